This is an optimization exercise on Yosys and OpenROAD, whose aim is small area, not a production implementation.
The RTL was checked by simulation tests, not by an equivalence proof against the original design.
Runs are listed by start time; runs that overlapped did not see each other's results, and the first one shown may already differ from the original design.
Not every run is shown, and edits may drop behaviour that the tests do not exercise.

`flow/run.sh`:
```
#!/bin/bash
# synth_recipe.tcl (not shown) runs the flow's synth.tcl, then flattens the netlist and writes it again
# the make line also repeats each setting of config.mk as NAME=value (left out here)
make -C /OpenROAD-flow-scripts/flow DESIGN_CONFIG=/design/flow/config.mk WORK_HOME=/design/flow/orfs CLKGATE_MAP_FILE= SYNTH_SCRIPT=/design/flow/synth_recipe.tcl finish
```
`flow/config.mk`:
```
export PLATFORM = sky130hd
export DESIGN_NAME = top
export DESIGN_NICKNAME = top
export VERILOG_FILES = /design/flow/design.v
export SDC_FILE = /design/flow/constraint.sdc
export NUM_CORES = 4
export LEC_CHECK = 0
export CAP_MARGIN = 20
export CORE_MARGIN = 2
export CORE_UTILIZATION = 40
export SLEW_MARGIN = 20
```
`flow/constraint.sdc`:
```
create_clock -name core_clock -period 7.0 [get_ports {clk}]
set_input_delay 1.4000 -clock core_clock [delete_from_list [all_inputs] [get_ports {clk}]]
set_output_delay 1.4000 -clock core_clock [all_outputs]
set_load 0.01 [all_outputs]
```
`flow/design.v`:
```
module top(input clk,
           input rst_n,
           input weight_select,
           input [7:0] fmaps_in1,
           input [7:0] fmaps_in2,
           input [7:0] fmaps_in3,
           input [7:0] fmaps_in4,
           input [7:0] fmaps_in5,
           input [7:0] fmaps_in6,
           input [7:0] fmaps_in7,
           input [7:0] weight_in1,
           input [7:0] weight_in2,
           input [7:0] weight_in3,
           input [7:0] weight_in4,
           input [7:0] weight_in5,
           output [1:0] cs,
           output [1:0] we,
           output [4:0] fmaps_addr,
           output [5:0] weight_addr,
           output valid,
           output signed [20:0] acc);
    wire worken;
    wire outputen;
    wire [2:0] flag;
    control control(
    .clk(clk),
    .rst_n(rst_n),
    .weight_select(weight_select),
    .fmaps_addr(fmaps_addr),
    .weight_addr(weight_addr),
    .cs(cs),
    .we(we),
    .worken(worken),
    .outputen(outputen),
    .flag(flag),
    .valid(valid)
    );
    wire [20:0] psum_out1;
    wire [20:0] psum_out2;
    wire [20:0] psum_out3;
    pe_array pe_array(
    .clk(clk),
    .rst_n(rst_n),
    .worken(worken),
    .outputen(outputen),
    .fmaps_in1_1(fmaps_in1),
    .fmaps_in2_1(fmaps_in2),
    .fmaps_in3_1(fmaps_in3),
    .fmaps_in4_1(fmaps_in4),
    .fmaps_in5_1(fmaps_in5),
    .fmaps_in5_2(fmaps_in6),
    .fmaps_in5_3(fmaps_in7),
    .weight_in1(weight_in1),
    .weight_in2(weight_in2),
    .weight_in3(weight_in3),
    .weight_in4(weight_in4),
    .weight_in5(weight_in5),
    .psum_out1_1(psum_out1),
    .psum_out1_2(psum_out2),
    .psum_out1_3(psum_out3)
    );
    mux4_1 mux4_1(
    .s(flag),
    .a(psum_out1),
    .b(psum_out2),
    .c(psum_out3),
    .d(acc)
    );
endmodule  
module control(input clk,
               input rst_n,
               input weight_select,
               output reg [4:0] fmaps_addr,
               output [5:0] weight_addr,
               output reg [1:0] cs,
               output reg [1:0] we,
               output reg worken,
               output reg outputen,
               output reg [2:0] flag,
               output reg valid);
    always @(posedge clk or negedge rst_n) begin
        if (!rst_n)
            fmaps_addr <= 0;
        else if (worken) begin
            if (fmaps_addr == 18)
                fmaps_addr <= 0;
            else
                fmaps_addr <= fmaps_addr + 1;
        end
        else
            fmaps_addr <= fmaps_addr;
    end
    reg [5:0] weight_addr_reg0;
    always @(posedge clk or negedge rst_n) begin
        if (!rst_n)
            weight_addr_reg0 <= 0;
        else if (worken) begin
            if (weight_addr_reg0 == 18)
                weight_addr_reg0 <= 0;
            else
                weight_addr_reg0 <= weight_addr_reg0 + 1;
        end
        else
            weight_addr_reg0 <= weight_addr_reg0;
    end
    reg [5:0] weight_addr_reg1;
    always @(posedge clk or negedge rst_n) begin
        if (!rst_n)
            weight_addr_reg1 <= 18;
        else if (worken) begin
            if (weight_addr_reg1 == 37)
                weight_addr_reg1 <= 18;
            else
                weight_addr_reg1 <= weight_addr_reg1 + 1;
        end
        else
            weight_addr_reg1 <= weight_addr_reg1;
    end
    assign weight_addr = weight_select ? weight_addr_reg1 : weight_addr_reg0;
    always @(posedge clk or negedge rst_n) begin
        if (!rst_n) begin
            worken <= 0;
            cs     <= 0;
            we     <= 0;
        end
        else begin
            worken <= 1;
            cs     <= 2'b11;
        end
    end
    always @(posedge clk or negedge rst_n) begin
        if (!rst_n)
            outputen <= 0;
        else if (fmaps_addr == 5)
            outputen <= 1;
        else if (fmaps_addr == 10)
            outputen <= 1;
        else if (fmaps_addr == 15)
            outputen <= 1;
        else
            outputen <= 0;
    end
    reg [4:0] cnt;       
    always @(posedge clk or negedge rst_n) begin
        if (!rst_n)
            cnt <= 0;
        else 
            cnt <= fmaps_addr;
    end
    reg [2:0] flag_reg;
    always @(posedge clk or negedge rst_n) begin
        if (!rst_n)
            flag_reg <= 0;
        else if (cnt == 8)
            flag_reg <= 1;
        else if (cnt == 13)
            flag_reg <= 1;
        else if (cnt == 18)
            flag_reg <= 1;
        else begin
            flag_reg[2] <= flag_reg[1];
            flag_reg[1] <= flag_reg[0];
            flag_reg[0] <= 0;
        end
    end
    always @(posedge clk or negedge rst_n) begin
        if (!rst_n)
            flag <= 0;
        else 
            flag <= flag_reg;
    end
    reg [2:0] valid_reg;
    always @(posedge clk or negedge rst_n) begin
        if (!rst_n)
            valid_reg <= 0;
        else if (cnt == 8)
            valid_reg <= 1;
        else if (cnt == 13)
            valid_reg <= 1;
        else if (cnt == 18)
            valid_reg <= 1;
        else begin
            valid_reg[2] <= valid_reg[1];
            valid_reg[1] <= valid_reg[0];
            valid_reg[0] <= 0;
        end            
    end
    always @(posedge clk or negedge rst_n) begin
        if (!rst_n)
            valid <= 0;
        else 
            valid = valid_reg[0]|valid_reg[1]|valid_reg[2];
    end
endmodule  
module pe_array(input clk,
                input rst_n,
                input worken,
                input outputen,
                input signed [7:0] fmaps_in1_1,     
                input signed [7:0] fmaps_in2_1,
                input signed [7:0] fmaps_in3_1,
                input signed [7:0] fmaps_in4_1,
                input signed [7:0] fmaps_in5_1,
                input signed [7:0] fmaps_in5_2,
                input signed [7:0] fmaps_in5_3,
                input signed [7:0] weight_in1,      
                input signed [7:0] weight_in2,
                input signed [7:0] weight_in3,
                input signed [7:0] weight_in4,
                input signed [7:0] weight_in5,
                output signed [20:0] psum_out1_1,   
                output signed [20:0] psum_out1_2,
                output signed [20:0] psum_out1_3);
    wire [7:0] connect_in[1:8];
    wire [7:0] connect_out[1:8];
    buffer buffer1(
    .clk(clk),
    .rst_n(rst_n),
    .data_in(connect_in[1]),
    .data_out(connect_out[1])
    );
    buffer buffer2(
    .clk(clk),
    .rst_n(rst_n),
    .data_in(connect_in[2]),
    .data_out(connect_out[2])
    );
    buffer buffer3(
    .clk(clk),
    .rst_n(rst_n),
    .data_in(connect_in[3]),
    .data_out(connect_out[3])
    );
    buffer buffer4(
    .clk(clk),
    .rst_n(rst_n),
    .data_in(connect_in[4]),
    .data_out(connect_out[4])
    );
    buffer buffer5(
    .clk(clk),
    .rst_n(rst_n),
    .data_in(connect_in[5]),
    .data_out(connect_out[5])
    );
    buffer buffer6(
    .clk(clk),
    .rst_n(rst_n),
    .data_in(connect_in[6]),
    .data_out(connect_out[6])
    );
    buffer buffer7(
    .clk(clk),
    .rst_n(rst_n),
    .data_in(connect_in[7]),
    .data_out(connect_out[7])
    );
    buffer buffer8(
    .clk(clk),
    .rst_n(rst_n),
    .data_in(connect_in[8]),
    .data_out(connect_out[8])
    );
    wire outputen_connection[0:5];
    wire [20:0] psum_in1_1, psum_in1_2, psum_in1_3;
    wire [20:0] psum_in2_1, psum_in2_2, psum_in2_3;
    wire [20:0] psum_in3_1, psum_in3_2, psum_in3_3;
    wire [20:0] psum_in4_1, psum_in4_2, psum_in4_3;
    wire [20:0] psum_in5_1, psum_in5_2, psum_in5_3;
    assign psum_in5_1 = 0;
    assign psum_in5_2 = 0;
    assign psum_in5_3 = 0;
    wire [7:0] weight_reuse1_1;
    wire [7:0] weight_reuse2_1;
    wire [7:0] weight_reuse3_1;
    wire [7:0] weight_reuse4_1;
    wire [7:0] weight_reuse5_1;
    pe pe1_1(
    .clk(clk),
    .rst_n(rst_n),
    .worken(worken),
    .outputen(outputen_connection[3]),
    .fmaps_in(fmaps_in1_1),
    .weight_in(weight_in1),
    .psum_in(psum_in1_1),
    .outputen_delay(),
    .fmaps_reuse(),
    .weight_reuse(weight_reuse1_1),
    .psum_out(psum_out1_1)
    );
    pe pe2_1(
    .clk(clk),
    .rst_n(rst_n),
    .worken(worken),
    .outputen(outputen_connection[2]),
    .fmaps_in(fmaps_in2_1),
    .weight_in(weight_in2),
    .psum_in(psum_in2_1),
    .outputen_delay(outputen_connection[3]),
    .fmaps_reuse(connect_in[1]),
    .weight_reuse(weight_reuse2_1),
    .psum_out(psum_in1_1)
    );
    pe pe3_1(
    .clk(clk),
    .rst_n(rst_n),
    .worken(worken),
    .outputen(outputen_connection[1]),
    .fmaps_in(fmaps_in3_1),
    .weight_in(weight_in3),
    .psum_in(psum_in3_1),
    .outputen_delay(outputen_connection[2]),
    .fmaps_reuse(connect_in[2]),
    .weight_reuse(weight_reuse3_1),
    .psum_out(psum_in2_1)
    );
    pe pe4_1(
    .clk(clk),
    .rst_n(rst_n),
    .worken(worken),
    .outputen(outputen_connection[0]),
    .fmaps_in(fmaps_in4_1),
    .weight_in(weight_in4),
    .psum_in(psum_in4_1),
    .outputen_delay(outputen_connection[1]),
    .fmaps_reuse(connect_in[3]),
    .weight_reuse(weight_reuse4_1),
    .psum_out(psum_in3_1)
    );
    pe pe5_1(
    .clk(clk),
    .rst_n(rst_n),
    .worken(worken),
    .outputen(outputen),
    .fmaps_in(fmaps_in5_1),
    .weight_in(weight_in5),
    .psum_in(psum_in5_1),
    .outputen_delay(outputen_connection[0]),
    .fmaps_reuse(connect_in[4]),
    .weight_reuse(weight_reuse5_1),
    .psum_out(psum_in4_1)
    );
    wire [7:0] weight_reuse1_2;
    wire [7:0] weight_reuse2_2;
    wire [7:0] weight_reuse3_2;
    wire [7:0] weight_reuse4_2;
    wire [7:0] weight_reuse5_2;
    pe pe1_2(
    .clk(clk),
    .rst_n(rst_n),
    .worken(worken),
    .outputen(outputen_connection[4]),
    .fmaps_in(connect_out[1]),
    .weight_in(weight_reuse1_1),
    .psum_in(psum_in1_2),
    .outputen_delay(outputen_connection[5]),
    .fmaps_reuse(),
    .weight_reuse(weight_reuse1_2),
    .psum_out(psum_out1_2)
    );
    pe pe2_2(
    .clk(clk),
    .rst_n(rst_n),
    .worken(worken),
    .outputen(outputen_connection[3]),
    .fmaps_in(connect_out[2]),
    .weight_in(weight_reuse2_1),
    .psum_in(psum_in2_2),
    .outputen_delay(outputen_connection[4]),
    .fmaps_reuse(connect_in[5]),
    .weight_reuse(weight_reuse2_2),
    .psum_out(psum_in1_2)
    );
    pe pe3_2(
    .clk(clk),
    .rst_n(rst_n),
    .worken(worken),
    .outputen(outputen_connection[2]),
    .fmaps_in(connect_out[3]),
    .weight_in(weight_reuse3_1),
    .psum_in(psum_in3_2),
    .outputen_delay(outputen_connection[3]),
    .fmaps_reuse(connect_in[6]),
    .weight_reuse(weight_reuse3_2),
    .psum_out(psum_in2_2)
    );
    pe pe4_2(
    .clk(clk),
    .rst_n(rst_n),
    .worken(worken),
    .outputen(outputen_connection[1]),
    .fmaps_in(connect_out[4]),
    .weight_in(weight_reuse4_1),
    .psum_in(psum_in4_2),
    .outputen_delay(outputen_connection[2]),
    .fmaps_reuse(connect_in[7]),
    .weight_reuse(weight_reuse4_2),
    .psum_out(psum_in3_2)
    );
    pe pe5_2(
    .clk(clk),
    .rst_n(rst_n),
    .worken(worken),
    .outputen(outputen_connection[0]),
    .fmaps_in(fmaps_in5_2),
    .weight_in(weight_reuse5_1),
    .psum_in(psum_in5_2),
    .outputen_delay(outputen_connection[1]),
    .fmaps_reuse(connect_in[8]),
    .weight_reuse(weight_reuse5_2),
    .psum_out(psum_in4_2)
    );
    pe pe1_3(
    .clk(clk),
    .rst_n(rst_n),
    .worken(worken),
    .outputen(outputen_connection[5]),
    .fmaps_in(connect_out[5]),
    .weight_in(weight_reuse1_2),
    .psum_in(psum_in1_3),
    .outputen_delay(),
    .fmaps_reuse(),
    .weight_reuse(),
    .psum_out(psum_out1_3)
    );
    pe pe2_3(
    .clk(clk),
    .rst_n(rst_n),
    .worken(worken),
    .outputen(outputen_connection[4]),
    .fmaps_in(connect_out[6]),
    .weight_in(weight_reuse2_2),
    .psum_in(psum_in2_3),
    .outputen_delay(outputen_connection[5]),
    .fmaps_reuse(),
    .weight_reuse(),
    .psum_out(psum_in1_3)
    );
    pe pe3_3(
    .clk(clk),
    .rst_n(rst_n),
    .worken(worken),
    .outputen(outputen_connection[3]),
    .fmaps_in(connect_out[7]),
    .weight_in(weight_reuse3_2),
    .psum_in(psum_in3_3),
    .outputen_delay(outputen_connection[4]),
    .fmaps_reuse(),
    .weight_reuse(),
    .psum_out(psum_in2_3)
    );
    pe pe4_3(
    .clk(clk),
    .rst_n(rst_n),
    .worken(worken),
    .outputen(outputen_connection[2]),
    .fmaps_in(connect_out[8]),
    .weight_in(weight_reuse4_2),
    .psum_in(psum_in4_3),
    .outputen_delay(outputen_connection[3]),
    .fmaps_reuse(),
    .weight_reuse(),
    .psum_out(psum_in3_3)
    );
    pe pe5_3(
    .clk(clk),
    .rst_n(rst_n),
    .worken(worken),
    .outputen(outputen_connection[1]),
    .fmaps_in(fmaps_in5_3),
    .weight_in(weight_reuse5_2),
    .psum_in(psum_in5_3),
    .outputen_delay(outputen_connection[2]),
    .fmaps_reuse(),
    .weight_reuse(),
    .psum_out(psum_in4_3)
    );
endmodule  
module pe(input clk,
          input rst_n,
          input worken,
          input outputen,
          input signed [7:0] fmaps_in,
          input signed [7:0] weight_in,
          input signed [20:0] psum_in,          
          output reg outputen_delay,
          output reg signed [7:0] fmaps_reuse,
          output reg signed [7:0] weight_reuse,
          output reg signed [20:0] psum_out);  
    reg signed [20:0] acc_reg;
    always @(posedge clk or negedge rst_n) begin
        if (!rst_n)
            outputen_delay <= 0;
        else
            outputen_delay <= outputen;
    end
    always @(posedge clk or negedge rst_n) begin
        if (!rst_n)
            fmaps_reuse <= 0;
        else if (worken)
            fmaps_reuse <= fmaps_in;
        else
            fmaps_reuse <= fmaps_reuse;
    end
    always @(posedge clk or negedge rst_n) begin
        if (!rst_n)
            weight_reuse <= 0;
        else if (worken)
            weight_reuse <= weight_in;
        else
            weight_reuse <= weight_reuse;
    end
    reg signed [15:0] mult_reg;
    always @(posedge clk or negedge rst_n) begin
        if (!rst_n)
            mult_reg <= 0;
        else if (worken)
            mult_reg <= fmaps_in*weight_in;
        else
            mult_reg <= mult_reg;
    end
    always @(posedge clk or negedge rst_n) begin
        if (!rst_n)
            acc_reg <= 0;
        else
            case ({outputen,worken})
                2'b01: acc_reg   <= acc_reg + mult_reg;
                2'b11: acc_reg   <= mult_reg;
                default: acc_reg <= acc_reg;
            endcase
    end
    always @(posedge clk or negedge rst_n) begin
        if (!rst_n)
            psum_out <= 0;
        else if (outputen)
            psum_out <= acc_reg + psum_in;
        else
            psum_out <= 0;
    end
endmodule  
module buffer(input clk,
              input rst_n,
              input [7:0] data_in,
              output reg [7:0] data_out);
    always @(posedge clk or negedge rst_n) begin
        if (!rst_n)
            data_out <= 0;
        else 
            data_out <= data_in;
    end
endmodule  
module mux4_1(input [2:0] s,         
              input [20:0] a,        
              input [20:0] b,        
              input [20:0] c,
              output reg [20:0] d);
always @(*) begin
    case (s)
        3'b001: d  = a;
        3'b010: d  = b;
        3'b100: d  = c;
        default: d = 0;
    endcase
end
endmodule  
```
==> results.py, run 1 <==
metrics = {
    "cts": {
        "cts_buffer_depth": 4,
        "clk_latency_ns": 0.82,
        "cts_post_setup_buffers_inserted": 0,
        "cts_resized": 0,
        "cts-htree-levels": 4,
        "hold_buffers": 0,
        "numCtsBuffers": 152,
        "clock-sinks": 1115,
        "clk_pin_slew_ns": 0.06,
        "cts_tree": "built",
        "cts_root_buf": "clkbuf_16",
    },
    "floorplan": {
        "start_util_pct": 40.2,
        "die-area_mm2": 0.256,
        "io_pins": 136,
        "rows": 184,
        "dieWidth_um": 506,
        "core_mm2": 0.251,
        "die_h_um": 506,
    },
    "worst_setup_path": {
        "cp-end-kind": "flop",
        "worstPathRequired_ns": 7.68,
        "cp.arrival_ns": 6.41,
        "startpoint_type": "input pin",
        "path_buf_inv": 5,
        "slowest_delay_ns": 0.60,
        "path_class": "input pin to flop",
        "rrSetupSlack_ns": 1.69,
        "cp_cell_sequence": "clkdlybuf4s50_1 > and2_1 > fa_1 > inv_1 > fa_1 > inv_1 > fa_1 > inv_1 > fa_1 > inv_1 > ha_1 > o21ai_0 > a21boi_0 > o21ai_0 > a21boi_0 > o21ai_0 > a21boi_0 > o21a_1 > o21a_1 > o31ai_1",
        "critPathMaxFanout": 8,
        "slowest_stage": "clkdlybuf4s50_1",
        "cp_top_family": "adder cells",
    },
    "yosys": {
        "synth_area_leader_cell": "dfrtp_1",
        "seq_area_frac_synth_pct": 27.6,
        "synth-seq-cells": 1115,
        "synth_area_mm2": 0.101,
        "synth_ff_type": "dfrtp_1",
        "ys_async_sr_fraction_pct": 100,
        "synth_edf_count": 0,
        "ys_top_cells_by_area": "dfrtp_1, fa_1, ha_1",
        "syn_avg_cell_area_um2": 9.39,
        "yosys_warnings": 10,
        "netlist_instances": 10700,
        "synth_top_area_share_pct": 27.6,
        "ys_types": 84,
    },
    "timing": {
        "slew_headroom_pct": 26.4,
        "finalCritPeriodShare_pct": 82.0,
        "fmax_ghz": 0.174,
        "rsz0062_at_grt": "false",
        "setup_viol": 0,
        "finalSetupTns_ns": 0,
        "worst_slew_pin_slew_ns": 1.10,
        "finalHoldViolCount": 0,
        "min_period_ns": 5.74,
        "drv_slew": 0,
        "clock_skew_ns": 0.0632,
    },
    "placement": {
        "gp_congestion": 0.890,
        "numPortBuffers": 133,
        "dp_hpwl_um": 199000,
    },
    "layout": {
        "fillCellCount": 23900,
        "syn_to_final_growth_pct": 10.1,
        "final_layout_size_suffix_gt1_share_pct": 6.02,
        "nNetsFinal": 12800,
    },
    "route": {
        "drt-wirelength-per-cell_um": 17.9,
        "drt-initial-drc-count": 4077,
        "drc": 0,
        "final_antenna_net_count": 0,
        "wirelength_um": 256000,
        "dr.pass1.iters": 6,
        "via_count": 74600,
        "viasPerCell": 5.22,
    },
    "global_routing": {
        "grt_first_pass_wirelength_um": 418000,
        "antenna_found_initial": 14,
        "grt_pass1_vias": 76800,
        "grt_use_met1_pct": 26.8,
        "grt_max_degree": 179,
        "globalRouteOverflowTotal": 0,
        "grt.total_usage_pct": 20.1,
        "met3_usage_pct": 2.32,
        "busiest_layer": "met2",
        "grtUsageMet2_pct": 33.9,
    },
    "job": {
        "drv_cap": 0,
    },
    "run_status": {
        "status": "finished clean",
    },
    "hold_path": {
        "min_path_type": "flop to flop",
    },
}
[metal layers]
| metal | share of wire, % | vias up |
|---|---|---|
| met1 | 45 | 36900 |
| met4 | 3.6 | 2 |
| met2 | 48 | 1307 |
| met5 | 0.0051 | - |
| li1 | - | 36000 |
| met3 | 3.6 | 351 |
[worst reg2reg max path, delay by kind of cell (launching register included)]
kind                     cells  cell delay (ns)
adder cells (fa/ha/maj)      5             2.28
AO/OA/AOI/OAI                9             1.74
flip-flops                   1             0.81
AND/OR/NAND/NOR              2             0.35
buffers and inverters        1             0.04
[stage by stage]
stage / cells / hold slack (ns) / utilization [%] / worst slack (ns) / cell area, um2
3_3_place_gp: 14000 / 0.355 / 42.2 / 0.547 / 106000
2_1_floorplan: 10700 / 0.346 / - / 1.37 / 101000
4_1_cts: 14300 / 0.363 / 44.2 / 1.33 / 111000
5_1_grt: 14300 / 0.377 / 44.2 / 0.861 / 111000
3_5_place_dp: 14000 / 0.361 / 42.2 / 0.473 / 106000
6_report: 14300 / 0.365 / 44.2 / 1.26 / 111000
[placed cells by master, fill, tap and decap left out, types with 51 or more instances in the layout]
| master | count |
|---|---|
| inv_1 | 1446 |
| dfrtp_1 | 1107 |
| ha_1 | 983 |
| fa_1 | 852 |
| nor2_1 | 841 |
| and2_1 | 732 |
| a21oi_1 | 700 |
| nand2_1 | 693 |
| xnor2_1 | 420 |
| o21ai_0 | 395 |
| mux2_2 | 299 |
| nor3_1 | 221 |
| a21o_1 | 179 |
| xor2_1 | 170 |
| clkbuf_16 | 153 |
| nor2b_1 | 148 |
| clkdlybuf4s50_1 | 132 |
| nand3_1 | 126 |
| o21a_1 | 123 |
| a31oi_1 | 85 |
| nand2b_1 | 72 |
| and3_1 | 70 |
| mux2i_1 | 63 |
| o21bai_1 | 62 |
| or3_1 | 58 |
| o31ai_1 | 51 |
| a21boi_0 | 51 |
[synth_stat cells (63+ instances only)]
| cell | instances |
|---|---|
| mux2_2 | 299 |
| and2_1 | 732 |
| clkbuf_1 | 223 |
| a21oi_1 | 700 |
| inv_1 | 1448 |
| xnor2_1 | 420 |
| nor3_1 | 221 |
| mux2i_1 | 63 |
| nand2b_1 | 72 |
| and3_1 | 70 |
| nand2_1 | 693 |
| fa_1 | 852 |
| nand3_1 | 126 |
| dfrtp_1 | 1113 |
| a31oi_1 | 85 |
| xor2_1 | 170 |
| ha_1 | 983 |
| o21ai_0 | 395 |
| a21o_1 | 179 |
| nor2_1 | 841 |
| o21a_1 | 123 |
| nor2b_1 | 148 |
[layout make-up]
cell class | count | area (um2) | share of cell area [%]
Multi-Input combinational cell | 7910 | 66600 | 59.9
Inverter | 1452 | 5460 | 4.91
Sequential cell | 1115 | 27900 | 25.1
Tap cell | 3348 | 4190 | 3.77
Antenna cell | 9 | 22.5 | 0.0203
Clock buffer | 195 | 4250 | 3.82
Timing Repair Buffer | 185 | 1880 | 1.69
Clock inverter | 65 | 860 | 0.773
[worst paths after layout]
check | start | endpoint | depth (start not counted)
hold / removal | pe_array.pe4_2.fmaps_reuse[7]$_DFFE_PN0P_ | pe_array.buffer7.data_out[7]$_DFF_PN0_ | 0
min in group asynchronous | rst_n | pe_array.pe1_1.weight_reuse[0]$_DFFE_PN0P_ | 1
max in group asynchronous | rst_n | pe_array.pe5_1.weight_reuse[4]$_DFFE_PN0P_ | 3
setup / recovery | fmaps_in7[4] | pe_array.pe5_3.mult_reg[14]$_DFFE_PN0P_ | 20
hold reg to reg | pe_array.pe4_2.fmaps_reuse[7]$_DFFE_PN0P_ | pe_array.buffer7.data_out[7]$_DFF_PN0_ | 0
setup reg to reg | pe_array.pe4_1.weight_reuse[2]$_DFFE_PN0P_ | pe_array.pe4_2.mult_reg[14]$_DFFE_PN0P_ | 17
[cell families (layout without fill, tap and decap cells)]
kind of cell / count (synthesis) / after routing / share of synthesized area (%)
and+or+nand+nor: 3103 / 3103 / 15.1
buffers and inverters: 1724 / 1897 / 6.43
other: 2 / 12 / 0.00744
DFF: 1115 / 1115 / 27.6
xor gates and xnor gates: 590 / 590 / 5.12
adders and majority gates: 1835 / 1835 / 29.1
muxes: 362 / 362 / 3.96
AOI/OAI and AO/OA: 2017 / 2017 / 12.6
Power of run 1 is not shown: the default activity estimate is doubtful for this run.
==> run 2: changes to the inputs <==
==> flow/design.v (replaced) <==
module fa(input a, input b, input c, output s, output co);
    assign s = a ^ b ^ c;
    assign co = (a & b) | (a & c) | (b & c);
endmodule
module ha(input a, input b, output s, output co);
    assign s = a ^ b;
    assign co = a & b;
endmodule
module mac5(input [3:0] one0, input [3:0] two0, input [3:0] neg0, input [7:0] x0,
            input [3:0] one1, input [3:0] two1, input [3:0] neg1, input [7:0] x1,
            input [3:0] one2, input [3:0] two2, input [3:0] neg2, input [7:0] x2,
            input [3:0] one3, input [3:0] two3, input [3:0] neg3, input [7:0] x3,
            input [3:0] one4, input [3:0] two4, input [3:0] neg4, input [7:0] x4,
            input [20:0] base,
            output [20:0] sum);
    wire b1;
    assign b1 = (one0[0] & x0[0]) ^ neg0[0];
    wire b2;
    assign b2 = ((one0[0] & x0[1]) | (two0[0] & x0[0])) ^ neg0[0];
    wire b3;
    assign b3 = ((one0[0] & x0[2]) | (two0[0] & x0[1])) ^ neg0[0];
    wire b4;
    assign b4 = ((one0[0] & x0[3]) | (two0[0] & x0[2])) ^ neg0[0];
    wire b5;
    assign b5 = ((one0[0] & x0[4]) | (two0[0] & x0[3])) ^ neg0[0];
    wire b6;
    assign b6 = ((one0[0] & x0[5]) | (two0[0] & x0[4])) ^ neg0[0];
    wire b7;
    assign b7 = ((one0[0] & x0[6]) | (two0[0] & x0[5])) ^ neg0[0];
    wire b8;
    assign b8 = ((one0[0] & x0[7]) | (two0[0] & x0[6])) ^ neg0[0];
    wire b9;
    assign b9 = ~(((one0[0] | two0[0]) & x0[7]) ^ neg0[0]);
    wire b10;
    assign b10 = (one0[1] & x0[0]) ^ neg0[1];
    wire b11;
    assign b11 = ((one0[1] & x0[1]) | (two0[1] & x0[0])) ^ neg0[1];
    wire b12;
    assign b12 = ((one0[1] & x0[2]) | (two0[1] & x0[1])) ^ neg0[1];
    wire b13;
    assign b13 = ((one0[1] & x0[3]) | (two0[1] & x0[2])) ^ neg0[1];
    wire b14;
    assign b14 = ((one0[1] & x0[4]) | (two0[1] & x0[3])) ^ neg0[1];
    wire b15;
    assign b15 = ((one0[1] & x0[5]) | (two0[1] & x0[4])) ^ neg0[1];
    wire b16;
    assign b16 = ((one0[1] & x0[6]) | (two0[1] & x0[5])) ^ neg0[1];
    wire b17;
    assign b17 = ((one0[1] & x0[7]) | (two0[1] & x0[6])) ^ neg0[1];
    wire b18;
    assign b18 = ~(((one0[1] | two0[1]) & x0[7]) ^ neg0[1]);
    wire b19;
    assign b19 = (one0[2] & x0[0]) ^ neg0[2];
    wire b20;
    assign b20 = ((one0[2] & x0[1]) | (two0[2] & x0[0])) ^ neg0[2];
    wire b21;
    assign b21 = ((one0[2] & x0[2]) | (two0[2] & x0[1])) ^ neg0[2];
    wire b22;
    assign b22 = ((one0[2] & x0[3]) | (two0[2] & x0[2])) ^ neg0[2];
    wire b23;
    assign b23 = ((one0[2] & x0[4]) | (two0[2] & x0[3])) ^ neg0[2];
    wire b24;
    assign b24 = ((one0[2] & x0[5]) | (two0[2] & x0[4])) ^ neg0[2];
    wire b25;
    assign b25 = ((one0[2] & x0[6]) | (two0[2] & x0[5])) ^ neg0[2];
    wire b26;
    assign b26 = ((one0[2] & x0[7]) | (two0[2] & x0[6])) ^ neg0[2];
    wire b27;
    assign b27 = ~(((one0[2] | two0[2]) & x0[7]) ^ neg0[2]);
    wire b28;
    assign b28 = (one0[3] & x0[0]) ^ neg0[3];
    wire b29;
    assign b29 = ((one0[3] & x0[1]) | (two0[3] & x0[0])) ^ neg0[3];
    wire b30;
    assign b30 = ((one0[3] & x0[2]) | (two0[3] & x0[1])) ^ neg0[3];
    wire b31;
    assign b31 = ((one0[3] & x0[3]) | (two0[3] & x0[2])) ^ neg0[3];
    wire b32;
    assign b32 = ((one0[3] & x0[4]) | (two0[3] & x0[3])) ^ neg0[3];
    wire b33;
    assign b33 = ((one0[3] & x0[5]) | (two0[3] & x0[4])) ^ neg0[3];
    wire b34;
    assign b34 = ((one0[3] & x0[6]) | (two0[3] & x0[5])) ^ neg0[3];
    wire b35;
    assign b35 = ((one0[3] & x0[7]) | (two0[3] & x0[6])) ^ neg0[3];
    wire b36;
    assign b36 = ~(((one0[3] | two0[3]) & x0[7]) ^ neg0[3]);
    wire b37;
    assign b37 = (one1[0] & x1[0]) ^ neg1[0];
    wire b38;
    assign b38 = ((one1[0] & x1[1]) | (two1[0] & x1[0])) ^ neg1[0];
    wire b39;
    assign b39 = ((one1[0] & x1[2]) | (two1[0] & x1[1])) ^ neg1[0];
    wire b40;
    assign b40 = ((one1[0] & x1[3]) | (two1[0] & x1[2])) ^ neg1[0];
    wire b41;
    assign b41 = ((one1[0] & x1[4]) | (two1[0] & x1[3])) ^ neg1[0];
    wire b42;
    assign b42 = ((one1[0] & x1[5]) | (two1[0] & x1[4])) ^ neg1[0];
    wire b43;
    assign b43 = ((one1[0] & x1[6]) | (two1[0] & x1[5])) ^ neg1[0];
    wire b44;
    assign b44 = ((one1[0] & x1[7]) | (two1[0] & x1[6])) ^ neg1[0];
    wire b45;
    assign b45 = ~(((one1[0] | two1[0]) & x1[7]) ^ neg1[0]);
    wire b46;
    assign b46 = (one1[1] & x1[0]) ^ neg1[1];
    wire b47;
    assign b47 = ((one1[1] & x1[1]) | (two1[1] & x1[0])) ^ neg1[1];
    wire b48;
    assign b48 = ((one1[1] & x1[2]) | (two1[1] & x1[1])) ^ neg1[1];
    wire b49;
    assign b49 = ((one1[1] & x1[3]) | (two1[1] & x1[2])) ^ neg1[1];
    wire b50;
    assign b50 = ((one1[1] & x1[4]) | (two1[1] & x1[3])) ^ neg1[1];
    wire b51;
    assign b51 = ((one1[1] & x1[5]) | (two1[1] & x1[4])) ^ neg1[1];
    wire b52;
    assign b52 = ((one1[1] & x1[6]) | (two1[1] & x1[5])) ^ neg1[1];
    wire b53;
    assign b53 = ((one1[1] & x1[7]) | (two1[1] & x1[6])) ^ neg1[1];
    wire b54;
    assign b54 = ~(((one1[1] | two1[1]) & x1[7]) ^ neg1[1]);
    wire b55;
    assign b55 = (one1[2] & x1[0]) ^ neg1[2];
    wire b56;
    assign b56 = ((one1[2] & x1[1]) | (two1[2] & x1[0])) ^ neg1[2];
    wire b57;
    assign b57 = ((one1[2] & x1[2]) | (two1[2] & x1[1])) ^ neg1[2];
    wire b58;
    assign b58 = ((one1[2] & x1[3]) | (two1[2] & x1[2])) ^ neg1[2];
    wire b59;
    assign b59 = ((one1[2] & x1[4]) | (two1[2] & x1[3])) ^ neg1[2];
    wire b60;
    assign b60 = ((one1[2] & x1[5]) | (two1[2] & x1[4])) ^ neg1[2];
    wire b61;
    assign b61 = ((one1[2] & x1[6]) | (two1[2] & x1[5])) ^ neg1[2];
    wire b62;
    assign b62 = ((one1[2] & x1[7]) | (two1[2] & x1[6])) ^ neg1[2];
    wire b63;
    assign b63 = ~(((one1[2] | two1[2]) & x1[7]) ^ neg1[2]);
    wire b64;
    assign b64 = (one1[3] & x1[0]) ^ neg1[3];
    wire b65;
    assign b65 = ((one1[3] & x1[1]) | (two1[3] & x1[0])) ^ neg1[3];
    wire b66;
    assign b66 = ((one1[3] & x1[2]) | (two1[3] & x1[1])) ^ neg1[3];
    wire b67;
    assign b67 = ((one1[3] & x1[3]) | (two1[3] & x1[2])) ^ neg1[3];
    wire b68;
    assign b68 = ((one1[3] & x1[4]) | (two1[3] & x1[3])) ^ neg1[3];
    wire b69;
    assign b69 = ((one1[3] & x1[5]) | (two1[3] & x1[4])) ^ neg1[3];
    wire b70;
    assign b70 = ((one1[3] & x1[6]) | (two1[3] & x1[5])) ^ neg1[3];
    wire b71;
    assign b71 = ((one1[3] & x1[7]) | (two1[3] & x1[6])) ^ neg1[3];
    wire b72;
    assign b72 = ~(((one1[3] | two1[3]) & x1[7]) ^ neg1[3]);
    wire b73;
    assign b73 = (one2[0] & x2[0]) ^ neg2[0];
    wire b74;
    assign b74 = ((one2[0] & x2[1]) | (two2[0] & x2[0])) ^ neg2[0];
    wire b75;
    assign b75 = ((one2[0] & x2[2]) | (two2[0] & x2[1])) ^ neg2[0];
    wire b76;
    assign b76 = ((one2[0] & x2[3]) | (two2[0] & x2[2])) ^ neg2[0];
    wire b77;
    assign b77 = ((one2[0] & x2[4]) | (two2[0] & x2[3])) ^ neg2[0];
    wire b78;
    assign b78 = ((one2[0] & x2[5]) | (two2[0] & x2[4])) ^ neg2[0];
    wire b79;
    assign b79 = ((one2[0] & x2[6]) | (two2[0] & x2[5])) ^ neg2[0];
    wire b80;
    assign b80 = ((one2[0] & x2[7]) | (two2[0] & x2[6])) ^ neg2[0];
    wire b81;
    assign b81 = ~(((one2[0] | two2[0]) & x2[7]) ^ neg2[0]);
    wire b82;
    assign b82 = (one2[1] & x2[0]) ^ neg2[1];
    wire b83;
    assign b83 = ((one2[1] & x2[1]) | (two2[1] & x2[0])) ^ neg2[1];
    wire b84;
    assign b84 = ((one2[1] & x2[2]) | (two2[1] & x2[1])) ^ neg2[1];
    wire b85;
    assign b85 = ((one2[1] & x2[3]) | (two2[1] & x2[2])) ^ neg2[1];
    wire b86;
    assign b86 = ((one2[1] & x2[4]) | (two2[1] & x2[3])) ^ neg2[1];
    wire b87;
    assign b87 = ((one2[1] & x2[5]) | (two2[1] & x2[4])) ^ neg2[1];
    wire b88;
    assign b88 = ((one2[1] & x2[6]) | (two2[1] & x2[5])) ^ neg2[1];
    wire b89;
    assign b89 = ((one2[1] & x2[7]) | (two2[1] & x2[6])) ^ neg2[1];
    wire b90;
    assign b90 = ~(((one2[1] | two2[1]) & x2[7]) ^ neg2[1]);
    wire b91;
    assign b91 = (one2[2] & x2[0]) ^ neg2[2];
    wire b92;
    assign b92 = ((one2[2] & x2[1]) | (two2[2] & x2[0])) ^ neg2[2];
    wire b93;
    assign b93 = ((one2[2] & x2[2]) | (two2[2] & x2[1])) ^ neg2[2];
    wire b94;
    assign b94 = ((one2[2] & x2[3]) | (two2[2] & x2[2])) ^ neg2[2];
    wire b95;
    assign b95 = ((one2[2] & x2[4]) | (two2[2] & x2[3])) ^ neg2[2];
    wire b96;
    assign b96 = ((one2[2] & x2[5]) | (two2[2] & x2[4])) ^ neg2[2];
    wire b97;
    assign b97 = ((one2[2] & x2[6]) | (two2[2] & x2[5])) ^ neg2[2];
    wire b98;
    assign b98 = ((one2[2] & x2[7]) | (two2[2] & x2[6])) ^ neg2[2];
    wire b99;
    assign b99 = ~(((one2[2] | two2[2]) & x2[7]) ^ neg2[2]);
    wire b100;
    assign b100 = (one2[3] & x2[0]) ^ neg2[3];
    wire b101;
    assign b101 = ((one2[3] & x2[1]) | (two2[3] & x2[0])) ^ neg2[3];
    wire b102;
    assign b102 = ((one2[3] & x2[2]) | (two2[3] & x2[1])) ^ neg2[3];
    wire b103;
    assign b103 = ((one2[3] & x2[3]) | (two2[3] & x2[2])) ^ neg2[3];
    wire b104;
    assign b104 = ((one2[3] & x2[4]) | (two2[3] & x2[3])) ^ neg2[3];
    wire b105;
    assign b105 = ((one2[3] & x2[5]) | (two2[3] & x2[4])) ^ neg2[3];
    wire b106;
    assign b106 = ((one2[3] & x2[6]) | (two2[3] & x2[5])) ^ neg2[3];
    wire b107;
    assign b107 = ((one2[3] & x2[7]) | (two2[3] & x2[6])) ^ neg2[3];
    wire b108;
    assign b108 = ~(((one2[3] | two2[3]) & x2[7]) ^ neg2[3]);
    wire b109;
    assign b109 = (one3[0] & x3[0]) ^ neg3[0];
    wire b110;
    assign b110 = ((one3[0] & x3[1]) | (two3[0] & x3[0])) ^ neg3[0];
    wire b111;
    assign b111 = ((one3[0] & x3[2]) | (two3[0] & x3[1])) ^ neg3[0];
    wire b112;
    assign b112 = ((one3[0] & x3[3]) | (two3[0] & x3[2])) ^ neg3[0];
    wire b113;
    assign b113 = ((one3[0] & x3[4]) | (two3[0] & x3[3])) ^ neg3[0];
    wire b114;
    assign b114 = ((one3[0] & x3[5]) | (two3[0] & x3[4])) ^ neg3[0];
    wire b115;
    assign b115 = ((one3[0] & x3[6]) | (two3[0] & x3[5])) ^ neg3[0];
    wire b116;
    assign b116 = ((one3[0] & x3[7]) | (two3[0] & x3[6])) ^ neg3[0];
    wire b117;
    assign b117 = ~(((one3[0] | two3[0]) & x3[7]) ^ neg3[0]);
    wire b118;
    assign b118 = (one3[1] & x3[0]) ^ neg3[1];
    wire b119;
    assign b119 = ((one3[1] & x3[1]) | (two3[1] & x3[0])) ^ neg3[1];
    wire b120;
    assign b120 = ((one3[1] & x3[2]) | (two3[1] & x3[1])) ^ neg3[1];
    wire b121;
    assign b121 = ((one3[1] & x3[3]) | (two3[1] & x3[2])) ^ neg3[1];
    wire b122;
    assign b122 = ((one3[1] & x3[4]) | (two3[1] & x3[3])) ^ neg3[1];
    wire b123;
    assign b123 = ((one3[1] & x3[5]) | (two3[1] & x3[4])) ^ neg3[1];
    wire b124;
    assign b124 = ((one3[1] & x3[6]) | (two3[1] & x3[5])) ^ neg3[1];
    wire b125;
    assign b125 = ((one3[1] & x3[7]) | (two3[1] & x3[6])) ^ neg3[1];
    wire b126;
    assign b126 = ~(((one3[1] | two3[1]) & x3[7]) ^ neg3[1]);
    wire b127;
    assign b127 = (one3[2] & x3[0]) ^ neg3[2];
    wire b128;
    assign b128 = ((one3[2] & x3[1]) | (two3[2] & x3[0])) ^ neg3[2];
    wire b129;
    assign b129 = ((one3[2] & x3[2]) | (two3[2] & x3[1])) ^ neg3[2];
    wire b130;
    assign b130 = ((one3[2] & x3[3]) | (two3[2] & x3[2])) ^ neg3[2];
    wire b131;
    assign b131 = ((one3[2] & x3[4]) | (two3[2] & x3[3])) ^ neg3[2];
    wire b132;
    assign b132 = ((one3[2] & x3[5]) | (two3[2] & x3[4])) ^ neg3[2];
    wire b133;
    assign b133 = ((one3[2] & x3[6]) | (two3[2] & x3[5])) ^ neg3[2];
    wire b134;
    assign b134 = ((one3[2] & x3[7]) | (two3[2] & x3[6])) ^ neg3[2];
    wire b135;
    assign b135 = ~(((one3[2] | two3[2]) & x3[7]) ^ neg3[2]);
    wire b136;
    assign b136 = (one3[3] & x3[0]) ^ neg3[3];
    wire b137;
    assign b137 = ((one3[3] & x3[1]) | (two3[3] & x3[0])) ^ neg3[3];
    wire b138;
    assign b138 = ((one3[3] & x3[2]) | (two3[3] & x3[1])) ^ neg3[3];
    wire b139;
    assign b139 = ((one3[3] & x3[3]) | (two3[3] & x3[2])) ^ neg3[3];
    wire b140;
    assign b140 = ((one3[3] & x3[4]) | (two3[3] & x3[3])) ^ neg3[3];
    wire b141;
    assign b141 = ((one3[3] & x3[5]) | (two3[3] & x3[4])) ^ neg3[3];
    wire b142;
    assign b142 = ((one3[3] & x3[6]) | (two3[3] & x3[5])) ^ neg3[3];
    wire b143;
    assign b143 = ((one3[3] & x3[7]) | (two3[3] & x3[6])) ^ neg3[3];
    wire b144;
    assign b144 = ~(((one3[3] | two3[3]) & x3[7]) ^ neg3[3]);
    wire b145;
    assign b145 = (one4[0] & x4[0]) ^ neg4[0];
    wire b146;
    assign b146 = ((one4[0] & x4[1]) | (two4[0] & x4[0])) ^ neg4[0];
    wire b147;
    assign b147 = ((one4[0] & x4[2]) | (two4[0] & x4[1])) ^ neg4[0];
    wire b148;
    assign b148 = ((one4[0] & x4[3]) | (two4[0] & x4[2])) ^ neg4[0];
    wire b149;
    assign b149 = ((one4[0] & x4[4]) | (two4[0] & x4[3])) ^ neg4[0];
    wire b150;
    assign b150 = ((one4[0] & x4[5]) | (two4[0] & x4[4])) ^ neg4[0];
    wire b151;
    assign b151 = ((one4[0] & x4[6]) | (two4[0] & x4[5])) ^ neg4[0];
    wire b152;
    assign b152 = ((one4[0] & x4[7]) | (two4[0] & x4[6])) ^ neg4[0];
    wire b153;
    assign b153 = ~(((one4[0] | two4[0]) & x4[7]) ^ neg4[0]);
    wire b154;
    assign b154 = (one4[1] & x4[0]) ^ neg4[1];
    wire b155;
    assign b155 = ((one4[1] & x4[1]) | (two4[1] & x4[0])) ^ neg4[1];
    wire b156;
    assign b156 = ((one4[1] & x4[2]) | (two4[1] & x4[1])) ^ neg4[1];
    wire b157;
    assign b157 = ((one4[1] & x4[3]) | (two4[1] & x4[2])) ^ neg4[1];
    wire b158;
    assign b158 = ((one4[1] & x4[4]) | (two4[1] & x4[3])) ^ neg4[1];
    wire b159;
    assign b159 = ((one4[1] & x4[5]) | (two4[1] & x4[4])) ^ neg4[1];
    wire b160;
    assign b160 = ((one4[1] & x4[6]) | (two4[1] & x4[5])) ^ neg4[1];
    wire b161;
    assign b161 = ((one4[1] & x4[7]) | (two4[1] & x4[6])) ^ neg4[1];
    wire b162;
    assign b162 = ~(((one4[1] | two4[1]) & x4[7]) ^ neg4[1]);
    wire b163;
    assign b163 = (one4[2] & x4[0]) ^ neg4[2];
    wire b164;
    assign b164 = ((one4[2] & x4[1]) | (two4[2] & x4[0])) ^ neg4[2];
    wire b165;
    assign b165 = ((one4[2] & x4[2]) | (two4[2] & x4[1])) ^ neg4[2];
    wire b166;
    assign b166 = ((one4[2] & x4[3]) | (two4[2] & x4[2])) ^ neg4[2];
    wire b167;
    assign b167 = ((one4[2] & x4[4]) | (two4[2] & x4[3])) ^ neg4[2];
    wire b168;
    assign b168 = ((one4[2] & x4[5]) | (two4[2] & x4[4])) ^ neg4[2];
    wire b169;
    assign b169 = ((one4[2] & x4[6]) | (two4[2] & x4[5])) ^ neg4[2];
    wire b170;
    assign b170 = ((one4[2] & x4[7]) | (two4[2] & x4[6])) ^ neg4[2];
    wire b171;
    assign b171 = ~(((one4[2] | two4[2]) & x4[7]) ^ neg4[2]);
    wire b172;
    assign b172 = (one4[3] & x4[0]) ^ neg4[3];
    wire b173;
    assign b173 = ((one4[3] & x4[1]) | (two4[3] & x4[0])) ^ neg4[3];
    wire b174;
    assign b174 = ((one4[3] & x4[2]) | (two4[3] & x4[1])) ^ neg4[3];
    wire b175;
    assign b175 = ((one4[3] & x4[3]) | (two4[3] & x4[2])) ^ neg4[3];
    wire b176;
    assign b176 = ((one4[3] & x4[4]) | (two4[3] & x4[3])) ^ neg4[3];
    wire b177;
    assign b177 = ((one4[3] & x4[5]) | (two4[3] & x4[4])) ^ neg4[3];
    wire b178;
    assign b178 = ((one4[3] & x4[6]) | (two4[3] & x4[5])) ^ neg4[3];
    wire b179;
    assign b179 = ((one4[3] & x4[7]) | (two4[3] & x4[6])) ^ neg4[3];
    wire b180;
    assign b180 = ~(((one4[3] | two4[3]) & x4[7]) ^ neg4[3]);
    wire s181;
    wire c182;
    fa us181 (.a(b5), .b(b12), .c(b19), .s(s181), .co(c182));
    wire s183;
    wire c184;
    fa us183 (.a(b7), .b(b14), .c(b21), .s(s183), .co(c184));
    wire s185;
    wire c186;
    fa us185 (.a(b28), .b(neg0[3]), .c(b43), .s(s185), .co(c186));
    wire s187;
    wire c188;
    fa us187 (.a(b50), .b(b57), .c(b64), .s(s187), .co(c188));
    wire s189;
    wire c190;
    ha us189 (.a(neg1[3]), .b(b79), .s(s189), .co(c190));
    wire s191;
    wire c192;
    fa us191 (.a(b8), .b(b15), .c(b22), .s(s191), .co(c192));
    wire s193;
    wire c194;
    fa us193 (.a(b29), .b(b44), .c(b51), .s(s193), .co(c194));
    wire s195;
    wire c196;
    fa us195 (.a(b58), .b(b65), .c(b80), .s(s195), .co(c196));
    wire s197;
    wire c198;
    fa us197 (.a(b9), .b(b16), .c(b23), .s(s197), .co(c198));
    wire s199;
    wire c200;
    fa us199 (.a(b30), .b(b45), .c(b52), .s(s199), .co(c200));
    wire s201;
    wire c202;
    fa us201 (.a(b59), .b(b66), .c(b81), .s(s201), .co(c202));
    wire s203;
    wire c204;
    ha us203 (.a(b17), .b(b24), .s(s203), .co(c204));
    wire s205;
    wire c206;
    fa us205 (.a(b3), .b(b10), .c(neg0[1]), .s(s205), .co(c206));
    wire s207;
    wire c208;
    ha us207 (.a(b39), .b(b46), .s(s207), .co(c208));
    wire s209;
    wire c210;
    fa us209 (.a(s181), .b(neg0[2]), .c(b41), .s(s209), .co(c210));
    wire s211;
    wire c212;
    fa us211 (.a(b48), .b(b55), .c(neg1[2]), .s(s211), .co(c212));
    wire s213;
    wire c214;
    fa us213 (.a(b77), .b(b84), .c(b91), .s(s213), .co(c214));
    wire s215;
    wire c216;
    fa us215 (.a(c182), .b(b6), .c(b13), .s(s215), .co(c216));
    wire s217;
    wire c218;
    fa us217 (.a(b20), .b(b42), .c(b49), .s(s217), .co(c218));
    wire s219;
    wire c220;
    fa us219 (.a(b56), .b(b78), .c(b85), .s(s219), .co(c220));
    wire s221;
    wire c222;
    ha us221 (.a(b92), .b(b114), .s(s221), .co(c222));
    wire s223;
    wire c224;
    fa us223 (.a(s183), .b(s185), .c(s187), .s(s223), .co(c224));
    wire s225;
    wire c226;
    fa us225 (.a(s189), .b(b86), .c(b93), .s(s225), .co(c226));
    wire s227;
    wire c228;
    fa us227 (.a(b100), .b(neg2[3]), .c(b115), .s(s227), .co(c228));
    wire s229;
    wire c230;
    fa us229 (.a(b122), .b(b129), .c(b136), .s(s229), .co(c230));
    wire s231;
    wire c232;
    fa us231 (.a(neg3[3]), .b(b151), .c(b158), .s(s231), .co(c232));
    wire s233;
    wire c234;
    fa us233 (.a(c184), .b(c186), .c(c188), .s(s233), .co(c234));
    wire s235;
    wire c236;
    fa us235 (.a(c190), .b(s191), .c(s193), .s(s235), .co(c236));
    wire s237;
    wire c238;
    fa us237 (.a(s195), .b(b87), .c(b94), .s(s237), .co(c238));
    wire s239;
    wire c240;
    fa us239 (.a(b101), .b(b116), .c(b123), .s(s239), .co(c240));
    wire s241;
    wire c242;
    fa us241 (.a(b130), .b(b137), .c(b152), .s(s241), .co(c242));
    wire s243;
    wire c244;
    ha us243 (.a(b159), .b(b166), .s(s243), .co(c244));
    wire s245;
    wire c246;
    fa us245 (.a(c192), .b(c194), .c(c196), .s(s245), .co(c246));
    wire s247;
    wire c248;
    fa us247 (.a(s197), .b(s199), .c(s201), .s(s247), .co(c248));
    wire s249;
    wire c250;
    fa us249 (.a(b88), .b(b95), .c(b102), .s(s249), .co(c250));
    wire s251;
    wire c252;
    fa us251 (.a(b117), .b(b124), .c(b131), .s(s251), .co(c252));
    wire s253;
    wire c254;
    fa us253 (.a(b138), .b(b153), .c(b160), .s(s253), .co(c254));
    wire s255;
    wire c256;
    fa us255 (.a(b167), .b(b174), .c(1'b1), .s(s255), .co(c256));
    wire s257;
    wire c258;
    fa us257 (.a(c198), .b(c200), .c(c202), .s(s257), .co(c258));
    wire s259;
    wire c260;
    fa us259 (.a(s203), .b(b31), .c(b53), .s(s259), .co(c260));
    wire s261;
    wire c262;
    fa us261 (.a(b60), .b(b67), .c(b89), .s(s261), .co(c262));
    wire s263;
    wire c264;
    fa us263 (.a(b96), .b(b103), .c(b125), .s(s263), .co(c264));
    wire s265;
    wire c266;
    fa us265 (.a(b132), .b(b139), .c(b161), .s(s265), .co(c266));
    wire s267;
    wire c268;
    fa us267 (.a(b168), .b(b175), .c(1'b1), .s(s267), .co(c268));
    wire s269;
    wire c270;
    fa us269 (.a(c204), .b(b18), .c(b25), .s(s269), .co(c270));
    wire s271;
    wire c272;
    fa us271 (.a(b32), .b(b54), .c(b61), .s(s271), .co(c272));
    wire s273;
    wire c274;
    fa us273 (.a(b68), .b(b90), .c(b97), .s(s273), .co(c274));
    wire s275;
    wire c276;
    fa us275 (.a(b104), .b(b126), .c(b133), .s(s275), .co(c276));
    wire s277;
    wire c278;
    fa us277 (.a(b140), .b(b162), .c(b169), .s(s277), .co(c278));
    wire s279;
    wire c280;
    ha us279 (.a(b176), .b(1'b1), .s(s279), .co(c280));
    wire s281;
    wire c282;
    fa us281 (.a(b26), .b(b33), .c(b62), .s(s281), .co(c282));
    wire s283;
    wire c284;
    fa us283 (.a(b69), .b(b98), .c(b105), .s(s283), .co(c284));
    wire s285;
    wire c286;
    ha us285 (.a(b27), .b(b34), .s(s285), .co(c286));
    wire s287;
    wire c288;
    fa us287 (.a(b1), .b(neg0[0]), .c(b37), .s(s287), .co(c288));
    wire s289;
    wire c290;
    fa us289 (.a(s205), .b(s207), .c(neg1[1]), .s(s289), .co(c290));
    wire s291;
    wire c292;
    fa us291 (.a(b75), .b(b82), .c(neg2[1]), .s(s291), .co(c292));
    wire s293;
    wire c294;
    fa us293 (.a(c206), .b(c208), .c(b4), .s(s293), .co(c294));
    wire s295;
    wire c296;
    fa us295 (.a(b11), .b(b40), .c(b47), .s(s295), .co(c296));
    wire s297;
    wire c298;
    fa us297 (.a(b76), .b(b83), .c(b112), .s(s297), .co(c298));
    wire s299;
    wire c300;
    fa us299 (.a(s209), .b(s211), .c(s213), .s(s299), .co(c300));
    wire s301;
    wire c302;
    fa us301 (.a(neg2[2]), .b(b113), .c(b120), .s(s301), .co(c302));
    wire s303;
    wire c304;
    fa us303 (.a(b127), .b(neg3[2]), .c(b149), .s(s303), .co(c304));
    wire s305;
    wire c306;
    ha us305 (.a(b156), .b(b163), .s(s305), .co(c306));
    wire s307;
    wire c308;
    fa us307 (.a(c210), .b(c212), .c(c214), .s(s307), .co(c308));
    wire s309;
    wire c310;
    fa us309 (.a(s215), .b(s217), .c(s219), .s(s309), .co(c310));
    wire s311;
    wire c312;
    fa us311 (.a(s221), .b(b121), .c(b128), .s(s311), .co(c312));
    wire s313;
    wire c314;
    fa us313 (.a(b150), .b(b157), .c(b164), .s(s313), .co(c314));
    wire s315;
    wire c316;
    fa us315 (.a(c216), .b(c218), .c(c220), .s(s315), .co(c316));
    wire s317;
    wire c318;
    fa us317 (.a(c222), .b(s223), .c(s225), .s(s317), .co(c318));
    wire s319;
    wire c320;
    fa us319 (.a(s227), .b(s229), .c(s231), .s(s319), .co(c320));
    wire s321;
    wire c322;
    fa us321 (.a(b165), .b(b172), .c(neg4[3]), .s(s321), .co(c322));
    wire s323;
    wire c324;
    fa us323 (.a(c224), .b(c226), .c(c228), .s(s323), .co(c324));
    wire s325;
    wire c326;
    fa us325 (.a(c230), .b(c232), .c(s233), .s(s325), .co(c326));
    wire s327;
    wire c328;
    fa us327 (.a(s235), .b(s237), .c(s239), .s(s327), .co(c328));
    wire s329;
    wire c330;
    fa us329 (.a(s241), .b(s243), .c(b173), .s(s329), .co(c330));
    wire s331;
    wire c332;
    fa us331 (.a(c234), .b(c236), .c(c238), .s(s331), .co(c332));
    wire s333;
    wire c334;
    fa us333 (.a(c240), .b(c242), .c(c244), .s(s333), .co(c334));
    wire s335;
    wire c336;
    fa us335 (.a(s245), .b(s247), .c(s249), .s(s335), .co(c336));
    wire s337;
    wire c338;
    fa us337 (.a(s251), .b(s253), .c(s255), .s(s337), .co(c338));
    wire s339;
    wire c340;
    fa us339 (.a(c246), .b(c248), .c(c250), .s(s339), .co(c340));
    wire s341;
    wire c342;
    fa us341 (.a(c252), .b(c254), .c(c256), .s(s341), .co(c342));
    wire s343;
    wire c344;
    fa us343 (.a(s257), .b(s259), .c(s261), .s(s343), .co(c344));
    wire s345;
    wire c346;
    fa us345 (.a(s263), .b(s265), .c(s267), .s(s345), .co(c346));
    wire s347;
    wire c348;
    fa us347 (.a(c258), .b(c260), .c(c262), .s(s347), .co(c348));
    wire s349;
    wire c350;
    fa us349 (.a(c264), .b(c266), .c(c268), .s(s349), .co(c350));
    wire s351;
    wire c352;
    fa us351 (.a(s269), .b(s271), .c(s273), .s(s351), .co(c352));
    wire s353;
    wire c354;
    fa us353 (.a(s275), .b(s277), .c(s279), .s(s353), .co(c354));
    wire s355;
    wire c356;
    fa us355 (.a(c270), .b(c272), .c(c274), .s(s355), .co(c356));
    wire s357;
    wire c358;
    fa us357 (.a(c276), .b(c278), .c(c280), .s(s357), .co(c358));
    wire s359;
    wire c360;
    fa us359 (.a(s281), .b(s283), .c(b134), .s(s359), .co(c360));
    wire s361;
    wire c362;
    fa us361 (.a(b141), .b(b170), .c(b177), .s(s361), .co(c362));
    wire s363;
    wire c364;
    fa us363 (.a(c282), .b(c284), .c(s285), .s(s363), .co(c364));
    wire s365;
    wire c366;
    fa us365 (.a(b63), .b(b70), .c(b99), .s(s365), .co(c366));
    wire s367;
    wire c368;
    fa us367 (.a(b106), .b(b135), .c(b142), .s(s367), .co(c368));
    wire s369;
    wire c370;
    fa us369 (.a(b171), .b(b178), .c(1'b1), .s(s369), .co(c370));
    wire s371;
    wire c372;
    fa us371 (.a(c286), .b(b35), .c(b71), .s(s371), .co(c372));
    wire s373;
    wire c374;
    fa us373 (.a(s287), .b(neg1[0]), .c(b73), .s(s373), .co(c374));
    wire s375;
    wire c376;
    ha us375 (.a(neg2[0]), .b(b109), .s(s375), .co(c376));
    wire s377;
    wire c378;
    fa us377 (.a(c288), .b(b2), .c(b38), .s(s377), .co(c378));
    wire s379;
    wire c380;
    ha us379 (.a(b74), .b(b110), .s(s379), .co(c380));
    wire s381;
    wire c382;
    fa us381 (.a(s289), .b(s291), .c(b111), .s(s381), .co(c382));
    wire s383;
    wire c384;
    fa us383 (.a(b118), .b(neg3[1]), .c(b147), .s(s383), .co(c384));
    wire s385;
    wire c386;
    ha us385 (.a(b154), .b(neg4[1]), .s(s385), .co(c386));
    wire s387;
    wire c388;
    fa us387 (.a(c290), .b(c292), .c(s293), .s(s387), .co(c388));
    wire s389;
    wire c390;
    fa us389 (.a(s295), .b(s297), .c(b119), .s(s389), .co(c390));
    wire s391;
    wire c392;
    fa us391 (.a(b148), .b(b155), .c(base[3]), .s(s391), .co(c392));
    wire s393;
    wire c394;
    fa us393 (.a(c294), .b(c296), .c(c298), .s(s393), .co(c394));
    wire s395;
    wire c396;
    fa us395 (.a(s299), .b(s301), .c(s303), .s(s395), .co(c396));
    wire s397;
    wire c398;
    fa us397 (.a(s305), .b(neg4[2]), .c(base[4]), .s(s397), .co(c398));
    wire s399;
    wire c400;
    fa us399 (.a(c300), .b(c302), .c(c304), .s(s399), .co(c400));
    wire s401;
    wire c402;
    fa us401 (.a(c306), .b(s307), .c(s309), .s(s401), .co(c402));
    wire s403;
    wire c404;
    fa us403 (.a(s311), .b(s313), .c(base[5]), .s(s403), .co(c404));
    wire s405;
    wire c406;
    fa us405 (.a(c308), .b(c310), .c(c312), .s(s405), .co(c406));
    wire s407;
    wire c408;
    fa us407 (.a(c314), .b(s315), .c(s317), .s(s407), .co(c408));
    wire s409;
    wire c410;
    fa us409 (.a(s319), .b(s321), .c(base[6]), .s(s409), .co(c410));
    wire s411;
    wire c412;
    fa us411 (.a(c316), .b(c318), .c(c320), .s(s411), .co(c412));
    wire s413;
    wire c414;
    fa us413 (.a(c322), .b(s323), .c(s325), .s(s413), .co(c414));
    wire s415;
    wire c416;
    fa us415 (.a(s327), .b(s329), .c(base[7]), .s(s415), .co(c416));
    wire s417;
    wire c418;
    fa us417 (.a(c324), .b(c326), .c(c328), .s(s417), .co(c418));
    wire s419;
    wire c420;
    fa us419 (.a(c330), .b(s331), .c(s333), .s(s419), .co(c420));
    wire s421;
    wire c422;
    fa us421 (.a(s335), .b(s337), .c(base[8]), .s(s421), .co(c422));
    wire s423;
    wire c424;
    fa us423 (.a(c332), .b(c334), .c(c336), .s(s423), .co(c424));
    wire s425;
    wire c426;
    fa us425 (.a(c338), .b(s339), .c(s341), .s(s425), .co(c426));
    wire s427;
    wire c428;
    fa us427 (.a(s343), .b(s345), .c(base[9]), .s(s427), .co(c428));
    wire s429;
    wire c430;
    fa us429 (.a(c340), .b(c342), .c(c344), .s(s429), .co(c430));
    wire s431;
    wire c432;
    fa us431 (.a(c346), .b(s347), .c(s349), .s(s431), .co(c432));
    wire s433;
    wire c434;
    fa us433 (.a(s351), .b(s353), .c(base[10]), .s(s433), .co(c434));
    wire s435;
    wire c436;
    fa us435 (.a(c348), .b(c350), .c(c352), .s(s435), .co(c436));
    wire s437;
    wire c438;
    fa us437 (.a(c354), .b(s355), .c(s357), .s(s437), .co(c438));
    wire s439;
    wire c440;
    fa us439 (.a(s359), .b(s361), .c(base[11]), .s(s439), .co(c440));
    wire s441;
    wire c442;
    fa us441 (.a(c356), .b(c358), .c(c360), .s(s441), .co(c442));
    wire s443;
    wire c444;
    fa us443 (.a(c362), .b(s363), .c(s365), .s(s443), .co(c444));
    wire s445;
    wire c446;
    fa us445 (.a(s367), .b(s369), .c(base[12]), .s(s445), .co(c446));
    wire s447;
    wire c448;
    fa us447 (.a(c364), .b(c366), .c(c368), .s(s447), .co(c448));
    wire s449;
    wire c450;
    fa us449 (.a(c370), .b(s371), .c(b107), .s(s449), .co(c450));
    wire s451;
    wire c452;
    fa us451 (.a(b143), .b(b179), .c(base[13]), .s(s451), .co(c452));
    wire s453;
    wire c454;
    fa us453 (.a(c372), .b(b36), .c(b72), .s(s453), .co(c454));
    wire s455;
    wire c456;
    fa us455 (.a(b108), .b(b144), .c(b180), .s(s455), .co(c456));
    wire s457;
    wire c458;
    ha us457 (.a(1'b1), .b(base[14]), .s(s457), .co(c458));
    wire s459;
    wire c460;
    fa us459 (.a(s373), .b(s375), .c(neg3[0]), .s(s459), .co(c460));
    wire s461;
    wire c462;
    fa us461 (.a(c374), .b(c376), .c(s377), .s(s461), .co(c462));
    wire s463;
    wire c464;
    ha us463 (.a(s379), .b(b146), .s(s463), .co(c464));
    wire s465;
    wire c466;
    fa us465 (.a(c378), .b(c380), .c(s381), .s(s465), .co(c466));
    wire s467;
    wire c468;
    fa us467 (.a(s383), .b(s385), .c(base[2]), .s(s467), .co(c468));
    wire s469;
    wire c470;
    fa us469 (.a(c382), .b(c384), .c(c386), .s(s469), .co(c470));
    wire s471;
    wire c472;
    fa us471 (.a(s387), .b(s389), .c(s391), .s(s471), .co(c472));
    wire s473;
    wire c474;
    fa us473 (.a(c388), .b(c390), .c(c392), .s(s473), .co(c474));
    wire s475;
    wire c476;
    fa us475 (.a(s393), .b(s395), .c(s397), .s(s475), .co(c476));
    wire s477;
    wire c478;
    fa us477 (.a(c394), .b(c396), .c(c398), .s(s477), .co(c478));
    wire s479;
    wire c480;
    fa us479 (.a(s399), .b(s401), .c(s403), .s(s479), .co(c480));
    wire s481;
    wire c482;
    fa us481 (.a(c400), .b(c402), .c(c404), .s(s481), .co(c482));
    wire s483;
    wire c484;
    fa us483 (.a(s405), .b(s407), .c(s409), .s(s483), .co(c484));
    wire s485;
    wire c486;
    fa us485 (.a(c406), .b(c408), .c(c410), .s(s485), .co(c486));
    wire s487;
    wire c488;
    fa us487 (.a(s411), .b(s413), .c(s415), .s(s487), .co(c488));
    wire s489;
    wire c490;
    fa us489 (.a(c412), .b(c414), .c(c416), .s(s489), .co(c490));
    wire s491;
    wire c492;
    fa us491 (.a(s417), .b(s419), .c(s421), .s(s491), .co(c492));
    wire s493;
    wire c494;
    fa us493 (.a(c418), .b(c420), .c(c422), .s(s493), .co(c494));
    wire s495;
    wire c496;
    fa us495 (.a(s423), .b(s425), .c(s427), .s(s495), .co(c496));
    wire s497;
    wire c498;
    fa us497 (.a(c424), .b(c426), .c(c428), .s(s497), .co(c498));
    wire s499;
    wire c500;
    fa us499 (.a(s429), .b(s431), .c(s433), .s(s499), .co(c500));
    wire s501;
    wire c502;
    fa us501 (.a(c430), .b(c432), .c(c434), .s(s501), .co(c502));
    wire s503;
    wire c504;
    fa us503 (.a(s435), .b(s437), .c(s439), .s(s503), .co(c504));
    wire s505;
    wire c506;
    fa us505 (.a(c436), .b(c438), .c(c440), .s(s505), .co(c506));
    wire s507;
    wire c508;
    fa us507 (.a(s441), .b(s443), .c(s445), .s(s507), .co(c508));
    wire s509;
    wire c510;
    fa us509 (.a(c442), .b(c444), .c(c446), .s(s509), .co(c510));
    wire s511;
    wire c512;
    fa us511 (.a(s447), .b(s449), .c(s451), .s(s511), .co(c512));
    wire s513;
    wire c514;
    fa us513 (.a(c448), .b(c450), .c(c452), .s(s513), .co(c514));
    wire s515;
    wire c516;
    fa us515 (.a(s453), .b(s455), .c(s457), .s(s515), .co(c516));
    wire s517;
    wire c518;
    fa us517 (.a(c454), .b(c456), .c(c458), .s(s517), .co(c518));
    wire s519;
    wire c520;
    ha us519 (.a(s459), .b(b145), .s(s519), .co(c520));
    wire s521;
    wire c522;
    fa us521 (.a(c460), .b(s461), .c(s463), .s(s521), .co(c522));
    wire s523;
    wire c524;
    fa us523 (.a(c462), .b(c464), .c(s465), .s(s523), .co(c524));
    wire s525;
    wire c526;
    fa us525 (.a(c466), .b(c468), .c(s469), .s(s525), .co(c526));
    wire s527;
    wire c528;
    fa us527 (.a(c470), .b(c472), .c(s473), .s(s527), .co(c528));
    wire s529;
    wire c530;
    fa us529 (.a(c474), .b(c476), .c(s477), .s(s529), .co(c530));
    wire s531;
    wire c532;
    fa us531 (.a(c478), .b(c480), .c(s481), .s(s531), .co(c532));
    wire s533;
    wire c534;
    fa us533 (.a(c482), .b(c484), .c(s485), .s(s533), .co(c534));
    wire s535;
    wire c536;
    fa us535 (.a(c486), .b(c488), .c(s489), .s(s535), .co(c536));
    wire s537;
    wire c538;
    fa us537 (.a(c490), .b(c492), .c(s493), .s(s537), .co(c538));
    wire s539;
    wire c540;
    fa us539 (.a(c494), .b(c496), .c(s497), .s(s539), .co(c540));
    wire s541;
    wire c542;
    fa us541 (.a(c498), .b(c500), .c(s501), .s(s541), .co(c542));
    wire s543;
    wire c544;
    fa us543 (.a(c502), .b(c504), .c(s505), .s(s543), .co(c544));
    wire s545;
    wire c546;
    fa us545 (.a(c506), .b(c508), .c(s509), .s(s545), .co(c546));
    wire s547;
    wire c548;
    fa us547 (.a(c510), .b(c512), .c(s513), .s(s547), .co(c548));
    wire s549;
    wire c550;
    fa us549 (.a(c514), .b(c516), .c(s517), .s(s549), .co(c550));
    wire s551;
    wire c552;
    ha us551 (.a(s519), .b(neg4[0]), .s(s551), .co(c552));
    wire s553;
    wire c554;
    fa us553 (.a(c520), .b(s521), .c(base[1]), .s(s553), .co(c554));
    wire s555;
    wire c556;
    fa us555 (.a(c522), .b(s523), .c(s467), .s(s555), .co(c556));
    wire s557;
    wire c558;
    fa us557 (.a(c524), .b(s525), .c(s471), .s(s557), .co(c558));
    wire s559;
    wire c560;
    fa us559 (.a(c526), .b(s527), .c(s475), .s(s559), .co(c560));
    wire s561;
    wire c562;
    fa us561 (.a(c528), .b(s529), .c(s479), .s(s561), .co(c562));
    wire s563;
    wire c564;
    fa us563 (.a(c530), .b(s531), .c(s483), .s(s563), .co(c564));
    wire s565;
    wire c566;
    fa us565 (.a(c532), .b(s533), .c(s487), .s(s565), .co(c566));
    wire s567;
    wire c568;
    fa us567 (.a(c534), .b(s535), .c(s491), .s(s567), .co(c568));
    wire s569;
    wire c570;
    fa us569 (.a(c536), .b(s537), .c(s495), .s(s569), .co(c570));
    wire s571;
    wire c572;
    fa us571 (.a(c538), .b(s539), .c(s499), .s(s571), .co(c572));
    wire s573;
    wire c574;
    fa us573 (.a(c540), .b(s541), .c(s503), .s(s573), .co(c574));
    wire s575;
    wire c576;
    fa us575 (.a(c542), .b(s543), .c(s507), .s(s575), .co(c576));
    wire s577;
    wire c578;
    fa us577 (.a(c544), .b(s545), .c(s511), .s(s577), .co(c578));
    wire s579;
    wire c580;
    fa us579 (.a(c546), .b(s547), .c(s515), .s(s579), .co(c580));
    wire s581;
    wire c582;
    fa us581 (.a(c548), .b(s549), .c(base[15]), .s(s581), .co(c582));
    wire s583;
    wire c584;
    fa us583 (.a(c550), .b(c518), .c(base[16]), .s(s583), .co(c584));
    wire s585;
    wire c586;
    ha us585 (.a(1'b1), .b(base[17]), .s(s585), .co(c586));
    wire s587;
    wire c588;
    ha us587 (.a(1'b1), .b(base[18]), .s(s587), .co(c588));
    wire s589;
    wire c590;
    ha us589 (.a(1'b1), .b(base[19]), .s(s589), .co(c590));
    wire s591;
    wire c592;
    ha us591 (.a(1'b1), .b(base[20]), .s(s591), .co(c592));
    wire [20:0] ra = {c590, c588, c586, c584, c582, c580, c578, c576, c574, c572, c570, c568, c566, c564, c562, c560, c558, c556, c554, c552, s551};
    wire [20:0] rb = {s591, s589, s587, s585, s583, s581, s579, s577, s575, s573, s571, s569, s567, s565, s563, s561, s559, s557, s555, s553, base[0]};
    assign sum = ra + rb;
endmodule
module booth_enc(input [7:0] w, output [3:0] one, output [3:0] two, output [3:0] neg);
    wire [8:0] we = {w, 1'b0};
    genvar k;
    generate for (k = 0; k < 4; k = k + 1) begin : dig
        assign one[k] = we[2*k+1] ^ we[2*k];
        assign two[k] = (we[2*k+2] & ~we[2*k+1] & ~we[2*k]) | (~we[2*k+2] & we[2*k+1] & we[2*k]);
        assign neg[k] = we[2*k+2];
    end endgenerate
endmodule
module top(input clk,
           input rst_n,
           input weight_select,
           input [7:0] fmaps_in1,
           input [7:0] fmaps_in2,
           input [7:0] fmaps_in3,
           input [7:0] fmaps_in4,
           input [7:0] fmaps_in5,
           input [7:0] fmaps_in6,
           input [7:0] fmaps_in7,
           input [7:0] weight_in1,
           input [7:0] weight_in2,
           input [7:0] weight_in3,
           input [7:0] weight_in4,
           input [7:0] weight_in5,
           output [1:0] cs,
           output [1:0] we,
           output [4:0] fmaps_addr,
           output [5:0] weight_addr,
           output valid,
           output signed [20:0] acc);
    reg        worken;
    reg [4:0]  faddr;
    reg [5:0]  waddr1;
    reg        started;
    always @(posedge clk or negedge rst_n) begin
        if (!rst_n) begin
            worken  <= 1'b0;
            faddr   <= 5'd0;
            waddr1  <= 6'd18;
            started <= 1'b0;
        end else begin
            worken <= 1'b1;
            if (worken) begin
                faddr  <= (faddr == 5'd18) ? 5'd0 : faddr + 5'd1;
                waddr1 <= (waddr1 == 6'd37) ? 6'd18 : waddr1 + 6'd1;
            end
            if (faddr == 5'd10)
                started <= 1'b1;
        end
    end
    assign cs          = {worken, worken};
    assign we          = 2'b00;
    assign fmaps_addr  = faddr;
    assign weight_addr = weight_select ? waddr1 : {1'b0, faddr};
    assign valid = started & ((faddr == 5'd2)  | (faddr == 5'd3)  | (faddr == 5'd4)  |
                              (faddr == 5'd11) | (faddr == 5'd12) | (faddr == 5'd13) |
                              (faddr == 5'd16) | (faddr == 5'd17) | (faddr == 5'd18));
    wire newwin = (faddr == 5'd1) | (faddr == 5'd10) | (faddr == 5'd15);
    wire [7:0] wk = {8{worken}};
    reg [7:0] x1_0;
    reg [7:0] x2_0, x2_1;
    reg [7:0] x3_0, x3_1, x3_2;
    reg [7:0] x4_0, x4_1, x4_2, x4_3;
    reg [7:0] x5_0, x5_1, x5_2, x5_3, x5_4;
    reg [7:0] x6_0, x6_1, x6_2, x6_3;
    reg [7:0] x7_0, x7_1, x7_2;
    reg [7:0] w5_0;
    always @(posedge clk or negedge rst_n) begin
        if (!rst_n) begin
            x1_0 <= 0;
            x2_0 <= 0; x2_1 <= 0;
            x3_0 <= 0; x3_1 <= 0; x3_2 <= 0;
            x4_0 <= 0; x4_1 <= 0; x4_2 <= 0; x4_3 <= 0;
            x5_0 <= 0; x5_1 <= 0; x5_2 <= 0; x5_3 <= 0; x5_4 <= 0;
            x6_0 <= 0; x6_1 <= 0; x6_2 <= 0; x6_3 <= 0;
            x7_0 <= 0; x7_1 <= 0; x7_2 <= 0;
            w5_0 <= 0;
        end else begin
            x1_0 <= fmaps_in1 & wk; x2_0 <= fmaps_in2 & wk; x3_0 <= fmaps_in3 & wk;
            x4_0 <= fmaps_in4 & wk; x5_0 <= fmaps_in5 & wk; x6_0 <= fmaps_in6 & wk;
            x7_0 <= fmaps_in7 & wk;
            w5_0 <= weight_in5 & wk;
            x2_1 <= x2_0;
            x3_1 <= x3_0; x3_2 <= x3_1;
            x4_1 <= x4_0; x4_2 <= x4_1; x4_3 <= x4_2;
            x5_1 <= x5_0; x5_2 <= x5_1; x5_3 <= x5_2; x5_4 <= x5_3;
            x6_1 <= x6_0; x6_2 <= x6_1; x6_3 <= x6_2;
            x7_1 <= x7_0; x7_2 <= x7_1;
        end
    end
    reg [7:0] w1_0;
    reg [7:0] w2_0, w2_1;
    reg [7:0] w3_0, w3_1, w3_2;
    reg [7:0] w4_0, w4_1, w4_2, w4_3;
    reg [7:0] w5_1, w5_2, w5_3, w5_4;
    always @(posedge clk) begin
        w1_0 <= weight_in1; w2_0 <= weight_in2; w3_0 <= weight_in3;
        w4_0 <= weight_in4;
        w2_1 <= w2_0;
        w3_1 <= w3_0; w3_2 <= w3_1;
        w4_1 <= w4_0; w4_2 <= w4_1; w4_3 <= w4_2;
        w5_1 <= w5_0; w5_2 <= w5_1; w5_3 <= w5_2; w5_4 <= w5_3;
    end
    wire [7:0] X1 = x1_0, X2 = x2_1, X3 = x3_2, X4 = x4_3, X5 = x5_4,
               X6 = x6_3, X7 = x7_2;
    wire [7:0] W1 = w1_0, W2 = w2_1, W3 = w3_2, W4 = w4_3, W5 = w5_4;
    reg [20:0] s1, s2, s3;
    reg [20:0] h2, h3, o;
    wire [20:0] base1 = s1 & {21{~newwin}};
    wire [20:0] base2 = s2 & {21{~newwin}};
    wire [20:0] base3 = s3 & {21{~newwin}};
    wire [3:0] one1, two1, neg1;
    booth_enc enc1(.w(W1), .one(one1), .two(two1), .neg(neg1));
    wire [3:0] one2, two2, neg2;
    booth_enc enc2(.w(W2), .one(one2), .two(two2), .neg(neg2));
    wire [3:0] one3, two3, neg3;
    booth_enc enc3(.w(W3), .one(one3), .two(two3), .neg(neg3));
    wire [3:0] one4, two4, neg4;
    booth_enc enc4(.w(W4), .one(one4), .two(two4), .neg(neg4));
    wire [3:0] one5, two5, neg5;
    booth_enc enc5(.w(W5), .one(one5), .two(two5), .neg(neg5));
    wire [20:0] sum1, sum2, sum3;
    mac5 mac_c1(.one0(one1), .two0(two1), .neg0(neg1), .x0(X1), .one1(one2), .two1(two2), .neg1(neg2), .x1(X2), .one2(one3), .two2(two3), .neg2(neg3), .x2(X3), .one3(one4), .two3(two4), .neg3(neg4), .x3(X4), .one4(one5), .two4(two5), .neg4(neg5), .x4(X5),
                .base(base1), .sum(sum1));
    mac5 mac_c2(.one0(one1), .two0(two1), .neg0(neg1), .x0(X2), .one1(one2), .two1(two2), .neg1(neg2), .x1(X3), .one2(one3), .two2(two3), .neg2(neg3), .x2(X4), .one3(one4), .two3(two4), .neg3(neg4), .x3(X5), .one4(one5), .two4(two5), .neg4(neg5), .x4(X6),
                .base(base2), .sum(sum2));
    mac5 mac_c3(.one0(one1), .two0(two1), .neg0(neg1), .x0(X3), .one1(one2), .two1(two2), .neg1(neg2), .x1(X4), .one2(one3), .two2(two3), .neg2(neg3), .x2(X5), .one3(one4), .two3(two4), .neg3(neg4), .x3(X6), .one4(one5), .two4(two5), .neg4(neg5), .x4(X7),
                .base(base3), .sum(sum3));
    always @(posedge clk) begin
        s1 <= sum1;
        s2 <= sum2;
        s3 <= sum3;
        o  <= newwin ? s1 : h2;
        h2 <= newwin ? s2 : h3;
        h3 <= s3;
    end
    assign acc = o;
endmodule
--- a/flow/config.mk
+++ b/flow/config.mk
@@ -10,2 +10,4 @@
 export CORE_UTILIZATION = 40
 export SLEW_MARGIN = 20
+export SYNTH_HIERARCHICAL = 1
+export SYNTH_MINIMUM_KEEP_SIZE = 0
==> run 2 against run 1 <==
Against the previous run: critical path depth decreased by 1; synthesized cell count fell by 70%; non-clock buffer count grew 108; flip-flop and latch count is 680 lower; highest routed layer unchanged; still clean on timing, DRC and antenna; maximum frequency decreased by 14%; worst hold slack got worse by 0.043 ns; critical endpoint is now s1[20]$_DFF_P_; clock skew decreased by 0.0044 ns; core utilization rose by 1.4 points; via count down 65%; global-route usage increased by 5.2 points.
==> results.py, run 2 <==
metrics = {
    "worst_setup_path": {
        "startpoint_type": "flop",
        "reg2reg_from": "w2_1[6]$_DFF_P_",
        "worstPathRequired_ns": 7.54,
        "cp_cell_sequence": "nand2b_1 > o21ai_2 > buf_4 > a22oi_1 > xnor2_1 > fa_1 > fa_1 > fa_1 > fa_1 > fa_1 > fa_1 > fa_1 > ha_1 > and4_2 > o2111ai_1 > a2111oi_0 > buf_4 > or3b_1 > nand3_1",
        "critPathMaxFanout": 24,
        "path_common_cell": "fa_1",
        "slowest_stage": "fa_1",
        "cp.arrival_ns": 7.22,
        "path_class": "flop to flop",
        "cp-end-kind": "flop",
        "slowest_delay_ns": 0.57,
        "r2r_cells": 19,
        "rrSetupSlack_ns": 0.31,
        "reg2reg_to": "s1[20]$_DFF_P_",
    },
    "route": {
        "drt-wirelength-per-cell_um": 25.9,
        "drc": 0,
        "final_antenna_net_count": 0,
        "drt-initial-drc-count": 2502,
        "dr.pass1.iters": 6,
        "viasPerCell": 5.73,
        "via_count": 26200,
        "wirelength_um": 119000,
    },
    "placement": {
        "dp_hpwl_um": 87300,
        "gp_congestion": 0.958,
        "place_area_mm2": 0.0402,
        "numPortBuffers": 133,
    },
    "yosys": {
        "netlist_instances": 3263,
        "seq_area_frac_synth_pct": 26.1,
        "synth_simple_gate_area_share_pct": 6.16,
        "synth_top_area_share_pct": 30.4,
        "synth_ff_type": "dfxtp_1",
        "yosys_warnings": 7,
        "synthMuxAreaShare_pct": 1.48,
        "synth_edf_count": 0,
        "yosys-top-cells-count": "fa_1, xnor2_1, a22oi_1, clkbuf_1, dfxtp_1",
        "synth_area_leader_cell": "fa_1",
        "synth-seq-cells": 435,
        "syn_avg_cell_area_um2": 11.4,
        "synth-xor-area-share_pct": 14.3,
        "ys_types": 65,
        "synth-compound-area-share_pct": 13.1,
        "yosysMostFrequentCell": "fa_1",
        "ys_top_cells_by_area": "fa_1, dfrtp_1, dfxtp_1",
        "ys_async_sr_fraction_pct": 45.3,
        "synth_top_family_by_area": "adder cells",
        "synth_area_mm2": 0.0371,
        "synthAdderAreaFrac_pct": 34.6,
    },
    "cts": {
        "cts-htree-levels": 2,
        "clk_pin_slew_ns": 0.06,
        "clock-sinks": 435,
        "cts_root_buf": "clkbuf_16",
        "hold_buffers": 0,
        "cts_tree": "built",
        "clk_latency_ns": 0.66,
        "numCtsBuffers": 49,
        "cts_buffer_depth": 3,
        "cts_resized": 0,
        "cts_post_setup_buffers_inserted": 0,
    },
    "layout": {
        "final_cell_area_mm2": 0.0419,
        "layout_common_cells": "fa_1, xnor2_1, a22oi_1",
        "final_common_cell": "fa_1",
        "final_layout_size_suffix_gt1_share_pct": 10.9,
        "nNetsFinal": 4071,
        "syn_to_final_growth_pct": 12.9,
        "post-route-util_pct": 45.7,
        "fillCellCount": 8523,
    },
    "run_status": {
        "status": "finished clean",
    },
    "timing": {
        "clock_skew_ns": 0.0588,
        "finalCritPeriodShare_pct": 95.5,
        "finalHoldViolCount": 0,
        "worst_slew_pin_slew_ns": 0.921,
        "drv_slew": 0,
        "min_period_ns": 6.69,
        "fmax_ghz": 0.150,
        "setup_viol": 0,
        "finalSetupTns_ns": 0,
        "rsz0062_at_grt": "false",
        "slew_headroom_pct": 38.6,
    },
    "global_routing": {
        "grt_pass1_vias": 27500,
        "globalRouteOverflowTotal": 0,
        "grt_max_degree": 80,
        "grt.total_usage_pct": 25.3,
        "grt_first_pass_wirelength_um": 177000,
        "antenna_found_initial": 3,
    },
    "hold_path": {
        "min_path_type": "flop to flop",
        "hold_depth": 0,
        "min_to": "w3_1[1]$_DFF_P_",
        "hp-start": "w3_0[1]$_DFF_P_",
    },
    "floorplan": {
        "core_mm2": 0.0918,
        "dieWidth_um": 309,
        "start_util_pct": 40.5,
        "rows": 111,
        "die_h_um": 309,
        "die-area_mm2": 0.0953,
        "io_pins": 136,
    },
    "job": {
        "drv_cap": 0,
    },
}
-- run 2: cell types whose count changed in the layout (fill, tap and decap cells not counted), moves of 218 or more --
cell,previous run,this run
a22oi_1,26,423
ha_1,983,124
nand2_1,693,114
inv_1,1446,19
fa_1,852,564
mux2_2,299,44
nor2_1,841,29
and2_1,732,134
o21ai_0,395,95
dfxtp_1,0,218
a21oi_1,700,48
dfrtp_1,1107,194
-- run 2: critical path: cells and delay by family, from the launching register on --
kind / cells / cell delay (ns)
compound gates: 4 / 0.94
xor+xnor: 1 / 0.26
fa+ha+maj: 8 / 3.85
buf+inv: 2 / 0.56
flops: 1 / 0.34
simple gates: 4 / 0.61
-- run 2: how the worst max path moves through the flow --
stage	start	end	slack (ns)	depth (start not counted)
2_1_floorplan	w1_0[3]$_DFF_P_	s3[17]$_DFF_P_	0.81	18
3_3_place_gp	w2_1[6]$_DFF_P_	s1[20]$_DFF_P_	0.37	19
3_5_place_dp	w2_1[6]$_DFF_P_	s1[20]$_DFF_P_	0.34	19
4_1_cts	w2_1[6]$_DFF_P_	s1[20]$_DFF_P_	0.31	19
5_1_grt	w2_1[5]$_DFF_P_	s1[20]$_DFF_P_	0.01	20
6_report	w2_1[6]$_DFF_P_	s1[20]$_DFF_P_	0.31	19
-- run 2: routing by layer --
layer,vias to the layer above,global-route usage [%],share of wire (%)
li1,11000,-,-
met4,4,9.87,4.3
met2,1478,38.4,44
met3,265,6.66,11
met1,13400,34.4,41
met5,-,0,0.028
-- run 2: stage by stage --
step	setup slack (ns)	std cells	hold WS, ns
floorplan	0.811	3288	0.310
global placement	0.367	4476	0.310
detailed placement	0.344	4476	0.312
CTS	0.314	4567	0.321
global route	0.0122	4567	0.321
finish	0.315	4572	0.322
-- run 2: kinds of logic after synthesis --
logic type               after synthesis
AO/OA/AOI/OAI                        692
adder cells (fa/ha/maj)              688
XOR/XNOR                             605
flip-flops                           435
AND/OR/NAND/NOR                      422
buffers and inverters                367
multiplexers                          49
other                                  5
-- run 2: layout make-up --
| cell class | count | area [um2] | share of cell area, % |
|---|---|---|---|
| antenna | 5 | 12.5 | 0.0298 |
| sequential | 435 | 9720 | 23.2 |
| tap | 1243 | 1560 | 3.71 |
| multi-input combinational | 2486 | 26200 | 62.3 |
| clock inverter | 24 | 368 | 0.877 |
| timing repair buffer | 293 | 2700 | 6.43 |
| clock buffer | 67 | 1360 | 3.25 |
| inverter | 19 | 71.3 | 0.170 |
-- run 2: per-module statistics from Yosys, one instance, submodules excluded --
module / flops+latches / times used / area, um2
top: 435 / 1 / 11600
mac5: 0 / 3 / 4320
booth_enc: 0 / 5 / 124
fa: 0 / 561 / 20.0
ha: 0 / 57 / 12.5
Power of run 2 is not shown: default switching activity piles up to over one toggle a cycle in this logic, so the estimate is an artifact.
==> run 3: changes to the inputs <==
--- a/flow/design.v
+++ b/flow/design.v
@@ -1,10 +1,10 @@
-module fa(input a, input b, input c, output s, output co);
-    assign s = a ^ b ^ c;
-    assign co = (a & b) | (a & c) | (b & c);
-endmodule
 module ha(input a, input b, output s, output co);
     assign s = a ^ b;
     assign co = a & b;
 endmodule
+module fa(input a, input b, input c, output s, output co);
+    assign s = a ^ b ^ c;
+    assign co = (a & b) | (a & c) | (b & c);
+endmodule
 module mac5(input [3:0] one0, input [3:0] two0, input [3:0] neg0, input [7:0] x0,
             input [3:0] one1, input [3:0] two1, input [3:0] neg1, input [7:0] x1,
@@ -376,622 +376,589 @@
     wire s181;
     wire c182;
-    fa us181 (.a(b5), .b(b12), .c(b19), .s(s181), .co(c182));
+    fa us181 (.a(base[0]), .b(neg0[0]), .c(neg1[0]), .s(s181), .co(c182));
     wire s183;
     wire c184;
-    fa us183 (.a(b7), .b(b14), .c(b21), .s(s183), .co(c184));
+    fa us183 (.a(neg2[0]), .b(neg3[0]), .c(neg4[0]), .s(s183), .co(c184));
     wire s185;
     wire c186;
-    fa us185 (.a(b28), .b(neg0[3]), .c(b43), .s(s185), .co(c186));
+    fa us185 (.a(s181), .b(s183), .c(b1), .s(s185), .co(c186));
     wire s187;
     wire c188;
-    fa us187 (.a(b50), .b(b57), .c(b64), .s(s187), .co(c188));
+    fa us187 (.a(b109), .b(b145), .c(b37), .s(s187), .co(c188));
     wire s189;
     wire c190;
-    ha us189 (.a(neg1[3]), .b(b79), .s(s189), .co(c190));
+    fa us189 (.a(b73), .b(s185), .c(s187), .s(s189), .co(c190));
     wire s191;
     wire c192;
-    fa us191 (.a(b8), .b(b15), .c(b22), .s(s191), .co(c192));
+    fa us191 (.a(base[1]), .b(c182), .c(c184), .s(s191), .co(c192));
     wire s193;
     wire c194;
-    fa us193 (.a(b29), .b(b44), .c(b51), .s(s193), .co(c194));
+    fa us193 (.a(b110), .b(b146), .c(b2), .s(s193), .co(c194));
     wire s195;
     wire c196;
-    fa us195 (.a(b58), .b(b65), .c(b80), .s(s195), .co(c196));
+    fa us195 (.a(b38), .b(b74), .c(s191), .s(s195), .co(c196));
     wire s197;
     wire c198;
-    fa us197 (.a(b9), .b(b16), .c(b23), .s(s197), .co(c198));
+    fa us197 (.a(c186), .b(c188), .c(s193), .s(s197), .co(c198));
     wire s199;
     wire c200;
-    fa us199 (.a(b30), .b(b45), .c(b52), .s(s199), .co(c200));
+    fa us199 (.a(s195), .b(c190), .c(s197), .s(s199), .co(c200));
     wire s201;
     wire c202;
-    fa us201 (.a(b59), .b(b66), .c(b81), .s(s201), .co(c202));
+    fa us201 (.a(base[2]), .b(neg0[1]), .c(neg1[1]), .s(s201), .co(c202));
     wire s203;
     wire c204;
-    ha us203 (.a(b17), .b(b24), .s(s203), .co(c204));
+    fa us203 (.a(neg2[1]), .b(neg3[1]), .c(neg4[1]), .s(s203), .co(c204));
     wire s205;
     wire c206;
-    fa us205 (.a(b3), .b(b10), .c(neg0[1]), .s(s205), .co(c206));
+    fa us205 (.a(s201), .b(s203), .c(b10), .s(s205), .co(c206));
     wire s207;
     wire c208;
-    ha us207 (.a(b39), .b(b46), .s(s207), .co(c208));
+    fa us207 (.a(b111), .b(b118), .c(b147), .s(s207), .co(c208));
     wire s209;
     wire c210;
-    fa us209 (.a(s181), .b(neg0[2]), .c(b41), .s(s209), .co(c210));
+    fa us209 (.a(b154), .b(b3), .c(b39), .s(s209), .co(c210));
     wire s211;
     wire c212;
-    fa us211 (.a(b48), .b(b55), .c(neg1[2]), .s(s211), .co(c212));
+    fa us211 (.a(b46), .b(b75), .c(b82), .s(s211), .co(c212));
     wire s213;
     wire c214;
-    fa us213 (.a(b77), .b(b84), .c(b91), .s(s213), .co(c214));
+    fa us213 (.a(c192), .b(c194), .c(s205), .s(s213), .co(c214));
     wire s215;
     wire c216;
-    fa us215 (.a(c182), .b(b6), .c(b13), .s(s215), .co(c216));
+    fa us215 (.a(s207), .b(s209), .c(s211), .s(s215), .co(c216));
     wire s217;
     wire c218;
-    fa us217 (.a(b20), .b(b42), .c(b49), .s(s217), .co(c218));
+    fa us217 (.a(c196), .b(c198), .c(s213), .s(s217), .co(c218));
     wire s219;
     wire c220;
-    fa us219 (.a(b56), .b(b78), .c(b85), .s(s219), .co(c220));
+    fa us219 (.a(s215), .b(c200), .c(s217), .s(s219), .co(c220));
     wire s221;
     wire c222;
-    ha us221 (.a(b92), .b(b114), .s(s221), .co(c222));
+    fa us221 (.a(base[3]), .b(c202), .c(c204), .s(s221), .co(c222));
     wire s223;
     wire c224;
-    fa us223 (.a(s183), .b(s185), .c(s187), .s(s223), .co(c224));
+    fa us223 (.a(b11), .b(b112), .c(b119), .s(s223), .co(c224));
     wire s225;
     wire c226;
-    fa us225 (.a(s189), .b(b86), .c(b93), .s(s225), .co(c226));
+    fa us225 (.a(b148), .b(b155), .c(b4), .s(s225), .co(c226));
     wire s227;
     wire c228;
-    fa us227 (.a(b100), .b(neg2[3]), .c(b115), .s(s227), .co(c228));
+    fa us227 (.a(b40), .b(b47), .c(b76), .s(s227), .co(c228));
     wire s229;
     wire c230;
-    fa us229 (.a(b122), .b(b129), .c(b136), .s(s229), .co(c230));
+    fa us229 (.a(b83), .b(s221), .c(c206), .s(s229), .co(c230));
     wire s231;
     wire c232;
-    fa us231 (.a(neg3[3]), .b(b151), .c(b158), .s(s231), .co(c232));
+    fa us231 (.a(c208), .b(c210), .c(c212), .s(s231), .co(c232));
     wire s233;
     wire c234;
-    fa us233 (.a(c184), .b(c186), .c(c188), .s(s233), .co(c234));
+    fa us233 (.a(s223), .b(s225), .c(s227), .s(s233), .co(c234));
     wire s235;
     wire c236;
-    fa us235 (.a(c190), .b(s191), .c(s193), .s(s235), .co(c236));
+    fa us235 (.a(c214), .b(c216), .c(s229), .s(s235), .co(c236));
     wire s237;
     wire c238;
-    fa us237 (.a(s195), .b(b87), .c(b94), .s(s237), .co(c238));
+    fa us237 (.a(s231), .b(s233), .c(c218), .s(s237), .co(c238));
     wire s239;
     wire c240;
-    fa us239 (.a(b101), .b(b116), .c(b123), .s(s239), .co(c240));
+    fa us239 (.a(s235), .b(c220), .c(s237), .s(s239), .co(c240));
     wire s241;
     wire c242;
-    fa us241 (.a(b130), .b(b137), .c(b152), .s(s241), .co(c242));
+    fa us241 (.a(base[4]), .b(neg0[2]), .c(neg1[2]), .s(s241), .co(c242));
     wire s243;
     wire c244;
-    ha us243 (.a(b159), .b(b166), .s(s243), .co(c244));
+    fa us243 (.a(neg2[2]), .b(neg3[2]), .c(neg4[2]), .s(s243), .co(c244));
     wire s245;
     wire c246;
-    fa us245 (.a(c192), .b(c194), .c(c196), .s(s245), .co(c246));
+    fa us245 (.a(s241), .b(s243), .c(b113), .s(s245), .co(c246));
     wire s247;
     wire c248;
-    fa us247 (.a(s197), .b(s199), .c(s201), .s(s247), .co(c248));
+    fa us247 (.a(b12), .b(b120), .c(b127), .s(s247), .co(c248));
     wire s249;
     wire c250;
-    fa us249 (.a(b88), .b(b95), .c(b102), .s(s249), .co(c250));
+    fa us249 (.a(b149), .b(b156), .c(b163), .s(s249), .co(c250));
     wire s251;
     wire c252;
-    fa us251 (.a(b117), .b(b124), .c(b131), .s(s251), .co(c252));
+    fa us251 (.a(b19), .b(b41), .c(b48), .s(s251), .co(c252));
     wire s253;
     wire c254;
-    fa us253 (.a(b138), .b(b153), .c(b160), .s(s253), .co(c254));
+    fa us253 (.a(b5), .b(b55), .c(b77), .s(s253), .co(c254));
     wire s255;
     wire c256;
-    fa us255 (.a(b167), .b(b174), .c(1'b1), .s(s255), .co(c256));
+    fa us255 (.a(b84), .b(b91), .c(c222), .s(s255), .co(c256));
     wire s257;
     wire c258;
-    fa us257 (.a(c198), .b(c200), .c(c202), .s(s257), .co(c258));
+    fa us257 (.a(c224), .b(c226), .c(c228), .s(s257), .co(c258));
     wire s259;
     wire c260;
-    fa us259 (.a(s203), .b(b31), .c(b53), .s(s259), .co(c260));
+    fa us259 (.a(s245), .b(s247), .c(s249), .s(s259), .co(c260));
     wire s261;
     wire c262;
-    fa us261 (.a(b60), .b(b67), .c(b89), .s(s261), .co(c262));
+    fa us261 (.a(s251), .b(s253), .c(s255), .s(s261), .co(c262));
     wire s263;
     wire c264;
-    fa us263 (.a(b96), .b(b103), .c(b125), .s(s263), .co(c264));
+    fa us263 (.a(c230), .b(c232), .c(c234), .s(s263), .co(c264));
     wire s265;
     wire c266;
-    fa us265 (.a(b132), .b(b139), .c(b161), .s(s265), .co(c266));
+    fa us265 (.a(s257), .b(s259), .c(s261), .s(s265), .co(c266));
     wire s267;
     wire c268;
-    fa us267 (.a(b168), .b(b175), .c(1'b1), .s(s267), .co(c268));
+    fa us267 (.a(c236), .b(s263), .c(s265), .s(s267), .co(c268));
     wire s269;
     wire c270;
-    fa us269 (.a(c204), .b(b18), .c(b25), .s(s269), .co(c270));
+    fa us269 (.a(c238), .b(s267), .c(c240), .s(s269), .co(c270));
     wire s271;
     wire c272;
-    fa us271 (.a(b32), .b(b54), .c(b61), .s(s271), .co(c272));
+    fa us271 (.a(base[5]), .b(c242), .c(c244), .s(s271), .co(c272));
     wire s273;
     wire c274;
-    fa us273 (.a(b68), .b(b90), .c(b97), .s(s273), .co(c274));
+    fa us273 (.a(b114), .b(b121), .c(b128), .s(s273), .co(c274));
     wire s275;
     wire c276;
-    fa us275 (.a(b104), .b(b126), .c(b133), .s(s275), .co(c276));
+    fa us275 (.a(b13), .b(b150), .c(b157), .s(s275), .co(c276));
     wire s277;
     wire c278;
-    fa us277 (.a(b140), .b(b162), .c(b169), .s(s277), .co(c278));
+    fa us277 (.a(b164), .b(b20), .c(b42), .s(s277), .co(c278));
     wire s279;
     wire c280;
-    ha us279 (.a(b176), .b(1'b1), .s(s279), .co(c280));
+    fa us279 (.a(b49), .b(b56), .c(b6), .s(s279), .co(c280));
     wire s281;
     wire c282;
-    fa us281 (.a(b26), .b(b33), .c(b62), .s(s281), .co(c282));
+    fa us281 (.a(b78), .b(b85), .c(b92), .s(s281), .co(c282));
     wire s283;
     wire c284;
-    fa us283 (.a(b69), .b(b98), .c(b105), .s(s283), .co(c284));
+    fa us283 (.a(s271), .b(c246), .c(c248), .s(s283), .co(c284));
     wire s285;
     wire c286;
-    ha us285 (.a(b27), .b(b34), .s(s285), .co(c286));
+    fa us285 (.a(c250), .b(c252), .c(c254), .s(s285), .co(c286));
     wire s287;
     wire c288;
-    fa us287 (.a(b1), .b(neg0[0]), .c(b37), .s(s287), .co(c288));
+    fa us287 (.a(c256), .b(s273), .c(s275), .s(s287), .co(c288));
     wire s289;
     wire c290;
-    fa us289 (.a(s205), .b(s207), .c(neg1[1]), .s(s289), .co(c290));
+    fa us289 (.a(s277), .b(s279), .c(s281), .s(s289), .co(c290));
     wire s291;
     wire c292;
-    fa us291 (.a(b75), .b(b82), .c(neg2[1]), .s(s291), .co(c292));
+    fa us291 (.a(c258), .b(c260), .c(s283), .s(s291), .co(c292));
     wire s293;
     wire c294;
-    fa us293 (.a(c206), .b(c208), .c(b4), .s(s293), .co(c294));
+    fa us293 (.a(s285), .b(c262), .c(s287), .s(s293), .co(c294));
     wire s295;
     wire c296;
-    fa us295 (.a(b11), .b(b40), .c(b47), .s(s295), .co(c296));
+    fa us295 (.a(s289), .b(c264), .c(s291), .s(s295), .co(c296));
     wire s297;
     wire c298;
-    fa us297 (.a(b76), .b(b83), .c(b112), .s(s297), .co(c298));
+    fa us297 (.a(c266), .b(s293), .c(s295), .s(s297), .co(c298));
     wire s299;
     wire c300;
-    fa us299 (.a(s209), .b(s211), .c(s213), .s(s299), .co(c300));
+    fa us299 (.a(c268), .b(s297), .c(c270), .s(s299), .co(c300));
     wire s301;
     wire c302;
-    fa us301 (.a(neg2[2]), .b(b113), .c(b120), .s(s301), .co(c302));
+    fa us301 (.a(base[6]), .b(neg0[3]), .c(neg1[3]), .s(s301), .co(c302));
     wire s303;
     wire c304;
-    fa us303 (.a(b127), .b(neg3[2]), .c(b149), .s(s303), .co(c304));
+    fa us303 (.a(neg2[3]), .b(neg3[3]), .c(neg4[3]), .s(s303), .co(c304));
     wire s305;
     wire c306;
-    ha us305 (.a(b156), .b(b163), .s(s305), .co(c306));
+    fa us305 (.a(s301), .b(s303), .c(b100), .s(s305), .co(c306));
     wire s307;
     wire c308;
-    fa us307 (.a(c210), .b(c212), .c(c214), .s(s307), .co(c308));
+    fa us307 (.a(b115), .b(b122), .c(b129), .s(s307), .co(c308));
     wire s309;
     wire c310;
-    fa us309 (.a(s215), .b(s217), .c(s219), .s(s309), .co(c310));
+    fa us309 (.a(b136), .b(b14), .c(b151), .s(s309), .co(c310));
     wire s311;
     wire c312;
-    fa us311 (.a(s221), .b(b121), .c(b128), .s(s311), .co(c312));
+    fa us311 (.a(b158), .b(b165), .c(b172), .s(s311), .co(c312));
     wire s313;
     wire c314;
-    fa us313 (.a(b150), .b(b157), .c(b164), .s(s313), .co(c314));
+    fa us313 (.a(b21), .b(b28), .c(b43), .s(s313), .co(c314));
     wire s315;
     wire c316;
-    fa us315 (.a(c216), .b(c218), .c(c220), .s(s315), .co(c316));
+    fa us315 (.a(b50), .b(b57), .c(b64), .s(s315), .co(c316));
     wire s317;
     wire c318;
-    fa us317 (.a(c222), .b(s223), .c(s225), .s(s317), .co(c318));
+    fa us317 (.a(b7), .b(b79), .c(b86), .s(s317), .co(c318));
     wire s319;
     wire c320;
-    fa us319 (.a(s227), .b(s229), .c(s231), .s(s319), .co(c320));
+    fa us319 (.a(b93), .b(c272), .c(c274), .s(s319), .co(c320));
     wire s321;
     wire c322;
-    fa us321 (.a(b165), .b(b172), .c(neg4[3]), .s(s321), .co(c322));
+    fa us321 (.a(c276), .b(c278), .c(c280), .s(s321), .co(c322));
     wire s323;
     wire c324;
-    fa us323 (.a(c224), .b(c226), .c(c228), .s(s323), .co(c324));
+    fa us323 (.a(c282), .b(s305), .c(s307), .s(s323), .co(c324));
     wire s325;
     wire c326;
-    fa us325 (.a(c230), .b(c232), .c(s233), .s(s325), .co(c326));
+    fa us325 (.a(s309), .b(s311), .c(s313), .s(s325), .co(c326));
     wire s327;
     wire c328;
-    fa us327 (.a(s235), .b(s237), .c(s239), .s(s327), .co(c328));
+    fa us327 (.a(s315), .b(s317), .c(c284), .s(s327), .co(c328));
     wire s329;
     wire c330;
-    fa us329 (.a(s241), .b(s243), .c(b173), .s(s329), .co(c330));
+    fa us329 (.a(c286), .b(c288), .c(c290), .s(s329), .co(c330));
     wire s331;
     wire c332;
-    fa us331 (.a(c234), .b(c236), .c(c238), .s(s331), .co(c332));
+    fa us331 (.a(s319), .b(s321), .c(s323), .s(s331), .co(c332));
     wire s333;
     wire c334;
-    fa us333 (.a(c240), .b(c242), .c(c244), .s(s333), .co(c334));
+    fa us333 (.a(s325), .b(c292), .c(s327), .s(s333), .co(c334));
     wire s335;
     wire c336;
-    fa us335 (.a(s245), .b(s247), .c(s249), .s(s335), .co(c336));
+    fa us335 (.a(c294), .b(s329), .c(s331), .s(s335), .co(c336));
     wire s337;
     wire c338;
-    fa us337 (.a(s251), .b(s253), .c(s255), .s(s337), .co(c338));
+    fa us337 (.a(c296), .b(s333), .c(s335), .s(s337), .co(c338));
     wire s339;
     wire c340;
-    fa us339 (.a(c246), .b(c248), .c(c250), .s(s339), .co(c340));
+    fa us339 (.a(c298), .b(s337), .c(c300), .s(s339), .co(c340));
     wire s341;
     wire c342;
-    fa us341 (.a(c252), .b(c254), .c(c256), .s(s341), .co(c342));
+    fa us341 (.a(base[7]), .b(c302), .c(c304), .s(s341), .co(c342));
     wire s343;
     wire c344;
-    fa us343 (.a(s257), .b(s259), .c(s261), .s(s343), .co(c344));
+    fa us343 (.a(b101), .b(b116), .c(b123), .s(s343), .co(c344));
     wire s345;
     wire c346;
-    fa us345 (.a(s263), .b(s265), .c(s267), .s(s345), .co(c346));
+    fa us345 (.a(b130), .b(b137), .c(b15), .s(s345), .co(c346));
     wire s347;
     wire c348;
-    fa us347 (.a(c258), .b(c260), .c(c262), .s(s347), .co(c348));
+    fa us347 (.a(b152), .b(b159), .c(b166), .s(s347), .co(c348));
     wire s349;
     wire c350;
-    fa us349 (.a(c264), .b(c266), .c(c268), .s(s349), .co(c350));
+    fa us349 (.a(b173), .b(b22), .c(b29), .s(s349), .co(c350));
     wire s351;
     wire c352;
-    fa us351 (.a(s269), .b(s271), .c(s273), .s(s351), .co(c352));
+    fa us351 (.a(b44), .b(b51), .c(b58), .s(s351), .co(c352));
     wire s353;
     wire c354;
-    fa us353 (.a(s275), .b(s277), .c(s279), .s(s353), .co(c354));
+    fa us353 (.a(b65), .b(b8), .c(b80), .s(s353), .co(c354));
     wire s355;
     wire c356;
-    fa us355 (.a(c270), .b(c272), .c(c274), .s(s355), .co(c356));
+    fa us355 (.a(b87), .b(b94), .c(s341), .s(s355), .co(c356));
     wire s357;
     wire c358;
-    fa us357 (.a(c276), .b(c278), .c(c280), .s(s357), .co(c358));
+    fa us357 (.a(c306), .b(c308), .c(c310), .s(s357), .co(c358));
     wire s359;
     wire c360;
-    fa us359 (.a(s281), .b(s283), .c(b134), .s(s359), .co(c360));
+    fa us359 (.a(c312), .b(c314), .c(c316), .s(s359), .co(c360));
     wire s361;
     wire c362;
-    fa us361 (.a(b141), .b(b170), .c(b177), .s(s361), .co(c362));
+    fa us361 (.a(c318), .b(s343), .c(s345), .s(s361), .co(c362));
     wire s363;
     wire c364;
-    fa us363 (.a(c282), .b(c284), .c(s285), .s(s363), .co(c364));
+    fa us363 (.a(s347), .b(s349), .c(s351), .s(s363), .co(c364));
     wire s365;
     wire c366;
-    fa us365 (.a(b63), .b(b70), .c(b99), .s(s365), .co(c366));
+    fa us365 (.a(s353), .b(s355), .c(c320), .s(s365), .co(c366));
     wire s367;
     wire c368;
-    fa us367 (.a(b106), .b(b135), .c(b142), .s(s367), .co(c368));
+    fa us367 (.a(c322), .b(c324), .c(c326), .s(s367), .co(c368));
     wire s369;
     wire c370;
-    fa us369 (.a(b171), .b(b178), .c(1'b1), .s(s369), .co(c370));
+    fa us369 (.a(s357), .b(s359), .c(s361), .s(s369), .co(c370));
     wire s371;
     wire c372;
-    fa us371 (.a(c286), .b(b35), .c(b71), .s(s371), .co(c372));
+    fa us371 (.a(s363), .b(c328), .c(c330), .s(s371), .co(c372));
     wire s373;
     wire c374;
-    fa us373 (.a(s287), .b(neg1[0]), .c(b73), .s(s373), .co(c374));
+    fa us373 (.a(s365), .b(c332), .c(s367), .s(s373), .co(c374));
     wire s375;
     wire c376;
-    ha us375 (.a(neg2[0]), .b(b109), .s(s375), .co(c376));
+    fa us375 (.a(s369), .b(c334), .c(s371), .s(s375), .co(c376));
     wire s377;
     wire c378;
-    fa us377 (.a(c288), .b(b2), .c(b38), .s(s377), .co(c378));
+    fa us377 (.a(c336), .b(s373), .c(s375), .s(s377), .co(c378));
     wire s379;
     wire c380;
-    ha us379 (.a(b74), .b(b110), .s(s379), .co(c380));
+    fa us379 (.a(c338), .b(s377), .c(c340), .s(s379), .co(c380));
     wire s381;
     wire c382;
-    fa us381 (.a(s289), .b(s291), .c(b111), .s(s381), .co(c382));
+    fa us381 (.a(base[8]), .b(b102), .c(b117), .s(s381), .co(c382));
     wire s383;
     wire c384;
-    fa us383 (.a(b118), .b(neg3[1]), .c(b147), .s(s383), .co(c384));
+    fa us383 (.a(b124), .b(b131), .c(b138), .s(s383), .co(c384));
     wire s385;
     wire c386;
-    ha us385 (.a(b154), .b(neg4[1]), .s(s385), .co(c386));
+    fa us385 (.a(b153), .b(b16), .c(b160), .s(s385), .co(c386));
     wire s387;
     wire c388;
-    fa us387 (.a(c290), .b(c292), .c(s293), .s(s387), .co(c388));
+    fa us387 (.a(b167), .b(b174), .c(b23), .s(s387), .co(c388));
     wire s389;
     wire c390;
-    fa us389 (.a(s295), .b(s297), .c(b119), .s(s389), .co(c390));
+    fa us389 (.a(b30), .b(b45), .c(b52), .s(s389), .co(c390));
     wire s391;
     wire c392;
-    fa us391 (.a(b148), .b(b155), .c(base[3]), .s(s391), .co(c392));
+    fa us391 (.a(b59), .b(b66), .c(b81), .s(s391), .co(c392));
     wire s393;
     wire c394;
-    fa us393 (.a(c294), .b(c296), .c(c298), .s(s393), .co(c394));
+    fa us393 (.a(b88), .b(b9), .c(b95), .s(s393), .co(c394));
     wire s395;
     wire c396;
-    fa us395 (.a(s299), .b(s301), .c(s303), .s(s395), .co(c396));
+    fa us395 (.a(c342), .b(c344), .c(c346), .s(s395), .co(c396));
     wire s397;
     wire c398;
-    fa us397 (.a(s305), .b(neg4[2]), .c(base[4]), .s(s397), .co(c398));
+    fa us397 (.a(c348), .b(c350), .c(c352), .s(s397), .co(c398));
     wire s399;
     wire c400;
-    fa us399 (.a(c300), .b(c302), .c(c304), .s(s399), .co(c400));
+    fa us399 (.a(c354), .b(s381), .c(s383), .s(s399), .co(c400));
     wire s401;
     wire c402;
-    fa us401 (.a(c306), .b(s307), .c(s309), .s(s401), .co(c402));
+    fa us401 (.a(s385), .b(s387), .c(s389), .s(s401), .co(c402));
     wire s403;
     wire c404;
-    fa us403 (.a(s311), .b(s313), .c(base[5]), .s(s403), .co(c404));
+    fa us403 (.a(s391), .b(s393), .c(c356), .s(s403), .co(c404));
     wire s405;
     wire c406;
-    fa us405 (.a(c308), .b(c310), .c(c312), .s(s405), .co(c406));
+    fa us405 (.a(c358), .b(c360), .c(c362), .s(s405), .co(c406));
     wire s407;
     wire c408;
-    fa us407 (.a(c314), .b(s315), .c(s317), .s(s407), .co(c408));
+    fa us407 (.a(c364), .b(s395), .c(s397), .s(s407), .co(c408));
     wire s409;
     wire c410;
-    fa us409 (.a(s319), .b(s321), .c(base[6]), .s(s409), .co(c410));
+    fa us409 (.a(s399), .b(s401), .c(s403), .s(s409), .co(c410));
     wire s411;
     wire c412;
-    fa us411 (.a(c316), .b(c318), .c(c320), .s(s411), .co(c412));
+    fa us411 (.a(c366), .b(c368), .c(c370), .s(s411), .co(c412));
     wire s413;
     wire c414;
-    fa us413 (.a(c322), .b(s323), .c(s325), .s(s413), .co(c414));
+    fa us413 (.a(s405), .b(s407), .c(s409), .s(s413), .co(c414));
     wire s415;
     wire c416;
-    fa us415 (.a(s327), .b(s329), .c(base[7]), .s(s415), .co(c416));
+    fa us415 (.a(c372), .b(c374), .c(s411), .s(s415), .co(c416));
     wire s417;
     wire c418;
-    fa us417 (.a(c324), .b(c326), .c(c328), .s(s417), .co(c418));
+    fa us417 (.a(s413), .b(c376), .c(s415), .s(s417), .co(c418));
     wire s419;
     wire c420;
-    fa us419 (.a(c330), .b(s331), .c(s333), .s(s419), .co(c420));
+    fa us419 (.a(c378), .b(s417), .c(c380), .s(s419), .co(c420));
     wire s421;
     wire c422;
-    fa us421 (.a(s335), .b(s337), .c(base[8]), .s(s421), .co(c422));
+    fa us421 (.a(base[9]), .b(b103), .c(b125), .s(s421), .co(c422));
     wire s423;
     wire c424;
-    fa us423 (.a(c332), .b(c334), .c(c336), .s(s423), .co(c424));
+    fa us423 (.a(b132), .b(b139), .c(b161), .s(s423), .co(c424));
     wire s425;
     wire c426;
-    fa us425 (.a(c338), .b(s339), .c(s341), .s(s425), .co(c426));
+    fa us425 (.a(b168), .b(b17), .c(b175), .s(s425), .co(c426));
     wire s427;
     wire c428;
-    fa us427 (.a(s343), .b(s345), .c(base[9]), .s(s427), .co(c428));
+    fa us427 (.a(b24), .b(b31), .c(b53), .s(s427), .co(c428));
     wire s429;
     wire c430;
-    fa us429 (.a(c340), .b(c342), .c(c344), .s(s429), .co(c430));
+    fa us429 (.a(b60), .b(b67), .c(b89), .s(s429), .co(c430));
     wire s431;
     wire c432;
-    fa us431 (.a(c346), .b(s347), .c(s349), .s(s431), .co(c432));
+    fa us431 (.a(b96), .b(c382), .c(c384), .s(s431), .co(c432));
     wire s433;
     wire c434;
-    fa us433 (.a(s351), .b(s353), .c(base[10]), .s(s433), .co(c434));
+    fa us433 (.a(c386), .b(c388), .c(c390), .s(s433), .co(c434));
     wire s435;
     wire c436;
-    fa us435 (.a(c348), .b(c350), .c(c352), .s(s435), .co(c436));
+    fa us435 (.a(c392), .b(c394), .c(s421), .s(s435), .co(c436));
     wire s437;
     wire c438;
-    fa us437 (.a(c354), .b(s355), .c(s357), .s(s437), .co(c438));
+    fa us437 (.a(s423), .b(s425), .c(s427), .s(s437), .co(c438));
     wire s439;
     wire c440;
-    fa us439 (.a(s359), .b(s361), .c(base[11]), .s(s439), .co(c440));
+    fa us439 (.a(s429), .b(c396), .c(c398), .s(s439), .co(c440));
     wire s441;
     wire c442;
-    fa us441 (.a(c356), .b(c358), .c(c360), .s(s441), .co(c442));
+    fa us441 (.a(c400), .b(c402), .c(s431), .s(s441), .co(c442));
     wire s443;
     wire c444;
-    fa us443 (.a(c362), .b(s363), .c(s365), .s(s443), .co(c444));
+    fa us443 (.a(s433), .b(c404), .c(s435), .s(s443), .co(c444));
     wire s445;
     wire c446;
-    fa us445 (.a(s367), .b(s369), .c(base[12]), .s(s445), .co(c446));
+    fa us445 (.a(s437), .b(c406), .c(c408), .s(s445), .co(c446));
     wire s447;
     wire c448;
-    fa us447 (.a(c364), .b(c366), .c(c368), .s(s447), .co(c448));
+    fa us447 (.a(s439), .b(s441), .c(c410), .s(s447), .co(c448));
     wire s449;
     wire c450;
-    fa us449 (.a(c370), .b(s371), .c(b107), .s(s449), .co(c450));
+    fa us449 (.a(s443), .b(c412), .c(s445), .s(s449), .co(c450));
     wire s451;
     wire c452;
-    fa us451 (.a(b143), .b(b179), .c(base[13]), .s(s451), .co(c452));
+    fa us451 (.a(c414), .b(s447), .c(c416), .s(s451), .co(c452));
     wire s453;
     wire c454;
-    fa us453 (.a(c372), .b(b36), .c(b72), .s(s453), .co(c454));
+    fa us453 (.a(s449), .b(c418), .c(s451), .s(s453), .co(c454));
     wire s455;
     wire c456;
-    fa us455 (.a(b108), .b(b144), .c(b180), .s(s455), .co(c456));
+    fa us455 (.a(base[10]), .b(b104), .c(b126), .s(s455), .co(c456));
     wire s457;
     wire c458;
-    ha us457 (.a(1'b1), .b(base[14]), .s(s457), .co(c458));
+    fa us457 (.a(b133), .b(b140), .c(b162), .s(s457), .co(c458));
     wire s459;
     wire c460;
-    fa us459 (.a(s373), .b(s375), .c(neg3[0]), .s(s459), .co(c460));
+    fa us459 (.a(b169), .b(b176), .c(b18), .s(s459), .co(c460));
     wire s461;
     wire c462;
-    fa us461 (.a(c374), .b(c376), .c(s377), .s(s461), .co(c462));
+    fa us461 (.a(b25), .b(b32), .c(b54), .s(s461), .co(c462));
     wire s463;
     wire c464;
-    ha us463 (.a(s379), .b(b146), .s(s463), .co(c464));
+    fa us463 (.a(b61), .b(b68), .c(b90), .s(s463), .co(c464));
     wire s465;
     wire c466;
-    fa us465 (.a(c378), .b(c380), .c(s381), .s(s465), .co(c466));
+    fa us465 (.a(b97), .b(c422), .c(c424), .s(s465), .co(c466));
     wire s467;
     wire c468;
-    fa us467 (.a(s383), .b(s385), .c(base[2]), .s(s467), .co(c468));
+    fa us467 (.a(c426), .b(c428), .c(c430), .s(s467), .co(c468));
     wire s469;
     wire c470;
-    fa us469 (.a(c382), .b(c384), .c(c386), .s(s469), .co(c470));
+    fa us469 (.a(s455), .b(s457), .c(s459), .s(s469), .co(c470));
     wire s471;
     wire c472;
-    fa us471 (.a(s387), .b(s389), .c(s391), .s(s471), .co(c472));
+    fa us471 (.a(s461), .b(s463), .c(c432), .s(s471), .co(c472));
     wire s473;
     wire c474;
-    fa us473 (.a(c388), .b(c390), .c(c392), .s(s473), .co(c474));
+    fa us473 (.a(c434), .b(c436), .c(c438), .s(s473), .co(c474));
     wire s475;
     wire c476;
-    fa us475 (.a(s393), .b(s395), .c(s397), .s(s475), .co(c476));
+    fa us475 (.a(s465), .b(s467), .c(s469), .s(s475), .co(c476));
     wire s477;
     wire c478;
-    fa us477 (.a(c394), .b(c396), .c(c398), .s(s477), .co(c478));
+    fa us477 (.a(c440), .b(c442), .c(s471), .s(s477), .co(c478));
     wire s479;
     wire c480;
-    fa us479 (.a(s399), .b(s401), .c(s403), .s(s479), .co(c480));
+    fa us479 (.a(c444), .b(s473), .c(s475), .s(s479), .co(c480));
     wire s481;
     wire c482;
-    fa us481 (.a(c400), .b(c402), .c(c404), .s(s481), .co(c482));
+    fa us481 (.a(c446), .b(s477), .c(c448), .s(s481), .co(c482));
     wire s483;
     wire c484;
-    fa us483 (.a(s405), .b(s407), .c(s409), .s(s483), .co(c484));
+    fa us483 (.a(s479), .b(c450), .c(s481), .s(s483), .co(c484));
     wire s485;
     wire c486;
-    fa us485 (.a(c406), .b(c408), .c(c410), .s(s485), .co(c486));
+    fa us485 (.a(c452), .b(s483), .c(c454), .s(s485), .co(c486));
     wire s487;
     wire c488;
-    fa us487 (.a(s411), .b(s413), .c(s415), .s(s487), .co(c488));
+    fa us487 (.a(base[11]), .b(b105), .c(b134), .s(s487), .co(c488));
     wire s489;
     wire c490;
-    fa us489 (.a(c412), .b(c414), .c(c416), .s(s489), .co(c490));
+    fa us489 (.a(b141), .b(b170), .c(b177), .s(s489), .co(c490));
     wire s491;
     wire c492;
-    fa us491 (.a(s417), .b(s419), .c(s421), .s(s491), .co(c492));
+    fa us491 (.a(b26), .b(b33), .c(b62), .s(s491), .co(c492));
     wire s493;
     wire c494;
-    fa us493 (.a(c418), .b(c420), .c(c422), .s(s493), .co(c494));
+    fa us493 (.a(b69), .b(b98), .c(c456), .s(s493), .co(c494));
     wire s495;
     wire c496;
-    fa us495 (.a(s423), .b(s425), .c(s427), .s(s495), .co(c496));
+    fa us495 (.a(c458), .b(c460), .c(c462), .s(s495), .co(c496));
     wire s497;
     wire c498;
-    fa us497 (.a(c424), .b(c426), .c(c428), .s(s497), .co(c498));
+    fa us497 (.a(c464), .b(s487), .c(s489), .s(s497), .co(c498));
     wire s499;
     wire c500;
-    fa us499 (.a(s429), .b(s431), .c(s433), .s(s499), .co(c500));
+    fa us499 (.a(s491), .b(c466), .c(c468), .s(s499), .co(c500));
     wire s501;
     wire c502;
-    fa us501 (.a(c430), .b(c432), .c(c434), .s(s501), .co(c502));
+    fa us501 (.a(c470), .b(s493), .c(s495), .s(s501), .co(c502));
     wire s503;
     wire c504;
-    fa us503 (.a(s435), .b(s437), .c(s439), .s(s503), .co(c504));
+    fa us503 (.a(s497), .b(c472), .c(c474), .s(s503), .co(c504));
     wire s505;
     wire c506;
-    fa us505 (.a(c436), .b(c438), .c(c440), .s(s505), .co(c506));
+    fa us505 (.a(s499), .b(c476), .c(s501), .s(s505), .co(c506));
     wire s507;
     wire c508;
-    fa us507 (.a(s441), .b(s443), .c(s445), .s(s507), .co(c508));
+    fa us507 (.a(c478), .b(s503), .c(c480), .s(s507), .co(c508));
     wire s509;
     wire c510;
-    fa us509 (.a(c442), .b(c444), .c(c446), .s(s509), .co(c510));
+    fa us509 (.a(s505), .b(c482), .c(s507), .s(s509), .co(c510));
     wire s511;
     wire c512;
-    fa us511 (.a(s447), .b(s449), .c(s451), .s(s511), .co(c512));
+    fa us511 (.a(c484), .b(s509), .c(c486), .s(s511), .co(c512));
     wire s513;
     wire c514;
-    fa us513 (.a(c448), .b(c450), .c(c452), .s(s513), .co(c514));
+    fa us513 (.a(base[12]), .b(b106), .c(b135), .s(s513), .co(c514));
     wire s515;
     wire c516;
-    fa us515 (.a(s453), .b(s455), .c(s457), .s(s515), .co(c516));
+    fa us515 (.a(b142), .b(b171), .c(b178), .s(s515), .co(c516));
     wire s517;
     wire c518;
-    fa us517 (.a(c454), .b(c456), .c(c458), .s(s517), .co(c518));
+    fa us517 (.a(b27), .b(b34), .c(b63), .s(s517), .co(c518));
     wire s519;
     wire c520;
-    ha us519 (.a(s459), .b(b145), .s(s519), .co(c520));
+    fa us519 (.a(b70), .b(b99), .c(c488), .s(s519), .co(c520));
     wire s521;
     wire c522;
-    fa us521 (.a(c460), .b(s461), .c(s463), .s(s521), .co(c522));
+    fa us521 (.a(c490), .b(c492), .c(s513), .s(s521), .co(c522));
     wire s523;
     wire c524;
-    fa us523 (.a(c462), .b(c464), .c(s465), .s(s523), .co(c524));
+    fa us523 (.a(s515), .b(s517), .c(c494), .s(s523), .co(c524));
     wire s525;
     wire c526;
-    fa us525 (.a(c466), .b(c468), .c(s469), .s(s525), .co(c526));
+    fa us525 (.a(c496), .b(c498), .c(s519), .s(s525), .co(c526));
     wire s527;
     wire c528;
-    fa us527 (.a(c470), .b(c472), .c(s473), .s(s527), .co(c528));
+    fa us527 (.a(s521), .b(c500), .c(c502), .s(s527), .co(c528));
     wire s529;
     wire c530;
-    fa us529 (.a(c474), .b(c476), .c(s477), .s(s529), .co(c530));
+    fa us529 (.a(s523), .b(s525), .c(c504), .s(s529), .co(c530));
     wire s531;
     wire c532;
-    fa us531 (.a(c478), .b(c480), .c(s481), .s(s531), .co(c532));
+    fa us531 (.a(c506), .b(s527), .c(s529), .s(s531), .co(c532));
     wire s533;
     wire c534;
-    fa us533 (.a(c482), .b(c484), .c(s485), .s(s533), .co(c534));
+    fa us533 (.a(c508), .b(s531), .c(c510), .s(s533), .co(c534));
     wire s535;
     wire c536;
-    fa us535 (.a(c486), .b(c488), .c(s489), .s(s535), .co(c536));
+    fa us535 (.a(base[13]), .b(b107), .c(b143), .s(s535), .co(c536));
     wire s537;
     wire c538;
-    fa us537 (.a(c490), .b(c492), .c(s493), .s(s537), .co(c538));
+    fa us537 (.a(b179), .b(b35), .c(b71), .s(s537), .co(c538));
     wire s539;
     wire c540;
-    fa us539 (.a(c494), .b(c496), .c(s497), .s(s539), .co(c540));
+    fa us539 (.a(c514), .b(c516), .c(c518), .s(s539), .co(c540));
     wire s541;
     wire c542;
-    fa us541 (.a(c498), .b(c500), .c(s501), .s(s541), .co(c542));
+    fa us541 (.a(s535), .b(s537), .c(c520), .s(s541), .co(c542));
     wire s543;
     wire c544;
-    fa us543 (.a(c502), .b(c504), .c(s505), .s(s543), .co(c544));
+    fa us543 (.a(c522), .b(s539), .c(c524), .s(s543), .co(c544));
     wire s545;
     wire c546;
-    fa us545 (.a(c506), .b(c508), .c(s509), .s(s545), .co(c546));
+    fa us545 (.a(c526), .b(s541), .c(c528), .s(s545), .co(c546));
     wire s547;
     wire c548;
-    fa us547 (.a(c510), .b(c512), .c(s513), .s(s547), .co(c548));
+    fa us547 (.a(s543), .b(c530), .c(s545), .s(s547), .co(c548));
     wire s549;
     wire c550;
-    fa us549 (.a(c514), .b(c516), .c(s517), .s(s549), .co(c550));
+    fa us549 (.a(c532), .b(s547), .c(c534), .s(s549), .co(c550));
     wire s551;
     wire c552;
-    ha us551 (.a(s519), .b(neg4[0]), .s(s551), .co(c552));
+    fa us551 (.a(base[14]), .b(b108), .c(b144), .s(s551), .co(c552));
     wire s553;
     wire c554;
-    fa us553 (.a(c520), .b(s521), .c(base[1]), .s(s553), .co(c554));
+    fa us553 (.a(b180), .b(b36), .c(b72), .s(s553), .co(c554));
     wire s555;
     wire c556;
-    fa us555 (.a(c522), .b(s523), .c(s467), .s(s555), .co(c556));
+    fa us555 (.a(c536), .b(c538), .c(s551), .s(s555), .co(c556));
     wire s557;
     wire c558;
-    fa us557 (.a(c524), .b(s525), .c(s471), .s(s557), .co(c558));
+    fa us557 (.a(s553), .b(c540), .c(s555), .s(s557), .co(c558));
     wire s559;
     wire c560;
-    fa us559 (.a(c526), .b(s527), .c(s475), .s(s559), .co(c560));
+    fa us559 (.a(c542), .b(s557), .c(c544), .s(s559), .co(c560));
     wire s561;
     wire c562;
-    fa us561 (.a(c528), .b(s529), .c(s479), .s(s561), .co(c562));
+    fa us561 (.a(c546), .b(s559), .c(c548), .s(s561), .co(c562));
     wire s563;
     wire c564;
-    fa us563 (.a(c530), .b(s531), .c(s483), .s(s563), .co(c564));
+    fa us563 (.a(base[15]), .b(c552), .c(c554), .s(s563), .co(c564));
     wire s565;
     wire c566;
-    fa us565 (.a(c532), .b(s533), .c(s487), .s(s565), .co(c566));
+    fa us565 (.a(c556), .b(s563), .c(c558), .s(s565), .co(c566));
     wire s567;
     wire c568;
-    fa us567 (.a(c534), .b(s535), .c(s491), .s(s567), .co(c568));
+    fa us567 (.a(s565), .b(c560), .c(c562), .s(s567), .co(c568));
     wire s569;
     wire c570;
-    fa us569 (.a(c536), .b(s537), .c(s495), .s(s569), .co(c570));
-    wire s571;
-    wire c572;
-    fa us571 (.a(c538), .b(s539), .c(s499), .s(s571), .co(c572));
-    wire s573;
-    wire c574;
-    fa us573 (.a(c540), .b(s541), .c(s503), .s(s573), .co(c574));
-    wire s575;
-    wire c576;
-    fa us575 (.a(c542), .b(s543), .c(s507), .s(s575), .co(c576));
-    wire s577;
-    wire c578;
-    fa us577 (.a(c544), .b(s545), .c(s511), .s(s577), .co(c578));
-    wire s579;
-    wire c580;
-    fa us579 (.a(c546), .b(s547), .c(s515), .s(s579), .co(c580));
-    wire s581;
-    wire c582;
-    fa us581 (.a(c548), .b(s549), .c(base[15]), .s(s581), .co(c582));
-    wire s583;
-    wire c584;
-    fa us583 (.a(c550), .b(c518), .c(base[16]), .s(s583), .co(c584));
-    wire s585;
-    wire c586;
-    ha us585 (.a(1'b1), .b(base[17]), .s(s585), .co(c586));
-    wire s587;
-    wire c588;
-    ha us587 (.a(1'b1), .b(base[18]), .s(s587), .co(c588));
-    wire s589;
-    wire c590;
-    ha us589 (.a(1'b1), .b(base[19]), .s(s589), .co(c590));
-    wire s591;
-    wire c592;
-    ha us591 (.a(1'b1), .b(base[20]), .s(s591), .co(c592));
-    wire [20:0] ra = {c590, c588, c586, c584, c582, c580, c578, c576, c574, c572, c570, c568, c566, c564, c562, c560, c558, c556, c554, c552, s551};
-    wire [20:0] rb = {s591, s589, s587, s585, s583, s581, s579, s577, s575, s573, s571, s569, s567, s565, s563, s561, s559, s557, s555, s553, base[0]};
+    fa us569 (.a(base[16]), .b(c564), .c(c566), .s(s569), .co(c570));
+    wire [20:0] ra = {base[20], base[19], base[18], base[17], c568, s567, c550, s549, c512, s511, s485, c420, s419, s379, s339, s299, s269, s239, s219, s199, s189};
+    wire [20:0] rb = {1'b0, 1'b0, 1'b0, c570, s569, 1'b0, s561, 1'b0, s533, 1'b0, 1'b0, s453, 1'b0, 1'b0, 1'b0, 1'b0, 1'b0, 1'b0, 1'b0, 1'b0, 1'b0};
     assign sum = ra + rb;
 endmodule
@@ -1104,7 +1071,8 @@
     reg [20:0] s1, s2, s3;
     reg [20:0] h2, h3, o;
-    wire [20:0] base1 = s1 & {21{~newwin}};
-    wire [20:0] base2 = s2 & {21{~newwin}};
-    wire [20:0] base3 = s3 & {21{~newwin}};
+    wire [20:0] kwin = (faddr == 5'd1) ? 21'd1117952 : 21'd1553152;
+    wire [20:0] base1 = newwin ? kwin : s1;
+    wire [20:0] base2 = newwin ? kwin : s2;
+    wire [20:0] base3 = newwin ? kwin : s3;
     wire [3:0] one1, two1, neg1;
     booth_enc enc1(.w(W1), .one(one1), .two(two1), .neg(neg1));
--- a/flow/config.mk
+++ b/flow/config.mk
@@ -8,5 +8,5 @@
 export CAP_MARGIN = 20
 export CORE_MARGIN = 2
-export CORE_UTILIZATION = 40
+export CORE_UTILIZATION = 60
 export SLEW_MARGIN = 20
 export SYNTH_HIERARCHICAL = 1
==> run 3 against run 2 <==
Against the previous run: via count shrank 7.5%; maximum frequency down 5.4%; core utilization rose by 24 points; critical path type unchanged; critical endpoint is now s1[19]$_DFF_P_; now fails the layout checks on negative setup slack; largest cell class unchanged; design area is 4.9% lower; critical path depth increased by 5; count of clock-buffer cells in the layout down 7.
==> results.py, run 3 <==
metrics = {
    "cts": {
        "numCtsBuffers": 45,
        "cts_tree": "built",
        "clk_latency_ns": 0.63,
        "cts_buffer_depth": 3,
        "cts_root_buf": "clkbuf_16",
        "cts-htree-levels": 2,
        "clk_pin_slew_ns": 0.07,
        "clock-sinks": 435,
    },
    "route": {
        "drt-wirelength-per-cell_um": 31.9,
        "dr.pass1.iters": 7,
        "drt-initial-drc-count": 3364,
        "drc": 0,
        "wirelength_um": 118000,
        "via_count": 24200,
        "final_antenna_net_count": 0,
        "viasPerCell": 6.54,
    },
    "run_status": {
        "status": "finished with violations",
        "so_faults": "negative setup slack",
    },
    "yosys": {
        "syn_avg_cell_area_um2": 12.1,
        "yosys_warnings": 7,
        "synth_area_mm2": 0.0346,
        "ys_async_sr_fraction_pct": 45.3,
        "ys_top_cells_by_area": "fa_1, dfrtp_1, dfxtp_1",
        "ys_types": 50,
        "synth_ff_type": "dfxtp_1",
        "yosys-top-cells-count": "fa_1, xnor2_1, a22oi_1, dfxtp_1, clkbuf_1",
        "synth_area_leader_cell": "fa_1",
        "synth_edf_count": 0,
        "yosysMostFrequentCell": "fa_1",
        "synth_top_area_share_pct": 33.8,
        "netlist_instances": 2875,
        "seq_area_frac_synth_pct": 28.0,
        "synth-seq-cells": 435,
    },
    "timing": {
        "rsz0062_at_grt": "true",
        "worst_slew_pin_slew_ns": 1.04,
        "fmax_ghz": 0.142,
        "slew_headroom_pct": 30.4,
        "clock_skew_ns": 0.0286,
        "setup_viol": 8,
        "finalCritPeriodShare_pct": 101,
        "finalHoldViolCount": 0,
        "min_period_ns": 7.06,
        "finalWorstSetupSlack_ns": -0.0645,
        "drv_slew": 0,
    },
    "placement": {
        "numPortBuffers": 133,
        "place_area_mm2": 0.0377,
        "dp_hpwl_um": 80800,
        "dp.cells": 3614,
        "gp_congestion": 0.973,
    },
    "floorplan": {
        "io_pins": 136,
        "rows": 88,
        "die_h_um": 244,
        "start_util_pct": 60.4,
        "die-area_mm2": 0.0597,
        "core_mm2": 0.0574,
        "dieWidth_um": 244,
    },
    "worst_setup_path": {
        "cp.arrival_ns": 7.60,
        "path_class": "flop to flop",
        "cp_cell_sequence": "ha_4 > and3_4 > ha_4 > a21oi_4 > buf_12 > buf_12 > and2_4 > fa_1 > fa_1 > fa_1 > fa_2 > fa_2 > fa_2 > fa_2 > fa_2 > fa_2 > fa_2 > fa_2 > ha_4 > ha_4 > a31oi_4 > o21bai_4 > a31oi_4 > xnor2_1",
        "path_common_cell": "fa_2",
        "critPathMaxFanout": 7,
        "startpoint_type": "flop",
        "slowest_stage": "fa_1",
        "slowest_delay_ns": 0.53,
        "cp-end-kind": "flop",
        "worstPathRequired_ns": 7.53,
    },
    "layout": {
        "fin_cells": 3710,
        "multi_input_area_mm2": 0.0240,
        "nNetsFinal": 3618,
        "syn_to_final_growth_pct": 15.2,
        "final_cell_area_mm2": 0.0399,
        "antenna_cells": 0,
        "ff_latch_area_mm2": 0.00973,
        "fillCellCount": 4030,
        "final_layout_size_suffix_gt1_share_pct": 18.2,
        "layout_common_cells": "xnor2_1, fa_1, a22oi_1",
    },
    "job": {
        "drv_cap": 0,
    },
    "global_routing": {
        "grt_first_pass_wirelength_um": 176000,
        "globalRouteOverflowTotal": 0,
        "grt_max_degree": 156,
        "grt_pass1_vias": 27200,
        "antenna_found_initial": 2,
        "grt.total_usage_pct": 41.0,
    },
    "hold_path": {
        "min_path_type": "flop to flop",
    },
}
==> run 3: area by class of cell <==
cell class | instances | share of cell area (%)
clock inverter | 23 | 0.812
clock buffer | 60 | 3.17
timing repair buffer | 351 | 9.05
multi-input combinational | 2066 | 60.1
sequential | 435 | 24.4
tap | 765 | 2.40
inverter | 10 | 0.0941
==> run 3: cells by family (layout without fill, tap and decap cells) <==
family / after synthesis / count (layout) / share of synthesized area, %
xor+xnor: 590 / 590 / 14.9
other cells: 2 / 3 / 0.0217
flops: 435 / 435 / 28.0
compound gates: 567 / 567 / 11.7
buf+inv: 375 / 444 / 5.01
fa+ha+maj: 610 / 610 / 34.7
mux: 46 / 46 / 1.70
simple gates: 250 / 250 / 3.93
==> run 3: Yosys stat by module (local to each module, per instance) <==
module | cells inside | area, um2 | flops+latches | copies in the design
booth_enc | 18 | 124 | 0 | 5
fa | 1 | 20.0 | 0 | 585
mac5 | 498 | 3540 | 0 | 3
top | 706 | 11700 | 435 | 1
==> run 3: what timing repair did <==
| item | CTS | global route |
|---|---|---|
| setup buffers | 9 | 4 |
| hold buffers | 0 | 0 |
| gates cloned | 2 | 0 |
| resized for setup | 83 | 45 |
| endpoints found under the setup margin | 24 | 21 |
| pin swaps | 36 | 56 |
==> run 3: metrics by stage <==
step / setup TNS, ns / util [%] / setup WS, ns / hold slack [ns]
finish: -0.281 / 69.6 / -0.0645 / 0.295
global route: -2.90 / 69.6 / -0.239 / 0.328
CTS: -0.590 / 69.2 / -0.107 / 0.308
detailed placement: -4.59 / 65.7 / -0.340 / 0.312
global placement: -2.52 / 65.7 / -0.224 / 0.310
floorplan: 0 / - / 0.00607 / 0.310
==> run 3: worst paths after layout <==
kind,start,end,slack (ns),cells after the start
max reg2reg,faddr[0]$_DFFE_PN0P_,s1[19]$_DFF_P_,-0.06,24
min,w3_1[6]$_DFF_P_,w3_2[6]$_DFF_P_,0.30,0
max,faddr[0]$_DFFE_PN0P_,s1[19]$_DFF_P_,-0.06,24
min in group asynchronous,rst_n,x6_0[4]$_DFF_PN0_,0.71,1
min reg2reg,w3_1[6]$_DFF_P_,w3_2[6]$_DFF_P_,0.30,0
max in group asynchronous,rst_n,faddr[0]$_DFFE_PN0P_,5.04,2
==> run 3: critical path, delay by kind of cell (launching register included) <==
family / cells / cell delay, ns
compound gates: 4 / 0.67
xor+xnor: 1 / 0.14
fa+ha+maj: 15 / 5.08
buf+inv: 2 / 0.28
flops: 1 / 0.46
simple gates: 2 / 0.33
==> run 3: routing by layer <==
layer  wire length, um  GRT usage [%]  share of wire, %  vias up
li1                  -              -                 -     9500
met1             41400           51.0                35    12300
met2             52700           62.2                44     1862
met3             15900           15.3                13      532
met4              8420           22.9               7.1        4
met5                24              0             0.020        -
Power of run 3 is left out for the same reason.
==> run 4: too many edits to list; what changed since run 3 <==
flow/design.v: 1103 -> 3240 lines; modules unchanged: 3
  mac_col1: new, 1113 lines, shown in part
  mac_col2: new, 987 lines, not shown
  mac_col3: new, 987 lines, not shown
  top: edited, 130 -> 136 lines
  removed: mac5
==> module mac_col1 as of run 4, first 77 of 1113 lines <==
module mac_col1(input [7:0] W1,
    input [7:0] X1,
    input [3:0] ew2_one,
    input [3:0] ew2_two,
    input [3:0] ew2_neg,
    input [7:0] X2,
    input [3:0] ew3_one,
    input [3:0] ew3_two,
    input [3:0] ew3_neg,
    input [7:0] X3,
    input [3:0] ew4_one,
    input [3:0] ew4_two,
    input [3:0] ew4_neg,
    input [7:0] X4,
    input [3:0] ew5_one,
    input [3:0] ew5_two,
    input [3:0] ew5_neg,
    input [7:0] X5,
    input [20:0] base,
    output [20:0] sum);
    wire p1;
    assign p1 = W1[0] & X1[0];
    wire p2;
    assign p2 = W1[0] & X1[1];
    wire p3;
    assign p3 = W1[0] & X1[2];
    wire p4;
    assign p4 = W1[0] & X1[3];
    wire p5;
    assign p5 = W1[0] & X1[4];
    wire p6;
    assign p6 = W1[0] & X1[5];
    wire p7;
    assign p7 = W1[0] & X1[6];
    wire p8;
    assign p8 = ~(W1[0] & X1[7]);
    wire p9;
    assign p9 = W1[1] & X1[0];
    wire p10;
    assign p10 = W1[1] & X1[1];
    wire p11;
    assign p11 = W1[1] & X1[2];
    wire p12;
    assign p12 = W1[1] & X1[3];
    wire p13;
    assign p13 = W1[1] & X1[4];
    wire p14;
    assign p14 = W1[1] & X1[5];
    wire p15;
    assign p15 = W1[1] & X1[6];
    wire p16;
    assign p16 = ~(W1[1] & X1[7]);
    wire p17;
    assign p17 = W1[2] & X1[0];
    wire p18;
    assign p18 = W1[2] & X1[1];
    wire p19;
    assign p19 = W1[2] & X1[2];
    wire p20;
    assign p20 = W1[2] & X1[3];
    wire p21;
    assign p21 = W1[2] & X1[4];
    wire p22;
    assign p22 = W1[2] & X1[5];
    wire p23;
    assign p23 = W1[2] & X1[6];
    wire p24;
    assign p24 = ~(W1[2] & X1[7]);
    wire p25;
    assign p25 = W1[3] & X1[0];
    wire p26;
    assign p26 = W1[3] & X1[1];
    wire p27;
    assign p27 = W1[3] & X1[2];
    wire p28;
    assign p28 = W1[3] & X1[3];
    wire p29;
==> module top as of run 4 <==
module top(input clk,
           input rst_n,
           input weight_select,
           input [7:0] fmaps_in1,
           input [7:0] fmaps_in2,
           input [7:0] fmaps_in3,
           input [7:0] fmaps_in4,
           input [7:0] fmaps_in5,
           input [7:0] fmaps_in6,
           input [7:0] fmaps_in7,
           input [7:0] weight_in1,
           input [7:0] weight_in2,
           input [7:0] weight_in3,
           input [7:0] weight_in4,
           input [7:0] weight_in5,
           output [1:0] cs,
           output [1:0] we,
           output [4:0] fmaps_addr,
           output [5:0] weight_addr,
           output valid,
           output signed [20:0] acc);
    reg        worken;
    reg [4:0]  faddr;
    reg [5:0]  waddr1;
    reg        started;
    always @(posedge clk or negedge rst_n) begin
        if (!rst_n) begin
            worken  <= 1'b0;
            faddr   <= 5'd0;
            waddr1  <= 6'd18;
            started <= 1'b0;
        end else begin
            worken <= 1'b1;
            if (worken) begin
                faddr  <= (faddr == 5'd18) ? 5'd0 : faddr + 5'd1;
                waddr1 <= (waddr1 == 6'd37) ? 6'd18 : waddr1 + 6'd1;
            end
            if (faddr == 5'd10)
                started <= 1'b1;
        end
    end
    assign cs          = {worken, worken};
    assign we          = 2'b00;
    assign fmaps_addr  = faddr;
    assign weight_addr = weight_select ? waddr1 : {1'b0, faddr};
    assign valid = started & ((faddr == 5'd2)  | (faddr == 5'd3)  | (faddr == 5'd4)  |
                              (faddr == 5'd11) | (faddr == 5'd12) | (faddr == 5'd13) |
                              (faddr == 5'd16) | (faddr == 5'd17) | (faddr == 5'd18));
    reg newwin, shift, k9;
    always @(posedge clk or negedge rst_n) begin
        if (!rst_n) begin
            newwin <= 1'b1;
            shift  <= 1'b0;
            k9     <= 1'b1;
        end else begin
            newwin <= ~worken | (faddr == 5'd18) | (faddr == 5'd8) | (faddr == 5'd13);
            shift  <= worken & ((faddr == 5'd1) | (faddr == 5'd2) | (faddr == 5'd10) |
                                (faddr == 5'd11) | (faddr == 5'd15) | (faddr == 5'd16));
            k9     <= ~worken | (faddr == 5'd18);
        end
    end
    wire [7:0] wk = {8{worken}};
    reg [7:0] x2_1;
    reg [7:0] x3_1, x3_2;
    reg [7:0] x4_1, x4_2, x4_3;
    reg [7:0] x5_1, x5_2, x5_3, x5_4;
    reg [7:0] x6_1, x6_2, x6_3;
    reg [7:0] x7_1, x7_2;
    reg [7:0] w5_1;
    always @(posedge clk or negedge rst_n) begin
        if (!rst_n) begin
            x2_1 <= 0;
            x3_1 <= 0; x3_2 <= 0;
            x4_1 <= 0; x4_2 <= 0; x4_3 <= 0;
            x5_1 <= 0; x5_2 <= 0; x5_3 <= 0; x5_4 <= 0;
            x6_1 <= 0; x6_2 <= 0; x6_3 <= 0;
            x7_1 <= 0; x7_2 <= 0;
            w5_1 <= 0;
        end else begin
            x2_1 <= fmaps_in2 & wk; x3_1 <= fmaps_in3 & wk; x4_1 <= fmaps_in4 & wk;
            x5_1 <= fmaps_in5 & wk; x6_1 <= fmaps_in6 & wk; x7_1 <= fmaps_in7 & wk;
            w5_1 <= weight_in5 & wk;
            x3_2 <= x3_1;
            x4_2 <= x4_1; x4_3 <= x4_2;
            x5_2 <= x5_1; x5_3 <= x5_2; x5_4 <= x5_3;
            x6_2 <= x6_1; x6_3 <= x6_2;
            x7_2 <= x7_1;
        end
    end
    reg [7:0] w2_1;
    reg [7:0] w3_1, w3_2;
    reg [7:0] w4_1, w4_2, w4_3;
    reg [7:0] w5_2, w5_3, w5_4;
    always @(posedge clk) begin
        w2_1 <= weight_in2; w3_1 <= weight_in3; w4_1 <= weight_in4;
        w3_2 <= w3_1;
        w4_2 <= w4_1; w4_3 <= w4_2;
        w5_2 <= w5_1; w5_3 <= w5_2; w5_4 <= w5_3;
    end
    wire [7:0] X1 = fmaps_in1, X2 = x2_1, X3 = x3_2, X4 = x4_3, X5 = x5_4,
               X6 = x6_3, X7 = x7_2;
    wire [7:0] W1 = weight_in1, W2 = w2_1, W3 = w3_2, W4 = w4_3, W5 = w5_4;
    reg [20:0] s1, s2, s3;
    reg [20:0] o, h2, h3;
    wire [20:0] base1 = newwin ? (k9 ? 21'd1021184 : 21'd1499392) : s1;
    wire [20:0] base2 = newwin ? (k9 ? 21'd1117952 : 21'd1553152) : s2;
    wire [20:0] base3 = newwin ? (k9 ? 21'd1117952 : 21'd1553152) : s3;
    wire [3:0] ew2_one, ew2_two, ew2_neg;
    booth_enc enc_w2(.w(W2), .one(ew2_one), .two(ew2_two), .neg(ew2_neg));
    wire [3:0] ew3_one, ew3_two, ew3_neg;
    booth_enc enc_w3(.w(W3), .one(ew3_one), .two(ew3_two), .neg(ew3_neg));
    wire [3:0] ew4_one, ew4_two, ew4_neg;
    booth_enc enc_w4(.w(W4), .one(ew4_one), .two(ew4_two), .neg(ew4_neg));
    wire [3:0] ew5_one, ew5_two, ew5_neg;
    booth_enc enc_w5(.w(W5), .one(ew5_one), .two(ew5_two), .neg(ew5_neg));
    wire [3:0] ex2_one, ex2_two, ex2_neg;
    booth_enc enc_x2(.w(X2), .one(ex2_one), .two(ex2_two), .neg(ex2_neg));
    wire [3:0] ex3_one, ex3_two, ex3_neg;
    booth_enc enc_x3(.w(X3), .one(ex3_one), .two(ex3_two), .neg(ex3_neg));
    wire [20:0] sum1, sum2, sum3;
    mac_col1 mac1(.W1(W1), .X1(X1), .ew2_one(ew2_one), .ew2_two(ew2_two), .ew2_neg(ew2_neg), .X2(X2), .ew3_one(ew3_one), .ew3_two(ew3_two), .ew3_neg(ew3_neg), .X3(X3), .ew4_one(ew4_one), .ew4_two(ew4_two), .ew4_neg(ew4_neg), .X4(X4), .ew5_one(ew5_one), .ew5_two(ew5_two), .ew5_neg(ew5_neg), .X5(X5),
        .base(base1), .sum(sum1));
    mac_col2 mac2(.ex2_one(ex2_one), .ex2_two(ex2_two), .ex2_neg(ex2_neg), .W1(W1), .ew2_one(ew2_one), .ew2_two(ew2_two), .ew2_neg(ew2_neg), .X3(X3), .ew3_one(ew3_one), .ew3_two(ew3_two), .ew3_neg(ew3_neg), .X4(X4), .ew4_one(ew4_one), .ew4_two(ew4_two), .ew4_neg(ew4_neg), .X5(X5), .ew5_one(ew5_one), .ew5_two(ew5_two), .ew5_neg(ew5_neg), .X6(X6),
        .base(base2), .sum(sum2));
    mac_col3 mac3(.ex3_one(ex3_one), .ex3_two(ex3_two), .ex3_neg(ex3_neg), .W1(W1), .ew2_one(ew2_one), .ew2_two(ew2_two), .ew2_neg(ew2_neg), .X4(X4), .ew3_one(ew3_one), .ew3_two(ew3_two), .ew3_neg(ew3_neg), .X5(X5), .ew4_one(ew4_one), .ew4_two(ew4_two), .ew4_neg(ew4_neg), .X6(X6), .ew5_one(ew5_one), .ew5_two(ew5_two), .ew5_neg(ew5_neg), .X7(X7),
        .base(base3), .sum(sum3));
    always @(posedge clk) begin
        s1 <= sum1;
        s2 <= sum2;
        s3 <= sum3;
        o  <= newwin ? s1 : (shift ? h2 : o);
        h2 <= newwin ? s2 : (shift ? h3 : h2);
        h3 <= newwin ? s3 : h3;
    end
    assign acc = o;
endmodule
--- a/flow/config.mk
+++ b/flow/config.mk
@@ -8,5 +8,5 @@
 export CAP_MARGIN = 20
 export CORE_MARGIN = 2
-export CORE_UTILIZATION = 60
+export CORE_UTILIZATION = 55
 export SLEW_MARGIN = 20
 export SYNTH_HIERARCHICAL = 1
==> run 4 against run 3 <==
Against the previous run: routed wire length rose by 1.4%; flip-flop and latch count fell by 93; cell count rose by 6.1%; clock skew fell by 0.0025 ns; maximum frequency rose by 3.8%; critical path depth fell by 7; now clean on timing, DRC and antenna; critical path type is now input pin to flop; synthesized cell count rose by 4.2%; highest routed layer unchanged; area after synthesis barely moved; count of clock-buffer cells in the layout fell by 13; worst hold slack improved by 0.026 ns; design area fell by 2.0%.
==> results.py, run 4 <==
metrics = {
    "run_status": {
        "status": "finished clean",
    },
    "cts": {
        "hold_buffers": 0,
        "cts_tree": "built",
        "numCtsBuffers": 37,
        "cts_root_buf": "clkbuf_16",
        "clk_pin_slew_ns": 0.06,
        "clock-sinks": 342,
        "cts_buffer_depth": 3,
        "cts_resized": 0,
        "clk_latency_ns": 0.59,
        "cts-htree-levels": 2,
        "cts_post_setup_buffers_inserted": 0,
    },
    "yosys": {
        "ys_top_cells_by_area": "fa_1, xnor2_1, dfrtp_1",
        "synth_area_mm2": 0.0347,
        "yosys-top-cells-count": "fa_1, xnor2_1, a22oi_1, clkbuf_1, dfrtp_1",
        "syn_avg_cell_area_um2": 11.6,
        "synth_edf_count": 63,
        "ys_async_sr_fraction_pct": 42.1,
        "ys_types": 75,
        "yosys_warnings": 7,
        "yosysMostFrequentCell": "fa_1",
        "synth_area_leader_cell": "fa_1",
        "seq_area_frac_synth_pct": 23.7,
        "synth_top_area_share_pct": 34.1,
        "synth-seq-cells": 342,
        "netlist_instances": 2997,
        "synth_ff_type": "dfrtp_1",
    },
    "route": {
        "final_antenna_net_count": 0,
        "viasPerCell": 6.37,
        "drt-wirelength-per-cell_um": 30.5,
        "drt-initial-drc-count": 2581,
        "via_count": 25100,
        "drc": 0,
        "dr.pass1.iters": 7,
        "wirelength_um": 120000,
    },
    "layout": {
        "fillCellCount": 4989,
        "layout_common_cells": "fa_1, xnor2_1, a22oi_1",
        "final_layout_size_suffix_gt1_share_pct": 13.3,
        "syn_to_final_growth_pct": 12.8,
        "final_common_cell": "fa_1",
        "fin_cells": 3936,
        "nNetsFinal": 3841,
        "post-route-util_pct": 62.3,
    },
    "placement": {
        "dp.cells": 3867,
        "numPortBuffers": 133,
        "dp_hpwl_um": 88500,
        "gp_congestion": 1.02,
        "place_ws_ns": -0.408,
    },
    "timing": {
        "setup_viol": 0,
        "fmax_ghz": 0.147,
        "rsz0062_at_grt": "false",
        "worst_slew_pin_slew_ns": 1.16,
        "drv_slew": 0,
        "slew_headroom_pct": 22.8,
        "finalHoldViolCount": 0,
        "finalSetupTns_ns": 0,
        "min_period_ns": 6.80,
        "finalWorstSetupSlack_ns": 0.195,
        "clock_skew_ns": 0.0261,
        "finalCritPeriodShare_pct": 97.2,
    },
    "global_routing": {
        "grt_max_degree": 88,
        "grt_pass1_vias": 27300,
        "globalRouteOverflowTotal": 0,
        "grt_first_pass_wirelength_um": 175000,
        "grt.total_usage_pct": 37.9,
        "antenna_found_initial": 5,
    },
    "worst_setup_path": {
        "cp.arrival_ns": 7.26,
        "crit_start": "fmaps_in1[0]",
        "reg2reg_from": "w4_3[1]$_DFF_P_",
        "worstPathRequired_ns": 7.46,
        "path_class": "input pin to flop",
        "cp-end-kind": "flop",
        "critPathMaxFanout": 4,
        "startpoint_type": "input pin",
    },
    "floorplan": {
        "die-area_mm2": 0.0651,
        "core_mm2": 0.0627,
        "dieWidth_um": 255,
        "rows": 92,
        "die_h_um": 255,
        "start_util_pct": 55.3,
        "io_pins": 136,
    },
    "hold_path": {
        "min_path_type": "flop to flop",
        "hp-start": "w5_2[7]$_DFF_P_",
    },
    "job": {
        "drv_cap": 0,
    },
}
## run 4: cell types whose count changed after synthesis, moves of 30 or more
cell,previous run,this run
buf_2,64,34
xnor2_1,500,470
ha_1,25,91
o21ai_0,11,67
edfxtp_1,0,63
dfrtp_1,195,140
dfxtp_1,238,135
o21ai_1,73,39
clkbuf_1,228,258
nor2b_1,8,39
## run 4: per-layer routing
layer,track usage [%],routed length [um]
met5,0,13
met4,21.3,7500
met3,10.2,13300
met2,59.4,55000
met1,47.8,44400
## run 4: area by class of cell
cell class                      instances  area (um2)  share of cell area, %
Inverter                               35         131                  0.336
Timing Repair Buffer                  355        3250                   8.31
Multi-Input combinational cell       2289       25100                   64.1
Sequential cell                       342        8230                   21.0
Tap cell                              846        1060                   2.71
Clock buffer                           47        1040                   2.65
Antenna cell                            1        2.50                0.00640
Clock inverter                         21         347                  0.886
## run 4: worst paths after layout
kind	to	slack, ns	depth (start not counted)
max reg2reg	s1[19]$_DFF_P_	0.33	19
min	w5_3[7]$_DFF_P_	0.32	0
min in group asynchronous	waddr1[5]$_DFFE_PN0P_	0.85	1
max in group asynchronous	x5_3[2]$_DFF_PN0_	4.79	2
min reg2reg	w5_3[7]$_DFF_P_	0.32	0
max	s1[19]$_DFF_P_	0.20	17
## run 4: modules after synthesis, one instance, submodules excluded
module,cell area (um2),cells inside,flip-flops and latches,times used
top,10100,617,342,1
mac_col2,3910,556,0,1
mac_col3,3910,550,0,1
mac_col1,3670,533,0,1
booth_enc,124,18,0,6
fa,20.0,1,0,585
ha,12.5,1,0,48
## run 4: worst max-delay path, stage by stage
cell and delay, ns:
clkdlybuf4s50_1 0.55, and2_1 0.24, fa_1 0.57, fa_1 0.44
fa_1 0.52, fa_1 0.44, fa_1 0.42, fa_1 0.40
fa_1 0.41, fa_1 0.56, inv_1 0.12, fa_1 0.19
and2b_1 0.20, o211ai_2 0.19, a21oi_1 0.17, a221oi_1 0.29
o311ai_1 0.14
## run 4: cells by family after synthesis
family          count (synthesis)  share of synthesized area, %
other cells                     5                        0.0541
buf+inv                       367                          4.54
mux                            50                          1.61
simple gates                  370                          5.84
compound gates                619                          12.7
flops                         342                          23.7
fa+ha+maj                     682                          37.4
xor+xnor                      562                          14.2
## run 4: metrics by stage
step | hold slack (ns) | instance area, um2
global placement | 0.310 | 37700
finish | 0.321 | 39100
floorplan | 0.310 | 34700
global route | 0.328 | 39100
detailed placement | 0.312 | 37700
CTS | 0.324 | 39100
Power of run 4 is left out for the same reason.
==> run 5: changes to the inputs <==
--- a/flow/config.mk
+++ b/flow/config.mk
@@ -6,8 +6,8 @@
 export NUM_CORES = 4
 export LEC_CHECK = 0
-export CAP_MARGIN = 20
+export CAP_MARGIN = 0
 export CORE_MARGIN = 2
-export CORE_UTILIZATION = 55
-export SLEW_MARGIN = 20
+export CORE_UTILIZATION = 70
+export SLEW_MARGIN = 0
 export SYNTH_HIERARCHICAL = 1
 export SYNTH_MINIMUM_KEEP_SIZE = 0
==> run 5 against run 4 <==
Against the previous run: core utilization up 17 points; count of clock-buffer cells in the layout unchanged; register-to-register slack worse by 0.03 ns; still clean on timing, DRC and antenna; first-iteration DRC count up 46%; non-clock buffer count up 5; sequential share of layout area up 0.16 points.
==> results.py, run 5 <==
metrics = {
    "run_status": {
        "status": "finished clean",
    },
    "worst_setup_path": {
        "cp-end-kind": "flop",
        "startpoint_type": "input pin",
        "cp.arrival_ns": 7.29,
        "path_class": "input pin to flop",
        "worstPathRequired_ns": 7.46,
        "rrSetupSlack_ns": 0.30,
        "crit_start": "weight_in1[1]",
        "critPathMaxFanout": 5,
        "reg2reg_from": "w3_2[3]$_DFF_P_",
    },
    "timing": {
        "fmax_ghz": 0.147,
        "finalCritPeriodShare_pct": 97.5,
        "worst_slew_pin_slew_ns": 1.15,
        "setup_viol": 0,
        "drv_slew": 0,
        "finalHoldViolCount": 0,
        "min_period_ns": 6.82,
        "clock_skew_ns": 0.0399,
        "rsz0062_at_grt": "false",
        "slew_headroom_pct": 23.2,
    },
    "placement": {
        "dp_hpwl_um": 87800,
        "numPortBuffers": 133,
        "gp_congestion": 1.08,
    },
    "route": {
        "viasPerCell": 7.06,
        "drc": 0,
        "dr.pass1.iters": 7,
        "drt-wirelength-per-cell_um": 32.6,
        "wirelength_um": 123000,
        "final_antenna_net_count": 0,
        "via_count": 26600,
        "drt-initial-drc-count": 3769,
    },
    "cts": {
        "clk_pin_slew_ns": 0.06,
        "cts_root_buf": "clkbuf_16",
        "cts_buffer_depth": 3,
        "cts_tree": "built",
        "clk_latency_ns": 0.61,
        "clock-sinks": 342,
        "numCtsBuffers": 38,
        "cts-htree-levels": 2,
    },
    "job": {
        "drv_cap": 0,
    },
    "floorplan": {
        "die-area_mm2": 0.0513,
        "die_h_um": 227,
        "rows": 81,
        "core_mm2": 0.0490,
        "dieWidth_um": 227,
        "io_pins": 136,
        "start_util_pct": 70.8,
    },
    "global_routing": {
        "grt_first_pass_wirelength_um": 180000,
        "antenna_found_initial": 12,
        "grt_pass1_vias": 29400,
        "globalRouteOverflowTotal": 0,
        "grt.total_usage_pct": 49.3,
        "grt_max_degree": 79,
    },
    "hold_path": {
        "min_path_type": "flop to flop",
        "hp-start": "w5_3[4]$_DFF_P_",
    },
    "yosys": {
        "ys_types": 75,
        "seq_area_frac_synth_pct": 23.7,
        "synth_ff_type": "dfrtp_1",
        "synth-seq-cells": 342,
        "synth_top_family_by_area": "adder cells",
        "yosys_warnings": 7,
        "synth_area_mm2": 0.0347,
        "synth_top_area_share_pct": 34.1,
        "yosysMostFrequentCell": "fa_1",
        "synth-xor-area-share_pct": 14.2,
        "synth_simple_gate_area_share_pct": 5.84,
        "netlist_instances": 2997,
        "synthMuxAreaShare_pct": 1.61,
        "yosys-top-cells-count": "fa_1, xnor2_1, a22oi_1, clkbuf_1, dfrtp_1",
        "synthAdderAreaFrac_pct": 37.4,
        "ys_async_sr_fraction_pct": 42.1,
        "synth_edf_count": 63,
        "synth-compound-area-share_pct": 12.7,
        "synth_area_leader_cell": "fa_1",
        "ys_top_cells_by_area": "fa_1, xnor2_1, dfrtp_1",
        "syn_avg_cell_area_um2": 11.6,
    },
    "layout": {
        "layout_common_cells": "fa_1, xnor2_1, a22oi_1",
        "final_layout_size_suffix_gt1_share_pct": 13.3,
        "final_common_cell": "fa_1",
        "nNetsFinal": 3847,
        "fillCellCount": 2874,
        "post-route-util_pct": 79.3,
        "syn_to_final_growth_pct": 12.0,
    },
}
run 5: cell types whose count changed in the layout (fill, tap and decap cells not counted), sizes merged:
cell / delta
buf: +5
bufinv: -5
clkinv: +6
clkinvlp: -1
diode: +3
inv: +2
run 5: per-layer routing:
layer / vias up / track usage [%] / routed length (um)
li1: 10200 / - / -
met1: 13100 / 57.7 / 39300
met2: 2446 / 74.5 / 54600
met3: 859 / 18.2 / 17300
met4: 8 / 37.1 / 11200
met5: - / 0.196 / 100
run 5: final cells by class:
type | count | area (um2) | share of cell area, %
inverter | 35 | 131 | 0.338
sequential | 342 | 8230 | 21.2
antenna | 4 | 10.0 | 0.0258
timing repair buffer | 360 | 3250 | 8.37
tap | 664 | 831 | 2.14
clock inverter | 23 | 258 | 0.664
multi-input combinational | 2289 | 25000 | 64.5
clock buffer | 47 | 1060 | 2.72
run 5: kinds of logic after synthesis:
logic type / count (synthesis)
xor gates and xnor gates: 562
muxes: 50
AOI/OAI and AO/OA: 619
other: 5
DFF: 342
buffers and inverters: 367
adders and majority gates: 682
and+or+nand+nor: 370
run 5: final timing paths:
kind / end / cells past startpoint
min in group asynchronous: waddr1[5]$_DFFE_PN0P_ / 1
worst max-delay path: s3[20]$_DFF_P_ / 18
max in group asynchronous: x5_4[0]$_DFF_PN0_ / 2
worst min register to register: w5_4[4]$_DFF_P_ / 0
worst min-delay path: w5_4[4]$_DFF_P_ / 0
worst max register to register: s1[15]$_DFF_P_ / 17
run 5: per-module statistics from Yosys (local to each module, per instance):
module,times used,flops+latches
top,1,342
mac_col1,1,0
mac_col3,1,0
ha,48,0
booth_enc,6,0
fa,585,0
mac_col2,1,0
run 5: worst max-delay path: stages:
cell and delay, ns:
clkdlybuf4s50_1 0.65, a22oi_1 0.11, buf_4 0.18, xnor2_1 0.24, fa_1 0.48, fa_1 0.51
fa_1 0.44, fa_1 0.42, fa_1 0.39, fa_1 0.39, fa_1 0.38, fa_1 0.49
buf_4 0.19, a211oi_2 0.24, o211ai_2 0.17, a41oi_2 0.29, nand4b_1 0.18, nand3_1 0.12
run 5: metrics by stage:
stage                     TNS, ns  hold slack, ns  cells  instance area, um2  setup slack (ns)
final                           0           0.326   3764               38800             0.178
after global routing            0           0.328   3763               38800            0.0146
after CTS                       0           0.327   3760               38800             0.183
after detailed placement    -5.71           0.312   3690               37500            -0.385
after global placement      -2.71           0.310   3690               37500            -0.222
after floorplan                 0           0.310   2998               34700             0.586
run 5: timing repair:
| item | CTS | global route |
|---|---|---|
| setup endpoints to repair | 0 | 1 |
| buffers inserted | 0 | 0 |
| resized for setup | 0 | 1 |
| hold buffers | 0 | 0 |
Power of run 5 is left out for the same reason.
==> run 6: changes to the inputs <==
--- a/flow/design.v
+++ b/flow/design.v
@@ -3151,45 +3151,47 @@
                               (faddr == 5'd11) | (faddr == 5'd12) | (faddr == 5'd13) |
                               (faddr == 5'd16) | (faddr == 5'd17) | (faddr == 5'd18));
-    reg newwin, shift, k9;
+    reg newwin, k9;
     always @(posedge clk or negedge rst_n) begin
         if (!rst_n) begin
             newwin <= 1'b1;
-            shift  <= 1'b0;
             k9     <= 1'b1;
         end else begin
             newwin <= ~worken | (faddr == 5'd18) | (faddr == 5'd8) | (faddr == 5'd13);
-            shift  <= worken & ((faddr == 5'd1) | (faddr == 5'd2) | (faddr == 5'd10) |
-                                (faddr == 5'd11) | (faddr == 5'd15) | (faddr == 5'd16));
             k9     <= ~worken | (faddr == 5'd18);
         end
     end
     wire [7:0] wk = {8{worken}};
-    reg [7:0] x2_1;
-    reg [7:0] x3_1, x3_2;
-    reg [7:0] x4_1, x4_2, x4_3;
-    reg [7:0] x5_1, x5_2, x5_3, x5_4;
-    reg [7:0] x6_1, x6_2, x6_3;
-    reg [7:0] x7_1, x7_2;
+    reg [7:0] x3_1;
+    reg [7:0] x4_1, x4_2;
+    reg [7:0] x5_1, x5_2, x5_3;
+    reg [7:0] x6_1, x6_2;
+    reg [7:0] x7_1;
     reg [7:0] w5_1;
     always @(posedge clk or negedge rst_n) begin
         if (!rst_n) begin
-            x2_1 <= 0;
-            x3_1 <= 0; x3_2 <= 0;
-            x4_1 <= 0; x4_2 <= 0; x4_3 <= 0;
-            x5_1 <= 0; x5_2 <= 0; x5_3 <= 0; x5_4 <= 0;
-            x6_1 <= 0; x6_2 <= 0; x6_3 <= 0;
-            x7_1 <= 0; x7_2 <= 0;
+            x3_1 <= 0;
+            x4_1 <= 0; x4_2 <= 0;
+            x5_1 <= 0; x5_2 <= 0; x5_3 <= 0;
+            x6_1 <= 0; x6_2 <= 0;
+            x7_1 <= 0;
             w5_1 <= 0;
         end else begin
-            x2_1 <= fmaps_in2 & wk; x3_1 <= fmaps_in3 & wk; x4_1 <= fmaps_in4 & wk;
+            x3_1 <= fmaps_in3 & wk; x4_1 <= fmaps_in4 & wk;
             x5_1 <= fmaps_in5 & wk; x6_1 <= fmaps_in6 & wk; x7_1 <= fmaps_in7 & wk;
             w5_1 <= weight_in5 & wk;
-            x3_2 <= x3_1;
-            x4_2 <= x4_1; x4_3 <= x4_2;
-            x5_2 <= x5_1; x5_3 <= x5_2; x5_4 <= x5_3;
-            x6_2 <= x6_1; x6_3 <= x6_2;
-            x7_2 <= x7_1;
+            x4_2 <= x4_1;
+            x5_2 <= x5_1; x5_3 <= x5_2;
+            x6_2 <= x6_1;
         end
     end
+    reg [7:0] x2_1, x3_2, x4_3, x5_4, x6_3, x7_2;
+    always @(posedge clk) begin
+        x2_1 <= fmaps_in2 & wk;
+        x3_2 <= x3_1;
+        x4_3 <= x4_2;
+        x5_4 <= x5_3;
+        x6_3 <= x6_2;
+        x7_2 <= x7_1;
+    end
     reg [7:0] w2_1;
     reg [7:0] w3_1, w3_2;
@@ -3206,5 +3208,5 @@
     wire [7:0] W1 = weight_in1, W2 = w2_1, W3 = w3_2, W4 = w4_3, W5 = w5_4;
     reg [20:0] s1, s2, s3;
-    reg [20:0] o, h2, h3;
+    reg [20:0] o, h2, h3, h4;
     wire [20:0] base1 = newwin ? (k9 ? 21'd1021184 : 21'd1499392) : s1;
     wire [20:0] base2 = newwin ? (k9 ? 21'd1117952 : 21'd1553152) : s2;
@@ -3233,7 +3235,8 @@
         s2 <= sum2;
         s3 <= sum3;
-        o  <= newwin ? s1 : (shift ? h2 : o);
-        h2 <= newwin ? s2 : (shift ? h3 : h2);
-        h3 <= newwin ? s3 : h3;
+        h2 <= newwin ? s1 : h3;
+        h3 <= newwin ? s2 : h4;
+        h4 <= s3;
+        o  <= h2;
     end
     assign acc = o;
--- a/flow/config.mk
+++ b/flow/config.mk
@@ -6,8 +6,8 @@
 export NUM_CORES = 4
 export LEC_CHECK = 0
-export CAP_MARGIN = 0
+export CAP_MARGIN = 20
 export CORE_MARGIN = 2
-export CORE_UTILIZATION = 70
-export SLEW_MARGIN = 0
+export CORE_UTILIZATION = 65
+export SLEW_MARGIN = 20
 export SYNTH_HIERARCHICAL = 1
 export SYNTH_MINIMUM_KEEP_SIZE = 0
==> run 6 against run 5 <==
Against the previous run: first-iteration DRC count decreased by 9.2%; register-to-register slack got worse by 0.13 ns; flip-flop and latch count increased by 20; clock skew decreased by 0.020 ns; die area increased by 5.9%; worst hold slack got worse by 0.00099 ns; highest routed layer unchanged; count of clock-buffer cells in the layout increased by 1; critical endpoint is now s3[19]$_DFF_P_; critical path depth increased by 1; sequential share of layout area decreased by 1.0 points; area after synthesis decreased by 1.5%.
==> results.py, run 6 <==
metrics = {
    "yosys": {
        "synth_ff_type": "dfxtp_1",
        "ys_types": 65,
        "netlist_instances": 3018,
        "synth_top_area_share_pct": 34.7,
        "seq_area_frac_synth_pct": 22.6,
        "synth-seq-cells": 362,
        "ys_async_sr_fraction_pct": 26.2,
        "ys_top_cells_by_area": "fa_1, dfxtp_1, xnor2_1",
        "synth_edf_count": 0,
        "synth_area_mm2": 0.0341,
        "synth_area_leader_cell": "fa_1",
        "yosys-top-cells-count": "fa_1, xnor2_1, a22oi_1, clkbuf_1, dfxtp_1",
        "yosys_warnings": 7,
        "syn_avg_cell_area_um2": 11.3,
        "yosysMostFrequentCell": "fa_1",
    },
    "route": {
        "drt-wirelength-per-cell_um": 31.9,
        "dr.pass1.iters": 6,
        "via_count": 26000,
        "drc": 0,
        "viasPerCell": 6.81,
        "final_antenna_net_count": 0,
        "wirelength_um": 122000,
        "drt-initial-drc-count": 3424,
    },
    "hold_path": {
        "min_to": "o[17]$_DFF_P_",
        "hold_depth": 0,
        "min_path_type": "flop to flop",
        "hp-start": "h2[17]$_DFF_P_",
    },
    "worst_setup_path": {
        "r2r_cells": 19,
        "reg2reg_from": "w4_3[5]$_DFF_P_",
        "path_class": "flop to flop",
        "path_common_cell": "fa_1",
        "cp.arrival_ns": 7.29,
        "critPathMaxFanout": 31,
        "rrSetupSlack_ns": 0.17,
        "startpoint_type": "flop",
        "cp_cell_sequence": "buf_4 > xor2_2 > buf_4 > a22oi_1 > xnor2_1 > fa_1 > fa_1 > fa_1 > fa_1 > fa_1 > fa_1 > fa_1 > ha_1 > o2111ai_1 > buf_4 > buf_4 > a211oi_1 > o21ai_1 > xnor2_1",
        "reg2reg_to": "s3[19]$_DFF_P_",
        "slowest_delay_ns": 0.69,
        "slowest_stage": "buf_4",
        "worstPathRequired_ns": 7.47,
        "cp-end-kind": "flop",
    },
    "floorplan": {
        "die-area_mm2": 0.0544,
        "rows": 83,
        "io_pins": 136,
        "die_h_um": 233,
        "dieWidth_um": 233,
        "start_util_pct": 66.1,
        "core_mm2": 0.0516,
    },
    "cts": {
        "cts_tree": "built",
        "cts_root_buf": "clkbuf_16",
        "hold_buffers": 0,
        "cts_post_setup_buffers_inserted": 0,
        "clk_latency_ns": 0.59,
        "cts-htree-levels": 2,
        "numCtsBuffers": 38,
        "cts_buffer_depth": 3,
        "clock-sinks": 362,
        "clk_pin_slew_ns": 0.06,
    },
    "run_status": {
        "status": "finished clean",
    },
    "timing": {
        "fmax_ghz": 0.146,
        "rsz0062_at_grt": "false",
        "finalHoldViolCount": 0,
        "drv_slew": 0,
        "finalCritPeriodShare_pct": 97.5,
        "clock_skew_ns": 0.0197,
        "min_period_ns": 6.83,
        "setup_viol": 0,
        "slew_headroom_pct": 17.5,
        "worst_slew_pin_slew_ns": 1.24,
    },
    "global_routing": {
        "grt.total_usage_pct": 46.6,
        "grt_first_pass_wirelength_um": 182000,
        "grt_pass1_vias": 28800,
        "antenna_found_initial": 7,
        "globalRouteOverflowTotal": 0,
        "grt_max_degree": 71,
    },
    "job": {
        "drv_cap": 0,
    },
    "placement": {
        "numPortBuffers": 133,
        "dp_hpwl_um": 89100,
        "gp_congestion": 0.985,
        "place_area_mm2": 0.0371,
    },
    "layout": {
        "final_common_cell": "fa_1",
        "ff_latch_area_mm2": 0.00775,
        "fillCellCount": 3340,
        "syn_to_final_growth_pct": 12.7,
        "layout_common_cells": "fa_1, xnor2_1, a22oi_1",
        "final_cell_area_mm2": 0.0385,
        "final_layout_size_suffix_gt1_share_pct": 13.8,
        "nNetsFinal": 3884,
        "multi_input_area_mm2": 0.0250,
    },
}
[run 6: worst max-delay path, delay by kind of cell, from the launching register on]
family	cells	cell delay, ns
AOI/OAI and AO/OA	4	0.67
adders and majority gates	8	3.66
buffers and inverters	4	1.42
DFF	1	0.39
xor gates and xnor gates	3	0.54
[run 6: final cells by class]
class	instances	area share [%]
Multi-Input combinational cell	2285	65.0
Sequential cell	362	20.2
Timing Repair Buffer	378	8.67
Clock buffer	48	2.70
Tap cell	680	2.21
Clock inverter	22	0.830
Inverter	39	0.381
Antenna cell	5	0.0325
[run 6: cells by family (layout without fill, tap and decap cells)]
| group | after synthesis | in the layout | synth area share (%) |
|---|---|---|---|
| AOI/OAI and AO/OA | 616 | 616 | 12.7 |
| xor gates and xnor gates | 562 | 562 | 14.4 |
| adders and majority gates | 681 | 681 | 38.0 |
| buffers and inverters | 372 | 487 | 4.63 |
| DFF | 362 | 362 | 22.6 |
| muxes | 52 | 52 | 1.69 |
| other | 5 | 11 | 0.0550 |
| and+or+nand+nor | 368 | 368 | 5.85 |
[run 6: worst max-delay path by stage]
stage,startpoint,slack (ns),to,cells past startpoint
global route,w4_3[5]$_DFF_P_,0.01,s1[19]$_DFF_P_,18
global placement,weight_in1[0],-0.35,s1[19]$_DFF_P_,18
finish,w4_3[5]$_DFF_P_,0.17,s3[19]$_DFF_P_,19
floorplan,weight_in1[0],0.60,s2[15]$_DFF_P_,18
detailed placement,weight_in1[1],-0.44,s1[19]$_DFF_P_,18
CTS,weight_in1[0],0.15,s1[19]$_DFF_P_,18
[run 6: per-stage QoR]
step                setup TNS (ns)  hold slack [ns]  util [%]  setup slack (ns)  instances
floorplan                        0            0.310         -             0.602       3019
CTS                              0            0.325      74.4             0.152       3814
detailed placement           -6.47            0.312      71.8            -0.444       3744
global route                     0            0.328      74.5            0.0140       3814
global placement             -3.65            0.309      71.8            -0.351       3744
finish                           0            0.325      74.5             0.172       3819
[run 6: modules after synthesis, one instance, submodules excluded, a selection]
| module | cells | cell area, um2 | times used | flops+latches |
|---|---|---|---|---|
| booth_enc | 18 | 124 | 6 | 0 |
| mac_col1 | 533 | 3670 | 1 | 0 |
| fa | 1 | 20.0 | 585 | 0 |
| ha | 1 | 12.5 | 48 | 0 |
| mac_col3 | 556 | 3910 | 1 | 0 |
| mac_col2 | 556 | 3910 | 1 | 0 |
[run 6: layer usage]
metal | vias up | part of all wire (%) | track usage, %
li1 | 10200 | - | -
met1 | 13000 | 34 | 57.5
met2 | 2110 | 44 | 71.2
met3 | 710 | 13 | 13.7
met4 | 6 | 8.3 | 31.3
met5 | - | 0.067 | 0
[run 6: what timing repair did]
item / CTS / global route
endpoints found under the hold margin: 0 / 0
resized for setup: 0 / 6
setup endpoints to repair: 0 / 5
Power of run 6 is left out for the same reason.
==> run 7: changes to the inputs <==
--- a/flow/config.mk
+++ b/flow/config.mk
@@ -9,4 +9,6 @@
 export CORE_MARGIN = 2
 export CORE_UTILIZATION = 65
+export CTS_BUF_LIST = sky130_fd_sc_hd__clkbuf_4 sky130_fd_sc_hd__clkbuf_8
+export GPL_TIMING_DRIVEN = 0
 export SLEW_MARGIN = 20
 export SYNTH_HIERARCHICAL = 1
==> run 7 against run 6 <==
Against the previous run: now fails the layout checks on negative setup slack; flip-flop and latch count unchanged; via count is 3.4% lower; design area down 1.8%; worst setup slack got worse by 0.17 ns; first-iteration DRC count shrank 26%; die area unchanged; count of clock-buffer cells in the layout increased by 35; routed wire length shrank 9.3%; sequential share of layout area increased by 0.30 points; non-clock buffer count is 83 higher; register-to-register slack got worse by 0.17 ns; critical endpoint is now s2[15]$_DFF_P_.
==> results.py, run 7 <==
metrics = {
    "route": {
        "via_count": 25100,
        "drt-wirelength-per-cell_um": 28.0,
        "drt-initial-drc-count": 2541,
        "drc": 0,
        "dr.pass1.iters": 8,
        "wirelength_um": 110000,
        "final_antenna_net_count": 0,
        "viasPerCell": 6.39,
    },
    "yosys": {
        "yosys_warnings": 7,
        "ys_async_sr_fraction_pct": 26.2,
        "synth_edf_count": 0,
        "yosysMostFrequentCell": "fa_1",
        "synth_area_leader_cell": "fa_1",
        "yosys-top-cells-count": "fa_1, xnor2_1, a22oi_1, clkbuf_1, dfxtp_1",
        "ys_top_cells_by_area": "fa_1, dfxtp_1, xnor2_1",
        "synthMuxAreaShare_pct": 1.69,
        "synth_area_mm2": 0.0341,
        "ys_types": 65,
        "synth-compound-area-share_pct": 12.7,
        "synth_ff_type": "dfxtp_1",
        "synth_top_family_by_area": "adder cells",
        "seq_area_frac_synth_pct": 22.6,
        "synth_top_area_share_pct": 34.7,
        "synth_simple_gate_area_share_pct": 5.85,
        "synth-xor-area-share_pct": 14.4,
        "syn_avg_cell_area_um2": 11.3,
        "synthAdderAreaFrac_pct": 38.0,
        "netlist_instances": 3018,
        "synth-seq-cells": 362,
    },
    "cts": {
        "clk_latency_ns": 0.70,
        "cts_tree": "built",
        "cts_root_buf": "clkbuf_8",
        "clk_pin_slew_ns": 0.07,
        "cts-htree-levels": 2,
        "hold_buffers": 0,
        "cts_buffer_depth": 3,
        "numCtsBuffers": 57,
        "clock-sinks": 362,
    },
    "layout": {
        "syn_to_final_growth_pct": 10.7,
        "nNetsFinal": 3986,
        "layout_common_cells": "fa_1, xnor2_1, a22oi_1",
        "fillCellCount": 3610,
        "final_cell_area_mm2": 0.0378,
        "final_layout_size_suffix_gt1_share_pct": 8.40,
        "final_common_cell": "fa_1",
        "ff_latch_area_mm2": 0.00773,
        "multi_input_area_mm2": 0.0250,
    },
    "timing": {
        "finalWorstSetupSlack_ns": -0.000354,
        "clock_skew_ns": 0.0422,
        "finalHoldViolCount": 0,
        "rsz0062_at_grt": "true",
        "whs_ns": 0.305,
        "setup_viol": 1,
        "min_period_ns": 7.00,
        "slew_headroom_pct": 23.6,
        "finalSetupTns_ns": -0.000354,
        "drv_slew": 0,
        "fmax_ghz": 0.143,
        "worst_slew_pin_slew_ns": 1.14,
        "finalCritPeriodShare_pct": 100,
    },
    "worst_setup_path": {
        "cp_cell_sequence": "nor2b_4 > clkbuf_1 > a22oi_1 > xnor2_1 > ha_1 > fa_1 > fa_1 > fa_1 > fa_1 > fa_1 > fa_1 > fa_1 > inv_1 > fa_1 > nor2b_1 > o2111ai_2 > a21boi_1 > o21a_1 > nor4_1",
        "slowest_stage": "nor2b_4",
        "path_common_cell": "fa_1",
        "cp-end-kind": "flop",
        "critPathMaxFanout": 10,
        "slowest_delay_ns": 0.61,
        "path_class": "flop to flop",
        "startpoint_type": "flop",
        "worstPathRequired_ns": 7.55,
        "rrSetupSlack_ns": -0.0004,
        "cp.arrival_ns": 7.55,
    },
    "hold_path": {
        "min_path_type": "flop to flop",
    },
    "placement": {
        "numPortBuffers": 132,
        "place_area_mm2": 0.0363,
        "gp_congestion": 1.05,
        "dp_hpwl_um": 88300,
    },
    "global_routing": {
        "grt_first_pass_wirelength_um": 163000,
        "globalRouteOverflowTotal": 0,
        "grt.total_usage_pct": 41.8,
        "antenna_found_initial": 4,
        "grt_max_degree": 55,
        "grt_pass1_vias": 26000,
    },
    "floorplan": {
        "rows": 83,
        "io_pins": 136,
        "die_h_um": 233,
        "dieWidth_um": 233,
        "start_util_pct": 66.1,
        "die-area_mm2": 0.0544,
        "core_mm2": 0.0516,
    },
    "run_status": {
        "status": "finished with violations",
        "so_faults": "negative setup slack",
    },
    "job": {
        "drv_cap": 0,
    },
}
[run 7: cell types whose count changed in the layout (fill, tap and decap cells not counted), sizes merged]
| cell | before | now |
|---|---|---|
| dlygate4sd2 | 0 | 1 |
| dlymetal6s2s | 2 | 6 |
| bufinv | 5 | 2 |
| diode | 5 | 6 |
| clkbuf | 48 | 357 |
| inv | 44 | 42 |
| buf | 246 | 57 |
| clkdlybuf4s15 | 0 | 2 |
| clkinv | 10 | 11 |
| clkinvlp | 2 | 3 |
| clkdlybuf4s50 | 130 | 121 |
[run 7: metal layers]
metal | track usage (%) | routed length [um] | vias up | part of all wire (%)
met3 | 10.4 | 11700 | 386 | 11
met2 | 61.9 | 48200 | 1640 | 44
met1 | 53.6 | 41100 | 12700 | 37
met4 | 30.7 | 9330 | 4 | 8.5
met5 | 0 | 26 | - | 0.024
li1 | - | - | 10400 | -
[run 7: worst paths after layout]
path / to / start / cells past startpoint
worst min-delay path: o[16]$_DFF_P_ / h2[16]$_DFF_P_ / 0
min in group asynchronous: waddr1[5]$_DFFE_PN0P_ / rst_n / 1
worst max-delay path: s2[15]$_DFF_P_ / w2_1[1]$_DFF_P_ / 19
worst max register to register: s2[15]$_DFF_P_ / w2_1[1]$_DFF_P_ / 19
worst min register to register: o[16]$_DFF_P_ / h2[16]$_DFF_P_ / 0
max in group asynchronous: newwin$_DFF_PN1_ / rst_n / 2
[run 7: cell type report]
cell class / count / share of cell area (%)
antenna: 6 / 0.0397
buffer: 328 / 3.82
clock buffer: 83 / 2.69
clock inverter: 19 / 0.513
inverter: 39 / 0.387
multi-input combinational: 2285 / 66.2
sequential: 362 / 20.5
tap: 680 / 2.25
timing repair buffer: 133 / 3.59
[run 7: cell families after synthesis]
| family | after synthesis |
|---|---|
| mux | 52 |
| other cells | 5 |
| fa+ha+maj | 681 |
| flops | 362 |
| compound gates | 616 |
| simple gates | 368 |
| xor+xnor | 562 |
| buf+inv | 372 |
[run 7: stage by stage]
step | std cells | setup WS [ns] | utilization, %
floorplan | 3019 | 0.602 | -
global placement | 3831 | -1.27 | 70.3
finish | 3935 | -0.000354 | 73.2
global route | 3929 | -0.0297 | 73.2
CTS | 3934 | 0.00919 | 72.9
detailed placement | 3832 | -1.31 | 70.4
[run 7: repair_timing]
action | in CTS | in global routing
buffers inserted | 0 | 0
gates resized for setup | 25 | 49
endpoints found under the setup margin | 18 | 18
[run 7: worst max-delay path, delay by kind of cell (launching register included)]
kind,cells,cell delay [ns]
DFF,1,0.56
adders and majority gates,9,3.49
buffers and inverters,2,0.46
and+or+nand+nor,3,1.09
AOI/OAI and AO/OA,4,0.90
xor gates and xnor gates,1,0.35
[run 7: Yosys stat by module (local to each module, per instance)]
module     copies in the design  area, um2
booth_enc                     6        124
fa                          585       20.0
ha                           48       12.5
mac_col1                      1       3670
mac_col2                      1       3910
mac_col3                      1       3910
top                           1       9580
Power of run 7 is left out for the same reason.
==> run 8: changes to the inputs <==
--- a/flow/design.v
+++ b/flow/design.v
@@ -1120,12 +1120,5 @@
     wire [20:0] ra = {base[20], base[19], base[18], c652, c650, c648, c646, c644, c642, c640, c638, c636, c634, c632, c630, c628, c626, c624, c622, c620, s619};
     wire [20:0] rb = {1'b0, 1'b0, 1'b0, base[17], s651, s649, s647, s645, s643, s641, s639, s637, s635, s633, s631, s629, s627, s625, s623, s621, s527};
-    wire [5:0] rc;
-    assign rc[0] = 1'b0;
-    fa ucpa0 (.a(ra[0]), .b(rb[0]), .c(rc[0]), .s(sum[0]), .co(rc[1]));
-    fa ucpa1 (.a(ra[1]), .b(rb[1]), .c(rc[1]), .s(sum[1]), .co(rc[2]));
-    fa ucpa2 (.a(ra[2]), .b(rb[2]), .c(rc[2]), .s(sum[2]), .co(rc[3]));
-    fa ucpa3 (.a(ra[3]), .b(rb[3]), .c(rc[3]), .s(sum[3]), .co(rc[4]));
-    fa ucpa4 (.a(ra[4]), .b(rb[4]), .c(rc[4]), .s(sum[4]), .co(rc[5]));
-    assign sum[20:5] = ra[20:5] + rb[20:5] + rc[5];
+    assign sum = ra + rb;
 endmodule
 module mac_col2(input [3:0] ex2_one,
@@ -2107,12 +2100,5 @@
     wire [20:0] ra = {base[20], base[19], base[18], c576, c574, c572, c570, c568, c566, c564, c562, c560, c558, c556, c554, c552, c550, c548, c546, c544, s543};
     wire [20:0] rb = {1'b0, 1'b0, 1'b0, base[17], s575, s573, s571, s569, s567, s565, s563, s561, s559, s557, s555, s553, s551, s549, s547, s545, s511};
-    wire [5:0] rc;
-    assign rc[0] = 1'b0;
-    fa ucpa0 (.a(ra[0]), .b(rb[0]), .c(rc[0]), .s(sum[0]), .co(rc[1]));
-    fa ucpa1 (.a(ra[1]), .b(rb[1]), .c(rc[1]), .s(sum[1]), .co(rc[2]));
-    fa ucpa2 (.a(ra[2]), .b(rb[2]), .c(rc[2]), .s(sum[2]), .co(rc[3]));
-    fa ucpa3 (.a(ra[3]), .b(rb[3]), .c(rc[3]), .s(sum[3]), .co(rc[4]));
-    fa ucpa4 (.a(ra[4]), .b(rb[4]), .c(rc[4]), .s(sum[4]), .co(rc[5]));
-    assign sum[20:5] = ra[20:5] + rb[20:5] + rc[5];
+    assign sum = ra + rb;
 endmodule
 module mac_col3(input [3:0] ex3_one,
@@ -3094,12 +3080,5 @@
     wire [20:0] ra = {base[20], base[19], base[18], c576, c574, c572, c570, c568, c566, c564, c562, c560, c558, c556, c554, c552, c550, c548, c546, c544, s543};
     wire [20:0] rb = {1'b0, 1'b0, 1'b0, base[17], s575, s573, s571, s569, s567, s565, s563, s561, s559, s557, s555, s553, s551, s549, s547, s545, s511};
-    wire [5:0] rc;
-    assign rc[0] = 1'b0;
-    fa ucpa0 (.a(ra[0]), .b(rb[0]), .c(rc[0]), .s(sum[0]), .co(rc[1]));
-    fa ucpa1 (.a(ra[1]), .b(rb[1]), .c(rc[1]), .s(sum[1]), .co(rc[2]));
-    fa ucpa2 (.a(ra[2]), .b(rb[2]), .c(rc[2]), .s(sum[2]), .co(rc[3]));
-    fa ucpa3 (.a(ra[3]), .b(rb[3]), .c(rc[3]), .s(sum[3]), .co(rc[4]));
-    fa ucpa4 (.a(ra[4]), .b(rb[4]), .c(rc[4]), .s(sum[4]), .co(rc[5]));
-    assign sum[20:5] = ra[20:5] + rb[20:5] + rc[5];
+    assign sum = ra + rb;
 endmodule
 module top(input clk,
--- a/flow/config.mk
+++ b/flow/config.mk
@@ -9,6 +9,4 @@
 export CORE_MARGIN = 2
 export CORE_UTILIZATION = 65
-export CTS_BUF_LIST = sky130_fd_sc_hd__clkbuf_4 sky130_fd_sc_hd__clkbuf_8
-export GPL_TIMING_DRIVEN = 0
 export SLEW_MARGIN = 20
 export SYNTH_HIERARCHICAL = 1
==> run 8 against run 7 <==
Against the previous run: the run now finishes clean; clock skew is 0.023 ns higher; sequential share of layout area is 0.53 points lower; routed wire length grew 11%; flip-flop and latch count did not move; critical path depth down 1; core utilization grew 1.1 points; critical path type is now input pin to flop.
==> results.py, run 8 <==
metrics = {
    "yosys": {
        "netlist_instances": 3073,
        "yosys-top-cells-count": "fa_1, xnor2_1, a22oi_1, clkbuf_1, dfxtp_1",
        "synth_ff_type": "dfxtp_1",
        "ys_types": 71,
        "synth-seq-cells": 362,
        "ys_async_sr_fraction_pct": 26.2,
        "ys_top_cells_by_area": "fa_1, dfxtp_1, xnor2_1",
        "synth_edf_count": 0,
        "synth_area_leader_cell": "fa_1",
        "synth_area_mm2": 0.0343,
        "syn_avg_cell_area_um2": 11.2,
        "yosys_warnings": 7,
        "yosysMostFrequentCell": "fa_1",
        "seq_area_frac_synth_pct": 22.5,
        "synth_top_area_share_pct": 33.4,
    },
    "floorplan": {
        "core_mm2": 0.0523,
        "rows": 84,
        "start_util_pct": 65.6,
        "dieWidth_um": 234,
        "io_pins": 136,
        "die_h_um": 234,
        "die-area_mm2": 0.0547,
    },
    "timing": {
        "whs_ns": 0.287,
        "slew_headroom_pct": 23.3,
        "rsz0062_at_grt": "false",
        "worst_slew_pin_slew_ns": 1.14,
        "setup_viol": 0,
        "fmax_ghz": 0.148,
        "clock_skew_ns": 0.0652,
        "finalCritPeriodShare_pct": 96.4,
        "min_period_ns": 6.75,
        "drv_slew": 0,
        "finalHoldViolCount": 0,
    },
    "layout": {
        "post-route-util_pct": 74.3,
        "ff_latch_area_mm2": 0.00775,
        "fillCellCount": 3459,
        "syn_to_final_growth_pct": 13.3,
        "multi_input_area_mm2": 0.0252,
        "nNetsFinal": 3977,
        "final_common_cell": "fa_1",
        "layout_common_cells": "fa_1, xnor2_1, a22oi_1",
        "final_layout_size_suffix_gt1_share_pct": 14.1,
    },
    "global_routing": {
        "grt.total_usage_pct": 46.6,
        "grt_max_degree": 90,
        "grt_pass1_vias": 28400,
        "globalRouteOverflowTotal": 0,
        "grt_first_pass_wirelength_um": 182000,
        "antenna_found_initial": 6,
    },
    "route": {
        "drt-initial-drc-count": 3378,
        "drt-wirelength-per-cell_um": 31.4,
        "viasPerCell": 6.76,
        "dr.pass1.iters": 8,
        "drc": 0,
        "final_antenna_net_count": 0,
        "via_count": 26500,
        "wirelength_um": 123000,
    },
    "placement": {
        "numPortBuffers": 133,
        "dp_hpwl_um": 93200,
        "gp_congestion": 1.16,
    },
    "cts": {
        "cts-htree-levels": 2,
        "cts_tree": "built",
        "clk_pin_slew_ns": 0.07,
        "clock-sinks": 362,
        "hold_buffers": 0,
        "cts_buffer_depth": 3,
        "cts_root_buf": "clkbuf_16",
        "clk_latency_ns": 0.62,
        "numCtsBuffers": 38,
    },
    "worst_setup_path": {
        "slowest_stage": "clkdlybuf4s50_1",
        "worstPathRequired_ns": 7.50,
        "cp_cell_sequence": "clkdlybuf4s50_1 > buf_4 > buf_4 > and2_1 > fa_1 > fa_1 > fa_1 > fa_1 > fa_1 > fa_1 > fa_1 > ha_1 > a21oi_1 > o21ai_0 > or4_1 > a31o_1 > a21oi_2 > xnor2_1",
        "cp.arrival_ns": 7.24,
        "critPathMaxFanout": 4,
        "path_buf_inv": 3,
        "slowest_delay_ns": 0.54,
        "rrSetupSlack_ns": 0.27,
        "cp_top_family": "adder cells",
        "cp-end-kind": "flop",
        "startpoint_type": "input pin",
        "path_class": "input pin to flop",
        "path_common_cell": "fa_1",
    },
    "hold_path": {
        "min_path_type": "flop to flop",
    },
    "job": {
        "drv_cap": 0,
    },
    "run_status": {
        "status": "finished clean",
    },
}
## run 8: cells by family after synthesis
| group | after synthesis | share of synthesized area, % |
|---|---|---|
| flip-flops | 362 | 22.5 |
| AND/OR/NAND/NOR | 387 | 6.01 |
| other | 2 | 0.0219 |
| AO/OA/AOI/OAI | 650 | 13.3 |
| buffers and inverters | 362 | 4.42 |
| adder cells (fa/ha/maj) | 681 | 37.4 |
| multiplexers | 49 | 1.59 |
| XOR/XNOR | 580 | 14.8 |
## run 8: stage by stage
stage | TNS (ns) | std cells | setup slack (ns) | instance area [um2]
after floorplan | 0 | 3074 | 0.554 | 34300
final | 0 | 3919 | 0.253 | 38900
after global placement | -2.38 | 3845 | -0.269 | 37500
after CTS | 0 | 3915 | 0.246 | 38900
after detailed placement | -3.49 | 3845 | -0.263 | 37500
after global routing | 0 | 3915 | 0.0127 | 38900
## run 8: path summary, 6_finish.rpt
path / start / endpoint / cells past startpoint
worst max-delay path: weight_in1[3] / s1[16]$_DFF_P_ / 18
worst min-delay path: w4_2[2]$_DFF_P_ / w4_3[2]$_DFF_P_ / 0
min in group asynchronous: rst_n / waddr1[5]$_DFFE_PN0P_ / 1
worst min register to register: w4_2[2]$_DFF_P_ / w4_3[2]$_DFF_P_ / 0
worst max register to register: w3_2[3]$_DFF_P_ / s1[17]$_DFF_P_ / 19
max in group asynchronous: rst_n / worken$_DFF_PN0_ / 2
## run 8: final cells by class
type	instances	share of cell area, %
Multi-Input combinational cell	2350	64.9
Sequential cell	362	19.9
Timing Repair Buffer	411	9.18
Clock buffer	49	2.65
Tap cell	688	2.21
Clock inverter	21	0.762
Inverter	34	0.328
Antenna cell	4	0.0257
## run 8: timing repair
action	in CTS	in global routing
gates resized for setup	0	3
setup endpoints to repair	0	5
setup buffers	0	0
## run 8: metal layers
metal | track usage (%) | share of wire (%) | vias up
met5 | 0.804 | 0.057 | -
met3 | 17.2 | 13 | 715
met1 | 54.9 | 33 | 13100
li1 | - | - | 10500
met2 | 70.5 | 44 | 2213
met4 | 33.4 | 9.2 | 6
## run 8: modules after synthesis (local to each module, per instance)
module | cell area (um2) | cells | flops+latches | times used
booth_enc | 124 | 18 | 0 | 6
fa | 20.0 | 1 | 0 | 570
mac_col3 | 4080 | 570 | 0 | 1
top | 9580 | 632 | 362 | 1
mac_col2 | 4100 | 592 | 0 | 1
ha | 12.5 | 1 | 0 | 48
mac_col1 | 3810 | 553 | 0 | 1
Power of run 8 is left out for the same reason.
==> run 9: changes to the inputs <==
==> flow/flow/run.sh (new file) <==
#!/bin/bash
# The standard synthesis and layout (standard.sh), with one change:
# the input and output ports are buffered with sky130_fd_sc_hd__buf_1
# instead of the placer's default buffer cell.  Each step's output goes to a
# log file of its own in this folder.
set -euo pipefail
bash standard.sh synth > synth.log 2>&1
export BUFFER_PORTS_ARGS="-buffer_cell sky130_fd_sc_hd__buf_1"
bash standard.sh finish > layout.log 2>&1
==> flow/standard.sh (new file) <==
#!/bin/bash
# synth_recipe.tcl (not shown) runs the flow's synth.tcl, then flattens the netlist and writes it again
# the make line also repeats each setting of config.mk as NAME=value (left out here)
make -C /OpenROAD-flow-scripts/flow DESIGN_CONFIG=/design/flow/config.mk WORK_HOME=/design/flow/orfs CLKGATE_MAP_FILE= SYNTH_SCRIPT=/design/flow/synth_recipe.tcl "${@:-finish}"
removed: flow/run.sh
==> run 9 against run 8 <==
Against the previous run: clock skew is 0.028 ns higher; area after synthesis stayed put; design area down 3.6%; synthesized cell count unchanged; critical path depth is the same; global-route usage barely moved; worst setup slack improved by 0.011 ns; die area unchanged; via count shrank 1.5%; sequential share of layout area up 0.74 points; flip-flop and latch count unchanged; critical path type is now flop to flop; largest cell class unchanged.
==> results.py, run 9 <==
metrics = {
    "run_status": {
        "status": "finished clean",
    },
    "yosys": {
        "yosys-top-cells-count": "fa_1, xnor2_1, a22oi_1, clkbuf_1, dfxtp_1",
        "ys_top_cells_by_area": "fa_1, dfxtp_1, xnor2_1",
        "yosys_warnings": 7,
        "synth_top_area_share_pct": 33.4,
        "synth-seq-cells": 362,
        "synth_area_leader_cell": "fa_1",
        "yosysMostFrequentCell": "fa_1",
        "netlist_instances": 3073,
        "synth_edf_count": 0,
        "ys_types": 71,
        "ys_async_sr_fraction_pct": 26.2,
        "seq_area_frac_synth_pct": 22.5,
        "syn_avg_cell_area_um2": 11.2,
        "synth_area_mm2": 0.0343,
        "synth_ff_type": "dfxtp_1",
    },
    "cts": {
        "clk_latency_ns": 0.65,
        "cts_tree": "built",
        "numCtsBuffers": 37,
        "cts_post_setup_buffers_inserted": 0,
        "clk_pin_slew_ns": 0.07,
        "cts_root_buf": "clkbuf_16",
        "cts_buffer_depth": 3,
        "clock-sinks": 362,
        "hold_buffers": 0,
        "cts-htree-levels": 2,
    },
    "route": {
        "via_count": 26100,
        "drc": 0,
        "wirelength_um": 123000,
        "drt-initial-drc-count": 3339,
        "final_antenna_net_count": 0,
        "dr.pass1.iters": 6,
        "viasPerCell": 6.80,
        "drt-wirelength-per-cell_um": 31.9,
    },
    "worst_setup_path": {
        "rrSetupSlack_ns": 0.26,
        "cp.arrival_ns": 7.22,
        "worstPathRequired_ns": 7.48,
        "critPathMaxFanout": 19,
        "path_class": "flop to flop",
        "cp-end-kind": "flop",
        "startpoint_type": "flop",
    },
    "layout": {
        "fin_cells": 3841,
        "antenna_cells": 0,
        "post-route-util_pct": 71.6,
        "syn_to_final_growth_pct": 9.23,
        "final_layout_size_suffix_gt1_share_pct": 12.1,
        "layout_common_cells": "fa_1, xnor2_1, a22oi_1",
        "final_common_cell": "fa_1",
        "fillCellCount": 3585,
        "nNetsFinal": 3907,
    },
    "timing": {
        "min_period_ns": 6.74,
        "finalHoldViolCount": 0,
        "slew_headroom_pct": 38.8,
        "rsz0062_at_grt": "false",
        "worst_slew_pin_slew_ns": 0.917,
        "clock_skew_ns": 0.0934,
        "fmax_ghz": 0.148,
        "drv_slew": 0,
        "finalCritPeriodShare_pct": 96.2,
        "setup_viol": 0,
        "whs_ns": 0.275,
    },
    "floorplan": {
        "start_util_pct": 65.6,
        "io_pins": 136,
        "die-area_mm2": 0.0547,
        "rows": 84,
        "core_mm2": 0.0523,
        "dieWidth_um": 234,
        "die_h_um": 234,
    },
    "job": {
        "drv_cap": 0,
    },
    "global_routing": {
        "grt_max_degree": 71,
        "grt_first_pass_wirelength_um": 181000,
        "busiest_layer": "met2",
        "grt.total_usage_pct": 46.6,
        "antenna_found_initial": 6,
        "grtUsageMet2_pct": 71.3,
        "globalRouteOverflowTotal": 0,
        "met3_usage_pct": 15.7,
        "grt_use_met1_pct": 55.4,
        "grt_pass1_vias": 28400,
    },
    "hold_path": {
        "min_path_type": "flop to flop",
    },
    "placement": {
        "dp.cells": 3775,
        "numPortBuffers": 133,
        "gp_congestion": 1.09,
        "dp_hpwl_um": 91200,
    },
}
-- run 9: cell count changes in the layout (fill, tap and decap cells not counted), moves of 3 or more --
cell,previous run,this run
clkdlybuf4s50_1,132,0
buf_4,266,196
buf_1,0,132
clkbuf_8,4,7
diode_2,4,0
-- run 9: what timing repair did --
| item | 4_1_cts | 5_1_grt |
|---|---|---|
| setup endpoints to repair | 0 | 4 |
| hold endpoints to repair | 0 | 0 |
| gates resized for setup | 0 | 1 |
-- run 9: final timing paths --
| check | start | endpoint | cells past startpoint |
|---|---|---|---|
| setup / recovery | w3_2[2]$_DFF_P_ | s1[16]$_DFF_P_ | 18 |
| hold / removal | w4_2[7]$_DFF_P_ | w4_3[7]$_DFF_P_ | 0 |
| setup reg to reg | w3_2[2]$_DFF_P_ | s1[16]$_DFF_P_ | 18 |
| hold reg to reg | w4_2[7]$_DFF_P_ | w4_3[7]$_DFF_P_ | 0 |
| max in group asynchronous | rst_n | x6_2[0]$_DFF_PN0_ | 2 |
| min in group asynchronous | rst_n | x7_1[5]$_DFF_PN0_ | 1 |
-- run 9: final cells by class --
class | count | area, um2 | share of cell area, %
Multi-Input combinational cell | 2350 | 25200 | 67.3
Sequential cell | 362 | 7750 | 20.7
Timing Repair Buffer | 342 | 2230 | 5.96
Clock buffer | 49 | 1040 | 2.78
Tap cell | 688 | 861 | 2.30
Clock inverter | 16 | 235 | 0.627
Inverter | 34 | 128 | 0.340
-- run 9: per-layer routing --
layer / wire length (um) / share of wire, %
met1: 41300 / 34
met2: 54700 / 45
met3: 15800 / 13
met4: 10700 / 8.7
met5: 48 / 0.039
-- run 9: kinds of logic (layout without fill, tap and decap cells) --
kind of cell               count (synthesis)  count (layout)  synth area share (%)
AOI/OAI and AO/OA                        650             650                  13.3
xor gates and xnor gates                 580             580                  14.8
adders and majority gates                681             681                  37.4
buffers and inverters                    362             441                  4.42
DFF                                      362             362                  22.5
muxes                                     49              49                  1.59
other                                      2               3                0.0219
and+or+nand+nor                          387             387                  6.01
-- run 9: critical path, cell delays in order (launching register included) --
cell and delay, ns:
dfxtp_1 0.38, xor2_2 0.54, buf_4 0.43, a22oi_1 0.14
xnor2_1 0.27, fa_1 0.49, fa_1 0.54, fa_1 0.44
fa_1 0.41, fa_1 0.51, fa_1 0.51, ha_1 0.40
o21a_1 0.19, nor2_1 0.16, a2111oi_2 0.09, or4_1 0.46
a31o_1 0.25, a21oi_2 0.19, xnor2_1 0.15
-- run 9: metrics by stage --
step / cell area (um2) / setup slack, ns / setup TNS, ns
floorplan: 34300 / 0.554 / 0
global placement: 36200 / 0.126 / 0
detailed placement: 36200 / -0.0185 / -0.0316
CTS: 37500 / 0.341 / 0
global route: 37500 / 0.0415 / 0
finish: 37500 / 0.264 / 0
-- run 9: Yosys stat by module, one instance, submodules excluded --
module     flip-flops and latches  cell area [um2]  cells  copies in the design
booth_enc                       0              124     18                     6
top                           362             9580    632                     1
mac_col3                        0             4080    570                     1
fa                              0             20.0      1                   570
mac_col2                        0             4100    592                     1
mac_col1                        0             3810    553                     1
ha                              0             12.5      1                    48
Power of run 9 is left out for the same reason.
==> run 10: changes to the inputs <==
--- a/flow/design.v
+++ b/flow/design.v
@@ -460,5 +460,5 @@
     wire s213;
     wire c214;
-    fa us213 (.a(base[5]), .b(p13), .c(p20), .s(s213), .co(c214));
+    fa us213 (.a(base[5]), .b(b106), .c(b113), .s(s213), .co(c214));
     wire s215;
     wire c216;
@@ -466,62 +466,62 @@
     wire s217;
     wire c218;
-    fa us217 (.a(ew5_neg[3]), .b(base[6]), .c(p14), .s(s217), .co(c218));
+    fa us217 (.a(ew5_neg[3]), .b(base[6]), .c(b107), .s(s217), .co(c218));
     wire s219;
     wire c220;
-    fa us219 (.a(p21), .b(p28), .c(p35), .s(s219), .co(c220));
+    fa us219 (.a(b114), .b(b121), .c(b128), .s(s219), .co(c220));
     wire s221;
     wire c222;
-    fa us221 (.a(p42), .b(p49), .c(p7), .s(s221), .co(c222));
+    fa us221 (.a(b143), .b(b150), .c(b157), .s(s221), .co(c222));
     wire s223;
     wire c224;
-    fa us223 (.a(b107), .b(b114), .c(b121), .s(s223), .co(c224));
+    fa us223 (.a(b164), .b(b179), .c(b186), .s(s223), .co(c224));
     wire s225;
     wire c226;
-    fa us225 (.a(base[7]), .b(p15), .c(p22), .s(s225), .co(c226));
+    fa us225 (.a(base[7]), .b(b108), .c(b115), .s(s225), .co(c226));
     wire s227;
     wire c228;
-    fa us227 (.a(p29), .b(p36), .c(p43), .s(s227), .co(c228));
+    fa us227 (.a(b122), .b(b129), .c(b144), .s(s227), .co(c228));
     wire s229;
     wire c230;
-    fa us229 (.a(p50), .b(p57), .c(p8), .s(s229), .co(c230));
+    fa us229 (.a(b151), .b(b158), .c(b165), .s(s229), .co(c230));
     wire s231;
     wire c232;
-    fa us231 (.a(b108), .b(b115), .c(b122), .s(s231), .co(c232));
+    fa us231 (.a(b180), .b(b187), .c(b194), .s(s231), .co(c232));
     wire s233;
     wire c234;
-    fa us233 (.a(b129), .b(b144), .c(b151), .s(s233), .co(c234));
+    fa us233 (.a(b201), .b(b72), .c(b79), .s(s233), .co(c234));
     wire s235;
     wire c236;
-    ha us235 (.a(b158), .b(b165), .s(s235), .co(c236));
+    ha us235 (.a(b86), .b(b93), .s(s235), .co(c236));
     wire s237;
     wire c238;
-    fa us237 (.a(base[8]), .b(p16), .c(p23), .s(s237), .co(c238));
+    fa us237 (.a(base[8]), .b(b109), .c(b116), .s(s237), .co(c238));
     wire s239;
     wire c240;
-    fa us239 (.a(p30), .b(p37), .c(p44), .s(s239), .co(c240));
+    fa us239 (.a(b123), .b(b130), .c(b145), .s(s239), .co(c240));
     wire s241;
     wire c242;
-    fa us241 (.a(p51), .b(p58), .c(b109), .s(s241), .co(c242));
+    fa us241 (.a(b152), .b(b159), .c(b166), .s(s241), .co(c242));
     wire s243;
     wire c244;
-    fa us243 (.a(b116), .b(b123), .c(b130), .s(s243), .co(c244));
+    fa us243 (.a(b181), .b(b188), .c(b195), .s(s243), .co(c244));
     wire s245;
     wire c246;
-    fa us245 (.a(b145), .b(b152), .c(b159), .s(s245), .co(c246));
+    fa us245 (.a(b202), .b(b73), .c(b80), .s(s245), .co(c246));
     wire s247;
     wire c248;
-    ha us247 (.a(b166), .b(b181), .s(s247), .co(c248));
+    ha us247 (.a(b87), .b(b94), .s(s247), .co(c248));
     wire s249;
     wire c250;
-    fa us249 (.a(base[9]), .b(p24), .c(p31), .s(s249), .co(c250));
+    fa us249 (.a(base[9]), .b(b117), .c(b124), .s(s249), .co(c250));
     wire s251;
     wire c252;
-    fa us251 (.a(p38), .b(p45), .c(p52), .s(s251), .co(c252));
+    fa us251 (.a(b131), .b(b153), .c(b160), .s(s251), .co(c252));
     wire s253;
     wire c254;
-    fa us253 (.a(p59), .b(b117), .c(b124), .s(s253), .co(c254));
+    fa us253 (.a(b167), .b(b189), .c(b196), .s(s253), .co(c254));
     wire s255;
     wire c256;
-    fa us255 (.a(base[10]), .b(p32), .c(p39), .s(s255), .co(c256));
+    fa us255 (.a(base[10]), .b(b118), .c(b125), .s(s255), .co(c256));
     wire s257;
     wire c258;
@@ -532,47 +532,47 @@
     wire s261;
     wire c262;
-    fa us261 (.a(base[3]), .b(p11), .c(p18), .s(s261), .co(c262));
+    fa us261 (.a(base[3]), .b(b104), .c(b111), .s(s261), .co(c262));
     wire s263;
     wire c264;
-    fa us263 (.a(s209), .b(s211), .c(p12), .s(s263), .co(c264));
+    fa us263 (.a(s209), .b(b105), .c(b112), .s(s263), .co(c264));
     wire s265;
     wire c266;
-    fa us265 (.a(p19), .b(p26), .c(p33), .s(s265), .co(c266));
+    fa us265 (.a(b119), .b(b141), .c(b148), .s(s265), .co(c266));
     wire s267;
     wire c268;
-    fa us267 (.a(p5), .b(b105), .c(b112), .s(s267), .co(c268));
+    fa us267 (.a(b155), .b(b177), .c(b184), .s(s267), .co(c268));
     wire s269;
     wire c270;
-    ha us269 (.a(b119), .b(b141), .s(s269), .co(c270));
+    ha us269 (.a(b191), .b(b69), .s(s269), .co(c270));
     wire s271;
     wire c272;
-    fa us271 (.a(c210), .b(c212), .c(p27), .s(s271), .co(c272));
+    fa us271 (.a(c210), .b(c212), .c(b120), .s(s271), .co(c272));
     wire s273;
     wire c274;
-    fa us273 (.a(p34), .b(p41), .c(p6), .s(s273), .co(c274));
+    fa us273 (.a(b142), .b(b149), .c(b156), .s(s273), .co(c274));
     wire s275;
     wire c276;
-    fa us275 (.a(b106), .b(b113), .c(b120), .s(s275), .co(c276));
+    fa us275 (.a(b178), .b(b185), .c(b192), .s(s275), .co(c276));
     wire s277;
     wire c278;
-    fa us277 (.a(b142), .b(b149), .c(b156), .s(s277), .co(c278));
+    fa us277 (.a(b70), .b(b77), .c(b84), .s(s277), .co(c278));
     wire s279;
     wire c280;
-    fa us279 (.a(b178), .b(b185), .c(b192), .s(s279), .co(c280));
+    fa us279 (.a(p13), .b(p20), .c(p27), .s(s279), .co(c280));
     wire s281;
     wire c282;
-    fa us281 (.a(s215), .b(b128), .c(b143), .s(s281), .co(c282));
+    fa us281 (.a(s215), .b(b193), .c(b200), .s(s281), .co(c282));
     wire s283;
     wire c284;
-    fa us283 (.a(b150), .b(b157), .c(b164), .s(s283), .co(c284));
+    fa us283 (.a(b71), .b(b78), .c(b85), .s(s283), .co(c284));
     wire s285;
     wire c286;
-    fa us285 (.a(b179), .b(b186), .c(b193), .s(s285), .co(c286));
+    fa us285 (.a(b92), .b(p14), .c(p21), .s(s285), .co(c286));
     wire s287;
     wire c288;
-    fa us287 (.a(b200), .b(b71), .c(b78), .s(s287), .co(c288));
+    fa us287 (.a(p28), .b(p35), .c(p42), .s(s287), .co(c288));
     wire s289;
     wire c290;
-    fa us289 (.a(b85), .b(b92), .c(c214), .s(s289), .co(c290));
+    fa us289 (.a(p49), .b(p7), .c(c214), .s(s289), .co(c290));
     wire s291;
     wire c292;
@@ -580,17 +580,17 @@
     wire s293;
     wire c294;
-    fa us293 (.a(c216), .b(b180), .c(b187), .s(s293), .co(c294));
+    fa us293 (.a(c216), .b(p15), .c(p22), .s(s293), .co(c294));
     wire s295;
     wire c296;
-    fa us295 (.a(b194), .b(b201), .c(b72), .s(s295), .co(c296));
+    fa us295 (.a(p29), .b(p36), .c(p43), .s(s295), .co(c296));
     wire s297;
     wire c298;
-    fa us297 (.a(b79), .b(b86), .c(b93), .s(s297), .co(c298));
+    fa us297 (.a(p50), .b(p57), .c(p8), .s(s297), .co(c298));
     wire s299;
     wire c300;
-    fa us299 (.a(c218), .b(c220), .c(c222), .s(s299), .co(c300));
+    fa us299 (.a(s235), .b(c218), .c(c220), .s(s299), .co(c300));
     wire s301;
     wire c302;
-    fa us301 (.a(s235), .b(c224), .c(s225), .s(s301), .co(c302));
+    fa us301 (.a(c222), .b(c224), .c(s225), .s(s301), .co(c302));
     wire s303;
     wire c304;
@@ -598,14 +598,14 @@
     wire s305;
     wire c306;
-    fa us305 (.a(b188), .b(b195), .c(b202), .s(s305), .co(c306));
+    fa us305 (.a(p16), .b(p23), .c(p30), .s(s305), .co(c306));
     wire s307;
     wire c308;
-    fa us307 (.a(b73), .b(b80), .c(b87), .s(s307), .co(c308));
+    fa us307 (.a(p37), .b(p44), .c(p51), .s(s307), .co(c308));
     wire s309;
     wire c310;
-    fa us309 (.a(b94), .b(c236), .c(c226), .s(s309), .co(c310));
+    fa us309 (.a(p58), .b(c236), .c(s247), .s(s309), .co(c310));
     wire s311;
     wire c312;
-    fa us311 (.a(c228), .b(c230), .c(s247), .s(s311), .co(c312));
+    fa us311 (.a(c226), .b(c228), .c(c230), .s(s311), .co(c312));
     wire s313;
     wire c314;
@@ -616,14 +616,14 @@
     wire s317;
     wire c318;
-    fa us317 (.a(b131), .b(b153), .c(b160), .s(s317), .co(c318));
+    fa us317 (.a(b203), .b(b81), .c(b88), .s(s317), .co(c318));
     wire s319;
     wire c320;
-    fa us319 (.a(b167), .b(b189), .c(b196), .s(s319), .co(c320));
+    fa us319 (.a(b95), .b(p24), .c(p31), .s(s319), .co(c320));
     wire s321;
     wire c322;
-    fa us321 (.a(b203), .b(b81), .c(b88), .s(s321), .co(c322));
+    fa us321 (.a(p38), .b(p45), .c(p52), .s(s321), .co(c322));
     wire s323;
     wire c324;
-    fa us323 (.a(b95), .b(c248), .c(c238), .s(s323), .co(c324));
+    fa us323 (.a(p59), .b(c248), .c(c238), .s(s323), .co(c324));
     wire s325;
     wire c326;
@@ -634,17 +634,17 @@
     wire s329;
     wire c330;
-    fa us329 (.a(p46), .b(p53), .c(p60), .s(s329), .co(c330));
+    fa us329 (.a(b132), .b(b154), .c(b161), .s(s329), .co(c330));
     wire s331;
     wire c332;
-    fa us331 (.a(b118), .b(b125), .c(b132), .s(s331), .co(c332));
+    fa us331 (.a(b168), .b(b190), .c(b197), .s(s331), .co(c332));
     wire s333;
     wire c334;
-    fa us333 (.a(b154), .b(b161), .c(b168), .s(s333), .co(c334));
+    fa us333 (.a(b204), .b(b82), .c(b89), .s(s333), .co(c334));
     wire s335;
     wire c336;
-    fa us335 (.a(b190), .b(b197), .c(b204), .s(s335), .co(c336));
+    fa us335 (.a(b96), .b(p32), .c(p39), .s(s335), .co(c336));
     wire s337;
     wire c338;
-    fa us337 (.a(b82), .b(b89), .c(b96), .s(s337), .co(c338));
+    fa us337 (.a(p46), .b(p53), .c(p60), .s(s337), .co(c338));
     wire s339;
     wire c340;
@@ -652,20 +652,20 @@
     wire s341;
     wire c342;
-    fa us341 (.a(base[11]), .b(p40), .c(p47), .s(s341), .co(c342));
+    fa us341 (.a(base[11]), .b(b126), .c(b133), .s(s341), .co(c342));
     wire s343;
     wire c344;
-    fa us343 (.a(p54), .b(p61), .c(b126), .s(s343), .co(c344));
+    fa us343 (.a(b162), .b(b169), .c(b198), .s(s343), .co(c344));
     wire s345;
     wire c346;
-    fa us345 (.a(b133), .b(b162), .c(b169), .s(s345), .co(c346));
+    fa us345 (.a(b205), .b(b90), .c(b97), .s(s345), .co(c346));
     wire s347;
     wire c348;
-    ha us347 (.a(b198), .b(b205), .s(s347), .co(c348));
+    ha us347 (.a(p40), .b(p47), .s(s347), .co(c348));
     wire s349;
     wire c350;
-    fa us349 (.a(base[12]), .b(p48), .c(p55), .s(s349), .co(c350));
+    fa us349 (.a(base[12]), .b(b127), .c(b134), .s(s349), .co(c350));
     wire s351;
     wire c352;
-    ha us351 (.a(p62), .b(b127), .s(s351), .co(c352));
+    ha us351 (.a(b163), .b(b170), .s(s351), .co(c352));
     wire s353;
     wire c354;
@@ -673,32 +673,32 @@
     wire s355;
     wire c356;
-    fa us355 (.a(s257), .b(s259), .c(p10), .s(s355), .co(c356));
+    fa us355 (.a(s257), .b(b103), .c(b110), .s(s355), .co(c356));
     wire s357;
     wire c358;
-    fa us357 (.a(p17), .b(p3), .c(b103), .s(s357), .co(c358));
+    fa us357 (.a(b139), .b(b146), .c(b175), .s(s357), .co(c358));
     wire s359;
     wire c360;
-    fa us359 (.a(c258), .b(c260), .c(p25), .s(s359), .co(c360));
+    fa us359 (.a(c258), .b(c260), .c(b140), .s(s359), .co(c360));
     wire s361;
     wire c362;
-    fa us361 (.a(p4), .b(b104), .c(b111), .s(s361), .co(c362));
+    fa us361 (.a(b147), .b(b176), .c(b183), .s(s361), .co(c362));
     wire s363;
     wire c364;
-    fa us363 (.a(b140), .b(b147), .c(b176), .s(s363), .co(c364));
+    fa us363 (.a(b68), .b(b75), .c(p11), .s(s363), .co(c364));
     wire s365;
     wire c366;
-    fa us365 (.a(b148), .b(b155), .c(b177), .s(s365), .co(c366));
+    fa us365 (.a(b76), .b(b83), .c(s211), .s(s365), .co(c366));
     wire s367;
     wire c368;
-    fa us367 (.a(b184), .b(b191), .c(b69), .s(s367), .co(c368));
+    fa us367 (.a(p12), .b(p19), .c(p26), .s(s367), .co(c368));
     wire s369;
     wire c370;
-    fa us369 (.a(b76), .b(b83), .c(c262), .s(s369), .co(c370));
+    fa us369 (.a(p33), .b(p5), .c(s269), .s(s369), .co(c370));
     wire s371;
     wire c372;
-    ha us371 (.a(s269), .b(s263), .s(s371), .co(c372));
+    ha us371 (.a(c262), .b(s263), .s(s371), .co(c372));
     wire s373;
     wire c374;
-    fa us373 (.a(b70), .b(b77), .c(b84), .s(s373), .co(c374));
+    fa us373 (.a(p34), .b(p41), .c(p6), .s(s373), .co(c374));
     wire s375;
     wire c376;
@@ -715,8 +715,8 @@
     wire s383;
     wire c384;
-    fa us383 (.a(c278), .b(c280), .c(s221), .s(s383), .co(c384));
+    fa us383 (.a(c278), .b(s221), .c(s223), .s(s383), .co(c384));
     wire s385;
     wire c386;
-    fa us385 (.a(s223), .b(s281), .c(s283), .s(s385), .co(c386));
+    fa us385 (.a(s281), .b(s283), .c(c280), .s(s385), .co(c386));
     wire s387;
     wire c388;
@@ -724,8 +724,8 @@
     wire s389;
     wire c390;
-    fa us389 (.a(c282), .b(c284), .c(c286), .s(s389), .co(c390));
+    fa us389 (.a(c282), .b(c284), .c(s233), .s(s389), .co(c390));
     wire s391;
     wire c392;
-    fa us391 (.a(c288), .b(s233), .c(s293), .s(s391), .co(c392));
+    fa us391 (.a(c286), .b(c288), .c(s293), .s(s391), .co(c392));
     wire s393;
     wire c394;
@@ -736,35 +736,35 @@
     wire s397;
     wire c398;
-    fa us397 (.a(c294), .b(c296), .c(c298), .s(s397), .co(c398));
+    fa us397 (.a(s245), .b(c294), .c(c296), .s(s397), .co(c398));
     wire s399;
     wire c400;
-    fa us399 (.a(s245), .b(s305), .c(s307), .s(s399), .co(c400));
+    fa us399 (.a(c298), .b(s305), .c(s307), .s(s399), .co(c400));
     wire s401;
     wire c402;
-    fa us401 (.a(c300), .b(c302), .c(s309), .s(s401), .co(c402));
+    fa us401 (.a(c300), .b(s309), .c(c302), .s(s401), .co(c402));
     wire s403;
     wire c404;
-    fa us403 (.a(s311), .b(c304), .c(s313), .s(s403), .co(c404));
+    fa us403 (.a(c304), .b(s311), .c(s313), .s(s403), .co(c404));
     wire s405;
     wire c406;
-    fa us405 (.a(c306), .b(c308), .c(s253), .s(s405), .co(c406));
+    fa us405 (.a(s253), .b(s317), .c(c306), .s(s405), .co(c406));
     wire s407;
     wire c408;
-    fa us407 (.a(s317), .b(s319), .c(s321), .s(s407), .co(c408));
+    fa us407 (.a(c308), .b(c310), .c(s319), .s(s407), .co(c408));
     wire s409;
     wire c410;
-    fa us409 (.a(c310), .b(c312), .c(c314), .s(s409), .co(c410));
+    fa us409 (.a(s321), .b(c312), .c(c314), .s(s409), .co(c410));
     wire s411;
     wire c412;
-    fa us411 (.a(s323), .b(c316), .c(s325), .s(s411), .co(c412));
+    fa us411 (.a(c316), .b(s323), .c(s325), .s(s411), .co(c412));
     wire s413;
     wire c414;
-    fa us413 (.a(c318), .b(c320), .c(c322), .s(s413), .co(c414));
+    fa us413 (.a(c318), .b(s255), .c(s329), .s(s413), .co(c414));
     wire s415;
     wire c416;
-    fa us415 (.a(s255), .b(s329), .c(s331), .s(s415), .co(c416));
+    fa us415 (.a(s331), .b(s333), .c(c320), .s(s415), .co(c416));
     wire s417;
     wire c418;
-    fa us417 (.a(s333), .b(s335), .c(s337), .s(s417), .co(c418));
+    fa us417 (.a(c322), .b(s335), .c(s337), .s(s417), .co(c418));
     wire s419;
     wire c420;
@@ -772,32 +772,32 @@
     wire s421;
     wire c422;
-    fa us421 (.a(b90), .b(b97), .c(c256), .s(s421), .co(c422));
+    fa us421 (.a(p54), .b(p61), .c(c256), .s(s421), .co(c422));
     wire s423;
     wire c424;
-    fa us423 (.a(c330), .b(s347), .c(c332), .s(s423), .co(c424));
+    fa us423 (.a(c330), .b(c332), .c(c334), .s(s423), .co(c424));
     wire s425;
     wire c426;
-    fa us425 (.a(c334), .b(c336), .c(c338), .s(s425), .co(c426));
+    fa us425 (.a(s341), .b(s343), .c(s345), .s(s425), .co(c426));
     wire s427;
     wire c428;
-    fa us427 (.a(s341), .b(s343), .c(s345), .s(s427), .co(c428));
+    fa us427 (.a(s347), .b(c336), .c(c338), .s(s427), .co(c428));
     wire s429;
     wire c430;
-    fa us429 (.a(b134), .b(b163), .c(b170), .s(s429), .co(c430));
+    fa us429 (.a(b199), .b(b206), .c(b91), .s(s429), .co(c430));
     wire s431;
     wire c432;
-    fa us431 (.a(b199), .b(b206), .c(b91), .s(s431), .co(c432));
+    fa us431 (.a(b98), .b(p48), .c(p55), .s(s431), .co(c432));
     wire s433;
     wire c434;
-    fa us433 (.a(b98), .b(c348), .c(c342), .s(s433), .co(c434));
+    fa us433 (.a(p62), .b(s351), .c(c342), .s(s433), .co(c434));
     wire s435;
     wire c436;
-    fa us435 (.a(s351), .b(c344), .c(c346), .s(s435), .co(c436));
+    fa us435 (.a(c344), .b(c346), .c(s349), .s(s435), .co(c436));
     wire s437;
     wire c438;
-    fa us437 (.a(base[13]), .b(p56), .c(p63), .s(s437), .co(c438));
+    fa us437 (.a(base[13]), .b(b135), .c(b171), .s(s437), .co(c438));
     wire s439;
     wire c440;
-    fa us439 (.a(b135), .b(b171), .c(b207), .s(s439), .co(c440));
+    fa us439 (.a(b207), .b(b99), .c(p56), .s(s439), .co(c440));
     wire s441;
     wire c442;
@@ -805,23 +805,23 @@
     wire s443;
     wire c444;
-    ha us443 (.a(s353), .b(p1), .s(s443), .co(c444));
+    ha us443 (.a(s353), .b(b101), .s(s443), .co(c444));
     wire s445;
     wire c446;
-    fa us445 (.a(base[1]), .b(c354), .c(p2), .s(s445), .co(c446));
+    fa us445 (.a(base[1]), .b(c354), .c(b102), .s(s445), .co(c446));
     wire s447;
     wire c448;
-    fa us447 (.a(p9), .b(b102), .c(b138), .s(s447), .co(c448));
+    fa us447 (.a(b138), .b(b174), .c(b66), .s(s447), .co(c448));
     wire s449;
     wire c450;
-    fa us449 (.a(b110), .b(b139), .c(b146), .s(s449), .co(c450));
+    fa us449 (.a(b182), .b(b67), .c(b74), .s(s449), .co(c450));
     wire s451;
     wire c452;
-    fa us451 (.a(b175), .b(b182), .c(b67), .s(s451), .co(c452));
+    fa us451 (.a(s259), .b(p10), .c(p17), .s(s451), .co(c452));
     wire s453;
     wire c454;
-    ha us453 (.a(b74), .b(s355), .s(s453), .co(c454));
+    ha us453 (.a(p3), .b(s355), .s(s453), .co(c454));
     wire s455;
     wire c456;
-    fa us455 (.a(b183), .b(b68), .c(b75), .s(s455), .co(c456));
+    fa us455 (.a(p18), .b(p25), .c(p4), .s(s455), .co(c456));
     wire s457;
     wire c458;
@@ -832,17 +832,17 @@
     wire s461;
     wire c462;
-    fa us461 (.a(c360), .b(c362), .c(c364), .s(s461), .co(c462));
+    fa us461 (.a(c360), .b(c362), .c(s265), .s(s461), .co(c462));
     wire s463;
     wire c464;
-    fa us463 (.a(s265), .b(s267), .c(s365), .s(s463), .co(c464));
+    fa us463 (.a(s267), .b(s365), .c(c364), .s(s463), .co(c464));
     wire s465;
     wire c466;
-    fa us465 (.a(s367), .b(s371), .c(s369), .s(s465), .co(c466));
+    fa us465 (.a(s367), .b(s369), .c(s371), .s(s465), .co(c466));
     wire s467;
     wire c468;
-    fa us467 (.a(c366), .b(c368), .c(s279), .s(s467), .co(c468));
+    fa us467 (.a(c366), .b(c368), .c(c370), .s(s467), .co(c468));
     wire s469;
     wire c470;
-    fa us469 (.a(s373), .b(c370), .c(c372), .s(s469), .co(c470));
+    fa us469 (.a(s279), .b(s373), .c(c372), .s(s469), .co(c470));
     wire s471;
     wire c472;
@@ -853,5 +853,5 @@
     wire s475;
     wire c476;
-    fa us475 (.a(s289), .b(c380), .c(s381), .s(s475), .co(c476));
+    fa us475 (.a(c380), .b(s289), .c(s381), .s(s475), .co(c476));
     wire s477;
     wire c478;
@@ -859,17 +859,17 @@
     wire s479;
     wire c480;
-    fa us479 (.a(c382), .b(c384), .c(c386), .s(s479), .co(c480));
+    fa us479 (.a(c382), .b(c384), .c(s303), .s(s479), .co(c480));
     wire s481;
     wire c482;
-    fa us481 (.a(s389), .b(s303), .c(s391), .s(s481), .co(c482));
+    fa us481 (.a(s389), .b(c386), .c(c388), .s(s481), .co(c482));
     wire s483;
     wire c484;
-    fa us483 (.a(c388), .b(s393), .c(s395), .s(s483), .co(c484));
+    fa us483 (.a(s391), .b(s393), .c(s395), .s(s483), .co(c484));
     wire s485;
     wire c486;
-    fa us485 (.a(c390), .b(c392), .c(s397), .s(s485), .co(c486));
+    fa us485 (.a(c390), .b(s315), .c(c392), .s(s485), .co(c486));
     wire s487;
     wire c488;
-    fa us487 (.a(s315), .b(s399), .c(c394), .s(s487), .co(c488));
+    fa us487 (.a(s397), .b(c394), .c(s399), .s(s487), .co(c488));
     wire s489;
     wire c490;
@@ -877,5 +877,5 @@
     wire s491;
     wire c492;
-    fa us491 (.a(c398), .b(c400), .c(s327), .s(s491), .co(c492));
+    fa us491 (.a(s327), .b(c398), .c(c400), .s(s491), .co(c492));
     wire s493;
     wire c494;
@@ -886,8 +886,8 @@
     wire s497;
     wire c498;
-    fa us497 (.a(c406), .b(c408), .c(s339), .s(s497), .co(c498));
+    fa us497 (.a(s339), .b(s413), .c(c406), .s(s497), .co(c498));
     wire s499;
     wire c500;
-    fa us499 (.a(s413), .b(s415), .c(s417), .s(s499), .co(c500));
+    fa us499 (.a(c408), .b(s415), .c(s417), .s(s499), .co(c500));
     wire s501;
     wire c502;
@@ -898,11 +898,11 @@
     wire s505;
     wire c506;
-    fa us505 (.a(c416), .b(c418), .c(s423), .s(s505), .co(c506));
+    fa us505 (.a(s423), .b(s425), .c(c416), .s(s505), .co(c506));
     wire s507;
     wire c508;
-    fa us507 (.a(s425), .b(s427), .c(c420), .s(s507), .co(c508));
+    fa us507 (.a(c418), .b(s427), .c(c420), .s(s507), .co(c508));
     wire s509;
     wire c510;
-    fa us509 (.a(s349), .b(s429), .c(s431), .s(s509), .co(c510));
+    fa us509 (.a(s429), .b(c348), .c(s431), .s(s509), .co(c510));
     wire s511;
     wire c512;
@@ -910,11 +910,11 @@
     wire s513;
     wire c514;
-    fa us513 (.a(s433), .b(c428), .c(s435), .s(s513), .co(c514));
+    fa us513 (.a(s433), .b(s435), .c(c428), .s(s513), .co(c514));
     wire s515;
     wire c516;
-    fa us515 (.a(b99), .b(c352), .c(c350), .s(s515), .co(c516));
+    fa us515 (.a(p63), .b(c352), .c(c350), .s(s515), .co(c516));
     wire s517;
     wire c518;
-    fa us517 (.a(c430), .b(c432), .c(s437), .s(s517), .co(c518));
+    fa us517 (.a(c430), .b(s437), .c(c432), .s(s517), .co(c518));
     wire s519;
     wire c520;
@@ -922,8 +922,8 @@
     wire s521;
     wire c522;
-    fa us521 (.a(base[14]), .b(p64), .c(b100), .s(s521), .co(c522));
+    fa us521 (.a(base[14]), .b(b100), .c(b136), .s(s521), .co(c522));
     wire s523;
     wire c524;
-    fa us523 (.a(b136), .b(b172), .c(b208), .s(s523), .co(c524));
+    fa us523 (.a(b172), .b(b208), .c(p64), .s(s523), .co(c524));
     wire s525;
     wire c526;
@@ -931,8 +931,8 @@
     wire s527;
     wire c528;
-    fa us527 (.a(s441), .b(b101), .c(b137), .s(s527), .co(c528));
+    fa us527 (.a(b137), .b(b173), .c(b65), .s(s527), .co(c528));
     wire s529;
     wire c530;
-    fa us529 (.a(c442), .b(b174), .c(b66), .s(s529), .co(c530));
+    fa us529 (.a(c442), .b(p2), .c(p9), .s(s529), .co(c530));
     wire s531;
     wire c532;
@@ -952,20 +952,20 @@
     wire s541;
     wire c542;
-    fa us541 (.a(c456), .b(c458), .c(c460), .s(s541), .co(c542));
+    fa us541 (.a(c456), .b(c458), .c(s461), .s(s541), .co(c542));
     wire s543;
     wire c544;
-    fa us543 (.a(s461), .b(s463), .c(s465), .s(s543), .co(c544));
+    fa us543 (.a(c460), .b(s463), .c(s465), .s(s543), .co(c544));
     wire s545;
     wire c546;
-    fa us545 (.a(c462), .b(c464), .c(s467), .s(s545), .co(c546));
+    fa us545 (.a(c462), .b(c464), .c(c466), .s(s545), .co(c546));
     wire s547;
     wire c548;
-    fa us547 (.a(c466), .b(s469), .c(s471), .s(s547), .co(c548));
+    fa us547 (.a(s467), .b(s469), .c(s471), .s(s547), .co(c548));
     wire s549;
     wire c550;
-    fa us549 (.a(c468), .b(c470), .c(s473), .s(s549), .co(c550));
+    fa us549 (.a(c468), .b(c470), .c(c472), .s(s549), .co(c550));
     wire s551;
     wire c552;
-    fa us551 (.a(c472), .b(s475), .c(s477), .s(s551), .co(c552));
+    fa us551 (.a(s473), .b(s475), .c(s477), .s(s551), .co(c552));
     wire s553;
     wire c554;
@@ -973,5 +973,5 @@
     wire s555;
     wire c556;
-    fa us555 (.a(s481), .b(c478), .c(s483), .s(s555), .co(c556));
+    fa us555 (.a(c478), .b(s481), .c(s483), .s(s555), .co(c556));
     wire s557;
     wire c558;
@@ -982,5 +982,5 @@
     wire s561;
     wire c562;
-    fa us561 (.a(c486), .b(s491), .c(c488), .s(s561), .co(c562));
+    fa us561 (.a(c486), .b(c488), .c(s491), .s(s561), .co(c562));
     wire s563;
     wire c564;
@@ -988,20 +988,20 @@
     wire s565;
     wire c566;
-    fa us565 (.a(c492), .b(s497), .c(s499), .s(s565), .co(c566));
+    fa us565 (.a(c492), .b(s497), .c(c494), .s(s565), .co(c566));
     wire s567;
     wire c568;
-    fa us567 (.a(c494), .b(c496), .c(s501), .s(s567), .co(c568));
+    fa us567 (.a(s499), .b(c496), .c(s501), .s(s567), .co(c568));
     wire s569;
     wire c570;
-    fa us569 (.a(c498), .b(s503), .c(c500), .s(s569), .co(c570));
+    fa us569 (.a(s503), .b(c498), .c(s505), .s(s569), .co(c570));
     wire s571;
     wire c572;
-    fa us571 (.a(s505), .b(c502), .c(s507), .s(s571), .co(c572));
+    fa us571 (.a(c500), .b(c502), .c(s507), .s(s571), .co(c572));
     wire s573;
     wire c574;
-    fa us573 (.a(s509), .b(c504), .c(c506), .s(s573), .co(c574));
+    fa us573 (.a(s509), .b(c504), .c(s511), .s(s573), .co(c574));
     wire s575;
     wire c576;
-    fa us575 (.a(s511), .b(s513), .c(c508), .s(s575), .co(c576));
+    fa us575 (.a(c506), .b(s513), .c(c508), .s(s575), .co(c576));
     wire s577;
     wire c578;
@@ -1009,5 +1009,5 @@
     wire s579;
     wire c580;
-    fa us579 (.a(c512), .b(c514), .c(s519), .s(s579), .co(c580));
+    fa us579 (.a(c512), .b(s519), .c(c514), .s(s579), .co(c580));
     wire s581;
     wire c582;
@@ -1021,5 +1021,5 @@
     wire s587;
     wire c588;
-    ha us587 (.a(b173), .b(b65), .s(s587), .co(c588));
+    ha us587 (.a(s441), .b(p1), .s(s587), .co(c588));
     wire s589;
     wire c590;
@@ -1030,14 +1030,14 @@
     wire s593;
     wire c594;
-    fa us593 (.a(c534), .b(s537), .c(c536), .s(s593), .co(c594));
+    fa us593 (.a(c534), .b(c536), .c(s537), .s(s593), .co(c594));
     wire s595;
     wire c596;
-    fa us595 (.a(c538), .b(c540), .c(s541), .s(s595), .co(c596));
+    fa us595 (.a(c538), .b(s541), .c(c540), .s(s595), .co(c596));
     wire s597;
     wire c598;
-    fa us597 (.a(c542), .b(s545), .c(c544), .s(s597), .co(c598));
+    fa us597 (.a(c542), .b(c544), .c(s545), .s(s597), .co(c598));
     wire s599;
     wire c600;
-    fa us599 (.a(c546), .b(s549), .c(c548), .s(s599), .co(c600));
+    fa us599 (.a(c546), .b(c548), .c(s549), .s(s599), .co(c600));
     wire s601;
     wire c602;
@@ -1054,8 +1054,8 @@
     wire s609;
     wire c610;
-    fa us609 (.a(c566), .b(s569), .c(c568), .s(s609), .co(c610));
+    fa us609 (.a(s569), .b(c566), .c(c568), .s(s609), .co(c610));
     wire s611;
     wire c612;
-    fa us611 (.a(c570), .b(s573), .c(s575), .s(s611), .co(c612));
+    fa us611 (.a(s573), .b(c570), .c(c572), .s(s611), .co(c612));
     wire s613;
     wire c614;
@@ -1063,5 +1063,5 @@
     wire s615;
     wire c616;
-    fa us615 (.a(s581), .b(c578), .c(c580), .s(s615), .co(c616));
+    fa us615 (.a(s581), .b(c578), .c(s583), .s(s615), .co(c616));
     wire s617;
     wire c618;
@@ -1069,5 +1069,5 @@
     wire s619;
     wire c620;
-    ha us619 (.a(s443), .b(s587), .s(s619), .co(c620));
+    ha us619 (.a(s443), .b(s527), .s(s619), .co(c620));
     wire s621;
     wire c622;
@@ -1084,5 +1084,5 @@
     wire s629;
     wire c630;
-    fa us629 (.a(c596), .b(s547), .c(s597), .s(s629), .co(c630));
+    fa us629 (.a(s547), .b(c596), .c(s597), .s(s629), .co(c630));
     wire s631;
     wire c632;
@@ -1099,5 +1099,5 @@
     wire s639;
     wire c640;
-    fa us639 (.a(s567), .b(c606), .c(s607), .s(s639), .co(c640));
+    fa us639 (.a(s567), .b(s607), .c(c606), .s(s639), .co(c640));
     wire s641;
     wire c642;
@@ -1105,5 +1105,5 @@
     wire s643;
     wire c644;
-    fa us643 (.a(c572), .b(s611), .c(c610), .s(s643), .co(c644));
+    fa us643 (.a(s575), .b(s611), .c(c610), .s(s643), .co(c644));
     wire s645;
     wire c646;
@@ -1111,5 +1111,5 @@
     wire s647;
     wire c648;
-    fa us647 (.a(s583), .b(c614), .c(s615), .s(s647), .co(c648));
+    fa us647 (.a(c580), .b(s615), .c(c614), .s(s647), .co(c648));
     wire s649;
     wire c650;
@@ -1119,5 +1119,5 @@
     fa us651 (.a(base[16]), .b(c586), .c(c618), .s(s651), .co(c652));
     wire [20:0] ra = {base[20], base[19], base[18], c652, c650, c648, c646, c644, c642, c640, c638, c636, c634, c632, c630, c628, c626, c624, c622, c620, s619};
-    wire [20:0] rb = {1'b0, 1'b0, 1'b0, base[17], s651, s649, s647, s645, s643, s641, s639, s637, s635, s633, s631, s629, s627, s625, s623, s621, s527};
+    wire [20:0] rb = {1'b0, 1'b0, 1'b0, base[17], s651, s649, s647, s645, s643, s641, s639, s637, s635, s633, s631, s629, s627, s625, s623, s621, s587};
     assign sum = ra + rb;
 endmodule
@@ -1566,35 +1566,35 @@
     wire s221;
     wire c222;
-    fa us221 (.a(s183), .b(s185), .c(b151), .s(s221), .co(c222));
+    fa us221 (.a(s183), .b(b151), .c(b158), .s(s221), .co(c222));
     wire s223;
     wire c224;
-    fa us223 (.a(b158), .b(b165), .c(b172), .s(s223), .co(c224));
+    fa us223 (.a(b165), .b(b172), .c(b43), .s(s223), .co(c224));
     wire s225;
     wire c226;
-    fa us225 (.a(b43), .b(b50), .c(b57), .s(s225), .co(c226));
+    fa us225 (.a(b50), .b(b57), .c(b64), .s(s225), .co(c226));
     wire s227;
     wire c228;
-    fa us227 (.a(b64), .b(b79), .c(b86), .s(s227), .co(c228));
+    fa us227 (.a(b79), .b(b86), .c(b93), .s(s227), .co(c228));
     wire s229;
     wire c230;
-    fa us229 (.a(b93), .b(b14), .c(b21), .s(s229), .co(c230));
+    fa us229 (.a(s185), .b(s189), .c(b14), .s(s229), .co(c230));
     wire s231;
     wire c232;
-    fa us231 (.a(c184), .b(c186), .c(b173), .s(s231), .co(c232));
+    fa us231 (.a(c184), .b(b173), .c(b44), .s(s231), .co(c232));
     wire s233;
     wire c234;
-    fa us233 (.a(b44), .b(b51), .c(b58), .s(s233), .co(c234));
+    fa us233 (.a(b51), .b(b58), .c(b65), .s(s233), .co(c234));
     wire s235;
     wire c236;
-    fa us235 (.a(b65), .b(b80), .c(b87), .s(s235), .co(c236));
+    fa us235 (.a(b80), .b(b87), .c(b94), .s(s235), .co(c236));
     wire s237;
     wire c238;
-    fa us237 (.a(b94), .b(b15), .c(b22), .s(s237), .co(c238));
+    fa us237 (.a(c186), .b(c190), .c(c188), .s(s237), .co(c238));
     wire s239;
     wire c240;
-    fa us239 (.a(b29), .b(b8), .c(c190), .s(s239), .co(c240));
+    fa us239 (.a(b15), .b(b22), .c(b29), .s(s239), .co(c240));
     wire s241;
     wire c242;
-    ha us241 (.a(c188), .b(s191), .s(s241), .co(c242));
+    ha us241 (.a(b8), .b(s191), .s(s241), .co(c242));
     wire s243;
     wire c244;
@@ -1608,11 +1608,11 @@
     wire s249;
     wire c250;
-    fa us249 (.a(b16), .b(b23), .c(b30), .s(s249), .co(c250));
+    fa us249 (.a(s201), .b(c192), .c(c194), .s(s249), .co(c250));
     wire s251;
     wire c252;
-    fa us251 (.a(b9), .b(s201), .c(c192), .s(s251), .co(c252));
+    fa us251 (.a(c196), .b(b16), .c(b23), .s(s251), .co(c252));
     wire s253;
     wire c254;
-    fa us253 (.a(c194), .b(c196), .c(s197), .s(s253), .co(c254));
+    fa us253 (.a(b30), .b(b9), .c(s197), .s(s253), .co(c254));
     wire s255;
     wire c256;
@@ -1629,8 +1629,8 @@
     wire s263;
     wire c264;
-    fa us263 (.a(b96), .b(b17), .c(b24), .s(s263), .co(c264));
+    fa us263 (.a(b96), .b(c202), .c(c198), .s(s263), .co(c264));
     wire s265;
     wire c266;
-    fa us265 (.a(b31), .b(c202), .c(c198), .s(s265), .co(c266));
+    fa us265 (.a(c200), .b(b17), .c(b24), .s(s265), .co(c266));
     wire s267;
     wire c268;
@@ -1674,11 +1674,11 @@
     wire s293;
     wire c294;
-    fa us293 (.a(s207), .b(b163), .c(b41), .s(s293), .co(c294));
+    fa us293 (.a(b163), .b(b41), .c(b48), .s(s293), .co(c294));
     wire s295;
     wire c296;
-    fa us295 (.a(b48), .b(b55), .c(b77), .s(s295), .co(c296));
+    fa us295 (.a(b55), .b(b77), .c(b84), .s(s295), .co(c296));
     wire s297;
     wire c298;
-    fa us297 (.a(b84), .b(b91), .c(b12), .s(s297), .co(c298));
+    fa us297 (.a(b91), .b(s207), .c(b12), .s(s297), .co(c298));
     wire s299;
     wire c300;
@@ -1686,23 +1686,23 @@
     wire s301;
     wire c302;
-    fa us301 (.a(c208), .b(b78), .c(b85), .s(s301), .co(c302));
+    fa us301 (.a(b78), .b(b85), .c(b92), .s(s301), .co(c302));
     wire s303;
     wire c304;
-    fa us303 (.a(b92), .b(b13), .c(b20), .s(s303), .co(c304));
+    fa us303 (.a(c208), .b(s219), .c(c210), .s(s303), .co(c304));
     wire s305;
     wire c306;
-    fa us305 (.a(b6), .b(s219), .c(c210), .s(s305), .co(c306));
+    fa us305 (.a(c212), .b(b13), .c(b20), .s(s305), .co(c306));
     wire s307;
     wire c308;
-    fa us307 (.a(c212), .b(s213), .c(s215), .s(s307), .co(c308));
+    fa us307 (.a(b6), .b(s213), .c(s215), .s(s307), .co(c308));
     wire s309;
     wire c310;
-    fa us309 (.a(b28), .b(b7), .c(c220), .s(s309), .co(c310));
+    fa us309 (.a(c220), .b(c214), .c(c216), .s(s309), .co(c310));
     wire s311;
     wire c312;
-    fa us311 (.a(s189), .b(c214), .c(c216), .s(s311), .co(c312));
+    fa us311 (.a(c218), .b(b21), .c(b28), .s(s311), .co(c312));
     wire s313;
     wire c314;
-    fa us313 (.a(c218), .b(s187), .c(s221), .s(s313), .co(c314));
+    fa us313 (.a(b7), .b(s187), .c(s221), .s(s313), .co(c314));
     wire s315;
     wire c316;
@@ -1719,5 +1719,5 @@
     wire s323;
     wire c324;
-    fa us323 (.a(c230), .b(s237), .c(s239), .s(s323), .co(c324));
+    fa us323 (.a(s241), .b(c230), .c(s237), .s(s323), .co(c324));
     wire s325;
     wire c326;
@@ -1728,14 +1728,14 @@
     wire s329;
     wire c330;
-    fa us329 (.a(s247), .b(c238), .c(c240), .s(s329), .co(c330));
+    fa us329 (.a(s247), .b(c238), .c(c242), .s(s329), .co(c330));
     wire s331;
     wire c332;
-    fa us331 (.a(s249), .b(c242), .c(s251), .s(s331), .co(c332));
+    fa us331 (.a(c240), .b(s249), .c(s251), .s(s331), .co(c332));
     wire s333;
     wire c334;
-    fa us333 (.a(c200), .b(c244), .c(c246), .s(s333), .co(c334));
+    fa us333 (.a(c244), .b(c246), .c(c248), .s(s333), .co(c334));
     wire s335;
     wire c336;
-    fa us335 (.a(c248), .b(s255), .c(s257), .s(s335), .co(c336));
+    fa us335 (.a(b31), .b(s255), .c(s257), .s(s335), .co(c336));
     wire s337;
     wire c338;
@@ -1743,11 +1743,11 @@
     wire s339;
     wire c340;
-    fa us339 (.a(s263), .b(c252), .c(c254), .s(s339), .co(c340));
+    fa us339 (.a(c252), .b(c254), .c(s263), .s(s339), .co(c340));
     wire s341;
     wire c342;
-    fa us341 (.a(b25), .b(b32), .c(c256), .s(s341), .co(c342));
+    fa us341 (.a(c256), .b(c258), .c(c260), .s(s341), .co(c342));
     wire s343;
     wire c344;
-    fa us343 (.a(c258), .b(c260), .c(c262), .s(s343), .co(c344));
+    fa us343 (.a(c262), .b(b25), .c(b32), .s(s343), .co(c344));
     wire s345;
     wire c346;
@@ -1755,5 +1755,5 @@
     wire s347;
     wire c348;
-    fa us347 (.a(s273), .b(s275), .c(c264), .s(s347), .co(c348));
+    fa us347 (.a(s273), .b(c264), .c(s275), .s(s347), .co(c348));
     wire s349;
     wire c350;
@@ -1761,11 +1761,11 @@
     wire s351;
     wire c352;
-    fa us351 (.a(b98), .b(b26), .c(b33), .s(s351), .co(c352));
+    fa us351 (.a(b98), .b(s279), .c(c268), .s(s351), .co(c352));
     wire s353;
     wire c354;
-    fa us353 (.a(s279), .b(c268), .c(c270), .s(s353), .co(c354));
+    fa us353 (.a(c270), .b(c272), .c(c274), .s(s353), .co(c354));
     wire s355;
     wire c356;
-    fa us355 (.a(c272), .b(c274), .c(c276), .s(s355), .co(c356));
+    fa us355 (.a(b26), .b(b33), .c(s277), .s(s355), .co(c356));
     wire s357;
     wire c358;
@@ -1779,5 +1779,5 @@
     wire s363;
     wire c364;
-    fa us363 (.a(b27), .b(b34), .c(c280), .s(s363), .co(c364));
+    fa us363 (.a(c280), .b(c278), .c(b27), .s(s363), .co(c364));
     wire s365;
     wire c366;
@@ -1806,11 +1806,11 @@
     wire s381;
     wire c382;
-    fa us381 (.a(c284), .b(s287), .c(b76), .s(s381), .co(c382));
+    fa us381 (.a(b76), .b(b83), .c(c284), .s(s381), .co(c382));
     wire s383;
     wire c384;
-    fa us383 (.a(b83), .b(b11), .c(b4), .s(s383), .co(c384));
+    fa us383 (.a(s287), .b(c286), .c(b11), .s(s383), .co(c384));
     wire s385;
     wire c386;
-    fa us385 (.a(c286), .b(s289), .c(s291), .s(s385), .co(c386));
+    fa us385 (.a(b4), .b(s289), .c(s291), .s(s385), .co(c386));
     wire s387;
     wire c388;
@@ -1824,8 +1824,8 @@
     wire s393;
     wire c394;
-    fa us393 (.a(c294), .b(c296), .c(c300), .s(s393), .co(c394));
+    fa us393 (.a(c294), .b(c296), .c(s217), .s(s393), .co(c394));
     wire s395;
     wire c396;
-    fa us395 (.a(s217), .b(s301), .c(c298), .s(s395), .co(c396));
+    fa us395 (.a(s301), .b(c300), .c(c298), .s(s395), .co(c396));
     wire s397;
     wire c398;
@@ -1833,8 +1833,8 @@
     wire s399;
     wire c400;
-    fa us399 (.a(c302), .b(c304), .c(s229), .s(s399), .co(c400));
+    fa us399 (.a(c302), .b(c304), .c(c306), .s(s399), .co(c400));
     wire s401;
     wire c402;
-    fa us401 (.a(c306), .b(s309), .c(c308), .s(s401), .co(c402));
+    fa us401 (.a(c308), .b(s309), .c(s229), .s(s401), .co(c402));
     wire s403;
     wire c404;
@@ -1842,8 +1842,8 @@
     wire s405;
     wire c406;
-    fa us405 (.a(c310), .b(c312), .c(s241), .s(s405), .co(c406));
+    fa us405 (.a(c310), .b(c312), .c(c314), .s(s405), .co(c406));
     wire s407;
     wire c408;
-    fa us407 (.a(c314), .b(c316), .c(s317), .s(s407), .co(c408));
+    fa us407 (.a(c316), .b(s317), .c(s239), .s(s407), .co(c408));
     wire s409;
     wire c410;
@@ -1860,8 +1860,8 @@
     wire s417;
     wire c418;
-    fa us417 (.a(c326), .b(c328), .c(s265), .s(s417), .co(c418));
+    fa us417 (.a(c326), .b(c328), .c(s333), .s(s417), .co(c418));
     wire s419;
     wire c420;
-    fa us419 (.a(s333), .b(s335), .c(c330), .s(s419), .co(c420));
+    fa us419 (.a(s265), .b(s335), .c(c330), .s(s419), .co(c420));
     wire s421;
     wire c422;
@@ -1869,23 +1869,23 @@
     wire s423;
     wire c424;
-    fa us423 (.a(c266), .b(c334), .c(c336), .s(s423), .co(c424));
+    fa us423 (.a(c334), .b(c266), .c(c336), .s(s423), .co(c424));
     wire s425;
     wire c426;
-    fa us425 (.a(s341), .b(s343), .c(c338), .s(s425), .co(c426));
+    fa us425 (.a(s341), .b(s343), .c(s345), .s(s425), .co(c426));
     wire s427;
     wire c428;
-    fa us427 (.a(s345), .b(s347), .c(c340), .s(s427), .co(c428));
+    fa us427 (.a(c338), .b(c340), .c(s347), .s(s427), .co(c428));
     wire s429;
     wire c430;
-    fa us429 (.a(s277), .b(s349), .c(s351), .s(s429), .co(c430));
+    fa us429 (.a(s349), .b(c276), .c(c342), .s(s429), .co(c430));
     wire s431;
     wire c432;
-    fa us431 (.a(c342), .b(c344), .c(c346), .s(s431), .co(c432));
+    fa us431 (.a(c344), .b(c346), .c(s351), .s(s431), .co(c432));
     wire s433;
     wire c434;
-    fa us433 (.a(s353), .b(c348), .c(s355), .s(s433), .co(c434));
+    fa us433 (.a(s353), .b(s355), .c(c348), .s(s433), .co(c434));
     wire s435;
     wire c436;
-    fa us435 (.a(c278), .b(c350), .c(s357), .s(s435), .co(c436));
+    fa us435 (.a(c350), .b(b34), .c(s357), .s(s435), .co(c436));
     wire s437;
     wire c438;
@@ -1893,5 +1893,5 @@
     wire s439;
     wire c440;
-    fa us439 (.a(c354), .b(s363), .c(c356), .s(s439), .co(c440));
+    fa us439 (.a(c354), .b(c356), .c(s363), .s(s439), .co(c440));
     wire s441;
     wire c442;
@@ -1899,8 +1899,8 @@
     wire s443;
     wire c444;
-    fa us443 (.a(b35), .b(s365), .c(c358), .s(s443), .co(c444));
+    fa us443 (.a(s365), .b(c358), .c(c360), .s(s443), .co(c444));
     wire s445;
     wire c446;
-    fa us445 (.a(c360), .b(c362), .c(c364), .s(s445), .co(c446));
+    fa us445 (.a(c362), .b(b35), .c(c364), .s(s445), .co(c446));
     wire s447;
     wire c448;
@@ -1908,14 +1908,14 @@
     wire s449;
     wire c450;
-    fa us449 (.a(b180), .b(b72), .c(b36), .s(s449), .co(c450));
+    fa us449 (.a(b180), .b(b72), .c(c366), .s(s449), .co(c450));
     wire s451;
     wire c452;
-    fa us451 (.a(s367), .b(b145), .c(b37), .s(s451), .co(c452));
+    fa us451 (.a(b145), .b(b37), .c(b73), .s(s451), .co(c452));
     wire s453;
     wire c454;
-    fa us453 (.a(c368), .b(b74), .c(b2), .s(s453), .co(c454));
+    fa us453 (.a(b74), .b(c368), .c(c370), .s(s453), .co(c454));
     wire s455;
     wire c456;
-    ha us455 (.a(c370), .b(s373), .s(s455), .co(c456));
+    ha us455 (.a(s373), .b(b2), .s(s455), .co(c456));
     wire s457;
     wire c458;
@@ -1926,8 +1926,8 @@
     wire s461;
     wire c462;
-    fa us461 (.a(c376), .b(c378), .c(c380), .s(s461), .co(c462));
+    fa us461 (.a(c376), .b(c378), .c(s381), .s(s461), .co(c462));
     wire s463;
     wire c464;
-    fa us463 (.a(s381), .b(s383), .c(s385), .s(s463), .co(c464));
+    fa us463 (.a(c380), .b(s383), .c(s385), .s(s463), .co(c464));
     wire s465;
     wire c466;
@@ -1944,14 +1944,14 @@
     wire s473;
     wire c474;
-    fa us473 (.a(c394), .b(c396), .c(s399), .s(s473), .co(c474));
+    fa us473 (.a(c394), .b(c396), .c(c398), .s(s473), .co(c474));
     wire s475;
     wire c476;
-    fa us475 (.a(c398), .b(s401), .c(s403), .s(s475), .co(c476));
+    fa us475 (.a(s399), .b(s401), .c(s403), .s(s475), .co(c476));
     wire s477;
     wire c478;
-    fa us477 (.a(c400), .b(c402), .c(s405), .s(s477), .co(c478));
+    fa us477 (.a(c400), .b(c402), .c(c404), .s(s477), .co(c478));
     wire s479;
     wire c480;
-    fa us479 (.a(c404), .b(s407), .c(s409), .s(s479), .co(c480));
+    fa us479 (.a(s405), .b(s407), .c(s409), .s(s479), .co(c480));
     wire s481;
     wire c482;
@@ -1968,20 +1968,20 @@
     wire s489;
     wire c490;
-    fa us489 (.a(c418), .b(s423), .c(c420), .s(s489), .co(c490));
+    fa us489 (.a(c418), .b(s423), .c(s425), .s(s489), .co(c490));
     wire s491;
     wire c492;
-    fa us491 (.a(s425), .b(c422), .c(s427), .s(s491), .co(c492));
+    fa us491 (.a(c420), .b(c422), .c(s427), .s(s491), .co(c492));
     wire s493;
     wire c494;
-    fa us493 (.a(s429), .b(c424), .c(c426), .s(s493), .co(c494));
+    fa us493 (.a(c424), .b(s429), .c(c426), .s(s493), .co(c494));
     wire s495;
     wire c496;
-    fa us495 (.a(s431), .b(s433), .c(c428), .s(s495), .co(c496));
+    fa us495 (.a(s431), .b(c428), .c(s433), .s(s495), .co(c496));
     wire s497;
     wire c498;
-    fa us497 (.a(s435), .b(c430), .c(s437), .s(s497), .co(c498));
+    fa us497 (.a(s435), .b(c430), .c(c432), .s(s497), .co(c498));
     wire s499;
     wire c500;
-    fa us499 (.a(c432), .b(c434), .c(s439), .s(s499), .co(c500));
+    fa us499 (.a(s437), .b(s439), .c(c434), .s(s499), .co(c500));
     wire s501;
     wire c502;
@@ -1989,11 +1989,11 @@
     wire s503;
     wire c504;
-    fa us503 (.a(c438), .b(s445), .c(c440), .s(s503), .co(c504));
+    fa us503 (.a(c438), .b(c440), .c(s445), .s(s503), .co(c504));
     wire s505;
     wire c506;
-    fa us505 (.a(c366), .b(c442), .c(s447), .s(s505), .co(c506));
+    fa us505 (.a(c442), .b(b36), .c(s447), .s(s505), .co(c506));
     wire s507;
     wire c508;
-    fa us507 (.a(s449), .b(c444), .c(c446), .s(s507), .co(c508));
+    fa us507 (.a(c444), .b(s449), .c(c446), .s(s507), .co(c508));
     wire s509;
     wire c510;
@@ -2001,5 +2001,5 @@
     wire s511;
     wire c512;
-    ha us511 (.a(b73), .b(b1), .s(s511), .co(c512));
+    ha us511 (.a(s367), .b(s369), .s(s511), .co(c512));
     wire s513;
     wire c514;
@@ -2019,8 +2019,8 @@
     wire s523;
     wire c524;
-    fa us523 (.a(c470), .b(s473), .c(c472), .s(s523), .co(c524));
+    fa us523 (.a(c470), .b(c472), .c(s473), .s(s523), .co(c524));
     wire s525;
     wire c526;
-    fa us525 (.a(c474), .b(s477), .c(c476), .s(s525), .co(c526));
+    fa us525 (.a(c474), .b(c476), .c(s477), .s(s525), .co(c526));
     wire s527;
     wire c528;
@@ -2031,5 +2031,5 @@
     wire s531;
     wire c532;
-    fa us531 (.a(c486), .b(s489), .c(s491), .s(s531), .co(c532));
+    fa us531 (.a(c486), .b(s489), .c(c488), .s(s531), .co(c532));
     wire s533;
     wire c534;
@@ -2037,11 +2037,11 @@
     wire s535;
     wire c536;
-    fa us535 (.a(s497), .b(c494), .c(s499), .s(s535), .co(c536));
+    fa us535 (.a(c494), .b(s497), .c(c496), .s(s535), .co(c536));
     wire s537;
     wire c538;
-    fa us537 (.a(s501), .b(c498), .c(c500), .s(s537), .co(c538));
+    fa us537 (.a(s501), .b(c498), .c(s503), .s(s537), .co(c538));
     wire s539;
     wire c540;
-    fa us539 (.a(s505), .b(c502), .c(s507), .s(s539), .co(c540));
+    fa us539 (.a(s505), .b(c502), .c(c504), .s(s539), .co(c540));
     wire s541;
     wire c542;
@@ -2049,5 +2049,5 @@
     wire s543;
     wire c544;
-    ha us543 (.a(s369), .b(s451), .s(s543), .co(c544));
+    ha us543 (.a(b1), .b(s451), .s(s543), .co(c544));
     wire s545;
     wire c546;
@@ -2055,11 +2055,11 @@
     wire s547;
     wire c548;
-    fa us547 (.a(s459), .b(c514), .c(s515), .s(s547), .co(c548));
+    fa us547 (.a(c514), .b(s459), .c(s515), .s(s547), .co(c548));
     wire s549;
     wire c550;
-    fa us549 (.a(c516), .b(s517), .c(s463), .s(s549), .co(c550));
+    fa us549 (.a(c516), .b(s463), .c(s517), .s(s549), .co(c550));
     wire s551;
     wire c552;
-    fa us551 (.a(c518), .b(s467), .c(s519), .s(s551), .co(c552));
+    fa us551 (.a(c518), .b(s519), .c(s467), .s(s551), .co(c552));
     wire s553;
     wire c554;
@@ -2067,8 +2067,8 @@
     wire s555;
     wire c556;
-    fa us555 (.a(c522), .b(s475), .c(s523), .s(s555), .co(c556));
+    fa us555 (.a(s475), .b(c522), .c(s523), .s(s555), .co(c556));
     wire s557;
     wire c558;
-    fa us557 (.a(s479), .b(c524), .c(s525), .s(s557), .co(c558));
+    fa us557 (.a(c524), .b(s479), .c(s525), .s(s557), .co(c558));
     wire s559;
     wire c560;
@@ -2079,5 +2079,5 @@
     wire s563;
     wire c564;
-    fa us563 (.a(c488), .b(c530), .c(s531), .s(s563), .co(c564));
+    fa us563 (.a(s491), .b(s531), .c(c530), .s(s563), .co(c564));
     wire s565;
     wire c566;
@@ -2085,11 +2085,11 @@
     wire s567;
     wire c568;
-    fa us567 (.a(c496), .b(s535), .c(c534), .s(s567), .co(c568));
+    fa us567 (.a(s499), .b(c534), .c(s535), .s(s567), .co(c568));
     wire s569;
     wire c570;
-    fa us569 (.a(s503), .b(c536), .c(s537), .s(s569), .co(c570));
+    fa us569 (.a(c500), .b(s537), .c(c536), .s(s569), .co(c570));
     wire s571;
     wire c572;
-    fa us571 (.a(c504), .b(s539), .c(c538), .s(s571), .co(c572));
+    fa us571 (.a(s507), .b(c538), .c(s539), .s(s571), .co(c572));
     wire s573;
     wire c574;
@@ -2546,35 +2546,35 @@
     wire s221;
     wire c222;
-    fa us221 (.a(s183), .b(s185), .c(b151), .s(s221), .co(c222));
+    fa us221 (.a(s183), .b(b151), .c(b158), .s(s221), .co(c222));
     wire s223;
     wire c224;
-    fa us223 (.a(b158), .b(b165), .c(b172), .s(s223), .co(c224));
+    fa us223 (.a(b165), .b(b172), .c(b43), .s(s223), .co(c224));
     wire s225;
     wire c226;
-    fa us225 (.a(b43), .b(b50), .c(b57), .s(s225), .co(c226));
+    fa us225 (.a(b50), .b(b57), .c(b64), .s(s225), .co(c226));
     wire s227;
     wire c228;
-    fa us227 (.a(b64), .b(b79), .c(b86), .s(s227), .co(c228));
+    fa us227 (.a(b79), .b(b86), .c(b93), .s(s227), .co(c228));
     wire s229;
     wire c230;
-    fa us229 (.a(b93), .b(b14), .c(b21), .s(s229), .co(c230));
+    fa us229 (.a(s185), .b(s189), .c(b14), .s(s229), .co(c230));
     wire s231;
     wire c232;
-    fa us231 (.a(c184), .b(c186), .c(b173), .s(s231), .co(c232));
+    fa us231 (.a(c184), .b(b173), .c(b44), .s(s231), .co(c232));
     wire s233;
     wire c234;
-    fa us233 (.a(b44), .b(b51), .c(b58), .s(s233), .co(c234));
+    fa us233 (.a(b51), .b(b58), .c(b65), .s(s233), .co(c234));
     wire s235;
     wire c236;
-    fa us235 (.a(b65), .b(b80), .c(b87), .s(s235), .co(c236));
+    fa us235 (.a(b80), .b(b87), .c(b94), .s(s235), .co(c236));
     wire s237;
     wire c238;
-    fa us237 (.a(b94), .b(b15), .c(b22), .s(s237), .co(c238));
+    fa us237 (.a(c186), .b(c190), .c(c188), .s(s237), .co(c238));
     wire s239;
     wire c240;
-    fa us239 (.a(b29), .b(b8), .c(c190), .s(s239), .co(c240));
+    fa us239 (.a(b15), .b(b22), .c(b29), .s(s239), .co(c240));
     wire s241;
     wire c242;
-    ha us241 (.a(c188), .b(s191), .s(s241), .co(c242));
+    ha us241 (.a(b8), .b(s191), .s(s241), .co(c242));
     wire s243;
     wire c244;
@@ -2588,11 +2588,11 @@
     wire s249;
     wire c250;
-    fa us249 (.a(b16), .b(b23), .c(b30), .s(s249), .co(c250));
+    fa us249 (.a(s201), .b(c192), .c(c194), .s(s249), .co(c250));
     wire s251;
     wire c252;
-    fa us251 (.a(b9), .b(s201), .c(c192), .s(s251), .co(c252));
+    fa us251 (.a(c196), .b(b16), .c(b23), .s(s251), .co(c252));
     wire s253;
     wire c254;
-    fa us253 (.a(c194), .b(c196), .c(s197), .s(s253), .co(c254));
+    fa us253 (.a(b30), .b(b9), .c(s197), .s(s253), .co(c254));
     wire s255;
     wire c256;
@@ -2609,8 +2609,8 @@
     wire s263;
     wire c264;
-    fa us263 (.a(b96), .b(b17), .c(b24), .s(s263), .co(c264));
+    fa us263 (.a(b96), .b(c202), .c(c198), .s(s263), .co(c264));
     wire s265;
     wire c266;
-    fa us265 (.a(b31), .b(c202), .c(c198), .s(s265), .co(c266));
+    fa us265 (.a(c200), .b(b17), .c(b24), .s(s265), .co(c266));
     wire s267;
     wire c268;
@@ -2654,11 +2654,11 @@
     wire s293;
     wire c294;
-    fa us293 (.a(s207), .b(b163), .c(b41), .s(s293), .co(c294));
+    fa us293 (.a(b163), .b(b41), .c(b48), .s(s293), .co(c294));
     wire s295;
     wire c296;
-    fa us295 (.a(b48), .b(b55), .c(b77), .s(s295), .co(c296));
+    fa us295 (.a(b55), .b(b77), .c(b84), .s(s295), .co(c296));
     wire s297;
     wire c298;
-    fa us297 (.a(b84), .b(b91), .c(b12), .s(s297), .co(c298));
+    fa us297 (.a(b91), .b(s207), .c(b12), .s(s297), .co(c298));
     wire s299;
     wire c300;
@@ -2666,23 +2666,23 @@
     wire s301;
     wire c302;
-    fa us301 (.a(c208), .b(b78), .c(b85), .s(s301), .co(c302));
+    fa us301 (.a(b78), .b(b85), .c(b92), .s(s301), .co(c302));
     wire s303;
     wire c304;
-    fa us303 (.a(b92), .b(b13), .c(b20), .s(s303), .co(c304));
+    fa us303 (.a(c208), .b(s219), .c(c210), .s(s303), .co(c304));
     wire s305;
     wire c306;
-    fa us305 (.a(b6), .b(s219), .c(c210), .s(s305), .co(c306));
+    fa us305 (.a(c212), .b(b13), .c(b20), .s(s305), .co(c306));
     wire s307;
     wire c308;
-    fa us307 (.a(c212), .b(s213), .c(s215), .s(s307), .co(c308));
+    fa us307 (.a(b6), .b(s213), .c(s215), .s(s307), .co(c308));
     wire s309;
     wire c310;
-    fa us309 (.a(b28), .b(b7), .c(c220), .s(s309), .co(c310));
+    fa us309 (.a(c220), .b(c214), .c(c216), .s(s309), .co(c310));
     wire s311;
     wire c312;
-    fa us311 (.a(s189), .b(c214), .c(c216), .s(s311), .co(c312));
+    fa us311 (.a(c218), .b(b21), .c(b28), .s(s311), .co(c312));
     wire s313;
     wire c314;
-    fa us313 (.a(c218), .b(s187), .c(s221), .s(s313), .co(c314));
+    fa us313 (.a(b7), .b(s187), .c(s221), .s(s313), .co(c314));
     wire s315;
     wire c316;
@@ -2699,5 +2699,5 @@
     wire s323;
     wire c324;
-    fa us323 (.a(c230), .b(s237), .c(s239), .s(s323), .co(c324));
+    fa us323 (.a(s241), .b(c230), .c(s237), .s(s323), .co(c324));
     wire s325;
     wire c326;
@@ -2708,14 +2708,14 @@
     wire s329;
     wire c330;
-    fa us329 (.a(s247), .b(c238), .c(c240), .s(s329), .co(c330));
+    fa us329 (.a(s247), .b(c238), .c(c242), .s(s329), .co(c330));
     wire s331;
     wire c332;
-    fa us331 (.a(s249), .b(c242), .c(s251), .s(s331), .co(c332));
+    fa us331 (.a(c240), .b(s249), .c(s251), .s(s331), .co(c332));
     wire s333;
     wire c334;
-    fa us333 (.a(c200), .b(c244), .c(c246), .s(s333), .co(c334));
+    fa us333 (.a(c244), .b(c246), .c(c248), .s(s333), .co(c334));
     wire s335;
     wire c336;
-    fa us335 (.a(c248), .b(s255), .c(s257), .s(s335), .co(c336));
+    fa us335 (.a(b31), .b(s255), .c(s257), .s(s335), .co(c336));
     wire s337;
     wire c338;
@@ -2723,11 +2723,11 @@
     wire s339;
     wire c340;
-    fa us339 (.a(s263), .b(c252), .c(c254), .s(s339), .co(c340));
+    fa us339 (.a(c252), .b(c254), .c(s263), .s(s339), .co(c340));
     wire s341;
     wire c342;
-    fa us341 (.a(b25), .b(b32), .c(c256), .s(s341), .co(c342));
+    fa us341 (.a(c256), .b(c258), .c(c260), .s(s341), .co(c342));
     wire s343;
     wire c344;
-    fa us343 (.a(c258), .b(c260), .c(c262), .s(s343), .co(c344));
+    fa us343 (.a(c262), .b(b25), .c(b32), .s(s343), .co(c344));
     wire s345;
     wire c346;
@@ -2735,5 +2735,5 @@
     wire s347;
     wire c348;
-    fa us347 (.a(s273), .b(s275), .c(c264), .s(s347), .co(c348));
+    fa us347 (.a(s273), .b(c264), .c(s275), .s(s347), .co(c348));
     wire s349;
     wire c350;
@@ -2741,11 +2741,11 @@
     wire s351;
     wire c352;
-    fa us351 (.a(b98), .b(b26), .c(b33), .s(s351), .co(c352));
+    fa us351 (.a(b98), .b(s279), .c(c268), .s(s351), .co(c352));
     wire s353;
     wire c354;
-    fa us353 (.a(s279), .b(c268), .c(c270), .s(s353), .co(c354));
+    fa us353 (.a(c270), .b(c272), .c(c274), .s(s353), .co(c354));
     wire s355;
     wire c356;
-    fa us355 (.a(c272), .b(c274), .c(c276), .s(s355), .co(c356));
+    fa us355 (.a(b26), .b(b33), .c(s277), .s(s355), .co(c356));
     wire s357;
     wire c358;
@@ -2759,5 +2759,5 @@
     wire s363;
     wire c364;
-    fa us363 (.a(b27), .b(b34), .c(c280), .s(s363), .co(c364));
+    fa us363 (.a(c280), .b(c278), .c(b27), .s(s363), .co(c364));
     wire s365;
     wire c366;
@@ -2786,11 +2786,11 @@
     wire s381;
     wire c382;
-    fa us381 (.a(c284), .b(s287), .c(b76), .s(s381), .co(c382));
+    fa us381 (.a(b76), .b(b83), .c(c284), .s(s381), .co(c382));
     wire s383;
     wire c384;
-    fa us383 (.a(b83), .b(b11), .c(b4), .s(s383), .co(c384));
+    fa us383 (.a(s287), .b(c286), .c(b11), .s(s383), .co(c384));
     wire s385;
     wire c386;
-    fa us385 (.a(c286), .b(s289), .c(s291), .s(s385), .co(c386));
+    fa us385 (.a(b4), .b(s289), .c(s291), .s(s385), .co(c386));
     wire s387;
     wire c388;
@@ -2804,8 +2804,8 @@
     wire s393;
     wire c394;
-    fa us393 (.a(c294), .b(c296), .c(c300), .s(s393), .co(c394));
+    fa us393 (.a(c294), .b(c296), .c(s217), .s(s393), .co(c394));
     wire s395;
     wire c396;
-    fa us395 (.a(s217), .b(s301), .c(c298), .s(s395), .co(c396));
+    fa us395 (.a(s301), .b(c300), .c(c298), .s(s395), .co(c396));
     wire s397;
     wire c398;
@@ -2813,8 +2813,8 @@
     wire s399;
     wire c400;
-    fa us399 (.a(c302), .b(c304), .c(s229), .s(s399), .co(c400));
+    fa us399 (.a(c302), .b(c304), .c(c306), .s(s399), .co(c400));
     wire s401;
     wire c402;
-    fa us401 (.a(c306), .b(s309), .c(c308), .s(s401), .co(c402));
+    fa us401 (.a(c308), .b(s309), .c(s229), .s(s401), .co(c402));
     wire s403;
     wire c404;
@@ -2822,8 +2822,8 @@
     wire s405;
     wire c406;
-    fa us405 (.a(c310), .b(c312), .c(s241), .s(s405), .co(c406));
+    fa us405 (.a(c310), .b(c312), .c(c314), .s(s405), .co(c406));
     wire s407;
     wire c408;
-    fa us407 (.a(c314), .b(c316), .c(s317), .s(s407), .co(c408));
+    fa us407 (.a(c316), .b(s317), .c(s239), .s(s407), .co(c408));
     wire s409;
     wire c410;
@@ -2840,8 +2840,8 @@
     wire s417;
     wire c418;
-    fa us417 (.a(c326), .b(c328), .c(s265), .s(s417), .co(c418));
+    fa us417 (.a(c326), .b(c328), .c(s333), .s(s417), .co(c418));
     wire s419;
     wire c420;
-    fa us419 (.a(s333), .b(s335), .c(c330), .s(s419), .co(c420));
+    fa us419 (.a(s265), .b(s335), .c(c330), .s(s419), .co(c420));
     wire s421;
     wire c422;
@@ -2849,23 +2849,23 @@
     wire s423;
     wire c424;
-    fa us423 (.a(c266), .b(c334), .c(c336), .s(s423), .co(c424));
+    fa us423 (.a(c334), .b(c266), .c(c336), .s(s423), .co(c424));
     wire s425;
     wire c426;
-    fa us425 (.a(s341), .b(s343), .c(c338), .s(s425), .co(c426));
+    fa us425 (.a(s341), .b(s343), .c(s345), .s(s425), .co(c426));
     wire s427;
     wire c428;
-    fa us427 (.a(s345), .b(s347), .c(c340), .s(s427), .co(c428));
+    fa us427 (.a(c338), .b(c340), .c(s347), .s(s427), .co(c428));
     wire s429;
     wire c430;
-    fa us429 (.a(s277), .b(s349), .c(s351), .s(s429), .co(c430));
+    fa us429 (.a(s349), .b(c276), .c(c342), .s(s429), .co(c430));
     wire s431;
     wire c432;
-    fa us431 (.a(c342), .b(c344), .c(c346), .s(s431), .co(c432));
+    fa us431 (.a(c344), .b(c346), .c(s351), .s(s431), .co(c432));
     wire s433;
     wire c434;
-    fa us433 (.a(s353), .b(c348), .c(s355), .s(s433), .co(c434));
+    fa us433 (.a(s353), .b(s355), .c(c348), .s(s433), .co(c434));
     wire s435;
     wire c436;
-    fa us435 (.a(c278), .b(c350), .c(s357), .s(s435), .co(c436));
+    fa us435 (.a(c350), .b(b34), .c(s357), .s(s435), .co(c436));
     wire s437;
     wire c438;
@@ -2873,5 +2873,5 @@
     wire s439;
     wire c440;
-    fa us439 (.a(c354), .b(s363), .c(c356), .s(s439), .co(c440));
+    fa us439 (.a(c354), .b(c356), .c(s363), .s(s439), .co(c440));
     wire s441;
     wire c442;
@@ -2879,8 +2879,8 @@
     wire s443;
     wire c444;
-    fa us443 (.a(b35), .b(s365), .c(c358), .s(s443), .co(c444));
+    fa us443 (.a(s365), .b(c358), .c(c360), .s(s443), .co(c444));
     wire s445;
     wire c446;
-    fa us445 (.a(c360), .b(c362), .c(c364), .s(s445), .co(c446));
+    fa us445 (.a(c362), .b(b35), .c(c364), .s(s445), .co(c446));
     wire s447;
     wire c448;
@@ -2888,14 +2888,14 @@
     wire s449;
     wire c450;
-    fa us449 (.a(b180), .b(b72), .c(b36), .s(s449), .co(c450));
+    fa us449 (.a(b180), .b(b72), .c(c366), .s(s449), .co(c450));
     wire s451;
     wire c452;
-    fa us451 (.a(s367), .b(b145), .c(b37), .s(s451), .co(c452));
+    fa us451 (.a(b145), .b(b37), .c(b73), .s(s451), .co(c452));
     wire s453;
     wire c454;
-    fa us453 (.a(c368), .b(b74), .c(b2), .s(s453), .co(c454));
+    fa us453 (.a(b74), .b(c368), .c(c370), .s(s453), .co(c454));
     wire s455;
     wire c456;
-    ha us455 (.a(c370), .b(s373), .s(s455), .co(c456));
+    ha us455 (.a(s373), .b(b2), .s(s455), .co(c456));
     wire s457;
     wire c458;
@@ -2906,8 +2906,8 @@
     wire s461;
     wire c462;
-    fa us461 (.a(c376), .b(c378), .c(c380), .s(s461), .co(c462));
+    fa us461 (.a(c376), .b(c378), .c(s381), .s(s461), .co(c462));
     wire s463;
     wire c464;
-    fa us463 (.a(s381), .b(s383), .c(s385), .s(s463), .co(c464));
+    fa us463 (.a(c380), .b(s383), .c(s385), .s(s463), .co(c464));
     wire s465;
     wire c466;
@@ -2924,14 +2924,14 @@
     wire s473;
     wire c474;
-    fa us473 (.a(c394), .b(c396), .c(s399), .s(s473), .co(c474));
+    fa us473 (.a(c394), .b(c396), .c(c398), .s(s473), .co(c474));
     wire s475;
     wire c476;
-    fa us475 (.a(c398), .b(s401), .c(s403), .s(s475), .co(c476));
+    fa us475 (.a(s399), .b(s401), .c(s403), .s(s475), .co(c476));
     wire s477;
     wire c478;
-    fa us477 (.a(c400), .b(c402), .c(s405), .s(s477), .co(c478));
+    fa us477 (.a(c400), .b(c402), .c(c404), .s(s477), .co(c478));
     wire s479;
     wire c480;
-    fa us479 (.a(c404), .b(s407), .c(s409), .s(s479), .co(c480));
+    fa us479 (.a(s405), .b(s407), .c(s409), .s(s479), .co(c480));
     wire s481;
     wire c482;
@@ -2948,20 +2948,20 @@
     wire s489;
     wire c490;
-    fa us489 (.a(c418), .b(s423), .c(c420), .s(s489), .co(c490));
+    fa us489 (.a(c418), .b(s423), .c(s425), .s(s489), .co(c490));
     wire s491;
     wire c492;
-    fa us491 (.a(s425), .b(c422), .c(s427), .s(s491), .co(c492));
+    fa us491 (.a(c420), .b(c422), .c(s427), .s(s491), .co(c492));
     wire s493;
     wire c494;
-    fa us493 (.a(s429), .b(c424), .c(c426), .s(s493), .co(c494));
+    fa us493 (.a(c424), .b(s429), .c(c426), .s(s493), .co(c494));
     wire s495;
     wire c496;
-    fa us495 (.a(s431), .b(s433), .c(c428), .s(s495), .co(c496));
+    fa us495 (.a(s431), .b(c428), .c(s433), .s(s495), .co(c496));
     wire s497;
     wire c498;
-    fa us497 (.a(s435), .b(c430), .c(s437), .s(s497), .co(c498));
+    fa us497 (.a(s435), .b(c430), .c(c432), .s(s497), .co(c498));
     wire s499;
     wire c500;
-    fa us499 (.a(c432), .b(c434), .c(s439), .s(s499), .co(c500));
+    fa us499 (.a(s437), .b(s439), .c(c434), .s(s499), .co(c500));
     wire s501;
     wire c502;
@@ -2969,11 +2969,11 @@
     wire s503;
     wire c504;
-    fa us503 (.a(c438), .b(s445), .c(c440), .s(s503), .co(c504));
+    fa us503 (.a(c438), .b(c440), .c(s445), .s(s503), .co(c504));
     wire s505;
     wire c506;
-    fa us505 (.a(c366), .b(c442), .c(s447), .s(s505), .co(c506));
+    fa us505 (.a(c442), .b(b36), .c(s447), .s(s505), .co(c506));
     wire s507;
     wire c508;
-    fa us507 (.a(s449), .b(c444), .c(c446), .s(s507), .co(c508));
+    fa us507 (.a(c444), .b(s449), .c(c446), .s(s507), .co(c508));
     wire s509;
     wire c510;
@@ -2981,5 +2981,5 @@
     wire s511;
     wire c512;
-    ha us511 (.a(b73), .b(b1), .s(s511), .co(c512));
+    ha us511 (.a(s367), .b(s369), .s(s511), .co(c512));
     wire s513;
     wire c514;
@@ -2999,8 +2999,8 @@
     wire s523;
     wire c524;
-    fa us523 (.a(c470), .b(s473), .c(c472), .s(s523), .co(c524));
+    fa us523 (.a(c470), .b(c472), .c(s473), .s(s523), .co(c524));
     wire s525;
     wire c526;
-    fa us525 (.a(c474), .b(s477), .c(c476), .s(s525), .co(c526));
+    fa us525 (.a(c474), .b(c476), .c(s477), .s(s525), .co(c526));
     wire s527;
     wire c528;
@@ -3011,5 +3011,5 @@
     wire s531;
     wire c532;
-    fa us531 (.a(c486), .b(s489), .c(s491), .s(s531), .co(c532));
+    fa us531 (.a(c486), .b(s489), .c(c488), .s(s531), .co(c532));
     wire s533;
     wire c534;
@@ -3017,11 +3017,11 @@
     wire s535;
     wire c536;
-    fa us535 (.a(s497), .b(c494), .c(s499), .s(s535), .co(c536));
+    fa us535 (.a(c494), .b(s497), .c(c496), .s(s535), .co(c536));
     wire s537;
     wire c538;
-    fa us537 (.a(s501), .b(c498), .c(c500), .s(s537), .co(c538));
+    fa us537 (.a(s501), .b(c498), .c(s503), .s(s537), .co(c538));
     wire s539;
     wire c540;
-    fa us539 (.a(s505), .b(c502), .c(s507), .s(s539), .co(c540));
+    fa us539 (.a(s505), .b(c502), .c(c504), .s(s539), .co(c540));
     wire s541;
     wire c542;
@@ -3029,5 +3029,5 @@
     wire s543;
     wire c544;
-    ha us543 (.a(s369), .b(s451), .s(s543), .co(c544));
+    ha us543 (.a(b1), .b(s451), .s(s543), .co(c544));
     wire s545;
     wire c546;
@@ -3035,11 +3035,11 @@
     wire s547;
     wire c548;
-    fa us547 (.a(s459), .b(c514), .c(s515), .s(s547), .co(c548));
+    fa us547 (.a(c514), .b(s459), .c(s515), .s(s547), .co(c548));
     wire s549;
     wire c550;
-    fa us549 (.a(c516), .b(s517), .c(s463), .s(s549), .co(c550));
+    fa us549 (.a(c516), .b(s463), .c(s517), .s(s549), .co(c550));
     wire s551;
     wire c552;
-    fa us551 (.a(c518), .b(s467), .c(s519), .s(s551), .co(c552));
+    fa us551 (.a(c518), .b(s519), .c(s467), .s(s551), .co(c552));
     wire s553;
     wire c554;
@@ -3047,8 +3047,8 @@
     wire s555;
     wire c556;
-    fa us555 (.a(c522), .b(s475), .c(s523), .s(s555), .co(c556));
+    fa us555 (.a(s475), .b(c522), .c(s523), .s(s555), .co(c556));
     wire s557;
     wire c558;
-    fa us557 (.a(s479), .b(c524), .c(s525), .s(s557), .co(c558));
+    fa us557 (.a(c524), .b(s479), .c(s525), .s(s557), .co(c558));
     wire s559;
     wire c560;
@@ -3059,5 +3059,5 @@
     wire s563;
     wire c564;
-    fa us563 (.a(c488), .b(c530), .c(s531), .s(s563), .co(c564));
+    fa us563 (.a(s491), .b(s531), .c(c530), .s(s563), .co(c564));
     wire s565;
     wire c566;
@@ -3065,11 +3065,11 @@
     wire s567;
     wire c568;
-    fa us567 (.a(c496), .b(s535), .c(c534), .s(s567), .co(c568));
+    fa us567 (.a(s499), .b(c534), .c(s535), .s(s567), .co(c568));
     wire s569;
     wire c570;
-    fa us569 (.a(s503), .b(c536), .c(s537), .s(s569), .co(c570));
+    fa us569 (.a(c500), .b(s537), .c(c536), .s(s569), .co(c570));
     wire s571;
     wire c572;
-    fa us571 (.a(c504), .b(s539), .c(c538), .s(s571), .co(c572));
+    fa us571 (.a(s507), .b(c538), .c(s539), .s(s571), .co(c572));
     wire s573;
     wire c574;
@@ -3173,17 +3173,29 @@
         x7_2 <= x7_1;
     end
-    reg [7:0] w2_1;
-    reg [7:0] w3_1, w3_2;
-    reg [7:0] w4_1, w4_2, w4_3;
-    reg [7:0] w5_2, w5_3, w5_4;
+    reg [7:0] w3_1;
+    reg [7:0] w4_1, w4_2;
+    reg [7:0] w5_2, w5_3;
+    reg [3:0] ew2_one, ew2_two, ew2_neg;
+    reg [3:0] ew3_one, ew3_two, ew3_neg;
+    reg [3:0] ew4_one, ew4_two, ew4_neg;
+    reg [3:0] ew5_one, ew5_two, ew5_neg;
+    wire [3:0] d2_one, d2_two, d2_neg, d3_one, d3_two, d3_neg;
+    wire [3:0] d4_one, d4_two, d4_neg, d5_one, d5_two, d5_neg;
+    booth_enc enc_w2(.w(weight_in2), .one(d2_one), .two(d2_two), .neg(d2_neg));
+    booth_enc enc_w3(.w(w3_1), .one(d3_one), .two(d3_two), .neg(d3_neg));
+    booth_enc enc_w4(.w(w4_2), .one(d4_one), .two(d4_two), .neg(d4_neg));
+    booth_enc enc_w5(.w(w5_3), .one(d5_one), .two(d5_two), .neg(d5_neg));
     always @(posedge clk) begin
-        w2_1 <= weight_in2; w3_1 <= weight_in3; w4_1 <= weight_in4;
-        w3_2 <= w3_1;
-        w4_2 <= w4_1; w4_3 <= w4_2;
-        w5_2 <= w5_1; w5_3 <= w5_2; w5_4 <= w5_3;
+        w3_1 <= weight_in3;
+        w4_1 <= weight_in4; w4_2 <= w4_1;
+        w5_2 <= w5_1; w5_3 <= w5_2;
+        ew2_one <= d2_one; ew2_two <= d2_two; ew2_neg <= d2_neg;
+        ew3_one <= d3_one; ew3_two <= d3_two; ew3_neg <= d3_neg;
+        ew4_one <= d4_one; ew4_two <= d4_two; ew4_neg <= d4_neg;
+        ew5_one <= d5_one; ew5_two <= d5_two; ew5_neg <= d5_neg;
     end
     wire [7:0] X1 = fmaps_in1, X2 = x2_1, X3 = x3_2, X4 = x4_3, X5 = x5_4,
                X6 = x6_3, X7 = x7_2;
-    wire [7:0] W1 = weight_in1, W2 = w2_1, W3 = w3_2, W4 = w4_3, W5 = w5_4;
+    wire [7:0] W1 = weight_in1;
     reg [20:0] s1, s2, s3;
     reg [20:0] o, h2, h3, h4;
@@ -3191,12 +3203,4 @@
     wire [20:0] base2 = newwin ? (k9 ? 21'd1117952 : 21'd1553152) : s2;
     wire [20:0] base3 = newwin ? (k9 ? 21'd1117952 : 21'd1553152) : s3;
-    wire [3:0] ew2_one, ew2_two, ew2_neg;
-    booth_enc enc_w2(.w(W2), .one(ew2_one), .two(ew2_two), .neg(ew2_neg));
-    wire [3:0] ew3_one, ew3_two, ew3_neg;
-    booth_enc enc_w3(.w(W3), .one(ew3_one), .two(ew3_two), .neg(ew3_neg));
-    wire [3:0] ew4_one, ew4_two, ew4_neg;
-    booth_enc enc_w4(.w(W4), .one(ew4_one), .two(ew4_two), .neg(ew4_neg));
-    wire [3:0] ew5_one, ew5_two, ew5_neg;
-    booth_enc enc_w5(.w(W5), .one(ew5_one), .two(ew5_two), .neg(ew5_neg));
     wire [3:0] ex2_one, ex2_two, ex2_neg;
     booth_enc enc_x2(.w(X2), .one(ex2_one), .two(ex2_two), .neg(ex2_neg));
==> run 10 against run 9 <==
Against the previous run: register-to-register slack about the same; worst setup slack worse by 0.0060 ns; global-route usage down 1.3 points; count of clock-buffer cells in the layout up 2; synthesized cell count up 0.52%.
==> results.py, run 10 <==
metrics = {
    "cts": {
        "clock-sinks": 378,
        "cts-htree-levels": 2,
        "clk_pin_slew_ns": 0.06,
        "hold_buffers": 0,
        "numCtsBuffers": 41,
        "cts_tree": "built",
        "cts_root_buf": "clkbuf_16",
        "cts_post_setup_buffers_inserted": 0,
        "cts_resized": 0,
        "cts_buffer_depth": 3,
        "clk_latency_ns": 0.64,
    },
    "yosys": {
        "ys_types": 71,
        "yosys-top-cells-count": "fa_1, xnor2_1, a22oi_1, dfxtp_1, clkbuf_1",
        "yosysMostFrequentCell": "fa_1",
        "synth-seq-cells": 378,
        "syn_avg_cell_area_um2": 11.2,
        "ys_async_sr_fraction_pct": 25.1,
        "netlist_instances": 3089,
        "synth_ff_type": "dfxtp_1",
        "synth_edf_count": 0,
        "synth_area_mm2": 0.0346,
        "ys_top_cells_by_area": "fa_1, dfxtp_1, xnor2_1",
        "yosys_warnings": 7,
        "synth_top_area_share_pct": 33.1,
        "synth_area_leader_cell": "fa_1",
        "seq_area_frac_synth_pct": 23.2,
    },
    "worst_setup_path": {
        "worstPathRequired_ns": 7.50,
        "path_common_cell": "fa_1",
        "path_class": "flop to flop",
        "slowest_delay_ns": 1.03,
        "slowest_stage": "dfxtp_1",
        "cp.arrival_ns": 7.24,
        "cp_cell_sequence": "buf_4 > a22oi_1 > xnor2_1 > fa_1 > fa_1 > fa_1 > fa_1 > fa_1 > ha_1 > o21ai_0 > a21oi_1 > o21ai_1 > buf_4 > nand2_1 > a211oi_1 > xnor2_1",
        "path_buf_inv": 2,
        "cp-end-kind": "flop",
        "cp_top_family": "adder cells",
        "startpoint_type": "flop",
        "critPathMaxFanout": 12,
    },
    "route": {
        "wirelength_um": 122000,
        "via_count": 26100,
        "dr.pass1.iters": 8,
        "final_antenna_net_count": 0,
        "drc": 0,
        "viasPerCell": 6.73,
        "drt-initial-drc-count": 3324,
        "drt-wirelength-per-cell_um": 31.6,
    },
    "global_routing": {
        "antenna_found_initial": 7,
        "grt.total_usage_pct": 45.2,
        "globalRouteOverflowTotal": 0,
        "grt_pass1_vias": 28200,
        "grt_first_pass_wirelength_um": 182000,
        "grt_max_degree": 71,
    },
    "layout": {
        "syn_to_final_growth_pct": 9.67,
        "multi_input_area_mm2": 0.0251,
        "ff_latch_area_mm2": 0.00808,
        "final_layout_size_suffix_gt1_share_pct": 11.7,
        "post-route-util_pct": 72.2,
        "final_cell_area_mm2": 0.0380,
        "fillCellCount": 3666,
        "layout_common_cells": "fa_1, xnor2_1, a22oi_1",
        "final_common_cell": "fa_1",
        "nNetsFinal": 3930,
    },
    "timing": {
        "fmax_ghz": 0.148,
        "drv_slew": 0,
        "finalSetupTns_ns": 0,
        "finalWorstSetupSlack_ns": 0.258,
        "worst_slew_pin_slew_ns": 1.08,
        "finalHoldViolCount": 0,
        "setup_viol": 0,
        "clock_skew_ns": 0.0723,
        "slew_headroom_pct": 28.0,
        "finalCritPeriodShare_pct": 96.3,
        "min_period_ns": 6.74,
        "rsz0062_at_grt": "false",
    },
    "floorplan": {
        "die_h_um": 235,
        "core_mm2": 0.0527,
        "rows": 84,
        "dieWidth_um": 235,
        "io_pins": 136,
        "die-area_mm2": 0.0552,
        "start_util_pct": 65.8,
    },
    "placement": {
        "gp_congestion": 1.11,
        "place_area_mm2": 0.0365,
        "dp_hpwl_um": 93200,
        "numPortBuffers": 133,
        "place_ws_ns": 0.161,
    },
    "job": {
        "drv_cap": 0,
    },
    "hold_path": {
        "min_path_type": "flop to flop",
    },
    "run_status": {
        "status": "finished clean",
    },
}
[run 10: kinds of logic (layout without fill, tap and decap cells)]
family	after synthesis	in the layout	synth area share [%]
adder cells (fa/ha/maj)	681	681	37.0
multiplexers	49	49	1.58
other	2	4	0.0217
buffers and inverters	362	455	4.38
XOR/XNOR	580	580	14.7
flip-flops	378	378	23.2
AND/OR/NAND/NOR	387	387	5.95
AO/OA/AOI/OAI	650	650	13.2
[run 10: stage by stage]
stage          instances  hold slack (ns)
2_1_floorplan       3090            0.310
3_3_place_gp        3795            0.310
4_1_cts             3871            0.309
5_1_grt             3871            0.320
3_5_place_dp        3795            0.312
6_report            3872            0.302
[run 10: layout make-up]
class,instances,share of cell area [%]
well taps,688,2.27
multi-input cells,2350,66.0
repair buffers,345,6.14
diodes,1,0.00659
inverters,34,0.336
clock inverters,25,0.965
flip-flops and latches,378,21.3
clock buffers,51,3.01
[run 10: worst register-to-register path, delay by kind of cell (launching register included)]
family	cells	cell delay, ns
buffers and inverters	2	0.61
flip-flops	1	1.03
XOR/XNOR	2	0.44
AO/OA/AOI/OAI	5	1.41
AND/OR/NAND/NOR	1	0.15
adder cells (fa/ha/maj)	6	3.00
[run 10: Yosys stat by module (local to each module, per instance)]
module     cell area, um2  flops+latches  cells inside
mac_col2             4100              0           592
mac_col1             3810              0           553
ha                   12.5              0             1
fa                   20.0              0             1
top                  9900            378           648
booth_enc             124              0            18
mac_col3             4080              0           570
[run 10: per-layer routing]
layer  track usage (%)  vias up  wire, um
met5              1.04        -       118
met4              29.2        8      9990
met3              14.9      651     15600
met2              68.5     1962     54000
met1              55.8    13000     42700
li1                  -    10500         -
[run 10: worst paths after layout]
path | from | end | slack [ns] | cells after the start
setup / recovery | x5_4[1]$_DFF_P_ | s2[17]$_DFF_P_ | 0.26 | 16
hold / removal | w4_1[4]$_DFF_P_ | w4_2[4]$_DFF_P_ | 0.30 | 0
setup reg to reg | x5_4[1]$_DFF_P_ | s2[17]$_DFF_P_ | 0.26 | 16
hold reg to reg | w4_1[4]$_DFF_P_ | w4_2[4]$_DFF_P_ | 0.30 | 0
max in group asynchronous | rst_n | x5_2[3]$_DFF_PN0_ | 5.11 | 2
min in group asynchronous | rst_n | waddr1[3]$_DFFE_PN0P_ | 0.83 | 1
Power of run 10 is left out for the same reason.
==> run 11: changes to the inputs <==
==> flow/design.v: back to that of run 8 <==
==> flow/flow/run.sh (replaced) <==
#!/bin/bash
# The standard synthesis and layout (standard.sh), with two changes:
# the input and output ports are buffered with sky130_fd_sc_hd__buf_1
# instead of the placer's default buffer cell, and clock tree synthesis
# uses larger sink clusters and no dummy loads.  Each step's output goes to
# a log file of its own in this folder.
set -euo pipefail
bash standard.sh synth > synth.log 2>&1
export BUFFER_PORTS_ARGS="-buffer_cell sky130_fd_sc_hd__buf_1"
export CTS_ARGS="-sink_clustering_enable -repair_clock_nets -dont_use_dummy_load -sink_clustering_size 30 -sink_clustering_max_diameter 100"
bash standard.sh finish > layout.log 2>&1
==> run 11 against run 10 <==
Against the previous run: synthesized cell count shrank 0.52%; register-to-register slack worse by 0.02 ns; clock skew increased by 0.032 ns; die area is 0.91% lower; worst setup slack got worse by 0.022 ns; non-clock buffer count is 4 lower; count of clock-buffer cells in the layout down 31; first-iteration DRC count fell by 6.1%; global-route usage increased by 0.29 points; flip-flop and latch count fell by 16; cell count shrank 2.0%; core utilization decreased by 2.0 points; critical path type unchanged.
==> results.py, run 11 <==
metrics = {
    "route": {
        "via_count": 25800,
        "viasPerCell": 6.80,
        "drc": 0,
        "drt-initial-drc-count": 3120,
        "drt-wirelength-per-cell_um": 31.6,
        "final_antenna_net_count": 0,
        "wirelength_um": 120000,
        "dr.pass1.iters": 6,
    },
    "yosys": {
        "ys_top_cells_by_area": "fa_1, dfxtp_1, xnor2_1",
        "netlist_instances": 3073,
        "synth_area_mm2": 0.0343,
        "synth-seq-cells": 362,
        "ys_async_sr_fraction_pct": 26.2,
        "synth-compound-area-share_pct": 13.3,
        "yosysMostFrequentCell": "fa_1",
        "synth_ff_type": "dfxtp_1",
        "synthAdderAreaFrac_pct": 37.4,
        "synthMuxAreaShare_pct": 1.59,
        "synth_simple_gate_area_share_pct": 6.01,
        "yosys-top-cells-count": "fa_1, xnor2_1, a22oi_1, clkbuf_1, dfxtp_1",
        "synth_top_family_by_area": "adder cells",
        "ys_types": 71,
        "synth_top_area_share_pct": 33.4,
        "synth-xor-area-share_pct": 14.8,
        "seq_area_frac_synth_pct": 22.5,
        "syn_avg_cell_area_um2": 11.2,
        "yosys_warnings": 7,
        "synth_edf_count": 0,
        "synth_area_leader_cell": "fa_1",
    },
    "layout": {
        "fillCellCount": 3715,
        "syn_to_final_growth_pct": 6.91,
        "final_common_cell": "fa_1",
        "final_layout_size_suffix_gt1_share_pct": 11.0,
        "nNetsFinal": 3889,
        "ff_latch_area_mm2": 0.00775,
        "multi_input_area_mm2": 0.0252,
        "final_cell_area_mm2": 0.0367,
        "antenna_cells": 0,
        "layout_common_cells": "fa_1, xnor2_1, a22oi_1",
    },
    "worst_setup_path": {
        "reg2reg_from": "w3_2[5]$_DFF_P_",
        "path_buf_inv": 1,
        "crit_start": "w3_2[5]$_DFF_P_",
        "slowest_delay_ns": 0.62,
        "slowest_stage": "dfxtp_2",
        "cp.arrival_ns": 7.27,
        "worstPathRequired_ns": 7.51,
        "path_class": "flop to flop",
        "cp.depth": 18,
        "crit_end": "s3[14]$_DFF_P_",
        "r2r_cells": 18,
        "cp_top_family": "adder cells",
        "cp_cell_sequence": "nand3b_1 > o21ai_2 > buf_4 > a22oi_1 > xnor2_1 > fa_1 > fa_1 > fa_1 > fa_1 > fa_1 > fa_1 > fa_1 > ha_1 > and2_1 > a221oi_4 > o21bai_1 > a21oi_1 > xnor2_1",
        "path_common_cell": "fa_1",
        "startpoint_type": "flop",
        "cp-end-kind": "flop",
        "reg2reg_to": "s3[14]$_DFF_P_",
        "rrSetupSlack_ns": 0.24,
        "critPathMaxFanout": 23,
    },
    "cts": {
        "numCtsBuffers": 20,
        "clock-sinks": 362,
        "hold_buffers": 0,
        "clk_latency_ns": 0.61,
        "cts_post_setup_buffers_inserted": 0,
        "cts_buffer_depth": 3,
        "cts_root_buf": "clkbuf_16",
        "cts_resized": 0,
        "cts_tree": "built",
        "clk_pin_slew_ns": 0.11,
        "cts-htree-levels": 1,
    },
    "global_routing": {
        "grt_max_degree": 71,
        "grt_pass1_vias": 28000,
        "antenna_found_initial": 4,
        "grt.total_usage_pct": 45.5,
        "globalRouteOverflowTotal": 0,
        "grt_first_pass_wirelength_um": 178000,
    },
    "job": {
        "drv_cap": 0,
    },
    "timing": {
        "whs_ns": 0.282,
        "finalHoldViolCount": 0,
        "slew_headroom_pct": 29.8,
        "worst_slew_pin_slew_ns": 1.05,
        "drv_slew": 0,
        "setup_viol": 0,
        "rsz0062_at_grt": "false",
        "finalWorstSetupSlack_ns": 0.236,
        "clock_skew_ns": 0.104,
        "finalCritPeriodShare_pct": 96.6,
        "fmax_ghz": 0.148,
        "min_period_ns": 6.76,
    },
    "placement": {
        "numPortBuffers": 133,
        "place_ws_ns": -0.0185,
        "gp_congestion": 1.09,
        "dp_hpwl_um": 91200,
        "place_area_mm2": 0.0362,
    },
    "floorplan": {
        "die_h_um": 234,
        "rows": 84,
        "die-area_mm2": 0.0547,
        "core_mm2": 0.0523,
        "start_util_pct": 65.6,
        "io_pins": 136,
        "dieWidth_um": 234,
    },
    "hold_path": {
        "min_path_type": "flop to flop",
    },
    "run_status": {
        "status": "finished clean",
    },
}
run 11: cell types whose count changed after synthesis:
cell,change
dfxtp_1,-16
run 11: layout make-up:
type | count | share of cell area, %
repair buffers | 341 | 6.04
flip-flops and latches | 362 | 21.1
multi-input cells | 2350 | 68.8
well taps | 688 | 2.35
inverters | 34 | 0.348
clock buffers | 20 | 1.36
run 11: worst min-delay path by stage:
stage                    start         endpoint  slack [ns]  cells after the start
3_5_place_dp   w5_3[5]$_DFF_P_  w5_4[5]$_DFF_P_        0.31                      0
2_1_floorplan    h2[0]$_DFF_P_     o[0]$_DFF_P_        0.31                      0
3_3_place_gp    h2[17]$_DFF_P_    o[17]$_DFF_P_        0.31                      0
5_1_grt          s3[6]$_DFF_P_    h4[6]$_DFF_P_        0.29                      0
4_1_cts          s3[6]$_DFF_P_    h4[6]$_DFF_P_        0.29                      0
6_report         s3[6]$_DFF_P_    h4[6]$_DFF_P_        0.28                      0
run 11: kinds of logic after synthesis:
group / count (synthesis)
adders and majority gates: 681
muxes: 49
buffers and inverters: 362
DFF: 362
AOI/OAI and AO/OA: 650
xor gates and xnor gates: 580
and+or+nand+nor: 387
other: 2
run 11: stage by stage:
stage | cells | setup TNS (ns) | util [%]
4_1_cts | 3795 | 0 | 70.1
2_1_floorplan | 3074 | 0 | -
3_5_place_dp | 3775 | -0.0316 | 69.1
6_report | 3795 | 0 | 70.1
5_1_grt | 3795 | 0 | 70.1
3_3_place_gp | 3775 | 0 | 69.1
run 11: layer usage:
layer | share of wire [%] | vias up | routed length (um) | global-route usage, %
met5 | 0.018 | - | 21 | 0
met4 | 8.9 | 4 | 10700 | 32.9
met2 | 44 | 2005 | 53300 | 69.4
met3 | 13 | 689 | 15400 | 15.0
li1 | - | 10300 | - | -
met1 | 34 | 12800 | 40500 | 54.5
run 11: per-module statistics from Yosys, one instance, submodules excluded:
| module | cells | times used | flops+latches |
|---|---|---|---|
| top | 632 | 1 | 362 |
| mac_col2 | 592 | 1 | 0 |
| fa | 1 | 570 | 0 |
| mac_col1 | 553 | 1 | 0 |
| ha | 1 | 48 | 0 |
| booth_enc | 18 | 6 | 0 |
| mac_col3 | 570 | 1 | 0 |
Power of run 11 is left out for the same reason.
==> run 12: changes to the inputs <==
==> flow/design.v: back to that of run 6 <==
==> run 12 against run 11 <==
Against the previous run: design area decreased by 0.93%; routed wire length shrank 6.3%; still clean; area after synthesis shrank 0.56%; worst hold slack improved by 0.021 ns.
==> results.py, run 12 <==
metrics = {
    "run_status": {
        "status": "finished clean",
    },
    "route": {
        "viasPerCell": 6.73,
        "drt-wirelength-per-cell_um": 30.2,
        "drt-initial-drc-count": 3035,
        "via_count": 25000,
        "dr.pass1.iters": 9,
        "drc": 0,
        "final_antenna_net_count": 0,
        "wirelength_um": 112000,
    },
    "floorplan": {
        "die_h_um": 233,
        "rows": 83,
        "die-area_mm2": 0.0544,
        "core_mm2": 0.0516,
        "dieWidth_um": 233,
        "io_pins": 136,
        "start_util_pct": 66.1,
    },
    "timing": {
        "min_period_ns": 6.84,
        "worst_slew_pin_slew_ns": 1.06,
        "clock_skew_ns": 0.0841,
        "finalCritPeriodShare_pct": 97.7,
        "fmax_ghz": 0.146,
        "rsz0062_at_grt": "false",
        "finalSetupTns_ns": 0,
        "setup_viol": 0,
        "slew_headroom_pct": 29.2,
        "drv_slew": 0,
        "finalWorstSetupSlack_ns": 0.162,
        "finalHoldViolCount": 0,
    },
    "yosys": {
        "seq_area_frac_synth_pct": 22.6,
        "netlist_instances": 3018,
        "ys_top_cells_by_area": "fa_1, dfxtp_1, xnor2_1",
        "ys_async_sr_fraction_pct": 26.2,
        "synth_area_mm2": 0.0341,
        "syn_avg_cell_area_um2": 11.3,
        "yosys_warnings": 7,
        "yosys-top-cells-count": "fa_1, xnor2_1, a22oi_1, clkbuf_1, dfxtp_1",
        "ys_types": 65,
        "synth_edf_count": 0,
        "yosysMostFrequentCell": "fa_1",
        "synth-seq-cells": 362,
        "synth_area_leader_cell": "fa_1",
        "synth_ff_type": "dfxtp_1",
        "synth_top_area_share_pct": 34.7,
    },
    "global_routing": {
        "grt.total_usage_pct": 42.7,
        "grt_pass1_vias": 27200,
        "grt_first_pass_wirelength_um": 168000,
        "globalRouteOverflowTotal": 0,
        "grt_max_degree": 71,
        "antenna_found_initial": 1,
    },
    "cts": {
        "cts_buffer_depth": 3,
        "clk_latency_ns": 0.60,
        "cts_resized": 0,
        "cts_root_buf": "clkbuf_16",
        "clk_pin_slew_ns": 0.10,
        "hold_buffers": 0,
        "cts-htree-levels": 1,
        "clock-sinks": 362,
        "cts_tree": "built",
        "numCtsBuffers": 20,
        "cts_post_setup_buffers_inserted": 0,
    },
    "layout": {
        "layout_common_cells": "fa_1, xnor2_1, a22oi_1",
        "nNetsFinal": 3819,
        "fillCellCount": 3751,
        "multi_input_area_mm2": 0.0250,
        "syn_to_final_growth_pct": 6.50,
        "final_layout_size_suffix_gt1_share_pct": 11.1,
        "final_common_cell": "fa_1",
        "antenna_cells": 0,
        "ff_latch_area_mm2": 0.00775,
    },
    "placement": {
        "gp_congestion": 0.997,
        "dp_hpwl_um": 83200,
        "place_ws_ns": -0.189,
        "numPortBuffers": 133,
    },
    "worst_setup_path": {
        "worstPathRequired_ns": 7.40,
        "cp.arrival_ns": 7.24,
        "critPathMaxFanout": 10,
        "path_class": "flop to flop",
        "cp-end-kind": "flop",
        "startpoint_type": "flop",
    },
    "job": {
        "drv_cap": 0,
    },
    "hold_path": {
        "min_path_type": "flop to flop",
    },
}
-- run 12: cell types whose count changed after synthesis, sizes merged, moves of 13 or more --
cell | before | now
ha | 108 | 90
a21oi | 50 | 32
nor2 | 35 | 22
xnor2 | 485 | 471
nand2 | 122 | 107
fa | 573 | 591
-- run 12: per-stage QoR --
step	hold slack, ns	instance area [um2]	utilization [%]	cells
floorplan	0.310	34100	-	3019
global placement	0.310	35900	69.5	3697
detailed placement	0.312	35900	69.5	3697
CTS	0.307	36400	70.4	3717
global route	0.308	36400	70.4	3717
finish	0.303	36400	70.4	3717
-- run 12: routing by layer --
layer,GRT usage [%],vias to the layer above,routed length (um)
li1,-,10000,-
met1,53.3,12700,39600
met2,66.5,1759,51000
met3,10.8,559,13000
met4,27.7,2,8700
met5,0,-,13
-- run 12: worst paths after layout --
path | from | depth (start not counted) | slack (ns) | to
max in group asynchronous | rst_n | 2 | 5.07 | x5_3[3]$_DFF_PN0_
worst max register to register | w5_4[3]$_DFF_P_ | 18 | 0.16 | s1[19]$_DFF_P_
worst min-delay path | w5_3[3]$_DFF_P_ | 0 | 0.30 | w5_4[3]$_DFF_P_
worst max-delay path | w5_4[3]$_DFF_P_ | 18 | 0.16 | s1[19]$_DFF_P_
worst min register to register | w5_3[3]$_DFF_P_ | 0 | 0.30 | w5_4[3]$_DFF_P_
min in group asynchronous | rst_n | 1 | 0.77 | waddr1[5]$_DFFE_PN0P_
-- run 12: modules after synthesis (local to each module, per instance) --
module | cells inside | times used | area (um2)
top | 632 | 1 | 9580
mac_col2 | 556 | 1 | 3910
mac_col3 | 556 | 1 | 3910
mac_col1 | 533 | 1 | 3670
booth_enc | 18 | 6 | 124
fa | 1 | 585 | 20.0
ha | 1 | 48 | 12.5
-- run 12: worst max-delay path: stages (launching register included) --
cell and delay, ns:
dfxtp_2 0.59, nand2b_1 0.12, o22ai_2 0.71, a22oi_1 0.24
xnor2_1 0.21, fa_1 0.57, fa_1 0.45, fa_1 0.54
fa_1 0.43, fa_1 0.46, fa_1 0.44, fa_1 0.58
inv_1 0.12, fa_1 0.18, and2b_1 0.21, o211ai_2 0.18
a21oi_1 0.16, a221oi_1 0.29, o311ai_1 0.14
-- run 12: area by class of cell --
cell class	instances	share of cell area, %
inverters	39	0.403
repair buffers	331	5.85
clock buffers	20	1.38
flip-flops and latches	362	21.3
well taps	680	2.34
multi-input cells	2285	68.7
-- run 12: cells by family after synthesis --
kind of cell,synth area share [%]
AOI/OAI and AO/OA,12.7
xor gates and xnor gates,14.4
adders and majority gates,38.0
buffers and inverters,4.63
DFF,22.6
muxes,1.69
other,0.0550
and+or+nand+nor,5.85
Power of run 12 is left out for the same reason.
==> run 13: changes to the inputs <==
==> flow/design.v: back to that of run 8 <==
--- a/flow/config.mk
+++ b/flow/config.mk
@@ -6,8 +6,8 @@
 export NUM_CORES = 4
 export LEC_CHECK = 0
-export CAP_MARGIN = 20
+export CAP_MARGIN = 0
 export CORE_MARGIN = 2
 export CORE_UTILIZATION = 65
-export SLEW_MARGIN = 20
+export SLEW_MARGIN = 0
 export SYNTH_HIERARCHICAL = 1
 export SYNTH_MINIMUM_KEEP_SIZE = 0
==> run 13 against run 12 <==
Against the previous run: routed wire length increased by 6.7%; design area is 0.94% higher; register-to-register slack improved by 0.07 ns; highest routed layer unchanged; count of clock-buffer cells in the layout unchanged; still clean on timing, DRC and antenna.
==> results.py, run 13 <==
metrics = {
    "layout": {
        "antenna_cells": 0,
        "post-route-util_pct": 70.1,
        "fillCellCount": 3715,
        "layout_common_cells": "fa_1, xnor2_1, a22oi_1",
        "final_common_cell": "fa_1",
        "nNetsFinal": 3889,
        "syn_to_final_growth_pct": 6.91,
        "final_layout_size_suffix_gt1_share_pct": 11.0,
    },
    "worst_setup_path": {
        "startpoint_type": "flop",
        "worstPathRequired_ns": 7.51,
        "slowest_delay_ns": 0.62,
        "crit_end": "s3[14]$_DFF_P_",
        "reg2reg_from": "w3_2[5]$_DFF_P_",
        "reg2reg_to": "s3[14]$_DFF_P_",
        "cp-end-kind": "flop",
        "slowest_stage": "dfxtp_2",
        "critPathMaxFanout": 23,
        "crit_start": "w3_2[5]$_DFF_P_",
        "path_class": "flop to flop",
        "rrSetupSlack_ns": 0.24,
        "cp.arrival_ns": 7.27,
        "cp_cell_sequence": "nand3b_1 > o21ai_2 > buf_4 > a22oi_1 > xnor2_1 > fa_1 > fa_1 > fa_1 > fa_1 > fa_1 > fa_1 > fa_1 > ha_1 > and2_1 > a221oi_4 > o21bai_1 > a21oi_1 > xnor2_1",
        "path_buf_inv": 1,
        "cp.depth": 18,
        "cp_top_family": "adder cells",
        "r2r_cells": 18,
        "path_common_cell": "fa_1",
    },
    "route": {
        "via_count": 25800,
        "final_antenna_net_count": 0,
        "drt-initial-drc-count": 3120,
        "drc": 0,
        "drt-wirelength-per-cell_um": 31.6,
        "wirelength_um": 120000,
        "viasPerCell": 6.80,
        "dr.pass1.iters": 6,
    },
    "timing": {
        "finalHoldViolCount": 0,
        "worst_slew_pin_slew_ns": 1.05,
        "slew_headroom_pct": 29.8,
        "min_period_ns": 6.76,
        "whs_ns": 0.282,
        "clock_skew_ns": 0.104,
        "finalCritPeriodShare_pct": 96.6,
        "setup_viol": 0,
        "finalWorstSetupSlack_ns": 0.236,
        "fmax_ghz": 0.148,
        "drv_slew": 0,
        "rsz0062_at_grt": "false",
    },
    "floorplan": {
        "rows": 84,
        "die-area_mm2": 0.0547,
        "die_h_um": 234,
        "dieWidth_um": 234,
        "start_util_pct": 65.6,
        "io_pins": 136,
        "core_mm2": 0.0523,
    },
    "yosys": {
        "synth_area_leader_cell": "fa_1",
        "syn_avg_cell_area_um2": 11.2,
        "yosys_warnings": 7,
        "synth_top_area_share_pct": 33.4,
        "ys_types": 71,
        "synth_edf_count": 0,
        "synth-seq-cells": 362,
        "synth_ff_type": "dfxtp_1",
        "netlist_instances": 3073,
        "yosys-top-cells-count": "fa_1, xnor2_1, a22oi_1, clkbuf_1, dfxtp_1",
        "ys_async_sr_fraction_pct": 26.2,
        "yosysMostFrequentCell": "fa_1",
        "synth_area_mm2": 0.0343,
        "seq_area_frac_synth_pct": 22.5,
        "ys_top_cells_by_area": "fa_1, dfxtp_1, xnor2_1",
    },
    "cts": {
        "clk_latency_ns": 0.61,
        "cts-htree-levels": 1,
        "cts_post_setup_buffers_inserted": 0,
        "cts_root_buf": "clkbuf_16",
        "cts_buffer_depth": 3,
        "numCtsBuffers": 20,
        "clock-sinks": 362,
        "cts_tree": "built",
        "cts_resized": 0,
        "hold_buffers": 0,
        "clk_pin_slew_ns": 0.11,
    },
    "global_routing": {
        "grt_pass1_vias": 28000,
        "grt.total_usage_pct": 45.5,
        "antenna_found_initial": 4,
        "globalRouteOverflowTotal": 0,
        "grt_first_pass_wirelength_um": 178000,
        "grt_max_degree": 71,
    },
    "placement": {
        "place_ws_ns": -0.0185,
        "dp_hpwl_um": 91200,
        "gp_congestion": 1.09,
        "numPortBuffers": 133,
    },
    "job": {
        "drv_cap": 0,
    },
    "hold_path": {
        "min_path_type": "flop to flop",
    },
    "run_status": {
        "status": "finished clean",
    },
}
run 13: Yosys stat by module, one instance, submodules excluded, excerpt:
module,cell area [um2],flops+latches,copies in the design
top,9580,362,1
mac_col2,4100,0,1
mac_col3,4080,0,1
booth_enc,124,0,6
fa,20.0,0,570
ha,12.5,0,48
run 13: logic make-up (layout without fill, tap and decap cells):
group	Yosys count	after routing	synth area share, %
adder cells (fa/ha/maj)	681	681	37.4
AO/OA/AOI/OAI	650	650	13.3
XOR/XNOR	580	580	14.8
AND/OR/NAND/NOR	387	387	6.01
flip-flops	362	362	22.5
buffers and inverters	362	395	4.42
multiplexers	49	49	1.59
other	2	3	0.0219
run 13: through the flow:
step	setup TNS, ns	instance area [um2]	instances
floorplan	0	34300	3074
global placement	0	36200	3775
detailed placement	-0.0316	36200	3775
CTS	0	36700	3795
global route	0	36700	3795
finish	0	36700	3795
run 13: worst reg2reg max path: cells and delay by family, from the launching register on:
family | cells | cell delay (ns)
and+or+nand+nor | 2 | 0.38
AOI/OAI and AO/OA | 5 | 1.09
DFF | 1 | 0.62
adders and majority gates | 8 | 3.76
buffers and inverters | 1 | 0.38
xor gates and xnor gates | 2 | 0.44
run 13: layer usage:
metal	vias up	global-route usage (%)	part of all wire (%)
met5	-	0	0.018
met4	4	32.9	8.9
met3	689	15.0	13
met2	2005	69.4	44
met1	12800	54.5	34
li1	10300	-	-
run 13: how the worst min path moves through the flow:
| stage | startpoint | endpoint | slack, ns | cells after the start |
|---|---|---|---|---|
| 2_1_floorplan | h2[0]$_DFF_P_ | o[0]$_DFF_P_ | 0.31 | 0 |
| 3_3_place_gp | h2[17]$_DFF_P_ | o[17]$_DFF_P_ | 0.31 | 0 |
| 3_5_place_dp | w5_3[5]$_DFF_P_ | w5_4[5]$_DFF_P_ | 0.31 | 0 |
| 4_1_cts | s3[6]$_DFF_P_ | h4[6]$_DFF_P_ | 0.29 | 0 |
| 5_1_grt | s3[6]$_DFF_P_ | h4[6]$_DFF_P_ | 0.29 | 0 |
| 6_report | s3[6]$_DFF_P_ | h4[6]$_DFF_P_ | 0.28 | 0 |
run 13: final cells by class:
class	instances	area (um2)	share of cell area (%)
multi-input combinational	2350	25200	68.8
sequential	362	7750	21.1
timing repair buffer	341	2210	6.04
tap	688	861	2.35
clock buffer	20	500	1.36
inverter	34	128	0.348
Power of run 13 is left out for the same reason.
==> run 14: changes to the inputs <==
==> flow/design.v: back to that of run 6 <==
--- a/flow/config.mk
+++ b/flow/config.mk
@@ -6,8 +6,9 @@
 export NUM_CORES = 4
 export LEC_CHECK = 0
-export CAP_MARGIN = 0
+export CAP_MARGIN = 20
 export CORE_MARGIN = 2
 export CORE_UTILIZATION = 65
-export SLEW_MARGIN = 0
+export PLACE_DENSITY = 0.7
+export SLEW_MARGIN = 20
 export SYNTH_HIERARCHICAL = 1
 export SYNTH_MINIMUM_KEEP_SIZE = 0
==> run 14 against run 13 <==
Against the previous run: sequential share of layout area increased by 0.21 points; area after synthesis decreased by 0.56%; design area decreased by 0.98%; core utilization increased by 0.29 points; worst hold slack better by 0.021 ns; cell count shrank 2.1%; still clean; non-clock buffer count fell by 10; register-to-register slack got worse by 0.07 ns.
==> results.py, run 14 <==
metrics = {
    "worst_setup_path": {
        "reg2reg_from": "w2_1[3]$_DFF_P_",
        "cp-end-kind": "flop",
        "reg2reg_to": "s1[13]$_DFF_P_",
        "slowest_stage": "dfxtp_2",
        "worstPathRequired_ns": 7.45,
        "path_buf_inv": 3,
        "cp.arrival_ns": 7.28,
        "rrSetupSlack_ns": 0.17,
        "r2r_cells": 17,
        "startpoint_type": "flop",
        "cp_cell_sequence": "buf_4 > fa_1 > fa_1 > ha_1 > fa_1 > fa_1 > fa_1 > fa_1 > fa_1 > fa_1 > inv_1 > fa_1 > and2b_1 > buf_4 > o2111ai_1 > a31oi_1 > xor2_1",
        "critPathMaxFanout": 15,
        "path_common_cell": "fa_1",
        "path_class": "flop to flop",
        "slowest_delay_ns": 0.74,
        "cp_top_family": "adder cells",
    },
    "cts": {
        "clk_latency_ns": 0.57,
        "cts-htree-levels": 1,
        "clock-sinks": 362,
        "cts_post_setup_buffers_inserted": 0,
        "cts_tree": "built",
        "cts_buffer_depth": 3,
        "numCtsBuffers": 17,
        "cts_resized": 0,
        "clk_pin_slew_ns": 0.10,
        "hold_buffers": 0,
        "cts_root_buf": "clkbuf_16",
    },
    "floorplan": {
        "die-area_mm2": 0.0544,
        "start_util_pct": 66.1,
        "rows": 83,
        "io_pins": 136,
        "die_h_um": 233,
        "dieWidth_um": 233,
        "core_mm2": 0.0516,
    },
    "placement": {
        "numPortBuffers": 133,
        "gp_congestion": 1.01,
        "dp_hpwl_um": 84800,
    },
    "timing": {
        "rsz0062_at_grt": "false",
        "finalHoldViolCount": 0,
        "setup_viol": 0,
        "worst_slew_pin_slew_ns": 1.11,
        "drv_slew": 0,
        "slew_headroom_pct": 25.6,
        "finalCritPeriodShare_pct": 97.6,
        "fmax_ghz": 0.146,
        "min_period_ns": 6.83,
        "clock_skew_ns": 0.0371,
    },
    "yosys": {
        "synth-seq-cells": 362,
        "yosys_warnings": 7,
        "seq_area_frac_synth_pct": 22.6,
        "netlist_instances": 3018,
        "synth_ff_type": "dfxtp_1",
        "syn_avg_cell_area_um2": 11.3,
        "ys_top_cells_by_area": "fa_1, dfxtp_1, xnor2_1",
        "ys_async_sr_fraction_pct": 26.2,
        "ys_types": 65,
        "synth_top_area_share_pct": 34.7,
        "synth_edf_count": 0,
        "synth_area_mm2": 0.0341,
        "yosys-top-cells-count": "fa_1, xnor2_1, a22oi_1, clkbuf_1, dfxtp_1",
        "yosysMostFrequentCell": "fa_1",
        "synth_area_leader_cell": "fa_1",
    },
    "route": {
        "drt-initial-drc-count": 2802,
        "drt-wirelength-per-cell_um": 30.9,
        "final_antenna_net_count": 0,
        "dr.pass1.iters": 6,
        "via_count": 25000,
        "viasPerCell": 6.72,
        "drc": 0,
        "wirelength_um": 115000,
    },
    "layout": {
        "final_common_cell": "fa_1",
        "fillCellCount": 3720,
        "final_layout_size_suffix_gt1_share_pct": 11.0,
        "post-route-util_pct": 70.4,
        "layout_common_cells": "fa_1, xnor2_1, a22oi_1",
        "syn_to_final_growth_pct": 6.46,
        "nNetsFinal": 3816,
        "antenna_cells": 0,
    },
    "hold_path": {
        "hp-start": "h2[17]$_DFF_P_",
        "min_to": "o[17]$_DFF_P_",
        "min_path_type": "flop to flop",
        "hold_depth": 0,
    },
    "global_routing": {
        "grt_max_degree": 92,
        "grt_pass1_vias": 27300,
        "grt_first_pass_wirelength_um": 171000,
        "grt.total_usage_pct": 43.8,
        "globalRouteOverflowTotal": 0,
        "antenna_found_initial": 4,
    },
    "job": {
        "drv_cap": 0,
    },
    "run_status": {
        "status": "finished clean",
    },
}
run 14: worst register-to-register path, cell delays in order, from the launching register on:
cell	delay, ns
dfxtp_2	0.74
buf_4	0.45
fa_1	0.49
fa_1	0.50
ha_1	0.32
fa_1	0.55
fa_1	0.45
fa_1	0.43
fa_1	0.42
fa_1	0.41
fa_1	0.61
inv_1	0.13
fa_1	0.19
and2b_1	0.22
buf_4	0.16
o2111ai_1	0.27
a31oi_1	0.19
xor2_1	0.17
run 14: cell type report:
class | instances | area (um2) | share of cell area, %
clock buffer | 17 | 425 | 1.17
multi-input combinational | 2285 | 25000 | 68.8
timing repair buffer | 331 | 2170 | 5.97
inverter | 39 | 146 | 0.403
tap | 680 | 851 | 2.34
sequential | 362 | 7750 | 21.3
run 14: per-stage QoR:
| stage | area (um2) | hold slack (ns) | TNS [ns] | worst slack, ns | cells |
|---|---|---|---|---|---|
| after CTS | 36300 | 0.321 | 0 | 0.260 | 3714 |
| final | 36300 | 0.304 | 0 | 0.167 | 3714 |
| after global routing | 36300 | 0.298 | 0 | 0.0338 | 3714 |
| after global placement | 35900 | 0.310 | -0.879 | -0.193 | 3697 |
| after detailed placement | 35900 | 0.312 | -2.41 | -0.270 | 3697 |
| after floorplan | 34100 | 0.310 | 0 | 0.602 | 3019 |
run 14: routing by layer:
layer | track usage [%] | vias up | wire length [um]
met5 | 0 | - | 13
met4 | 28.2 | 2 | 9320
met3 | 11.2 | 594 | 13000
met2 | 68.3 | 1858 | 51900
met1 | 54.4 | 12500 | 40500
li1 | - | 10000 | -
run 14: kinds of logic after synthesis:
logic type | count (synthesis) | synth area share [%]
buffers and inverters | 372 | 4.63
adder cells (fa/ha/maj) | 681 | 38.0
multiplexers | 52 | 1.69
other | 5 | 0.0550
AND/OR/NAND/NOR | 368 | 5.85
flip-flops | 362 | 22.6
XOR/XNOR | 562 | 14.4
AO/OA/AOI/OAI | 616 | 12.7
run 14: worst max path at each step:
stage	from	endpoint	depth (start not counted)
3_5_place_dp	weight_in1[0]	s1[19]$_DFF_P_	18
5_1_grt	w2_1[3]$_DFF_P_	s1[19]$_DFF_P_	17
2_1_floorplan	weight_in1[0]	s2[15]$_DFF_P_	18
6_report	w2_1[3]$_DFF_P_	s1[13]$_DFF_P_	17
4_1_cts	w2_1[3]$_DFF_P_	s1[19]$_DFF_P_	18
3_3_place_gp	weight_in1[0]	s3[15]$_DFF_P_	18
run 14: Yosys stat by module, one instance, submodules excluded:
module     times used  flops+latches  cells
booth_enc           6              0     18
fa                585              0      1
ha                 48              0      1
mac_col1            1              0    533
mac_col2            1              0    556
mac_col3            1              0    556
top                 1            362    632
Power of run 14 is left out for the same reason.
==> run 15: too many edits to list; what changed since run 14 <==
flow/design.v: 3243 -> 3189 lines; modules unchanged: 4
  mac_col1: edited, 1113 -> 1091 lines, shown in part
  mac_col2: edited, 987 -> 971 lines, not shown
  mac_col3: edited, 987 -> 971 lines, not shown
==> module mac_col1, changes in run 15, first 43 of 898 lines <==
@@ -437,677 +437,655 @@
     wire s209;
     wire c210;
-    fa us209 (.a(ew2_neg[2]), .b(ew3_neg[2]), .c(ew4_neg[2]), .s(s209), .co(c210));
+    fa us209 (.a(ew2_neg[0]), .b(ew3_neg[0]), .c(ew4_neg[0]), .s(s209), .co(c210));
     wire s211;
     wire c212;
-    ha us211 (.a(ew5_neg[2]), .b(base[4]), .s(s211), .co(c212));
+    fa us211 (.a(ew5_neg[0]), .b(base[0]), .c(s209), .s(s211), .co(c212));
     wire s213;
     wire c214;
-    fa us213 (.a(base[5]), .b(p13), .c(p20), .s(s213), .co(c214));
+    fa us213 (.a(p1), .b(b101), .c(b137), .s(s213), .co(c214));
     wire s215;
     wire c216;
-    fa us215 (.a(ew2_neg[3]), .b(ew3_neg[3]), .c(ew4_neg[3]), .s(s215), .co(c216));
+    fa us215 (.a(b173), .b(b65), .c(s211), .s(s215), .co(c216));
     wire s217;
     wire c218;
-    fa us217 (.a(ew5_neg[3]), .b(base[6]), .c(p14), .s(s217), .co(c218));
+    fa us217 (.a(base[1]), .b(c210), .c(c212), .s(s217), .co(c218));
     wire s219;
     wire c220;
-    fa us219 (.a(p21), .b(p28), .c(p35), .s(s219), .co(c220));
+    fa us219 (.a(p2), .b(p9), .c(b102), .s(s219), .co(c220));
     wire s221;
     wire c222;
-    fa us221 (.a(p42), .b(p49), .c(p7), .s(s221), .co(c222));
+    fa us221 (.a(b138), .b(b174), .c(b66), .s(s221), .co(c222));
     wire s223;
     wire c224;
-    fa us223 (.a(b107), .b(b114), .c(b121), .s(s223), .co(c224));
+    fa us223 (.a(c214), .b(c216), .c(s217), .s(s223), .co(c224));
     wire s225;
     wire c226;
-    fa us225 (.a(base[7]), .b(p15), .c(p22), .s(s225), .co(c226));
+    fa us225 (.a(s219), .b(s221), .c(s223), .s(s225), .co(c226));
     wire s227;
     wire c228;
-    fa us227 (.a(p29), .b(p36), .c(p43), .s(s227), .co(c228));
+    fa us227 (.a(ew2_neg[1]), .b(ew3_neg[1]), .c(ew4_neg[1]), .s(s227), .co(c228));
     wire s229;
     wire c230;
--- a/flow/config.mk
+++ b/flow/config.mk
@@ -9,5 +9,4 @@
 export CORE_MARGIN = 2
 export CORE_UTILIZATION = 65
-export PLACE_DENSITY = 0.7
 export SLEW_MARGIN = 20
 export SYNTH_HIERARCHICAL = 1
==> run 15 against run 14 <==
Against the previous run: still clean; synthesized cell count down 5.1%; count of clock-buffer cells in the layout up 2; maximum frequency down 0.99%; critical path depth up 2; sequential share of layout area down 0.45 points; cell count down 0.22%; area after synthesis down 3.1%; first-iteration DRC count up 22%; design area up 2.4%; worst hold slack worse by 0.053 ns; clock skew up 0.035 ns; core utilization up 3.7 points.
==> results.py, run 15 <==
metrics = {
    "run_status": {
        "status": "finished clean",
    },
    "yosys": {
        "synth_area_leader_cell": "fa_1",
        "ys_async_sr_fraction_pct": 26.2,
        "syn_avg_cell_area_um2": 11.6,
        "yosysMostFrequentCell": "fa_1",
        "yosys_warnings": 7,
        "netlist_instances": 2864,
        "yosys-top-cells-count": "fa_1, xnor2_1, a22oi_1, dfxtp_1, clkbuf_1",
        "synth_top_area_share_pct": 36.7,
        "synth-seq-cells": 362,
        "seq_area_frac_synth_pct": 23.4,
        "synth_edf_count": 0,
        "ys_top_cells_by_area": "fa_1, dfxtp_1, xnor2_1",
        "ys_types": 58,
        "synth_area_mm2": 0.0331,
        "synth_ff_type": "dfxtp_1",
    },
    "route": {
        "drt-wirelength-per-cell_um": 32.2,
        "final_antenna_net_count": 0,
        "dr.pass1.iters": 7,
        "via_count": 24900,
        "viasPerCell": 6.72,
        "drc": 0,
        "wirelength_um": 120000,
        "drt-initial-drc-count": 3427,
    },
    "floorplan": {
        "core_mm2": 0.0502,
        "dieWidth_um": 230,
        "io_pins": 136,
        "rows": 82,
        "die-area_mm2": 0.0527,
        "die_h_um": 230,
        "start_util_pct": 65.9,
    },
    "cts": {
        "clock-sinks": 362,
        "clk_pin_slew_ns": 0.11,
        "numCtsBuffers": 19,
        "clk_latency_ns": 0.57,
        "cts-htree-levels": 1,
        "cts_root_buf": "clkbuf_16",
        "cts_buffer_depth": 3,
        "cts_tree": "built",
    },
    "worst_setup_path": {
        "cp_cell_sequence": "buf_12 > nor2b_1 > a22oi_1 > xnor2_1 > fa_2 > fa_1 > fa_1 > fa_1 > fa_2 > fa_1 > fa_2 > fa_2 > fa_2 > ha_2 > ha_1 > a31oi_4 > o21bai_2 > a31oi_2 > xnor2_1",
        "slowest_stage": "nor2b_1",
        "cp.depth": 19,
        "critPathMaxFanout": 13,
        "cp-end-kind": "flop",
        "slowest_delay_ns": 0.66,
        "startpoint_type": "flop",
        "r2r_cells": 19,
        "cp_top_family": "adder cells",
        "path_class": "flop to flop",
        "path_common_cell": "fa_2",
        "rrSetupSlack_ns": 0.1,
        "worstPathRequired_ns": 7.50,
        "path_buf_inv": 1,
        "cp.arrival_ns": 7.40,
    },
    "timing": {
        "drv_slew": 0,
        "finalWorstSetupSlack_ns": 0.0986,
        "setup_viol": 0,
        "finalCritPeriodShare_pct": 98.6,
        "worst_slew_pin_slew_ns": 1.06,
        "finalHoldViolCount": 0,
        "min_period_ns": 6.90,
        "clock_skew_ns": 0.0726,
        "slew_headroom_pct": 29.1,
        "finalSetupTns_ns": 0,
        "fmax_ghz": 0.145,
        "rsz0062_at_grt": "true",
    },
    "global_routing": {
        "globalRouteOverflowTotal": 0,
        "grt_pass1_vias": 27000,
        "grt.total_usage_pct": 46.4,
        "grt_first_pass_wirelength_um": 176000,
        "antenna_found_initial": 7,
        "grt_max_degree": 71,
    },
    "layout": {
        "final_cell_area_mm2": 0.0372,
        "final_common_cell": "fa_1",
        "syn_to_final_growth_pct": 12.4,
        "fin_cells": 3706,
        "final_layout_size_suffix_gt1_share_pct": 18.3,
        "nNetsFinal": 3764,
        "layout_common_cells": "fa_1, xnor2_1, a22oi_1",
    },
    "hold_path": {
        "hold_depth": 0,
        "min_path_type": "flop to flop",
    },
    "job": {
        "drv_cap": 0,
    },
    "placement": {
        "place_ws_ns": -0.693,
        "place_area_mm2": 0.0360,
        "numPortBuffers": 133,
        "dp_hpwl_um": 92300,
        "gp_congestion": 1.03,
        "dp.cells": 3656,
    },
}
-- run 15: cell types whose count changed in the layout (fill, tap and decap cells not counted), sizes merged, moves of 9 or more --
cell and delta:
inv -14, nor2 -11, a21o -10, ha -64, buf +159, fa +16
nand2 -9, a21oi -18, o21ai -16
-- run 15: repair_timing --
item	4_1_cts	5_1_grt
gates resized for setup	26	92
buffers inserted	7	20
pin swaps	3	57
setup endpoints to repair	18	20
hold buffers	0	0
-- run 15: path summary, 6_finish.rpt --
kind | startpoint | endpoint
setup / recovery | x3_2[1]$_DFF_P_ | s3[19]$_DFF_P_
setup reg to reg | x3_2[1]$_DFF_P_ | s3[19]$_DFF_P_
min in group asynchronous | rst_n | w5_1[1]$_DFF_PN0_
max in group asynchronous | rst_n | faddr[1]$_DFFE_PN0P_
hold / removal | x7_1[6]$_DFF_PN0_ | x7_2[6]$_DFF_P_
hold reg to reg | x7_1[6]$_DFF_PN0_ | x7_2[6]$_DFF_P_
-- run 15: kinds of logic (layout without fill, tap and decap cells) --
kind of cell	count (synthesis)	in the layout	share of synthesized area, %
adder cells (fa/ha/maj)	633	633	37.7
multiplexers	49	49	1.65
AND/OR/NAND/NOR	338	338	5.62
buffers and inverters	368	533	4.96
other	2	7	0.0227
AO/OA/AOI/OAI	551	551	11.8
flip-flops	362	362	23.4
XOR/XNOR	561	561	14.9
-- run 15: area by class of cell --
| cell class | instances | area [um2] |
|---|---|---|
| diodes | 4 | 10.0 |
| repair buffers | 489 | 3800 |
| inverters | 25 | 93.8 |
| flip-flops and latches | 362 | 7770 |
| clock buffers | 19 | 475 |
| well taps | 672 | 841 |
| fillers | 3364 | 13000 |
| multi-input cells | 2135 | 24200 |
-- run 15: through the flow --
| step | util, % | hold WS (ns) |
|---|---|---|
| floorplan | - | 0.310 |
| global placement | 71.7 | 0.310 |
| detailed placement | 71.7 | 0.312 |
| CTS | 73.0 | 0.251 |
| global route | 74.1 | 0.251 |
| finish | 74.1 | 0.251 |
-- run 15: Yosys stat by module, one instance, submodules excluded --
module     flops+latches  copies in the design
booth_enc              0                     6
fa                     0                   607
mac_col1               0                     1
mac_col2               0                     1
mac_col3               0                     1
top                  362                     1
-- run 15: worst reg2reg max path, stage by stage (launching register included) --
cell and delay (ns):
dfxtp_1 0.40, buf_12 0.18, nor2b_1 0.66, a22oi_1 0.23, xnor2_1 0.19, fa_2 0.61
fa_1 0.46, fa_1 0.52, fa_1 0.43, fa_2 0.39, fa_1 0.40, fa_2 0.37
fa_2 0.36, fa_2 0.43, ha_2 0.25, ha_1 0.24, a31oi_4 0.22, o21bai_2 0.11
a31oi_2 0.21, xnor2_1 0.14
-- run 15: layer usage --
metal	wire, um	track usage (%)
met1	41200	59.9
met2	52300	70.3
met3	16400	13.6
met4	9540	26.8
met5	11	0
Power of run 15 is left out for the same reason.
--- run 16: outline of the changes from run 15 ---
flow/design.v: 3189 -> 3193 lines; modules unchanged: 3
  mac_col1: edited, 1091 -> 1091 lines, shown in part
  mac_col2: edited, 971 -> 971 lines
  mac_col3: edited, 971 -> 971 lines, not shown
  top: edited, 139 -> 143 lines
==> module mac_col1, changes in run 16, first 46 of 718 lines <==
@@ -443,23 +443,23 @@
     wire s213;
     wire c214;
-    fa us213 (.a(p1), .b(b101), .c(b137), .s(s213), .co(c214));
+    fa us213 (.a(b101), .b(b137), .c(b173), .s(s213), .co(c214));
     wire s215;
     wire c216;
-    fa us215 (.a(b173), .b(b65), .c(s211), .s(s215), .co(c216));
+    fa us215 (.a(b65), .b(p1), .c(s211), .s(s215), .co(c216));
     wire s217;
     wire c218;
-    fa us217 (.a(base[1]), .b(c210), .c(c212), .s(s217), .co(c218));
+    fa us217 (.a(base[1]), .b(c210), .c(b102), .s(s217), .co(c218));
     wire s219;
     wire c220;
-    fa us219 (.a(p2), .b(p9), .c(b102), .s(s219), .co(c220));
+    fa us219 (.a(b138), .b(b174), .c(b66), .s(s219), .co(c220));
     wire s221;
     wire c222;
-    fa us221 (.a(b138), .b(b174), .c(b66), .s(s221), .co(c222));
+    fa us221 (.a(c212), .b(p2), .c(p9), .s(s221), .co(c222));
     wire s223;
     wire c224;
-    fa us223 (.a(c214), .b(c216), .c(s217), .s(s223), .co(c224));
+    fa us223 (.a(c214), .b(s217), .c(s219), .s(s223), .co(c224));
     wire s225;
     wire c226;
-    fa us225 (.a(s219), .b(s221), .c(s223), .s(s225), .co(c226));
+    fa us225 (.a(c216), .b(s221), .c(s223), .s(s225), .co(c226));
     wire s227;
     wire c228;
@@ -470,20 +470,20 @@
     wire s231;
     wire c232;
-    fa us231 (.a(p10), .b(p17), .c(p3), .s(s231), .co(c232));
+    fa us231 (.a(b103), .b(b110), .c(b139), .s(s231), .co(c232));
     wire s233;
     wire c234;
-    fa us233 (.a(b103), .b(b110), .c(b139), .s(s233), .co(c234));
+    fa us233 (.a(b146), .b(b175), .c(b182), .s(s233), .co(c234));
     wire s235;
     wire c236;
-    fa us235 (.a(b146), .b(b175), .c(b182), .s(s235), .co(c236));
+    fa us235 (.a(b67), .b(b74), .c(p10), .s(s235), .co(c236));
     wire s237;
     wire c238;
==> module mac_col2, changes in run 16 <==
@@ -389,8 +389,8 @@
     wire s185;
     wire c186;
-    fa us185 (.a(s181), .b(s183), .c(b109), .s(s185), .co(c186));
+    fa us185 (.a(s181), .b(b109), .c(b145), .s(s185), .co(c186));
     wire s187;
     wire c188;
-    fa us187 (.a(b145), .b(b37), .c(b73), .s(s187), .co(c188));
+    fa us187 (.a(b37), .b(b73), .c(s183), .s(s187), .co(c188));
     wire s189;
     wire c190;
@@ -398,14 +398,14 @@
     wire s191;
     wire c192;
-    fa us191 (.a(base[1]), .b(c182), .c(c184), .s(s191), .co(c192));
+    fa us191 (.a(base[1]), .b(c182), .c(b110), .s(s191), .co(c192));
     wire s193;
     wire c194;
-    fa us193 (.a(b110), .b(b146), .c(b38), .s(s193), .co(c194));
+    fa us193 (.a(b146), .b(b38), .c(b74), .s(s193), .co(c194));
     wire s195;
     wire c196;
-    fa us195 (.a(b74), .b(b2), .c(s191), .s(s195), .co(c196));
+    fa us195 (.a(c184), .b(c186), .c(b2), .s(s195), .co(c196));
     wire s197;
     wire c198;
-    fa us197 (.a(c186), .b(c188), .c(s193), .s(s197), .co(c198));
+    fa us197 (.a(s191), .b(s193), .c(c188), .s(s197), .co(c198));
     wire s199;
     wire c200;
@@ -419,17 +419,17 @@
     wire s205;
     wire c206;
-    fa us205 (.a(s201), .b(s203), .c(b111), .s(s205), .co(c206));
+    fa us205 (.a(s201), .b(b111), .c(b118), .s(s205), .co(c206));
     wire s207;
     wire c208;
-    fa us207 (.a(b118), .b(b147), .c(b154), .s(s207), .co(c208));
+    fa us207 (.a(b147), .b(b154), .c(b39), .s(s207), .co(c208));
     wire s209;
     wire c210;
-    fa us209 (.a(b39), .b(b46), .c(b75), .s(s209), .co(c210));
+    fa us209 (.a(b46), .b(b75), .c(b82), .s(s209), .co(c210));
     wire s211;
     wire c212;
-    fa us211 (.a(b82), .b(c192), .c(b10), .s(s211), .co(c212));
+    fa us211 (.a(s203), .b(c192), .c(c194), .s(s211), .co(c212));
     wire s213;
     wire c214;
-    fa us213 (.a(b3), .b(c194), .c(s205), .s(s213), .co(c214));
+    fa us213 (.a(b10), .b(b3), .c(s205), .s(s213), .co(c214));
     wire s215;
     wire c216;
@@ -443,29 +443,29 @@
     wire s221;
     wire c222;
-    fa us221 (.a(base[3]), .b(c202), .c(c204), .s(s221), .co(c222));
+    fa us221 (.a(base[3]), .b(c202), .c(b112), .s(s221), .co(c222));
     wire s223;
     wire c224;
-    fa us223 (.a(b112), .b(b119), .c(b148), .s(s223), .co(c224));
+    fa us223 (.a(b119), .b(b148), .c(b155), .s(s223), .co(c224));
     wire s225;
     wire c226;
-    fa us225 (.a(b155), .b(b40), .c(b47), .s(s225), .co(c226));
+    fa us225 (.a(b40), .b(b47), .c(b76), .s(s225), .co(c226));
     wire s227;
     wire c228;
-    fa us227 (.a(b76), .b(b83), .c(b11), .s(s227), .co(c228));
+    fa us227 (.a(b83), .b(c204), .c(c206), .s(s227), .co(c228));
     wire s229;
     wire c230;
-    fa us229 (.a(b4), .b(s221), .c(c206), .s(s229), .co(c230));
+    fa us229 (.a(c208), .b(c210), .c(b11), .s(s229), .co(c230));
     wire s231;
     wire c232;
-    fa us231 (.a(c208), .b(c210), .c(s223), .s(s231), .co(c232));
+    fa us231 (.a(b4), .b(s221), .c(s223), .s(s231), .co(c232));
     wire s233;
     wire c234;
-    fa us233 (.a(s225), .b(c212), .c(s227), .s(s233), .co(c234));
+    fa us233 (.a(s225), .b(c212), .c(c214), .s(s233), .co(c234));
     wire s235;
     wire c236;
-    fa us235 (.a(c214), .b(s229), .c(s231), .s(s235), .co(c236));
+    fa us235 (.a(s227), .b(s229), .c(s231), .s(s235), .co(c236));
     wire s237;
     wire c238;
-    fa us237 (.a(c216), .b(s233), .c(c218), .s(s237), .co(c238));
+    fa us237 (.a(c216), .b(c218), .c(s233), .s(s237), .co(c238));
     wire s239;
     wire c240;
@@ -479,23 +479,23 @@
     wire s245;
     wire c246;
-    fa us245 (.a(s241), .b(s243), .c(b113), .s(s245), .co(c246));
+    fa us245 (.a(s241), .b(b113), .c(b120), .s(s245), .co(c246));
     wire s247;
     wire c248;
-    fa us247 (.a(b120), .b(b127), .c(b149), .s(s247), .co(c248));
+    fa us247 (.a(b127), .b(b149), .c(b156), .s(s247), .co(c248));
     wire s249;
     wire c250;
-    fa us249 (.a(b156), .b(b163), .c(b41), .s(s249), .co(c250));
+    fa us249 (.a(b163), .b(b41), .c(b48), .s(s249), .co(c250));
     wire s251;
     wire c252;
-    fa us251 (.a(b48), .b(b55), .c(b77), .s(s251), .co(c252));
+    fa us251 (.a(b55), .b(b77), .c(b84), .s(s251), .co(c252));
     wire s253;
     wire c254;
-    fa us253 (.a(b84), .b(b91), .c(c222), .s(s253), .co(c254));
+    fa us253 (.a(b91), .b(s243), .c(c222), .s(s253), .co(c254));
     wire s255;
     wire c256;
-    fa us255 (.a(b12), .b(b19), .c(b5), .s(s255), .co(c256));
+    fa us255 (.a(c224), .b(c226), .c(b12), .s(s255), .co(c256));
     wire s257;
     wire c258;
-    fa us257 (.a(c224), .b(c226), .c(s245), .s(s257), .co(c258));
+    fa us257 (.a(b19), .b(b5), .c(s245), .s(s257), .co(c258));
     wire s259;
     wire c260;
@@ -503,41 +503,41 @@
     wire s261;
     wire c262;
-    fa us261 (.a(c228), .b(s253), .c(s255), .s(s261), .co(c262));
+    fa us261 (.a(c228), .b(c230), .c(c232), .s(s261), .co(c262));
     wire s263;
     wire c264;
-    fa us263 (.a(c230), .b(c232), .c(s257), .s(s263), .co(c264));
+    fa us263 (.a(s253), .b(s255), .c(s257), .s(s263), .co(c264));
     wire s265;
     wire c266;
-    fa us265 (.a(s259), .b(c234), .c(s261), .s(s265), .co(c266));
+    fa us265 (.a(s259), .b(c234), .c(c236), .s(s265), .co(c266));
     wire s267;
     wire c268;
-    fa us267 (.a(c236), .b(s263), .c(s265), .s(s267), .co(c268));
+    fa us267 (.a(s261), .b(s263), .c(c238), .s(s267), .co(c268));
     wire s269;
     wire c270;
-    fa us269 (.a(c238), .b(s267), .c(c240), .s(s269), .co(c270));
+    fa us269 (.a(s265), .b(c240), .c(s267), .s(s269), .co(c270));
     wire s271;
     wire c272;
-    fa us271 (.a(base[5]), .b(c242), .c(c244), .s(s271), .co(c272));
+    fa us271 (.a(base[5]), .b(c242), .c(b114), .s(s271), .co(c272));
     wire s273;
     wire c274;
-    fa us273 (.a(b114), .b(b121), .c(b128), .s(s273), .co(c274));
+    fa us273 (.a(b121), .b(b128), .c(b150), .s(s273), .co(c274));
     wire s275;
     wire c276;
-    fa us275 (.a(b150), .b(b157), .c(b164), .s(s275), .co(c276));
+    fa us275 (.a(b157), .b(b164), .c(b42), .s(s275), .co(c276));
     wire s277;
     wire c278;
-    fa us277 (.a(b42), .b(b49), .c(b56), .s(s277), .co(c278));
+    fa us277 (.a(b49), .b(b56), .c(b78), .s(s277), .co(c278));
     wire s279;
     wire c280;
-    fa us279 (.a(b78), .b(b85), .c(b92), .s(s279), .co(c280));
+    fa us279 (.a(b85), .b(b92), .c(c244), .s(s279), .co(c280));
     wire s281;
     wire c282;
-    fa us281 (.a(b13), .b(b20), .c(b6), .s(s281), .co(c282));
+    fa us281 (.a(c246), .b(c248), .c(c250), .s(s281), .co(c282));
     wire s283;
     wire c284;
-    fa us283 (.a(s271), .b(c246), .c(c248), .s(s283), .co(c284));
+    fa us283 (.a(c252), .b(b13), .c(b20), .s(s283), .co(c284));
     wire s285;
     wire c286;
-    fa us285 (.a(c250), .b(c252), .c(s273), .s(s285), .co(c286));
+    fa us285 (.a(b6), .b(s271), .c(s273), .s(s285), .co(c286));
     wire s287;
     wire c288;
@@ -545,8 +545,8 @@
     wire s289;
     wire c290;
-    fa us289 (.a(c254), .b(c256), .c(s281), .s(s289), .co(c290));
+    fa us289 (.a(c254), .b(c256), .c(c258), .s(s289), .co(c290));
     wire s291;
     wire c292;
-    fa us291 (.a(c258), .b(c260), .c(s283), .s(s291), .co(c292));
+    fa us291 (.a(c260), .b(s281), .c(s283), .s(s291), .co(c292));
     wire s293;
     wire c294;
@@ -554,5 +554,5 @@
     wire s295;
     wire c296;
-    fa us295 (.a(s289), .b(c264), .c(s291), .s(s295), .co(c296));
+    fa us295 (.a(c264), .b(s289), .c(s291), .s(s295), .co(c296));
     wire s297;
     wire c298;
@@ -569,29 +569,29 @@
     wire s305;
     wire c306;
-    fa us305 (.a(s301), .b(s303), .c(b100), .s(s305), .co(c306));
+    fa us305 (.a(s301), .b(b100), .c(b115), .s(s305), .co(c306));
     wire s307;
     wire c308;
-    fa us307 (.a(b115), .b(b122), .c(b129), .s(s307), .co(c308));
+    fa us307 (.a(b122), .b(b129), .c(b136), .s(s307), .co(c308));
     wire s309;
     wire c310;
-    fa us309 (.a(b136), .b(b151), .c(b158), .s(s309), .co(c310));
+    fa us309 (.a(b151), .b(b158), .c(b165), .s(s309), .co(c310));
     wire s311;
     wire c312;
-    fa us311 (.a(b165), .b(b172), .c(b43), .s(s311), .co(c312));
+    fa us311 (.a(b172), .b(b43), .c(b50), .s(s311), .co(c312));
     wire s313;
     wire c314;
-    fa us313 (.a(b50), .b(b57), .c(b64), .s(s313), .co(c314));
+    fa us313 (.a(b57), .b(b64), .c(b79), .s(s313), .co(c314));
     wire s315;
     wire c316;
-    fa us315 (.a(b79), .b(b86), .c(b93), .s(s315), .co(c316));
+    fa us315 (.a(b86), .b(b93), .c(s303), .s(s315), .co(c316));
     wire s317;
     wire c318;
-    fa us317 (.a(c272), .b(b14), .c(b21), .s(s317), .co(c318));
+    fa us317 (.a(c272), .b(c274), .c(c276), .s(s317), .co(c318));
     wire s319;
     wire c320;
-    fa us319 (.a(b28), .b(b7), .c(c274), .s(s319), .co(c320));
+    fa us319 (.a(c278), .b(c280), .c(b14), .s(s319), .co(c320));
     wire s321;
     wire c322;
-    fa us321 (.a(c276), .b(c278), .c(c280), .s(s321), .co(c322));
+    fa us321 (.a(b21), .b(b28), .c(b7), .s(s321), .co(c322));
     wire s323;
     wire c324;
@@ -602,8 +602,8 @@
     wire s327;
     wire c328;
-    fa us327 (.a(c282), .b(s317), .c(c284), .s(s327), .co(c328));
+    fa us327 (.a(c282), .b(c284), .c(c286), .s(s327), .co(c328));
     wire s329;
     wire c330;
-    fa us329 (.a(c286), .b(c288), .c(s319), .s(s329), .co(c330));
+    fa us329 (.a(s317), .b(c288), .c(s319), .s(s329), .co(c330));
     wire s331;
     wire c332;
@@ -614,5 +614,5 @@
     wire s335;
     wire c336;
-    fa us335 (.a(s329), .b(c294), .c(s331), .s(s335), .co(c336));
+    fa us335 (.a(s329), .b(s331), .c(c294), .s(s335), .co(c336));
     wire s337;
     wire c338;
@@ -623,53 +623,53 @@
     wire s341;
     wire c342;
-    fa us341 (.a(base[7]), .b(c302), .c(c304), .s(s341), .co(c342));
+    fa us341 (.a(base[7]), .b(c302), .c(b101), .s(s341), .co(c342));
     wire s343;
     wire c344;
-    fa us343 (.a(b101), .b(b116), .c(b123), .s(s343), .co(c344));
+    fa us343 (.a(b116), .b(b123), .c(b130), .s(s343), .co(c344));
     wire s345;
     wire c346;
-    fa us345 (.a(b130), .b(b137), .c(b152), .s(s345), .co(c346));
+    fa us345 (.a(b137), .b(b152), .c(b159), .s(s345), .co(c346));
     wire s347;
     wire c348;
-    fa us347 (.a(b159), .b(b166), .c(b173), .s(s347), .co(c348));
+    fa us347 (.a(b166), .b(b173), .c(b44), .s(s347), .co(c348));
     wire s349;
     wire c350;
-    fa us349 (.a(b44), .b(b51), .c(b58), .s(s349), .co(c350));
+    fa us349 (.a(b51), .b(b58), .c(b65), .s(s349), .co(c350));
     wire s351;
     wire c352;
-    fa us351 (.a(b65), .b(b80), .c(b87), .s(s351), .co(c352));
+    fa us351 (.a(b80), .b(b87), .c(b94), .s(s351), .co(c352));
     wire s353;
     wire c354;
-    fa us353 (.a(b94), .b(b15), .c(b22), .s(s353), .co(c354));
+    fa us353 (.a(c304), .b(c306), .c(c308), .s(s353), .co(c354));
     wire s355;
     wire c356;
-    fa us355 (.a(b29), .b(b8), .c(s341), .s(s355), .co(c356));
+    fa us355 (.a(c310), .b(c312), .c(c314), .s(s355), .co(c356));
     wire s357;
     wire c358;
-    fa us357 (.a(c306), .b(c308), .c(c310), .s(s357), .co(c358));
+    fa us357 (.a(b15), .b(b22), .c(b29), .s(s357), .co(c358));
     wire s359;
     wire c360;
-    fa us359 (.a(c312), .b(c314), .c(c316), .s(s359), .co(c360));
+    fa us359 (.a(b8), .b(s341), .c(s343), .s(s359), .co(c360));
     wire s361;
     wire c362;
-    fa us361 (.a(s343), .b(s345), .c(s347), .s(s361), .co(c362));
+    fa us361 (.a(s345), .b(s347), .c(s349), .s(s361), .co(c362));
     wire s363;
     wire c364;
-    fa us363 (.a(s349), .b(s351), .c(c318), .s(s363), .co(c364));
+    fa us363 (.a(s351), .b(c316), .c(c318), .s(s363), .co(c364));
     wire s365;
     wire c366;
-    fa us365 (.a(s353), .b(s355), .c(c320), .s(s365), .co(c366));
+    fa us365 (.a(c320), .b(c322), .c(c324), .s(s365), .co(c366));
     wire s367;
     wire c368;
-    fa us367 (.a(c322), .b(c324), .c(c326), .s(s367), .co(c368));
+    fa us367 (.a(s353), .b(s355), .c(s357), .s(s367), .co(c368));
     wire s369;
     wire c370;
-    fa us369 (.a(s357), .b(s359), .c(s361), .s(s369), .co(c370));
+    fa us369 (.a(s359), .b(s361), .c(c326), .s(s369), .co(c370));
     wire s371;
     wire c372;
-    fa us371 (.a(s363), .b(c328), .c(c330), .s(s371), .co(c372));
+    fa us371 (.a(c328), .b(s363), .c(c330), .s(s371), .co(c372));
     wire s373;
     wire c374;
-    fa us373 (.a(s365), .b(c332), .c(s367), .s(s373), .co(c374));
+    fa us373 (.a(s365), .b(s367), .c(c332), .s(s373), .co(c374));
     wire s375;
     wire c376;
@@ -677,5 +677,5 @@
     wire s377;
     wire c378;
-    fa us377 (.a(c336), .b(s373), .c(s375), .s(s377), .co(c378));
+    fa us377 (.a(s373), .b(c336), .c(s375), .s(s377), .co(c378));
     wire s379;
     wire c380;
@@ -701,11 +701,11 @@
     wire s393;
     wire c394;
-    fa us393 (.a(b16), .b(b23), .c(b30), .s(s393), .co(c394));
+    fa us393 (.a(c344), .b(c346), .c(c348), .s(s393), .co(c394));
     wire s395;
     wire c396;
-    fa us395 (.a(b9), .b(c344), .c(c346), .s(s395), .co(c396));
+    fa us395 (.a(c350), .b(c352), .c(b16), .s(s395), .co(c396));
     wire s397;
     wire c398;
-    fa us397 (.a(c348), .b(c350), .c(c352), .s(s397), .co(c398));
+    fa us397 (.a(b23), .b(b30), .c(b9), .s(s397), .co(c398));
     wire s399;
     wire c400;
@@ -716,23 +716,23 @@
     wire s403;
     wire c404;
-    fa us403 (.a(c356), .b(s391), .c(s393), .s(s403), .co(c404));
+    fa us403 (.a(c356), .b(c358), .c(c360), .s(s403), .co(c404));
     wire s405;
     wire c406;
-    fa us405 (.a(c358), .b(c360), .c(c362), .s(s405), .co(c406));
+    fa us405 (.a(c362), .b(s391), .c(s393), .s(s405), .co(c406));
     wire s407;
     wire c408;
-    fa us407 (.a(s395), .b(s397), .c(c364), .s(s407), .co(c408));
+    fa us407 (.a(s395), .b(s397), .c(s399), .s(s407), .co(c408));
     wire s409;
     wire c410;
-    fa us409 (.a(s399), .b(s401), .c(c366), .s(s409), .co(c410));
+    fa us409 (.a(c364), .b(c366), .c(s401), .s(s409), .co(c410));
     wire s411;
     wire c412;
-    fa us411 (.a(s403), .b(c368), .c(c370), .s(s411), .co(c412));
+    fa us411 (.a(c368), .b(s403), .c(s405), .s(s411), .co(c412));
     wire s413;
     wire c414;
-    fa us413 (.a(s405), .b(s407), .c(c372), .s(s413), .co(c414));
+    fa us413 (.a(c370), .b(s407), .c(c372), .s(s413), .co(c414));
     wire s415;
     wire c416;
-    fa us415 (.a(s409), .b(c374), .c(s411), .s(s415), .co(c416));
+    fa us415 (.a(s409), .b(s411), .c(c374), .s(s415), .co(c416));
     wire s417;
     wire c418;
@@ -755,11 +755,11 @@
     wire s429;
     wire c430;
-    fa us429 (.a(b96), .b(b17), .c(b24), .s(s429), .co(c430));
+    fa us429 (.a(b96), .b(c382), .c(c384), .s(s429), .co(c430));
     wire s431;
     wire c432;
-    fa us431 (.a(b31), .b(c382), .c(c384), .s(s431), .co(c432));
+    fa us431 (.a(c386), .b(c388), .c(c390), .s(s431), .co(c432));
     wire s433;
     wire c434;
-    fa us433 (.a(c386), .b(c388), .c(c390), .s(s433), .co(c434));
+    fa us433 (.a(b17), .b(b24), .c(b31), .s(s433), .co(c434));
     wire s435;
     wire c436;
@@ -770,26 +770,26 @@
     wire s439;
     wire c440;
-    fa us439 (.a(s429), .b(c396), .c(c398), .s(s439), .co(c440));
+    fa us439 (.a(c396), .b(c398), .c(c400), .s(s439), .co(c440));
     wire s441;
     wire c442;
-    fa us441 (.a(c400), .b(s431), .c(s433), .s(s441), .co(c442));
+    fa us441 (.a(s429), .b(s431), .c(s433), .s(s441), .co(c442));
     wire s443;
     wire c444;
-    fa us443 (.a(c402), .b(s435), .c(c404), .s(s443), .co(c444));
+    fa us443 (.a(s435), .b(c402), .c(c404), .s(s443), .co(c444));
     wire s445;
     wire c446;
-    fa us445 (.a(s437), .b(c406), .c(s439), .s(s445), .co(c446));
+    fa us445 (.a(c406), .b(s437), .c(c408), .s(s445), .co(c446));
     wire s447;
     wire c448;
-    fa us447 (.a(c408), .b(s441), .c(c410), .s(s447), .co(c448));
+    fa us447 (.a(s439), .b(s441), .c(c410), .s(s447), .co(c448));
     wire s449;
     wire c450;
-    fa us449 (.a(s443), .b(c412), .c(s445), .s(s449), .co(c450));
+    fa us449 (.a(c412), .b(s443), .c(s445), .s(s449), .co(c450));
     wire s451;
     wire c452;
-    fa us451 (.a(c414), .b(s447), .c(s449), .s(s451), .co(c452));
+    fa us451 (.a(c414), .b(s447), .c(c416), .s(s451), .co(c452));
     wire s453;
     wire c454;
-    fa us453 (.a(c416), .b(s451), .c(c418), .s(s453), .co(c454));
+    fa us453 (.a(s449), .b(c418), .c(s451), .s(s453), .co(c454));
     wire s455;
     wire c456;
@@ -806,11 +806,11 @@
     wire s463;
     wire c464;
-    fa us463 (.a(b97), .b(b18), .c(b25), .s(s463), .co(c464));
+    fa us463 (.a(b97), .b(c422), .c(c424), .s(s463), .co(c464));
     wire s465;
     wire c466;
-    fa us465 (.a(b32), .b(c422), .c(c424), .s(s465), .co(c466));
+    fa us465 (.a(c426), .b(c428), .c(b18), .s(s465), .co(c466));
     wire s467;
     wire c468;
-    fa us467 (.a(c426), .b(c428), .c(s455), .s(s467), .co(c468));
+    fa us467 (.a(b25), .b(b32), .c(s455), .s(s467), .co(c468));
     wire s469;
     wire c470;
@@ -818,11 +818,11 @@
     wire s471;
     wire c472;
-    fa us471 (.a(c430), .b(s463), .c(c432), .s(s471), .co(c472));
+    fa us471 (.a(c430), .b(c432), .c(c434), .s(s471), .co(c472));
     wire s473;
     wire c474;
-    fa us473 (.a(c434), .b(c436), .c(s465), .s(s473), .co(c474));
+    fa us473 (.a(c436), .b(s463), .c(s465), .s(s473), .co(c474));
     wire s475;
     wire c476;
-    fa us475 (.a(c438), .b(s467), .c(s469), .s(s475), .co(c476));
+    fa us475 (.a(s467), .b(s469), .c(c438), .s(s475), .co(c476));
     wire s477;
     wire c478;
@@ -851,8 +851,8 @@
     wire s493;
     wire c494;
-    fa us493 (.a(b26), .b(b33), .c(c456), .s(s493), .co(c494));
+    fa us493 (.a(c456), .b(c458), .c(c460), .s(s493), .co(c494));
     wire s495;
     wire c496;
-    fa us495 (.a(c458), .b(c460), .c(c462), .s(s495), .co(c496));
+    fa us495 (.a(c462), .b(b26), .c(b33), .s(s495), .co(c496));
     wire s497;
     wire c498;
@@ -869,5 +869,5 @@
     wire s505;
     wire c506;
-    fa us505 (.a(c476), .b(s499), .c(s501), .s(s505), .co(c506));
+    fa us505 (.a(s499), .b(s501), .c(c476), .s(s505), .co(c506));
     wire s507;
     wire c508;
@@ -890,8 +890,8 @@
     wire s519;
     wire c520;
-    fa us519 (.a(b27), .b(b34), .c(c488), .s(s519), .co(c520));
+    fa us519 (.a(c488), .b(c490), .c(c492), .s(s519), .co(c520));
     wire s521;
     wire c522;
-    fa us521 (.a(c490), .b(c492), .c(s513), .s(s521), .co(c522));
+    fa us521 (.a(b27), .b(b34), .c(s513), .s(s521), .co(c522));
     wire s523;
     wire c524;
@@ -902,11 +902,11 @@
     wire s527;
     wire c528;
-    fa us527 (.a(s521), .b(c500), .c(c502), .s(s527), .co(c528));
+    fa us527 (.a(s521), .b(c500), .c(s523), .s(s527), .co(c528));
     wire s529;
     wire c530;
-    fa us529 (.a(s523), .b(s525), .c(c504), .s(s529), .co(c530));
+    fa us529 (.a(c502), .b(s525), .c(c504), .s(s529), .co(c530));
     wire s531;
     wire c532;
-    fa us531 (.a(c506), .b(s527), .c(s529), .s(s531), .co(c532));
+    fa us531 (.a(s527), .b(c506), .c(s529), .s(s531), .co(c532));
     wire s533;
     wire c534;
@@ -917,14 +917,14 @@
     wire s537;
     wire c538;
-    fa us537 (.a(b179), .b(b71), .c(b35), .s(s537), .co(c538));
+    fa us537 (.a(b179), .b(b71), .c(c514), .s(s537), .co(c538));
     wire s539;
     wire c540;
-    fa us539 (.a(c514), .b(c516), .c(c518), .s(s539), .co(c540));
+    fa us539 (.a(c516), .b(c518), .c(b35), .s(s539), .co(c540));
     wire s541;
     wire c542;
-    fa us541 (.a(s535), .b(s537), .c(c520), .s(s541), .co(c542));
+    fa us541 (.a(s535), .b(c520), .c(c522), .s(s541), .co(c542));
     wire s543;
     wire c544;
-    fa us543 (.a(c522), .b(s539), .c(c524), .s(s543), .co(c544));
+    fa us543 (.a(s537), .b(s539), .c(c524), .s(s543), .co(c544));
     wire s545;
     wire c546;
@@ -935,5 +935,5 @@
     wire s549;
     wire c550;
-    fa us549 (.a(c532), .b(s547), .c(c534), .s(s549), .co(c550));
+    fa us549 (.a(s547), .b(c532), .c(c534), .s(s549), .co(c550));
     wire s551;
     wire c552;
@@ -941,14 +941,14 @@
     wire s553;
     wire c554;
-    fa us553 (.a(b180), .b(b72), .c(b36), .s(s553), .co(c554));
+    fa us553 (.a(b180), .b(b72), .c(c536), .s(s553), .co(c554));
     wire s555;
     wire c556;
-    fa us555 (.a(c536), .b(s551), .c(c538), .s(s555), .co(c556));
+    fa us555 (.a(b36), .b(s551), .c(c538), .s(s555), .co(c556));
     wire s557;
     wire c558;
-    fa us557 (.a(s553), .b(c540), .c(s555), .s(s557), .co(c558));
+    fa us557 (.a(c540), .b(s553), .c(c542), .s(s557), .co(c558));
     wire s559;
     wire c560;
-    fa us559 (.a(c542), .b(c544), .c(s557), .s(s559), .co(c560));
+    fa us559 (.a(s555), .b(c544), .c(s557), .s(s559), .co(c560));
     wire s561;
     wire c562;
==> module top, changes in run 16 <==
@@ -90,17 +90,29 @@
         x7_2 <= x7_1;
     end
-    reg [7:0] w2_1;
-    reg [7:0] w3_1, w3_2;
-    reg [7:0] w4_1, w4_2, w4_3;
-    reg [7:0] w5_2, w5_3, w5_4;
+    reg [7:0] w3_1;
+    reg [7:0] w4_1, w4_2;
+    reg [7:0] w5_2, w5_3;
+    reg [3:0] ew2_one, ew2_two, ew2_neg;
+    reg [3:0] ew3_one, ew3_two, ew3_neg;
+    reg [3:0] ew4_one, ew4_two, ew4_neg;
+    reg [3:0] ew5_one, ew5_two, ew5_neg;
+    wire [3:0] d2_one, d2_two, d2_neg, d3_one, d3_two, d3_neg;
+    wire [3:0] d4_one, d4_two, d4_neg, d5_one, d5_two, d5_neg;
+    booth_enc enc_w2(.w(weight_in2), .one(d2_one), .two(d2_two), .neg(d2_neg));
+    booth_enc enc_w3(.w(w3_1), .one(d3_one), .two(d3_two), .neg(d3_neg));
+    booth_enc enc_w4(.w(w4_2), .one(d4_one), .two(d4_two), .neg(d4_neg));
+    booth_enc enc_w5(.w(w5_3), .one(d5_one), .two(d5_two), .neg(d5_neg));
     always @(posedge clk) begin
-        w2_1 <= weight_in2; w3_1 <= weight_in3; w4_1 <= weight_in4;
-        w3_2 <= w3_1;
-        w4_2 <= w4_1; w4_3 <= w4_2;
-        w5_2 <= w5_1; w5_3 <= w5_2; w5_4 <= w5_3;
+        w3_1 <= weight_in3;
+        w4_1 <= weight_in4; w4_2 <= w4_1;
+        w5_2 <= w5_1; w5_3 <= w5_2;
+        ew2_one <= d2_one; ew2_two <= d2_two; ew2_neg <= d2_neg;
+        ew3_one <= d3_one; ew3_two <= d3_two; ew3_neg <= d3_neg;
+        ew4_one <= d4_one; ew4_two <= d4_two; ew4_neg <= d4_neg;
+        ew5_one <= d5_one; ew5_two <= d5_two; ew5_neg <= d5_neg;
     end
     wire [7:0] X1 = fmaps_in1, X2 = x2_1, X3 = x3_2, X4 = x4_3, X5 = x5_4,
                X6 = x6_3, X7 = x7_2;
-    wire [7:0] W1 = weight_in1, W2 = w2_1, W3 = w3_2, W4 = w4_3, W5 = w5_4;
+    wire [7:0] W1 = weight_in1;
     reg [20:0] s1, s2, s3;
     reg [20:0] o, h2, h3, h4;
@@ -108,12 +120,4 @@
     wire [20:0] base2 = newwin ? (k9 ? 21'd1117952 : 21'd1553152) : s2;
     wire [20:0] base3 = newwin ? (k9 ? 21'd1117952 : 21'd1553152) : s3;
-    wire [3:0] ew2_one, ew2_two, ew2_neg;
-    booth_enc enc_w2(.w(W2), .one(ew2_one), .two(ew2_two), .neg(ew2_neg));
-    wire [3:0] ew3_one, ew3_two, ew3_neg;
-    booth_enc enc_w3(.w(W3), .one(ew3_one), .two(ew3_two), .neg(ew3_neg));
-    wire [3:0] ew4_one, ew4_two, ew4_neg;
-    booth_enc enc_w4(.w(W4), .one(ew4_one), .two(ew4_two), .neg(ew4_neg));
-    wire [3:0] ew5_one, ew5_two, ew5_neg;
-    booth_enc enc_w5(.w(W5), .one(ew5_one), .two(ew5_two), .neg(ew5_neg));
     wire [3:0] ex2_one, ex2_two, ex2_neg;
     booth_enc enc_x2(.w(X2), .one(ex2_one), .two(ex2_two), .neg(ex2_neg));
==> run 16 against run 15 <==
Against the previous run: maximum frequency up 0.62%; design area shrank 2.7%; flip-flop and latch count increased by 16; register-to-register slack improved by 0.04 ns; via count decreased by 1.5%; synthesized cell count increased by 0.56%; global-route usage decreased by 0.95 points; critical path depth fell by 2; worst hold slack improved by 0.080 ns; core utilization decreased by 3.3 points; die area grew 0.95%; routed wire length decreased by 1.7%; highest routed layer unchanged.
==> results.py, run 16 <==
metrics = {
    "cts": {
        "cts_root_buf": "clkbuf_16",
        "hold_buffers": 0,
        "clock-sinks": 378,
        "numCtsBuffers": 21,
        "cts_tree": "built",
        "cts-htree-levels": 1,
        "clk_latency_ns": 0.59,
        "clk_pin_slew_ns": 0.10,
        "cts_buffer_depth": 3,
    },
    "route": {
        "drc": 0,
        "dr.pass1.iters": 6,
        "via_count": 24500,
        "final_antenna_net_count": 0,
        "viasPerCell": 6.75,
        "drt-wirelength-per-cell_um": 32.3,
        "wirelength_um": 117000,
        "drt-initial-drc-count": 2787,
    },
    "yosys": {
        "synth_area_leader_cell": "fa_1",
        "yosys_warnings": 7,
        "ys_async_sr_fraction_pct": 25.1,
        "synth_ff_type": "dfxtp_1",
        "ys_top_cells_by_area": "fa_1, dfxtp_1, xnor2_1",
        "synth_area_mm2": 0.0334,
        "yosys-top-cells-count": "fa_1, xnor2_1, a22oi_1, dfxtp_1, clkbuf_1",
        "ys_types": 58,
        "netlist_instances": 2880,
        "seq_area_frac_synth_pct": 24.1,
        "synth-seq-cells": 378,
        "synth_edf_count": 0,
        "yosysMostFrequentCell": "fa_1",
        "synth_top_area_share_pct": 36.4,
        "syn_avg_cell_area_um2": 11.6,
    },
    "layout": {
        "nNetsFinal": 3684,
        "final_layout_size_suffix_gt1_share_pct": 12.8,
        "layout_common_cells": "fa_1, xnor2_1, a22oi_1",
        "final_common_cell": "fa_1",
        "syn_to_final_growth_pct": 8.38,
        "final_cell_area_mm2": 0.0362,
    },
    "global_routing": {
        "grtUsageMet2_pct": 68.6,
        "grt_max_degree": 89,
        "grt_use_met1_pct": 57.6,
        "busiest_layer": "met2",
        "met3_usage_pct": 13.9,
        "globalRouteOverflowTotal": 0,
        "grt_pass1_vias": 26700,
        "antenna_found_initial": 5,
        "grt_first_pass_wirelength_um": 173000,
        "grt.total_usage_pct": 45.5,
    },
    "placement": {
        "numPortBuffers": 133,
        "place_area_mm2": 0.0355,
        "dp_hpwl_um": 88600,
        "place_ws_ns": -0.389,
        "gp_congestion": 1.06,
    },
    "worst_setup_path": {
        "startpoint_type": "flop",
        "reg2reg_from": "ew2_two[0]$_DFF_P_",
        "worstPathRequired_ns": 7.45,
        "cp_cell_sequence": "buf_4 > a22oi_1 > xnor2_1 > fa_1 > fa_1 > fa_1 > fa_1 > fa_1 > fa_1 > fa_1 > fa_1 > fa_1 > ha_1 > a41o_1 > o211ai_2 > o21ai_1 > xor2_1",
        "rrSetupSlack_ns": 0.14,
        "cp.arrival_ns": 7.31,
        "reg2reg_to": "s3[18]$_DFF_P_",
        "cp-end-kind": "flop",
        "slowest_stage": "dfxtp_1",
        "path_class": "flop to flop",
        "cp_top_family": "adder cells",
        "path_common_cell": "fa_1",
        "slowest_delay_ns": 0.67,
        "cp.depth": 17,
        "crit_start": "ew2_two[0]$_DFF_P_",
        "critPathMaxFanout": 14,
        "path_buf_inv": 1,
        "r2r_cells": 17,
    },
    "timing": {
        "drv_slew": 0,
        "clock_skew_ns": 0.0683,
        "finalHoldViolCount": 0,
        "worst_slew_pin_slew_ns": 0.806,
        "whs_ns": 0.331,
        "setup_viol": 0,
        "min_period_ns": 6.86,
        "fmax_ghz": 0.146,
        "finalWorstSetupSlack_ns": 0.141,
        "slew_headroom_pct": 46.3,
        "rsz0062_at_grt": "false",
        "finalCritPeriodShare_pct": 98.0,
    },
    "floorplan": {
        "rows": 83,
        "io_pins": 136,
        "core_mm2": 0.0511,
        "die_h_um": 231,
        "dieWidth_um": 231,
        "die-area_mm2": 0.0532,
        "start_util_pct": 65.4,
    },
    "hold_path": {
        "min_to": "w5_3[7]$_DFF_P_",
        "hold_depth": 0,
        "min_path_type": "flop to flop",
        "hp-start": "w5_2[7]$_DFF_P_",
    },
    "job": {
        "drv_cap": 0,
    },
    "run_status": {
        "status": "finished clean",
    },
}
[run 16: final cells by class]
| class | instances | area [um2] |
|---|---|---|
| multi-input cells | 2135 | 23800 |
| clock buffers | 21 | 526 |
| diodes | 2 | 5.00 |
| inverters | 25 | 93.8 |
| flip-flops and latches | 378 | 8090 |
| fillers | 3636 | 14900 |
| well taps | 680 | 851 |
| repair buffers | 391 | 2850 |
[run 16: per-stage QoR]
stage	setup TNS, ns	utilization, %	std cells
floorplan	0	-	2881
detailed placement	-6.29	69.6	3609
finish	0	70.8	3632
CTS	0	70.6	3630
global placement	-3.73	69.6	3609
global route	0	70.8	3630
[run 16: per-module statistics from Yosys, one instance, submodules excluded]
module / times used / flip-flops and latches / cells / cell area (um2)
mac_col2: 1 / 0 / 498 / 3540
mac_col3: 1 / 0 / 498 / 3540
fa: 607 / 0 / 1 / 20.0
mac_col1: 1 / 0 / 521 / 3530
booth_enc: 6 / 0 / 18 / 124
top: 1 / 378 / 648 / 9900
[run 16: repair_timing]
item | CTS | global route
buffers inserted | 0 | 0
setup endpoints to repair | 3 | 21
pin swaps | 0 | 3
resized for setup | 3 | 28
[run 16: how the worst max path moves through the flow]
stage	end	slack (ns)
floorplan	s3[17]$_DFF_P_	0.18
global placement	s3[17]$_DFF_P_	-0.28
detailed placement	s2[19]$_DFF_P_	-0.39
CTS	s1[19]$_DFF_P_	0.02
global route	s3[18]$_DFF_P_	0.0007
finish	s3[18]$_DFF_P_	0.14
[run 16: logic make-up (layout without fill, tap and decap cells)]
kind of cell	after synthesis	after routing	share of synthesized area (%)
adders and majority gates	633	633	37.4
xor gates and xnor gates	561	561	14.7
AOI/OAI and AO/OA	551	551	11.7
DFF	378	378	24.1
buffers and inverters	368	437	4.91
and+or+nand+nor	338	338	5.57
muxes	49	49	1.64
other	2	5	0.0225
[run 16: layer usage]
| layer | up-vias | share of wire [%] |
|---|---|---|
| met4 | 4 | 8.0 |
| met2 | 1930 | 44 |
| met3 | 608 | 13 |
| li1 | 9580 | - |
| met5 | - | 0.019 |
| met1 | 12400 | 35 |
Power of run 16 is left out for the same reason.
==> run 17: changes to the inputs <==
--- a/flow/design.v
+++ b/flow/design.v
@@ -775,5 +775,5 @@
     wire s423;
     wire c424;
-    fa us423 (.a(c376), .b(s421), .c(c378), .s(s423), .co(c424));
+    ha us423 (.a(c376), .b(s421), .s(s423), .co(c424));
     wire s425;
     wire c426;
@@ -1003,5 +1003,5 @@
     wire s575;
     wire c576;
-    fa us575 (.a(c544), .b(s573), .c(c546), .s(s575), .co(c576));
+    ha us575 (.a(c544), .b(s573), .s(s575), .co(c576));
     wire s577;
     wire c578;
@@ -1042,5 +1042,5 @@
     wire s601;
     wire c602;
-    fa us601 (.a(c574), .b(s599), .c(c576), .s(s601), .co(c602));
+    ha us601 (.a(c574), .b(s599), .s(s601), .co(c602));
     wire s603;
     wire c604;
@@ -1090,5 +1090,5 @@
     wire s633;
     wire c634;
-    fa us633 (.a(c618), .b(s631), .c(c620), .s(s633), .co(c634));
+    ha us633 (.a(c618), .b(s631), .s(s633), .co(c634));
     wire s635;
     wire c636;
@@ -1103,6 +1103,6 @@
     wire c642;
     fa us641 (.a(base[16]), .b(c636), .c(c638), .s(s641), .co(c642));
-    wire [20:0] ra = {base[20], base[19], base[18], base[17], c640, c634, s633, c602, s601, s575, c510, c470, s469, s423, s377, s333, s299, s267, s245, s225, s213};
-    wire [20:0] rb = {1'b0, 1'b0, 1'b0, c642, s641, s639, 1'b0, s619, 1'b0, 1'b0, s545, s509, 1'b0, 1'b0, 1'b0, 1'b0, 1'b0, 1'b0, 1'b0, 1'b0, s215};
+    wire [20:0] ra = {base[20], base[19], base[18], base[17], c640, c634, c620, c602, c576, c546, c510, c470, s469, c378, s377, s333, s299, s267, s245, s225, s213};
+    wire [20:0] rb = {1'b0, 1'b0, 1'b0, c642, s641, s639, s633, s619, s601, s575, s545, s509, 1'b0, s423, 1'b0, 1'b0, 1'b0, 1'b0, 1'b0, 1'b0, s215};
     assign sum = ra + rb;
 endmodule
@@ -1788,5 +1788,5 @@
     wire s379;
     wire c380;
-    fa us379 (.a(c338), .b(s377), .c(c340), .s(s379), .co(c380));
+    ha us379 (.a(c338), .b(s377), .s(s379), .co(c380));
     wire s381;
     wire c382;
@@ -1986,5 +1986,5 @@
     wire s511;
     wire c512;
-    fa us511 (.a(c484), .b(s509), .c(c486), .s(s511), .co(c512));
+    ha us511 (.a(c484), .b(s509), .s(s511), .co(c512));
     wire s513;
     wire c514;
@@ -2043,5 +2043,5 @@
     wire s549;
     wire c550;
-    fa us549 (.a(s547), .b(c532), .c(c534), .s(s549), .co(c550));
+    ha us549 (.a(s547), .b(c532), .s(s549), .co(c550));
     wire s551;
     wire c552;
@@ -2074,6 +2074,6 @@
     wire c570;
     fa us569 (.a(base[16]), .b(c564), .c(c566), .s(s569), .co(c570));
-    wire [20:0] ra = {base[20], base[19], base[18], base[17], c568, s567, c550, s549, c512, s511, s485, c420, s419, s379, s339, s299, s269, s239, s219, s199, s189};
-    wire [20:0] rb = {1'b0, 1'b0, 1'b0, c570, s569, 1'b0, s561, 1'b0, s533, 1'b0, 1'b0, s453, 1'b0, 1'b0, 1'b0, 1'b0, 1'b0, 1'b0, 1'b0, 1'b0, 1'b0};
+    wire [20:0] ra = {base[20], base[19], base[18], base[17], c568, s567, c550, c534, c512, c486, s485, c420, s419, c340, s339, s299, s269, s239, s219, s199, s189};
+    wire [20:0] rb = {1'b0, 1'b0, 1'b0, c570, s569, 1'b0, s561, s549, s533, s511, 1'b0, s453, 1'b0, s379, 1'b0, 1'b0, 1'b0, 1'b0, 1'b0, 1'b0, 1'b0};
     assign sum = ra + rb;
 endmodule
@@ -2759,5 +2759,5 @@
     wire s379;
     wire c380;
-    fa us379 (.a(c338), .b(s377), .c(c340), .s(s379), .co(c380));
+    ha us379 (.a(c338), .b(s377), .s(s379), .co(c380));
     wire s381;
     wire c382;
@@ -2957,5 +2957,5 @@
     wire s511;
     wire c512;
-    fa us511 (.a(c484), .b(s509), .c(c486), .s(s511), .co(c512));
+    ha us511 (.a(c484), .b(s509), .s(s511), .co(c512));
     wire s513;
     wire c514;
@@ -3014,5 +3014,5 @@
     wire s549;
     wire c550;
-    fa us549 (.a(s547), .b(c532), .c(c534), .s(s549), .co(c550));
+    ha us549 (.a(s547), .b(c532), .s(s549), .co(c550));
     wire s551;
     wire c552;
@@ -3045,6 +3045,6 @@
     wire c570;
     fa us569 (.a(base[16]), .b(c564), .c(c566), .s(s569), .co(c570));
-    wire [20:0] ra = {base[20], base[19], base[18], base[17], c568, s567, c550, s549, c512, s511, s485, c420, s419, s379, s339, s299, s269, s239, s219, s199, s189};
-    wire [20:0] rb = {1'b0, 1'b0, 1'b0, c570, s569, 1'b0, s561, 1'b0, s533, 1'b0, 1'b0, s453, 1'b0, 1'b0, 1'b0, 1'b0, 1'b0, 1'b0, 1'b0, 1'b0, 1'b0};
+    wire [20:0] ra = {base[20], base[19], base[18], base[17], c568, s567, c550, c534, c512, c486, s485, c420, s419, c340, s339, s299, s269, s239, s219, s199, s189};
+    wire [20:0] rb = {1'b0, 1'b0, 1'b0, c570, s569, 1'b0, s561, s549, s533, s511, 1'b0, s453, 1'b0, s379, 1'b0, 1'b0, 1'b0, 1'b0, 1'b0, 1'b0, 1'b0};
     assign sum = ra + rb;
 endmodule
==> run 17 against run 16 <==
Against the previous run: core utilization is 1.3 points lower; non-clock buffer count fell by 74; worst hold slack improved by 0.0015 ns; register-to-register slack barely moved; area after synthesis grew 1.2%; maximum frequency barely moved; flip-flop and latch count stayed put; first-iteration DRC count increased by 5.6%; critical endpoint is now s1[17]$_DFF_P_; highest routed layer unchanged.
==> results.py, run 17 <==
metrics = {
    "placement": {
        "place_ws_ns": -0.118,
        "dp_hpwl_um": 84100,
        "gp_congestion": 1.02,
        "numPortBuffers": 133,
    },
    "yosys": {
        "yosys-top-cells-count": "fa_1, xnor2_1, a22oi_1, dfxtp_1, clkbuf_1",
        "synth_ff_type": "dfxtp_1",
        "yosys_warnings": 7,
        "ys_top_cells_by_area": "fa_1, dfxtp_1, xnor2_1",
        "synth-seq-cells": 378,
        "ys_async_sr_fraction_pct": 25.1,
        "synth_top_area_share_pct": 35.4,
        "synth_edf_count": 0,
        "synth_area_leader_cell": "fa_1",
        "syn_avg_cell_area_um2": 11.4,
        "ys_types": 60,
        "seq_area_frac_synth_pct": 23.8,
        "netlist_instances": 2957,
        "yosysMostFrequentCell": "fa_1",
        "synth_area_mm2": 0.0338,
    },
    "hold_path": {
        "min_path_type": "flop to flop",
        "hold_depth": 0,
        "hp-start": "h2[9]$_DFF_P_",
        "min_to": "o[9]$_DFF_P_",
    },
    "floorplan": {
        "core_mm2": 0.0514,
        "io_pins": 136,
        "rows": 83,
        "start_util_pct": 65.8,
        "die-area_mm2": 0.0539,
        "die_h_um": 232,
        "dieWidth_um": 232,
    },
    "route": {
        "drt-initial-drc-count": 2943,
        "via_count": 24500,
        "drc": 0,
        "drt-wirelength-per-cell_um": 31.3,
        "viasPerCell": 6.73,
        "dr.pass1.iters": 7,
        "wirelength_um": 114000,
        "final_antenna_net_count": 0,
    },
    "worst_setup_path": {
        "reg2reg_to": "s1[17]$_DFF_P_",
        "r2r_cells": 16,
        "cp-end-kind": "flop",
        "startpoint_type": "flop",
        "critPathMaxFanout": 10,
        "worstPathRequired_ns": 7.42,
        "path_class": "flop to flop",
        "rrSetupSlack_ns": 0.14,
        "cp.arrival_ns": 7.28,
        "reg2reg_from": "ew5_neg[0]$_DFF_P_",
    },
    "global_routing": {
        "globalRouteOverflowTotal": 0,
        "grt_pass1_vias": 26300,
        "antenna_found_initial": 3,
        "grt.total_usage_pct": 43.7,
        "grt_max_degree": 71,
        "grt_first_pass_wirelength_um": 169000,
    },
    "cts": {
        "cts_buffer_depth": 3,
        "cts_root_buf": "clkbuf_16",
        "numCtsBuffers": 18,
        "clk_latency_ns": 0.58,
        "cts_tree": "built",
        "clk_pin_slew_ns": 0.10,
        "cts-htree-levels": 1,
        "hold_buffers": 0,
        "clock-sinks": 378,
    },
    "timing": {
        "clock_skew_ns": 0.0421,
        "slew_headroom_pct": 33.9,
        "rsz0062_at_grt": "false",
        "fmax_ghz": 0.146,
        "min_period_ns": 6.86,
        "drv_slew": 0,
        "setup_viol": 0,
        "finalHoldViolCount": 0,
        "worst_slew_pin_slew_ns": 0.991,
        "finalCritPeriodShare_pct": 98.0,
        "finalWorstSetupSlack_ns": 0.142,
    },
    "layout": {
        "final_common_cell": "fa_1",
        "layout_common_cells": "fa_1, xnor2_1, a22oi_1",
        "nNetsFinal": 3698,
        "final_layout_size_suffix_gt1_share_pct": 9.48,
        "syn_to_final_growth_pct": 5.76,
    },
    "job": {
        "drv_cap": 0,
    },
    "run_status": {
        "status": "finished clean",
    },
}
[run 17: changes by cell type in the layout (fill, tap and decap cells not counted), sizes merged, moves of 8 or more]
cell	previous run	this run
buf	390	316
ha	26	46
o21ai	92	105
a21o	2	14
fa	607	597
nand2	98	106
nor2	11	19
nor3	5	13
[run 17: through the flow]
stage               utilization, %  setup TNS, ns  area [um2]  hold slack (ns)  instances
floorplan                        -              0       33800            0.310       2958
global placement              68.6        -0.0746       35300            0.310       3613
detailed placement            68.6         -0.118       35300            0.312       3613
CTS                           69.5              0       35700            0.331       3631
global route                  69.5              0       35700            0.339       3634
finish                        69.6              0       35800            0.333       3637
[run 17: modules after synthesis, one instance, submodules excluded]
module     times used  area [um2]  flip-flops and latches
ha                 10        12.5                       0
fa                597        20.0                       0
booth_enc           6         124                       0
top                 1        9900                     378
mac_col2            1        3720                       0
mac_col3            1        3720                       0
mac_col1            1        3650                       0
[run 17: cell type report]
class | instances | area, um2
inverter | 26 | 97.6
multi-input combinational | 2215 | 24200
fill | 3815 | 15600
sequential | 378 | 8070
clock buffer | 18 | 450
timing repair buffer | 317 | 2080
antenna | 3 | 7.51
tap | 680 | 851
[run 17: metal layers]
metal | part of all wire [%] | vias to the layer above | GRT usage, %
li1 | - | 9752 | -
met1 | 36 | 12400 | 56.8
met2 | 44 | 1838 | 65.8
met3 | 12 | 534 | 11.8
met4 | 7.5 | 2 | 26.4
met5 | 0.011 | - | 0
[run 17: timing repair]
action,in CTS,in global routing
endpoints found under the setup margin,1,8
pin swaps,0,1
buffers inserted,0,3
endpoints found under the hold margin,0,0
gates resized for setup,1,1
[run 17: cell families after synthesis]
logic type | Yosys count | share of synthesized area [%]
buffers and inverters | 365 | 4.65
multiplexers | 49 | 1.62
adder cells (fa/ha/maj) | 643 | 37.1
AND/OR/NAND/NOR | 375 | 6.14
other | 2 | 0.0222
AO/OA/AOI/OAI | 583 | 12.1
flip-flops | 378 | 23.8
XOR/XNOR | 562 | 14.6
[run 17: how the worst max path moves through the flow]
stage,startpoint,end,slack (ns),cells after the start
2_1_floorplan,newwin$_DFF_PN1_,s3[19]$_DFF_P_,0.66,19
5_1_grt,ew5_neg[0]$_DFF_P_,s1[20]$_DFF_P_,0.01,17
3_5_place_dp,fmaps_in1[2],s1[17]$_DFF_P_,-0.12,14
6_report,ew5_neg[0]$_DFF_P_,s1[17]$_DFF_P_,0.14,16
3_3_place_gp,weight_in1[2],s1[17]$_DFF_P_,-0.07,15
4_1_cts,newwin$_DFF_PN1_,s1[17]$_DFF_P_,0.07,15
[run 17: worst max-delay path: stages, from the launching register on]
cell and delay [ns]:
dfxtp_2 0.64, buf_4 0.32, buf_4 0.27, xnor2_1 0.17
fa_1 0.47, fa_1 0.42, fa_1 0.50, fa_1 0.43
fa_1 0.44, fa_1 0.42, fa_1 0.43, fa_1 0.44
ha_1 0.42, nand4_1 0.38, nor4_4 0.39, a2111oi_4 0.10
o311ai_1 0.42
Power of run 17 is left out for the same reason.
==> run 18: changes to the inputs <==
==> flow/design.v: back to that of run 16 <==
--- a/flow/config.mk
+++ b/flow/config.mk
@@ -9,4 +9,5 @@
 export CORE_MARGIN = 2
 export CORE_UTILIZATION = 65
+export PLACE_DENSITY = 0.7
 export SLEW_MARGIN = 20
 export SYNTH_HIERARCHICAL = 1
==> run 18 against run 17 <==
Against the previous run: still clean on timing, DRC and antenna; first-iteration DRC count up 3.9%; core utilization up 1.2 points; register-to-register slack worse by 0.03 ns; sequential share of layout area down 0.21 points; worst setup slack worse by 0.032 ns; routed wire length up 3.8%; non-clock buffer count up 76; largest cell class unchanged; highest routed layer unchanged.
==> results.py, run 18 <==
metrics = {
    "route": {
        "viasPerCell": 6.72,
        "drt-wirelength-per-cell_um": 32.6,
        "via_count": 24400,
        "drt-initial-drc-count": 3059,
        "wirelength_um": 118000,
        "drc": 0,
        "final_antenna_net_count": 0,
        "dr.pass1.iters": 9,
    },
    "worst_setup_path": {
        "worstPathRequired_ns": 7.51,
        "cp_top_family": "adder cells",
        "cp-end-kind": "flop",
        "cp_cell_sequence": "nor2b_1 > fa_1 > fa_1 > fa_1 > fa_1 > fa_1 > fa_2 > fa_1 > fa_1 > fa_1 > fa_1 > fa_2 > ha_1 > ha_1 > a31oi_4 > o21bai_2 > a31oi_1 > xnor2_1",
        "slowest_delay_ns": 0.74,
        "startpoint_type": "flop",
        "path_buf_inv": 0,
        "path_class": "flop to flop",
        "path_common_cell": "fa_1",
        "critPathMaxFanout": 5,
        "slowest_stage": "dfstp_4",
        "cp.arrival_ns": 7.40,
    },
    "timing": {
        "worst_slew_pin_slew_ns": 1.04,
        "clock_skew_ns": 0.0663,
        "min_period_ns": 6.89,
        "finalHoldViolCount": 0,
        "slew_headroom_pct": 30.6,
        "drv_slew": 0,
        "finalCritPeriodShare_pct": 98.4,
        "finalSetupTns_ns": 0,
        "fmax_ghz": 0.145,
        "setup_viol": 0,
    },
    "yosys": {
        "ys_top_cells_by_area": "fa_1, dfxtp_1, xnor2_1",
        "synth_simple_gate_area_share_pct": 5.57,
        "synth-compound-area-share_pct": 11.7,
        "synthAdderAreaFrac_pct": 37.4,
        "syn_avg_cell_area_um2": 11.6,
        "synth_ff_type": "dfxtp_1",
        "ys_types": 58,
        "synth_area_leader_cell": "fa_1",
        "synth-seq-cells": 378,
        "ys_async_sr_fraction_pct": 25.1,
        "synth_top_area_share_pct": 36.4,
        "synth-xor-area-share_pct": 14.7,
        "yosys_warnings": 7,
        "yosys-top-cells-count": "fa_1, xnor2_1, a22oi_1, dfxtp_1, clkbuf_1",
        "synth_edf_count": 0,
        "seq_area_frac_synth_pct": 24.1,
        "synth_area_mm2": 0.0334,
        "yosysMostFrequentCell": "fa_1",
        "netlist_instances": 2880,
        "synthMuxAreaShare_pct": 1.64,
        "synth_top_family_by_area": "adder cells",
    },
    "global_routing": {
        "antenna_found_initial": 10,
        "grt_max_degree": 71,
        "globalRouteOverflowTotal": 0,
        "grt.total_usage_pct": 45.7,
        "grt_pass1_vias": 26700,
        "grt_first_pass_wirelength_um": 174000,
    },
    "cts": {
        "clk_latency_ns": 0.58,
        "clock-sinks": 378,
        "cts_buffer_depth": 3,
        "clk_pin_slew_ns": 0.10,
        "numCtsBuffers": 19,
        "cts_root_buf": "clkbuf_16",
        "hold_buffers": 0,
        "cts_tree": "built",
        "cts-htree-levels": 1,
    },
    "hold_path": {
        "min_path_type": "flop to flop",
    },
    "layout": {
        "ff_latch_area_mm2": 0.00809,
        "syn_to_final_growth_pct": 8.29,
        "final_cell_area_mm2": 0.0362,
        "final_layout_size_suffix_gt1_share_pct": 13.2,
        "final_common_cell": "fa_1",
        "multi_input_area_mm2": 0.0238,
        "nNetsFinal": 3684,
        "layout_common_cells": "fa_1, xnor2_1, a22oi_1",
        "fillCellCount": 3636,
        "fin_cells": 3631,
    },
    "job": {
        "drv_cap": 0,
    },
    "run_status": {
        "status": "finished clean",
    },
    "floorplan": {
        "core_mm2": 0.0511,
        "rows": 83,
        "die_h_um": 231,
        "dieWidth_um": 231,
        "die-area_mm2": 0.0532,
        "start_util_pct": 65.4,
        "io_pins": 136,
    },
    "placement": {
        "dp_hpwl_um": 90200,
        "numPortBuffers": 133,
        "gp_congestion": 1.01,
        "place_area_mm2": 0.0355,
        "dp.cells": 3609,
    },
}
==> run 18: cell count changes after synthesis, moves of 5 or more <==
cell | before | now
o21ai_0 | 91 | 38
buf_2 | 12 | 52
o21ai_1 | 14 | 54
clkbuf_1 | 277 | 239
ha_1 | 46 | 26
a21o_1 | 14 | 2
fa_1 | 597 | 607
nand2_1 | 106 | 98
nor2_1 | 19 | 11
nor3_1 | 12 | 4
xnor2_1 | 475 | 470
==> run 18: path summary, 6_finish.rpt <==
kind,from,end,cells after the start,slack (ns)
max,newwin$_DFF_PN1_,s3[19]$_DFF_P_,18,0.11
min,x4_2[1]$_DFF_PN0_,x4_3[1]$_DFF_P_,0,0.31
max reg2reg,newwin$_DFF_PN1_,s3[19]$_DFF_P_,18,0.11
min reg2reg,x4_2[1]$_DFF_PN0_,x4_3[1]$_DFF_P_,0,0.31
max in group asynchronous,rst_n,x5_2[1]$_DFF_PN0_,2,5.03
min in group asynchronous,rst_n,x6_2[7]$_DFF_PN0_,1,0.82
==> run 18: per-stage QoR <==
| stage | setup WS [ns] | hold WS [ns] | util, % |
|---|---|---|---|
| 3_3_place_gp | -0.440 | 0.310 | 69.5 |
| 6_report | 0.110 | 0.314 | 70.8 |
| 3_5_place_dp | -0.528 | 0.313 | 69.5 |
| 2_1_floorplan | 0.179 | 0.310 | - |
| 5_1_grt | -0.0240 | 0.331 | 70.8 |
| 4_1_cts | 0.0118 | 0.314 | 70.5 |
==> run 18: worst reg2reg max path: stages (launching register included) <==
cell      delay, ns
dfstp_4        0.74
nor2b_1        0.09
fa_1           0.50
fa_1           0.44
fa_1           0.41
fa_1           0.44
fa_1           0.44
fa_2           0.41
fa_1           0.41
fa_1           0.39
fa_1           0.42
fa_1           0.41
fa_2           0.42
ha_1           0.27
ha_1           0.25
a31oi_4        0.24
o21bai_2       0.12
a31oi_1        0.27
xnor2_1        0.15
==> run 18: area by class of cell <==
| class | count | share of cell area (%) |
|---|---|---|
| Inverter | 25 | 0.259 |
| Sequential cell | 378 | 22.4 |
| Antenna cell | 1 | 0.00692 |
| Clock buffer | 19 | 1.31 |
| Multi-Input combinational cell | 2135 | 65.8 |
| Tap cell | 680 | 2.35 |
| Timing Repair Buffer | 393 | 7.87 |
==> run 18: what timing repair did <==
item / in CTS / in global routing
setup endpoints to repair: 4 / 17
buffers inserted: 0 / 1
gates resized for setup: 2 / 38
gates cloned: 0 / 1
==> run 18: cells by family (layout without fill, tap and decap cells) <==
group                    after synthesis  in the layout
flip-flops                           378            378
AO/OA/AOI/OAI                        551            551
AND/OR/NAND/NOR                      338            338
XOR/XNOR                             561            561
multiplexers                          49             49
other                                  2              4
adder cells (fa/ha/maj)              633            633
buffers and inverters                368            437
==> run 18: metal layers <==
metal	track usage (%)	wire length, um	part of all wire, %	vias up
li1	-	-	-	9568
met1	59.4	42100	36	12300
met2	69.3	52100	44	1918
met3	11.7	14600	12	604
met4	28.4	9440	8.0	10
met5	0	70	0.059	-
==> run 18: Yosys stat by module (local to each module, per instance) <==
module / copies in the design / cell area, um2 / cells / flops+latches
top: 1 / 9900 / 648 / 378
fa: 607 / 20.0 / 1 / 0
booth_enc: 6 / 124 / 18 / 0
mac_col1: 1 / 3530 / 521 / 0
mac_col2: 1 / 3540 / 498 / 0
mac_col3: 1 / 3540 / 498 / 0
Power of run 18 is left out for the same reason.
==> run 19: changes to the inputs <==
--- a/flow/design.v
+++ b/flow/design.v
@@ -706,5 +706,5 @@
     wire s377;
     wire c378;
-    fa us377 (.a(c332), .b(s375), .c(c334), .s(s377), .co(c378));
+    ha us377 (.a(c332), .b(s375), .s(s377), .co(c378));
     wire s379;
     wire c380;
@@ -775,5 +775,5 @@
     wire s423;
     wire c424;
-    fa us423 (.a(c376), .b(s421), .c(c378), .s(s423), .co(c424));
+    ha us423 (.a(c376), .b(s421), .s(s423), .co(c424));
     wire s425;
     wire c426;
@@ -844,5 +844,5 @@
     wire s469;
     wire c470;
-    fa us469 (.a(c422), .b(s467), .c(c424), .s(s469), .co(c470));
+    ha us469 (.a(c422), .b(s467), .s(s469), .co(c470));
     wire s471;
     wire c472;
@@ -1003,5 +1003,5 @@
     wire s575;
     wire c576;
-    fa us575 (.a(c544), .b(s573), .c(c546), .s(s575), .co(c576));
+    ha us575 (.a(c544), .b(s573), .s(s575), .co(c576));
     wire s577;
     wire c578;
@@ -1042,5 +1042,5 @@
     wire s601;
     wire c602;
-    fa us601 (.a(c574), .b(s599), .c(c576), .s(s601), .co(c602));
+    ha us601 (.a(c574), .b(s599), .s(s601), .co(c602));
     wire s603;
     wire c604;
@@ -1090,5 +1090,5 @@
     wire s633;
     wire c634;
-    fa us633 (.a(c618), .b(s631), .c(c620), .s(s633), .co(c634));
+    ha us633 (.a(c618), .b(s631), .s(s633), .co(c634));
     wire s635;
     wire c636;
@@ -1103,6 +1103,6 @@
     wire c642;
     fa us641 (.a(base[16]), .b(c636), .c(c638), .s(s641), .co(c642));
-    wire [20:0] ra = {base[20], base[19], base[18], base[17], c640, c634, s633, c602, s601, s575, c510, c470, s469, s423, s377, s333, s299, s267, s245, s225, s213};
-    wire [20:0] rb = {1'b0, 1'b0, 1'b0, c642, s641, s639, 1'b0, s619, 1'b0, 1'b0, s545, s509, 1'b0, 1'b0, 1'b0, 1'b0, 1'b0, 1'b0, 1'b0, 1'b0, s215};
+    wire [20:0] ra = {base[20], base[19], base[18], base[17], c640, c634, c620, c602, c576, c546, c510, c470, c424, c378, c334, s333, s299, s267, s245, s225, s213};
+    wire [20:0] rb = {1'b0, 1'b0, 1'b0, c642, s641, s639, s633, s619, s601, s575, s545, s509, s469, s423, s377, 1'b0, 1'b0, 1'b0, 1'b0, 1'b0, s215};
     assign sum = ra + rb;
 endmodule
@@ -1728,5 +1728,5 @@
     wire s339;
     wire c340;
-    fa us339 (.a(c298), .b(s337), .c(c300), .s(s339), .co(c340));
+    ha us339 (.a(c298), .b(s337), .s(s339), .co(c340));
     wire s341;
     wire c342;
@@ -1788,5 +1788,5 @@
     wire s379;
     wire c380;
-    fa us379 (.a(c338), .b(s377), .c(c340), .s(s379), .co(c380));
+    ha us379 (.a(c338), .b(s377), .s(s379), .co(c380));
     wire s381;
     wire c382;
@@ -1848,5 +1848,5 @@
     wire s419;
     wire c420;
-    fa us419 (.a(c378), .b(s417), .c(c380), .s(s419), .co(c420));
+    ha us419 (.a(c378), .b(s417), .s(s419), .co(c420));
     wire s421;
     wire c422;
@@ -1947,5 +1947,5 @@
     wire s485;
     wire c486;
-    fa us485 (.a(c452), .b(s483), .c(c454), .s(s485), .co(c486));
+    ha us485 (.a(c452), .b(s483), .s(s485), .co(c486));
     wire s487;
     wire c488;
@@ -1986,5 +1986,5 @@
     wire s511;
     wire c512;
-    fa us511 (.a(c484), .b(s509), .c(c486), .s(s511), .co(c512));
+    ha us511 (.a(c484), .b(s509), .s(s511), .co(c512));
     wire s513;
     wire c514;
@@ -2043,5 +2043,5 @@
     wire s549;
     wire c550;
-    fa us549 (.a(s547), .b(c532), .c(c534), .s(s549), .co(c550));
+    ha us549 (.a(s547), .b(c532), .s(s549), .co(c550));
     wire s551;
     wire c552;
@@ -2070,10 +2070,10 @@
     wire s567;
     wire c568;
-    fa us567 (.a(c560), .b(s565), .c(c562), .s(s567), .co(c568));
+    ha us567 (.a(c560), .b(s565), .s(s567), .co(c568));
     wire s569;
     wire c570;
     fa us569 (.a(base[16]), .b(c564), .c(c566), .s(s569), .co(c570));
-    wire [20:0] ra = {base[20], base[19], base[18], base[17], c568, s567, c550, s549, c512, s511, s485, c420, s419, s379, s339, s299, s269, s239, s219, s199, s189};
-    wire [20:0] rb = {1'b0, 1'b0, 1'b0, c570, s569, 1'b0, s561, 1'b0, s533, 1'b0, 1'b0, s453, 1'b0, 1'b0, 1'b0, 1'b0, 1'b0, 1'b0, 1'b0, 1'b0, 1'b0};
+    wire [20:0] ra = {base[20], base[19], base[18], base[17], c568, c562, c550, c534, c512, c486, c454, c420, c380, c340, c300, s299, s269, s239, s219, s199, s189};
+    wire [20:0] rb = {1'b0, 1'b0, 1'b0, c570, s569, s567, s561, s549, s533, s511, s485, s453, s419, s379, s339, 1'b0, 1'b0, 1'b0, 1'b0, 1'b0, 1'b0};
     assign sum = ra + rb;
 endmodule
@@ -2699,5 +2699,5 @@
     wire s339;
     wire c340;
-    fa us339 (.a(c298), .b(s337), .c(c300), .s(s339), .co(c340));
+    ha us339 (.a(c298), .b(s337), .s(s339), .co(c340));
     wire s341;
     wire c342;
@@ -2759,5 +2759,5 @@
     wire s379;
     wire c380;
-    fa us379 (.a(c338), .b(s377), .c(c340), .s(s379), .co(c380));
+    ha us379 (.a(c338), .b(s377), .s(s379), .co(c380));
     wire s381;
     wire c382;
@@ -2819,5 +2819,5 @@
     wire s419;
     wire c420;
-    fa us419 (.a(c378), .b(s417), .c(c380), .s(s419), .co(c420));
+    ha us419 (.a(c378), .b(s417), .s(s419), .co(c420));
     wire s421;
     wire c422;
@@ -2918,5 +2918,5 @@
     wire s485;
     wire c486;
-    fa us485 (.a(c452), .b(s483), .c(c454), .s(s485), .co(c486));
+    ha us485 (.a(c452), .b(s483), .s(s485), .co(c486));
     wire s487;
     wire c488;
@@ -2957,5 +2957,5 @@
     wire s511;
     wire c512;
-    fa us511 (.a(c484), .b(s509), .c(c486), .s(s511), .co(c512));
+    ha us511 (.a(c484), .b(s509), .s(s511), .co(c512));
     wire s513;
     wire c514;
@@ -3014,5 +3014,5 @@
     wire s549;
     wire c550;
-    fa us549 (.a(s547), .b(c532), .c(c534), .s(s549), .co(c550));
+    ha us549 (.a(s547), .b(c532), .s(s549), .co(c550));
     wire s551;
     wire c552;
@@ -3041,10 +3041,10 @@
     wire s567;
     wire c568;
-    fa us567 (.a(c560), .b(s565), .c(c562), .s(s567), .co(c568));
+    ha us567 (.a(c560), .b(s565), .s(s567), .co(c568));
     wire s569;
     wire c570;
     fa us569 (.a(base[16]), .b(c564), .c(c566), .s(s569), .co(c570));
-    wire [20:0] ra = {base[20], base[19], base[18], base[17], c568, s567, c550, s549, c512, s511, s485, c420, s419, s379, s339, s299, s269, s239, s219, s199, s189};
-    wire [20:0] rb = {1'b0, 1'b0, 1'b0, c570, s569, 1'b0, s561, 1'b0, s533, 1'b0, 1'b0, s453, 1'b0, 1'b0, 1'b0, 1'b0, 1'b0, 1'b0, 1'b0, 1'b0, 1'b0};
+    wire [20:0] ra = {base[20], base[19], base[18], base[17], c568, c562, c550, c534, c512, c486, c454, c420, c380, c340, c300, s299, s269, s239, s219, s199, s189};
+    wire [20:0] rb = {1'b0, 1'b0, 1'b0, c570, s569, s567, s561, s549, s533, s511, s485, s453, s419, s379, s339, 1'b0, 1'b0, 1'b0, 1'b0, 1'b0, 1'b0};
     assign sum = ra + rb;
 endmodule
--- a/flow/config.mk
+++ b/flow/config.mk
@@ -9,5 +9,4 @@
 export CORE_MARGIN = 2
 export CORE_UTILIZATION = 65
-export PLACE_DENSITY = 0.7
 export SLEW_MARGIN = 20
 export SYNTH_HIERARCHICAL = 1
==> run 19 against run 18 <==
Against the previous run: still clean on timing, DRC and antenna; area after synthesis increased by 1.8%; maximum frequency increased by 1.0%; core utilization about the same; worst hold slack got worse by 0.028 ns; global-route usage increased by 1.3 points; first-iteration DRC count increased by 27%; sequential share of layout area decreased by 0.23 points; flip-flop and latch count unchanged; die area increased by 1.8%; largest cell class unchanged.
==> results.py, run 19 <==
metrics = {
    "run_status": {
        "status": "finished clean",
    },
    "worst_setup_path": {
        "slowest_stage": "dfxtp_1",
        "path_class": "flop to flop",
        "rrSetupSlack_ns": 0.18,
        "path_common_cell": "fa_1",
        "cp.arrival_ns": 7.30,
        "cp_top_family": "adder cells",
        "startpoint_type": "flop",
        "cp_cell_sequence": "buf_4 > a22oi_1 > xnor2_1 > fa_1 > fa_1 > fa_1 > fa_1 > fa_1 > fa_1 > fa_1 > ha_1 > fa_1 > a21oi_1 > nor2_1 > o211ai_1 > a31oi_1 > o211ai_2 > xnor2_1",
        "critPathMaxFanout": 9,
        "cp-end-kind": "flop",
        "path_buf_inv": 1,
        "reg2reg_to": "s3[20]$_DFF_P_",
        "slowest_delay_ns": 0.99,
        "r2r_cells": 18,
        "reg2reg_from": "x5_4[1]$_DFF_P_",
        "worstPathRequired_ns": 7.48,
    },
    "timing": {
        "worst_slew_pin_slew_ns": 1.14,
        "setup_viol": 0,
        "finalCritPeriodShare_pct": 97.5,
        "drv_slew": 0,
        "clock_skew_ns": 0.0601,
        "min_period_ns": 6.82,
        "fmax_ghz": 0.147,
        "rsz0062_at_grt": "false",
        "finalHoldViolCount": 0,
        "slew_headroom_pct": 24.2,
        "finalSetupTns_ns": 0,
    },
    "floorplan": {
        "core_mm2": 0.0515,
        "die_h_um": 233,
        "die-area_mm2": 0.0542,
        "start_util_pct": 66.0,
        "rows": 83,
        "io_pins": 136,
        "dieWidth_um": 233,
    },
    "route": {
        "final_antenna_net_count": 0,
        "via_count": 25600,
        "wirelength_um": 123000,
        "dr.pass1.iters": 9,
        "drc": 0,
        "drt-wirelength-per-cell_um": 33.2,
        "drt-initial-drc-count": 3900,
        "viasPerCell": 6.88,
    },
    "yosys": {
        "synth-xor-area-share_pct": 14.7,
        "yosysMostFrequentCell": "fa_1",
        "seq_area_frac_synth_pct": 23.7,
        "synth_ff_type": "dfxtp_1",
        "netlist_instances": 2986,
        "synth_top_family_by_area": "adder cells",
        "syn_avg_cell_area_um2": 11.4,
        "yosys_warnings": 7,
        "synth-compound-area-share_pct": 12.6,
        "ys_top_cells_by_area": "fa_1, dfxtp_1, xnor2_1",
        "yosys-top-cells-count": "fa_1, xnor2_1, a22oi_1, dfxtp_1, clkbuf_1",
        "synthMuxAreaShare_pct": 1.58,
        "synthAdderAreaFrac_pct": 37.0,
        "synth-seq-cells": 378,
        "synth_edf_count": 0,
        "synth_area_leader_cell": "fa_1",
        "synth_top_area_share_pct": 34.7,
        "synth_area_mm2": 0.0340,
        "ys_async_sr_fraction_pct": 25.1,
        "synth_simple_gate_area_share_pct": 5.77,
        "ys_types": 68,
    },
    "cts": {
        "hold_buffers": 0,
        "clk_pin_slew_ns": 0.11,
        "numCtsBuffers": 21,
        "cts_resized": 0,
        "clock-sinks": 378,
        "cts_root_buf": "clkbuf_16",
        "cts-htree-levels": 1,
        "cts_post_setup_buffers_inserted": 0,
        "cts_buffer_depth": 3,
        "cts_tree": "built",
        "clk_latency_ns": 0.58,
    },
    "global_routing": {
        "globalRouteOverflowTotal": 0,
        "grt_pass1_vias": 27400,
        "grt_max_degree": 71,
        "antenna_found_initial": 2,
        "grt_first_pass_wirelength_um": 181000,
        "grt.total_usage_pct": 47.0,
    },
    "hold_path": {
        "min_path_type": "flop to flop",
        "hp-start": "h2[3]$_DFF_P_",
        "min_to": "o[3]$_DFF_P_",
        "hold_depth": 0,
    },
    "layout": {
        "layout_common_cells": "fa_1, xnor2_1, a22oi_1",
        "ff_latch_area_mm2": 0.00808,
        "nNetsFinal": 3790,
        "fillCellCount": 3610,
        "syn_to_final_growth_pct": 7.24,
        "final_layout_size_suffix_gt1_share_pct": 11.4,
        "multi_input_area_mm2": 0.0244,
        "final_common_cell": "fa_1",
    },
    "placement": {
        "dp_hpwl_um": 90000,
        "numPortBuffers": 133,
        "gp_congestion": 0.999,
    },
    "job": {
        "drv_cap": 0,
    },
}
run 19: logic make-up (layout without fill, tap and decap cells):
family | after synthesis | count (layout)
buffers and inverters | 368 | 417
other | 2 | 8
AND/OR/NAND/NOR | 363 | 363
AO/OA/AOI/OAI | 603 | 603
XOR/XNOR | 571 | 571
multiplexers | 48 | 48
flip-flops | 378 | 378
adder cells (fa/ha/maj) | 653 | 653
run 19: area by class of cell:
| class | instances | area share [%] |
|---|---|---|
| repair buffers | 367 | 6.88 |
| inverters | 29 | 0.298 |
| clock buffers | 21 | 1.44 |
| flip-flops and latches | 378 | 22.1 |
| diodes | 5 | 0.0343 |
| well taps | 680 | 2.33 |
| multi-input cells | 2241 | 66.9 |
run 19: worst reg2reg max path, cell delays in order, from the launching register on:
cell,delay (ns)
dfxtp_1,0.99
buf_4,0.30
a22oi_1,0.09
xnor2_1,0.28
fa_1,0.49
fa_1,0.43
fa_1,0.44
fa_1,0.50
fa_1,0.40
fa_1,0.41
fa_1,0.42
ha_1,0.29
fa_1,0.48
a21oi_1,0.26
nor2_1,0.15
o211ai_1,0.26
a31oi_1,0.21
o211ai_2,0.21
xnor2_1,0.13
run 19: metal layers:
| metal | wire length [um] | global-route usage, % |
|---|---|---|
| met1 | 45100 | 61.9 |
| met2 | 52000 | 68.5 |
| met3 | 16700 | 15.5 |
| met4 | 9700 | 26.6 |
| met5 | 13 | 0 |
run 19: how the worst max path moves through the flow:
stage / start / to / slack (ns) / cells after the start
6_report: x5_4[1]$_DFF_P_ / s3[20]$_DFF_P_ / 0.18 / 18
5_1_grt: x5_4[0]$_DFF_P_ / s3[17]$_DFF_P_ / 0.04 / 18
4_1_cts: ew2_one[0]$_DFF_P_ / s3[20]$_DFF_P_ / 0.19 / 18
3_5_place_dp: weight_in1[7] / s1[15]$_DFF_P_ / 0.12 / 16
3_3_place_gp: weight_in1[7] / s1[19]$_DFF_P_ / 0.27 / 16
2_1_floorplan: newwin$_DFF_PN1_ / s2[17]$_DFF_P_ / 0.78 / 20
run 19: per-module statistics from Yosys (local to each module, per instance):
module / flops+latches / area, um2 / cells inside / times used
booth_enc: 0 / 124 / 18 / 6
mac_col3: 0 / 3780 / 538 / 1
fa: 0 / 20.0 / 1 / 587
ha: 0 / 12.5 / 1 / 20
mac_col1: 0 / 3720 / 539 / 1
mac_col2: 0 / 3860 / 546 / 1
top: 378 / 9900 / 648 / 1
run 19: per-stage QoR:
| step | hold WS (ns) | setup slack (ns) | instance area [um2] | cells | util [%] |
|---|---|---|---|---|---|
| after global routing | 0.286 | 0.0427 | 36500 | 3716 | 70.8 |
| final | 0.286 | 0.178 | 36500 | 3721 | 70.8 |
| after global placement | 0.310 | 0.275 | 35900 | 3695 | 69.8 |
| after floorplan | 0.310 | 0.783 | 34000 | 2987 | - |
| after CTS | 0.293 | 0.195 | 36500 | 3716 | 70.8 |
| after detailed placement | 0.312 | 0.116 | 35900 | 3695 | 69.8 |
Power of run 19 is left out for the same reason.
==> run 20: changes to the inputs <==
==> flow/design.v: back to that of run 17 <==
--- a/flow/config.mk
+++ b/flow/config.mk
@@ -9,4 +9,5 @@
 export CORE_MARGIN = 2
 export CORE_UTILIZATION = 65
+export PLACE_DENSITY = 0.7
 export SLEW_MARGIN = 20
 export SYNTH_HIERARCHICAL = 1
==> run 20 against run 19 <==
Against the previous run: count of clock-buffer cells in the layout decreased by 3; design area shrank 1.7%; worst hold slack better by 0.035 ns; routed wire length is 6.3% lower; cell count shrank 2.2%; maximum frequency is 0.77% higher.
==> results.py, run 20 <==
metrics = {
    "timing": {
        "finalSetupTns_ns": 0,
        "rsz0062_at_grt": "false",
        "drv_slew": 0,
        "slew_headroom_pct": 38.7,
        "min_period_ns": 6.77,
        "setup_viol": 0,
        "worst_slew_pin_slew_ns": 0.919,
        "finalCritPeriodShare_pct": 96.7,
        "clock_skew_ns": 0.120,
        "fmax_ghz": 0.148,
        "finalWorstSetupSlack_ns": 0.230,
        "finalHoldViolCount": 0,
    },
    "global_routing": {
        "grt_max_degree": 71,
        "grt_first_pass_wirelength_um": 173000,
        "antenna_found_initial": 4,
        "grt_pass1_vias": 27000,
        "grt.total_usage_pct": 44.6,
        "globalRouteOverflowTotal": 0,
    },
    "cts": {
        "cts_buffer_depth": 3,
        "cts_root_buf": "clkbuf_16",
        "cts-htree-levels": 1,
        "clock-sinks": 378,
        "clk_pin_slew_ns": 0.12,
        "numCtsBuffers": 18,
        "cts_post_setup_buffers_inserted": 0,
        "clk_latency_ns": 0.60,
        "cts_tree": "built",
    },
    "route": {
        "drc": 0,
        "viasPerCell": 6.75,
        "drt-wirelength-per-cell_um": 31.8,
        "drt-initial-drc-count": 2998,
        "via_count": 24600,
        "final_antenna_net_count": 0,
        "wirelength_um": 116000,
        "dr.pass1.iters": 7,
    },
    "yosys": {
        "synth_edf_count": 0,
        "ys_async_sr_fraction_pct": 25.1,
        "ys_top_cells_by_area": "fa_1, dfxtp_1, xnor2_1",
        "ys_types": 60,
        "yosys-top-cells-count": "fa_1, xnor2_1, a22oi_1, dfxtp_1, clkbuf_1",
        "synth_area_leader_cell": "fa_1",
        "seq_area_frac_synth_pct": 23.8,
        "synth-seq-cells": 378,
        "synth_ff_type": "dfxtp_1",
        "yosys_warnings": 7,
        "netlist_instances": 2957,
        "yosysMostFrequentCell": "fa_1",
        "synth_top_area_share_pct": 35.4,
        "syn_avg_cell_area_um2": 11.4,
        "synth_area_mm2": 0.0338,
    },
    "floorplan": {
        "io_pins": 136,
        "die-area_mm2": 0.0539,
        "dieWidth_um": 232,
        "start_util_pct": 65.8,
        "die_h_um": 232,
        "core_mm2": 0.0514,
        "rows": 83,
    },
    "worst_setup_path": {
        "path_class": "flop to flop",
        "cp_cell_sequence": "nor2b_1 > fa_1 > fa_1 > fa_1 > fa_1 > fa_1 > fa_1 > fa_1 > fa_1 > fa_1 > ha_1 > ha_1 > a21o_1 > a221o_1 > a211o_1 > o311ai_1",
        "slowest_stage": "dfstp_4",
        "startpoint_type": "flop",
        "cp-end-kind": "flop",
        "critPathMaxFanout": 19,
        "cp.arrival_ns": 7.27,
        "cp_top_family": "adder cells",
        "path_common_cell": "fa_1",
        "path_buf_inv": 0,
        "slowest_delay_ns": 0.86,
        "worstPathRequired_ns": 7.50,
    },
    "hold_path": {
        "min_path_type": "flop to flop",
    },
    "layout": {
        "layout_common_cells": "fa_1, xnor2_1, a22oi_1",
        "fin_cells": 3640,
        "fillCellCount": 3796,
        "multi_input_area_mm2": 0.0242,
        "ff_latch_area_mm2": 0.00807,
        "nNetsFinal": 3700,
        "final_common_cell": "fa_1",
        "syn_to_final_growth_pct": 6.09,
        "final_layout_size_suffix_gt1_share_pct": 9.57,
    },
    "run_status": {
        "status": "finished clean",
    },
    "job": {
        "drv_cap": 0,
    },
    "placement": {
        "place_ws_ns": 0.0289,
        "dp.cells": 3617,
        "gp_congestion": 0.988,
        "dp_hpwl_um": 84500,
        "numPortBuffers": 133,
    },
}
-- run 20: stage by stage --
stage	hold WS [ns]	util (%)	instance area, um2
2_1_floorplan	0.310	-	33800
3_3_place_gp	0.311	68.8	35400
3_5_place_dp	0.312	68.8	35400
4_1_cts	0.326	69.7	35800
5_1_grt	0.322	69.8	35900
6_report	0.321	69.8	35900
-- run 20: worst reg2reg max path: cells and delay by family (launching register included) --
kind	cells	cell delay (ns)
adder cells (fa/ha/maj)	11	4.60
AO/OA/AOI/OAI	4	1.05
AND/OR/NAND/NOR	1	0.17
flip-flops	1	0.86
-- run 20: area by class of cell --
type	instances	area share (%)
Antenna cell	4	0.0279
Clock buffer	18	1.26
Inverter	26	0.272
Multi-Input combinational cell	2215	67.5
Sequential cell	378	22.5
Tap cell	680	2.37
Timing Repair Buffer	319	6.10
-- run 20: Yosys stat by module (local to each module, per instance), a selection --
| module | times used | cells inside | flip-flops and latches |
|---|---|---|---|
| mac_col3 | 1 | 533 | 0 |
| fa | 597 | 1 | 0 |
| mac_col1 | 1 | 528 | 0 |
| mac_col2 | 1 | 533 | 0 |
| ha | 10 | 1 | 0 |
| top | 1 | 648 | 378 |
-- run 20: cell families after synthesis --
| group | synth area share [%] |
|---|---|
| buf+inv | 4.65 |
| fa+ha+maj | 37.1 |
| flops | 23.8 |
| mux | 1.62 |
| simple gates | 6.14 |
| xor+xnor | 14.6 |
| other cells | 0.0222 |
| compound gates | 12.1 |
-- run 20: routing by layer --
metal | track usage, % | wire length, um
met3 | 12.7 | 14000
met5 | 0 | 47
met4 | 22.8 | 7200
met2 | 69.2 | 52300
met1 | 57.5 | 42000
-- run 20: what timing repair did --
action	4_1_cts	5_1_grt
resized for setup	0	2
hold buffers	0	0
endpoints found under the setup margin	0	5
-- run 20: final timing paths --
check | startpoint | end | slack (ns) | depth (start not counted)
worst max-delay path | newwin$_DFF_PN1_ | s2[19]$_DFF_P_ | 0.23 | 16
worst max register to register | newwin$_DFF_PN1_ | s2[19]$_DFF_P_ | 0.23 | 16
min in group asynchronous | rst_n | waddr1[5]$_DFFE_PN0P_ | 0.77 | 1
max in group asynchronous | rst_n | x5_3[3]$_DFF_PN0_ | 5.02 | 2
worst min register to register | h2[2]$_DFF_P_ | o[2]$_DFF_P_ | 0.32 | 0
worst min-delay path | h2[2]$_DFF_P_ | o[2]$_DFF_P_ | 0.32 | 0
Power of run 20 is left out for the same reason.
==> run 21: changes to the inputs <==
--- a/flow/design.v
+++ b/flow/design.v
@@ -1003,5 +1003,5 @@
     wire s575;
     wire c576;
-    ha us575 (.a(c544), .b(s573), .s(s575), .co(c576));
+    fa us575 (.a(c544), .b(s573), .c(c546), .s(s575), .co(c576));
     wire s577;
     wire c578;
@@ -1090,5 +1090,5 @@
     wire s633;
     wire c634;
-    ha us633 (.a(c618), .b(s631), .s(s633), .co(c634));
+    fa us633 (.a(c618), .b(s631), .c(c620), .s(s633), .co(c634));
     wire s635;
     wire c636;
@@ -1103,6 +1103,6 @@
     wire c642;
     fa us641 (.a(base[16]), .b(c636), .c(c638), .s(s641), .co(c642));
-    wire [20:0] ra = {base[20], base[19], base[18], base[17], c640, c634, c620, c602, c576, c546, c510, c470, s469, c378, s377, s333, s299, s267, s245, s225, s213};
-    wire [20:0] rb = {1'b0, 1'b0, 1'b0, c642, s641, s639, s633, s619, s601, s575, s545, s509, 1'b0, s423, 1'b0, 1'b0, 1'b0, 1'b0, 1'b0, 1'b0, s215};
+    wire [20:0] ra = {base[20], base[19], base[18], base[17], c640, c634, s633, c602, c576, s575, c510, c470, s469, c378, s377, s333, s299, s267, s245, s225, s213};
+    wire [20:0] rb = {1'b0, 1'b0, 1'b0, c642, s641, s639, 1'b0, s619, s601, 1'b0, s545, s509, 1'b0, s423, 1'b0, 1'b0, 1'b0, 1'b0, 1'b0, 1'b0, s215};
     assign sum = ra + rb;
 endmodule
@@ -2043,5 +2043,5 @@
     wire s549;
     wire c550;
-    ha us549 (.a(s547), .b(c532), .s(s549), .co(c550));
+    fa us549 (.a(s547), .b(c532), .c(c534), .s(s549), .co(c550));
     wire s551;
     wire c552;
@@ -2074,6 +2074,6 @@
     wire c570;
     fa us569 (.a(base[16]), .b(c564), .c(c566), .s(s569), .co(c570));
-    wire [20:0] ra = {base[20], base[19], base[18], base[17], c568, s567, c550, c534, c512, c486, s485, c420, s419, c340, s339, s299, s269, s239, s219, s199, s189};
-    wire [20:0] rb = {1'b0, 1'b0, 1'b0, c570, s569, 1'b0, s561, s549, s533, s511, 1'b0, s453, 1'b0, s379, 1'b0, 1'b0, 1'b0, 1'b0, 1'b0, 1'b0, 1'b0};
+    wire [20:0] ra = {base[20], base[19], base[18], base[17], c568, s567, c550, s549, c512, c486, s485, c420, s419, c340, s339, s299, s269, s239, s219, s199, s189};
+    wire [20:0] rb = {1'b0, 1'b0, 1'b0, c570, s569, 1'b0, s561, 1'b0, s533, s511, 1'b0, s453, 1'b0, s379, 1'b0, 1'b0, 1'b0, 1'b0, 1'b0, 1'b0, 1'b0};
     assign sum = ra + rb;
 endmodule
@@ -3014,5 +3014,5 @@
     wire s549;
     wire c550;
-    ha us549 (.a(s547), .b(c532), .s(s549), .co(c550));
+    fa us549 (.a(s547), .b(c532), .c(c534), .s(s549), .co(c550));
     wire s551;
     wire c552;
@@ -3045,6 +3045,6 @@
     wire c570;
     fa us569 (.a(base[16]), .b(c564), .c(c566), .s(s569), .co(c570));
-    wire [20:0] ra = {base[20], base[19], base[18], base[17], c568, s567, c550, c534, c512, c486, s485, c420, s419, c340, s339, s299, s269, s239, s219, s199, s189};
-    wire [20:0] rb = {1'b0, 1'b0, 1'b0, c570, s569, 1'b0, s561, s549, s533, s511, 1'b0, s453, 1'b0, s379, 1'b0, 1'b0, 1'b0, 1'b0, 1'b0, 1'b0, 1'b0};
+    wire [20:0] ra = {base[20], base[19], base[18], base[17], c568, s567, c550, s549, c512, c486, s485, c420, s419, c340, s339, s299, s269, s239, s219, s199, s189};
+    wire [20:0] rb = {1'b0, 1'b0, 1'b0, c570, s569, 1'b0, s561, 1'b0, s533, s511, 1'b0, s453, 1'b0, s379, 1'b0, 1'b0, 1'b0, 1'b0, 1'b0, 1'b0, 1'b0};
     assign sum = ra + rb;
 endmodule
--- a/flow/config.mk
+++ b/flow/config.mk
@@ -9,5 +9,4 @@
 export CORE_MARGIN = 2
 export CORE_UTILIZATION = 65
-export PLACE_DENSITY = 0.7
 export SLEW_MARGIN = 20
 export SYNTH_HIERARCHICAL = 1
==> run 21 against run 20 <==
Against the previous run: via count grew 1.7%; routed wire length up 1.8%; sequential share of layout area fell by 0.058 points; non-clock buffer count increased by 33; core utilization grew 0.33 points.
==> results.py, run 21 <==
metrics = {
    "run_status": {
        "status": "finished clean",
    },
    "yosys": {
        "netlist_instances": 2942,
        "synth_area_leader_cell": "fa_1",
        "synth_area_mm2": 0.0338,
        "ys_top_cells_by_area": "fa_1, dfxtp_1, xnor2_1",
        "yosysMostFrequentCell": "fa_1",
        "synth_edf_count": 0,
        "ys_async_sr_fraction_pct": 25.1,
        "synth_ff_type": "dfxtp_1",
        "synth_top_area_share_pct": 35.6,
        "seq_area_frac_synth_pct": 23.8,
        "ys_types": 64,
        "yosys-top-cells-count": "fa_1, xnor2_1, a22oi_1, dfxtp_1, clkbuf_1",
        "syn_avg_cell_area_um2": 11.5,
        "synth-seq-cells": 378,
        "yosys_warnings": 7,
    },
    "timing": {
        "worst_slew_pin_slew_ns": 1.06,
        "rsz0062_at_grt": "false",
        "setup_viol": 0,
        "finalHoldViolCount": 0,
        "finalCritPeriodShare_pct": 97.2,
        "clock_skew_ns": 0.0625,
        "fmax_ghz": 0.147,
        "finalSetupTns_ns": 0,
        "drv_slew": 0,
        "finalWorstSetupSlack_ns": 0.199,
        "slew_headroom_pct": 29.3,
        "whs_ns": 0.319,
        "min_period_ns": 6.80,
    },
    "worst_setup_path": {
        "cp.arrival_ns": 7.31,
        "path_buf_inv": 1,
        "cp_cell_sequence": "buf_4 > a22oi_1 > xnor2_1 > fa_1 > fa_1 > fa_1 > fa_1 > fa_1 > fa_1 > fa_1 > fa_1 > ha_1 > a21oi_1 > nor3b_2 > a41o_1 > xor2_1",
        "cp-end-kind": "flop",
        "cp.depth": 16,
        "startpoint_type": "flop",
        "slowest_stage": "dfxtp_1",
        "worstPathRequired_ns": 7.51,
        "cp_top_family": "adder cells",
        "rrSetupSlack_ns": 0.20,
        "path_common_cell": "fa_1",
        "r2r_cells": 16,
        "slowest_delay_ns": 0.67,
        "critPathMaxFanout": 10,
        "path_class": "flop to flop",
    },
    "route": {
        "final_antenna_net_count": 0,
        "wirelength_um": 118000,
        "top_layer": "met5",
        "wl_met1_um": 41000,
        "wl_met3_um": 15600,
        "via_count": 25000,
        "viasPerCell": 6.83,
        "drt-wirelength-per-cell_um": 32.2,
        "drt-initial-drc-count": 3480,
        "drc": 0,
        "dr.pass1.iters": 9,
        "wl_met2_um": 51500,
    },
    "floorplan": {
        "start_util_pct": 65.8,
        "core_mm2": 0.0513,
        "rows": 83,
        "die-area_mm2": 0.0538,
        "dieWidth_um": 232,
        "die_h_um": 232,
        "io_pins": 136,
    },
    "global_routing": {
        "grt.total_usage_pct": 45.1,
        "grt_pass1_vias": 26700,
        "grt_first_pass_wirelength_um": 173000,
        "grt_max_degree": 71,
        "globalRouteOverflowTotal": 0,
        "antenna_found_initial": 6,
    },
    "cts": {
        "cts_tree": "built",
        "clock-sinks": 378,
        "cts-htree-levels": 1,
        "hold_buffers": 0,
        "cts_root_buf": "clkbuf_16",
        "clk_latency_ns": 0.58,
        "cts_buffer_depth": 3,
        "clk_pin_slew_ns": 0.11,
        "cts_resized": 0,
        "cts_post_setup_buffers_inserted": 0,
        "numCtsBuffers": 19,
    },
    "layout": {
        "layout_common_cells": "fa_1, xnor2_1, a22oi_1",
        "syn_to_final_growth_pct": 6.54,
        "final_common_cell": "fa_1",
        "nNetsFinal": 3713,
        "final_layout_size_suffix_gt1_share_pct": 10.7,
        "final_cell_area_mm2": 0.0360,
    },
    "placement": {
        "numPortBuffers": 133,
        "place_area_mm2": 0.0355,
        "dp_hpwl_um": 90900,
        "place_ws_ns": 0.138,
        "gp_congestion": 1.08,
    },
    "hold_path": {
        "min_path_type": "flop to flop",
        "hold_depth": 0,
    },
    "job": {
        "drv_cap": 0,
    },
}
[run 21: area by class of cell]
class / count / area (um2)
diodes: 3 / 7.51
clock buffers: 19 / 475
fillers: 3843 / 15300
inverters: 31 / 116
multi-input cells: 2193 / 24100
flip-flops and latches: 378 / 8070
well taps: 680 / 851
repair buffers: 352 / 2370
[run 21: path summary, 6_finish.rpt]
check                                         to            start
max                               s3[16]$_DFF_P_  x4_3[1]$_DFF_P_
min                                o[11]$_DFF_P_   h2[11]$_DFF_P_
max reg2reg                       s3[16]$_DFF_P_  x4_3[1]$_DFF_P_
min reg2reg                        o[11]$_DFF_P_   h2[11]$_DFF_P_
max in group asynchronous      x3_1[3]$_DFF_PN0_            rst_n
min in group asynchronous  waddr1[3]$_DFFE_PN0P_            rst_n
[run 21: per-module statistics from Yosys (local to each module, per instance)]
module	copies in the design	cell area (um2)	cells
ha	6	12.5	1
fa	601	20.0	1
mac_col2	1	3650	518
top	1	9900	648
mac_col3	1	3650	518
mac_col1	1	3710	543
booth_enc	6	124	18
[run 21: routing by layer]
layer | GRT usage [%] | vias to the layer above
met5 | 0 | -
met4 | 28.8 | 6
met3 | 14.5 | 610
met2 | 67.7 | 1997
met1 | 56.8 | 12600
li1 | - | 9774
[run 21: logic make-up after synthesis]
kind of cell / after synthesis / synth area share (%)
AND/OR/NAND/NOR: 358 / 5.91
other: 2 / 0.0222
buffers and inverters: 372 / 4.87
XOR/XNOR: 562 / 14.6
adder cells (fa/ha/maj): 639 / 37.0
multiplexers: 48 / 1.59
AO/OA/AOI/OAI: 583 / 12.1
flip-flops: 378 / 23.8
[run 21: stage by stage]
step | instances | util [%]
finish | 3656 | 70.1
global route | 3653 | 70.1
CTS | 3653 | 70.1
detailed placement | 3634 | 69.2
global placement | 3634 | 69.2
floorplan | 2943 | -
[run 21: worst reg2reg max path: cells and delay by family (launching register included)]
| kind | cells | cell delay, ns |
|---|---|---|
| flops | 1 | 0.67 |
| fa+ha+maj | 9 | 4.21 |
| xor+xnor | 2 | 0.70 |
| simple gates | 1 | 0.38 |
| compound gates | 3 | 0.45 |
| buf+inv | 1 | 0.32 |
Power of run 21 is left out for the same reason.
==> run 22: changes to the inputs <==
--- a/flow/design.v
+++ b/flow/design.v
@@ -775,5 +775,5 @@
     wire s423;
     wire c424;
-    ha us423 (.a(c376), .b(s421), .s(s423), .co(c424));
+    fa us423 (.a(c376), .b(s421), .c(c378), .s(s423), .co(c424));
     wire s425;
     wire c426;
@@ -844,5 +844,5 @@
     wire s469;
     wire c470;
-    fa us469 (.a(c422), .b(s467), .c(c424), .s(s469), .co(c470));
+    ha us469 (.a(c422), .b(s467), .s(s469), .co(c470));
     wire s471;
     wire c472;
@@ -1042,5 +1042,5 @@
     wire s601;
     wire c602;
-    ha us601 (.a(c574), .b(s599), .s(s601), .co(c602));
+    fa us601 (.a(c574), .b(s599), .c(c576), .s(s601), .co(c602));
     wire s603;
     wire c604;
@@ -1103,6 +1103,6 @@
     wire c642;
     fa us641 (.a(base[16]), .b(c636), .c(c638), .s(s641), .co(c642));
-    wire [20:0] ra = {base[20], base[19], base[18], base[17], c640, c634, s633, c602, c576, s575, c510, c470, s469, c378, s377, s333, s299, s267, s245, s225, s213};
-    wire [20:0] rb = {1'b0, 1'b0, 1'b0, c642, s641, s639, 1'b0, s619, s601, 1'b0, s545, s509, 1'b0, s423, 1'b0, 1'b0, 1'b0, 1'b0, 1'b0, 1'b0, s215};
+    wire [20:0] ra = {base[20], base[19], base[18], base[17], c640, c634, s633, c602, s601, s575, c510, c470, c424, s423, s377, s333, s299, s267, s245, s225, s213};
+    wire [20:0] rb = {1'b0, 1'b0, 1'b0, c642, s641, s639, 1'b0, s619, 1'b0, 1'b0, s545, s509, s469, 1'b0, 1'b0, 1'b0, 1'b0, 1'b0, 1'b0, 1'b0, s215};
     assign sum = ra + rb;
 endmodule
@@ -1788,5 +1788,5 @@
     wire s379;
     wire c380;
-    ha us379 (.a(c338), .b(s377), .s(s379), .co(c380));
+    fa us379 (.a(c338), .b(s377), .c(c340), .s(s379), .co(c380));
     wire s381;
     wire c382;
@@ -1848,5 +1848,5 @@
     wire s419;
     wire c420;
-    fa us419 (.a(c378), .b(s417), .c(c380), .s(s419), .co(c420));
+    ha us419 (.a(c378), .b(s417), .s(s419), .co(c420));
     wire s421;
     wire c422;
@@ -1986,5 +1986,5 @@
     wire s511;
     wire c512;
-    ha us511 (.a(c484), .b(s509), .s(s511), .co(c512));
+    fa us511 (.a(c484), .b(s509), .c(c486), .s(s511), .co(c512));
     wire s513;
     wire c514;
@@ -2074,6 +2074,6 @@
     wire c570;
     fa us569 (.a(base[16]), .b(c564), .c(c566), .s(s569), .co(c570));
-    wire [20:0] ra = {base[20], base[19], base[18], base[17], c568, s567, c550, s549, c512, c486, s485, c420, s419, c340, s339, s299, s269, s239, s219, s199, s189};
-    wire [20:0] rb = {1'b0, 1'b0, 1'b0, c570, s569, 1'b0, s561, 1'b0, s533, s511, 1'b0, s453, 1'b0, s379, 1'b0, 1'b0, 1'b0, 1'b0, 1'b0, 1'b0, 1'b0};
+    wire [20:0] ra = {base[20], base[19], base[18], base[17], c568, s567, c550, s549, c512, s511, s485, c420, c380, s379, s339, s299, s269, s239, s219, s199, s189};
+    wire [20:0] rb = {1'b0, 1'b0, 1'b0, c570, s569, 1'b0, s561, 1'b0, s533, 1'b0, 1'b0, s453, s419, 1'b0, 1'b0, 1'b0, 1'b0, 1'b0, 1'b0, 1'b0, 1'b0};
     assign sum = ra + rb;
 endmodule
@@ -2759,5 +2759,5 @@
     wire s379;
     wire c380;
-    ha us379 (.a(c338), .b(s377), .s(s379), .co(c380));
+    fa us379 (.a(c338), .b(s377), .c(c340), .s(s379), .co(c380));
     wire s381;
     wire c382;
@@ -2819,5 +2819,5 @@
     wire s419;
     wire c420;
-    fa us419 (.a(c378), .b(s417), .c(c380), .s(s419), .co(c420));
+    ha us419 (.a(c378), .b(s417), .s(s419), .co(c420));
     wire s421;
     wire c422;
@@ -2957,5 +2957,5 @@
     wire s511;
     wire c512;
-    ha us511 (.a(c484), .b(s509), .s(s511), .co(c512));
+    fa us511 (.a(c484), .b(s509), .c(c486), .s(s511), .co(c512));
     wire s513;
     wire c514;
@@ -3045,6 +3045,6 @@
     wire c570;
     fa us569 (.a(base[16]), .b(c564), .c(c566), .s(s569), .co(c570));
-    wire [20:0] ra = {base[20], base[19], base[18], base[17], c568, s567, c550, s549, c512, c486, s485, c420, s419, c340, s339, s299, s269, s239, s219, s199, s189};
-    wire [20:0] rb = {1'b0, 1'b0, 1'b0, c570, s569, 1'b0, s561, 1'b0, s533, s511, 1'b0, s453, 1'b0, s379, 1'b0, 1'b0, 1'b0, 1'b0, 1'b0, 1'b0, 1'b0};
+    wire [20:0] ra = {base[20], base[19], base[18], base[17], c568, s567, c550, s549, c512, s511, s485, c420, c380, s379, s339, s299, s269, s239, s219, s199, s189};
+    wire [20:0] rb = {1'b0, 1'b0, 1'b0, c570, s569, 1'b0, s561, 1'b0, s533, 1'b0, 1'b0, s453, s419, 1'b0, 1'b0, 1'b0, 1'b0, 1'b0, 1'b0, 1'b0, 1'b0};
     assign sum = ra + rb;
 endmodule
==> run 22 against run 21 <==
Against the previous run: flip-flop and latch count unchanged; design area increased by 0.39%; synthesized cell count decreased by 1.7%; largest cell class unchanged; highest routed layer unchanged.
==> results.py, run 22 <==
metrics = {
    "run_status": {
        "status": "finished clean",
    },
    "hold_path": {
        "min_path_type": "flop to flop",
    },
    "global_routing": {
        "grt_max_degree": 71,
        "globalRouteOverflowTotal": 0,
        "grt_pass1_vias": 26500,
        "grt_first_pass_wirelength_um": 170000,
        "grt.total_usage_pct": 44.3,
        "antenna_found_initial": 8,
    },
    "placement": {
        "numPortBuffers": 133,
        "dp_hpwl_um": 86600,
        "dp.cells": 3614,
        "gp_congestion": 1.02,
        "place_area_mm2": 0.0356,
    },
    "worst_setup_path": {
        "cp_cell_sequence": "buf_4 > nand2_1 > xnor2_1 > fa_1 > fa_1 > fa_1 > fa_1 > fa_1 > fa_1 > fa_1 > fa_1 > fa_1 > ha_1 > nand4_1 > or4_4 > a211oi_1 > o21ai_1 > xnor2_1",
        "startpoint_type": "flop",
        "cp-end-kind": "flop",
        "cp.arrival_ns": 7.30,
        "slowest_delay_ns": 0.56,
        "critPathMaxFanout": 8,
        "slowest_stage": "dfxtp_1",
        "path_common_cell": "fa_1",
        "path_class": "flop to flop",
        "worstPathRequired_ns": 7.44,
    },
    "layout": {
        "final_cell_area_mm2": 0.0361,
        "fillCellCount": 3733,
        "nNetsFinal": 3691,
        "final_common_cell": "fa_1",
        "layout_common_cells": "fa_1, xnor2_1, a22oi_1",
        "syn_to_final_growth_pct": 7.80,
        "fin_cells": 3636,
        "final_layout_size_suffix_gt1_share_pct": 12.3,
    },
    "floorplan": {
        "die_h_um": 231,
        "dieWidth_um": 231,
        "rows": 83,
        "core_mm2": 0.0511,
        "die-area_mm2": 0.0534,
        "io_pins": 136,
        "start_util_pct": 65.6,
    },
    "yosys": {
        "yosys_warnings": 7,
        "ys_types": 54,
        "synth_edf_count": 0,
        "synth_area_mm2": 0.0335,
        "synth_ff_type": "dfxtp_1",
        "yosys-top-cells-count": "fa_1, xnor2_1, a22oi_1, dfxtp_1, clkbuf_1",
        "synth_top_area_share_pct": 36.2,
        "ys_async_sr_fraction_pct": 25.1,
        "ys_top_cells_by_area": "fa_1, dfxtp_1, xnor2_1",
        "synth-seq-cells": 378,
        "netlist_instances": 2892,
        "yosysMostFrequentCell": "fa_1",
        "syn_avg_cell_area_um2": 11.6,
        "synth_area_leader_cell": "fa_1",
        "seq_area_frac_synth_pct": 24.0,
    },
    "timing": {
        "finalHoldViolCount": 0,
        "clock_skew_ns": 0.0567,
        "finalSetupTns_ns": 0,
        "slew_headroom_pct": 32.4,
        "min_period_ns": 6.86,
        "setup_viol": 0,
        "worst_slew_pin_slew_ns": 1.01,
        "finalCritPeriodShare_pct": 98.0,
        "drv_slew": 0,
        "whs_ns": 0.300,
        "fmax_ghz": 0.146,
        "rsz0062_at_grt": "false",
    },
    "route": {
        "dr.pass1.iters": 8,
        "via_count": 24200,
        "final_antenna_net_count": 0,
        "viasPerCell": 6.65,
        "drt-initial-drc-count": 2900,
        "wirelength_um": 114000,
        "drt-wirelength-per-cell_um": 31.3,
        "drc": 0,
    },
    "job": {
        "drv_cap": 0,
    },
    "cts": {
        "clk_pin_slew_ns": 0.10,
        "cts_root_buf": "clkbuf_16",
        "clock-sinks": 378,
        "cts_tree": "built",
        "numCtsBuffers": 19,
        "cts_buffer_depth": 3,
        "hold_buffers": 0,
        "cts-htree-levels": 1,
        "clk_latency_ns": 0.59,
    },
}
-- run 22: cell count changes in the layout (fill, tap and decap cells not counted), sizes merged, moves of 5 or more --
cell	before	now
ha	38	30
a311oi	5	0
nand3	13	8
a31oi	6	0
fa	601	606
a21oi	25	17
and3	5	0
xnor2	473	479
buf	351	380
-- run 22: path summary, 6_finish.rpt --
kind / slack [ns] / endpoint / from / cells past startpoint
worst min register to register: 0.30 / x7_2[5]$_DFF_P_ / x7_1[5]$_DFF_PN0_ / 0
max in group asynchronous: 5.06 / x7_1[4]$_DFF_PN0_ / rst_n / 2
min in group asynchronous: 0.84 / waddr1[3]$_DFFE_PN0P_ / rst_n / 1
worst min-delay path: 0.30 / x7_2[5]$_DFF_P_ / x7_1[5]$_DFF_PN0_ / 0
worst max-delay path: 0.14 / s1[19]$_DFF_P_ / x4_3[0]$_DFF_P_ / 18
worst max register to register: 0.14 / s1[19]$_DFF_P_ / x4_3[0]$_DFF_P_ / 18
-- run 22: per-module statistics from Yosys, one instance, submodules excluded --
| module | cells | times used |
|---|---|---|
| booth_enc | 18 | 6 |
| fa | 1 | 604 |
| ha | 1 | 3 |
| mac_col1 | 503 | 1 |
| mac_col2 | 513 | 1 |
| mac_col3 | 513 | 1 |
| top | 648 | 1 |
-- run 22: stage by stage --
| stage | worst slack [ns] | utilization, % |
|---|---|---|
| final | 0.140 | 70.7 |
| after floorplan | 0.399 | - |
| after CTS | 0.0752 | 70.6 |
| after detailed placement | -0.166 | 69.7 |
| after global placement | -0.0423 | 69.7 |
| after global routing | 0.00624 | 70.7 |
-- run 22: cell families (layout without fill, tap and decap cells) --
| logic type | after synthesis | count (layout) | share of synthesized area, % |
|---|---|---|---|
| AND/OR/NAND/NOR | 335 | 335 | 5.51 |
| flip-flops | 378 | 378 | 24.0 |
| XOR/XNOR | 568 | 568 | 14.9 |
| buffers and inverters | 371 | 432 | 4.91 |
| multiplexers | 48 | 48 | 1.60 |
| adder cells (fa/ha/maj) | 636 | 636 | 37.3 |
| other | 2 | 5 | 0.0224 |
| AO/OA/AOI/OAI | 554 | 554 | 11.7 |
-- run 22: worst max-delay path, delay by kind of cell (launching register included) --
family	cells	cell delay, ns
xor+xnor	2	0.30
simple gates	3	0.84
fa+ha+maj	10	4.32
flops	1	0.56
compound gates	2	0.41
buf+inv	1	0.27
-- run 22: cell type report --
class / instances / area (um2) / area share, %
clock buffers: 19 / 475 / 1.32
well taps: 680 / 851 / 2.36
inverters: 32 / 120 / 0.333
diodes: 2 / 5.00 / 0.0139
flip-flops and latches: 378 / 8080 / 22.4
multi-input cells: 2144 / 23800 / 65.9
repair buffers: 381 / 2770 / 7.67
-- run 22: per-layer routing --
layer	track usage, %	routed length [um]
met1	55.9	40100
met2	66.7	49900
met3	13.4	14400
met4	28.6	9130
met5	0.551	88
-- run 22: timing repair --
item,4_1_cts,5_1_grt
buffers inserted,0,1
endpoints found under the hold margin,0,0
endpoints found under the setup margin,0,15
resized for setup,0,7
Power of run 22 is left out for the same reason.

==> afterwards: timing with drivers on the ports <==
How much do the figures lean on ideal ports? The routed layouts below were timed once more, with nothing changed but the port constraints. Step 1 assumes that a clkbuf_16 drives the clock port and a buf_2 every other input. Step 2 adds t to the input delays and takes it off the output delays; t is the mean of the earliest and latest rising clock arrival at the registers after step 1. Input paths then give back, and output paths get back, about the clock's delay inside the block. Three values: ideal ports, drivers, drivers and shift; two values: the first two.
run | t (ns) | setup slack, ns | hold slack, ns
run 1 | 0.887 | 1.262 / 1.320 / 0.433 | 0.365 / 0.365 / 0.365
run 2 | 0.703 | 0.315 / 0.315 / 0.315 | 0.322 / 0.322 / 0.322
run 3 | 0.678 | -0.065 / -0.065 / -0.065 | 0.295 / 0.295 / 0.295
run 4 | 0.645 | 0.195 / 0.178 / -0.467 | 0.321 / 0.321 / 0.321
run 5 | 0.656 | 0.178 / 0.217 / -0.439 | 0.326 / 0.326 / 0.326
run 6 | 0.652 | 0.172 / 0.172 / -0.256 | 0.325 / 0.325 / 0.325
run 7 | 0.739 | 0.000 / 0.000 / -0.677 | 0.305 / 0.305 / 0.305
run 8 | 0.651 | 0.253 / 0.269 / -0.357 | 0.287 / 0.287 / 0.287
run 9 | 0.660 | 0.264 / 0.264 / -0.111 | 0.275 / 0.275 / 0.275
run 10 | 0.663 | 0.258 / 0.258 / 0.006 | 0.302 / 0.302 / 0.302
run 11 | 0.611 | 0.236 / 0.236 / -0.121 | 0.282 / 0.282 / 0.282
run 12 | 0.619 | 0.162 / 0.162 / -0.271 | 0.303 / 0.303 / 0.303
run 13 | 0.611 | 0.236 / 0.236 / -0.121 | 0.282 / 0.282 / 0.282
run 14 | 0.619 | 0.167 / 0.167 / -0.213 | 0.304 / 0.304 / 0.304
run 15 | 0.603 | 0.099 / 0.099 / -0.348 | 0.251 / 0.251 / 0.251
run 16 | 0.625 | 0.141 / 0.141 / -0.347 | 0.331 / 0.331 / 0.331
run 17 | 0.621 | 0.142 / 0.142 / -0.022 | 0.333 / 0.333 / 0.333
run 18 | 0.607 | 0.110 / 0.110 / -0.264 | 0.314 / 0.314 / 0.314
run 19 | 0.619 | 0.178 / 0.178 / -0.033 | 0.286 / 0.286 / 0.286
run 20 | 0.611 | 0.230 / 0.230 / -0.241 | 0.321 / 0.321 / 0.321
run 21 | 0.611 | 0.199 / 0.199 / 0.039 | 0.319 / 0.319 / 0.319
run 22 | 0.619 | 0.140 / 0.140 / -0.193 | 0.300 / 0.300 / 0.300
For run 1, which loses most, drivers alone change the setup slack by +0.058 ns; drivers and shift together by -0.829 ns.
